From an optimization exercise on the open Yosys and OpenROAD flow, aimed at small area and a short achievable clock period; shortcuts taken in it are not production practice.
At most, simulation tests tie the RTL to the original design; equivalence was not proved.
Runs are listed by start time; runs that overlapped did not see each other's results, and the first one shown may already differ from the original design.
Not every run is shown, and edits may drop behaviour that the tests do not exercise.
The RTL of runs 2 to 6, 9, 20, 22 to 24, 30, 33 and 34 was laid out without a check of its function.
Power figures rest on the tool's default switching activity, not on a simulated workload.

==> flow/design.v <==
module and_gate(a,b,out);
    input a,b;
    output out;
    assign out = a&&b;
endmodule
module not_gate (a, out); 
	input a;
	output out;
	assign out = !a;
endmodule
module or_gate (a, b, out); 
	input a, b;
	output out;
	assign out = a || b;	
endmodule
module full_adder(a,b,cin,sum,cout);
    input a, b, cin;
    output sum, cout;
    assign cout = a&b | b&cin | cin&a;
    assign sum = a^b^cin;
endmodule
module eight_bit_adder(a,b,cin,sum,cout);
    input [7:0] a, b;
	input cin;
	output [7:0] sum;
	output cout;
	wire cout1, cout2, cout3, cout4, cout5, cout6, cout7;
	full_adder fa0 (.a(a[0]), .b(b[0]), .cin(cin), .sum(sum[0]), .cout(cout1));
	full_adder fa1 (.a(a[1]), .b(b[1]), .cin(cout1), .sum(sum[1]), .cout(cout2));
	full_adder fa2 (.a(a[2]), .b(b[2]), .cin(cout2), .sum(sum[2]), .cout(cout3));
	full_adder fa3 (.a(a[3]), .b(b[3]), .cin(cout3), .sum(sum[3]), .cout(cout4));
	full_adder fa4 (.a(a[4]), .b(b[4]), .cin(cout4), .sum(sum[4]), .cout(cout5));
	full_adder fa5 (.a(a[5]), .b(b[5]), .cin(cout5), .sum(sum[5]), .cout(cout6));
	full_adder fa6 (.a(a[6]), .b(b[6]), .cin(cout6), .sum(sum[6]), .cout(cout7));
	full_adder fa7 (.a(a[7]), .b(b[7]), .cin(cout7), .sum(sum[7]), .cout(cout));
endmodule
module multiplier(a, b , product);
	input [7:0] a, b;
	output [7:0] product;
	wire  cout1,cout2,cout3,cout4,cout5,cout6,cout7;
	wire [7:0] AND_0,AND_1,AND_2,AND_3,AND_4,AND_5,AND_6,AND_7;
	wire [7:0] ADD_0,ADD_1,ADD_2,ADD_3,ADD_4,ADD_5,ADD_6;
	      and_gate a0_0(a[0], b[0], AND_0[0]);
	      and_gate a0_1(a[0], b[1], AND_0[1]);
	      and_gate a0_2(a[0], b[2], AND_0[2]);
	      and_gate a0_3(a[0], b[3], AND_0[3]);
	      and_gate a0_4(a[0], b[4], AND_0[4]);
	      and_gate a0_5(a[0], b[5], AND_0[5]);
	      and_gate a0_6(a[0], b[6], AND_0[6]);
	      and_gate a0_7(a[0], b[7], AND_0[7]);
	      and_gate a1_0(a[1], b[0], AND_1[0]);
	      and_gate a1_1(a[1], b[1], AND_1[1]);
	      and_gate a1_2(a[1], b[2], AND_1[2]);
	      and_gate a1_3(a[1], b[3], AND_1[3]);
	      and_gate a1_4(a[1], b[4], AND_1[4]);
	      and_gate a1_5(a[1], b[5], AND_1[5]);
	      and_gate a1_6(a[1], b[6], AND_1[6]);
	      and_gate a1_7(a[1], b[7], AND_1[7]);
	      and_gate a2_0(a[2], b[0], AND_2[0]);
	      and_gate a2_1(a[2], b[1], AND_2[1]);
	      and_gate a2_2(a[2], b[2], AND_2[2]);
	      and_gate a2_3(a[2], b[3], AND_2[3]);
	      and_gate a2_4(a[2], b[4], AND_2[4]);
	      and_gate a2_5(a[2], b[5], AND_2[5]);
    	  and_gate a2_6(a[2], b[6], AND_2[6]);
	      and_gate a2_7(a[2], b[7], AND_2[7]);
	      and_gate a3_0(a[3], b[0], AND_3[0]);
          and_gate a3_1(a[3], b[1], AND_3[1]);
          and_gate a3_2(a[3], b[2], AND_3[2]);
          and_gate a3_3(a[3], b[3], AND_3[3]);
          and_gate a3_4(a[3], b[4], AND_3[4]);
          and_gate a3_5(a[3], b[5], AND_3[5]);
          and_gate a3_6(a[3], b[6], AND_3[6]);
          and_gate a3_7(a[3], b[7], AND_3[7]);
          and_gate a4_0(a[4], b[0], AND_4[0]);
          and_gate a4_1(a[4], b[1], AND_4[1]);
          and_gate a4_2(a[4], b[2], AND_4[2]);
          and_gate a4_3(a[4], b[3], AND_4[3]);
          and_gate a4_4(a[4], b[4], AND_4[4]);
          and_gate a4_5(a[4], b[5], AND_4[5]);
          and_gate a4_6(a[4], b[6], AND_4[6]);
          and_gate a4_7(a[4], b[7], AND_4[7]);
	      and_gate a5_0(a[5], b[0], AND_5[0]);
          and_gate a5_1(a[5], b[1], AND_5[1]);
          and_gate a5_2(a[5], b[2], AND_5[2]);
          and_gate a5_3(a[5], b[3], AND_5[3]);
          and_gate a5_4(a[5], b[4], AND_5[4]);
          and_gate a5_5(a[5], b[5], AND_5[5]);
          and_gate a5_6(a[5], b[6], AND_5[6]);
          and_gate a5_7(a[5], b[7], AND_5[7]);
	      and_gate a6_0(a[6], b[0], AND_6[0]);
          and_gate a6_1(a[6], b[1], AND_6[1]);
          and_gate a6_2(a[6], b[2], AND_6[2]);
          and_gate a6_3(a[6], b[3], AND_6[3]);
          and_gate a6_4(a[6], b[4], AND_6[4]);
          and_gate a6_5(a[6], b[5], AND_6[5]);
          and_gate a6_6(a[6], b[6], AND_6[6]);
          and_gate a6_7(a[6], b[7], AND_6[7]);
	      and_gate a7_0(a[7], b[0], AND_7[0]);
          and_gate a7_1(a[7], b[1], AND_7[1]);
          and_gate a7_2(a[7], b[2], AND_7[2]);
          and_gate a7_3(a[7], b[3], AND_7[3]);
          and_gate a7_4(a[7], b[4], AND_7[4]);
          and_gate a7_5(a[7], b[5], AND_7[5]);
          and_gate a7_6(a[7], b[6], AND_7[6]);
          and_gate a7_7(a[7], b[7], AND_7[7]);
	eight_bit_adder Add0({1'b0,AND_0[7:1]}, AND_1,1'b0 ,ADD_0, cout1);
	eight_bit_adder Add1({cout1,ADD_0[7:1]}, AND_2, 1'b0, ADD_1, cout2);
	eight_bit_adder Add2({cout2,ADD_1[7:1]}, AND_3, 1'b0, ADD_2, cout3);
	eight_bit_adder Add3({cout3,ADD_2[7:1]}, AND_4, 1'b0, ADD_3, cout4);
	eight_bit_adder Add4({cout4,ADD_3[7:1]}, AND_5, 1'b0, ADD_4, cout5);
	eight_bit_adder Add5({cout5,ADD_4[7:1]}, AND_6, 1'b0, ADD_5, cout6);
	eight_bit_adder Add6({cout6,ADD_5[7:1]}, AND_7, 1'b0, ADD_6, cout7);
	assign product =  {ADD_6[0],ADD_5[0],ADD_4[0],ADD_3[0],ADD_2[0],ADD_1[0],ADD_0[0],AND_0[0]};
endmodule
module singlePE(clk, rst, in_a,in_b,b_en, p_sum,out_a,out_b,out_conv);
    input clk, rst, b_en;
    input [7:0] in_a,in_b, p_sum;
    output reg [7:0] out_a, out_b;
    output [7:0] out_conv;   
    reg [7:0] pre_out;
    wire[7:0]  a_product_b;
    wire cout;
    always @(posedge clk or posedge rst)begin
        if(rst) begin
            out_a <= 8'd0;
            out_b <= 8'd0;   
            pre_out <= 8'd0;
        end
        else begin
            out_a <= in_a;
            pre_out<=p_sum;
            if(b_en==1) begin
             out_b <= in_b;
          end
        end
     end
    multiplier m1(out_a, out_b, a_product_b);
    eight_bit_adder a1(pre_out,a_product_b,1'b0,out_conv,cout);
endmodule
module two_to_one_mux_gatelevel_module (a, b, s, out);
	input a, b;
	input s;	
	output out;
	wire not_1_output;
	wire and_1_output, and_2_output;
	not_gate not_1(.a(s), .out(not_1_output));
	and_gate and_1(.a(a), .b(not_1_output), .out(and_1_output));
	and_gate and_2(.a(b), .b(s), .out(and_2_output));
	or_gate or_1(.a(and_1_output), .b(and_2_output), .out(out));
endmodule
module two_to_one_eight_mux(a, b, s, out);
    input [7:0] a, b;
    input s;
    output [7:0] out;
    two_to_one_mux_gatelevel_module out0(.a(a[0]), .b(b[0]), .s(s), .out(out[0]));
    two_to_one_mux_gatelevel_module out1(.a(a[1]), .b(b[1]), .s(s), .out(out[1]));
    two_to_one_mux_gatelevel_module out2(.a(a[2]), .b(b[2]), .s(s), .out(out[2]));
    two_to_one_mux_gatelevel_module out3(.a(a[3]), .b(b[3]), .s(s), .out(out[3]));
    two_to_one_mux_gatelevel_module out4(.a(a[4]), .b(b[4]), .s(s), .out(out[4]));
    two_to_one_mux_gatelevel_module out5(.a(a[5]), .b(b[5]), .s(s), .out(out[5]));
    two_to_one_mux_gatelevel_module out6(.a(a[6]), .b(b[6]), .s(s), .out(out[6]));
    two_to_one_mux_gatelevel_module out7(.a(a[7]), .b(b[7]), .s(s), .out(out[7]));
endmodule
module four_to_one_mux_behavioral_module (a, b, c, d, s0, s1, out);
	input a, b, c, d;
	input s0, s1;	
	output out;
	reg out;
	always@(a or b or c or d or s0 or s1)
	begin
		case({s1, s0})
			2'b00 : out = a;
			2'b01 : out = b;
			2'b10 : out = c;
			2'b11 : out = d;
		endcase
	end
endmodule
module four_to_one_eight_mux(a, b, c, d, s, out);
    input [7:0] a, b, c, d;
    input [1:0] s;
    output [7:0] out;
    four_to_one_mux_behavioral_module out0(.a(a[0]), .b(b[0]), .c(c[0]), .d(d[0]), .s0(s[0]), .s1(s[1]), .out(out[0]));
    four_to_one_mux_behavioral_module out1(.a(a[1]), .b(b[1]), .c(c[1]), .d(d[1]), .s0(s[0]), .s1(s[1]), .out(out[1]));
    four_to_one_mux_behavioral_module out2(.a(a[2]), .b(b[2]), .c(c[2]), .d(d[2]), .s0(s[0]), .s1(s[1]), .out(out[2]));
    four_to_one_mux_behavioral_module out3(.a(a[3]), .b(b[3]), .c(c[3]), .d(d[3]), .s0(s[0]), .s1(s[1]), .out(out[3]));
    four_to_one_mux_behavioral_module out4(.a(a[4]), .b(b[4]), .c(c[4]), .d(d[4]), .s0(s[0]), .s1(s[1]), .out(out[4]));
    four_to_one_mux_behavioral_module out5(.a(a[5]), .b(b[5]), .c(c[5]), .d(d[5]), .s0(s[0]), .s1(s[1]), .out(out[5]));
    four_to_one_mux_behavioral_module out6(.a(a[6]), .b(b[6]), .c(c[6]), .d(d[6]), .s0(s[0]), .s1(s[1]), .out(out[6]));
    four_to_one_mux_behavioral_module out7(.a(a[7]), .b(b[7]), .c(c[7]), .d(d[7]), .s0(s[0]), .s1(s[1]), .out(out[7]));
endmodule
module one_to_four_demux (a, s0, s1, out1, out2, out3, out4);
	input a;
	input s0, s1;	
	output out1, out2, out3, out4;
	reg out1, out2, out3, out4;
	always@(a or s1 or s0)
	begin
		case({s1, s0})
			2'b00 : {out1, out2, out3, out4} = {a, 3'b000};
			2'b01 : {out1, out2, out3, out4} = {1'b0, a, 2'b00};
			2'b10 : {out1, out2, out3, out4} = {2'b00, a, 1'b0};
			2'b11 : {out1, out2, out3, out4} = {3'b000, a};
		endcase
	end
endmodule
module one_to_four_eight_demux(a, s, out1, out2, out3, out4);
    input [7:0] a;
    input [1:0] s;
    output [7:0] out1, out2, out3, out4;
    one_to_four_demux OUT0(.a(a[0]), .s0(s[0]), .s1(s[1]), .out1(out1[0]), .out2(out2[0]), .out3(out3[0]), .out4(out4[0]));
    one_to_four_demux OUT1(.a(a[1]), .s0(s[0]), .s1(s[1]), .out1(out1[1]), .out2(out2[1]), .out3(out3[1]), .out4(out4[1]));
    one_to_four_demux OUT2(.a(a[2]), .s0(s[0]), .s1(s[1]), .out1(out1[2]), .out2(out2[2]), .out3(out3[2]), .out4(out4[2]));
    one_to_four_demux OUT3(.a(a[3]), .s0(s[0]), .s1(s[1]), .out1(out1[3]), .out2(out2[3]), .out3(out3[3]), .out4(out4[3]));
    one_to_four_demux OUT4(.a(a[4]), .s0(s[0]), .s1(s[1]), .out1(out1[4]), .out2(out2[4]), .out3(out3[4]), .out4(out4[4]));
    one_to_four_demux OUT5(.a(a[5]), .s0(s[0]), .s1(s[1]), .out1(out1[5]), .out2(out2[5]), .out3(out3[5]), .out4(out4[5]));
    one_to_four_demux OUT6(.a(a[6]), .s0(s[0]), .s1(s[1]), .out1(out1[6]), .out2(out2[6]), .out3(out3[6]), .out4(out4[6]));
    one_to_four_demux OUT7(.a(a[7]), .s0(s[0]), .s1(s[1]), .out1(out1[7]), .out2(out2[7]), .out3(out3[7]), .out4(out4[7]));
endmodule
module CM_Serial(a, b, clk, rst, mux_reset, out);
    input clk;
    input rst;   
    input mux_reset;
    input  [7:0] a, b;
    output [7:0] out;
    wire [7:0] mux_out;
    singlePE PE1(.clk(clk), .rst(rst), .in_a(a), .in_b(b), .b_en(1'b1), .p_sum(mux_out), 
	.out_a(), .out_b(), .out_conv(out));
    two_to_one_eight_mux MUX(.a(out), .b(8'd0), .s(mux_reset), .out(mux_out));
endmodule
module SA_3x3(clk, rst, A_in_1, A_in_2, A_in_3, B_in_1, B_in_2, B_in_3, P1_en , C_out);
  input clk, rst, P1_en;
  input [7:0] A_in_1, A_in_2, A_in_3, B_in_1, B_in_2, B_in_3;
  output [7:0] C_out;
  wire[7:0]  a_bridge[5:0], b_bridge[5:0], out_bridge[5:0];  
  wire [7:0] result1, result2, result3, temp;
  singlePE PE11(.clk(clk), .rst(rst), .in_a(A_in_1), .in_b(B_in_1), .b_en(P1_en), .p_sum(8'd0), .out_a(a_bridge[0]), .out_b(b_bridge[0]), .out_conv(out_bridge[0]));
  singlePE PE12(.clk(clk), .rst(rst), .in_a(a_bridge[0]), .in_b(B_in_2), .b_en(P1_en), .p_sum(8'd0), .out_a(a_bridge[1]), .out_b(b_bridge[1]), .out_conv(out_bridge[1]));
  singlePE PE13(.clk(clk), .rst(rst), .in_a(a_bridge[1]), .in_b(B_in_3), .b_en(P1_en), .p_sum(8'd0), .out_a(), .out_b(b_bridge[2]), .out_conv(out_bridge[2]));
  singlePE PE21(.clk(clk), .rst(rst), .in_a(A_in_2), .in_b(b_bridge[0]), .b_en(P1_en), .p_sum(out_bridge[0]), .out_a(a_bridge[2]), .out_b(b_bridge[3]), .out_conv(out_bridge[3]));
  singlePE PE22(.clk(clk), .rst(rst), .in_a(a_bridge[2]), .in_b(b_bridge[1]), .b_en(P1_en), .p_sum(out_bridge[1]), .out_a(a_bridge[3]), .out_b(b_bridge[4]), .out_conv(out_bridge[4]));
  singlePE PE23(.clk(clk), .rst(rst), .in_a(a_bridge[3]), .in_b(b_bridge[2]), .b_en(P1_en), .p_sum(out_bridge[2]), .out_a(), .out_b(b_bridge[5]), .out_conv(out_bridge[5]));
  singlePE PE31(.clk(clk), .rst(rst), .in_a(A_in_3), .in_b(b_bridge[3]), .b_en(P1_en), .p_sum(out_bridge[3]), .out_a(a_bridge[4]), .out_b(), .out_conv(result1));
  singlePE PE32(.clk(clk), .rst(rst), .in_a(a_bridge[4]), .in_b(b_bridge[4]), .b_en(P1_en), .p_sum(out_bridge[4]), .out_a(a_bridge[5]), .out_b(), .out_conv(result2));
  singlePE PE33(.clk(clk), .rst(rst), .in_a(a_bridge[5]), .in_b(b_bridge[5]), .b_en(P1_en), .p_sum(out_bridge[5]), .out_a(), .out_b(), .out_conv(result3));
  eight_bit_adder ADD1(.a(result1), .b(result2), .cin(1'b0), .sum(temp), .cout());
  eight_bit_adder ADD2(.a(temp), .b(result3), .cin(1'b0), .sum(C_out), .cout());
endmodule
module accumulator(clk, rst, ctrl, p_sum,out_conv);
    input clk, rst;
    input [2:0] ctrl;
    input [7:0] p_sum;
    output [7:0] out_conv;
    reg [7:0] temp;   
    reg [7:0] c11, c12, c21, c22;
    always @(posedge clk or posedge rst)begin
        if(rst) begin
	       c11<=8'd0;
	       c12<=8'd0;
	       c21<=8'd0;
	       c22<=8'd0;
	       temp<=8'd0;   
        end
        else begin
	         if (ctrl[2]==1) begin
	           case(ctrl[1:0])
	             2'b00: begin c11<=c11+p_sum; temp<=c11+p_sum; end
	             2'b01: begin c12<=c12+p_sum; temp<=c12+p_sum; end
	             2'b10: begin c21<=c21+p_sum; temp<=c21+p_sum; end             
	             2'b11: begin c22<=c22+p_sum; temp<=c22+p_sum; end
	           endcase
	         end
          	else begin
	           temp<=0; end
	      end
  end
  assign out_conv=temp;
endmodule
module SA_2x2(clk, rst, A_in_1, A_in_2, B_in_1, B_in_2, P2_en, c_sel, SAout);
  input clk, rst;
  input [7:0] A_in_1, A_in_2, B_in_1, B_in_2;
  input [1:0] P2_en;
  input [2:0] c_sel;
  output [7:0] SAout;
  wire[7:0]  a_bridge[1:0], b_bridge[1:0], out_bridge[1:0];  
  wire [7:0] result1, result2, temp; 
  singlePE PE11(.clk(clk), .rst(rst), .in_a(A_in_1), .in_b(B_in_1), .b_en(P2_en[0]), .p_sum(8'd0), .out_a(a_bridge[0]), .out_b(b_bridge[0]), .out_conv(out_bridge[0]));
  singlePE PE12(.clk(clk), .rst(rst), .in_a(a_bridge[0]), .in_b(B_in_2), .b_en(P2_en[0]), .p_sum(8'd0), .out_a(), .out_b(b_bridge[1]), .out_conv(out_bridge[1]));
  singlePE PE21(.clk(clk), .rst(rst), .in_a(A_in_2), .in_b(b_bridge[0]), .b_en(P2_en[1]), .p_sum(out_bridge[0]), .out_a(a_bridge[1]), .out_b(), .out_conv(result1));
  singlePE PE22(.clk(clk), .rst(rst), .in_a(a_bridge[1]), .in_b(b_bridge[1]), .b_en(P2_en[1]), .p_sum(out_bridge[1]), .out_a(), .out_b(), .out_conv(result2));
  eight_bit_adder ADD1(.a(result1), .b(result2), .cin(1'b0), .sum(temp), .cout());
  accumulator acc(.clk(clk), .rst(rst), .ctrl(c_sel), .p_sum(temp), .out_conv(SAout));
endmodule
module computation_module(clk, rst, a_1, a_2, a_3, b_1, b_2, b_3, P1_en, P2_en, mux_reset,c_sel, sel_m, out);
  input clk, rst;
  input[7:0] a_1, a_2, a_3;
  input [7:0] b_1, b_2, b_3;
  input [1:0] sel_m;
  input mux_reset, P1_en;
  input [2:0] c_sel;
  input [1:0] P2_en;
  output [7:0] out;
  wire [7:0] s_a1, p1_a1, p1_a2, p1_a3, p2_a1, p2_a2, s_b1, p1_b1, p1_b2, p1_b3, p2_b1, p2_b2;
  wire [7:0] out_s, out_p1, out_p2;
  one_to_four_eight_demux demux_A1(a_1, sel_m,,s_a1, p1_a1, p2_a1);
  one_to_four_eight_demux demux_A2(a_2, sel_m,,,p1_a2, p2_a2);
  one_to_four_eight_demux demux_A3(a_3, sel_m,,,p1_a3,);
  one_to_four_eight_demux demux_B1(b_1, sel_m,,s_b1, p1_b1, p2_b1);  
  one_to_four_eight_demux demux_B2(b_2, sel_m,,,p1_b2, p2_b2);
  one_to_four_eight_demux demux_B3(b_3, sel_m,,,p1_b3,);
  CM_Serial Serial(.a(s_a1), .b(s_b1), .clk(clk), .rst(rst), .mux_reset(mux_reset), .out(out_s));
  SA_3x3 Parallel1(.clk(clk), .rst(rst), .A_in_1(p1_a1), .A_in_2(p1_a2), .A_in_3(p1_a3), .B_in_1(p1_b1), .B_in_2(p1_b2), .B_in_3(p1_b3), .P1_en(P1_en), .C_out(out_p1));
  SA_2x2 Parallel2(.clk(clk), .rst(rst), .A_in_1(p2_a1), .A_in_2(p2_a2), .B_in_1(p2_b1), .B_in_2(p2_b2), .P2_en(P2_en), .c_sel(c_sel), .SAout(out_p2));
  four_to_one_eight_mux conv_out(.a(8'd0), .b(out_s), .c(out_p1), .d(out_p2), .s(sel_m), .out(out[7:0]));
endmodule
==> flow/run.sh <==
#!/bin/bash
# synth_recipe.tcl (not shown) runs the flow's synth.tcl, then flattens the netlist and writes it again
# the make line also repeats each setting of config.mk as NAME=value (left out here)
make -C /OpenROAD-flow-scripts/flow DESIGN_CONFIG=/design/flow/config.mk WORK_HOME=/design/flow/orfs CLKGATE_MAP_FILE= SYNTH_SCRIPT=/design/flow/synth_recipe.tcl finish
==> flow/config.mk <==
export PLATFORM = sky130hd
export DESIGN_NAME = computation_module
export DESIGN_NICKNAME = computation_module
export VERILOG_FILES = /design/flow/design.v
export SDC_FILE = /design/flow/constraint.sdc
export NUM_CORES = 4
export LEC_CHECK = 0
export CAP_MARGIN = 20
export CORE_MARGIN = 2
export CORE_UTILIZATION = 40
export SLEW_MARGIN = 20
==> flow/constraint.sdc <==
create_clock -name core_clock -period 11.0 [get_ports {clk}]
set_input_delay 2.2000 -clock core_clock [delete_from_list [all_inputs] [get_ports {clk}]]
set_output_delay 2.2000 -clock core_clock [all_outputs]
set_load 0.01 [all_outputs]
==> results.json, run 1 <==
{
  "cp_top_family": "adder cells",
  "clock_sinks": 336,
  "cts_buffer_depth": 3,
  "ys_ff_latch": 336,
  "cp.buffers_inverters": 10,
  "period_share_pct": 97.1,
  "synth_top_family_by_area": "adder cells",
  "syn_avg_cell_area_um2": 10.6,
  "h-tree-depth": 2,
  "synth_xor_area_share_pct": 8.44,
  "antenna_found_initial": 1,
  "final_max_slew_viol_count": 0,
  "grt_overflow": 0,
  "reg2reg_slack_ns": 2.46,
  "hp-start": "Parallel2.PE11.out_a[7]$_DFF_PP0_",
  "drive_gt1_share_pct": 8.93,
  "core_area_um2": 61400,
  "leakagePower_nw": 13.4,
  "final-hold-violation-count": 0,
  "fmax_mhz": 93.6,
  "yosysTopAreaCell": "dfrtp_1",
  "clk_pin_slew_ns": 0.06,
  "synth_compound_area_share_pct": 2.79,
  "path_common_cell": "inv_2",
  "utilization_pct": 45.4,
  "ant_nets": 0,
  "die_h_um": 252,
  "rsz0062_at_grt": "true",
  "wl_per_cell_um": 17.5,
  "die_w_um": 252,
  "area_growth_pct": 12.9,
  "place_ws_ns": 0.0592,
  "post-route-drc-count": 0,
  "place_inst": 3143,
  "ys_warn_count": 6,
  "diodes": 0,
  "peakVddDrop_uv": 105,
  "worst-r2r-cell-count": 31,
  "yosys_most_used_dff": "dfrtp_1",
  "final_cells": 3220,
  "drv_cap": 0,
  "grt_first_pass_wirelength_um": 91800,
  "hold_end": "Parallel2.PE12.out_a[7]$_DFF_PP0_",
  "grt_max_degree": 182,
  "synth_area_leaders": "dfrtp_1, fa_1, and2_1",
  "gp_congestion": 0.886,
  "cts_root_buffer": "clkbuf_16",
  "r2r_start": "Parallel2.PE21.out_b[1]$_DFFE_PP0P_",
  "arrival_ns": 8.48,
  "synth-simple-area-share_pct": 14.2,
  "synthArstFlopShare_pct": 100,
  "routed_wl_um": 56500,
  "relSlewSlack_pct": 20.5,
  "syn_inst": 2323,
  "dr.pass1.iters": 6,
  "yosysSeqAreaShare_pct": 34.1,
  "route.detailed.vias_per_inst": 4.84,
  "final_nets": 2868,
  "io_buffers": 66,
  "cp_max_fo": 2,
  "dpl.hpwl_um": 44300,
  "cellPowerDensity_nw_per_um2": 143,
  "rows": 91,
  "synth_top_area_share_pct": 34.1,
  "worst_path_largest_cell_delay_ns": 0.57,
  "insertion_delay_ns": 0.57,
  "fin_tns_setup_ns": 0,
  "num_io_pins": 67,
  "timing.rr.end": "Parallel2.acc.temp[7]$_DFF_PP0_",
  "path_class": "flop to output pin",
  "fin_skew_ns": 0.0225,
  "cts_hold_buf": 0,
  "synth_mux_area_share_pct": 4.06,
  "grt_pass1_vias": 16804,
  "cp-end-kind": "output pin",
  "slowest_stage": "fa_2",
  "status": "complete, no violations",
  "hold_path.class": "flop to flop",
  "syn_area_um2": 24700,
  "cts_tree": "yes",
  "crit_required_ns": 8.80,
  "setup_viol": 0,
  "synthAdderAreaFrac_pct": 29.5,
  "die-area_um2": 63700,
  "worstHoldPathCells": 0,
  "synth_edf_count": 0,
  "cts_made_buffers": 39,
  "start_kind": "flop",
  "vias": 15575,
  "dr.first_iter.drc_count": 886,
  "grt.total_usage_pct": 18.5,
  "synth_cell_types": 42,
  "tightest_slew_ns": 1.19,
  "fin_crit_ns": 10.68,
  "initial_core_util_pct": 40.2,
  "layout_setup_ws_ns": 0.318
}
[cell type report]
type	instances	area, um2
Tap cell	790	988
Sequential cell	336	8410
Clock buffer	56	1150
Inverter	396	1490
Clock inverter	16	302
Multi-Input combinational cell	1539	14700
Fill cell	5630	33500
Timing Repair Buffer	87	852
[cells in the mapped netlist (2+ instances only)]
| library cell | instances |
|---|---|
| nand2b_1 | 4 |
| nor3b_1 | 2 |
| o21ai_0 | 54 |
| nor2b_1 | 14 |
| nand2_1 | 317 |
| and3_1 | 19 |
| xnor2_1 | 184 |
| o21a_1 | 2 |
| dfrtp_1 | 336 |
| a211oi_1 | 3 |
| a21oi_1 | 15 |
| and2_1 | 290 |
| buf_4 | 8 |
| nand3b_1 | 3 |
| fa_1 | 286 |
| and2_2 | 2 |
| inv_1 | 395 |
| a22o_1 | 6 |
| nor2_1 | 15 |
| clkbuf_1 | 44 |
| o211ai_1 | 4 |
| mux2_2 | 77 |
| mux4_2 | 6 |
| ha_1 | 124 |
| o21bai_1 | 3 |
| nand3_1 | 27 |
| a21o_1 | 6 |
| xnor3_1 | 2 |
| xor2_1 | 44 |
| nor3_1 | 4 |
| o22ai_1 | 16 |
[layout by cell type (no fill, tap or decap), types with 18 or more instances in the layout]
cell and count:
and2_1 287, and3_1 19, buf_4 18, clkbuf_16 40, clkdlybuf4s50_1 64, dfrtp_1 334
fa_1 273, ha_1 121, inv_1 379, mux2_2 77, nand2_1 317, nand3_1 27
o21ai_0 53, xnor2_1 183, xor2_1 44
[kinds of logic (layout without fill, tap and decap cells)]
family,count (synthesis),in the layout
adders and majority gates,410,410
xor gates and xnor gates,232,232
muxes,83,83
and+or+nand+nor,699,699
buffers and inverters,448,555
AOI/OAI and AO/OA,115,115
DFF,336,336
[timing repair]
action | CTS | global route
hold endpoints to repair | 0 | 0
setup endpoints to repair | 1 | 1
setup buffers | 0 | 3
resized for setup | 7 | 37
pin swaps | 9 | 28
gates cloned | 0 | 0
[worst reg2reg max path: cells and delay by family (launching register included)]
family	cells	cell delay, ns
AND/OR/NAND/NOR	3	0.42
AO/OA/AOI/OAI	4	0.83
flip-flops	1	0.53
buffers and inverters	8	0.55
adder cells (fa/ha/maj)	14	5.73
XOR/XNOR	2	0.34
[stage by stage]
step | instance area (um2) | hold WS, ns | power, mW
3_5_place_dp | 26200 | 0.393 | 2.53
2_1_floorplan | 24700 | 0.354 | 2.20
3_3_place_gp | 26200 | 0.386 | 2.49
4_1_cts | 27700 | 0.416 | 4.01
5_1_grt | 27900 | 0.418 | 4.20
6_report | 27900 | 0.404 | 3.97
[power by group]
| part | switching, mW | total, mW | internal, mW |
|---|---|---|---|
| clock | 0.540 | 1.46 | 0.919 |
| combinational | 0.542 | 1.01 | 0.464 |
| sequential | 0.135 | 1.51 | 1.37 |
| total | 1.22 | 3.97 | 2.75 |
[worst max path at each step]
stage	from	endpoint	slack, ns	cells past startpoint
2_1_floorplan	Parallel1.PE31.out_a[0]$_DFF_PP0_	out[7]	0.98	33
4_1_cts	Parallel1.PE31.out_a[0]$_DFF_PP0_	out[7]	0.01	33
3_3_place_gp	Parallel1.PE31.out_a[0]$_DFF_PP0_	out[7]	0.20	33
6_report	Parallel1.PE32.out_a[0]$_DFF_PP0_	out[7]	0.32	33
5_1_grt	Parallel1.PE32.out_a[0]$_DFF_PP0_	out[7]	-0.05	32
3_5_place_dp	Parallel1.PE32.out_a[0]$_DFF_PP0_	out[7]	0.06	33
[layer usage]
| layer | track usage, % | wire length [um] | vias to the layer above | share of wire (%) |
|---|---|---|---|---|
| li1 | - | - | 7204 | - |
| met5 | 0 | 0 | - | 0 |
| met2 | 29.1 | 26000 | 244 | 46 |
| met4 | 6.27 | 1640 | 0 | 2.9 |
| met3 | 2.29 | 1830 | 83 | 3.2 |
| met1 | 26.7 | 27100 | 8044 | 48 |
==> run 2, diff against run 1 <==
==> flow/design.v (replaced) <==
module computation_module(clk, rst, a_1, a_2, a_3, b_1, b_2, b_3, P1_en, P2_en, mux_reset, c_sel, sel_m, out);
  input clk, rst;
  input [7:0] a_1, a_2, a_3;
  input [7:0] b_1, b_2, b_3;
  input [1:0] sel_m;
  input mux_reset, P1_en;
  input [2:0] c_sel;
  input [1:0] P2_en;
  output reg [7:0] out;
  wire s1 = sel_m == 2'b01, s2 = sel_m == 2'b10, s3 = sel_m == 2'b11;
  reg [7:0] Rs;
  reg [7:0] A11, A12, A13, A21, A22, A23, A31, A32;
  reg [7:0] B11, B12, B13, B21, B22, B23, B31, B32, B33;
  reg [7:0] P21, P22, P23;
  reg [7:0] O3;
  reg [7:0] C11, C12, C21, C22, D11, D12, D21, D22, Q21, Q22;
  reg [7:0] c0, c1, c2, c3, T;
  wire [7:0] Bn31 = P1_en ? B21 : B31;
  wire [7:0] Bn32 = P1_en ? B22 : B32;
  wire [7:0] Bn33 = P1_en ? B23 : B33;
  wire [7:0] a3g = s2 ? a_3 : 8'd0;
  wire [7:0] O3n = P21 + A21*B21 + P22 + A22*B22 + P23 + A23*B23 + a3g*Bn31 + A31*Bn32 + A32*Bn33;
  wire [7:0] a1s = s1 ? a_1 : 8'd0;
  wire [7:0] Rsn = (mux_reset ? 8'd0 : Rs) + a1s*b_1;
  reg [7:0] slot;
  always @(*) case (c_sel[1:0])
    2'd0: slot = c0; 2'd1: slot = c1; 2'd2: slot = c2; default: slot = c3;
  endcase
  wire [7:0] acc = slot + Q21 + C21*D21 + Q22 + C22*D22;
  always @(posedge clk or posedge rst) begin
    if (rst) begin
      Rs <= 0; O3 <= 0;
      A11 <= 0; A12 <= 0; A13 <= 0; A21 <= 0; A22 <= 0; A23 <= 0; A31 <= 0; A32 <= 0;
      B11 <= 0; B12 <= 0; B13 <= 0; B21 <= 0; B22 <= 0; B23 <= 0; B31 <= 0; B32 <= 0; B33 <= 0;
      P21 <= 0; P22 <= 0; P23 <= 0;
      C11 <= 0; C12 <= 0; C21 <= 0; C22 <= 0; D11 <= 0; D12 <= 0; D21 <= 0; D22 <= 0; Q21 <= 0; Q22 <= 0;
      c0 <= 0; c1 <= 0; c2 <= 0; c3 <= 0; T <= 0;
    end else begin
      Rs <= Rsn;
      O3 <= O3n;
      A11 <= s2 ? a_1 : 8'd0; A12 <= A11; A13 <= A12;
      A21 <= s2 ? a_2 : 8'd0; A22 <= A21; A23 <= A22;
      A31 <= a3g; A32 <= A31;
      if (P1_en) begin
        B11 <= s2 ? b_1 : 8'd0; B12 <= s2 ? b_2 : 8'd0; B13 <= s2 ? b_3 : 8'd0;
        B21 <= B11; B22 <= B12; B23 <= B13;
        B31 <= B21; B32 <= B22; B33 <= B23;
      end
      P21 <= A11*B11; P22 <= A12*B12; P23 <= A13*B13;
      C11 <= s3 ? a_1 : 8'd0; C12 <= C11;
      C21 <= s3 ? a_2 : 8'd0; C22 <= C21;
      if (P2_en[0]) begin D11 <= s3 ? b_1 : 8'd0; D12 <= s3 ? b_2 : 8'd0; end
      if (P2_en[1]) begin D21 <= D11; D22 <= D12; end
      Q21 <= C11*D11; Q22 <= C12*D12;
      if (c_sel[2]) begin
        T <= acc;
        case (c_sel[1:0])
          2'd0: c0 <= acc; 2'd1: c1 <= acc; 2'd2: c2 <= acc; default: c3 <= acc;
        endcase
      end else T <= 8'd0;
    end
  end
  always @(*) case (sel_m)
    2'b00: out = 8'd0;
    2'b01: out = Rs;
    2'b10: out = O3;
    default: out = T;
  endcase
endmodule
==> results.json, run 2 <==
{
  "final_nets": 2921,
  "layout_commonest_cell": "inv_1",
  "cellPowerDensity_nw_per_um2": 132,
  "peakVddDrop_uv": 136,
  "route.detailed.vias_per_inst": 4.89,
  "h-tree-depth": 2,
  "synthArstFlopShare_pct": 100,
  "grt_pass1_vias": 17300,
  "synthAdderAreaFrac_pct": 33.0,
  "cts_root_buffer": "clkbuf_16",
  "leakagePower_nw": 13.5,
  "dr.first_iter.drc_count": 909,
  "synth_top_area_share_pct": 30.3,
  "fmax_mhz": 106,
  "cts_setup_buffers": 0,
  "final-hold-violation-count": 0,
  "syn_inst": 2303,
  "fill_cells": 5710,
  "post-route-drc-count": 0,
  "die_h_um": 251,
  "reg2reg_slack_ns": 3.36,
  "path_class": "primary input to flop",
  "dr.pass1.iters": 5,
  "core_area_um2": 60400,
  "cts_resized": 0,
  "grt_overflow": 0,
  "fin_crit_ns": 9.47,
  "cp-end-kind": "flop",
  "antenna_found_initial": 3,
  "rsz0062_at_grt": "false",
  "regArea_um2": 7410,
  "synth_mux_area_share_pct": 5.02,
  "relSlewSlack_pct": 43.2,
  "tightest_slew_ns": 0.852,
  "die-area_um2": 63000,
  "arrival_ns": 9.91,
  "drive_gt1_share_pct": 7.25,
  "fin_total_pwr_mw": 3.60,
  "final_max_slew_viol_count": 0,
  "wl_per_cell_um": 19.4,
  "syn_avg_cell_area_um2": 10.6,
  "hold_path.class": "flop to flop",
  "synth_xor_area_share_pct": 8.74,
  "synth_area_leaders": "dfrtp_1, fa_1, ha_1",
  "final_area_um2": 27200,
  "drv_cap": 0,
  "rows": 90,
  "dpl.hpwl_um": 48900,
  "synth_edf_count": 0,
  "synth_cell_types": 39,
  "ys_warn_count": 1,
  "yosys_most_used_dff": "dfrtp_1",
  "grt_max_degree": 111,
  "cts_hold_buf": 0,
  "yosysSeqAreaShare_pct": 30.3,
  "period_share_pct": 86.1,
  "vias": 15551,
  "status": "complete, no violations",
  "area_growth_pct": 11.4,
  "synth_top_family_by_area": "adder cells",
  "ys_ff_latch": 296,
  "clock_sinks": 296,
  "start_kind": "primary input",
  "multiInputGateArea_um2": 15200,
  "die_w_um": 251,
  "cts_made_buffers": 37,
  "gp_congestion": 0.917,
  "place_area_um2": 25900,
  "insertion_delay_ns": 0.58,
  "io_buffers": 66,
  "crit_required_ns": 11.44,
  "timing.hold.ws_ns": 0.368,
  "setup_viol": 0,
  "synth-simple-area-share_pct": 13.2,
  "initial_core_util_pct": 40.4,
  "worstHoldPathCells": 0,
  "grt_first_pass_wirelength_um": 99100,
  "synth.most_common_cell": "inv_1",
  "synth_compound_area_share_pct": 2.36,
  "clk_pin_slew_ns": 0.06,
  "worst-r2r-cell-count": 24,
  "fin_skew_ns": 0.0227,
  "cts_tree": "yes",
  "final_cell_mix": "inv_1, dfrtp_1, and2_1, fa_1, nand2_1",
  "grt.total_usage_pct": 20.6,
  "syn_area_um2": 24400,
  "cts_buffer_depth": 3,
  "cp_max_fo": 12,
  "routed_wl_um": 61800,
  "synth_common_cells": "inv_1, dfrtp_1, and2_1",
  "fin_tns_setup_ns": 0,
  "yosysTopAreaCell": "dfrtp_1",
  "ant_nets": 0,
  "num_io_pins": 67
}
run 2: cell types whose count changed after synthesis, sizes merged, moves of 16 or more:
| cell | delta |
|---|---|
| ha | +108 |
| nand2 | -83 |
| xnor2 | +16 |
| xor2 | -16 |
| fa | -29 |
| inv | +21 |
| dfrtp | -40 |
run 2: layout make-up:
| cell class | instances | area share (%) |
|---|---|---|
| Tap cell | 782 | 3.60 |
| Clock buffer | 52 | 3.91 |
| Multi-Input combinational cell | 1543 | 55.9 |
| Sequential cell | 296 | 27.2 |
| Timing Repair Buffer | 78 | 2.81 |
| Inverter | 417 | 5.78 |
| Clock inverter | 14 | 0.722 |
| Antenna cell | 1 | 0.00920 |
run 2: routing by layer:
metal  up-vias  GRT usage [%]  share of wire [%]
li1       7208              -                  -
met1      7914           27.7                 44
met2       329           33.8                 48
met3        98           3.50                5.0
met4         2           7.06                3.3
met5         -              0              0.021
run 2: logic make-up (layout without fill, tap and decap cells):
kind of cell / Yosys count / in the layout
simple gates: 627 / 627
fa+ha+maj: 489 / 489
buf+inv: 464 / 561
flops: 296 / 296
xor+xnor: 234 / 234
compound gates: 97 / 97
mux: 96 / 96
other cells: 0 / 1
run 2: final timing paths:
kind                                    start               end
max                                  sel_m[1]   O3[7]$_DFF_PP0_
min                          C11[7]$_DFF_PP0_  C12[7]$_DFF_PP0_
max reg2reg                B21[3]$_DFFE_PP0P_   O3[7]$_DFF_PP0_
min reg2reg                  C11[7]$_DFF_PP0_  C12[7]$_DFF_PP0_
max in group asynchronous                 rst  A23[3]$_DFF_PP0_
min in group asynchronous                 rst  A11[5]$_DFF_PP0_
run 2: critical path, cell delays in order:
cell	delay (ns)
clkdlybuf4s50_1	0.72
and2b_2	0.36
nand2_1	0.20
inv_1	0.12
nand2_1	0.08
fa_1	0.41
fa_1	0.52
inv_1	0.05
fa_1	0.49
inv_1	0.06
fa_1	0.50
fa_1	0.52
inv_1	0.06
fa_1	0.57
fa_1	0.44
fa_1	0.50
inv_1	0.05
fa_1	0.47
inv_1	0.05
ha_1	0.32
a21o_1	0.19
a21oi_1	0.17
xnor2_1	0.15
xnor2_1	0.15
xnor2_1	0.14
xnor3_1	0.41
run 2: where the power goes:
group          leakage [nW]  internal (mW)  switching [mW]
Sequential             3.95           1.23           0.139
Clock                 0.621          0.750           0.505
Combinational          8.95          0.437           0.538
run 2: metrics by stage:
| step | util (%) | instances | setup slack, ns |
|---|---|---|---|
| CTS | 45.0 | 3181 | 1.55 |
| finish | 45.1 | 3183 | 1.53 |
| global route | 45.1 | 3182 | 1.15 |
| floorplan | - | 2303 | 0.624 |
| global placement | 42.9 | 3115 | 1.01 |
| detailed placement | 42.9 | 3115 | 1.01 |
==> run 3, diff against run 2 <==
==> flow/flow/run.sh (new file) <==
#!/bin/bash
set -euo pipefail
cd "$(dirname "$0")/.."
bash standard.sh ADDER_MAP_FILE= finish > standard_flow.log 2>&1
==> flow/standard.sh (new file) <==
#!/bin/bash
# synth_recipe.tcl (not shown) runs the flow's synth.tcl, then flattens the netlist and writes it again
# the make line also repeats each setting of config.mk as NAME=value (left out here)
make -C /OpenROAD-flow-scripts/flow DESIGN_CONFIG=/design/flow/config.mk WORK_HOME=/design/flow/orfs CLKGATE_MAP_FILE= SYNTH_SCRIPT=/design/flow/synth_recipe.tcl "${@:-finish}"
removed: flow/run.sh
==> results.json, run 3 <==
{
  "hold_path.class": "flop to flop",
  "grt_first_pass_wirelength_um": 117000,
  "cts_hold_buf": 0,
  "final_max_slew_viol_count": 0,
  "core_area_um2": 67000,
  "clk_pin_slew_ns": 0.06,
  "grt.total_usage_pct": 21.2,
  "routed_wl_um": 74900,
  "layout_commonest_cell": "nand2_1",
  "yosysSeqAreaShare_pct": 27.4,
  "dpl.hpwl_um": 56300,
  "cp-end-kind": "flop",
  "path_common_cell": "xnor3_1",
  "io_buffers": 66,
  "rows": 95,
  "dr.first_iter.drc_count": 1677,
  "ant_nets": 0,
  "synth_area_leaders": "dfrtp_1, xnor2_1, nand2_1",
  "route.detailed.vias_per_inst": 5.39,
  "yosys_most_used_dff": "dfrtp_1",
  "post-route-drc-count": 0,
  "tightest_slew_ns": 0.987,
  "ys_warn_count": 1,
  "fin_skew_ns": 0.0348,
  "reg2reg_slack_ns": 5.31,
  "hold_end": "C12[7]$_DFF_PP0_",
  "grt_pass1_vias": 20713,
  "grt_overflow": 0,
  "crit_required_ns": 11.41,
  "cp_max_fo": 86,
  "cts_made_buffers": 37,
  "die-area_um2": 69700,
  "cts_setup_buffers": 0,
  "cellPowerDensity_nw_per_um2": 132,
  "peakVddDrop_uv": 108,
  "fin_crit_ns": 7.70,
  "drv_cap": 0,
  "final_cell_mix": "nand2_1, xnor2_1, dfrtp_1, xor2_1, nor2_1",
  "synthArstFlopShare_pct": 100,
  "syn_inst": 3281,
  "antenna_found_initial": 3,
  "synth_edf_count": 0,
  "cts_resized": 0,
  "fin_total_pwr_mw": 3.88,
  "final_area_um2": 29500,
  "area_growth_pct": 9.13,
  "synth-simple-area-share_pct": 19.6,
  "synth_cell_types": 86,
  "syn_area_um2": 27000,
  "synth_top_family_by_area": "XOR/XNOR gates",
  "start_kind": "primary input",
  "synth_mux_area_share_pct": 4.68,
  "final_nets": 3302,
  "cp_top_family": "XOR/XNOR gates",
  "rsz0062_at_grt": "false",
  "path_class": "primary input to flop",
  "grt_max_degree": 110,
  "place_area_um2": 28300,
  "worst_path_largest_cell_delay_ns": 0.77,
  "place_inst": 4077,
  "initial_core_util_pct": 40.3,
  "dr.pass1.iters": 5,
  "syn_avg_cell_area_um2": 8.24,
  "yosysTopAreaCell": "dfrtp_1",
  "status": "complete, no violations",
  "hp-start": "C11[7]$_DFF_PP0_",
  "final_cells": 4145,
  "cts_buffer_depth": 3,
  "cts_tree": "yes",
  "period_share_pct": 70.0,
  "drive_gt1_share_pct": 5.84,
  "gp_congestion": 0.907,
  "timing.hold.ws_ns": 0.370,
  "cts_root_buffer": "clkbuf_16",
  "setup_viol": 0,
  "cp.buffers_inverters": 3,
  "timing.rr.end": "O3[7]$_DFF_PP0_",
  "clock_sinks": 296,
  "worstPathCellList": "buf_4 > buf_4 > mux2i_1 > inv_2 > and2_1 > xnor3_1 > maj3_2 > a211oi_2 > xor2_1 > xnor3_1 > xnor2_2 > xor3_1 > maj3_1 > xor2_1 > xnor2_1 > a311o_1 > a31oi_1 > xnor3_1",
  "die_h_um": 264,
  "synth_common_cells": "nand2_1, xnor2_1, dfrtp_1",
  "leakagePower_nw": 11.1,
  "worst-r2r-cell-count": 17,
  "arrival_ns": 8.11,
  "synthAdderAreaFrac_pct": 5.27,
  "insertion_delay_ns": 0.57,
  "synth.most_common_cell": "nand2_1",
  "relSlewSlack_pct": 34.0,
  "worstHoldPathCells": 0,
  "fmax_mhz": 130,
  "final-hold-violation-count": 0,
  "r2r_start": "B22[1]$_DFFE_PP0P_",
  "ys_ff_latch": 296,
  "synth_top_area_share_pct": 27.4,
  "synth_xor_area_share_pct": 27.1,
  "h-tree-depth": 2,
  "synth_compound_area_share_pct": 12.3,
  "die_w_um": 264,
  "wl_per_cell_um": 18.1,
  "slowest_stage": "buf_4",
  "fin_tns_setup_ns": 0,
  "vias": 22321,
  "num_io_pins": 67
}
[run 3: worst max-delay path by stage]
stage | endpoint | cells after the start | from | slack (ns)
floorplan | A11[0]$_DFF_PP0_ | 1 | rst | 0.62
global placement | O3[7]$_DFF_PP0_ | 17 | P1_en | 2.87
detailed placement | O3[7]$_DFF_PP0_ | 17 | P1_en | 2.79
CTS | O3[7]$_DFF_PP0_ | 18 | P1_en | 3.36
global route | O3[7]$_DFF_PP0_ | 17 | P1_en | 2.93
finish | O3[7]$_DFF_PP0_ | 18 | P1_en | 3.30
[run 3: power by group]
part	internal, mW	total, mW	switching (mW)
combinational	0.569	1.22	0.656
clock	0.745	1.26	0.514
sequential	1.23	1.40	0.169
total	2.54	3.88	1.34
[run 3: layout make-up]
class / instances / area (um2)
clock buffer: 51 / 1050
timing repair buffer: 77 / 736
antenna: 1 / 2.50
inverter: 101 / 387
tap: 873 / 1090
clock inverter: 16 / 190
sequential: 296 / 7410
multi-input combinational: 2730 / 18600
fill: 6709 / 37500
[run 3: kinds of logic (layout without fill, tap and decap cells)]
family / after synthesis / after routing
buf+inv: 255 / 245
simple gates: 1195 / 1195
flops: 296 / 296
xor+xnor: 760 / 760
other cells: 0 / 1
fa+ha+maj: 142 / 142
compound gates: 530 / 530
mux: 103 / 103
[run 3: layer usage]
layer  vias up  track usage, %  share of wire [%]
li1      10978               -                  -
met1     10683            30.9                 48
met2       571            33.1                 44
met3        89            2.77                5.7
met4         0            5.18                2.0
met5         -               0                  0
[run 3: metrics by stage]
step	util, %	setup slack [ns]
floorplan	-	0.624
CTS	44.0	3.36
global placement	42.2	2.87
global route	44.0	2.93
detailed placement	42.2	2.79
finish	44.0	3.30
[run 3: worst reg2reg max path, stage by stage, from the launching register on]
cell     delay, ns
dfrtp_1       0.80
mux2i_2       0.25
inv_2         0.26
and2_1        0.23
xnor3_1       0.36
xor3_2        0.44
xnor2_2       0.17
xnor2_2       0.17
xnor2_1       0.29
xor3_1        0.41
xor3_1        0.41
xnor3_2       0.43
xnor2_1       0.26
xnor2_2       0.16
xnor2_1       0.15
a311o_1       0.32
a31oi_1       0.19
xnor3_1       0.23
==> run 4, diff against run 3 <==
--- a/flow/config.mk
+++ b/flow/config.mk
@@ -10,2 +10,3 @@
 export CORE_UTILIZATION = 40
+export SETUP_SLACK_MARGIN = 5
 export SLEW_MARGIN = 20
==> results.json, run 4 <==
{
  "tightest_slew_ns": 1.11,
  "initial_core_util_pct": 40.3,
  "drv_cap": 0,
  "synth_area_leaders": "dfrtp_1, xnor2_1, nand2_1",
  "start_kind": "primary input",
  "wl_per_cell_um": 18.6,
  "routed_wl_um": 78100,
  "clock_sinks": 296,
  "reg2reg_slack_ns": 5.64,
  "period_share_pct": 57.7,
  "rows": 95,
  "timing.rr.end": "O3[7]$_DFF_PP0_",
  "cts_buffer_depth": 3,
  "grt_overflow": 0,
  "regArea_um2": 7410,
  "grt.total_usage_pct": 22.0,
  "final_cell_mix": "nand2_1, xnor2_1, dfrtp_1, xor2_1, nor2_1",
  "vias": 22707,
  "num_io_pins": 67,
  "cp-end-kind": "flop",
  "diodes": 0,
  "die_h_um": 264,
  "fmax_mhz": 158,
  "fill_cells": 6574,
  "area_growth_pct": 14.1,
  "place_inst": 4076,
  "syn_area_um2": 27000,
  "synth_edf_count": 0,
  "fin_tns_setup_ns": 0,
  "synth_common_cells": "nand2_1, xnor2_1, dfrtp_1",
  "cellPowerDensity_nw_per_um2": 129,
  "worstPathCellList": "buf_16 > buf_16 > mux2_4 > buf_6 > or3_1 > a31o_1 > and3_4 > o21ai_2 > xor2_2 > xor2_2 > xnor3_2 > xnor2_2 > xor3_2 > maj3_2 > xor2_2 > xnor2_2 > a211o_1 > a31oi_1 > xnor3_1",
  "worstHoldPathCells": 0,
  "grt_max_degree": 149,
  "peakVddDrop_uv": 110,
  "synth_cell_types": 86,
  "timing.hold.ws_ns": 0.377,
  "syn_inst": 3281,
  "status": "complete, no violations",
  "h-tree-depth": 2,
  "dr.first_iter.drc_count": 1639,
  "final-hold-violation-count": 0,
  "cts_root_buffer": "clkbuf_16",
  "setup.worst_path.start": "P1_en",
  "cp.buffers_inverters": 3,
  "grt_first_pass_wirelength_um": 121000,
  "final_nets": 3367,
  "grt_pass1_vias": 21105,
  "path_class": "primary input to flop",
  "yosysTopAreaCell": "dfrtp_1",
  "multiInputGateArea_um2": 19200,
  "io_buffers": 66,
  "synth_top_area_share_pct": 27.4,
  "synth.most_common_cell": "nand2_1",
  "yosysSeqAreaShare_pct": 27.4,
  "final_max_slew_viol_count": 0,
  "synthArstFlopShare_pct": 100,
  "hold_path.class": "flop to flop",
  "insertion_delay_ns": 0.56,
  "path_depth": 19,
  "layout_commonest_cell": "nand2_1",
  "fin_total_pwr_mw": 3.98,
  "cp_top_family": "XOR/XNOR gates",
  "syn_avg_cell_area_um2": 8.24,
  "route.detailed.vias_per_inst": 5.40,
  "clk_pin_slew_ns": 0.06,
  "relSlewSlack_pct": 25.5,
  "cts_made_buffers": 37,
  "drive_gt1_share_pct": 10.4,
  "worst-r2r-cell-count": 16,
  "path_common_cell": "xor2_2",
  "r2r_start": "B22[1]$_DFFE_PP0P_",
  "worst_path_largest_cell_delay_ns": 0.44,
  "hold_end": "A23[7]$_DFF_PP0_",
  "slowest_stage": "xnor3_2",
  "dr.pass1.iters": 6,
  "ys_warn_count": 1,
  "cts_hold_buf": 0,
  "arrival_ns": 6.75,
  "fin_skew_ns": 0.0410,
  "cts_tree": "yes",
  "ant_nets": 0,
  "fin_crit_ns": 6.34,
  "die-area_um2": 69700,
  "crit_required_ns": 11.41,
  "dpl.hpwl_um": 56700,
  "cp_max_fo": 8,
  "setup_viol": 0,
  "leakagePower_nw": 11.7,
  "antenna_found_initial": 0,
  "rsz0062_at_grt": "true",
  "post-route-drc-count": 0,
  "gp_congestion": 0.893,
  "yosys_most_used_dff": "dfrtp_1",
  "die_w_um": 264,
  "hp-start": "A22[7]$_DFF_PP0_",
  "ys_ff_latch": 296,
  "core_area_um2": 67000,
  "final_cells": 4207
}
## run 4: cell counts after synthesis
Identical to the previous run, type by type.
## run 4: power breakdown
part	total [mW]	internal (mW)	switching (mW)	leakage, nW
Sequential	1.40	1.23	0.169	3.96
Combinational	1.36	0.659	0.701	7.19
Clock	1.23	0.731	0.496	0.586
Total	3.98	2.62	1.37	11.7
## run 4: logic make-up (layout without fill, tap and decap cells)
logic type | count (synthesis) | count (layout) | share of synthesized area (%)
xor+xnor | 760 | 760 | 27.1
fa+ha+maj | 142 | 142 | 5.27
flops | 296 | 296 | 27.4
mux | 103 | 103 | 4.68
simple gates | 1195 | 1195 | 19.6
compound gates | 530 | 530 | 12.3
buf+inv | 255 | 308 | 3.69
## run 4: how the worst max path moves through the flow
stage	slack [ns]	end
final	4.66	O3[7]$_DFF_PP0_
after global placement	2.91	O3[7]$_DFF_PP0_
after global routing	4.52	O3[7]$_DFF_PP0_
after floorplan	4.73	O3[7]$_DFF_PP0_
after detailed placement	2.87	O3[7]$_DFF_PP0_
after CTS	4.68	O3[7]$_DFF_PP0_
## run 4: through the flow
stage               cell area (um2)  setup slack, ns  utilization, %
floorplan                     27200             4.73               -
global placement              28400             2.91            42.4
detailed placement            28400             2.87            42.4
CTS                           30400             4.68            45.4
global route                  30800             4.52            46.0
finish                        30800             4.66            46.0
## run 4: worst reg2reg max path, cell delays in order, from the launching register on
cell	delay (ns)
dfrtp_1	0.79
nand2_1	0.21
maj3_1	0.40
xor2_1	0.20
xnor3_1	0.49
xor3_1	0.41
xnor2_1	0.15
xnor2_1	0.32
xnor2_1	0.14
xnor2_1	0.25
xor3_2	0.42
maj3_2	0.35
xor2_2	0.17
xnor2_2	0.19
a211o_1	0.29
a31oi_1	0.21
xnor3_1	0.24
## run 4: cell type report
type | count | share of cell area [%]
Clock buffer | 51 | 3.47
Clock inverter | 14 | 0.503
Inverter | 101 | 1.29
Multi-Input combinational cell | 2730 | 62.1
Sequential cell | 296 | 24.0
Tap cell | 873 | 3.54
Timing Repair Buffer | 142 | 5.08
## run 4: what timing repair did
action                     CTS  global route
pin swaps                   20            18
gates cloned                 9             0
setup endpoints to repair   20            11
gates resized for setup     72            63
buffers inserted            38            19
## run 4: per-layer routing
layer | vias up | share of wire, % | routed length, um | global-route usage, %
li1 | 11122 | - | - | -
met1 | 10871 | 47 | 36900 | 31.7
met5 | - | 0 | 0 | 0
met2 | 599 | 44 | 34400 | 34.1
met3 | 115 | 6.2 | 4810 | 3.53
met4 | 0 | 2.5 | 1960 | 5.90
==> run 5, diff against run 4 <==
==> flow/design.v (replaced) <==
module computation_module(clk, rst, a_1, a_2, a_3, b_1, b_2, b_3, P1_en, P2_en, mux_reset, c_sel, sel_m, out);
  input clk, rst;
  input [7:0] a_1, a_2, a_3;
  input [7:0] b_1, b_2, b_3;
  input [1:0] sel_m;
  input mux_reset, P1_en;
  input [2:0] c_sel;
  input [1:0] P2_en;
  output reg [7:0] out;
  wire e_s = sel_m == 2'b01, e_3 = sel_m == 2'b10, e_2 = sel_m == 2'b11;
  reg [1:0] sd1, sd2, sd3;
  reg [7:0] X11, X12, X13, X21, X22, X23, X31, X32;
  reg [7:0] B11, B12, B13, B21, B22, B23, B31, B32, B33;
  reg [7:0] D11, D12, D21, D22;
  reg [7:0] PP21, PP22, PP23;
  reg [7:0] Rs, Q, V;
  reg [7:0] c0, c1, c2, c3, T;
  wire g3_1 = sd1 == 2'b10, g2_1 = sd1 == 2'b11;
  wire g3_2 = sd2 == 2'b10, g2_2 = sd2 == 2'b11;
  wire g3_3 = sd3 == 2'b10;
  wire [7:0] BB11 = g3_1 ? B11 : g2_1 ? D11 : 8'd0;
  wire [7:0] BB12 = g3_2 ? B12 : g2_2 ? D12 : 8'd0;
  wire [7:0] BB13 = g3_3 ? B13 : 8'd0;
  wire [7:0] BB21 = g3_1 ? B21 : g2_1 ? D21 : 8'd0;
  wire [7:0] BB22 = g3_2 ? B22 : g2_2 ? D22 : 8'd0;
  wire [7:0] BB23 = g3_3 ? B23 : 8'd0;
  wire [7:0] M11 = X11 * BB11, M12 = X12 * BB12, M13 = X13 * BB13;
  wire [7:0] M21 = X21 * BB21, M22 = X22 * BB22, M23 = X23 * BB23;
  wire [7:0] P3_21 = sd2[0] ? 8'd0 : PP21, P2_21 = sd2[0] ? PP21 : 8'd0;
  wire [7:0] P3_22 = sd3[0] ? 8'd0 : PP22, P2_22 = sd3[0] ? PP22 : 8'd0;
  wire [7:0] M3_21 = sd1[0] ? 8'd0 : M21, M2_21 = sd1[0] ? M21 : 8'd0;
  wire [7:0] M3_22 = sd2[0] ? 8'd0 : M22, M2_22 = sd2[0] ? M22 : 8'd0;
  wire [7:0] Qn = P3_21 + M3_21 + P3_22 + M3_22 + PP23 + M23;
  wire [7:0] S = P2_21 + M2_21 + P2_22 + M2_22;
  wire [7:0] Bn31 = P1_en ? B21 : B31;
  wire [7:0] Bn32 = P1_en ? B22 : B32;
  wire [7:0] Bn33 = P1_en ? B23 : B33;
  wire [7:0] a3g = e_3 ? a_3 : 8'd0;
  wire [7:0] X31g = g3_1 ? X31 : 8'd0;
  wire [7:0] X32g = g3_2 ? X32 : 8'd0;
  wire [7:0] Vn = a3g * Bn31 + X31g * Bn32 + X32g * Bn33;
  wire [7:0] a1s = e_s ? a_1 : 8'd0;
  wire [7:0] Rsn = (mux_reset ? 8'd0 : Rs) + a1s * b_1;
  reg [7:0] slot;
  always @(*) case (c_sel[1:0])
    2'd0: slot = c0; 2'd1: slot = c1; 2'd2: slot = c2; default: slot = c3;
  endcase
  wire [7:0] acc = slot + S;
  always @(posedge clk or posedge rst) begin
    if (rst) begin
      sd1 <= 0; sd2 <= 0; sd3 <= 0;
      X11 <= 0; X12 <= 0; X13 <= 0; X21 <= 0; X22 <= 0; X23 <= 0; X31 <= 0; X32 <= 0;
      B11 <= 0; B12 <= 0; B13 <= 0; B21 <= 0; B22 <= 0; B23 <= 0; B31 <= 0; B32 <= 0; B33 <= 0;
      D11 <= 0; D12 <= 0; D21 <= 0; D22 <= 0;
      PP21 <= 0; PP22 <= 0; PP23 <= 0;
      Rs <= 0; Q <= 0; V <= 0;
      c0 <= 0; c1 <= 0; c2 <= 0; c3 <= 0; T <= 0;
    end else begin
      sd1 <= sel_m; sd2 <= sd1; sd3 <= sd2;
      X11 <= a_1; X12 <= X11; X13 <= X12;
      X21 <= a_2; X22 <= X21; X23 <= X22;
      X31 <= a_3; X32 <= X31;
      if (P1_en) begin
        B11 <= e_3 ? b_1 : 8'd0; B12 <= e_3 ? b_2 : 8'd0; B13 <= e_3 ? b_3 : 8'd0;
        B21 <= B11; B22 <= B12; B23 <= B13;
      end
      B31 <= Bn31; B32 <= Bn32; B33 <= Bn33;
      if (P2_en[0]) begin D11 <= e_2 ? b_1 : 8'd0; D12 <= e_2 ? b_2 : 8'd0; end
      if (P2_en[1]) begin D21 <= D11; D22 <= D12; end
      PP21 <= M11; PP22 <= M12; PP23 <= M13;
      Rs <= Rsn; Q <= Qn; V <= Vn;
      if (c_sel[2]) begin
        T <= acc;
        case (c_sel[1:0])
          2'd0: c0 <= acc; 2'd1: c1 <= acc; 2'd2: c2 <= acc; default: c3 <= acc;
        endcase
      end else T <= 8'd0;
    end
  end
  wire [7:0] o3 = Q + V;
  always @(*) case (sel_m)
    2'b00: out = 8'd0;
    2'b01: out = Rs;
    2'b10: out = o3;
    default: out = T;
  endcase
endmodule
--- a/flow/config.mk
+++ b/flow/config.mk
@@ -10,3 +10,2 @@
 export CORE_UTILIZATION = 40
-export SETUP_SLACK_MARGIN = 5
 export SLEW_MARGIN = 20
==> results.json, run 5 <==
{
  "fmax_mhz": 137,
  "drv_cap": 0,
  "synth_cell_types": 89,
  "hold_end": "X13[7]$_DFF_PP0_",
  "power_frac_seq_pct": 35.6,
  "worstPathCellList": "buf_4 > buf_4 > mux2_2 > nand2_1 > xor3_1 > nand2b_1 > xnor3_1 > xnor3_1 > xnor2_1 > xnor2_2 > xnor3_1 > xnor3_1 > xnor2_2 > maj3_2 > nor2b_1 > o21ai_2 > o211ai_1 > xnor2_1",
  "ant_nets": 0,
  "die_h_um": 247,
  "internal_power_mw": 2.28,
  "synth_common_cells": "nand2_1, xnor2_1, dfrtp_1",
  "syn_inst": 2841,
  "peakVddDrop_uv": 133,
  "r2r_start": "sd1[0]$_DFF_PP0_",
  "cp-end-kind": "flop",
  "io_buffers": 66,
  "rsz0062_at_grt": "false",
  "routed_wl_um": 67300,
  "antenna_found_initial": 2,
  "reg2reg_slack_ns": 5.12,
  "vias": 20107,
  "die_w_um": 247,
  "syn_area_um2": 23700,
  "period_share_pct": 66.2,
  "rows": 89,
  "relSlewSlack_pct": 34.4,
  "status": "complete, no violations",
  "worst_path_largest_cell_delay_ns": 0.62,
  "ys_ff_latch": 262,
  "cts_setup_buffers": 0,
  "wl_per_cell_um": 18.5,
  "cellPowerDensity_nw_per_um2": 137,
  "tightest_slew_ns": 0.982,
  "crit_required_ns": 11.45,
  "arrival_ns": 7.74,
  "insertion_delay_ns": 0.60,
  "route.detailed.vias_per_inst": 5.53,
  "post-route-drc-count": 0,
  "slowest_stage": "buf_4",
  "leakagePower_nw": 9.76,
  "h-tree-depth": 1,
  "final_cells": 3633,
  "fin_skew_ns": 0.0302,
  "syn_avg_cell_area_um2": 8.33,
  "area_growth_pct": 9.87,
  "synth_top_area_share_pct": 27.7,
  "synthArstFlopShare_pct": 100,
  "num_io_pins": 67,
  "diodes": 0,
  "ys_warn_count": 1,
  "cts_resized": 0,
  "yosysSeqAreaShare_pct": 27.7,
  "synth.most_common_cell": "nand2_1",
  "hp-start": "X12[7]$_DFF_PP0_",
  "cp_top_family": "XOR/XNOR gates",
  "dr.pass1.iters": 6,
  "drive_gt1_share_pct": 7.03,
  "setup_viol": 0,
  "final_nets": 2894,
  "yosys_most_used_dff": "dfrtp_1",
  "die-area_um2": 61100,
  "grt_overflow": 0,
  "grt_max_degree": 158,
  "final-hold-violation-count": 0,
  "initial_core_util_pct": 40.3,
  "worstHoldPathCells": 0,
  "combPwrFrac_pct": 33.5,
  "fin_crit_ns": 7.28,
  "clock_sinks": 262,
  "grt_pass1_vias": 19444,
  "worst-r2r-cell-count": 17,
  "grt_first_pass_wirelength_um": 107000,
  "start_kind": "primary input",
  "cp_max_fo": 55,
  "clkPwrFrac_pct": 30.8,
  "p_switching_mw": 1.27,
  "core_area_um2": 58700,
  "place_inst": 3575,
  "yosysTopAreaCell": "dfrtp_1",
  "path_common_cell": "xnor3_1",
  "dpl.hpwl_um": 51500,
  "cts_hold_buf": 0,
  "cts_tree": "yes",
  "grt.total_usage_pct": 21.9,
  "clk_pin_slew_ns": 0.07,
  "final_cell_mix": "nand2_1, xnor2_1, dfrtp_1, nor2_1, o21ai_0",
  "path_class": "primary input to flop",
  "gp_congestion": 0.922,
  "hold_path.class": "flop to flop",
  "final_max_slew_viol_count": 0,
  "synth_edf_count": 0,
  "switching_share_pct": 35.9,
  "dr.first_iter.drc_count": 1329,
  "fin_tns_setup_ns": 0,
  "timing.rr.end": "c1[7]$_DFFE_PP0P_",
  "cts_root_buffer": "clkbuf_16",
  "cp.buffers_inverters": 2,
  "cts_buffer_depth": 3,
  "layout_commonest_cell": "nand2_1",
  "cts_made_buffers": 31,
  "synth_area_leaders": "dfrtp_1, xnor2_1, nand2_1"
}
==> run 5: cell types whose count changed after synthesis, moves of 20 or more <==
cell      previous run  this run
dfrtp_1            296       262
clkbuf_1           123        94
mux2i_1             25        45
inv_1               90       113
maj3_1             139       112
and2_1              69        28
xor2_1             213       154
nand2_1            632       478
xnor2_1            497       386
==> run 5: worst max-delay path by stage <==
stage	cells past startpoint	slack, ns	from	end
after floorplan	1	1.59	rst	B11[0]$_DFFE_PP0P_
after global placement	18	3.23	P1_en	V[7]$_DFF_PP0_
after detailed placement	18	3.13	P1_en	V[7]$_DFF_PP0_
after CTS	18	3.72	P1_en	V[7]$_DFF_PP0_
after global routing	18	3.50	P1_en	V[7]$_DFF_PP0_
final	18	3.72	P1_en	V[7]$_DFF_PP0_
==> run 5: kinds of logic after synthesis <==
family | count (synthesis) | synth area share [%]
multiplexers | 126 | 6.38
flip-flops | 262 | 27.7
adder cells (fa/ha/maj) | 119 | 5.07
AND/OR/NAND/NOR | 1023 | 19.4
AO/OA/AOI/OAI | 486 | 12.9
XOR/XNOR | 589 | 24.6
buffers and inverters | 236 | 3.94
==> run 5: per-stage QoR <==
step | setup slack (ns) | hold WS, ns | area (um2) | util, % | total power, mW
6_report | 3.72 | 0.447 | 26000 | 44.3 | 3.55
5_1_grt | 3.50 | 0.443 | 26000 | 44.3 | 3.74
4_1_cts | 3.72 | 0.436 | 26000 | 44.3 | 3.57
3_5_place_dp | 3.13 | 0.420 | 24900 | 42.4 | 2.46
3_3_place_gp | 3.23 | 0.415 | 24900 | 42.4 | 2.42
2_1_floorplan | 1.59 | 0.352 | 23700 | - | 2.10
==> run 5: cell type report <==
class,instances,area [um2]
clock buffer,41,873
clock inverter,17,209
fill,5697,32700
inverter,120,458
multi-input combinational,2343,16200
sequential,262,6560
tap,773,967
timing repair buffer,77,753
==> run 5: power by group through the flow <==
stage / logic (mW) / clock network (mW) / registers (mW)
finish: 1.19 / 1.09 / 1.27
global route: 1.30 / 1.16 / 1.28
CTS: 1.19 / 1.12 / 1.26
detailed placement: 1.18 / 0 / 1.28
global placement: 1.15 / 0 / 1.27
floorplan: 0.918 / 0 / 1.19
==> run 5: per-layer routing <==
metal / track usage, % / share of wire (%) / vias up
li1: - / - / 9671
met1: 29.4 / 45 / 9791
met2: 36.6 / 47 / 549
met3: 2.59 / 5.1 / 96
met4: 7.36 / 3.4 / 0
met5: 0 / 0 / -
==> run 6, diff against run 5 <==
--- a/flow/config.mk
+++ b/flow/config.mk
@@ -10,2 +10,3 @@
 export CORE_UTILIZATION = 40
+export SETUP_SLACK_MARGIN = 5
 export SLEW_MARGIN = 20
==> results.json, run 6 <==
{
  "status": "complete, no violations",
  "cts_buffer_depth": 3,
  "insertion_delay_ns": 0.58,
  "grt_pass1_vias": 19438,
  "path_depth": 18,
  "yosysSeqAreaShare_pct": 27.7,
  "h-tree-depth": 1,
  "final_max_slew_viol_count": 0,
  "grt_first_pass_wirelength_um": 108000,
  "grt_overflow": 0,
  "cellPowerDensity_nw_per_um2": 138,
  "cp.buffers_inverters": 2,
  "clk_pin_slew_ns": 0.06,
  "cts_hold_buf": 0,
  "drv_cap": 0,
  "dr.first_iter.drc_count": 1482,
  "routed_wl_um": 69500,
  "ys_ff_latch": 262,
  "vias": 20168,
  "syn_area_um2": 23700,
  "grt.total_usage_pct": 22.4,
  "crit_required_ns": 11.46,
  "clock_sinks": 262,
  "yosysTopAreaCell": "dfrtp_1",
  "worstHoldPathCells": 0,
  "utilization_pct": 45.3,
  "final_cell_mix": "nand2_1, xnor2_1, dfrtp_1, nor2_1, xor2_1",
  "cts_made_buffers": 31,
  "worst-r2r-cell-count": 16,
  "num_io_pins": 67,
  "die_h_um": 247,
  "ys_warn_count": 1,
  "worst_path_largest_cell_delay_ns": 0.41,
  "synth_area_leaders": "dfrtp_1, xnor2_1, nand2_1",
  "layout_commonest_cell": "nand2_1",
  "die_w_um": 247,
  "rows": 89,
  "die-area_um2": 61100,
  "cts_root_buffer": "clkbuf_16",
  "fin_skew_ns": 0.0126,
  "dpl.hpwl_um": 52600,
  "synth_cell_types": 89,
  "ant_nets": 0,
  "final-hold-violation-count": 0,
  "synth_edf_count": 0,
  "wl_per_cell_um": 19.0,
  "leakagePower_nw": 10.1,
  "syn_inst": 2841,
  "yosys_most_used_dff": "dfrtp_1",
  "synth.most_common_cell": "nand2_1",
  "synthArstFlopShare_pct": 100,
  "area_growth_pct": 12.4,
  "gp_congestion": 0.912,
  "worstPathCellList": "buf_16 > buf_16 > mux2_4 > a211o_1 > a21oi_1 > xor2_1 > nor2_1 > xor3_1 > xnor3_1 > xor2_1 > xnor3_1 > xnor2_1 > maj3_2 > maj3_2 > nor2b_1 > o21ai_2 > o211ai_1 > xnor2_1",
  "synth_common_cells": "nand2_1, xnor2_1, dfrtp_1",
  "peakVddDrop_uv": 96.8,
  "fin_tns_setup_ns": 0,
  "cp-end-kind": "flop",
  "arrival_ns": 6.44,
  "start_kind": "primary input",
  "relSlewSlack_pct": 43.4,
  "route.detailed.vias_per_inst": 5.52,
  "hold_path.class": "flop to flop",
  "syn_avg_cell_area_um2": 8.33,
  "period_share_pct": 54.4,
  "core_area_um2": 58700,
  "dr.pass1.iters": 6,
  "cts_tree": "yes",
  "final_nets": 2916,
  "fmax_mhz": 167,
  "setup_viol": 0,
  "cp_top_family": "XOR/XNOR gates",
  "cp_max_fo": 13,
  "synth_top_area_share_pct": 27.7,
  "grt_max_degree": 178,
  "io_buffers": 66,
  "post-route-drc-count": 0,
  "tightest_slew_ns": 0.847,
  "antenna_found_initial": 0,
  "path_class": "primary input to flop",
  "fin_crit_ns": 5.98,
  "rsz0062_at_grt": "true",
  "slowest_stage": "xor3_1",
  "diodes": 0,
  "drive_gt1_share_pct": 9.48,
  "initial_core_util_pct": 40.3
}
## run 6: cell counts after synthesis
Identical to the previous run, type by type.
## run 6: area by class of cell
cell class	count	area, um2
fillers	5699	32100
multi-input cells	2343	16400
flip-flops and latches	262	6560
repair buffers	99	1060
well taps	773	967
clock buffers	35	821
inverters	120	457
clock inverters	22	348
## run 6: per-layer routing
| layer | vias up | part of all wire, % | GRT usage, % |
|---|---|---|---|
| met5 | - | 0 | 0 |
| met4 | 0 | 3.5 | 7.01 |
| met3 | 113 | 4.2 | 2.31 |
| met2 | 525 | 47 | 37.5 |
| met1 | 9806 | 46 | 30.4 |
| li1 | 9724 | - | - |
## run 6: worst paths after layout
path                                  startpoint          endpoint  slack (ns)
worst max-delay path                       P1_en    V[7]$_DFF_PP0_        5.02
worst min-delay path            X11[7]$_DFF_PP0_  X12[7]$_DFF_PP0_        0.39
worst max register to register  sd1[0]$_DFF_PP0_    Q[7]$_DFF_PP0_        5.34
worst min register to register  X11[7]$_DFF_PP0_  X12[7]$_DFF_PP0_        0.39
max in group asynchronous                    rst  B32[2]$_DFF_PP0_        6.71
min in group asynchronous                    rst  X21[3]$_DFF_PP0_        2.09
## run 6: cell families after synthesis
| kind of cell | synth area share, % |
|---|---|
| compound gates | 12.9 |
| xor+xnor | 24.6 |
| fa+ha+maj | 5.07 |
| buf+inv | 3.94 |
| flops | 27.7 |
| mux | 6.38 |
| simple gates | 19.4 |
## run 6: report_power, final
part,switching (mW),total [mW],internal [mW]
clock network,0.453,1.18,0.727
registers,0.142,1.25,1.11
logic,0.710,1.25,0.540
## run 6: timing repair
| item | 4_1_cts | 5_1_grt |
|---|---|---|
| setup endpoints to repair | 18 | 16 |
| resized for setup | 47 | 39 |
| buffers inserted | 3 | 12 |
| gates cloned | 2 | 2 |
| pin swaps | 2 | 9 |
| hold endpoints to repair | 0 | 0 |
## run 6: stage by stage
stage                     cell area (um2)  cells  power, mW  hold slack (ns)  setup WS, ns
after global placement              25000   3577       2.43            0.370          3.55
after global routing                26600   3654       3.87            0.405          4.85
after CTS                           26300   3639       3.68            0.386          5.00
after detailed placement            25000   3577       2.47            0.372          3.49
final                               26600   3654       3.68            0.388          5.02
after floorplan                     23700   2841       2.11            0.352          4.89
==> run 7, diff against run 6 <==
--- a/flow/design.v
+++ b/flow/design.v
@@ -15,3 +15,3 @@
   reg [7:0] PP21, PP22, PP23;
-  reg [7:0] Rs, Q, V;
+  reg [7:0] Rs, Q, Vs, Vc;
   reg [7:0] c0, c1, c2, c3, T;
@@ -40,3 +40,39 @@
   wire [7:0] X32g = g3_2 ? X32 : 8'd0;
-  wire [7:0] Vn = a3g * Bn31 + X31g * Bn32 + X32g * Bn33;
+  function [15:0] csa;   
+    input [7:0] x, y, z;
+    csa = {x ^ y ^ z, ((x & y) | (x & z) | (y & z)) << 1};
+  endfunction
+  wire [7:0] r [0:23];
+  genvar gi;
+  generate for (gi = 0; gi < 8; gi = gi + 1) begin: pp
+    assign r[gi]      = (a3g  & {8{Bn31[gi]}}) << gi;
+    assign r[gi + 8]  = (X31g & {8{Bn32[gi]}}) << gi;
+    assign r[gi + 16] = (X32g & {8{Bn33[gi]}}) << gi;
+  end endgenerate
+  wire [7:0] l1 [0:15];
+  generate for (gi = 0; gi < 8; gi = gi + 1) begin: L1
+    assign {l1[2*gi], l1[2*gi+1]} = csa(r[3*gi], r[3*gi+1], r[3*gi+2]);
+  end endgenerate
+  wire [7:0] l2 [0:10];
+  generate for (gi = 0; gi < 5; gi = gi + 1) begin: L2
+    assign {l2[2*gi], l2[2*gi+1]} = csa(l1[3*gi], l1[3*gi+1], l1[3*gi+2]);
+  end endgenerate
+  assign l2[10] = l1[15];
+  wire [7:0] l3 [0:7];
+  generate for (gi = 0; gi < 3; gi = gi + 1) begin: L3
+    assign {l3[2*gi], l3[2*gi+1]} = csa(l2[3*gi], l2[3*gi+1], l2[3*gi+2]);
+  end endgenerate
+  assign l3[6] = l2[9]; assign l3[7] = l2[10];
+  wire [7:0] l4 [0:5];
+  generate for (gi = 0; gi < 2; gi = gi + 1) begin: L4
+    assign {l4[2*gi], l4[2*gi+1]} = csa(l3[3*gi], l3[3*gi+1], l3[3*gi+2]);
+  end endgenerate
+  assign l4[4] = l3[6]; assign l4[5] = l3[7];
+  wire [7:0] l5 [0:3];
+  generate for (gi = 0; gi < 2; gi = gi + 1) begin: L5
+    assign {l5[2*gi], l5[2*gi+1]} = csa(l4[3*gi], l4[3*gi+1], l4[3*gi+2]);
+  end endgenerate
+  wire [7:0] l6a, l6b, Vsn, Vcn;
+  assign {l6a, l6b} = csa(l5[0], l5[1], l5[2]);
+  assign {Vsn, Vcn} = csa(l6a, l6b, l5[3]);
   wire [7:0] a1s = e_s ? a_1 : 8'd0;
@@ -55,3 +91,3 @@
       PP21 <= 0; PP22 <= 0; PP23 <= 0;
-      Rs <= 0; Q <= 0; V <= 0;
+      Rs <= 0; Q <= 0; Vs <= 0; Vc <= 0;
       c0 <= 0; c1 <= 0; c2 <= 0; c3 <= 0; T <= 0;
@@ -70,3 +106,3 @@
       PP21 <= M11; PP22 <= M12; PP23 <= M13;
-      Rs <= Rsn; Q <= Qn; V <= Vn;
+      Rs <= Rsn; Q <= Qn; Vs <= Vsn; Vc <= Vcn;
       if (c_sel[2]) begin
@@ -79,3 +115,3 @@
   end
-  wire [7:0] o3 = Q + V;
+  wire [7:0] o3 = Q + Vs + Vc;
   always @(*) case (sel_m)
==> results.json, run 7 <==
{
  "status": "complete, no violations",
  "relSlewSlack_pct": 37.2,
  "synth_area_leaders": "dfrtp_1, xnor2_1, nand2_1",
  "cts_made_buffers": 34,
  "synth_cell_types": 80,
  "cts_buffer_depth": 3,
  "core_area_um2": 57500,
  "crit_required_ns": 8.80,
  "final-hold-violation-count": 0,
  "diodes": 0,
  "grt.total_usage_pct": 21.9,
  "die-area_um2": 59900,
  "syn_area_um2": 23200,
  "final_cell_mix": "nand2_1, xnor2_1, dfrtp_1, nor2_1, o21ai_0",
  "initial_core_util_pct": 40.3,
  "crit_end": "out[6]",
  "area_growth_pct": 11.4,
  "grt_max_degree": 141,
  "die_w_um": 245,
  "clk_pin_slew_ns": 0.06,
  "synth_edf_count": 0,
  "rows": 88,
  "dr.pass1.iters": 6,
  "worstPathCellList": "a31oi_2 > nor2_2 > maj3_2 > nor2b_4 > and2_4 > nor2_4 > nor2_2 > a22o_1 > a21oi_2 > a21oi_4 > a21o_1 > a22o_1 > a21oi_4 > xnor2_4 > mux2_4 > a22o_1 > buf_2",
  "routed_wl_um": 65700,
  "ys_ff_latch": 267,
  "r2r_start": "sd1[0]$_DFF_PP0_",
  "yosysSeqAreaShare_pct": 28.8,
  "start_kind": "flop",
  "io_buffers": 66,
  "final_nets": 2854,
  "dr.first_iter.drc_count": 1281,
  "setup_viol": 0,
  "yosysTopAreaCell": "dfrtp_1",
  "synth_common_cells": "nand2_1, xnor2_1, dfrtp_1",
  "final_max_slew_viol_count": 0,
  "h-tree-depth": 2,
  "wl_per_cell_um": 18.3,
  "vias": 19439,
  "period_share_pct": 55.4,
  "regArea_um2": 6680,
  "insertion_delay_ns": 0.56,
  "grt_pass1_vias": 18938,
  "gp_congestion": 0.896,
  "ant_nets": 0,
  "worst_path_largest_cell_delay_ns": 0.41,
  "clock_sinks": 267,
  "arrival_ns": 3.90,
  "antenna_found_initial": 0,
  "hold_path.class": "flop to flop",
  "dpl.hpwl_um": 49700,
  "yosys_most_used_dff": "dfrtp_1",
  "fmax_mhz": 164,
  "layout_commonest_cell": "nand2_1",
  "num_io_pins": 67,
  "fin_skew_ns": 0.0137,
  "path_class": "flop to output pin",
  "fin_crit_ns": 6.10,
  "grt_first_pass_wirelength_um": 104000,
  "timing.rr.end": "Q[7]$_DFF_PP0_",
  "cp_max_fo": 6,
  "synth.most_common_cell": "nand2_1",
  "drive_gt1_share_pct": 8.40,
  "post-route-drc-count": 0,
  "cp-end-kind": "output pin",
  "peakVddDrop_uv": 86.9,
  "fin_total_pwr_mw": 3.78,
  "syn_inst": 2800,
  "cellPowerDensity_nw_per_um2": 146,
  "route.detailed.vias_per_inst": 5.42,
  "hp-start": "X22[3]$_DFF_PP0_",
  "worst-r2r-cell-count": 17,
  "die_h_um": 245,
  "syn_avg_cell_area_um2": 8.28,
  "tightest_slew_ns": 0.939,
  "rsz0062_at_grt": "true",
  "leakagePower_nw": 9.48,
  "drv_cap": 0,
  "setup.worst_path.start": "Q[1]$_DFF_PP0_",
  "fin_tns_setup_ns": 0,
  "path_common_cell": "a22o_1",
  "cts_tree": "yes",
  "reg2reg_slack_ns": 5.18,
  "synthArstFlopShare_pct": 100,
  "fill_cells": 5614,
  "slowest_stage": "dfrtp_1",
  "ys_warn_count": 1,
  "multiInputGateArea_um2": 15800,
  "cts_root_buffer": "clkbuf_16",
  "synth_top_area_share_pct": 28.8,
  "grt_overflow": 0
}
-- run 7: cell types whose count changed after synthesis, moves of 8 or more --
cell / change
xor2_1: +10
xnor2_1: +37
nand3_1: +8
maj3_1: +15
xnor3_1: -19
o22ai_1: -10
o21ai_1: -9
mux2_2: +9
inv_1: -21
nor2_1: +11
nor3_1: -14
clkbuf_1: +19
a21oi_1: -16
-- run 7: repair_timing --
item,CTS,global route
hold buffers,0,0
buffers inserted,6,2
resized for setup,39,33
pin swaps,9,10
endpoints found under the hold margin,0,0
endpoints found under the setup margin,23,20
-- run 7: where the power goes --
part           total [mW]  leakage [nW]  switching (mW)  internal (mW)
Sequential           1.29          3.43           0.161           1.13
Combinational        1.37          5.51           0.772          0.594
Clock                1.12         0.538           0.471          0.651
-- run 7: routing by layer --
metal | track usage, % | part of all wire (%)
met5 | 0 | 0
met1 | 29.8 | 45
met4 | 6.10 | 2.4
met2 | 36.8 | 48
met3 | 2.53 | 4.8
-- run 7: worst min-delay path by stage --
stage | end | slack, ns | depth (start not counted)
global placement | X23[3]$_DFF_PP0_ | 0.39 | 0
floorplan | sd3[0]$_DFF_PP0_ | 0.35 | 0
finish | X23[3]$_DFF_PP0_ | 0.42 | 0
CTS | X23[3]$_DFF_PP0_ | 0.42 | 0
detailed placement | X23[3]$_DFF_PP0_ | 0.41 | 0
global route | X23[3]$_DFF_PP0_ | 0.42 | 0
-- run 7: worst max-delay path: cells and delay by family (launching register included) --
family | cells | cell delay (ns)
AND/OR/NAND/NOR | 5 | 0.50
buffers and inverters | 1 | 0.14
XOR/XNOR | 1 | 0.13
flip-flops | 1 | 0.41
AO/OA/AOI/OAI | 8 | 1.51
adder cells (fa/ha/maj) | 1 | 0.32
multiplexers | 1 | 0.34
-- run 7: metrics by stage --
stage          hold WS, ns  util (%)  worst slack, ns  area (um2)  cells
2_1_floorplan        0.349         -             5.01       23200   2800
3_5_place_dp         0.406      42.5             4.02       24400   3516
6_report             0.418      44.9             4.90       25800   3586
3_3_place_gp         0.394      42.5             4.21       24400   3516
4_1_cts              0.420      44.6             4.84       25700   3584
5_1_grt              0.419      44.9             4.77       25800   3586
-- run 7: kinds of logic (layout without fill, tap and decap cells) --
kind of cell / count (synthesis) / after routing / synth area share, %
and+or+nand+nor: 1004 / 1004 / 19.1
DFF: 267 / 267 / 28.8
xor gates and xnor gates: 616 / 616 / 24.8
adders and majority gates: 129 / 129 / 5.58
buffers and inverters: 224 / 245 / 3.72
muxes: 128 / 128 / 6.49
AOI/OAI and AO/OA: 432 / 432 / 11.5
-- run 7: final cells by class --
cell class	count	share of cell area, %
well taps	765	3.71
inverters	94	1.38
clock inverters	14	0.528
multi-input cells	2309	61.4
flip-flops and latches	267	25.9
clock buffers	48	3.77
repair buffers	89	3.37
==> run 8, diff against run 7 <==
==> flow/flow/run.sh (replaced) <==
#!/bin/bash
set -euo pipefail
cd "$(dirname "$0")/.."
bash standard.sh ADDER_MAP_FILE= SETUP_SLACK_MARGIN=5.7 finish > standard_flow.log 2>&1
--- a/flow/config.mk
+++ b/flow/config.mk
@@ -10,3 +10,2 @@
 export CORE_UTILIZATION = 40
-export SETUP_SLACK_MARGIN = 5
 export SLEW_MARGIN = 20
==> results.json, run 8 <==
{
  "final_max_slew_viol_count": 0,
  "dr.first_iter.drc_count": 1636,
  "leakagePower_nw": 9.99,
  "worst-r2r-cell-count": 17,
  "peakVddDrop_uv": 99.8,
  "combPwrFrac_pct": 36.3,
  "setup_viol": 0,
  "gp_congestion": 0.873,
  "worstPathCellList": "a31oi_1 > nor2_1 > maj3_2 > nor2b_4 > and2_4 > buf_4 > a22o_1 > a21oi_2 > a21oi_4 > a21o_1 > a22o_1 > a21oi_2 > xnor2_2 > mux2_4 > a22o_1 > buf_2",
  "diodes": 0,
  "synth_area_leaders": "dfrtp_1, xnor2_1, nand2_1",
  "synth.most_common_cell": "nand2_1",
  "final_cells": 3625,
  "final_cell_mix": "nand2_1, xnor2_1, dfrtp_1, nor2_1, o21ai_0",
  "tightest_slew_ns": 0.921,
  "timing.hold.ws_ns": 0.393,
  "wl_per_cell_um": 18.8,
  "die_h_um": 245,
  "power_frac_seq_pct": 33.1,
  "cts_root_buffer": "clkbuf_16",
  "crit_required_ns": 8.80,
  "syn_area_um2": 23200,
  "cp-end-kind": "output pin",
  "layout_setup_ws_ns": 4.92,
  "synth_edf_count": 0,
  "worstHoldPathCells": 0,
  "cts_hold_buf": 0,
  "ant_nets": 0,
  "rsz0062_at_grt": "true",
  "cellPowerDensity_nw_per_um2": 144,
  "path_common_cell": "a22o_1",
  "p_switching_mw": 1.41,
  "vias": 19890,
  "drv_cap": 0,
  "utilization_pct": 46.7,
  "yosysSeqAreaShare_pct": 28.8,
  "grt.total_usage_pct": 22.4,
  "synthArstFlopShare_pct": 100,
  "fin_crit_ns": 6.08,
  "start_kind": "flop",
  "clk_pin_slew_ns": 0.06,
  "clock_sinks": 267,
  "area_growth_pct": 15.7,
  "insertion_delay_ns": 0.57,
  "cts_tree": "yes",
  "relSlewSlack_pct": 38.4,
  "slowest_stage": "dfrtp_1",
  "grt_max_degree": 66,
  "final-hold-violation-count": 0,
  "fin_skew_ns": 0.0277,
  "routed_wl_um": 68200,
  "die_w_um": 245,
  "clkPwrFrac_pct": 30.6,
  "period_share_pct": 55.3,
  "rows": 88,
  "final_area_um2": 26800,
  "fmax_mhz": 164,
  "antenna_found_initial": 0,
  "cts_made_buffers": 34,
  "ys_ff_latch": 267,
  "drive_gt1_share_pct": 12.4,
  "synth_common_cells": "nand2_1, xnor2_1, dfrtp_1",
  "syn_avg_cell_area_um2": 8.28,
  "fin_tns_setup_ns": 0,
  "cp_top_family": "compound AO/OA/AOI/OAI gates",
  "place_ws_ns": 4.31,
  "grt_overflow": 0,
  "final_nets": 2895,
  "h-tree-depth": 2,
  "dpl.hpwl_um": 50100,
  "status": "complete, no violations",
  "cts_buffer_depth": 3,
  "initial_core_util_pct": 40.3,
  "arrival_ns": 3.88,
  "cp_max_fo": 5,
  "post-route-drc-count": 0,
  "yosys_most_used_dff": "dfrtp_1",
  "num_io_pins": 67,
  "place_area_um2": 24500,
  "io_buffers": 66,
  "layout_commonest_cell": "nand2_1",
  "switching_share_pct": 36.4,
  "synth_top_area_share_pct": 28.8,
  "grt_pass1_vias": 19274,
  "syn_inst": 2800,
  "fin_total_pwr_mw": 3.87,
  "grt_first_pass_wirelength_um": 107000,
  "dr.pass1.iters": 6,
  "internal_power_mw": 2.46,
  "route.detailed.vias_per_inst": 5.49,
  "core_area_um2": 57500,
  "path_depth": 16,
  "synth_cell_types": 80,
  "place_inst": 3519,
  "hold_path.class": "flop to flop",
  "ys_warn_count": 1,
  "die-area_um2": 59900,
  "worst_path_largest_cell_delay_ns": 0.40,
  "yosysTopAreaCell": "dfrtp_1",
  "cp.buffers_inverters": 2,
  "path_class": "flop to output pin"
}
-- run 8: cell count changes in the layout (fill, tap and decap cells not counted), sizes merged --
cell,previous run,this run
clkinv,9,8
clkdlybuf4s18,0,1
buf,25,64
clkdlybuf4s50,58,49
clkbuf,51,48
dlygate4sd2,0,6
bufinv,1,4
clkinvlp,4,2
bufbuf,0,4
inv,94,95
-- run 8: worst paths after layout --
kind                                       start                 end  slack (ns)
worst max-delay path              Q[0]$_DFF_PP0_              out[6]        4.92
max in group asynchronous                    rst    sd1[0]$_DFF_PP0_        6.70
worst min-delay path            X22[3]$_DFF_PP0_    X23[3]$_DFF_PP0_        0.39
min in group asynchronous                    rst  B13[7]$_DFFE_PP0P_        2.12
worst min register to register  X22[3]$_DFF_PP0_    X23[3]$_DFF_PP0_        0.39
worst max register to register  sd2[0]$_DFF_PP0_      Q[7]$_DFF_PP0_        5.90
-- run 8: logic make-up (layout without fill, tap and decap cells) --
group | count (synthesis) | count (layout) | share of synthesized area [%]
and+or+nand+nor | 1004 | 1004 | 19.1
xor gates and xnor gates | 616 | 616 | 24.8
AOI/OAI and AO/OA | 432 | 432 | 11.5
DFF | 267 | 267 | 28.8
buffers and inverters | 224 | 284 | 3.72
adders and majority gates | 129 | 129 | 5.58
muxes | 128 | 128 | 6.49
-- run 8: what timing repair did --
action	in CTS	in global routing
endpoints found under the setup margin	38	26
gates cloned	5	3
gates resized for setup	113	64
pin swaps	17	19
buffers inserted	24	14
-- run 8: area by class of cell --
class	instances	area, um2
Clock buffer	45	952
Clock inverter	15	236
Fill cell	5534	30700
Inverter	94	358
Multi-Input combinational cell	2309	16300
Sequential cell	267	6690
Tap cell	765	957
Timing Repair Buffer	130	1370
-- run 8: power by group through the flow --
| stage | Clock [mW] | Combinational [mW] | Sequential [mW] |
|---|---|---|---|
| detailed placement | 0 | 1.26 | 1.29 |
| finish | 1.18 | 1.41 | 1.28 |
| floorplan | 0 | 0.960 | 1.21 |
| global placement | 0 | 1.23 | 1.29 |
| CTS | 1.21 | 1.35 | 1.28 |
| global route | 1.25 | 1.52 | 1.30 |
-- run 8: metal layers --
| metal | GRT usage, % | vias to the layer above | share of wire (%) |
|---|---|---|---|
| met5 | 0 | - | 0 |
| met4 | 5.56 | 0 | 2.1 |
| met3 | 2.77 | 85 | 4.6 |
| met2 | 38.1 | 560 | 48 |
| met1 | 30.1 | 9730 | 45 |
| li1 | - | 9515 | - |
==> run 9, diff against run 8 <==
--- a/flow/design.v
+++ b/flow/design.v
@@ -15,3 +15,3 @@
   reg [7:0] PP21, PP22, PP23;
-  reg [7:0] Rs, Q, Vs, Vc;
+  reg [7:0] Rss, Rsc, Os, Oc;
   reg [7:0] c0, c1, c2, c3, T;
@@ -32,3 +32,2 @@
   wire [7:0] M3_22 = sd2[0] ? 8'd0 : M22, M2_22 = sd2[0] ? M22 : 8'd0;
-  wire [7:0] Qn = P3_21 + M3_21 + P3_22 + M3_22 + PP23 + M23;
   wire [7:0] S = P2_21 + M2_21 + P2_22 + M2_22;
@@ -77,4 +76,26 @@
   assign {Vsn, Vcn} = csa(l6a, l6b, l5[3]);
+  wire [7:0] q1a, q1b, q1c, q1d, q2a, q2b, Qs, Qc;
+  assign {q1a, q1b} = csa(P3_21, M3_21, P3_22);
+  assign {q1c, q1d} = csa(M3_22, PP23, M23);
+  assign {q2a, q2b} = csa(q1a, q1b, q1c);
+  assign {Qs, Qc} = csa(q2a, q2b, q1d);
+  wire [7:0] o1a, o1b, Osn, Ocn;
+  assign {o1a, o1b} = csa(Qs, Qc, Vsn);
+  assign {Osn, Ocn} = csa(o1a, o1b, Vcn);
   wire [7:0] a1s = e_s ? a_1 : 8'd0;
-  wire [7:0] Rsn = (mux_reset ? 8'd0 : Rs) + a1s * b_1;
+  wire [7:0] sr [0:9];
+  generate for (gi = 0; gi < 8; gi = gi + 1) begin: spp
+    assign sr[gi] = (a1s & {8{b_1[gi]}}) << gi;
+  end endgenerate
+  assign sr[8] = mux_reset ? 8'd0 : Rss;
+  assign sr[9] = mux_reset ? 8'd0 : Rsc;
+  wire [7:0] t1a, t1b, t1c, t1d, t1e, t1f, t2a, t2b, t2c, t2d, t3a, t3b, t4a, t4b, Rssn, Rscn;
+  assign {t1a, t1b} = csa(sr[0], sr[1], sr[2]);
+  assign {t1c, t1d} = csa(sr[3], sr[4], sr[5]);
+  assign {t1e, t1f} = csa(sr[6], sr[7], sr[8]);
+  assign {t2a, t2b} = csa(t1a, t1b, t1c);
+  assign {t2c, t2d} = csa(t1d, t1e, t1f);
+  assign {t3a, t3b} = csa(t2a, t2b, t2c);
+  assign {t4a, t4b} = csa(t2d, sr[9], t3a);
+  assign {Rssn, Rscn} = csa(t4a, t4b, t3b);
   reg [7:0] slot;
@@ -91,3 +112,3 @@
       PP21 <= 0; PP22 <= 0; PP23 <= 0;
-      Rs <= 0; Q <= 0; Vs <= 0; Vc <= 0;
+      Rss <= 0; Rsc <= 0; Os <= 0; Oc <= 0;
       c0 <= 0; c1 <= 0; c2 <= 0; c3 <= 0; T <= 0;
@@ -106,3 +127,3 @@
       PP21 <= M11; PP22 <= M12; PP23 <= M13;
-      Rs <= Rsn; Q <= Qn; Vs <= Vsn; Vc <= Vcn;
+      Rss <= Rssn; Rsc <= Rscn; Os <= Osn; Oc <= Ocn;
       if (c_sel[2]) begin
@@ -115,3 +136,4 @@
   end
-  wire [7:0] o3 = Q + Vs + Vc;
+  wire [7:0] o3 = Os + Oc;
+  wire [7:0] Rs = Rss + Rsc;
   always @(*) case (sel_m)
==> flow/flow/run.sh (replaced) <==
#!/bin/bash
set -euo pipefail
cd "$(dirname "$0")/.."
bash standard.sh ADDER_MAP_FILE= finish > standard_flow.log 2>&1
--- a/flow/config.mk
+++ b/flow/config.mk
@@ -10,2 +10,3 @@
 export CORE_UTILIZATION = 40
+export SETUP_SLACK_MARGIN = 5
 export SLEW_MARGIN = 20
==> results.json, run 9 <==
{
  "rsz0062_at_grt": "false",
  "period_share_pct": 53.9,
  "syn_area_um2": 24100,
  "hold_path.class": "flop to flop",
  "gp_congestion": 0.902,
  "place_ws_ns": 3.17,
  "path_class": "primary input to flop",
  "ys_ff_latch": 266,
  "fin_tns_setup_ns": 0,
  "io_buffers": 66,
  "synth_common_cells": "nand2_1, xnor2_1, dfrtp_1",
  "antenna_found_initial": 2,
  "utilization_pct": 45.7,
  "leakagePower_nw": 10.5,
  "layout_setup_ws_ns": 5.07,
  "cts_root_buffer": "clkbuf_16",
  "grt_overflow": 0,
  "grt_first_pass_wirelength_um": 109000,
  "die-area_um2": 62200,
  "vias": 20682,
  "peakVddDrop_uv": 99.3,
  "synth.most_common_cell": "nand2_1",
  "initial_core_util_pct": 40.7,
  "yosys_most_used_dff": "dfrtp_1",
  "num_io_pins": 67,
  "yosysTopAreaCell": "dfrtp_1",
  "grt.total_usage_pct": 21.8,
  "synth_area_leaders": "dfrtp_1, xnor2_1, nand2_1",
  "arrival_ns": 6.40,
  "die_h_um": 249,
  "cellPowerDensity_nw_per_um2": 138,
  "cts_buffer_depth": 3,
  "worstPathCellList": "buf_16 > mux2i_4 > inv_4 > buf_4 > nand4_1 > a2111o_1 > a21oi_2 > xnor2_2 > buf_4 > maj3_2 > xor3_1 > xor3_2 > maj3_2 > a221oi_4 > xnor2_2 > o211ai_1 > o41ai_2 > a211oi_2 > xnor2_1",
  "grt_pass1_vias": 19798,
  "fin_skew_ns": 0.0195,
  "syn_inst": 2847,
  "synth_edf_count": 0,
  "slowest_stage": "a2111o_1",
  "final_max_slew_viol_count": 0,
  "status": "complete, no violations",
  "dr.first_iter.drc_count": 1812,
  "dr.pass1.iters": 6,
  "clock_sinks": 266,
  "ys_warn_count": 1,
  "cts_made_buffers": 36,
  "crit_required_ns": 11.47,
  "layout_commonest_cell": "nand2_1",
  "cts_tree": "yes",
  "cp_top_family": "compound AO/OA/AOI/OAI gates",
  "worst_path_largest_cell_delay_ns": 0.46,
  "fmax_mhz": 169,
  "wl_per_cell_um": 19.1,
  "routed_wl_um": 70000,
  "insertion_delay_ns": 0.55,
  "synth_cell_types": 94,
  "clk_pin_slew_ns": 0.06,
  "drive_gt1_share_pct": 9.85,
  "multiInputGateArea_um2": 16700,
  "drv_cap": 0,
  "relSlewSlack_pct": 33.0,
  "syn_avg_cell_area_um2": 8.46,
  "setup_viol": 0,
  "synth_top_area_share_pct": 27.6,
  "synthArstFlopShare_pct": 100,
  "grt_max_degree": 146,
  "ant_nets": 0,
  "cp.buffers_inverters": 4,
  "tightest_slew_ns": 1.00,
  "yosysSeqAreaShare_pct": 27.6,
  "cp-end-kind": "flop",
  "core_area_um2": 59200,
  "dpl.hpwl_um": 51400,
  "place_area_um2": 25300,
  "h-tree-depth": 2,
  "final_cell_mix": "nand2_1, xnor2_1, dfrtp_1, nor2_1, o21ai_0",
  "final_area_um2": 27100,
  "rows": 89,
  "regArea_um2": 6660,
  "die_w_um": 249,
  "start_kind": "primary input",
  "area_growth_pct": 12.3,
  "route.detailed.vias_per_inst": 5.64,
  "cp_max_fo": 8,
  "final-hold-violation-count": 0,
  "final_nets": 2924,
  "fin_crit_ns": 5.93,
  "fill_cells": 5656,
  "post-route-drc-count": 0
}
## run 9: changes by cell type in the layout (fill, tap and decap cells not counted), sizes merged, moves of 12 or more
cell and delta:
inv +22, xnor2 -84, xnor3 +18, buf -21
nor2 -26, nand2 -21, xor3 +13, xor2 -14
or2 +13, o211ai +12
## run 9: timing repair
item                       CTS  global route
hold buffers                 0             0
resized for setup           49            53
setup endpoints to repair   27            19
pin swaps                    9            16
cloned                       4             3
setup buffers               10            13
## run 9: logic make-up after synthesis
| logic type | Yosys count | share of synthesized area, % |
|---|---|---|
| adder cells (fa/ha/maj) | 130 | 5.45 |
| AO/OA/AOI/OAI | 522 | 14.2 |
| buffers and inverters | 248 | 4.22 |
| flip-flops | 266 | 27.6 |
| XOR/XNOR | 549 | 23.4 |
| multiplexers | 131 | 6.38 |
| AND/OR/NAND/NOR | 1001 | 18.7 |
## run 9: worst paths after layout
| check | depth (start not counted) | to | slack [ns] | startpoint |
|---|---|---|---|---|
| max | 19 | Os[7]$_DFF_PP0_ | 5.07 | P1_en |
| min | 0 | X12[7]$_DFF_PP0_ | 0.44 | X11[7]$_DFF_PP0_ |
| max reg2reg | 16 | c2[7]$_DFFE_PP0P_ | 5.34 | sd2[0]$_DFF_PP0_ |
| min reg2reg | 0 | X12[7]$_DFF_PP0_ | 0.44 | X11[7]$_DFF_PP0_ |
| max in group asynchronous | 4 | sd1[0]$_DFF_PP0_ | 7.28 | rst |
| min in group asynchronous | 3 | B13[6]$_DFFE_PP0P_ | 2.25 | rst |
## run 9: area by class of cell
type / count / area share, %
diodes: 1 / 0.00925
clock buffers: 48 / 3.68
clock inverters: 17 / 0.869
inverters: 115 / 1.64
multi-input cells: 2335 / 61.5
flip-flops and latches: 266 / 24.6
well taps: 773 / 3.57
repair buffers: 110 / 4.05
repair inverters: 1 / 0.0231
## run 9: metrics by stage
step	hold slack (ns)	instances	total power, mW
6_report	0.435	3666	3.74
5_1_grt	0.454	3665	3.94
4_1_cts	0.459	3649	3.73
3_5_place_dp	0.437	3570	2.47
3_3_place_gp	0.433	3570	2.44
2_1_floorplan	0.349	2847	2.16
## run 9: routing by layer
layer	GRT usage, %	vias up	share of wire, %	wire length (um)
met5	0	-	0	0
met1	29.1	10120	44	31000
met3	3.69	110	5.9	4130
met4	6.73	0	2.7	1910
li1	-	9883	-	-
met2	36.1	569	47	32900
## run 9: where the power goes
part           internal [mW]  switching [mW]  leakage, nW
logic                  0.557           0.707         6.49
registers               1.12           0.133         3.42
clock network          0.760           0.461        0.604
total                   2.43            1.30         10.5
==> run 10, diff against run 9 <==
==> flow/design.v (replaced) <==
module mul8(a, b, p);
  input [7:0] a, b;
  output [7:0] p;
  assign p = a * b;
endmodule
module mul8cs(a, b, s, c);
  input [7:0] a, b;
  output [7:0] s, c;
  function [15:0] csa;   
    input [7:0] x, y, z;
    csa = {x ^ y ^ z, ((x & y) | (x & z) | (y & z)) << 1};
  endfunction
  wire [7:0] r0 = b[0] ? a : 8'd0;
  wire [7:0] r1 = b[1] ? {a[6:0], 1'b0} : 8'd0;
  wire [7:0] r2 = b[2] ? {a[5:0], 2'b0} : 8'd0;
  wire [7:0] r3 = b[3] ? {a[4:0], 3'b0} : 8'd0;
  wire [7:0] r4 = b[4] ? {a[3:0], 4'b0} : 8'd0;
  wire [7:0] r5 = b[5] ? {a[2:0], 5'b0} : 8'd0;
  wire [7:0] r6 = b[6] ? {a[1:0], 6'b0} : 8'd0;
  wire [7:0] r7 = b[7] ? {a[0], 7'b0} : 8'd0;
  wire [7:0] s1, c1, s2, c2, s3, c3, s4, c4, s5, c5;
  assign {s1, c1} = csa(r0, r1, r2);
  assign {s2, c2} = csa(r3, r4, r5);
  assign {s3, c3} = csa(r6, r7, s1);
  assign {s4, c4} = csa(c1, s2, c2);
  assign {s5, c5} = csa(s3, c3, s4);
  assign {s, c} = csa(s5, c5, c4);
endmodule
module vlate(a3, b31, x31, b32, x32, b33, s, c);
  input [7:0] a3, b31, x31, b32, x32, b33;
  output [7:0] s, c;
  function [15:0] csa;   
    input [7:0] x, y, z;
    csa = {x ^ y ^ z, ((x & y) | (x & z) | (y & z)) << 1};
  endfunction
  wire [7:0] r [0:23];
  genvar g;
  generate for (g = 0; g < 8; g = g + 1) begin: pp
    assign r[g]      = (a3  & {8{b31[g]}}) << g;
    assign r[g + 8]  = (x31 & {8{b32[g]}}) << g;
    assign r[g + 16] = (x32 & {8{b33[g]}}) << g;
  end endgenerate
  wire [7:0] l1 [0:15];
  generate for (g = 0; g < 8; g = g + 1) begin: L1
    assign {l1[2*g], l1[2*g+1]} = csa(r[3*g], r[3*g+1], r[3*g+2]);
  end endgenerate
  wire [7:0] l2 [0:10];
  generate for (g = 0; g < 5; g = g + 1) begin: L2
    assign {l2[2*g], l2[2*g+1]} = csa(l1[3*g], l1[3*g+1], l1[3*g+2]);
  end endgenerate
  assign l2[10] = l1[15];
  wire [7:0] l3 [0:7];
  generate for (g = 0; g < 3; g = g + 1) begin: L3
    assign {l3[2*g], l3[2*g+1]} = csa(l2[3*g], l2[3*g+1], l2[3*g+2]);
  end endgenerate
  assign l3[6] = l2[9]; assign l3[7] = l2[10];
  wire [7:0] l4 [0:5];
  generate for (g = 0; g < 2; g = g + 1) begin: L4
    assign {l4[2*g], l4[2*g+1]} = csa(l3[3*g], l3[3*g+1], l3[3*g+2]);
  end endgenerate
  assign l4[4] = l3[6]; assign l4[5] = l3[7];
  wire [7:0] l5 [0:3];
  generate for (g = 0; g < 2; g = g + 1) begin: L5
    assign {l5[2*g], l5[2*g+1]} = csa(l4[3*g], l4[3*g+1], l4[3*g+2]);
  end endgenerate
  wire [7:0] l6a, l6b;
  assign {l6a, l6b} = csa(l5[0], l5[1], l5[2]);
  assign {s, c} = csa(l6a, l6b, l5[3]);
endmodule
module sernext(p, a, b, y);
  input [7:0] p, a, b;
  output [7:0] y;
  assign y = p + a * b;
endmodule
module add3(x, y, z, o);
  input [7:0] x, y, z;
  output [7:0] o;
  function [15:0] csa;   
    input [7:0] x, y, z;
    csa = {x ^ y ^ z, ((x & y) | (x & z) | (y & z)) << 1};
  endfunction
  wire [7:0] s, c;
  assign {s, c} = csa(x, y, z);
  assign o = s + c;
endmodule
module sum9(v0, v1, v2, v3, v4, v5, v6, v7, v8, o);
  input [7:0] v0, v1, v2, v3, v4, v5, v6, v7, v8;
  output [7:0] o;
  function [15:0] csa;   
    input [7:0] x, y, z;
    csa = {x ^ y ^ z, ((x & y) | (x & z) | (y & z)) << 1};
  endfunction
  wire [7:0] s1, c1, s2, c2, s3, c3, s4, c4, s5, c5, s6, c6, s7, c7;
  assign {s1, c1} = csa(v0, v1, v2);
  assign {s2, c2} = csa(v3, v4, v5);
  assign {s3, c3} = csa(v6, v7, v8);
  assign {s4, c4} = csa(s1, c1, s2);
  assign {s5, c5} = csa(c2, s3, c3);
  assign {s6, c6} = csa(s4, c4, s5);
  assign {s7, c7} = csa(s6, c6, c5);
  assign o = s7 + c7;
endmodule
module red6(v0, v1, v2, v3, v4, v5, s, c);
  input [7:0] v0, v1, v2, v3, v4, v5;
  output [7:0] s, c;
  function [15:0] csa;   
    input [7:0] x, y, z;
    csa = {x ^ y ^ z, ((x & y) | (x & z) | (y & z)) << 1};
  endfunction
  wire [7:0] s1, c1, s2, c2, s3, c3;
  assign {s1, c1} = csa(v0, v1, v2);
  assign {s2, c2} = csa(v3, v4, v5);
  assign {s3, c3} = csa(s1, c1, s2);
  assign {s, c} = csa(s3, c3, c2);
endmodule
module computation_module(clk, rst, a_1, a_2, a_3, b_1, b_2, b_3, P1_en, P2_en, mux_reset, c_sel, sel_m, out);
  input clk, rst;
  input [7:0] a_1, a_2, a_3;
  input [7:0] b_1, b_2, b_3;
  input [1:0] sel_m;
  input mux_reset, P1_en;
  input [2:0] c_sel;
  input [1:0] P2_en;
  output reg [7:0] out;
  wire e_s = sel_m == 2'b01, e_3 = sel_m == 2'b10, e_2 = sel_m == 2'b11;
  reg [1:0] sd1, sd2, sd3;
  reg [7:0] X11, X12, X13, X21, X22, X23, X31, X32;
  reg [7:0] B11, B12, B13, B21, B22, B23, B31, B32, B33;
  reg [7:0] D11, D12, D21, D22;
  reg [7:0] PP21, PP22, PP23;
  reg [7:0] Rs, Q, Vs, Vc;
  reg [7:0] c0, c1, c2, c3, T;
  wire g3_1 = sd1 == 2'b10, g2_1 = sd1 == 2'b11;
  wire g3_2 = sd2 == 2'b10, g2_2 = sd2 == 2'b11;
  wire g3_3 = sd3 == 2'b10;
  wire [7:0] BB11 = g3_1 ? B11 : g2_1 ? D11 : 8'd0;
  wire [7:0] BB12 = g3_2 ? B12 : g2_2 ? D12 : 8'd0;
  wire [7:0] BB13 = g3_3 ? B13 : 8'd0;
  wire [7:0] BB21 = g3_1 ? B21 : g2_1 ? D21 : 8'd0;
  wire [7:0] BB22 = g3_2 ? B22 : g2_2 ? D22 : 8'd0;
  wire [7:0] BB23 = g3_3 ? B23 : 8'd0;
  wire [7:0] M11, M12, M13, M21s, M21c, M22s, M22c, M23s, M23c;
  mul8 u_m11(X11, BB11, M11);
  mul8 u_m12(X12, BB12, M12);
  mul8 u_m13(X13, BB13, M13);
  mul8cs u_m21(X21, BB21, M21s, M21c);
  mul8cs u_m22(X22, BB22, M22s, M22c);
  mul8cs u_m23(X23, BB23, M23s, M23c);
  wire [7:0] P3_21 = sd2[0] ? 8'd0 : PP21, P2_21 = sd2[0] ? PP21 : 8'd0;
  wire [7:0] P3_22 = sd3[0] ? 8'd0 : PP22, P2_22 = sd3[0] ? PP22 : 8'd0;
  wire [7:0] M3_21s = sd1[0] ? 8'd0 : M21s, M2_21s = sd1[0] ? M21s : 8'd0;
  wire [7:0] M3_21c = sd1[0] ? 8'd0 : M21c, M2_21c = sd1[0] ? M21c : 8'd0;
  wire [7:0] M3_22s = sd2[0] ? 8'd0 : M22s, M2_22s = sd2[0] ? M22s : 8'd0;
  wire [7:0] M3_22c = sd2[0] ? 8'd0 : M22c, M2_22c = sd2[0] ? M22c : 8'd0;
  wire [7:0] Qn, Ss, Sc;
  sum9 u_q(P3_21, P3_22, PP23, M3_21s, M3_21c, M3_22s, M3_22c, M23s, M23c, Qn);
  red6 u_s(P2_21, P2_22, M2_21s, M2_21c, M2_22s, M2_22c, Ss, Sc);
  wire [7:0] Bn31 = P1_en ? B21 : B31;
  wire [7:0] Bn32 = P1_en ? B22 : B32;
  wire [7:0] Bn33 = P1_en ? B23 : B33;
  wire [7:0] Bn31g = e_3 ? Bn31 : 8'd0;
  wire [7:0] X31g = g3_1 ? X31 : 8'd0;
  wire [7:0] X32g = g3_2 ? X32 : 8'd0;
  wire [7:0] Vsn, Vcn;
  vlate u_v(a_3, Bn31g, X31g, Bn32, X32g, Bn33, Vsn, Vcn);
  wire [7:0] b1s = e_s ? b_1 : 8'd0;
  wire [7:0] Rsn;
  sernext u_r(mux_reset ? 8'd0 : Rs, a_1, b1s, Rsn);
  reg [7:0] slot;
  always @(*) case (c_sel[1:0])
    2'd0: slot = c0; 2'd1: slot = c1; 2'd2: slot = c2; default: slot = c3;
  endcase
  wire [7:0] acc;
  add3 u_acc(slot, Ss, Sc, acc);
  always @(posedge clk or posedge rst) begin
    if (rst) begin
      sd1 <= 0; sd2 <= 0; sd3 <= 0;
      X11 <= 0; X12 <= 0; X13 <= 0; X21 <= 0; X22 <= 0; X23 <= 0; X31 <= 0; X32 <= 0;
      B11 <= 0; B12 <= 0; B13 <= 0; B21 <= 0; B22 <= 0; B23 <= 0; B31 <= 0; B32 <= 0; B33 <= 0;
      D11 <= 0; D12 <= 0; D21 <= 0; D22 <= 0;
      PP21 <= 0; PP22 <= 0; PP23 <= 0;
      Rs <= 0; Q <= 0; Vs <= 0; Vc <= 0;
      c0 <= 0; c1 <= 0; c2 <= 0; c3 <= 0; T <= 0;
    end else begin
      sd1 <= sel_m; sd2 <= sd1; sd3 <= sd2;
      X11 <= a_1; X12 <= X11; X13 <= X12;
      X21 <= a_2; X22 <= X21; X23 <= X22;
      X31 <= a_3; X32 <= X31;
      if (P1_en) begin
        B11 <= e_3 ? b_1 : 8'd0; B12 <= e_3 ? b_2 : 8'd0; B13 <= e_3 ? b_3 : 8'd0;
        B21 <= B11; B22 <= B12; B23 <= B13;
      end
      B31 <= Bn31; B32 <= Bn32; B33 <= Bn33;
      if (P2_en[0]) begin D11 <= e_2 ? b_1 : 8'd0; D12 <= e_2 ? b_2 : 8'd0; end
      if (P2_en[1]) begin D21 <= D11; D22 <= D12; end
      PP21 <= M11; PP22 <= M12; PP23 <= M13;
      Rs <= Rsn; Q <= Qn; Vs <= Vsn; Vc <= Vcn;
      if (c_sel[2]) begin
        T <= acc;
        case (c_sel[1:0])
          2'd0: c0 <= acc; 2'd1: c1 <= acc; 2'd2: c2 <= acc; default: c3 <= acc;
        endcase
      end else T <= 8'd0;
    end
  end
  wire [7:0] o3;
  add3 u_o3(Q, Vs, Vc, o3);
  always @(*) case (sel_m)
    2'b00: out = 8'd0;
    2'b01: out = Rs;
    2'b10: out = o3;
    default: out = T;
  endcase
endmodule
--- a/flow/flow/run.sh
+++ b/flow/flow/run.sh
@@ -1,2 +1,3 @@
 #!/bin/bash
+
 set -euo pipefail
--- a/flow/config.mk
+++ b/flow/config.mk
@@ -12 +12,2 @@
 export SLEW_MARGIN = 20
+export SYNTH_HIERARCHICAL = 1
==> results.json, run 10 <==
{
  "hold_path.class": "flop to flop",
  "final_cell_mix": "nand2_1, xnor2_1, dfrtp_1, and2_1, xor2_1",
  "ys_warn_count": 12,
  "fin_skew_ns": 0.0121,
  "final_max_slew_viol_count": 0,
  "route.detailed.vias_per_inst": 5.29,
  "diodes": 0,
  "grt.total_usage_pct": 19.8,
  "area_growth_pct": 9.40,
  "synth_common_cells": "nand2_1, xnor2_1, dfrtp_1",
  "clk_pin_slew_ns": 0.05,
  "final-hold-violation-count": 0,
  "initial_core_util_pct": 40.3,
  "rows": 92,
  "gp_congestion": 0.864,
  "drv_cap": 0,
  "h-tree-depth": 2,
  "grt_max_degree": 79,
  "final_nets": 2772,
  "arrival_ns": 3.77,
  "antenna_found_initial": 0,
  "dr.first_iter.drc_count": 877,
  "clock_sinks": 270,
  "status": "complete, no violations",
  "crit_required_ns": 8.80,
  "drive_gt1_share_pct": 14.0,
  "routed_wl_um": 65900,
  "synth_area_leaders": "dfrtp_1, xnor2_1, nand2_1",
  "cts_root_buffer": "clkbuf_16",
  "setup_viol": 0,
  "rsz0062_at_grt": "true",
  "yosysTopAreaCell": "dfrtp_1",
  "cts_buffer_depth": 3,
  "syn_area_um2": 25400,
  "synth_top_family_by_area": "XOR/XNOR gates",
  "path_class": "primary input to output pin",
  "ant_nets": 0,
  "synth_cell_types": 103,
  "utilization_pct": 44.1,
  "cp-end-kind": "output pin",
  "yosysSeqAreaShare_pct": 26.6,
  "core_area_um2": 62900,
  "grt_pass1_vias": 18871,
  "grt_first_pass_wirelength_um": 104000,
  "synthArstFlopShare_pct": 100,
  "synthAdderAreaFrac_pct": 6.77,
  "post-route-drc-count": 0,
  "synth_compound_area_share_pct": 9.66,
  "synth_top_area_share_pct": 26.6,
  "peakVddDrop_uv": 135,
  "synth_mux_area_share_pct": 7.24,
  "synth-simple-area-share_pct": 18.7,
  "start_kind": "primary input",
  "period_share_pct": 54.3,
  "die_w_um": 256,
  "yosys_most_used_dff": "dfrtp_1",
  "cts_tree": "yes",
  "io_buffers": 66,
  "place_area_um2": 26400,
  "timing.hold.ws_ns": 0.369,
  "synth.most_common_cell": "nand2_1",
  "final_area_um2": 27700,
  "synth_xor_area_share_pct": 26.7,
  "die-area_um2": 65400,
  "tightest_slew_ns": 1.00,
  "cp_max_fo": 12,
  "syn_avg_cell_area_um2": 9.35,
  "layout_commonest_cell": "nand2_1",
  "insertion_delay_ns": 0.55,
  "num_io_pins": 67,
  "vias": 18947,
  "relSlewSlack_pct": 33.3,
  "fin_tns_setup_ns": 0,
  "wl_per_cell_um": 18.4,
  "fin_crit_ns": 5.97,
  "dpl.hpwl_um": 50800,
  "synth_edf_count": 0,
  "dr.pass1.iters": 5,
  "cts_made_buffers": 35,
  "die_h_um": 256,
  "grt_overflow": 0,
  "fin_total_pwr_mw": 4.11,
  "cellPowerDensity_nw_per_um2": 148,
  "leakagePower_nw": 10.6,
  "syn_inst": 2712,
  "fmax_mhz": 167,
  "ys_ff_latch": 270
}
==> run 10: changes by cell type after synthesis, moves of 39 or more <==
cell,before,now
o21ai_0,165,54
and2_1,39,143
nor2_1,196,100
nor2b_1,35,123
nand3_1,104,32
clkbuf_1,102,34
maj3_2,9,58
inv_1,109,64
buf_4,4,48
mux2_2,64,106
nand2_1,453,411
xnor2_1,339,378
==> run 10: area by class of cell <==
| cell class | count | area, um2 |
|---|---|---|
| Fill cell | 6090 | 35100 |
| Multi-Input combinational cell | 2255 | 17700 |
| Sequential cell | 270 | 6760 |
| Tap cell | 846 | 1060 |
| Clock buffer | 45 | 963 |
| Timing Repair Buffer | 87 | 842 |
| Inverter | 64 | 244 |
| Clock inverter | 16 | 166 |
==> run 10: cells by family (layout without fill, tap and decap cells) <==
| logic type | Yosys count | in the layout |
|---|---|---|
| fa+ha+maj | 164 | 164 |
| other cells | 5 | 17 |
| flops | 270 | 270 |
| xor+xnor | 613 | 613 |
| compound gates | 353 | 353 |
| simple gates | 950 | 950 |
| mux | 158 | 158 |
| buf+inv | 199 | 212 |
==> run 10: per-layer routing <==
layer	part of all wire (%)	GRT usage (%)
met5	0	0
met2	50	34.8
met3	2.8	1.95
met1	45	25.6
met4	2.3	5.73
==> run 10: path summary, 6_finish.rpt <==
| kind | from | cells after the start | slack (ns) | end |
|---|---|---|---|---|
| min | X31[5]$_DFF_PP0_ | 0 | 0.37 | X32[5]$_DFF_PP0_ |
| max in group asynchronous | rst | 4 | 6.79 | sd1[0]$_DFF_PP0_ |
| min in group asynchronous | rst | 2 | 1.97 | X12[2]$_DFF_PP0_ |
| min reg2reg | X31[5]$_DFF_PP0_ | 0 | 0.37 | X32[5]$_DFF_PP0_ |
| max reg2reg | sd1[0]$_DFF_PP0_ | 21 | 5.21 | Q[7]$_DFF_PP0_ |
| max | sel_m[0] | 4 | 5.03 | out[6] |
==> run 10: what timing repair did <==
action / in CTS / in global routing
pin swaps: 0 / 2
endpoints found under the setup margin: 43 / 28
resized for setup: 33 / 19
hold buffers: 0 / 0
setup buffers: 4 / 6
==> run 10: critical path: stages <==
cell and delay (ns):
buf_2 0.33, mux2_2 0.47, a22o_1 0.27, clkdlybuf4s50_1 0.48
==> run 10: power breakdown <==
group | switching [mW] | total [mW] | internal [mW]
combinational | 0.907 | 1.69 | 0.785
clock | 0.465 | 1.14 | 0.672
sequential | 0.129 | 1.28 | 1.15
total | 1.50 | 4.11 | 2.61
==> run 10: modules after synthesis (local to each module, per instance) <==
module | flops+latches | times used | cells
vlate | 0 | 1 | 500
computation_module | 270 | 1 | 788
add3 | 0 | 2 | 72
sernext | 0 | 1 | 199
mul8cs | 0 | 3 | 126
sum9 | 0 | 1 | 216
mul8 | 0 | 3 | 135
red6 | 0 | 1 | 82
==> run 10: stage by stage <==
stage               instances  setup WS (ns)
floorplan                2724           5.20
global placement         3512           3.86
detailed placement       3512           3.72
CTS                      3577           5.00
global route             3583           4.97
finish                   3583           5.03
==> run 11, diff against run 10 <==
==> flow/flow/run.sh (replaced) <==
#!/bin/bash
set -euo pipefail
cd "$(dirname "$0")/.."
bash standard.sh ADDER_MAP_FILE= "BUFFER_PORTS_ARGS=-buffer_cell sky130_fd_sc_hd__buf_4" finish > standard_flow.log 2>&1
==> results.json, run 11 <==
{
  "status": "complete, no violations",
  "final_max_slew_viol_count": 0,
  "relSlewSlack_pct": 36.2,
  "syn_inst": 2712,
  "area_growth_pct": 8.71,
  "cp-end-kind": "flop",
  "cts_made_buffers": 34,
  "dpl.hpwl_um": 50400,
  "clk_pin_slew_ns": 0.06,
  "core_area_um2": 62900,
  "die_h_um": 256,
  "final_nets": 2758,
  "yosysSeqAreaShare_pct": 26.6,
  "crit_required_ns": 11.42,
  "synth_edf_count": 0,
  "grtUsageMet1_pct": 25.1,
  "final_area_um2": 27600,
  "initial_core_util_pct": 40.3,
  "fin_crit_ns": 5.70,
  "dr.first_iter.drc_count": 975,
  "rsz0062_at_grt": "true",
  "synthArstFlopShare_pct": 100,
  "grt_max_degree": 152,
  "gp_congestion": 0.884,
  "tightest_slew_ns": 0.956,
  "grt_overflow": 0,
  "hold_path.class": "flop to flop",
  "insertion_delay_ns": 0.56,
  "vias": 19040,
  "post-route-drc-count": 0,
  "drive_gt1_share_pct": 16.1,
  "cts_buffer_depth": 3,
  "grt_first_pass_wirelength_um": 103000,
  "dr.pass1.iters": 5,
  "drv_cap": 0,
  "routed_wl_um": 64900,
  "cts_tree": "yes",
  "fin_skew_ns": 0.0251,
  "yosysTopAreaCell": "dfrtp_1",
  "grt_pass1_vias": 18852,
  "grt.total_usage_pct": 19.7,
  "die-area_um2": 65400,
  "wl_per_cell_um": 18.2,
  "r2r_start": "sd1[0]$_DFF_PP0_",
  "io_buffers": 66,
  "ys_ff_latch": 270,
  "place_area_um2": 26200,
  "busiest_layer": "met2",
  "cts_hold_buf": 0,
  "h-tree-depth": 2,
  "setup_viol": 0,
  "cts_root_buffer": "clkbuf_16",
  "multiInputGateArea_um2": 17700,
  "num_io_pins": 67,
  "layout_commonest_cell": "nand2_1",
  "peakVddDrop_uv": 119,
  "reg2reg_slack_ns": 5.30,
  "ant_nets": 0,
  "cellPowerDensity_nw_per_um2": 151,
  "fin_tns_setup_ns": 0,
  "ys_warn_count": 12,
  "synth.most_common_cell": "nand2_1",
  "final-hold-violation-count": 0,
  "final_cell_mix": "nand2_1, xnor2_1, dfrtp_1, and2_1, xor2_1",
  "synth_area_leaders": "dfrtp_1, xnor2_1, nand2_1",
  "arrival_ns": 6.12,
  "leakagePower_nw": 10.7,
  "route.detailed.vias_per_inst": 5.34,
  "timing.hold.ws_ns": 0.362,
  "yosys_most_used_dff": "dfrtp_1",
  "rows": 92,
  "syn_avg_cell_area_um2": 9.35,
  "synth_cell_types": 103,
  "synth_common_cells": "nand2_1, xnor2_1, dfrtp_1",
  "fill_cells": 6070,
  "grt_use_met2_pct": 33.6,
  "syn_area_um2": 25400,
  "fmax_mhz": 175,
  "synth_top_area_share_pct": 26.6,
  "antenna_found_initial": 0,
  "path_class": "flop to flop",
  "regArea_um2": 6760,
  "clock_sinks": 270,
  "start_kind": "flop",
  "die_w_um": 256,
  "cp_max_fo": 50,
  "hp-start": "X31[0]$_DFF_PP0_",
  "setup.worst_path.start": "sd1[0]$_DFF_PP0_",
  "grtUsageMet3_pct": 2.89,
  "period_share_pct": 51.8
}
==> run 11: changes by cell type in the layout (fill, tap and decap cells not counted), moves of 3 or more <==
cell	delta
xnor2_1	-4
xnor2_2	+4
buf_4	+53
clkbuf_1	-3
clkdlybuf4s50_1	-62
==> run 11: per-module statistics from Yosys, one instance, submodules excluded, excerpt <==
| module | times used | flip-flops and latches | cell area [um2] |
|---|---|---|---|
| add3 | 2 | 0 | 569 |
| red6 | 1 | 0 | 930 |
| sum9 | 1 | 0 | 1910 |
| mul8cs | 3 | 0 | 875 |
| mul8 | 3 | 0 | 1030 |
| sernext | 1 | 0 | 1550 |
| computation_module | 1 | 270 | 10600 |
==> run 11: logic make-up (layout without fill, tap and decap cells) <==
kind of cell / count (synthesis) / count (layout) / share of synthesized area (%)
and+or+nand+nor: 950 / 950 / 18.7
xor gates and xnor gates: 613 / 613 / 26.7
AOI/OAI and AO/OA: 353 / 353 / 9.66
DFF: 270 / 270 / 26.6
buffers and inverters: 199 / 196 / 4.23
adders and majority gates: 164 / 164 / 6.77
muxes: 158 / 158 / 7.24
other: 5 / 18 / 0.0740
==> run 11: layout make-up <==
| class | count | area share (%) |
|---|---|---|
| clock buffers | 41 | 3.36 |
| clock inverters | 17 | 0.858 |
| diodes | 1 | 0.00908 |
| repair buffers | 74 | 2.16 |
| multi-input cells | 2255 | 64.4 |
| inverters | 64 | 0.885 |
| well taps | 846 | 3.84 |
| flip-flops and latches | 270 | 24.5 |
==> run 11: worst max-delay path: stages (launching register included) <==
cell and delay (ns):
dfrtp_2 0.37, buf_12 0.27, mux2i_1 0.14, nor2b_2 0.28
nand2_1 0.19, maj3_1 0.43, maj3_1 0.38, xor2_1 0.35
nor2b_1 0.26, xor3_1 0.39, maj3_1 0.39, maj3_2 0.37
or3_1 0.39, o21ai_0 0.23, a21oi_2 0.08, xnor2_2 0.31
mux2i_1 0.13, a31oi_1 0.14, or4b_1 0.44
==> run 11: per-layer routing <==
| metal | wire [um] | vias to the layer above | share of wire (%) |
|---|---|---|---|
| met1 | 28600 | 9268 | 44 |
| met3 | 2800 | 126 | 4.3 |
| li1 | - | 9222 | - |
| met4 | 2490 | 0 | 3.8 |
| met2 | 31100 | 424 | 48 |
| met5 | 0 | - | 0 |
==> run 11: where the power goes <==
group	internal, mW	switching (mW)
logic	0.778	0.921
clock network	0.702	0.466
registers	1.15	0.128
==> run 11: repair_timing <==
item | in CTS | in global routing
endpoints found under the hold margin | 0 | 0
buffers inserted | 0 | 0
setup endpoints to repair | 23 | 27
cloned | 0 | 0
resized for setup | 13 | 37
==> run 11: metrics by stage <==
stage / total power [mW] / setup slack, ns / util [%] / instances
4_1_cts: 4.17 / 5.02 / 43.6 / 3567
3_5_place_dp: 2.98 / 4.38 / 41.7 / 3509
2_1_floorplan: 2.55 / 5.20 / - / 2724
6_report: 4.15 / 5.30 / 43.9 / 3568
3_3_place_gp: 2.93 / 4.42 / 41.7 / 3509
5_1_grt: 4.40 / 4.98 / 43.9 / 3567
==> run 11: final timing paths <==
path                            cells after the start          endpoint
worst min register to register                      0  X32[0]$_DFF_PP0_
worst max-delay path                               18    Q[7]$_DFF_PP0_
min in group asynchronous                           3  X21[5]$_DFF_PP0_
worst max register to register                     18    Q[7]$_DFF_PP0_
worst min-delay path                                0  X32[0]$_DFF_PP0_
max in group asynchronous                           5  sd1[0]$_DFF_PP0_
==> run 12, diff against run 11 <==
==> flow/flow/run.sh (replaced) <==
#!/bin/bash
set -euo pipefail
cd "$(dirname "$0")/.."
bash standard.sh ADDER_MAP_FILE= SETUP_SLACK_MARGIN=5.8 "BUFFER_PORTS_ARGS=-buffer_cell sky130_fd_sc_hd__buf_4" finish > standard_flow.log 2>&1
--- a/flow/config.mk
+++ b/flow/config.mk
@@ -10,3 +10,2 @@
 export CORE_UTILIZATION = 40
-export SETUP_SLACK_MARGIN = 5
 export SLEW_MARGIN = 20
==> results.json, run 12 <==
{
  "final-hold-violation-count": 0,
  "fin_crit_ns": 5.30,
  "yosysSeqAreaShare_pct": 26.6,
  "start_kind": "flop",
  "tightest_slew_ns": 0.948,
  "cts_root_buffer": "clkbuf_16",
  "io_buffers": 66,
  "num_io_pins": 67,
  "ant_nets": 0,
  "core_area_um2": 62900,
  "arrival_ns": 5.70,
  "h-tree-depth": 2,
  "die-area_um2": 65400,
  "drive_gt1_share_pct": 25.1,
  "die_w_um": 256,
  "leakagePower_nw": 11.9,
  "reg2reg_slack_ns": 5.70,
  "worst_path_largest_cell_delay_ns": 0.44,
  "cts_made_buffers": 35,
  "dpl.hpwl_um": 50300,
  "cp_max_fo": 25,
  "layout_commonest_cell": "nand2_1",
  "cp-end-kind": "flop",
  "grt_max_degree": 176,
  "route.detailed.vias_per_inst": 5.36,
  "slowest_stage": "or4b_1",
  "die_h_um": 256,
  "cellPowerDensity_nw_per_um2": 147,
  "hp-start": "X31[6]$_DFF_PP0_",
  "cts_tree": "yes",
  "grt_overflow": 0,
  "yosysTopAreaCell": "dfrtp_1",
  "ys_ff_latch": 270,
  "dr.first_iter.drc_count": 1101,
  "hold_end": "X32[6]$_DFF_PP0_",
  "syn_inst": 2712,
  "status": "complete, no violations",
  "initial_core_util_pct": 40.3,
  "final_max_slew_viol_count": 0,
  "antenna_found_initial": 2,
  "clk_pin_slew_ns": 0.06,
  "layout_setup_ws_ns": 5.70,
  "dr.pass1.iters": 5,
  "timing.rr.end": "Q[7]$_DFF_PP0_",
  "grt_pass1_vias": 19401,
  "post-route-drc-count": 0,
  "timing.hold.ws_ns": 0.360,
  "final_cell_mix": "nand2_1, xnor2_1, dfrtp_1, buf_4, and2_1",
  "synth.most_common_cell": "nand2_1",
  "yosys_most_used_dff": "dfrtp_1",
  "drv_cap": 0,
  "syn_area_um2": 25400,
  "gp_congestion": 0.879,
  "fin_skew_ns": 0.0272,
  "rows": 92,
  "path_class": "flop to flop",
  "wl_per_cell_um": 18.8,
  "fill_cells": 5860,
  "setup_viol": 0,
  "routed_wl_um": 69600,
  "synthArstFlopShare_pct": 100,
  "synth_area_leaders": "dfrtp_1, xnor2_1, nand2_1",
  "insertion_delay_ns": 0.55,
  "relSlewSlack_pct": 36.7,
  "worstPathCellList": "buf_12 > mux2i_2 > nor2b_4 > buf_4 > nand2_1 > maj3_2 > nor2_4 > nor2b_4 > xnor2_2 > xnor2_2 > nor2b_4 > xnor3_1 > xor3_2 > maj3_2 > maj3_2 > a211o_1 > a21oi_4 > xnor2_4 > mux2i_1 > a31oi_1 > or4b_1",
  "crit_required_ns": 11.40,
  "cp_top_family": "XOR/XNOR gates",
  "worstHoldPathCells": 0,
  "fin_tns_setup_ns": 0,
  "syn_avg_cell_area_um2": 9.35,
  "rsz0062_at_grt": "true",
  "worst-r2r-cell-count": 21,
  "hold_path.class": "flop to flop",
  "synth_common_cells": "nand2_1, xnor2_1, dfrtp_1",
  "grt_first_pass_wirelength_um": 108000,
  "period_share_pct": 48.2,
  "fmax_mhz": 189,
  "vias": 19811,
  "synth_top_area_share_pct": 26.6,
  "synth_cell_types": 103,
  "area_growth_pct": 17.4,
  "cp.buffers_inverters": 2,
  "synth_edf_count": 0,
  "final_nets": 2886,
  "peakVddDrop_uv": 105,
  "place_ws_ns": 4.29,
  "clock_sinks": 270,
  "cts_buffer_depth": 3,
  "grt.total_usage_pct": 20.7,
  "ys_warn_count": 12,
  "r2r_start": "sd1[0]$_DFF_PP0_",
  "fin_total_pwr_mw": 4.38
}
## run 12: layout make-up
class | count | area (um2) | share of cell area [%]
Sequential cell | 270 | 6770 | 22.7
Clock inverter | 10 | 140 | 0.471
Tap cell | 846 | 1060 | 3.56
Clock buffer | 51 | 1020 | 3.41
Antenna cell | 2 | 5.00 | 0.0168
Inverter | 64 | 244 | 0.820
Timing Repair Buffer | 200 | 1860 | 6.26
Multi-Input combinational cell | 2256 | 18700 | 62.7
## run 12: per-stage QoR
stage                     std cells  area [um2]  utilization [%]
after CTS                      3654       29000             46.1
after global routing           3699       29800             47.4
after detailed placement       3509       26300             41.8
final                          3699       29800             47.4
after floorplan                2724       25500                -
after global placement         3509       26300             41.8
## run 12: routing by layer
| metal | routed length (um) | global-route usage (%) | vias up | part of all wire, % |
|---|---|---|---|---|
| met5 | 0 | 0 | - | 0 |
| met4 | 1740 | 5.78 | 0 | 2.5 |
| met3 | 2940 | 2.51 | 106 | 4.2 |
| met2 | 34800 | 36.6 | 431 | 50 |
| met1 | 30200 | 26.7 | 9796 | 43 |
| li1 | - | - | 9478 | - |
## run 12: worst max path at each step
| stage | slack, ns | cells after the start | end | startpoint |
|---|---|---|---|---|
| 4_1_cts | 5.72 | 19 | Q[7]$_DFF_PP0_ | sd2[0]$_DFF_PP0_ |
| 3_5_place_dp | 4.29 | 15 | Vc[7]$_DFF_PP0_ | P1_en |
| 5_1_grt | 5.50 | 20 | Q[7]$_DFF_PP0_ | sd1[0]$_DFF_PP0_ |
| 3_3_place_gp | 4.38 | 15 | Vc[7]$_DFF_PP0_ | P1_en |
| 6_report | 5.70 | 21 | Q[7]$_DFF_PP0_ | sd1[0]$_DFF_PP0_ |
| 2_1_floorplan | 5.23 | 1 | B11[0]$_DFFE_PP0P_ | rst |
## run 12: cell families (layout without fill, tap and decap cells)
kind of cell / count (synthesis) / count (layout) / share of synthesized area (%)
AND/OR/NAND/NOR: 950 / 951 / 18.7
multiplexers: 158 / 158 / 7.24
adder cells (fa/ha/maj): 164 / 164 / 6.77
other: 5 / 19 / 0.0740
flip-flops: 270 / 270 / 26.6
AO/OA/AOI/OAI: 353 / 353 / 9.66
buffers and inverters: 199 / 325 / 4.23
XOR/XNOR: 613 / 613 / 26.7
## run 12: timing repair
item	CTS	global route
buffers inserted	77	42
gates resized for setup	175	92
hold buffers	0	0
endpoints found under the setup margin	47	43
pin swaps	51	65
gates cloned	7	0
## run 12: report_power, final
group,internal [mW],total [mW],switching [mW]
clock,0.695,1.16,0.464
sequential,1.15,1.28,0.127
combinational,0.930,1.94,1.01
## run 12: Yosys stat by module, one instance, submodules excluded
| module | flops+latches | times used | cells | cell area (um2) |
|---|---|---|---|---|
| vlate | 0 | 1 | 500 | 3510 |
| mul8cs | 0 | 3 | 126 | 875 |
| red6 | 0 | 1 | 82 | 930 |
| sum9 | 0 | 1 | 216 | 1910 |
| sernext | 0 | 1 | 199 | 1550 |
| add3 | 0 | 2 | 72 | 569 |
| mul8 | 0 | 3 | 135 | 1030 |
| computation_module | 270 | 1 | 788 | 10600 |
==> run 13, diff against run 12 <==
==> flow/flow/run.sh (replaced) <==
#!/bin/bash
set -euo pipefail
cd "$(dirname "$0")/.."
bash standard.sh ADDER_MAP_FILE= SETUP_SLACK_MARGIN=6.3 "BUFFER_PORTS_ARGS=-buffer_cell sky130_fd_sc_hd__buf_4" finish > standard_flow.log 2>&1
==> results.json, run 13 <==
{
  "peakVddDrop_uv": 132,
  "final-hold-violation-count": 0,
  "route.detailed.vias_per_inst": 5.37,
  "routed_wl_um": 70100,
  "gp_congestion": 0.866,
  "io_buffers": 66,
  "cts_tree": "yes",
  "diodes": 0,
  "relSlewSlack_pct": 34.6,
  "grt_overflow": 0,
  "drv_cap": 0,
  "grt_max_degree": 148,
  "start_kind": "flop",
  "period_share_pct": 48.3,
  "post-route-drc-count": 0,
  "wl_per_cell_um": 18.9,
  "synth_area_leaders": "dfrtp_1, xnor2_1, nand2_1",
  "dr.pass1.iters": 5,
  "final_area_um2": 30100,
  "syn_area_um2": 25400,
  "cellPowerDensity_nw_per_um2": 148,
  "cts_made_buffers": 31,
  "leakagePower_nw": 12.0,
  "final_nets": 2903,
  "grt_first_pass_wirelength_um": 108000,
  "insertion_delay_ns": 0.60,
  "fin_crit_ns": 5.31,
  "status": "complete, no violations",
  "die_w_um": 256,
  "synth_edf_count": 0,
  "area_growth_pct": 18.8,
  "timing.hold.ws_ns": 0.363,
  "synth_common_cells": "nand2_1, xnor2_1, dfrtp_1",
  "setup_viol": 0,
  "worstPathCellList": "buf_12 > mux2i_1 > nor2b_2 > buf_4 > nand2_2 > maj3_2 > xnor2_2 > xnor2_2 > xor2_2 > nor2b_4 > xor3_1 > maj3_2 > maj3_2 > maj3_2 > a211o_1 > a21oi_2 > xnor2_2 > mux2i_1 > a31oi_1 > or4b_1",
  "yosysSeqAreaShare_pct": 26.6,
  "tightest_slew_ns": 0.979,
  "ys_ff_latch": 270,
  "grt.total_usage_pct": 20.5,
  "crit_required_ns": 11.47,
  "hold_path.class": "flop to flop",
  "slowest_stage": "xor3_1",
  "final_cells": 3711,
  "fin_total_pwr_mw": 4.46,
  "grt_pass1_vias": 19373,
  "layout_commonest_cell": "nand2_1",
  "clk_pin_slew_ns": 0.06,
  "layout_setup_ws_ns": 5.69,
  "yosysTopAreaCell": "dfrtp_1",
  "vias": 19912,
  "place_ws_ns": 4.40,
  "cp_top_family": "adder cells",
  "die-area_um2": 65400,
  "arrival_ns": 5.78,
  "rows": 92,
  "cts_buffer_depth": 3,
  "fin_tns_setup_ns": 0,
  "synth_cell_types": 103,
  "dpl.hpwl_um": 50300,
  "final_cell_mix": "nand2_1, xnor2_1, dfrtp_1, buf_4, and2_1",
  "cts_hold_buf": 0,
  "cp.buffers_inverters": 2,
  "cp_max_fo": 8,
  "ys_warn_count": 12,
  "utilization_pct": 47.9,
  "cp-end-kind": "flop",
  "die_h_um": 256,
  "drive_gt1_share_pct": 27.6,
  "worst_path_largest_cell_delay_ns": 0.45,
  "yosys_most_used_dff": "dfrtp_1",
  "cts_root_buffer": "clkbuf_16",
  "rsz0062_at_grt": "true",
  "final_max_slew_viol_count": 0,
  "clock_sinks": 270,
  "synth.most_common_cell": "nand2_1",
  "path_common_cell": "maj3_2",
  "num_io_pins": 67,
  "fin_skew_ns": 0.0176,
  "initial_core_util_pct": 40.3,
  "place_area_um2": 26400,
  "syn_inst": 2712,
  "syn_avg_cell_area_um2": 9.35,
  "synth_top_area_share_pct": 26.6,
  "dr.first_iter.drc_count": 1284,
  "place_inst": 3507,
  "antenna_found_initial": 2,
  "ant_nets": 0,
  "synthArstFlopShare_pct": 100,
  "fmax_mhz": 188,
  "h-tree-depth": 1,
  "path_class": "flop to flop",
  "core_area_um2": 62900
}
## run 13: layout make-up
type	instances	area, um2
multi-input cells	2257	19100
inverters	64	244
clock buffers	43	851
repair buffers	220	2010
fillers	5881	32700
well taps	846	1060
clock inverters	11	129
flip-flops and latches	270	6770
## run 13: logic make-up after synthesis
kind of cell / count (synthesis) / synth area share (%)
AND/OR/NAND/NOR: 950 / 18.7
other: 5 / 0.0740
adder cells (fa/ha/maj): 164 / 6.77
multiplexers: 158 / 7.24
XOR/XNOR: 613 / 26.7
AO/OA/AOI/OAI: 353 / 9.66
flip-flops: 270 / 26.6
buffers and inverters: 199 / 4.23
## run 13: what timing repair did
action / 4_1_cts / 5_1_grt
pin swaps: 75 / 69
setup endpoints to repair: 59 / 47
gates resized for setup: 201 / 102
gates cloned: 9 / 1
buffers inserted: 81 / 59
## run 13: metal layers
metal,routed length [um],global-route usage [%],up-vias
met3,2700,2.52,112
met4,1900,5.15,2
met2,35000,36.2,432
met5,11,0,-
met1,30500,26.6,9882
li1,-,-,9484
## run 13: where the power goes
| group | switching, mW | internal [mW] |
|---|---|---|
| clock network | 0.430 | 0.585 |
| registers | 0.126 | 1.15 |
| logic | 1.08 | 1.08 |
| total | 1.64 | 2.82 |
## run 13: path summary, 6_finish.rpt
| check | cells past startpoint | endpoint | slack (ns) | startpoint |
|---|---|---|---|---|
| hold reg to reg | 0 | X32[6]$_DFF_PP0_ | 0.36 | X31[6]$_DFF_PP0_ |
| setup / recovery | 20 | Q[7]$_DFF_PP0_ | 5.69 | sd1[0]$_DFF_PP0_ |
| setup reg to reg | 20 | Q[7]$_DFF_PP0_ | 5.69 | sd1[0]$_DFF_PP0_ |
| max in group asynchronous | 4 | sd1[1]$_DFF_PP0_ | 7.88 | rst |
| min in group asynchronous | 3 | X21[4]$_DFF_PP0_ | 1.81 | rst |
| hold / removal | 0 | X32[6]$_DFF_PP0_ | 0.36 | X31[6]$_DFF_PP0_ |
## run 13: Yosys stat by module (local to each module, per instance)
| module | cells inside | copies in the design | area [um2] | flops+latches |
|---|---|---|---|---|
| add3 | 72 | 2 | 569 | 0 |
| computation_module | 788 | 1 | 10600 | 270 |
| mul8 | 135 | 3 | 1030 | 0 |
| mul8cs | 126 | 3 | 875 | 0 |
| red6 | 82 | 1 | 930 | 0 |
| sernext | 199 | 1 | 1550 | 0 |
| sum9 | 216 | 1 | 1910 | 0 |
| vlate | 500 | 1 | 3510 | 0 |
==> run 14, diff against run 13 <==
==> flow/flow/run.sh (replaced) <==
#!/bin/bash
set -euo pipefail
cd "$(dirname "$0")/.."
bash standard.sh ADDER_MAP_FILE= "BUFFER_PORTS_ARGS=-buffer_cell sky130_fd_sc_hd__buf_4" finish > standard_flow.log 2>&1
--- a/flow/config.mk
+++ b/flow/config.mk
@@ -7,2 +7,3 @@
 export LEC_CHECK = 0
+export ABC_AREA = 1
 export CAP_MARGIN = 20
@@ -10,2 +11,3 @@
 export CORE_UTILIZATION = 40
+export SETUP_SLACK_MARGIN = 5
 export SLEW_MARGIN = 20
==> results.json, run 14 <==
{
  "cellPowerDensity_nw_per_um2": 116,
  "fin_skew_ns": 0.0316,
  "grtUsageMet3_pct": 1.65,
  "cts_made_buffers": 30,
  "syn_area_um2": 28600,
  "clk_pin_slew_ns": 0.06,
  "hold_path.class": "flop to flop",
  "fin_tns_setup_ns": 0,
  "slowest_stage": "inv_1",
  "tightest_slew_ns": 1.10,
  "internal_power_mw": 2.15,
  "yosysSeqAreaShare_pct": 23.6,
  "ys_warn_count": 12,
  "drv_cap": 0,
  "fmax_mhz": 171,
  "grt.total_usage_pct": 20.6,
  "worstPathCellList": "buf_4 > nand2_1 > inv_1 > nand2_1 > nand3_1 > buf_4",
  "final-hold-violation-count": 0,
  "drive_gt1_share_pct": 12.5,
  "insertion_delay_ns": 0.60,
  "path_class": "primary input to output pin",
  "worst_path_largest_cell_delay_ns": 0.74,
  "area_growth_pct": 8.07,
  "die_w_um": 271,
  "num_io_pins": 67,
  "busiest_layer": "met2",
  "die_h_um": 271,
  "final_area_um2": 30900,
  "post-route-drc-count": 0,
  "initial_core_util_pct": 40.2,
  "yosysTopAreaCell": "nand2_1",
  "h-tree-depth": 1,
  "grtUsageMet1_pct": 26.9,
  "setup_viol": 0,
  "cp_max_fo": 24,
  "io_buffers": 66,
  "ys_ff_latch": 270,
  "arrival_ns": 3.65,
  "crit_required_ns": 8.80,
  "grt_max_degree": 141,
  "relSlewSlack_pct": 27.0,
  "power_frac_seq_pct": 34.3,
  "reg2reg_slack_ns": 5.72,
  "vias": 27884,
  "cts_hold_buf": 0,
  "layout_commonest_cell": "nand2_1",
  "yosys_most_used_dff": "dfrtp_1",
  "cts_tree": "yes",
  "final_cell_mix": "nand2_1, inv_1, nand3_1, dfrtp_1, nor2_1",
  "syn_avg_cell_area_um2": 5.85,
  "cp.buffers_inverters": 3,
  "grt_first_pass_wirelength_um": 126000,
  "rows": 98,
  "fin_crit_ns": 5.85,
  "ant_nets": 0,
  "final_nets": 4971,
  "timing.rr.end": "Q[5]$_DFF_PP0_",
  "core_area_um2": 71100,
  "synth_common_cells": "nand2_1, inv_1, nand3_1",
  "dr.pass1.iters": 5,
  "synth.most_common_cell": "nand2_1",
  "combPwrFrac_pct": 36.8,
  "worst-r2r-cell-count": 26,
  "cp_top_family": "buffers and inverters",
  "dr.first_iter.drc_count": 1601,
  "start_kind": "primary input",
  "grt_overflow": 0,
  "period_share_pct": 53.2,
  "peakVddDrop_uv": 94.5,
  "place_area_um2": 29800,
  "route.detailed.vias_per_inst": 4.74,
  "synth_top_area_share_pct": 26.3,
  "rsz0062_at_grt": "false",
  "die-area_um2": 73700,
  "antenna_found_initial": 1,
  "gp_congestion": 0.868,
  "syn_inst": 4894,
  "clkPwrFrac_pct": 28.9,
  "r2r_start": "sd3[0]$_DFF_PP0_",
  "worstHoldPathCells": 0,
  "hp-start": "X31[2]$_DFF_PP0_",
  "dpl.hpwl_um": 60700,
  "cp-end-kind": "output pin",
  "p_switching_mw": 1.44,
  "switching_share_pct": 40.2,
  "cts_setup_buffers": 0,
  "final_max_slew_viol_count": 0,
  "synthArstFlopShare_pct": 100,
  "grt_use_met2_pct": 37.2,
  "clock_sinks": 270,
  "cts_root_buffer": "clkbuf_16",
  "hold_end": "X32[2]$_DFF_PP0_",
  "leakagePower_nw": 17.6,
  "cts_buffer_depth": 3,
  "synth_edf_count": 0,
  "grt_pass1_vias": 25652,
  "routed_wl_um": 75400,
  "status": "complete, no violations",
  "synth_cell_types": 50,
  "wl_per_cell_um": 12.8,
  "synth_area_leaders": "nand2_1, dfrtp_1, inv_1"
}
## run 14: worst max-delay path by stage
stage,to,cells past startpoint,slack (ns),startpoint
floorplan,B11[0]$_DFFE_PP0P_,1,5.23,rst
global placement,Vs[6]$_DFF_PP0_,20,4.97,P1_en
detailed placement,Vs[6]$_DFF_PP0_,23,4.83,P1_en
CTS,c3[4]$_DFFE_PP0P_,33,5.11,sd2[0]$_DFF_PP0_
global route,Q[5]$_DFF_PP0_,27,5.03,sd3[0]$_DFF_PP0_
finish,out[6],6,5.15,sel_m[0]
## run 14: power by group through the flow
stage / sequential [mW] / clock [mW] / combinational (mW)
2_1_floorplan: 1.20 / 0 / 1.03
3_3_place_gp: 1.25 / 0 / 1.30
3_5_place_dp: 1.25 / 0 / 1.31
4_1_cts: 1.23 / 1.06 / 1.32
5_1_grt: 1.25 / 1.10 / 1.52
6_report: 1.23 / 1.04 / 1.32
## run 14: kinds of logic after synthesis
kind of cell | Yosys count | synth area share [%]
simple gates | 3188 | 50.6
buf+inv | 942 | 13.3
compound gates | 309 | 6.16
flops | 270 | 23.6
xor+xnor | 180 | 6.20
other cells | 5 | 0.0656
## run 14: cell type report
type	count	area [um2]
clock buffer	38	852
clock inverter	18	161
antenna	1	2.50
inverter	837	3150
multi-input combinational	3694	18200
fill	7701	40200
timing repair buffer	79	603
tap	950	1190
sequential	270	6760
## run 14: what timing repair did
action / 4_1_cts / 5_1_grt
gates resized for setup: 0 / 21
setup endpoints to repair: 0 / 35
endpoints found under the hold margin: 0 / 0
## run 14: worst reg2reg max path, stage by stage, from the launching register on
cell and delay (ns):
dfrtp_1 0.61, inv_1 0.17, nand2_1 0.31, nor2_1 0.91, nand2_1 0.17, o21ai_1 0.21, nand4_1 0.21, nand2_1 0.15
xor2_1 0.22, xor2_1 0.34, inv_1 0.07, nand2_1 0.10, nand2_1 0.05, nand2_1 0.08, nand3_1 0.10, nand3_1 0.09
nand2_1 0.11, nand2_1 0.09, nand3_2 0.11, inv_1 0.09, nand3_1 0.10, nand3_1 0.11, nand3_2 0.09, nand2_2 0.10
nor2_2 0.05, a21oi_2 0.13, xor2_1 0.37
## run 14: Yosys stat by module (local to each module, per instance)
module	area, um2	copies in the design	flops+latches	cells inside
mul8cs	1200	3	0	238
add3	652	2	0	138
sernext	1440	1	0	304
vlate	4250	1	0	904
mul8	1220	3	0	250
computation_module	10500	1	270	1116
sum9	2650	1	0	533
red6	1270	1	0	297
## run 14: metrics by stage
| stage | setup WS, ns | power [mW] | util [%] | hold slack, ns | std cells |
|---|---|---|---|---|---|
| 3_5_place_dp | 4.83 | 2.56 | 41.9 | 0.363 | 5829 |
| 4_1_cts | 5.11 | 3.62 | 43.3 | 0.377 | 5885 |
| 3_3_place_gp | 4.97 | 2.55 | 41.9 | 0.356 | 5829 |
| 6_report | 5.15 | 3.59 | 43.5 | 0.377 | 5887 |
| 2_1_floorplan | 5.23 | 2.24 | - | 0.349 | 4906 |
| 5_1_grt | 5.03 | 3.88 | 43.5 | 0.380 | 5886 |
## run 14: per-layer routing
metal	vias up	share of wire [%]
li1	15021	-
met1	12421	47
met2	359	48
met3	81	2.9
met4	2	1.6
met5	-	0.021
==> run 15, diff against run 14 <==
--- a/flow/config.mk
+++ b/flow/config.mk
@@ -10,3 +10,3 @@
 export CORE_MARGIN = 2
-export CORE_UTILIZATION = 40
+export CORE_UTILIZATION = 60
 export SETUP_SLACK_MARGIN = 5
==> results.json, run 15 <==
{
  "area_growth_pct": 6.88,
  "cts_buffer_depth": 3,
  "cts_resized": 0,
  "path_class": "primary input to output pin",
  "worstHoldPathCells": 0,
  "yosysSeqAreaShare_pct": 23.6,
  "ys_ff_latch": 270,
  "ant_nets": 0,
  "antenna_found_initial": 0,
  "synth.most_common_cell": "nand2_1",
  "arrival_ns": 3.25,
  "post-route-drc-count": 0,
  "synth_xor_area_share_pct": 6.20,
  "place_area_um2": 29400,
  "cts_hold_buf": 0,
  "routed_wl_um": 72400,
  "dr.first_iter.drc_count": 1804,
  "route.detailed.vias_per_inst": 5.06,
  "hp-start": "X31[0]$_DFF_PP0_",
  "grt_pass1_vias": 25584,
  "cts_setup_buffers": 0,
  "rsz0062_at_grt": "false",
  "die_w_um": 222,
  "worst-r2r-cell-count": 30,
  "rows": 80,
  "cellPowerDensity_nw_per_um2": 120,
  "synth_top_area_share_pct": 26.3,
  "ys_warn_count": 12,
  "grt_max_degree": 162,
  "leakagePower_nw": 17.7,
  "fin_crit_ns": 5.45,
  "hold_path.class": "flop to flop",
  "cts_made_buffers": 31,
  "cp-end-kind": "output pin",
  "cp_top_family": "buffers and inverters",
  "synthAdderAreaFrac_pct": 0,
  "fmax_mhz": 184,
  "synth_edf_count": 0,
  "final_max_slew_viol_count": 0,
  "synth_common_cells": "nand2_1, inv_1, nand3_1",
  "dpl.hpwl_um": 57900,
  "reg2reg_slack_ns": 5.63,
  "yosys_most_used_dff": "dfrtp_1",
  "synthArstFlopShare_pct": 100,
  "final_nets": 4976,
  "die_h_um": 222,
  "clk_pin_slew_ns": 0.06,
  "num_io_pins": 67,
  "clock_sinks": 270,
  "h-tree-depth": 1,
  "layout_commonest_cell": "nand2_1",
  "dr.pass1.iters": 5,
  "fin_skew_ns": 0.0385,
  "relSlewSlack_pct": 30.1,
  "synth_top_family_by_area": "simple AND/OR/NAND/NOR gates",
  "vias": 28096,
  "insertion_delay_ns": 0.59,
  "tightest_slew_ns": 1.05,
  "cp.buffers_inverters": 4,
  "cts_root_buffer": "clkbuf_16",
  "peakVddDrop_uv": 149,
  "synth_cell_types": 50,
  "final_cell_mix": "nand2_1, inv_1, nand3_1, dfrtp_1, nor2_1",
  "final-hold-violation-count": 0,
  "final_cells": 5558,
  "worstPathCellList": "buf_4 > inv_1 > nand2_1 > inv_1 > nand2_1 > nand3_1 > buf_4",
  "status": "complete, no violations",
  "die-area_um2": 49500,
  "grt.total_usage_pct": 29.6,
  "grt_first_pass_wirelength_um": 121000,
  "synth-simple-area-share_pct": 50.6,
  "syn_inst": 4894,
  "synth_area_leaders": "nand2_1, dfrtp_1, inv_1",
  "r2r_start": "sd1[0]$_DFF_PP0_",
  "worst_path_largest_cell_delay_ns": 0.33,
  "syn_avg_cell_area_um2": 5.85,
  "drive_gt1_share_pct": 12.4,
  "drv_cap": 0,
  "period_share_pct": 49.5,
  "wl_per_cell_um": 13.0,
  "io_buffers": 66,
  "setup_viol": 0,
  "hold_end": "X32[0]$_DFF_PP0_",
  "final_area_um2": 30600,
  "grt_overflow": 0,
  "core_area_um2": 47400,
  "crit_required_ns": 8.80,
  "cp_max_fo": 9,
  "slowest_stage": "inv_1",
  "timing.rr.end": "Q[5]$_DFF_PP0_",
  "gp_congestion": 0.910,
  "initial_core_util_pct": 60.3,
  "synth_mux_area_share_pct": 0,
  "place_inst": 5497,
  "synth_compound_area_share_pct": 6.16,
  "cts_tree": "yes",
  "yosysTopAreaCell": "nand2_1",
  "fin_tns_setup_ns": 0,
  "syn_area_um2": 28600,
  "start_kind": "primary input"
}
-- run 15: cell counts after synthesis --
Identical to the previous run, type by type.
-- run 15: worst register-to-register path: cells and delay by family (launching register included) --
kind                   cells  cell delay (ns)
XOR/XNOR                   3             1.08
buffers and inverters      7             0.99
AO/OA/AOI/OAI              4             0.82
AND/OR/NAND/NOR           16             1.94
flip-flops                 1             0.36
-- run 15: modules after synthesis (local to each module, per instance) --
module | cell area (um2) | cells inside | copies in the design | flip-flops and latches
mul8cs | 1200 | 238 | 3 | 0
sum9 | 2650 | 533 | 1 | 0
red6 | 1270 | 297 | 1 | 0
vlate | 4250 | 904 | 1 | 0
computation_module | 10500 | 1116 | 1 | 270
add3 | 652 | 138 | 2 | 0
sernext | 1440 | 304 | 1 | 0
mul8 | 1220 | 250 | 3 | 0
-- run 15: logic make-up after synthesis --
| group | count (synthesis) |
|---|---|
| compound gates | 309 |
| xor+xnor | 180 |
| buf+inv | 942 |
| flops | 270 |
| other cells | 5 |
| simple gates | 3188 |
-- run 15: how the worst max path moves through the flow --
stage | from | to | slack [ns] | cells after the start
floorplan | rst | B11[0]$_DFFE_PP0P_ | 5.23 | 1
CTS | sd1[0]$_DFF_PP0_ | c3[7]$_DFFE_PP0P_ | 5.01 | 40
global route | sd2[0]$_DFF_PP0_ | c3[5]$_DFFE_PP0P_ | 5.01 | 35
finish | sel_m[1] | out[1] | 5.55 | 7
global placement | P1_en | Vs[6]$_DFF_PP0_ | 4.86 | 24
detailed placement | P1_en | Vs[6]$_DFF_PP0_ | 4.82 | 25
-- run 15: area by class of cell --
type | instances | area, um2
diodes | 1 | 2.50
flip-flops and latches | 270 | 6760
clock inverters | 9 | 135
multi-input cells | 3694 | 18200
repair buffers | 83 | 637
well taps | 615 | 769
clock buffers | 49 | 953
inverters | 837 | 3150
fillers | 4672 | 16900
-- run 15: routing by layer --
metal | routed length [um] | up-vias | GRT usage, %
met5 | 0 | - | 0
met4 | 1920 | 0 | 8.25
met3 | 2810 | 102 | 2.31
met2 | 34200 | 476 | 52.1
met1 | 33400 | 12503 | 39.2
li1 | - | 15015 | -
-- run 15: where the power goes --
part	switching (mW)	internal, mW	leakage (nW)
sequential	0.0928	1.13	3.45
combinational	0.917	0.437	13.7
clock	0.431	0.662	0.525
-- run 15: through the flow --
| stage | total power [mW] | hold slack (ns) | setup WS, ns | util, % |
|---|---|---|---|---|
| CTS | 3.67 | 0.373 | 5.01 | 64.2 |
| floorplan | 2.24 | 0.349 | 5.23 | - |
| detailed placement | 2.57 | 0.359 | 4.82 | 62.0 |
| finish | 3.67 | 0.372 | 5.55 | 64.5 |
| global placement | 2.55 | 0.355 | 4.86 | 62.0 |
| global route | 3.93 | 0.392 | 5.01 | 64.5 |
==> run 16, diff against run 15 <==
--- a/flow/config.mk
+++ b/flow/config.mk
@@ -7,3 +7,2 @@
 export LEC_CHECK = 0
-export ABC_AREA = 1
 export CAP_MARGIN = 20
==> results.json, run 16 <==
{
  "status": "complete, no violations",
  "h-tree-depth": 1,
  "grt.total_usage_pct": 28.4,
  "initial_core_util_pct": 60.6,
  "vias": 18878,
  "cts_tree": "yes",
  "tightest_slew_ns": 0.939,
  "place_inst": 3203,
  "crit_required_ns": 11.43,
  "dpl.hpwl_um": 47800,
  "ys_warn_count": 12,
  "path_class": "flop to flop",
  "grt_max_degree": 189,
  "die_w_um": 210,
  "relSlewSlack_pct": 37.3,
  "layout_commonest_cell": "nand2_1",
  "yosys_most_used_dff": "dfrtp_1",
  "wl_per_cell_um": 19.2,
  "grt_pass1_vias": 18327,
  "hold_path.class": "flop to flop",
  "leakagePower_nw": 10.6,
  "cellPowerDensity_nw_per_um2": 151,
  "setup_viol": 0,
  "final_cells": 3260,
  "cts_hold_buf": 0,
  "grt_first_pass_wirelength_um": 99400,
  "final_cell_mix": "nand2_1, xnor2_1, dfrtp_1, and2_1, xor2_1",
  "busiest_layer": "met2",
  "die-area_um2": 43900,
  "route.detailed.vias_per_inst": 5.79,
  "gp_congestion": 0.867,
  "synth_cell_types": 103,
  "start_kind": "flop",
  "area_growth_pct": 6.78,
  "syn_avg_cell_area_um2": 9.35,
  "power_frac_seq_pct": 31.4,
  "syn_inst": 2712,
  "final-hold-violation-count": 0,
  "synth.most_common_cell": "nand2_1",
  "cts_buffer_depth": 3,
  "rows": 75,
  "ys_ff_latch": 270,
  "grtUsageMet3_pct": 2.95,
  "io_buffers": 66,
  "internal_power_mw": 2.59,
  "dr.pass1.iters": 5,
  "insertion_delay_ns": 0.58,
  "cts_root_buffer": "clkbuf_16",
  "core_area_um2": 41900,
  "num_io_pins": 67,
  "synth_area_leaders": "dfrtp_1, xnor2_1, nand2_1",
  "drive_gt1_share_pct": 15.8,
  "worstHoldPathCells": 0,
  "clkPwrFrac_pct": 26.9,
  "p_switching_mw": 1.49,
  "peakVddDrop_uv": 150,
  "post-route-drc-count": 0,
  "path_common_cell": "xnor2_1",
  "synthArstFlopShare_pct": 100,
  "fin_total_pwr_mw": 4.08,
  "die_h_um": 210,
  "final_max_slew_viol_count": 0,
  "worst_path_largest_cell_delay_ns": 0.47,
  "grtUsageMet1_pct": 39.7,
  "synth_top_area_share_pct": 26.6,
  "cts_resized": 10,
  "fmax_mhz": 175,
  "cts_made_buffers": 31,
  "cts_setup_buffers": 0,
  "grt_use_met2_pct": 48.3,
  "clk_pin_slew_ns": 0.06,
  "slowest_stage": "xnor3_1",
  "combPwrFrac_pct": 41.8,
  "fin_skew_ns": 0.0150,
  "period_share_pct": 51.8,
  "fin_tns_setup_ns": 0,
  "worst-r2r-cell-count": 19,
  "diodes": 0,
  "synth_edf_count": 0,
  "drv_cap": 0,
  "switching_share_pct": 36.4,
  "antenna_found_initial": 2,
  "routed_wl_um": 62500,
  "yosysSeqAreaShare_pct": 26.6,
  "fin_crit_ns": 5.70,
  "syn_area_um2": 25400,
  "worstPathCellList": "buf_4 > nor2b_4 > and2_1 > nand2_1 > xor2_1 > xnor2_1 > xor2_1 > xnor2_1 > xnor2_1 > xnor3_1 > xnor3_2 > maj3_2 > maj3_2 > a211o_1 > a21oi_2 > xnor2_2 > mux2i_1 > a31oi_1 > or4b_1",
  "rsz0062_at_grt": "true",
  "final_nets": 2757,
  "ant_nets": 0,
  "grt_overflow": 0,
  "synth_common_cells": "nand2_1, xnor2_1, dfrtp_1",
  "dr.first_iter.drc_count": 1128,
  "cp-end-kind": "flop",
  "arrival_ns": 6.13,
  "cp_max_fo": 17,
  "clock_sinks": 270,
  "yosysTopAreaCell": "dfrtp_1"
}
[run 16: cell count changes in the layout (fill, tap and decap cells not counted), moves of 118 or more]
cell and change:
nand2_1 -1594, xnor2_1 +314, nor2_1 -118, and2_1 +140, nand2_2 -169, nand3_1 -476
inv_1 -722
[run 16: power groups by stage]
stage | clock (mW) | combinational [mW] | sequential, mW
2_1_floorplan | 0 | 1.32 | 1.23
3_3_place_gp | 0 | 1.65 | 1.29
3_5_place_dp | 0 | 1.68 | 1.29
4_1_cts | 1.11 | 1.70 | 1.28
5_1_grt | 1.16 | 1.85 | 1.30
6_report | 1.10 | 1.71 | 1.28
[run 16: critical path: cells and delay by family, from the launching register on]
kind	cells	cell delay (ns)
muxes	1	0.12
xor gates and xnor gates	8	2.30
and+or+nand+nor	4	1.24
DFF	1	0.36
buffers and inverters	1	0.21
adders and majority gates	2	0.68
AOI/OAI and AO/OA	3	0.63
[run 16: kinds of logic (layout without fill, tap and decap cells)]
kind of cell,Yosys count,count (layout),synth area share (%)
muxes,158,158,7.24
adders and majority gates,164,164,6.77
buffers and inverters,199,196,4.23
other,5,17,0.0740
DFF,270,270,26.6
xor gates and xnor gates,613,613,26.7
AOI/OAI and AO/OA,353,353,9.66
and+or+nand+nor,950,950,18.7
[run 16: path summary, 6_finish.rpt]
path	start	endpoint	slack (ns)
worst max-delay path	sd3[0]$_DFF_PP0_	Q[7]$_DFF_PP0_	5.30
worst min-delay path	X31[2]$_DFF_PP0_	X32[2]$_DFF_PP0_	0.39
worst max register to register	sd3[0]$_DFF_PP0_	Q[7]$_DFF_PP0_	5.30
worst min register to register	X31[2]$_DFF_PP0_	X32[2]$_DFF_PP0_	0.39
max in group asynchronous	rst	c3[7]$_DFFE_PP0P_	7.69
min in group asynchronous	rst	D21[6]$_DFFE_PP0P_	1.81
[run 16: routing by layer]
metal / share of wire, % / routed length (um)
met5: 0 / 0
met2: 47 / 29500
met4: 2.1 / 1320
met1: 47 / 29500
met3: 3.4 / 2130
[run 16: per-stage QoR]
step | hold slack [ns] | setup slack (ns) | util [%] | instance area (um2)
floorplan | 0.346 | 5.20 | - | 25400
global placement | 0.386 | 4.52 | 61.7 | 25800
detailed placement | 0.373 | 4.47 | 61.7 | 25800
CTS | 0.386 | 5.05 | 64.3 | 26900
global route | 0.402 | 4.99 | 64.7 | 27100
finish | 0.390 | 5.30 | 64.7 | 27100
[run 16: cell type report]
class | instances | area [um2]
flip-flops and latches | 270 | 6760
well taps | 539 | 674
clock buffers | 44 | 875
clock inverters | 12 | 200
fillers | 3500 | 14800
repair buffers | 76 | 623
multi-input cells | 2255 | 17700
inverters | 64 | 244
[run 16: modules after synthesis (local to each module, per instance)]
module              flip-flops and latches  cells  area (um2)
computation_module                     270    788       10600
sum9                                     0    216        1910
vlate                                    0    500        3510
add3                                     0     72         569
mul8cs                                   0    126         875
mul8                                     0    135        1030
red6                                     0     82         930
sernext                                  0    199        1550
==> run 17, diff against run 16 <==
==> flow/design.v: back to that of run 7 <==
--- a/flow/config.mk
+++ b/flow/config.mk
@@ -12,2 +12 @@
 export SLEW_MARGIN = 20
-export SYNTH_HIERARCHICAL = 1
==> results.json, run 17 <==
{
  "routed_wl_um": 60900,
  "die-area_um2": 40200,
  "num_io_pins": 67,
  "gp_congestion": 0.884,
  "grt_first_pass_wirelength_um": 98400,
  "synth_common_cells": "nand2_1, xnor2_1, dfrtp_1",
  "drive_gt1_share_pct": 10.3,
  "area_growth_pct": 8.72,
  "peakVddDrop_uv": 113,
  "layout_commonest_cell": "nand2_1",
  "grt_pass1_vias": 18849,
  "ant_nets": 0,
  "synth.most_common_cell": "nand2_1",
  "r2r_start": "sd2[0]$_DFF_PP0_",
  "synth_top_area_share_pct": 28.8,
  "timing.rr.end": "Q[7]$_DFF_PP0_",
  "syn_avg_cell_area_um2": 8.28,
  "hold_end": "X23[3]$_DFF_PP0_",
  "antenna_found_initial": 3,
  "ys_warn_count": 1,
  "yosysSeqAreaShare_pct": 28.8,
  "start_kind": "flop",
  "core_area_um2": 37800,
  "insertion_delay_ns": 0.58,
  "grt_overflow": 0,
  "yosys_most_used_dff": "dfrtp_1",
  "grt.total_usage_pct": 30.0,
  "final-hold-violation-count": 0,
  "place_inst": 3262,
  "vias": 19435,
  "utilization_pct": 66.6,
  "cp_max_fo": 5,
  "final_area_um2": 25200,
  "final_cell_mix": "nand2_1, xnor2_1, dfrtp_1, nor2_1, o21ai_0",
  "worst-r2r-cell-count": 17,
  "status": "complete, no violations",
  "synth_area_leaders": "dfrtp_1, xnor2_1, nand2_1",
  "fin_crit_ns": 6.05,
  "fmax_mhz": 165,
  "leakagePower_nw": 9.46,
  "layout_setup_ws_ns": 4.95,
  "place_area_um2": 23900,
  "setup_viol": 0,
  "hold_path.class": "flop to flop",
  "cts_tree": "yes",
  "period_share_pct": 55.0,
  "cts_root_buffer": "clkbuf_16",
  "syn_inst": 2800,
  "die_w_um": 201,
  "reg2reg_slack_ns": 5.33,
  "die_h_um": 201,
  "worstHoldPathCells": 0,
  "crit_required_ns": 8.80,
  "cts_buffer_depth": 3,
  "synth_cell_types": 80,
  "dr.pass1.iters": 5,
  "final_max_slew_viol_count": 0,
  "synth_edf_count": 0,
  "h-tree-depth": 1,
  "arrival_ns": 3.85,
  "rsz0062_at_grt": "true",
  "fill_cells": 3248,
  "clk_pin_slew_ns": 0.07,
  "tightest_slew_ns": 1.13,
  "final_cells": 3327,
  "rows": 71,
  "route.detailed.vias_per_inst": 5.84,
  "yosysTopAreaCell": "dfrtp_1",
  "hp-start": "X22[3]$_DFF_PP0_",
  "dr.first_iter.drc_count": 1283,
  "io_buffers": 66,
  "fin_tns_setup_ns": 0,
  "cellPowerDensity_nw_per_um2": 143,
  "place_ws_ns": 4.35,
  "relSlewSlack_pct": 23.9,
  "fin_skew_ns": 0.0145,
  "path_class": "flop to output pin",
  "cts_made_buffers": 31,
  "wl_per_cell_um": 18.3,
  "initial_core_util_pct": 61.2,
  "diodes": 0,
  "synthArstFlopShare_pct": 100,
  "drv_cap": 0,
  "clock_sinks": 267,
  "cp-end-kind": "output pin",
  "dpl.hpwl_um": 46200,
  "final_nets": 2852,
  "ys_ff_latch": 267,
  "grt_max_degree": 97,
  "syn_area_um2": 23200,
  "post-route-drc-count": 0
}
run 17: cell types whose count changed after synthesis, moves of 67 or more:
| cell | before | now |
|---|---|---|
| and2_1 | 143 | 31 |
| clkbuf_1 | 34 | 113 |
| nand3_1 | 32 | 99 |
| nor2_1 | 100 | 219 |
| nor2b_1 | 123 | 44 |
| o21ai_0 | 54 | 170 |
run 17: cell type report:
type                            instances  area, um2  share of cell area, %
Multi-Input combinational cell       2309      15800                   62.6
Sequential cell                       267       6690                   26.5
Clock buffer                           39        836                   3.32
Timing Repair Buffer                   90        703                   2.79
Tap cell                              511        639                   2.54
Inverter                               94        357                   1.42
Clock inverter                         17        209                  0.829
run 17: cell families after synthesis:
group	count (synthesis)	synth area share, %
xor gates and xnor gates	616	24.8
AOI/OAI and AO/OA	432	11.5
muxes	128	6.49
and+or+nand+nor	1004	19.1
DFF	267	28.8
buffers and inverters	224	3.72
adders and majority gates	129	5.58
run 17: routing by layer:
layer,GRT usage [%],vias up,share of wire (%),wire [um]
li1,-,9404,-,-
met1,40.6,9478,46,27800
met2,51.4,460,48,29000
met3,2.84,93,4.3,2640
met4,8.02,0,2.3,1410
met5,0,-,0,0
run 17: worst max path at each step:
stage / start / to / slack, ns
after global placement: P1_en / Vc[7]$_DFF_PP0_ / 4.48
after global routing: Q[0]$_DFF_PP0_ / out[6] / 4.82
final: Q[0]$_DFF_PP0_ / out[7] / 4.95
after CTS: Q[0]$_DFF_PP0_ / out[6] / 5.00
after detailed placement: P1_en / Vc[7]$_DFF_PP0_ / 4.35
after floorplan: P1_en / Vc[7]$_DFF_PP0_ / 5.01
run 17: timing repair:
action,in CTS,in global routing
gates resized for setup,13,27
pin swaps,8,8
hold buffers,0,0
buffers inserted,6,3
setup endpoints to repair,3,16
cloned,0,0
run 17: worst max-delay path, cell delays in order, from the launching register on:
cell and delay (ns):
dfrtp_1 0.44, a21oi_2 0.21, nor2_2 0.08, maj3_2 0.31, nor2b_4 0.14, and2_4 0.16, nor2_4 0.08, nor2_2 0.05
a22o_1 0.19, a21oi_2 0.18, a21oi_2 0.11, a21oi_1 0.17, maj3_1 0.21, o21ai_2 0.06, xnor2_1 0.17, mux2_4 0.34
a22o_1 0.22, buf_4 0.15
run 17: report_power, final:
part / switching, mW / leakage [nW] / internal [mW]
clock: 0.433 / 0.512 / 0.633
sequential: 0.138 / 3.43 / 1.13
combinational: 0.725 / 5.51 / 0.561
run 17: stage by stage:
stage                     total power [mW]  hold WS (ns)
after global placement                2.46         0.402
after global routing                  3.80         0.423
after CTS                             3.60         0.416
after detailed placement              2.50         0.401
final                                 3.61         0.421
after floorplan                       2.16         0.349
==> run 18, diff against run 17 <==
==> flow/flow/run.sh (replaced) <==
#!/bin/bash
set -euo pipefail
cd "$(dirname "$0")/.."
bash standard.sh ADDER_MAP_FILE= SETUP_SLACK_MARGIN=5.5 "BUFFER_PORTS_ARGS=-buffer_cell sky130_fd_sc_hd__buf_4" finish > standard_flow.log 2>&1
--- a/flow/config.mk
+++ b/flow/config.mk
@@ -10,3 +10,2 @@
 export CORE_UTILIZATION = 60
-export SETUP_SLACK_MARGIN = 5
 export SLEW_MARGIN = 20
==> results.json, run 18 <==
{
  "peakVddDrop_uv": 144,
  "layout_commonest_cell": "nand2_1",
  "yosysSeqAreaShare_pct": 28.8,
  "start_kind": "flop",
  "drv_cap": 0,
  "wl_per_cell_um": 18.6,
  "final_cell_mix": "nand2_1, xnor2_1, dfrtp_1, nor2_1, o21ai_0",
  "rows": 71,
  "fin_crit_ns": 6.06,
  "place_area_um2": 23900,
  "fin_skew_ns": 0.0236,
  "tightest_slew_ns": 0.976,
  "cp_max_fo": 6,
  "rsz0062_at_grt": "true",
  "grt_overflow": 0,
  "synthArstFlopShare_pct": 100,
  "diodes": 0,
  "setup.worst_path.start": "Vs[0]$_DFF_PP0_",
  "die-area_um2": 40200,
  "cts_hold_buf": 0,
  "ys_warn_count": 1,
  "grt_max_degree": 170,
  "dpl.hpwl_um": 45900,
  "final-hold-violation-count": 0,
  "ant_nets": 0,
  "setup_viol": 0,
  "cts_made_buffers": 30,
  "dr.first_iter.drc_count": 1543,
  "dr.pass1.iters": 6,
  "grt.total_usage_pct": 30.1,
  "r2r_start": "sd2[0]$_DFF_PP0_",
  "num_io_pins": 67,
  "vias": 19551,
  "cp-end-kind": "output pin",
  "grt_first_pass_wirelength_um": 99000,
  "status": "complete, no violations",
  "post-route-drc-count": 0,
  "cts_tree": "yes",
  "hp-start": "X11[7]$_DFF_PP0_",
  "cellPowerDensity_nw_per_um2": 141,
  "grt_pass1_vias": 18671,
  "drive_gt1_share_pct": 11.7,
  "internal_power_mw": 2.32,
  "fill_cells": 3232,
  "path_class": "flop to output pin",
  "yosys_most_used_dff": "dfrtp_1",
  "ys_ff_latch": 267,
  "initial_core_util_pct": 61.2,
  "io_buffers": 66,
  "insertion_delay_ns": 0.59,
  "crit_required_ns": 8.80,
  "switching_share_pct": 35.9,
  "cts_buffer_depth": 3,
  "clk_pin_slew_ns": 0.06,
  "gp_congestion": 0.885,
  "place_ws_ns": 4.30,
  "p_switching_mw": 1.30,
  "clkPwrFrac_pct": 28.5,
  "area_growth_pct": 10.6,
  "combPwrFrac_pct": 36.6,
  "core_area_um2": 37800,
  "synth_top_area_share_pct": 28.8,
  "place_inst": 3260,
  "final_cells": 3333,
  "period_share_pct": 55.1,
  "die_h_um": 201,
  "die_w_um": 201,
  "power_frac_seq_pct": 34.9,
  "syn_inst": 2800,
  "fin_tns_setup_ns": 0,
  "final_max_slew_viol_count": 0,
  "synth_area_leaders": "dfrtp_1, xnor2_1, nand2_1",
  "syn_area_um2": 23200,
  "arrival_ns": 3.86,
  "synth_cell_types": 80,
  "routed_wl_um": 62000,
  "leakagePower_nw": 9.62,
  "timing.hold.ws_ns": 0.408,
  "final_area_um2": 25600,
  "hold_path.class": "flop to flop",
  "clock_sinks": 267,
  "syn_avg_cell_area_um2": 8.28,
  "cts_root_buffer": "clkbuf_16",
  "layout_setup_ws_ns": 4.94,
  "antenna_found_initial": 0,
  "yosysTopAreaCell": "dfrtp_1",
  "synth_edf_count": 0,
  "route.detailed.vias_per_inst": 5.87,
  "final_nets": 2858,
  "synth.most_common_cell": "nand2_1",
  "fmax_mhz": 165,
  "relSlewSlack_pct": 34.9,
  "synth_common_cells": "nand2_1, xnor2_1, dfrtp_1",
  "h-tree-depth": 1
}
==> run 18: cell counts after synthesis <==
Identical to the previous run, type by type.
==> run 18: kinds of logic (layout without fill, tap and decap cells) <==
kind of cell	after synthesis	count (layout)	share of synthesized area [%]
AND/OR/NAND/NOR	1004	1004	19.1
XOR/XNOR	616	616	24.8
flip-flops	267	267	28.8
buffers and inverters	224	246	3.72
multiplexers	128	128	6.49
adder cells (fa/ha/maj)	129	129	5.58
AO/OA/AOI/OAI	432	432	11.5
==> run 18: layout make-up <==
| type | count | area (um2) | area share [%] |
|---|---|---|---|
| Clock buffer | 43 | 860 | 3.36 |
| Timing Repair Buffer | 97 | 895 | 3.49 |
| Tap cell | 511 | 639 | 2.50 |
| Clock inverter | 12 | 166 | 0.650 |
| Multi-Input combinational cell | 2309 | 16000 | 62.5 |
| Sequential cell | 267 | 6690 | 26.1 |
| Inverter | 94 | 358 | 1.40 |
==> run 18: path summary, 6_finish.rpt <==
| path | end | cells past startpoint | slack, ns |
|---|---|---|---|
| setup / recovery | out[6] | 17 | 4.94 |
| hold / removal | X12[7]$_DFF_PP0_ | 0 | 0.41 |
| setup reg to reg | Q[7]$_DFF_PP0_ | 17 | 5.70 |
| hold reg to reg | X12[7]$_DFF_PP0_ | 0 | 0.41 |
| max in group asynchronous | c3[6]$_DFFE_PP0P_ | 3 | 7.94 |
| min in group asynchronous | X21[5]$_DFF_PP0_ | 2 | 1.70 |
==> run 18: layer usage <==
layer | up-vias | part of all wire, % | track usage, %
met3 | 96 | 5.0 | 3.51
met1 | 9524 | 45 | 41.8
met4 | 0 | 2.5 | 6.72
li1 | 9442 | - | -
met5 | - | 0 | 0
met2 | 489 | 47 | 50.7
==> run 18: power by group through the flow <==
stage,combinational [mW],sequential (mW),clock [mW]
finish,1.33,1.26,1.03
global route,1.44,1.28,1.10
CTS,1.28,1.26,1.05
detailed placement,1.23,1.28,0
global placement,1.20,1.27,0
floorplan,0.953,1.21,0
==> run 18: worst max-delay path, stage by stage (launching register included) <==
cell	delay (ns)
dfrtp_1	0.40
a31oi_1	0.18
nor2_1	0.08
maj3_2	0.32
nor2b_4	0.14
and2_4	0.16
nor2_4	0.07
nor2_2	0.05
a22o_1	0.20
a21oi_2	0.21
a21oi_4	0.11
a21o_1	0.19
a22o_1	0.19
a21oi_2	0.17
xnor2_2	0.09
mux2_4	0.34
a22o_1	0.23
buf_6	0.13
==> run 18: through the flow <==
step                utilization, %  total power [mW]
floorplan                        -              2.16
global placement              63.3              2.47
detailed placement            63.3              2.50
CTS                           66.6              3.59
global route                  67.7              3.82
finish                        67.7              3.62
==> run 18: timing repair <==
item / CTS / global route
pin swaps: 10 / 18
endpoints found under the setup margin: 28 / 23
gates cloned: 0 / 4
resized for setup: 47 / 43
buffers inserted: 6 / 8
==> run 19, diff against run 18 <==
==> flow/design.v: back to that of run 10 <==
==> flow/flow/run.sh (replaced) <==
#!/bin/bash
set -euo pipefail
cd "$(dirname "$0")/.."
bash standard.sh ADDER_MAP_FILE= "BUFFER_PORTS_ARGS=-buffer_cell sky130_fd_sc_hd__buf_4" finish > standard_flow.log 2>&1
--- a/flow/config.mk
+++ b/flow/config.mk
@@ -10,2 +10,3 @@
 export CORE_UTILIZATION = 60
+export SETUP_SLACK_MARGIN = 5
 export SLEW_MARGIN = 20
==> results.json, run 19 <==
{
  "num_io_pins": 67,
  "period_share_pct": 53.6,
  "h-tree-depth": 2,
  "die_h_um": 203,
  "cellPowerDensity_nw_per_um2": 144,
  "grt_pass1_vias": 19732,
  "status": "complete, no violations",
  "fmax_mhz": 169,
  "gp_congestion": 0.905,
  "initial_core_util_pct": 61.2,
  "cts_made_buffers": 35,
  "synth_cell_types": 94,
  "clock_sinks": 267,
  "grt_first_pass_wirelength_um": 105000,
  "cts_buffer_depth": 3,
  "fin_crit_ns": 5.90,
  "dr.first_iter.drc_count": 1406,
  "insertion_delay_ns": 0.56,
  "wl_per_cell_um": 19.3,
  "final-hold-violation-count": 0,
  "yosys_most_used_dff": "dfrtp_1",
  "routed_wl_um": 65400,
  "dr.pass1.iters": 6,
  "synth_common_cells": "nand2_1, xnor2_1, dfrtp_1",
  "cts_root_buffer": "clkbuf_16",
  "final_nets": 2908,
  "multiInputGateArea_um2": 16300,
  "fin_skew_ns": 0.0286,
  "cts_hold_buf": 0,
  "final_cell_mix": "nand2_1, xnor2_1, dfrtp_1, nor2_1, o21ai_0",
  "yosysSeqAreaShare_pct": 28.1,
  "clk_pin_slew_ns": 0.06,
  "fin_tns_setup_ns": 0,
  "post-route-drc-count": 0,
  "drive_gt1_share_pct": 9.91,
  "antenna_found_initial": 1,
  "hold_path.class": "flop to flop",
  "regArea_um2": 6690,
  "grt_max_degree": 75,
  "syn_avg_cell_area_um2": 8.31,
  "cp-end-kind": "output pin",
  "cts_tree": "yes",
  "ys_ff_latch": 267,
  "fill_cells": 3316,
  "arrival_ns": 3.70,
  "layout_commonest_cell": "nand2_1",
  "setup_viol": 0,
  "peakVddDrop_uv": 131,
  "tightest_slew_ns": 0.931,
  "io_buffers": 66,
  "synth_area_leaders": "dfrtp_1, xnor2_1, nand2_1",
  "area_growth_pct": 8.42,
  "die_w_um": 203,
  "rsz0062_at_grt": "true",
  "grt_overflow": 0,
  "ys_warn_count": 6,
  "die-area_um2": 41200,
  "synthArstFlopShare_pct": 100,
  "diodes": 0,
  "core_area_um2": 38800,
  "syn_inst": 2859,
  "rows": 72,
  "synth.most_common_cell": "nand2_1",
  "syn_area_um2": 23800,
  "synth_edf_count": 0,
  "cp_max_fo": 4,
  "final_max_slew_viol_count": 0,
  "utilization_pct": 66.3,
  "path_class": "flop to output pin",
  "yosysTopAreaCell": "dfrtp_1",
  "start_kind": "flop",
  "dpl.hpwl_um": 49900,
  "relSlewSlack_pct": 37.3,
  "vias": 20299,
  "drv_cap": 0,
  "ant_nets": 0,
  "crit_required_ns": 8.80,
  "leakagePower_nw": 9.92,
  "grt.total_usage_pct": 32.0,
  "synth_top_area_share_pct": 28.1,
  "route.detailed.vias_per_inst": 5.98
}
## run 19: final cells by class
class                   count  share of cell area (%)
multi-input cells        2376                    63.2
flip-flops and latches    267                    26.0
clock buffers              45                    3.82
well taps                 518                    2.52
repair buffers             80                    2.39
inverters                  89                    1.31
clock inverters            18                   0.831
## run 19: layer usage
layer	vias up	track usage, %	wire length [um]
met3	109	3.92	3990
met5	-	0	0
met1	9814	43.1	28800
li1	9709	-	-
met2	667	54.1	31000
met4	0	9.65	1630
## run 19: path summary, 6_finish.rpt
path / start / to / slack (ns) / depth (start not counted)
min in group asynchronous: rst / X11[7]$_DFF_PP0_ / 1.63 / 2
setup reg to reg: sd1[0]$_DFF_PP0_ / Q[7]$_DFF_PP0_ / 5.26 / 18
setup / recovery: Q[0]$_DFF_PP0_ / out[6] / 5.10 / 16
max in group asynchronous: rst / sd2[0]$_DFF_PP0_ / 7.19 / 4
hold reg to reg: X22[7]$_DFF_PP0_ / X23[7]$_DFF_PP0_ / 0.40 / 0
hold / removal: X22[7]$_DFF_PP0_ / X23[7]$_DFF_PP0_ / 0.40 / 0
## run 19: stage by stage
stage | worst slack (ns) | cell area [um2] | instances | power [mW] | hold WS, ns
2_1_floorplan | 5.02 | 23800 | 2859 | 2.19 | 0.349
3_3_place_gp | 4.84 | 24500 | 3328 | 2.48 | 0.381
3_5_place_dp | 4.74 | 24500 | 3328 | 2.51 | 0.379
4_1_cts | 5.00 | 25700 | 3392 | 3.71 | 0.399
5_1_grt | 4.84 | 25800 | 3393 | 3.90 | 0.408
6_report | 5.10 | 25800 | 3393 | 3.70 | 0.400
## run 19: worst max-delay path: stages (launching register included)
cell and delay (ns):
dfrtp_1 0.38, nand2_1 0.10, a21oi_1 0.11, maj3_2 0.35
or2_2 0.31, o21a_1 0.14, a22oi_2 0.24, nor2b_4 0.23
o21ai_1 0.09, nor2_1 0.09, a21oi_1 0.05, o221ai_1 0.17
a21oi_1 0.07, xnor2_1 0.14, mux2_4 0.34, a22o_1 0.20
buf_4 0.14
## run 19: what timing repair did
action,CTS,global route
setup buffers,1,1
endpoints found under the setup margin,2,20
resized for setup,4,12
pin swaps,0,1
## run 19: logic make-up (layout without fill, tap and decap cells)
logic type | Yosys count | in the layout | share of synthesized area [%]
flip-flops | 267 | 267 | 28.1
adder cells (fa/ha/maj) | 122 | 122 | 5.16
AND/OR/NAND/NOR | 1065 | 1065 | 20.1
multiplexers | 130 | 130 | 6.43
AO/OA/AOI/OAI | 451 | 451 | 12.3
XOR/XNOR | 608 | 608 | 24.3
buffers and inverters | 216 | 232 | 3.61
## run 19: where the power goes
part | internal, mW | switching [mW] | leakage (nW)
combinational | 0.546 | 0.704 | 5.90
sequential | 1.13 | 0.150 | 3.44
clock | 0.710 | 0.470 | 0.587
total | 2.38 | 1.32 | 9.92
==> run 20, diff against run 19 <==
--- a/flow/design.v
+++ b/flow/design.v
@@ -1,29 +1 @@
-module mul8(a, b, p);
-  input [7:0] a, b;
-  output [7:0] p;
-  assign p = a * b;
-endmodule
-module mul8cs(a, b, s, c);
-  input [7:0] a, b;
-  output [7:0] s, c;
-  function [15:0] csa;   
-    input [7:0] x, y, z;
-    csa = {x ^ y ^ z, ((x & y) | (x & z) | (y & z)) << 1};
-  endfunction
-  wire [7:0] r0 = b[0] ? a : 8'd0;
-  wire [7:0] r1 = b[1] ? {a[6:0], 1'b0} : 8'd0;
-  wire [7:0] r2 = b[2] ? {a[5:0], 2'b0} : 8'd0;
-  wire [7:0] r3 = b[3] ? {a[4:0], 3'b0} : 8'd0;
-  wire [7:0] r4 = b[4] ? {a[3:0], 4'b0} : 8'd0;
-  wire [7:0] r5 = b[5] ? {a[2:0], 5'b0} : 8'd0;
-  wire [7:0] r6 = b[6] ? {a[1:0], 6'b0} : 8'd0;
-  wire [7:0] r7 = b[7] ? {a[0], 7'b0} : 8'd0;
-  wire [7:0] s1, c1, s2, c2, s3, c3, s4, c4, s5, c5;
-  assign {s1, c1} = csa(r0, r1, r2);
-  assign {s2, c2} = csa(r3, r4, r5);
-  assign {s3, c3} = csa(r6, r7, s1);
-  assign {s4, c4} = csa(c1, s2, c2);
-  assign {s5, c5} = csa(s3, c3, s4);
-  assign {s, c} = csa(s5, c5, c4);
-endmodule
 module vlate(a3, b31, x31, b32, x32, b33, s, c);
@@ -85,32 +57,2 @@
 endmodule
-module sum9(v0, v1, v2, v3, v4, v5, v6, v7, v8, o);
-  input [7:0] v0, v1, v2, v3, v4, v5, v6, v7, v8;
-  output [7:0] o;
-  function [15:0] csa;   
-    input [7:0] x, y, z;
-    csa = {x ^ y ^ z, ((x & y) | (x & z) | (y & z)) << 1};
-  endfunction
-  wire [7:0] s1, c1, s2, c2, s3, c3, s4, c4, s5, c5, s6, c6, s7, c7;
-  assign {s1, c1} = csa(v0, v1, v2);
-  assign {s2, c2} = csa(v3, v4, v5);
-  assign {s3, c3} = csa(v6, v7, v8);
-  assign {s4, c4} = csa(s1, c1, s2);
-  assign {s5, c5} = csa(c2, s3, c3);
-  assign {s6, c6} = csa(s4, c4, s5);
-  assign {s7, c7} = csa(s6, c6, c5);
-  assign o = s7 + c7;
-endmodule
-module red6(v0, v1, v2, v3, v4, v5, s, c);
-  input [7:0] v0, v1, v2, v3, v4, v5;
-  output [7:0] s, c;
-  function [15:0] csa;   
-    input [7:0] x, y, z;
-    csa = {x ^ y ^ z, ((x & y) | (x & z) | (y & z)) << 1};
-  endfunction
-  wire [7:0] s1, c1, s2, c2, s3, c3;
-  assign {s1, c1} = csa(v0, v1, v2);
-  assign {s2, c2} = csa(v3, v4, v5);
-  assign {s3, c3} = csa(s1, c1, s2);
-  assign {s, c} = csa(s3, c3, c2);
-endmodule
 module computation_module(clk, rst, a_1, a_2, a_3, b_1, b_2, b_3, P1_en, P2_en, mux_reset, c_sel, sel_m, out);
@@ -141,18 +83,10 @@
   wire [7:0] BB23 = g3_3 ? B23 : 8'd0;
-  wire [7:0] M11, M12, M13, M21s, M21c, M22s, M22c, M23s, M23c;
-  mul8 u_m11(X11, BB11, M11);
-  mul8 u_m12(X12, BB12, M12);
-  mul8 u_m13(X13, BB13, M13);
-  mul8cs u_m21(X21, BB21, M21s, M21c);
-  mul8cs u_m22(X22, BB22, M22s, M22c);
-  mul8cs u_m23(X23, BB23, M23s, M23c);
+  wire [7:0] M11 = X11 * BB11, M12 = X12 * BB12, M13 = X13 * BB13;
+  wire [7:0] M21 = X21 * BB21, M22 = X22 * BB22, M23 = X23 * BB23;
   wire [7:0] P3_21 = sd2[0] ? 8'd0 : PP21, P2_21 = sd2[0] ? PP21 : 8'd0;
   wire [7:0] P3_22 = sd3[0] ? 8'd0 : PP22, P2_22 = sd3[0] ? PP22 : 8'd0;
-  wire [7:0] M3_21s = sd1[0] ? 8'd0 : M21s, M2_21s = sd1[0] ? M21s : 8'd0;
-  wire [7:0] M3_21c = sd1[0] ? 8'd0 : M21c, M2_21c = sd1[0] ? M21c : 8'd0;
-  wire [7:0] M3_22s = sd2[0] ? 8'd0 : M22s, M2_22s = sd2[0] ? M22s : 8'd0;
-  wire [7:0] M3_22c = sd2[0] ? 8'd0 : M22c, M2_22c = sd2[0] ? M22c : 8'd0;
-  wire [7:0] Qn, Ss, Sc;
-  sum9 u_q(P3_21, P3_22, PP23, M3_21s, M3_21c, M3_22s, M3_22c, M23s, M23c, Qn);
-  red6 u_s(P2_21, P2_22, M2_21s, M2_21c, M2_22s, M2_22c, Ss, Sc);
+  wire [7:0] M3_21 = sd1[0] ? 8'd0 : M21, M2_21 = sd1[0] ? M21 : 8'd0;
+  wire [7:0] M3_22 = sd2[0] ? 8'd0 : M22, M2_22 = sd2[0] ? M22 : 8'd0;
+  wire [7:0] Qn = P3_21 + P3_22 + PP23 + M3_21 + M3_22 + M23;
+  wire [7:0] S = P2_21 + P2_22 + M2_21 + M2_22;
   wire [7:0] Bn31 = P1_en ? B21 : B31;
@@ -172,4 +106,3 @@
   endcase
-  wire [7:0] acc;
-  add3 u_acc(slot, Ss, Sc, acc);
+  wire [7:0] acc = slot + S;
   always @(posedge clk or posedge rst) begin
--- a/flow/config.mk
+++ b/flow/config.mk
@@ -12 +12,2 @@
 export SLEW_MARGIN = 20
+export SYNTH_HIERARCHICAL = 1
==> results.json, run 20 <==
{
  "status": "complete, no violations",
  "tightest_slew_ns": 1.12,
  "final_cells": 3342,
  "die_h_um": 203,
  "leakagePower_nw": 9.81,
  "fin_tns_setup_ns": 0,
  "synth_edf_count": 0,
  "synth_area_leaders": "dfrtp_1, xnor2_1, nand2_1",
  "cts_made_buffers": 34,
  "syn_inst": 2816,
  "cts_buffer_depth": 3,
  "period_share_pct": 54.0,
  "peakVddDrop_uv": 121,
  "yosysTopAreaCell": "dfrtp_1",
  "fin_crit_ns": 5.94,
  "final-hold-violation-count": 0,
  "drv_cap": 0,
  "start_kind": "primary input",
  "clk_pin_slew_ns": 0.06,
  "crit_required_ns": 11.46,
  "worstHoldPathCells": 0,
  "core_area_um2": 38800,
  "cts_root_buffer": "clkbuf_16",
  "post-route-drc-count": 0,
  "place_inst": 3284,
  "io_buffers": 66,
  "syn_area_um2": 23700,
  "path_depth": 15,
  "yosysSeqAreaShare_pct": 28.5,
  "relSlewSlack_pct": 25.3,
  "synthArstFlopShare_pct": 100,
  "routed_wl_um": 65200,
  "route.detailed.vias_per_inst": 5.96,
  "cts_hold_buf": 0,
  "cts_setup_buffers": 0,
  "final_cell_mix": "nand2_1, xnor2_1, dfrtp_1, nor2_1, xor2_1",
  "timing.rr.end": "Q[7]$_DFF_PP0_",
  "grt_overflow": 0,
  "diodes": 0,
  "slowest_stage": "a2111oi_0",
  "path_class": "primary input to flop",
  "grt.total_usage_pct": 31.7,
  "setup_viol": 0,
  "wl_per_cell_um": 19.5,
  "rsz0062_at_grt": "true",
  "worst_path_largest_cell_delay_ns": 0.48,
  "fin_skew_ns": 0.0306,
  "arrival_ns": 6.40,
  "hold_path.class": "flop to flop",
  "cp.buffers_inverters": 2,
  "dr.first_iter.drc_count": 1526,
  "ys_ff_latch": 270,
  "cp-end-kind": "flop",
  "final_max_slew_viol_count": 0,
  "synth_cell_types": 96,
  "path_common_cell": "xnor2_1",
  "syn_avg_cell_area_um2": 8.43,
  "worst-r2r-cell-count": 17,
  "synth_top_area_share_pct": 28.5,
  "cp_top_family": "XOR/XNOR gates",
  "clock_sinks": 270,
  "hold_end": "X32[5]$_DFF_PP0_",
  "ant_nets": 0,
  "reg2reg_slack_ns": 5.19,
  "initial_core_util_pct": 61.2,
  "insertion_delay_ns": 0.55,
  "ys_warn_count": 9,
  "vias": 19923,
  "cts_tree": "yes",
  "final_nets": 2861,
  "grt_max_degree": 172,
  "h-tree-depth": 2,
  "cp_max_fo": 32,
  "num_io_pins": 67,
  "gp_congestion": 0.919,
  "fmax_mhz": 168,
  "dpl.hpwl_um": 49300,
  "grt_pass1_vias": 18998,
  "worstPathCellList": "buf_4 > nand2b_1 > buf_4 > nor2b_2 > nand2_1 > xor3_2 > xor3_2 > xnor2_1 > xnor2_1 > xor3_1 > maj3_2 > a2111oi_0 > nor3b_1 > nand3_1 > xnor2_1",
  "hp-start": "X31[5]$_DFF_PP0_",
  "r2r_start": "sd1[0]$_DFF_PP0_",
  "grt_first_pass_wirelength_um": 103000,
  "rows": 72,
  "layout_commonest_cell": "nand2_1",
  "antenna_found_initial": 1,
  "cellPowerDensity_nw_per_um2": 147,
  "die-area_um2": 41200,
  "synth.most_common_cell": "nand2_1",
  "die_w_um": 203,
  "area_growth_pct": 7.99,
  "synth_common_cells": "nand2_1, xnor2_1, dfrtp_1",
  "drive_gt1_share_pct": 10.6,
  "dr.pass1.iters": 6,
  "yosys_most_used_dff": "dfrtp_1"
}
-- run 20: cell count changes after synthesis, sizes merged, moves of 21 or more --
cell	change
a21oi	+21
and2	+23
nand2	+27
nand3	-37
nor2	-55
nor2b	+25
o21ai	-28
o22ai	+30
-- run 20: worst max path at each step --
stage / from / endpoint
2_1_floorplan: P1_en / Vc[7]$_DFF_PP0_
3_3_place_gp: sel_m[0] / Vs[7]$_DFF_PP0_
3_5_place_dp: sel_m[0] / Vs[7]$_DFF_PP0_
4_1_cts: sel_m[0] / Vs[7]$_DFF_PP0_
5_1_grt: sel_m[0] / Vs[7]$_DFF_PP0_
6_report: sel_m[0] / Vs[7]$_DFF_PP0_
-- run 20: per-layer routing --
| layer | wire [um] | up-vias | global-route usage, % | part of all wire [%] |
|---|---|---|---|---|
| met2 | 30400 | 564 | 52.1 | 47 |
| met1 | 29300 | 9768 | 43.8 | 45 |
| li1 | - | 9506 | - | - |
| met4 | 1850 | 0 | 10.1 | 2.8 |
| met3 | 3600 | 85 | 3.92 | 5.5 |
| met5 | 0 | - | 0 | 0 |
-- run 20: kinds of logic (layout without fill, tap and decap cells) --
group                      after synthesis  after routing  synth area share (%)
and+or+nand+nor                        999            999                  18.9
xor gates and xnor gates               606            606                  24.5
AOI/OAI and AO/OA                      466            466                  12.5
DFF                                    270            270                  28.5
buffers and inverters                  226            232                  3.99
muxes                                  137            137                  6.81
adders and majority gates              111            111                  4.78
other                                    1              3                0.0158
-- run 20: cell type report --
cell class,instances,area [um2]
clock buffers,46,1020
clock inverters,12,179
fillers,3243,13200
inverters,98,372
multi-input cells,2322,16100
flip-flops and latches,270,6760
well taps,518,648
repair buffers,76,591
-- run 20: power by group --
part           total (mW)  switching, mW  internal, mW  leakage, nW
Clock                1.19          0.449         0.742        0.582
Sequential           1.27          0.137          1.14         3.45
Combinational        1.31          0.750         0.556         5.78
-- run 20: metrics by stage --
step | power, mW | util, % | cell area [um2] | setup WS [ns] | hold slack (ns)
final | 3.77 | 66.0 | 25600 | 5.06 | 0.376
after global routing | 3.95 | 66.0 | 25600 | 4.92 | 0.392
after CTS | 3.78 | 66.0 | 25600 | 5.04 | 0.375
after detailed placement | 2.57 | 62.9 | 24400 | 4.26 | 0.366
after global placement | 2.54 | 62.9 | 24400 | 4.40 | 0.350
after floorplan | 2.21 | - | 23800 | 5.00 | 0.346
-- run 20: per-module statistics from Yosys, one instance, submodules excluded --
module / flops+latches / cells / area, um2
computation_module: 270 / 2049 / 18300
vlate: 0 / 500 / 3510
sernext: 0 / 195 / 1320
add3: 0 / 72 / 569
-- run 20: repair_timing --
item	4_1_cts	5_1_grt
gates resized for setup	3	5
endpoints found under the setup margin	5	6
gates cloned	0	0
==> run 21, diff against run 20 <==
==> flow/design.v: back to that of run 10 <==
--- a/flow/config.mk
+++ b/flow/config.mk
@@ -7,2 +7,3 @@
 export LEC_CHECK = 0
+export ABC_AREA = 1
 export CAP_MARGIN = 20
@@ -12,2 +13 @@
 export SLEW_MARGIN = 20
-export SYNTH_HIERARCHICAL = 1
==> results.json, run 21 <==
{
  "cts_tree": "yes",
  "worst-r2r-cell-count": 28,
  "fill_cells": 3741,
  "synth_top_family_by_area": "simple AND/OR/NAND/NOR gates",
  "route.detailed.vias_per_inst": 5.47,
  "synth_common_cells": "nand2_1, inv_1, nand3_1",
  "switching_share_pct": 39.0,
  "dr.pass1.iters": 6,
  "start_kind": "primary input",
  "slowest_stage": "inv_4",
  "synth_top_area_share_pct": 27.9,
  "crit_required_ns": 8.80,
  "period_share_pct": 53.5,
  "synth_area_leaders": "dfrtp_1, nand2_1, inv_1",
  "vias": 24672,
  "synth_xor_area_share_pct": 9.84,
  "die_w_um": 204,
  "final-hold-violation-count": 0,
  "layout_setup_ws_ns": 5.11,
  "insertion_delay_ns": 0.58,
  "cp_top_family": "buffers and inverters",
  "syn_inst": 3917,
  "cts_made_buffers": 31,
  "internal_power_mw": 2.09,
  "io_buffers": 66,
  "wl_per_cell_um": 15.3,
  "combPwrFrac_pct": 35.0,
  "timing.rr.end": "Q[6]$_DFF_PP0_",
  "grt_max_degree": 169,
  "fin_crit_ns": 5.89,
  "yosysTopAreaCell": "dfrtp_1",
  "synth-simple-area-share_pct": 42.6,
  "status": "complete, no violations",
  "synth_compound_area_share_pct": 9.09,
  "cp_max_fo": 34,
  "worstPathCellList": "buf_4 > inv_4 > nand2_2 > inv_4 > nand3_1 > o211ai_1 > buf_4",
  "synthAdderAreaFrac_pct": 0.0835,
  "cts_root_buffer": "clkbuf_16",
  "clock_sinks": 267,
  "synthArstFlopShare_pct": 100,
  "final_max_slew_viol_count": 0,
  "drive_gt1_share_pct": 7.93,
  "final_nets": 4020,
  "synth_cell_types": 57,
  "crit_end": "out[6]",
  "syn_area_um2": 24000,
  "leakagePower_nw": 13.5,
  "worst_path_largest_cell_delay_ns": 0.45,
  "num_io_pins": 67,
  "fin_skew_ns": 0.0151,
  "yosys_most_used_dff": "dfrtp_1",
  "syn_avg_cell_area_um2": 6.12,
  "reg2reg_slack_ns": 5.39,
  "hold_path.class": "flop to flop",
  "path_depth": 7,
  "setup_viol": 0,
  "yosysSeqAreaShare_pct": 27.9,
  "area_growth_pct": 7.87,
  "cts_buffer_depth": 3,
  "rows": 73,
  "die_h_um": 204,
  "rsz0062_at_grt": "false",
  "clk_pin_slew_ns": 0.06,
  "h-tree-depth": 1,
  "post-route-drc-count": 0,
  "tightest_slew_ns": 0.968,
  "relSlewSlack_pct": 35.5,
  "final_cell_mix": "nand2_1, inv_1, nand3_1, nor2_1, dfrtp_1",
  "layout_commonest_cell": "nand2_1",
  "fin_tns_setup_ns": 0,
  "synth.most_common_cell": "nand2_1",
  "fmax_mhz": 170,
  "cellPowerDensity_nw_per_um2": 133,
  "arrival_ns": 3.69,
  "diodes": 0,
  "grt_first_pass_wirelength_um": 113000,
  "place_ws_ns": 4.55,
  "routed_wl_um": 69200,
  "ys_warn_count": 6,
  "gp_congestion": 0.932,
  "timing.hold.ws_ns": 0.382,
  "p_switching_mw": 1.33,
  "setup.worst_path.start": "sel_m[0]",
  "dpl.hpwl_um": 54600,
  "path_class": "primary input to output pin",
  "drv_cap": 0,
  "ys_ff_latch": 267,
  "r2r_start": "sd3[0]$_DFF_PP0_",
  "grt.total_usage_pct": 33.7,
  "cp.buffers_inverters": 4,
  "synth_edf_count": 0,
  "dr.first_iter.drc_count": 1739,
  "peakVddDrop_uv": 134,
  "grt_pass1_vias": 23112,
  "initial_core_util_pct": 60.6,
  "antenna_found_initial": 2,
  "grt_overflow": 0,
  "die-area_um2": 41600,
  "ant_nets": 0,
  "power_frac_seq_pct": 35.5,
  "core_area_um2": 39500,
  "synth_mux_area_share_pct": 0,
  "cp-end-kind": "output pin",
  "utilization_pct": 65.4,
  "clkPwrFrac_pct": 29.6
}
## run 21: power groups by stage
stage	registers, mW	clock network (mW)	logic, mW
3_3_place_gp	1.23	0	1.14
3_5_place_dp	1.23	0	1.17
4_1_cts	1.21	1.03	1.18
2_1_floorplan	1.19	0	0.903
6_report	1.22	1.01	1.20
5_1_grt	1.23	1.06	1.35
## run 21: logic make-up (layout without fill, tap and decap cells)
kind of cell / after synthesis / in the layout
flops: 267 / 267
simple gates: 2351 / 2351
xor+xnor: 265 / 265
buf+inv: 644 / 710
fa+ha+maj: 2 / 2
compound gates: 388 / 388
## run 21: final cells by class
cell class	count	area [um2]	area share (%)
Inverter	584	2200	8.52
Clock inverter	20	183	0.707
Multi-Input combinational cell	3006	14800	57.1
Timing Repair Buffer	71	557	2.15
Sequential cell	267	6680	25.8
Clock buffer	35	801	3.10
Tap cell	525	657	2.54
## run 21: what timing repair did
action,in CTS,in global routing
buffers inserted,0,0
endpoints found under the setup margin,4,10
resized for setup,1,5
hold buffers,0,0
## run 21: layer usage
| layer | vias up | track usage (%) | share of wire [%] |
|---|---|---|---|
| met5 | - | 0 | 0 |
| met2 | 806 | 55.6 | 45 |
| met4 | 0 | 14.3 | 4.5 |
| met1 | 11316 | 45.0 | 44 |
| li1 | 12383 | - | - |
| met3 | 167 | 3.59 | 6.4 |
## run 21: worst min-delay path by stage
stage | start | to | slack [ns] | cells after the start
after global routing | X31[3]$_DFF_PP0_ | X32[3]$_DFF_PP0_ | 0.39 | 0
after CTS | X31[3]$_DFF_PP0_ | X32[3]$_DFF_PP0_ | 0.38 | 0
after global placement | X31[3]$_DFF_PP0_ | X32[3]$_DFF_PP0_ | 0.36 | 0
final | X31[3]$_DFF_PP0_ | X32[3]$_DFF_PP0_ | 0.38 | 0
after detailed placement | X31[3]$_DFF_PP0_ | X32[3]$_DFF_PP0_ | 0.37 | 0
after floorplan | X21[1]$_DFF_PP0_ | X22[1]$_DFF_PP0_ | 0.35 | 0
## run 21: through the flow
stage	instances	power, mW	instance area (um2)
after floorplan	3917	2.09	24000
after global placement	4453	2.37	24900
after detailed placement	4453	2.40	24900
after CTS	4508	3.42	25800
after global routing	4508	3.64	25900
final	4508	3.43	25900
==> run 22, diff against run 21 <==
--- a/flow/design.v
+++ b/flow/design.v
@@ -1,29 +1 @@
-module mul8(a, b, p);
-  input [7:0] a, b;
-  output [7:0] p;
-  assign p = a * b;
-endmodule
-module mul8cs(a, b, s, c);
-  input [7:0] a, b;
-  output [7:0] s, c;
-  function [15:0] csa;   
-    input [7:0] x, y, z;
-    csa = {x ^ y ^ z, ((x & y) | (x & z) | (y & z)) << 1};
-  endfunction
-  wire [7:0] r0 = b[0] ? a : 8'd0;
-  wire [7:0] r1 = b[1] ? {a[6:0], 1'b0} : 8'd0;
-  wire [7:0] r2 = b[2] ? {a[5:0], 2'b0} : 8'd0;
-  wire [7:0] r3 = b[3] ? {a[4:0], 3'b0} : 8'd0;
-  wire [7:0] r4 = b[4] ? {a[3:0], 4'b0} : 8'd0;
-  wire [7:0] r5 = b[5] ? {a[2:0], 5'b0} : 8'd0;
-  wire [7:0] r6 = b[6] ? {a[1:0], 6'b0} : 8'd0;
-  wire [7:0] r7 = b[7] ? {a[0], 7'b0} : 8'd0;
-  wire [7:0] s1, c1, s2, c2, s3, c3, s4, c4, s5, c5;
-  assign {s1, c1} = csa(r0, r1, r2);
-  assign {s2, c2} = csa(r3, r4, r5);
-  assign {s3, c3} = csa(r6, r7, s1);
-  assign {s4, c4} = csa(c1, s2, c2);
-  assign {s5, c5} = csa(s3, c3, s4);
-  assign {s, c} = csa(s5, c5, c4);
-endmodule
 module vlate(a3, b31, x31, b32, x32, b33, s, c);
@@ -85,32 +57,2 @@
 endmodule
-module sum9(v0, v1, v2, v3, v4, v5, v6, v7, v8, o);
-  input [7:0] v0, v1, v2, v3, v4, v5, v6, v7, v8;
-  output [7:0] o;
-  function [15:0] csa;   
-    input [7:0] x, y, z;
-    csa = {x ^ y ^ z, ((x & y) | (x & z) | (y & z)) << 1};
-  endfunction
-  wire [7:0] s1, c1, s2, c2, s3, c3, s4, c4, s5, c5, s6, c6, s7, c7;
-  assign {s1, c1} = csa(v0, v1, v2);
-  assign {s2, c2} = csa(v3, v4, v5);
-  assign {s3, c3} = csa(v6, v7, v8);
-  assign {s4, c4} = csa(s1, c1, s2);
-  assign {s5, c5} = csa(c2, s3, c3);
-  assign {s6, c6} = csa(s4, c4, s5);
-  assign {s7, c7} = csa(s6, c6, c5);
-  assign o = s7 + c7;
-endmodule
-module red6(v0, v1, v2, v3, v4, v5, s, c);
-  input [7:0] v0, v1, v2, v3, v4, v5;
-  output [7:0] s, c;
-  function [15:0] csa;   
-    input [7:0] x, y, z;
-    csa = {x ^ y ^ z, ((x & y) | (x & z) | (y & z)) << 1};
-  endfunction
-  wire [7:0] s1, c1, s2, c2, s3, c3;
-  assign {s1, c1} = csa(v0, v1, v2);
-  assign {s2, c2} = csa(v3, v4, v5);
-  assign {s3, c3} = csa(s1, c1, s2);
-  assign {s, c} = csa(s3, c3, c2);
-endmodule
 module computation_module(clk, rst, a_1, a_2, a_3, b_1, b_2, b_3, P1_en, P2_en, mux_reset, c_sel, sel_m, out);
@@ -129,3 +71,3 @@
   reg [7:0] D11, D12, D21, D22;
-  reg [7:0] PP21, PP22, PP23;
+  reg [7:0] PPQ, PPS;
   reg [7:0] Rs, Q, Vs, Vc;
@@ -141,18 +83,12 @@
   wire [7:0] BB23 = g3_3 ? B23 : 8'd0;
-  wire [7:0] M11, M12, M13, M21s, M21c, M22s, M22c, M23s, M23c;
-  mul8 u_m11(X11, BB11, M11);
-  mul8 u_m12(X12, BB12, M12);
-  mul8 u_m13(X13, BB13, M13);
-  mul8cs u_m21(X21, BB21, M21s, M21c);
-  mul8cs u_m22(X22, BB22, M22s, M22c);
-  mul8cs u_m23(X23, BB23, M23s, M23c);
-  wire [7:0] P3_21 = sd2[0] ? 8'd0 : PP21, P2_21 = sd2[0] ? PP21 : 8'd0;
-  wire [7:0] P3_22 = sd3[0] ? 8'd0 : PP22, P2_22 = sd3[0] ? PP22 : 8'd0;
-  wire [7:0] M3_21s = sd1[0] ? 8'd0 : M21s, M2_21s = sd1[0] ? M21s : 8'd0;
-  wire [7:0] M3_21c = sd1[0] ? 8'd0 : M21c, M2_21c = sd1[0] ? M21c : 8'd0;
-  wire [7:0] M3_22s = sd2[0] ? 8'd0 : M22s, M2_22s = sd2[0] ? M22s : 8'd0;
-  wire [7:0] M3_22c = sd2[0] ? 8'd0 : M22c, M2_22c = sd2[0] ? M22c : 8'd0;
-  wire [7:0] Qn, Ss, Sc;
-  sum9 u_q(P3_21, P3_22, PP23, M3_21s, M3_21c, M3_22s, M3_22c, M23s, M23c, Qn);
-  red6 u_s(P2_21, P2_22, M2_21s, M2_21c, M2_22s, M2_22c, Ss, Sc);
+  wire [7:0] M11 = X11 * BB11, M12 = X12 * BB12, M13 = X13 * BB13;
+  wire [7:0] M21 = X21 * BB21, M22 = X22 * BB22, M23 = X23 * BB23;
+  wire [7:0] M3_11 = sd1[0] ? 8'd0 : M11, M2_11 = sd1[0] ? M11 : 8'd0;
+  wire [7:0] M3_12 = sd2[0] ? 8'd0 : M12, M2_12 = sd2[0] ? M12 : 8'd0;
+  wire [7:0] M3_21 = sd1[0] ? 8'd0 : M21, M2_21 = sd1[0] ? M21 : 8'd0;
+  wire [7:0] M3_22 = sd2[0] ? 8'd0 : M22, M2_22 = sd2[0] ? M22 : 8'd0;
+  wire [7:0] PPQn = M3_11 + M3_12 + M13;
+  wire [7:0] PPSn = M2_11 + M2_12;
+  wire [7:0] Qn = PPQ + M3_21 + M3_22 + M23;
+  wire [7:0] S = PPS + M2_21 + M2_22;
   wire [7:0] Bn31 = P1_en ? B21 : B31;
@@ -172,4 +108,3 @@
   endcase
-  wire [7:0] acc;
-  add3 u_acc(slot, Ss, Sc, acc);
+  wire [7:0] acc = slot + S;
   always @(posedge clk or posedge rst) begin
@@ -180,3 +115,3 @@
       D11 <= 0; D12 <= 0; D21 <= 0; D22 <= 0;
-      PP21 <= 0; PP22 <= 0; PP23 <= 0;
+      PPQ <= 0; PPS <= 0;
       Rs <= 0; Q <= 0; Vs <= 0; Vc <= 0;
@@ -195,3 +130,3 @@
       if (P2_en[1]) begin D21 <= D11; D22 <= D12; end
-      PP21 <= M11; PP22 <= M12; PP23 <= M13;
+      PPQ <= PPQn; PPS <= PPSn;
       Rs <= Rsn; Q <= Qn; Vs <= Vsn; Vc <= Vcn;
==> results.json, run 22 <==
{
  "r2r_start": "sd1[0]$_DFF_PP0_",
  "yosys_most_used_dff": "dfrtp_1",
  "cts_buffer_depth": 3,
  "hold_path.class": "flop to flop",
  "synth_mux_area_share_pct": 0,
  "peakVddDrop_uv": 175,
  "tightest_slew_ns": 1.03,
  "grt_first_pass_wirelength_um": 105000,
  "layout_commonest_cell": "nand2_1",
  "antenna_found_initial": 1,
  "num_io_pins": 67,
  "relSlewSlack_pct": 31.3,
  "synth_edf_count": 0,
  "final_nets": 3811,
  "path_class": "primary input to output pin",
  "synth_top_area_share_pct": 28.1,
  "cts_root_buffer": "clkbuf_16",
  "synth_compound_area_share_pct": 10.4,
  "worstPathCellList": "buf_4 > nand2_1 > inv_1 > nand2_1 > o221ai_1 > buf_4",
  "final-hold-violation-count": 0,
  "fin_total_pwr_mw": 3.24,
  "route.detailed.vias_per_inst": 5.40,
  "area_growth_pct": 7.98,
  "synth_top_family_by_area": "simple AND/OR/NAND/NOR gates",
  "insertion_delay_ns": 0.58,
  "crit_end": "out[7]",
  "initial_core_util_pct": 61.0,
  "ys_warn_count": 3,
  "cp_max_fo": 24,
  "timing.rr.end": "T[7]$_DFF_PP0_",
  "fmax_mhz": 172,
  "clock_sinks": 259,
  "synth_cell_types": 64,
  "dr.first_iter.drc_count": 1558,
  "final_max_slew_viol_count": 0,
  "setup.worst_path.start": "sel_m[0]",
  "synthAdderAreaFrac_pct": 0.326,
  "final_cell_mix": "nand2_1, inv_1, nor2_1, nand3_1, dfrtp_1",
  "crit_required_ns": 8.80,
  "start_kind": "primary input",
  "ant_nets": 0,
  "yosysSeqAreaShare_pct": 28.1,
  "clk_pin_slew_ns": 0.06,
  "fin_tns_setup_ns": 0,
  "cts_made_buffers": 29,
  "die_h_um": 200,
  "utilization_pct": 65.9,
  "synth_xor_area_share_pct": 10.7,
  "fin_skew_ns": 0.0128,
  "syn_avg_cell_area_um2": 6.22,
  "period_share_pct": 52.8,
  "cp-end-kind": "output pin",
  "grt.total_usage_pct": 33.0,
  "wl_per_cell_um": 15.1,
  "grt_overflow": 0,
  "syn_area_um2": 23000,
  "io_buffers": 66,
  "h-tree-depth": 1,
  "die_w_um": 200,
  "synth_area_leaders": "dfrtp_1, nand2_1, inv_1",
  "routed_wl_um": 64800,
  "drive_gt1_share_pct": 8.41,
  "reg2reg_slack_ns": 5.59,
  "synth.most_common_cell": "nand2_1",
  "fin_crit_ns": 5.80,
  "drv_cap": 0,
  "setup_viol": 0,
  "synthArstFlopShare_pct": 100,
  "ys_ff_latch": 259,
  "arrival_ns": 3.60,
  "worst-r2r-cell-count": 35,
  "cts_tree": "yes",
  "yosysTopAreaCell": "dfrtp_1",
  "rsz0062_at_grt": "false",
  "worst_path_largest_cell_delay_ns": 0.61,
  "grt_pass1_vias": 21474,
  "slowest_stage": "inv_1",
  "post-route-drc-count": 0,
  "vias": 23125,
  "gp_congestion": 0.974,
  "cellPowerDensity_nw_per_um2": 130,
  "syn_inst": 3700,
  "synth-simple-area-share_pct": 39.2,
  "leakagePower_nw": 12.6,
  "synth_common_cells": "nand2_1, inv_1, nor2_1",
  "status": "complete, no violations",
  "dr.pass1.iters": 8,
  "rows": 71,
  "dpl.hpwl_um": 51300,
  "core_area_um2": 37800,
  "die-area_um2": 40000,
  "grt_max_degree": 184,
  "fill_cells": 3511
}
-- run 22: cell count changes after synthesis, sizes merged, moves of 20 or more --
cell	change
inv	+27
o21ai	+37
or2	+20
nand3	-69
nand2	-243
nor2	+32
-- run 22: power by group --
group	internal, mW	switching (mW)
Clock	0.505	0.400
Combinational	0.388	0.771
Sequential	1.09	0.0890
Total	1.98	1.26
-- run 22: what timing repair did --
action                                 CTS  global route
endpoints found under the hold margin    0             0
pin swaps                                1             1
cloned                                   1             0
buffers inserted                         0             2
gates resized for setup                  1             7
setup endpoints to repair                1            10
hold buffers                             0             0
-- run 22: cell families after synthesis --
group                      count (synthesis)
adders and majority gates                  7
buffers and inverters                    669
DFF                                      259
xor gates and xnor gates                 272
AOI/OAI and AO/OA                        413
and+or+nand+nor                         2080
-- run 22: critical path, delay by kind of cell --
| kind | cells | cell delay [ns] |
|---|---|---|
| AO/OA/AOI/OAI | 1 | 0.17 |
| buffers and inverters | 3 | 0.93 |
| AND/OR/NAND/NOR | 2 | 0.30 |
-- run 22: per-layer routing --
layer,up-vias,wire [um],track usage [%]
li1,11647,-,-
met1,10637,28300,43.0
met2,701,30100,56.4
met3,140,3950,4.07
met4,0,2440,12.2
met5,-,0,0
-- run 22: worst min path at each step --
stage | to | startpoint | depth (start not counted)
5_1_grt | X32[0]$_DFF_PP0_ | X31[0]$_DFF_PP0_ | 0
6_report | X32[2]$_DFF_PP0_ | X31[2]$_DFF_PP0_ | 0
2_1_floorplan | X12[2]$_DFF_PP0_ | X11[2]$_DFF_PP0_ | 0
3_5_place_dp | X32[2]$_DFF_PP0_ | X31[2]$_DFF_PP0_ | 0
3_3_place_gp | X32[2]$_DFF_PP0_ | X31[2]$_DFF_PP0_ | 0
4_1_cts | X32[2]$_DFF_PP0_ | X31[2]$_DFF_PP0_ | 0
-- run 22: cell type report --
cell class	count	area, um2	area share, %
antenna	2	5.00	0.0201
clock buffer	36	792	3.19
clock inverter	12	75.1	0.302
inverter	616	2330	9.37
multi-input combinational	2773	14000	56.1
sequential	259	6480	26.1
tap	511	639	2.57
timing repair buffer	73	584	2.35
-- run 22: stage by stage --
step	instances	area (um2)	hold slack (ns)	worst slack, ns
after global routing	4280	24900	0.392	5.03
after CTS	4278	24800	0.373	5.05
after floorplan	3700	23000	0.352	5.39
after detailed placement	4229	23900	0.360	4.33
after global placement	4229	23900	0.359	4.46
final	4282	24900	0.373	5.20
==> run 23, diff against run 22 <==
==> flow/flow/run.sh (replaced) <==
#!/bin/bash
set -euo pipefail
cd "$(dirname "$0")/.."
bash standard.sh ADDER_MAP_FILE= SETUP_SLACK_MARGIN=5.8 "BUFFER_PORTS_ARGS=-buffer_cell sky130_fd_sc_hd__buf_4" finish > standard_flow.log 2>&1
--- a/flow/config.mk
+++ b/flow/config.mk
@@ -11,3 +11,2 @@
 export CORE_UTILIZATION = 60
-export SETUP_SLACK_MARGIN = 5
 export SLEW_MARGIN = 20
==> results.json, run 23 <==
{
  "status": "complete, no violations",
  "ys_ff_latch": 259,
  "antenna_found_initial": 1,
  "syn_inst": 3700,
  "die_h_um": 200,
  "synth_compound_area_share_pct": 10.4,
  "grt.total_usage_pct": 34.0,
  "num_io_pins": 67,
  "diodes": 0,
  "setup.worst_path.start": "Q[3]$_DFF_PP0_",
  "fin_crit_ns": 5.58,
  "grt_overflow": 0,
  "area_growth_pct": 13.7,
  "insertion_delay_ns": 0.58,
  "r2r_start": "sd1[0]$_DFF_PP0_",
  "route.detailed.vias_per_inst": 5.43,
  "grt_max_degree": 179,
  "fin_skew_ns": 0.0162,
  "cts_root_buffer": "clkbuf_16",
  "drv_cap": 0,
  "layout_setup_ws_ns": 5.42,
  "cp-end-kind": "output pin",
  "crit_required_ns": 8.80,
  "period_share_pct": 50.7,
  "clock_sinks": 259,
  "start_kind": "flop",
  "synth-simple-area-share_pct": 39.2,
  "peakVddDrop_uv": 130,
  "syn_avg_cell_area_um2": 6.22,
  "place_ws_ns": 4.14,
  "syn_area_um2": 23000,
  "synthAdderAreaFrac_pct": 0.326,
  "fin_total_pwr_mw": 3.55,
  "synth_cell_types": 64,
  "post-route-drc-count": 0,
  "synth_top_area_share_pct": 28.1,
  "hold_path.class": "flop to flop",
  "synthArstFlopShare_pct": 100,
  "leakagePower_nw": 13.1,
  "die_w_um": 200,
  "hp-start": "X31[3]$_DFF_PP0_",
  "io_buffers": 66,
  "rsz0062_at_grt": "true",
  "yosys_most_used_dff": "dfrtp_1",
  "fmax_mhz": 179,
  "die-area_um2": 40000,
  "vias": 23497,
  "grt_first_pass_wirelength_um": 107000,
  "synth.most_common_cell": "nand2_1",
  "rows": 71,
  "cp_max_fo": 3,
  "core_area_um2": 37800,
  "cts_made_buffers": 30,
  "cts_tree": "yes",
  "ant_nets": 0,
  "gp_congestion": 0.933,
  "layout_commonest_cell": "nand2_1",
  "routed_wl_um": 69400,
  "final_max_slew_viol_count": 0,
  "synth_xor_area_share_pct": 10.7,
  "clk_pin_slew_ns": 0.06,
  "cts_hold_buf": 0,
  "setup_viol": 0,
  "dr.first_iter.drc_count": 1935,
  "tightest_slew_ns": 1.11,
  "yosysTopAreaCell": "dfrtp_1",
  "yosysSeqAreaShare_pct": 28.1,
  "arrival_ns": 3.38,
  "synth_mux_area_share_pct": 0,
  "synth_common_cells": "nand2_1, inv_1, nor2_1",
  "grt_pass1_vias": 21343,
  "fin_tns_setup_ns": 0,
  "fill_cells": 3325,
  "cellPowerDensity_nw_per_um2": 136,
  "synth_top_family_by_area": "simple AND/OR/NAND/NOR gates",
  "h-tree-depth": 1,
  "wl_per_cell_um": 16.0,
  "synth_edf_count": 0,
  "drive_gt1_share_pct": 11.9,
  "final_cell_mix": "nand2_1, inv_1, nor2_1, nand3_1, dfrtp_1",
  "synth_area_leaders": "dfrtp_1, nand2_1, inv_1",
  "relSlewSlack_pct": 26.0,
  "path_class": "flop to output pin",
  "final-hold-violation-count": 0,
  "ys_warn_count": 3,
  "timing.hold.ws_ns": 0.370,
  "final_nets": 3853,
  "cts_buffer_depth": 3,
  "dpl.hpwl_um": 51900,
  "initial_core_util_pct": 61.0,
  "dr.pass1.iters": 7
}
## run 23: worst paths after layout
check | endpoint | slack (ns) | depth (start not counted)
worst max-delay path | out[7] | 5.42 | 14
worst min-delay path | X32[3]$_DFF_PP0_ | 0.37 | 0
worst max register to register | PPQ[7]$_DFF_PP0_ | 6.22 | 33
worst min register to register | X32[3]$_DFF_PP0_ | 0.37 | 0
max in group asynchronous | sd2[0]$_DFF_PP0_ | 7.65 | 4
min in group asynchronous | X22[4]$_DFF_PP0_ | 1.86 | 3
## run 23: critical path: stages (launching register included)
cell,delay (ns)
dfrtp_1,0.42
nand2_1,0.13
a21oi_4,0.20
o21ai_0,0.17
nand3_1,0.16
nand4_1,0.19
a21oi_2,0.23
a31oi_2,0.08
nor2_2,0.24
a31oi_2,0.08
nor2_1,0.18
nor2_1,0.08
xor2_1,0.27
o221ai_2,0.19
buf_4,0.18
## run 23: area by class of cell
cell class	count	area [um2]	area share (%)
multi-input cells	2773	14500	55.4
repair buffers	112	1100	4.20
inverters	616	2380	9.08
clock inverters	11	168	0.640
repair inverters	2	12.5	0.0478
flip-flops and latches	259	6490	24.8
clock buffers	43	881	3.36
well taps	511	639	2.44
## run 23: cells by family after synthesis
kind of cell    count (synthesis)
compound gates                413
xor+xnor                      272
fa+ha+maj                       7
buf+inv                       669
flops                         259
simple gates                 2080
## run 23: through the flow
stage	utilization, %	area (um2)	instances
after floorplan	-	23100	3700
after global placement	63.6	24000	4229
after detailed placement	63.6	24000	4229
after CTS	67.6	25500	4303
after global routing	69.3	26200	4327
final	69.3	26200	4327
## run 23: where the power goes
part | leakage, nW | internal (mW) | switching (mW) | total [mW]
combinational | 9.29 | 0.455 | 0.833 | 1.29
clock | 0.509 | 0.647 | 0.424 | 1.07
sequential | 3.26 | 1.09 | 0.101 | 1.19
total | 13.1 | 2.19 | 1.36 | 3.55
## run 23: layer usage
| metal | GRT usage [%] | part of all wire [%] |
|---|---|---|
| met1 | 44.4 | 42 |
| met2 | 57.5 | 47 |
| met3 | 4.92 | 7.0 |
| met4 | 12.3 | 3.8 |
| met5 | 0 | 0.017 |
## run 23: repair_timing
item                       4_1_cts  5_1_grt
setup buffers                   13       22
setup endpoints to repair       32       44
gates cloned                     7        2
resized for setup               46      101
pin swaps                        8       33
==> run 24, diff against run 23 <==
==> flow/flow/run.sh (replaced) <==
#!/bin/bash
set -euo pipefail
cd "$(dirname "$0")/.."
bash standard.sh ADDER_MAP_FILE= SETUP_SLACK_MARGIN=6.2 "BUFFER_PORTS_ARGS=-buffer_cell sky130_fd_sc_hd__buf_4" finish > standard_flow.log 2>&1
==> results.json, run 24 <==
{
  "status": "complete, no violations",
  "wl_met1_um": 28800,
  "setup.worst_path.start": "sel_m[1]",
  "final_cell_mix": "nand2_1, inv_1, nor2_1, nand3_1, dfrtp_1",
  "syn_avg_cell_area_um2": 6.22,
  "grt_first_pass_wirelength_um": 107000,
  "yosysTopAreaCell": "dfrtp_1",
  "initial_core_util_pct": 61.0,
  "fin_total_pwr_mw": 3.56,
  "grt_overflow": 0,
  "syn_area_um2": 23000,
  "routed_wl_um": 71000,
  "grt_pass1_vias": 21775,
  "hold_path.class": "flop to flop",
  "yosys_most_used_dff": "dfrtp_1",
  "ys_warn_count": 3,
  "area_growth_pct": 17.8,
  "syn_inst": 3700,
  "clock_sinks": 259,
  "num_io_pins": 67,
  "cts_buffer_depth": 3,
  "route.detailed.vias_per_inst": 5.48,
  "layout_commonest_cell": "nand2_1",
  "leakagePower_nw": 13.4,
  "synthArstFlopShare_pct": 100,
  "cp-end-kind": "output pin",
  "ys_ff_latch": 259,
  "place_area_um2": 24100,
  "crit_required_ns": 8.80,
  "synth-simple-area-share_pct": 39.2,
  "grt.total_usage_pct": 33.9,
  "peakVddDrop_uv": 131,
  "relSlewSlack_pct": 35.4,
  "gp_congestion": 0.945,
  "synthAdderAreaFrac_pct": 0.326,
  "fin_tns_setup_ns": 0,
  "synth_area_leaders": "dfrtp_1, nand2_1, inv_1",
  "final_nets": 3897,
  "ant_nets": 0,
  "cts_root_buffer": "clkbuf_16",
  "drive_gt1_share_pct": 16.2,
  "dpl.hpwl_um": 52200,
  "final-hold-violation-count": 0,
  "clk_pin_slew_ns": 0.06,
  "synth_mux_area_share_pct": 0,
  "tightest_slew_ns": 0.968,
  "dr.pass1.iters": 6,
  "path_class": "primary input to output pin",
  "h-tree-depth": 1,
  "routed.top_layer": "met4",
  "dr.first_iter.drc_count": 1804,
  "io_buffers": 66,
  "synth_xor_area_share_pct": 10.7,
  "insertion_delay_ns": 0.59,
  "fin_crit_ns": 5.43,
  "antenna_found_initial": 0,
  "final_area_um2": 27100,
  "die-area_um2": 40000,
  "fin_skew_ns": 0.0241,
  "rows": 71,
  "synth_top_family_by_area": "simple AND/OR/NAND/NOR gates",
  "r2r_start": "sd1[0]$_DFF_PP0_",
  "fmax_mhz": 184,
  "yosysSeqAreaShare_pct": 28.1,
  "rsz0062_at_grt": "true",
  "final_max_slew_viol_count": 0,
  "synth_common_cells": "nand2_1, inv_1, nor2_1",
  "vias": 23973,
  "dr_wl_met3_um": 4740,
  "drv_cap": 0,
  "setup_viol": 0,
  "wl_per_cell_um": 16.2,
  "cts_made_buffers": 29,
  "dr_wl_met2_um": 33700,
  "core_area_um2": 37800,
  "cp_max_fo": 3,
  "hp-start": "X31[0]$_DFF_PP0_",
  "utilization_pct": 71.8,
  "post-route-drc-count": 0,
  "grt_max_degree": 73,
  "period_share_pct": 49.3,
  "synth.most_common_cell": "nand2_1",
  "arrival_ns": 3.23,
  "cellPowerDensity_nw_per_um2": 131,
  "synth_cell_types": 64,
  "synth_edf_count": 0,
  "die_h_um": 200,
  "die_w_um": 200,
  "synth_compound_area_share_pct": 10.4,
  "cts_tree": "yes",
  "start_kind": "primary input",
  "synth_top_area_share_pct": 28.1
}
run 24: cell counts after synthesis:
No cell type changed its count.
run 24: what timing repair did:
item                                    4_1_cts  5_1_grt
endpoints found under the setup margin       35       50
hold buffers                                  0        0
pin swaps                                    43       75
resized for setup                            84      211
cloned                                        2        5
buffers inserted                             29       51
run 24: final cells by class:
type	instances	area, um2
Multi-Input combinational cell	2775	15200
Fill cell	3145	10600
Sequential cell	259	6490
Inverter	616	2410
Timing Repair Buffer	156	1440
Clock buffer	37	796
Tap cell	511	639
Clock inverter	15	163
Timing Repair inverter	1	11.3
Antenna cell	1	2.50
run 24: cell families after synthesis:
family / Yosys count
AND/OR/NAND/NOR: 2080
XOR/XNOR: 272
adder cells (fa/ha/maj): 7
flip-flops: 259
buffers and inverters: 669
AO/OA/AOI/OAI: 413
run 24: layer usage:
metal  vias to the layer above  GRT usage, %
li1                      11819             -
met1                     11128          42.4
met2                       826          58.0
met3                       200          4.44
met4                         0          16.1
met5                         -             0
run 24: final timing paths:
path	slack, ns	cells after the start	to
worst min register to register	0.38	0	X32[0]$_DFF_PP0_
min in group asynchronous	1.73	2	X21[3]$_DFF_PP0_
worst max-delay path	5.57	8	out[2]
worst min-delay path	0.38	0	X32[0]$_DFF_PP0_
worst max register to register	6.46	32	Q[7]$_DFF_PP0_
max in group asynchronous	7.21	4	sd1[1]$_DFF_PP0_
run 24: power breakdown:
part / switching, mW / internal, mW / leakage [nW] / total (mW)
sequential: 0.104 / 1.09 / 3.26 / 1.19
combinational: 0.876 / 0.487 / 9.64 / 1.36
clock: 0.424 / 0.580 / 0.474 / 1.00
run 24: critical path: stages:
cell and delay, ns:
buf_12 0.10, inv_16 0.03, nor2_4 0.15, buf_4 0.16, o21ai_1 0.09, a21oi_1 0.17, a221o_1 0.21, buf_6 0.12
run 24: through the flow:
stage / cells / hold slack (ns) / worst slack, ns
floorplan: 3700 / 0.352 / 5.39
global placement: 4231 / 0.363 / 4.55
detailed placement: 4231 / 0.372 / 4.47
CTS: 4314 / 0.382 / 5.67
global route: 4370 / 0.388 / 5.49
finish: 4371 / 0.375 / 5.57
==> run 25, diff against run 24 <==
==> flow/design.v (replaced) <==
module engines(clk, rst, a_1, a_2, a_3, b_1, b_2, b_3, P1_en, P2_en, mux_reset, c_sel, sel_m, Rs, Q, Vs, Vc, T);
  input clk, rst;
  input [7:0] a_1, a_2, a_3;
  input [7:0] b_1, b_2, b_3;
  input [1:0] sel_m;
  input mux_reset, P1_en;
  input [2:0] c_sel;
  input [1:0] P2_en;
  output reg [7:0] Rs, Q, Vs, Vc, T;
  wire e_s = sel_m == 2'b01, e_3 = sel_m == 2'b10, e_2 = sel_m == 2'b11;
  reg [1:0] sd1, sd2, sd3;
  reg [7:0] X11, X12, X13, X21, X22, X23, X31, X32;
  reg [7:0] B11, B12, B13, B21, B22, B23, B31, B32, B33;
  reg [7:0] D11, D12, D21, D22;
  reg [7:0] PPQ, PPS;
  reg [7:0] c0, c1, c2, c3;
  wire g3_1 = sd1 == 2'b10, g2_1 = sd1 == 2'b11;
  wire g3_2 = sd2 == 2'b10, g2_2 = sd2 == 2'b11;
  wire g3_3 = sd3 == 2'b10;
  wire [7:0] BB11 = g3_1 ? B11 : g2_1 ? D11 : 8'd0;
  wire [7:0] BB12 = g3_2 ? B12 : g2_2 ? D12 : 8'd0;
  wire [7:0] BB13 = g3_3 ? B13 : 8'd0;
  wire [7:0] BB21 = g3_1 ? B21 : g2_1 ? D21 : 8'd0;
  wire [7:0] BB22 = g3_2 ? B22 : g2_2 ? D22 : 8'd0;
  wire [7:0] BB23 = g3_3 ? B23 : 8'd0;
  wire [7:0] M11 = X11 * BB11, M12 = X12 * BB12, M13 = X13 * BB13;
  wire [7:0] M21 = X21 * BB21, M22 = X22 * BB22, M23 = X23 * BB23;
  wire [7:0] M3_11 = sd1[0] ? 8'd0 : M11, M2_11 = sd1[0] ? M11 : 8'd0;
  wire [7:0] M3_12 = sd2[0] ? 8'd0 : M12, M2_12 = sd2[0] ? M12 : 8'd0;
  wire [7:0] M3_21 = sd1[0] ? 8'd0 : M21, M2_21 = sd1[0] ? M21 : 8'd0;
  wire [7:0] M3_22 = sd2[0] ? 8'd0 : M22, M2_22 = sd2[0] ? M22 : 8'd0;
  wire [7:0] PPQn = M3_11 + M3_12 + M13;
  wire [7:0] PPSn = M2_11 + M2_12;
  wire [7:0] Qn = PPQ + M3_21 + M3_22 + M23;
  wire [7:0] S = PPS + M2_21 + M2_22;
  wire [7:0] Bn31 = P1_en ? B21 : B31;
  wire [7:0] Bn32 = P1_en ? B22 : B32;
  wire [7:0] Bn33 = P1_en ? B23 : B33;
  wire [7:0] Bn31g = e_3 ? Bn31 : 8'd0;
  wire [7:0] X31g = g3_1 ? X31 : 8'd0;
  wire [7:0] X32g = g3_2 ? X32 : 8'd0;
  wire [7:0] Vsn, Vcn;
  function [15:0] csa;   
    input [7:0] x, y, z;
    csa = {x ^ y ^ z, ((x & y) | (x & z) | (y & z)) << 1};
  endfunction
  wire [7:0] r [0:23];
  genvar g;
  generate for (g = 0; g < 8; g = g + 1) begin: pp
    assign r[g]      = (a_3 & {8{Bn31g[g]}}) << g;
    assign r[g + 8]  = (X31g & {8{Bn32[g]}}) << g;
    assign r[g + 16] = (X32g & {8{Bn33[g]}}) << g;
  end endgenerate
  wire [7:0] l1 [0:15];
  generate for (g = 0; g < 8; g = g + 1) begin: L1
    assign {l1[2*g], l1[2*g+1]} = csa(r[3*g], r[3*g+1], r[3*g+2]);
  end endgenerate
  wire [7:0] l2 [0:10];
  generate for (g = 0; g < 5; g = g + 1) begin: L2
    assign {l2[2*g], l2[2*g+1]} = csa(l1[3*g], l1[3*g+1], l1[3*g+2]);
  end endgenerate
  assign l2[10] = l1[15];
  wire [7:0] l3 [0:7];
  generate for (g = 0; g < 3; g = g + 1) begin: L3
    assign {l3[2*g], l3[2*g+1]} = csa(l2[3*g], l2[3*g+1], l2[3*g+2]);
  end endgenerate
  assign l3[6] = l2[9]; assign l3[7] = l2[10];
  wire [7:0] l4 [0:5];
  generate for (g = 0; g < 2; g = g + 1) begin: L4
    assign {l4[2*g], l4[2*g+1]} = csa(l3[3*g], l3[3*g+1], l3[3*g+2]);
  end endgenerate
  assign l4[4] = l3[6]; assign l4[5] = l3[7];
  wire [7:0] l5 [0:3];
  generate for (g = 0; g < 2; g = g + 1) begin: L5
    assign {l5[2*g], l5[2*g+1]} = csa(l4[3*g], l4[3*g+1], l4[3*g+2]);
  end endgenerate
  wire [7:0] l6a, l6b;
  assign {l6a, l6b} = csa(l5[0], l5[1], l5[2]);
  assign {Vsn, Vcn} = csa(l6a, l6b, l5[3]);
  wire [7:0] b1s = e_s ? b_1 : 8'd0;
  wire [7:0] Rsn = (mux_reset ? 8'd0 : Rs) + a_1 * b1s;
  reg [7:0] slot;
  always @(*) case (c_sel[1:0])
    2'd0: slot = c0; 2'd1: slot = c1; 2'd2: slot = c2; default: slot = c3;
  endcase
  wire [7:0] acc = slot + S;
  always @(posedge clk or posedge rst) begin
    if (rst) begin
      sd1 <= 0; sd2 <= 0; sd3 <= 0;
      X11 <= 0; X12 <= 0; X13 <= 0; X21 <= 0; X22 <= 0; X23 <= 0; X31 <= 0; X32 <= 0;
      B11 <= 0; B12 <= 0; B13 <= 0; B21 <= 0; B22 <= 0; B23 <= 0; B31 <= 0; B32 <= 0; B33 <= 0;
      D11 <= 0; D12 <= 0; D21 <= 0; D22 <= 0;
      PPQ <= 0; PPS <= 0;
      Rs <= 0; Q <= 0; Vs <= 0; Vc <= 0;
      c0 <= 0; c1 <= 0; c2 <= 0; c3 <= 0; T <= 0;
    end else begin
      sd1 <= sel_m; sd2 <= sd1; sd3 <= sd2;
      X11 <= a_1; X12 <= X11; X13 <= X12;
      X21 <= a_2; X22 <= X21; X23 <= X22;
      X31 <= a_3; X32 <= X31;
      if (P1_en) begin
        B11 <= e_3 ? b_1 : 8'd0; B12 <= e_3 ? b_2 : 8'd0; B13 <= e_3 ? b_3 : 8'd0;
        B21 <= B11; B22 <= B12; B23 <= B13;
      end
      B31 <= Bn31; B32 <= Bn32; B33 <= Bn33;
      if (P2_en[0]) begin D11 <= e_2 ? b_1 : 8'd0; D12 <= e_2 ? b_2 : 8'd0; end
      if (P2_en[1]) begin D21 <= D11; D22 <= D12; end
      PPQ <= PPQn; PPS <= PPSn;
      Rs <= Rsn; Q <= Qn; Vs <= Vsn; Vc <= Vcn;
      if (c_sel[2]) begin
        T <= acc;
        case (c_sel[1:0])
          2'd0: c0 <= acc; 2'd1: c1 <= acc; 2'd2: c2 <= acc; default: c3 <= acc;
        endcase
      end else T <= 8'd0;
    end
  end
endmodule
module computation_module(clk, rst, a_1, a_2, a_3, b_1, b_2, b_3, P1_en, P2_en, mux_reset, c_sel, sel_m, out);
  input clk, rst;
  input [7:0] a_1, a_2, a_3;
  input [7:0] b_1, b_2, b_3;
  input [1:0] sel_m;
  input mux_reset, P1_en;
  input [2:0] c_sel;
  input [1:0] P2_en;
  output reg [7:0] out;
  wire [7:0] Rs, Q, Vs, Vc, T;
  engines u_e(clk, rst, a_1, a_2, a_3, b_1, b_2, b_3, P1_en, P2_en, mux_reset, c_sel, sel_m, Rs, Q, Vs, Vc, T);
  function [15:0] csa;   
    input [7:0] x, y, z;
    csa = {x ^ y ^ z, ((x & y) | (x & z) | (y & z)) << 1};
  endfunction
  wire [7:0] os, oc;
  assign {os, oc} = csa(Q, Vs, Vc);
  wire [7:0] o3 = os + oc;
  always @(*) case (sel_m)
    2'b00: out = 8'd0;
    2'b01: out = Rs;
    2'b10: out = o3;
    default: out = T;
  endcase
endmodule
==> flow/flow/run.sh (replaced) <==
#!/bin/bash
set -euo pipefail
cd "$(dirname "$0")/.."
bash standard.sh ADDER_MAP_FILE= "BUFFER_PORTS_ARGS=-buffer_cell sky130_fd_sc_hd__buf_4" finish > standard_flow.log 2>&1
--- a/flow/config.mk
+++ b/flow/config.mk
@@ -11,2 +11,4 @@
 export CORE_UTILIZATION = 60
+export SETUP_SLACK_MARGIN = 5
 export SLEW_MARGIN = 20
+export SYNTH_HIERARCHICAL = 1
==> results.json, run 25 <==
{
  "combPwrFrac_pct": 34.8,
  "wl_per_cell_um": 15.2,
  "cp.buffers_inverters": 2,
  "hold_path.class": "flop to flop",
  "ys_ff_latch": 259,
  "clk_pin_slew_ns": 0.06,
  "final-hold-violation-count": 0,
  "grt_pass1_vias": 22205,
  "synthArstFlopShare_pct": 100,
  "cp-end-kind": "output pin",
  "dr.pass1.iters": 8,
  "yosysSeqAreaShare_pct": 27.9,
  "clock_sinks": 259,
  "crit_required_ns": 8.80,
  "synth_common_cells": "nand2_1, inv_1, nor2_1",
  "synth_edf_count": 0,
  "yosys_most_used_dff": "dfrtp_1",
  "reg2reg_slack_ns": 5.52,
  "grt_max_degree": 191,
  "tightest_slew_ns": 0.903,
  "core_area_um2": 38400,
  "final_cell_mix": "nand2_1, inv_1, nor2_1, nand3_1, dfrtp_1",
  "slowest_stage": "nor2_1",
  "hold_end": "u_e.X32[0]$_DFF_PP0_",
  "ys_warn_count": 8,
  "cts_made_buffers": 30,
  "arrival_ns": 3.31,
  "path_depth": 6,
  "grt_first_pass_wirelength_um": 108000,
  "yosysTopAreaCell": "dfrtp_1",
  "cts_buffer_depth": 3,
  "post-route-drc-count": 0,
  "cts_root_buffer": "clkbuf_16",
  "p_switching_mw": 1.34,
  "place_inst": 4307,
  "peakVddDrop_uv": 103,
  "gp_congestion": 0.953,
  "clkPwrFrac_pct": 30.6,
  "path_common_cell": "buf_4",
  "diodes": 0,
  "timing.rr.end": "u_e.Q[7]$_DFF_PP0_",
  "multiInputGateArea_um2": 14100,
  "die-area_um2": 40200,
  "synth_cell_types": 63,
  "fin_total_pwr_mw": 3.47,
  "status": "complete, no violations",
  "fin_skew_ns": 0.0150,
  "fin_crit_ns": 5.51,
  "num_io_pins": 67,
  "syn_avg_cell_area_um2": 6.16,
  "cp_top_family": "simple AND/OR/NAND/NOR gates",
  "die_h_um": 201,
  "rows": 72,
  "fin_tns_setup_ns": 0,
  "period_share_pct": 50.1,
  "internal_power_mw": 2.13,
  "grt_overflow": 0,
  "setup_viol": 0,
  "vias": 23371,
  "cp_max_fo": 8,
  "grt.total_usage_pct": 33.0,
  "worst-r2r-cell-count": 33,
  "synth_top_area_share_pct": 27.9,
  "final_nets": 3883,
  "start_kind": "primary input",
  "dpl.hpwl_um": 52200,
  "route.detailed.vias_per_inst": 5.35,
  "routed_wl_um": 66200,
  "final_cells": 4366,
  "path_class": "primary input to output pin",
  "drv_cap": 0,
  "initial_core_util_pct": 60.4,
  "worst_path_largest_cell_delay_ns": 0.41,
  "die_w_um": 201,
  "cellPowerDensity_nw_per_um2": 137,
  "io_buffers": 66,
  "relSlewSlack_pct": 39.8,
  "area_growth_pct": 8.89,
  "final_max_slew_viol_count": 0,
  "regArea_um2": 6480,
  "worstHoldPathCells": 0,
  "cts_tree": "yes",
  "cts_hold_buf": 0,
  "drive_gt1_share_pct": 7.82,
  "fmax_mhz": 181,
  "ant_nets": 0,
  "switching_share_pct": 38.5,
  "syn_inst": 3766,
  "rsz0062_at_grt": "false",
  "synth.most_common_cell": "nand2_1",
  "dr.first_iter.drc_count": 1511,
  "layout_commonest_cell": "nand2_1",
  "power_frac_seq_pct": 34.6,
  "hp-start": "u_e.X31[0]$_DFF_PP0_",
  "h-tree-depth": 1,
  "fill_cells": 3650,
  "r2r_start": "u_e.sd1[0]$_DFF_PP0_",
  "antenna_found_initial": 0,
  "synth_area_leaders": "dfrtp_1, nand2_1, inv_1",
  "worstPathCellList": "buf_4 > nor2_1 > a21boi_0 > o21ai_0 > nand3_1 > buf_4",
  "leakagePower_nw": 13.1,
  "insertion_delay_ns": 0.58,
  "syn_area_um2": 23200
}
run 25: power by group through the flow:
stage               Sequential (mW)  Clock [mW]  Combinational, mW
global placement               1.21           0               1.16
global route                   1.21        1.11               1.37
detailed placement             1.21           0               1.19
CTS                            1.20        1.08               1.20
floorplan                      1.16           0              0.922
finish                         1.20        1.06               1.21
run 25: what timing repair did:
action | 4_1_cts | 5_1_grt
setup endpoints to repair | 0 | 9
endpoints found under the hold margin | 0 | 0
resized for setup | 0 | 7
setup buffers | 0 | 1
run 25: layer usage:
metal  part of all wire, %  vias to the layer above  wire length (um)  GRT usage [%]
li1                      -                    11890                 -              -
met1                    43                    10662             28400           41.1
met2                    47                      629             31000           57.6
met3                   5.0                      190              3290           3.15
met4                   5.4                        0              3570           15.5
met5                     0                        -                 0              0
run 25: worst max path at each step:
| stage | startpoint | to | slack, ns |
|---|---|---|---|
| after floorplan | rst | u_e.B11[0]$_DFFE_PP0P_ | 5.39 |
| after global placement | P1_en | u_e.Vs[5]$_DFF_PP0_ | 4.60 |
| after detailed placement | P1_en | u_e.Vs[5]$_DFF_PP0_ | 4.54 |
| after CTS | P1_en | u_e.Vs[5]$_DFF_PP0_ | 5.12 |
| after global routing | u_e.sd1[0]$_DFF_PP0_ | u_e.Q[7]$_DFF_PP0_ | 5.03 |
| final | sel_m[0] | out[0] | 5.49 |
run 25: cells by family after synthesis:
family | after synthesis | synth area share, %
other cells | 1 | 0.0162
simple gates | 2156 | 40.3
fa+ha+maj | 7 | 0.313
compound gates | 412 | 10.5
buf+inv | 676 | 11.3
flops | 259 | 27.9
xor+xnor | 255 | 9.66
run 25: through the flow:
stage               utilization, %  setup WS, ns  hold WS (ns)  area (um2)
floorplan                        -          5.39         0.349       23200
global placement              62.9          4.60         0.360       24100
detailed placement            62.9          4.54         0.367       24100
CTS                           65.7          5.12         0.381       25200
global route                  65.8          5.03         0.387       25300
finish                        65.8          5.49         0.378       25300
run 25: area by class of cell:
class	instances	share of cell area [%]
flip-flops and latches	259	25.7
well taps	518	2.57
clock inverters	14	0.703
inverters	626	9.34
clock buffers	42	3.47
multi-input cells	2834	55.9
repair buffers	73	2.36
run 25: per-module statistics from Yosys, one instance, submodules excluded:
module	cells	cell area, um2
computation_module	179	853
engines	3587	22300
==> run 26, diff against run 25 <==
==> flow/design.v: back to that of run 10 <==
==> flow/flow/run.sh (replaced) <==
#!/bin/bash
set -euo pipefail
cd "$(dirname "$0")/.."
bash standard.sh ADDER_MAP_FILE= SETUP_SLACK_MARGIN=5.6 "BUFFER_PORTS_ARGS=-buffer_cell sky130_fd_sc_hd__buf_4" finish > standard_flow.log 2>&1
--- a/flow/config.mk
+++ b/flow/config.mk
@@ -11,4 +11,2 @@
 export CORE_UTILIZATION = 60
-export SETUP_SLACK_MARGIN = 5
 export SLEW_MARGIN = 20
-export SYNTH_HIERARCHICAL = 1
==> results.json, run 26 <==
{
  "status": "complete, no violations",
  "num_io_pins": 67,
  "cts_tree": "yes",
  "rsz0062_at_grt": "true",
  "synth_cell_types": 57,
  "syn_avg_cell_area_um2": 6.12,
  "hold_path.class": "flop to flop",
  "arrival_ns": 3.23,
  "grt_first_pass_wirelength_um": 115000,
  "grt.total_usage_pct": 34.3,
  "fin_crit_ns": 5.43,
  "cts_buffer_depth": 3,
  "syn_area_um2": 24000,
  "synth_area_leaders": "dfrtp_1, nand2_1, inv_1",
  "leakagePower_nw": 13.7,
  "cp-end-kind": "output pin",
  "ys_ff_latch": 267,
  "yosys_most_used_dff": "dfrtp_1",
  "cts_hold_buf": 0,
  "initial_core_util_pct": 60.6,
  "final_nets": 4040,
  "period_share_pct": 49.4,
  "gp_congestion": 0.959,
  "dr.first_iter.drc_count": 1927,
  "grt_max_degree": 154,
  "diodes": 0,
  "final_max_slew_viol_count": 0,
  "syn_inst": 3917,
  "cts_made_buffers": 31,
  "grt_pass1_vias": 23393,
  "cellPowerDensity_nw_per_um2": 136,
  "clock_sinks": 267,
  "ys_warn_count": 6,
  "clk_pin_slew_ns": 0.06,
  "drv_cap": 0,
  "routed_wl_um": 71300,
  "fin_total_pwr_mw": 3.59,
  "final-hold-violation-count": 0,
  "cts_root_buffer": "clkbuf_16",
  "layout_commonest_cell": "nand2_1",
  "die_w_um": 204,
  "yosysTopAreaCell": "dfrtp_1",
  "fill_cells": 3613,
  "drive_gt1_share_pct": 9.09,
  "synth_common_cells": "nand2_1, inv_1, nand3_1",
  "h-tree-depth": 1,
  "ant_nets": 0,
  "io_buffers": 66,
  "dpl.hpwl_um": 54900,
  "antenna_found_initial": 0,
  "peakVddDrop_uv": 123,
  "synthArstFlopShare_pct": 100,
  "synth_top_area_share_pct": 27.9,
  "grt_overflow": 0,
  "die_h_um": 204,
  "final_cell_mix": "nand2_1, inv_1, nand3_1, nor2_1, dfrtp_1",
  "tightest_slew_ns": 0.898,
  "path_class": "flop to output pin",
  "core_area_um2": 39500,
  "yosysSeqAreaShare_pct": 27.9,
  "crit_required_ns": 8.80,
  "cp_max_fo": 3,
  "fin_tns_setup_ns": 0,
  "route.detailed.vias_per_inst": 5.50,
  "post-route-drc-count": 0,
  "die-area_um2": 41600,
  "area_growth_pct": 9.92,
  "fin_skew_ns": 0.0282,
  "dr.pass1.iters": 6,
  "setup_viol": 0,
  "insertion_delay_ns": 0.59,
  "relSlewSlack_pct": 40.1,
  "fmax_mhz": 184,
  "synth_edf_count": 0,
  "rows": 73,
  "start_kind": "flop",
  "wl_per_cell_um": 15.7,
  "vias": 24924,
  "synth.most_common_cell": "nand2_1"
}
run 26: changes by cell type after synthesis, moves of 8 or more:
cell / previous run / this run
nand2_2: 34 / 48
dfrtp_1: 259 / 267
o21ai_0: 203 / 190
inv_1: 592 / 556
or2_1: 29 / 12
nor2_1: 381 / 360
xor2_1: 154 / 166
nand3_1: 316 / 388
nand2_1: 1220 / 1351
nand4_1: 41 / 50
run 26: routing by layer:
metal / part of all wire [%] / global-route usage (%) / vias up
met2: 46 / 58.0 / 888
met1: 42 / 43.5 / 11413
met5: 0 / 0 / -
met3: 6.6 / 4.16 / 218
li1: - / - / 12405
met4: 5.5 / 17.1 / 0
run 26: cell type report:
| type | instances | area, um2 | share of cell area, % |
|---|---|---|---|
| Timing Repair Buffer | 90 | 792 | 3.01 |
| Multi-Input combinational cell | 3006 | 14900 | 56.7 |
| Inverter | 584 | 2220 | 8.43 |
| Sequential cell | 267 | 6680 | 25.4 |
| Tap cell | 525 | 657 | 2.49 |
| Clock buffer | 40 | 840 | 3.19 |
| Timing Repair inverter | 1 | 8.76 | 0.0332 |
| Clock inverter | 17 | 211 | 0.803 |
run 26: path summary, 6_finish.rpt:
kind	from	endpoint	slack, ns	depth (start not counted)
max reg2reg	sd3[0]$_DFF_PP0_	Q[6]$_DFF_PP0_	6.06	27
min	X31[5]$_DFF_PP0_	X32[5]$_DFF_PP0_	0.39	0
max in group asynchronous	rst	c0[7]$_DFFE_PP0P_	7.82	4
min in group asynchronous	rst	X32[1]$_DFF_PP0_	1.83	3
max	Vs[4]$_DFF_PP0_	out[5]	5.57	16
min reg2reg	X31[5]$_DFF_PP0_	X32[5]$_DFF_PP0_	0.39	0
run 26: timing repair:
item                       in CTS  in global routing
gates resized for setup        23                 36
hold endpoints to repair        0                  0
pin swaps                       8                  9
setup buffers                  11                  4
cloned                          2                  2
setup endpoints to repair      19                 21
run 26: per-stage QoR:
step	util (%)	setup WS (ns)	hold WS, ns	cells	cell area [um2]
after floorplan	-	5.27	0.349	3917	24000
after global placement	62.9	4.54	0.359	4454	24900
after detailed placement	62.9	4.38	0.367	4454	24900
after CTS	66.1	5.61	0.386	4524	26100
after global routing	66.6	5.50	0.403	4530	26300
final	66.6	5.57	0.386	4530	26300
run 26: worst max-delay path, cell delays in order, from the launching register on:
cell and delay (ns):
dfrtp_1 0.42, nor2_2 0.18, a21oi_2 0.06, o21ai_1 0.15, nand2_1 0.14, xor2_2 0.26
a21oi_4 0.06, a31oi_2 0.21, nor2_2 0.08, buf_4 0.14, buf_4 0.12, buf_4 0.13
buf_4 0.12, nor2_1 0.10, nand2_2 0.10, o211ai_1 0.19, buf_4 0.19
run 26: logic make-up (layout without fill, tap and decap cells):
logic type / count (synthesis) / count (layout) / share of synthesized area [%]
AOI/OAI and AO/OA: 388 / 388 / 9.09
and+or+nand+nor: 2351 / 2351 / 42.6
buffers and inverters: 644 / 732 / 10.5
DFF: 267 / 267 / 27.9
adders and majority gates: 2 / 2 / 0.0835
xor gates and xnor gates: 265 / 265 / 9.84
run 26: report_power, final:
part | switching [mW] | internal, mW | leakage [nW] | total, mW
combinational | 0.850 | 0.445 | 9.78 | 1.30
sequential | 0.100 | 1.12 | 3.37 | 1.22
clock | 0.445 | 0.634 | 0.509 | 1.08
==> run 27, diff against run 26 <==
==> flow/design.v: back to that of run 25 <==
--- a/flow/config.mk
+++ b/flow/config.mk
@@ -12 +12,2 @@
 export SLEW_MARGIN = 20
+export SYNTH_HIERARCHICAL = 1
==> results.json, run 27 <==
{
  "status": "complete, no violations",
  "io_buffers": 66,
  "fmax_mhz": 189,
  "cts_tree": "yes",
  "fill_cells": 3593,
  "setup_viol": 0,
  "timing.hold.ws_ns": 0.381,
  "cts_buffer_depth": 3,
  "post-route-drc-count": 0,
  "synth_edf_count": 0,
  "final-hold-violation-count": 0,
  "dr.pass1.iters": 6,
  "start_kind": "primary input",
  "final_cell_mix": "nand2_1, inv_1, nor2_1, nand3_1, dfrtp_1",
  "cp.buffers_inverters": 4,
  "layout_setup_ws_ns": 5.71,
  "clock_sinks": 259,
  "worst_path_largest_cell_delay_ns": 0.21,
  "route.detailed.vias_per_inst": 5.35,
  "ant_nets": 0,
  "cp_top_family": "buffers and inverters",
  "wl_per_cell_um": 15.4,
  "grt_first_pass_wirelength_um": 109000,
  "dr.first_iter.drc_count": 1733,
  "crit_required_ns": 8.80,
  "grt_max_degree": 191,
  "area_growth_pct": 10.7,
  "die_w_um": 201,
  "cp_max_fo": 8,
  "place_ws_ns": 4.54,
  "reg2reg_slack_ns": 6.06,
  "gp_congestion": 0.953,
  "slowest_stage": "inv_1",
  "synth_cell_types": 63,
  "final_max_slew_viol_count": 0,
  "grt_overflow": 0,
  "antenna_found_initial": 0,
  "path_class": "primary input to output pin",
  "cellPowerDensity_nw_per_um2": 136,
  "final_nets": 3889,
  "drive_gt1_share_pct": 9.50,
  "hp-start": "u_e.X31[0]$_DFF_PP0_",
  "initial_core_util_pct": 60.4,
  "yosys_most_used_dff": "dfrtp_1",
  "peakVddDrop_uv": 102,
  "yosysTopAreaCell": "dfrtp_1",
  "fin_tns_setup_ns": 0,
  "arrival_ns": 3.09,
  "die-area_um2": 40200,
  "drv_cap": 0,
  "synthArstFlopShare_pct": 100,
  "tightest_slew_ns": 0.894,
  "fin_skew_ns": 0.0139,
  "rows": 72,
  "cp-end-kind": "output pin",
  "worstPathCellList": "buf_6 > nand2_1 > inv_1 > a22o_1 > inv_1 > nand2_1 > buf_4",
  "syn_area_um2": 23200,
  "timing.rr.end": "u_e.T[7]$_DFF_PP0_",
  "synth_area_leaders": "dfrtp_1, nand2_1, inv_1",
  "ys_warn_count": 8,
  "rsz0062_at_grt": "true",
  "h-tree-depth": 1,
  "r2r_start": "u_e.sd2[0]$_DFF_PP0_",
  "fin_total_pwr_mw": 3.50,
  "setup.worst_path.start": "sel_m[0]",
  "ys_ff_latch": 259,
  "synth.most_common_cell": "nand2_1",
  "die_h_um": 201,
  "syn_inst": 3766,
  "routed_wl_um": 67200,
  "syn_avg_cell_area_um2": 6.16,
  "layout_commonest_cell": "nand2_1",
  "vias": 23412,
  "relSlewSlack_pct": 40.4,
  "synth_common_cells": "nand2_1, inv_1, nor2_1",
  "diodes": 0,
  "fin_crit_ns": 5.29,
  "grt.total_usage_pct": 33.2,
  "leakagePower_nw": 13.2,
  "dpl.hpwl_um": 52200,
  "insertion_delay_ns": 0.58,
  "cts_hold_buf": 0,
  "core_area_um2": 38400,
  "num_io_pins": 67,
  "grt_pass1_vias": 22238,
  "synth_top_area_share_pct": 27.9,
  "hold_path.class": "flop to flop",
  "period_share_pct": 48.1,
  "hold_end": "u_e.X32[0]$_DFF_PP0_",
  "worstHoldPathCells": 0,
  "clk_pin_slew_ns": 0.06,
  "cts_root_buffer": "clkbuf_16",
  "yosysSeqAreaShare_pct": 27.9,
  "worst-r2r-cell-count": 27,
  "cts_made_buffers": 30
}
-- run 27: changes by cell type in the layout (fill, tap and decap cells not counted), sizes merged, moves of 10 or more --
cell and change:
or2 +13, nand2 -145, xor2 -16, a21oi -11
nand3 -69, buf -10, inv +37, o21ai +22
nor2 +14
-- run 27: final cells by class --
cell class,count,area (um2),area share (%)
Timing Repair Buffer,79,708,2.76
Inverter,626,2380,9.28
Tap cell,518,648,2.52
Clock buffer,42,877,3.42
Sequential cell,259,6480,25.2
Clock inverter,14,178,0.692
Multi-Input combinational cell,2834,14400,56.1
-- run 27: where the power goes --
part	internal [mW]	total [mW]	switching, mW
registers	1.09	1.20	0.113
logic	0.425	1.23	0.807
clock network	0.631	1.06	0.431
-- run 27: kinds of logic (layout without fill, tap and decap cells) --
kind of cell | Yosys count | after routing | synth area share, %
simple gates | 2156 | 2157 | 40.3
buf+inv | 676 | 761 | 11.3
compound gates | 412 | 412 | 10.5
flops | 259 | 259 | 27.9
xor+xnor | 255 | 255 | 9.66
fa+ha+maj | 7 | 7 | 0.313
other cells | 1 | 3 | 0.0162
-- run 27: Yosys stat by module (local to each module, per instance) --
module	cell area (um2)	cells inside	flops+latches
engines	22300	3587	259
computation_module	853	179	0
-- run 27: how the worst max path moves through the flow --
stage          cells after the start  slack [ns]                      to
3_5_place_dp                      20        4.54     u_e.Vs[5]$_DFF_PP0_
2_1_floorplan                      1        5.39  u_e.B11[0]$_DFFE_PP0P_
6_report                           7        5.71                  out[6]
3_3_place_gp                      27        4.60     u_e.Vs[5]$_DFF_PP0_
4_1_cts                            6        5.62                  out[0]
5_1_grt                           29        5.52     u_e.Vs[5]$_DFF_PP0_
-- run 27: through the flow --
step / instance area [um2] / utilization, % / cells
after CTS: 25200 / 65.8 / 4365
after floorplan: 23200 / - / 3768
final: 25700 / 66.9 / 4372
after global placement: 24100 / 62.9 / 4307
after global routing: 25700 / 66.9 / 4372
after detailed placement: 24100 / 62.9 / 4307
-- run 27: timing repair --
action	CTS	global route
buffers inserted	1	4
pin swaps	1	22
cloned	1	2
gates resized for setup	7	95
endpoints found under the setup margin	15	38
-- run 27: routing by layer --
metal | global-route usage, % | wire length (um) | share of wire, %
met2 | 57.9 | 31700 | 47
met4 | 15.8 | 3590 | 5.3
met3 | 3.57 | 3620 | 5.4
met1 | 41.1 | 28300 | 42
met5 | 0 | 0 | 0
==> run 28, diff against run 27 <==
==> flow/flow/run.sh (replaced) <==
#!/bin/bash
set -euo pipefail
cd "$(dirname "$0")/.."
bash standard.sh ADDER_MAP_FILE= SETUP_SLACK_MARGIN=6.0 "BUFFER_PORTS_ARGS=-buffer_cell sky130_fd_sc_hd__buf_4" finish > standard_flow.log 2>&1
==> results.json, run 28 <==
{
  "status": "complete, no violations",
  "layout_commonest_cell": "nand2_1",
  "layout_setup_ws_ns": 5.70,
  "place_ws_ns": 4.32,
  "post-route-drc-count": 0,
  "synth_edf_count": 0,
  "cts_tree": "yes",
  "grt.total_usage_pct": 33.7,
  "clock_sinks": 259,
  "tightest_slew_ns": 0.978,
  "peakVddDrop_uv": 127,
  "h-tree-depth": 1,
  "worstHoldPathCells": 0,
  "final_cell_mix": "nand2_1, inv_1, nor2_1, nand3_1, dfrtp_1",
  "ys_ff_latch": 259,
  "synth-simple-area-share_pct": 40.3,
  "fmax_mhz": 189,
  "period_share_pct": 48.2,
  "worst-r2r-cell-count": 35,
  "synth_area_leaders": "dfrtp_1, nand2_1, inv_1",
  "die_w_um": 201,
  "gp_congestion": 0.917,
  "synth_cell_types": 63,
  "synthAdderAreaFrac_pct": 0.313,
  "yosysTopAreaCell": "dfrtp_1",
  "insertion_delay_ns": 0.59,
  "dpl.hpwl_um": 52300,
  "hold_path.class": "flop to flop",
  "hp-start": "u_e.X22[7]$_DFF_PP0_",
  "drive_gt1_share_pct": 12.6,
  "rows": 72,
  "yosysSeqAreaShare_pct": 27.9,
  "cp-end-kind": "output pin",
  "timing.hold.ws_ns": 0.382,
  "setup_viol": 0,
  "synth_compound_area_share_pct": 10.5,
  "vias": 23971,
  "drv_cap": 0,
  "synth_common_cells": "nand2_1, inv_1, nor2_1",
  "relSlewSlack_pct": 34.8,
  "cts_hold_buf": 0,
  "num_io_pins": 67,
  "ant_nets": 0,
  "final_max_slew_viol_count": 0,
  "leakagePower_nw": 13.5,
  "hold_end": "u_e.X23[7]$_DFF_PP0_",
  "fin_skew_ns": 0.0237,
  "final_cells": 4416,
  "fin_crit_ns": 5.30,
  "route.detailed.vias_per_inst": 5.43,
  "cp_max_fo": 6,
  "diodes": 0,
  "dr.first_iter.drc_count": 1672,
  "synth_top_family_by_area": "simple AND/OR/NAND/NOR gates",
  "cellPowerDensity_nw_per_um2": 135,
  "start_kind": "primary input",
  "timing.rr.end": "u_e.Q[7]$_DFF_PP0_",
  "syn_area_um2": 23200,
  "fin_total_pwr_mw": 3.57,
  "synth_xor_area_share_pct": 9.66,
  "die_h_um": 201,
  "core_area_um2": 38400,
  "initial_core_util_pct": 60.4,
  "final-hold-violation-count": 0,
  "synthArstFlopShare_pct": 100,
  "cts_buffer_depth": 3,
  "cts_root_buffer": "clkbuf_16",
  "reg2reg_slack_ns": 6.27,
  "arrival_ns": 3.10,
  "utilization_pct": 69.1,
  "die-area_um2": 40200,
  "dr.pass1.iters": 6,
  "syn_avg_cell_area_um2": 6.16,
  "r2r_start": "u_e.sd2[0]$_DFF_PP0_",
  "path_class": "primary input to output pin",
  "clk_pin_slew_ns": 0.06,
  "wl_per_cell_um": 15.7,
  "final_nets": 3933,
  "ys_warn_count": 8,
  "place_inst": 4310,
  "yosys_most_used_dff": "dfrtp_1",
  "crit_required_ns": 8.80,
  "grt_first_pass_wirelength_um": 111000,
  "regArea_um2": 6490,
  "routed_wl_um": 69400,
  "grt_max_degree": 75,
  "synth_mux_area_share_pct": 0,
  "antenna_found_initial": 0,
  "grt_pass1_vias": 22897,
  "syn_inst": 3766,
  "area_growth_pct": 14.4,
  "cts_made_buffers": 30,
  "grt_overflow": 0,
  "place_area_um2": 24300,
  "fill_cells": 3487,
  "synth.most_common_cell": "nand2_1",
  "rsz0062_at_grt": "true",
  "fin_tns_setup_ns": 0,
  "multiInputGateArea_um2": 14700,
  "final_area_um2": 26500,
  "synth_top_area_share_pct": 27.9,
  "io_buffers": 66
}
-- run 28: cell count changes in the layout (fill, tap and decap cells not counted), moves of 5 or more --
cell / before / now
buf_12: 1 / 6
buf_4: 71 / 102
inv_1: 589 / 582
inv_6: 3 / 8
nand2_1: 1213 / 1187
nand2_2: 39 / 62
nand3_1: 316 / 298
nand3_2: 29 / 47
nor2_1: 356 / 349
o21ai_0: 191 / 183
-- run 28: power breakdown --
part / total [mW] / internal (mW) / switching (mW) / leakage, nW
sequential: 1.21 / 1.09 / 0.118 / 3.25
combinational: 1.31 / 0.466 / 0.840 / 9.76
clock: 1.06 / 0.607 / 0.453 / 0.514
-- run 28: cells by family after synthesis --
logic type,Yosys count
buf+inv,676
simple gates,2156
other cells,1
fa+ha+maj,7
compound gates,412
xor+xnor,255
flops,259
-- run 28: layer usage --
metal  vias to the layer above  share of wire, %  GRT usage (%)
met1                     11069                41           41.5
met5                         -                 0              0
met4                         0               5.6           16.1
met2                       716                48           59.9
met3                       208               5.1           2.84
li1                      11978                 -              -
-- run 28: repair_timing --
| item | 4_1_cts | 5_1_grt |
|---|---|---|
| cloned | 4 | 5 |
| setup buffers | 17 | 24 |
| endpoints found under the setup margin | 40 | 49 |
| gates resized for setup | 58 | 118 |
| pin swaps | 25 | 55 |
-- run 28: per-module statistics from Yosys (local to each module, per instance) --
module	cells inside	flip-flops and latches	copies in the design	cell area [um2]
engines	3587	259	1	22300
computation_module	179	0	1	853
-- run 28: worst max-delay path by stage --
stage                        start                endpoint  cells after the start
after floorplan                rst  u_e.B11[0]$_DFFE_PP0P_                      1
after global placement       P1_en     u_e.Vs[6]$_DFF_PP0_                     26
after detailed placement     P1_en     u_e.Vs[6]$_DFF_PP0_                     26
after CTS                 sel_m[1]                  out[0]                      7
after global routing      sel_m[1]     u_e.Vs[5]$_DFF_PP0_                     26
final                     sel_m[1]                  out[0]                      8
-- run 28: cell type report --
class | count | share of cell area (%)
Multi-Input combinational cell | 2834 | 55.5
Sequential cell | 259 | 24.4
Inverter | 626 | 9.12
Timing Repair Buffer | 122 | 4.53
Clock buffer | 35 | 3.05
Tap cell | 518 | 2.44
Clock inverter | 21 | 0.891
Timing Repair inverter | 1 | 0.0424
-- run 28: critical path: stages --
cell,delay (ns)
buf_12,0.09
buf_4,0.14
inv_6,0.04
nor2_4,0.16
a21boi_2,0.18
o21ai_1,0.07
nand3_1,0.10
buf_6,0.12
==> run 29, diff against run 28 <==
==> flow/flow/run.sh (replaced) <==
#!/bin/bash
set -euo pipefail
cd "$(dirname "$0")/.."
bash standard.sh ADDER_MAP_FILE= SETUP_SLACK_MARGIN=5.6 "BUFFER_PORTS_ARGS=-buffer_cell sky130_fd_sc_hd__buf_4" finish > standard_flow.log 2>&1
--- a/flow/config.mk
+++ b/flow/config.mk
@@ -11,2 +11,4 @@
 export CORE_UTILIZATION = 60
+export CTS_BUF_LIST = sky130_fd_sc_hd__clkbuf_8
+export CTS_CLUSTER_SIZE = 30
 export SLEW_MARGIN = 20
==> results.json, run 29 <==
{
  "r2r_start": "u_e.sd1[0]$_DFF_PP0_",
  "dr_wl_met2_um": 31400,
  "worst-r2r-cell-count": 32,
  "reg2reg_slack_ns": 6.02,
  "start_kind": "primary input",
  "dr_wl_met3_um": 3510,
  "cp-end-kind": "output pin",
  "die-area_um2": 40200,
  "dr.first_iter.drc_count": 1514,
  "die_h_um": 201,
  "synth_common_cells": "nand2_1, inv_1, nor2_1",
  "hold_end": "u_e.X32[0]$_DFF_PP0_",
  "ys_warn_count": 8,
  "die_w_um": 201,
  "hp-start": "u_e.X31[0]$_DFF_PP0_",
  "syn_avg_cell_area_um2": 6.16,
  "fmax_mhz": 190,
  "synth_edf_count": 0,
  "antenna_found_initial": 0,
  "crit_required_ns": 8.80,
  "num_io_pins": 67,
  "clk_pin_slew_ns": 0.06,
  "h-tree-depth": 2,
  "routed_wl_um": 66700,
  "routed.top_layer": "met4",
  "cts_tree": "yes",
  "grt_first_pass_wirelength_um": 108000,
  "synth.most_common_cell": "nand2_1",
  "relSlewSlack_pct": 39.2,
  "post-route-drc-count": 0,
  "rows": 72,
  "path_class": "primary input to output pin",
  "cp_max_fo": 7,
  "timing.rr.end": "u_e.Q[7]$_DFF_PP0_",
  "diodes": 0,
  "core_area_um2": 38400,
  "final_area_um2": 25400,
  "leakagePower_nw": 13.1,
  "yosysTopAreaCell": "dfrtp_1",
  "dr.pass1.iters": 6,
  "insertion_delay_ns": 0.63,
  "final_max_slew_viol_count": 0,
  "grt_pass1_vias": 22214,
  "cts_hold_buf": 0,
  "initial_core_util_pct": 60.4,
  "syn_inst": 3766,
  "fin_crit_ns": 5.27,
  "grt_overflow": 0,
  "synthArstFlopShare_pct": 100,
  "fin_skew_ns": 0.0437,
  "vias": 23443,
  "hold_path.class": "flop to flop",
  "wl_per_cell_um": 15.2,
  "cellPowerDensity_nw_per_um2": 132,
  "route.detailed.vias_per_inst": 5.34,
  "yosys_most_used_dff": "dfrtp_1",
  "cts_buffer_depth": 3,
  "final-hold-violation-count": 0,
  "synth_cell_types": 63,
  "tightest_slew_ns": 0.912,
  "ant_nets": 0,
  "drv_cap": 0,
  "setup_viol": 0,
  "worstHoldPathCells": 0,
  "synth_top_area_share_pct": 27.9,
  "final_nets": 3905,
  "yosysSeqAreaShare_pct": 27.9,
  "drive_gt1_share_pct": 9.52,
  "arrival_ns": 3.07,
  "fin_tns_setup_ns": 0,
  "io_buffers": 66,
  "place_area_um2": 24100,
  "clock_sinks": 259,
  "dpl.hpwl_um": 52200,
  "status": "complete, no violations",
  "gp_congestion": 0.953,
  "grt.total_usage_pct": 33.2,
  "grt_max_degree": 191,
  "area_growth_pct": 9.71,
  "period_share_pct": 47.9,
  "synth_area_leaders": "dfrtp_1, nand2_1, inv_1",
  "peakVddDrop_uv": 82.3,
  "layout_commonest_cell": "nand2_1",
  "final_cell_mix": "nand2_1, inv_1, nor2_1, nand3_1, dfrtp_1",
  "syn_area_um2": 23200,
  "wl_met1_um": 28500,
  "cts_root_buffer": "clkbuf_8",
  "rsz0062_at_grt": "true",
  "ys_ff_latch": 259,
  "cts_made_buffers": 46
}
run 29: cell count changes in the layout (fill, tap and decap cells not counted), sizes merged, moves of 3 or more:
cell,delta
clkinv,+3
buf,-38
clkbuf,+18
bufbuf,-4
run 29: worst max path at each step:
stage / from / end / slack [ns] / cells past startpoint
after floorplan: rst / u_e.B11[0]$_DFFE_PP0P_ / 5.39 / 1
after global placement: P1_en / u_e.Vs[5]$_DFF_PP0_ / 4.60 / 27
after detailed placement: P1_en / u_e.Vs[5]$_DFF_PP0_ / 4.54 / 20
after CTS: sel_m[0] / out[0] / 5.62 / 6
after global routing: sel_m[0] / u_e.Vc[7]$_DFF_PP0_ / 5.52 / 22
final: sel_m[1] / out[4] / 5.73 / 7
run 29: cell type report:
class,count,area (um2)
tap,518,648
sequential,259,6480
inverter,626,2380
clock buffer,54,743
fill,3643,12900
clock inverter,24,170
multi-input combinational,2834,14300
timing repair buffer,79,693
run 29: power breakdown:
part / leakage, nW / total [mW] / internal, mW / switching [mW]
sequential: 3.26 / 1.20 / 1.09 / 0.113
clock: 0.506 / 0.921 / 0.494 / 0.427
combinational: 9.38 / 1.22 / 0.423 / 0.801
run 29: critical path, cell delays in order:
cell and delay [ns]:
buf_4 0.13, inv_1 0.08, nor2_4 0.18, buf_4 0.14
nand3b_1 0.08, nand2_1 0.12, buf_4 0.14
run 29: per-module statistics from Yosys, one instance, submodules excluded:
module              cell area, um2  flip-flops and latches  cells inside  copies in the design
computation_module             853                       0           179                     1
engines                      22300                     259          3587                     1
run 29: kinds of logic (layout without fill, tap and decap cells):
group | after synthesis | count (layout) | share of synthesized area (%)
and+or+nand+nor | 2156 | 2157 | 40.3
buffers and inverters | 676 | 783 | 11.3
AOI/OAI and AO/OA | 412 | 412 | 10.5
DFF | 259 | 259 | 27.9
other | 1 | 3 | 0.0162
xor gates and xnor gates | 255 | 255 | 9.66
adders and majority gates | 7 | 7 | 0.313
run 29: repair_timing:
item | in CTS | in global routing
setup endpoints to repair | 14 | 37
buffers inserted | 1 | 4
pin swaps | 1 | 15
hold endpoints to repair | 0 | 0
cloned | 1 | 2
gates resized for setup | 7 | 69
run 29: metrics by stage:
| step | total power [mW] | setup slack (ns) | instances | hold WS, ns | utilization, % |
|---|---|---|---|---|---|
| after detailed placement | 2.40 | 4.54 | 4307 | 0.367 | 62.9 |
| after global placement | 2.36 | 4.60 | 4307 | 0.360 | 62.9 |
| final | 3.35 | 5.73 | 4394 | 0.381 | 66.3 |
| after CTS | 3.32 | 5.62 | 4387 | 0.381 | 65.4 |
| after global routing | 3.57 | 5.52 | 4394 | 0.389 | 66.3 |
| after floorplan | 2.08 | 5.39 | 3768 | 0.349 | - |
run 29: layer usage:
metal	up-vias	track usage [%]
li1	11945	-
met1	10679	41.2
met2	654	57.5
met3	165	4.20
met4	0	15.9
met5	-	0
==> run 30, diff against run 29 <==
--- a/flow/design.v
+++ b/flow/design.v
@@ -1 +1,42 @@
+module vlate(a3, b31, x31, b32, x32, b33, s, c);
+  input [7:0] a3, b31, x31, b32, x32, b33;
+  output [7:0] s, c;
+  function [15:0] csa;   
+    input [7:0] x, y, z;
+    csa = {x ^ y ^ z, ((x & y) | (x & z) | (y & z)) << 1};
+  endfunction
+  wire [7:0] r [0:23];
+  genvar g;
+  generate for (g = 0; g < 8; g = g + 1) begin: pp
+    assign r[g]      = (a3  & {8{b31[g]}}) << g;
+    assign r[g + 8]  = (x31 & {8{b32[g]}}) << g;
+    assign r[g + 16] = (x32 & {8{b33[g]}}) << g;
+  end endgenerate
+  wire [7:0] l1 [0:15];
+  generate for (g = 0; g < 8; g = g + 1) begin: L1
+    assign {l1[2*g], l1[2*g+1]} = csa(r[3*g], r[3*g+1], r[3*g+2]);
+  end endgenerate
+  wire [7:0] l2 [0:10];
+  generate for (g = 0; g < 5; g = g + 1) begin: L2
+    assign {l2[2*g], l2[2*g+1]} = csa(l1[3*g], l1[3*g+1], l1[3*g+2]);
+  end endgenerate
+  assign l2[10] = l1[15];
+  wire [7:0] l3 [0:7];
+  generate for (g = 0; g < 3; g = g + 1) begin: L3
+    assign {l3[2*g], l3[2*g+1]} = csa(l2[3*g], l2[3*g+1], l2[3*g+2]);
+  end endgenerate
+  assign l3[6] = l2[9]; assign l3[7] = l2[10];
+  wire [7:0] l4 [0:5];
+  generate for (g = 0; g < 2; g = g + 1) begin: L4
+    assign {l4[2*g], l4[2*g+1]} = csa(l3[3*g], l3[3*g+1], l3[3*g+2]);
+  end endgenerate
+  assign l4[4] = l3[6]; assign l4[5] = l3[7];
+  wire [7:0] l5 [0:3];
+  generate for (g = 0; g < 2; g = g + 1) begin: L5
+    assign {l5[2*g], l5[2*g+1]} = csa(l4[3*g], l4[3*g+1], l4[3*g+2]);
+  end endgenerate
+  wire [7:0] l6a, l6b;
+  assign {l6a, l6b} = csa(l5[0], l5[1], l5[2]);
+  assign {s, c} = csa(l6a, l6b, l5[3]);
+endmodule
 module engines(clk, rst, a_1, a_2, a_3, b_1, b_2, b_3, P1_en, P2_en, mux_reset, c_sel, sel_m, Rs, Q, Vs, Vc, T);
@@ -42,39 +83,3 @@
   wire [7:0] Vsn, Vcn;
-  function [15:0] csa;   
-    input [7:0] x, y, z;
-    csa = {x ^ y ^ z, ((x & y) | (x & z) | (y & z)) << 1};
-  endfunction
-  wire [7:0] r [0:23];
-  genvar g;
-  generate for (g = 0; g < 8; g = g + 1) begin: pp
-    assign r[g]      = (a_3 & {8{Bn31g[g]}}) << g;
-    assign r[g + 8]  = (X31g & {8{Bn32[g]}}) << g;
-    assign r[g + 16] = (X32g & {8{Bn33[g]}}) << g;
-  end endgenerate
-  wire [7:0] l1 [0:15];
-  generate for (g = 0; g < 8; g = g + 1) begin: L1
-    assign {l1[2*g], l1[2*g+1]} = csa(r[3*g], r[3*g+1], r[3*g+2]);
-  end endgenerate
-  wire [7:0] l2 [0:10];
-  generate for (g = 0; g < 5; g = g + 1) begin: L2
-    assign {l2[2*g], l2[2*g+1]} = csa(l1[3*g], l1[3*g+1], l1[3*g+2]);
-  end endgenerate
-  assign l2[10] = l1[15];
-  wire [7:0] l3 [0:7];
-  generate for (g = 0; g < 3; g = g + 1) begin: L3
-    assign {l3[2*g], l3[2*g+1]} = csa(l2[3*g], l2[3*g+1], l2[3*g+2]);
-  end endgenerate
-  assign l3[6] = l2[9]; assign l3[7] = l2[10];
-  wire [7:0] l4 [0:5];
-  generate for (g = 0; g < 2; g = g + 1) begin: L4
-    assign {l4[2*g], l4[2*g+1]} = csa(l3[3*g], l3[3*g+1], l3[3*g+2]);
-  end endgenerate
-  assign l4[4] = l3[6]; assign l4[5] = l3[7];
-  wire [7:0] l5 [0:3];
-  generate for (g = 0; g < 2; g = g + 1) begin: L5
-    assign {l5[2*g], l5[2*g+1]} = csa(l4[3*g], l4[3*g+1], l4[3*g+2]);
-  end endgenerate
-  wire [7:0] l6a, l6b;
-  assign {l6a, l6b} = csa(l5[0], l5[1], l5[2]);
-  assign {Vsn, Vcn} = csa(l6a, l6b, l5[3]);
+  vlate u_v(a_3, Bn31g, X31g, Bn32, X32g, Bn33, Vsn, Vcn);
   wire [7:0] b1s = e_s ? b_1 : 8'd0;
--- a/flow/config.mk
+++ b/flow/config.mk
@@ -11,4 +11,2 @@
 export CORE_UTILIZATION = 60
-export CTS_BUF_LIST = sky130_fd_sc_hd__clkbuf_8
-export CTS_CLUSTER_SIZE = 30
 export SLEW_MARGIN = 20
==> results.json, run 30 <==
{
  "insertion_delay_ns": 0.55,
  "worst_path_largest_cell_delay_ns": 0.32,
  "drive_gt1_share_pct": 10.7,
  "reg2reg_slack_ns": 6.07,
  "final_cell_mix": "nand2_1, inv_1, nand3_1, nor2_1, dfrtp_1",
  "dr.first_iter.drc_count": 1610,
  "yosys_most_used_dff": "dfrtp_1",
  "tightest_slew_ns": 0.902,
  "dr.pass1.iters": 5,
  "final_cells": 4692,
  "cp_max_fo": 6,
  "clock_sinks": 262,
  "synth_cell_types": 61,
  "arrival_ns": 3.14,
  "cts_tree": "yes",
  "grt_max_degree": 95,
  "core_area_um2": 40600,
  "io_buffers": 66,
  "cts_buffer_depth": 3,
  "ys_ff_latch": 262,
  "grt_first_pass_wirelength_um": 109000,
  "gp_congestion": 0.927,
  "synth_area_leaders": "dfrtp_1, nand2_1, inv_1",
  "antenna_found_initial": 0,
  "status": "complete, no violations",
  "layout_commonest_cell": "nand2_1",
  "hold_path.class": "flop to flop",
  "diodes": 0,
  "leakagePower_nw": 14.5,
  "place_inst": 4626,
  "syn_inst": 4079,
  "cellPowerDensity_nw_per_um2": 130,
  "period_share_pct": 48.5,
  "r2r_start": "u_e.sd1[0]$_DFF_PP0_",
  "synthArstFlopShare_pct": 100,
  "relSlewSlack_pct": 39.9,
  "crit_required_ns": 8.80,
  "route.detailed.vias_per_inst": 5.22,
  "slowest_stage": "o211ai_1",
  "grt_overflow": 0,
  "final_max_slew_viol_count": 0,
  "cp-end-kind": "output pin",
  "area_growth_pct": 9.82,
  "vias": 24479,
  "die-area_um2": 42500,
  "fmax_mhz": 187,
  "synth_top_area_share_pct": 26.7,
  "grt.total_usage_pct": 32.3,
  "ant_nets": 0,
  "initial_core_util_pct": 60.4,
  "worstPathCellList": "buf_6 > inv_2 > nor2_4 > nand2_1 > o211ai_1 > buf_4",
  "num_io_pins": 67,
  "timing.hold.ws_ns": 0.373,
  "h-tree-depth": 2,
  "ys_warn_count": 9,
  "routed_wl_um": 66900,
  "die_w_um": 206,
  "fin_skew_ns": 0.0172,
  "start_kind": "primary input",
  "fill_cells": 3939,
  "wl_per_cell_um": 14.3,
  "fin_crit_ns": 5.34,
  "worstHoldPathCells": 0,
  "fin_total_pwr_mw": 3.50,
  "final_nets": 4193,
  "post-route-drc-count": 0,
  "yosysSeqAreaShare_pct": 26.7,
  "yosysTopAreaCell": "dfrtp_1",
  "cts_root_buffer": "clkbuf_16",
  "grt_pass1_vias": 22351,
  "synth_edf_count": 0,
  "synth_common_cells": "nand2_1, inv_1, nand3_1",
  "dpl.hpwl_um": 52700,
  "hp-start": "u_e.X21[7]$_DFF_PP0_",
  "fin_tns_setup_ns": 0,
  "setup_viol": 0,
  "final-hold-violation-count": 0,
  "syn_avg_cell_area_um2": 6.01,
  "path_class": "primary input to output pin",
  "rsz0062_at_grt": "true",
  "timing.rr.end": "u_e.T[6]$_DFF_PP0_",
  "die_h_um": 206,
  "drv_cap": 0,
  "peakVddDrop_uv": 86.5,
  "synth.most_common_cell": "nand2_1",
  "syn_area_um2": 24500,
  "cts_made_buffers": 34,
  "worst-r2r-cell-count": 30,
  "hold_end": "u_e.X22[7]$_DFF_PP0_",
  "rows": 74,
  "clk_pin_slew_ns": 0.05
}
-- run 30: layout make-up --
cell class	instances	area, um2	share of cell area, %
multi-input combinational	3135	15400	57.4
sequential	262	6560	24.4
inverter	621	2340	8.70
clock buffer	41	927	3.44
tap	532	666	2.47
timing repair buffer	80	633	2.35
clock inverter	21	347	1.29
-- run 30: through the flow --
stage / cell area [um2] / util [%] / worst slack, ns
floorplan: 24500 / - / 5.34
global placement: 25400 / 62.7 / 4.62
detailed placement: 25400 / 62.7 / 4.47
CTS: 26700 / 66.0 / 5.57
global route: 26900 / 66.4 / 5.57
finish: 26900 / 66.4 / 5.66
-- run 30: modules after synthesis, one instance, submodules excluded --
module	cells	flip-flops and latches	area [um2]	times used
engines	2996	262	19400	1
vlate	904	0	4250	1
computation_module	179	0	853	1
-- run 30: worst max-delay path, delay by kind of cell --
kind                   cells  cell delay [ns]
buffers and inverters      3             0.37
AND/OR/NAND/NOR            2             0.25
AO/OA/AOI/OAI              1             0.32
-- run 30: logic make-up after synthesis --
kind of cell               count (synthesis)  synth area share [%]
buffers and inverters                    684                  10.8
adders and majority gates                  2                0.0817
AOI/OAI and AO/OA                        388                  9.27
DFF                                      262                  26.7
and+or+nand+nor                         2552                  46.1
xor gates and xnor gates                 190                  6.97
other                                      1                0.0153
-- run 30: power breakdown --
group | internal (mW) | total [mW] | switching, mW | leakage [nW]
clock network | 0.797 | 1.26 | 0.458 | 0.616
registers | 1.09 | 1.18 | 0.0892 | 3.33
logic | 0.349 | 1.07 | 0.719 | 10.5
-- run 30: worst max path at each step --
stage          startpoint                     end  slack [ns]
2_1_floorplan         rst  u_e.B11[0]$_DFFE_PP0P_        5.34
3_3_place_gp        P1_en     u_e.Vs[6]$_DFF_PP0_        4.62
3_5_place_dp        P1_en     u_e.Vs[6]$_DFF_PP0_        4.47
4_1_cts             P1_en     u_e.Vs[6]$_DFF_PP0_        5.57
5_1_grt             P1_en     u_e.Vs[6]$_DFF_PP0_        5.57
6_report         sel_m[1]                  out[3]        5.66
-- run 30: what timing repair did --
action / CTS / global route
hold buffers: 0 / 0
endpoints found under the setup margin: 19 / 40
pin swaps: 0 / 3
buffers inserted: 0 / 4
resized for setup: 16 / 40
-- run 30: metal layers --
metal	GRT usage [%]	vias to the layer above	share of wire (%)
met5	0	-	0
met4	12.8	0	4.1
met3	3.94	133	4.2
met2	55.9	491	47
met1	41.2	10962	45
li1	-	12893	-
==> run 31, diff against run 30 <==
==> flow/design.v: back to that of run 25 <==
--- a/flow/config.mk
+++ b/flow/config.mk
@@ -10,3 +10,5 @@
 export CORE_MARGIN = 2
-export CORE_UTILIZATION = 60
+export CORE_UTILIZATION = 70
+export CTS_BUF_LIST = sky130_fd_sc_hd__clkbuf_8
+export CTS_CLUSTER_SIZE = 30
 export SLEW_MARGIN = 20
==> results.json, run 31 <==
{
  "status": "complete, no violations",
  "synthAdderAreaFrac_pct": 0.313,
  "die_h_um": 186,
  "dr.pass1.iters": 8,
  "synth_top_area_share_pct": 27.9,
  "synth_top_family_by_area": "simple AND/OR/NAND/NOR gates",
  "hold_path.class": "flop to flop",
  "worst-r2r-cell-count": 27,
  "cts_tree": "yes",
  "synthArstFlopShare_pct": 100,
  "h-tree-depth": 2,
  "reg2reg_slack_ns": 6.06,
  "crit_required_ns": 11.52,
  "relSlewSlack_pct": 35.8,
  "cp-end-kind": "flop",
  "dpl.hpwl_um": 51200,
  "slowest_stage": "a21oi_1",
  "multiInputGateArea_um2": 14400,
  "area_growth_pct": 10.4,
  "layout_commonest_cell": "nand2_1",
  "wl_per_cell_um": 16.0,
  "path_common_cell": "nand2_2",
  "fin_tns_setup_ns": 0,
  "period_share_pct": 48.0,
  "final_max_slew_viol_count": 0,
  "internal_power_mw": 2.13,
  "grt.total_usage_pct": 39.3,
  "synth-simple-area-share_pct": 40.3,
  "cts_hold_buf": 0,
  "grt_max_degree": 96,
  "path_depth": 27,
  "antenna_found_initial": 0,
  "layout_setup_ws_ns": 5.72,
  "start_kind": "primary input",
  "syn_avg_cell_area_um2": 6.16,
  "io_buffers": 66,
  "drv_cap": 0,
  "fin_crit_ns": 5.28,
  "insertion_delay_ns": 0.63,
  "final_cell_mix": "nand2_1, inv_1, nor2_1, nand3_1, dfrtp_1",
  "die-area_um2": 34600,
  "cp_top_family": "simple AND/OR/NAND/NOR gates",
  "fin_skew_ns": 0.0268,
  "dr.first_iter.drc_count": 2277,
  "cp_max_fo": 8,
  "yosysSeqAreaShare_pct": 27.9,
  "vias": 24741,
  "final-hold-violation-count": 0,
  "tightest_slew_ns": 0.962,
  "grt_first_pass_wirelength_um": 108000,
  "yosys_most_used_dff": "dfrtp_1",
  "clkPwrFrac_pct": 29.7,
  "synth_common_cells": "nand2_1, inv_1, nor2_1",
  "grtUsageMet3_pct": 6.61,
  "routed_wl_um": 69300,
  "busiest_layer": "met2",
  "clock_sinks": 259,
  "ys_ff_latch": 259,
  "grt_overflow": 0,
  "arrival_ns": 5.80,
  "cts_root_buffer": "clkbuf_8",
  "combPwrFrac_pct": 36.0,
  "synth_mux_area_share_pct": 0,
  "power_frac_seq_pct": 34.4,
  "die_w_um": 186,
  "grt_use_met2_pct": 67.5,
  "timing.hold.ws_ns": 0.372,
  "cellPowerDensity_nw_per_um2": 137,
  "route.detailed.vias_per_inst": 5.72,
  "drive_gt1_share_pct": 9.94,
  "leakagePower_nw": 13.3,
  "synth.most_common_cell": "nand2_1",
  "yosysTopAreaCell": "dfrtp_1",
  "ant_nets": 0,
  "syn_area_um2": 23200,
  "worst_path_largest_cell_delay_ns": 0.26,
  "synth_edf_count": 0,
  "synth_xor_area_share_pct": 9.66,
  "cts_buffer_depth": 3,
  "place_ws_ns": 4.56,
  "final_nets": 3912,
  "clk_pin_slew_ns": 0.06,
  "utilization_pct": 78.5,
  "core_area_um2": 32600,
  "fmax_mhz": 189,
  "peakVddDrop_uv": 137,
  "grt_pass1_vias": 23119,
  "synth_compound_area_share_pct": 10.5,
  "synth_area_leaders": "dfrtp_1, nand2_1, inv_1",
  "synth_cell_types": 63,
  "initial_core_util_pct": 71.1,
  "cts_made_buffers": 46,
  "rows": 66,
  "p_switching_mw": 1.39,
  "ys_warn_count": 8,
  "worstHoldPathCells": 0,
  "setup_viol": 0,
  "grtUsageMet1_pct": 44.7,
  "num_io_pins": 67,
  "syn_inst": 3766,
  "rsz0062_at_grt": "true",
  "fin_total_pwr_mw": 3.51,
  "path_class": "primary input to flop",
  "switching_share_pct": 39.5,
  "fill_cells": 2449,
  "post-route-drc-count": 0,
  "cp.buffers_inverters": 6,
  "regArea_um2": 6480,
  "diodes": 0,
  "gp_congestion": 0.966
}
-- run 31: final timing paths --
| path | from | to |
|---|---|---|
| min | u_e.X31[3]$_DFF_PP0_ | u_e.X32[3]$_DFF_PP0_ |
| min reg2reg | u_e.X31[3]$_DFF_PP0_ | u_e.X32[3]$_DFF_PP0_ |
| min in group asynchronous | rst | u_e.D22[6]$_DFFE_PP0P_ |
| max | sel_m[0] | u_e.Vs[4]$_DFF_PP0_ |
| max reg2reg | u_e.sd2[0]$_DFF_PP0_ | u_e.T[7]$_DFF_PP0_ |
| max in group asynchronous | rst | u_e.sd1[1]$_DFF_PP0_ |
-- run 31: area by class of cell --
class	instances	area share [%]
Inverter	626	9.33
Timing Repair Buffer	86	2.97
Clock inverter	21	1.00
Multi-Input combinational cell	2834	56.2
Sequential cell	259	25.3
Tap cell	442	2.16
Clock buffer	57	3.06
-- run 31: per-module statistics from Yosys, one instance, submodules excluded --
module,area [um2],flip-flops and latches,cells inside,copies in the design
engines,22300,259,3587,1
computation_module,853,0,179,1
-- run 31: cells by family (layout without fill, tap and decap cells) --
group	after synthesis	after routing
adder cells (fa/ha/maj)	7	7
buffers and inverters	676	790
other	1	3
AND/OR/NAND/NOR	2156	2157
AO/OA/AOI/OAI	412	412
flip-flops	259	259
XOR/XNOR	255	255
-- run 31: power groups by stage --
stage | sequential (mW) | clock [mW] | combinational [mW]
2_1_floorplan | 1.16 | 0 | 0.922
3_3_place_gp | 1.21 | 0 | 1.13
3_5_place_dp | 1.21 | 0 | 1.18
4_1_cts | 1.20 | 1.05 | 1.20
5_1_grt | 1.22 | 1.09 | 1.41
6_report | 1.21 | 1.04 | 1.26
-- run 31: per-layer routing --
layer | routed length [um] | vias up
li1 | - | 11938
met1 | 26300 | 11239
met2 | 32200 | 1192
met3 | 5590 | 372
met4 | 5250 | 0
met5 | 0 | -
-- run 31: through the flow --
step,cell area (um2),instances
finish,25600,4325
global route,25600,4325
CTS,25100,4312
detailed placement,24000,4232
global placement,24000,4232
floorplan,23200,3768
-- run 31: timing repair --
item	4_1_cts	5_1_grt
pin swaps	1	31
resized for setup	6	91
cloned	1	2
buffers inserted	1	10
setup endpoints to repair	17	35
==> run 32, diff against run 31 <==
--- a/flow/config.mk
+++ b/flow/config.mk
@@ -10,3 +10,3 @@
 export CORE_MARGIN = 2
-export CORE_UTILIZATION = 70
+export CORE_UTILIZATION = 50
 export CTS_BUF_LIST = sky130_fd_sc_hd__clkbuf_8
==> results.json, run 32 <==
{
  "synth_xor_area_share_pct": 9.66,
  "gp_congestion": 0.932,
  "ys_ff_latch": 259,
  "initial_core_util_pct": 50.9,
  "cts_root_buffer": "clkbuf_8",
  "syn_avg_cell_area_um2": 6.16,
  "final_cell_mix": "nand2_1, inv_1, nor2_1, nand3_1, dfrtp_1",
  "peakVddDrop_uv": 128,
  "insertion_delay_ns": 0.64,
  "post-route-drc-count": 0,
  "num_io_pins": 67,
  "layout_commonest_cell": "nand2_1",
  "period_share_pct": 49.0,
  "synthArstFlopShare_pct": 100,
  "rsz0062_at_grt": "true",
  "routed_wl_um": 69400,
  "grt_first_pass_wirelength_um": 110000,
  "core_area_um2": 45600,
  "leakagePower_nw": 13.2,
  "ys_warn_count": 8,
  "synth_top_area_share_pct": 27.9,
  "grt.total_usage_pct": 29.0,
  "yosys_most_used_dff": "dfrtp_1",
  "synth_cell_types": 63,
  "start_kind": "primary input",
  "synthAdderAreaFrac_pct": 0.313,
  "fin_crit_ns": 5.39,
  "final_nets": 3911,
  "dpl.hpwl_um": 54400,
  "clk_pin_slew_ns": 0.06,
  "synth_mux_area_share_pct": 0,
  "cts_buffer_depth": 3,
  "synth_area_leaders": "dfrtp_1, nand2_1, inv_1",
  "die-area_um2": 48100,
  "place_area_um2": 24300,
  "synth-simple-area-share_pct": 40.3,
  "drive_gt1_share_pct": 9.62,
  "rows": 78,
  "relSlewSlack_pct": 30.4,
  "h-tree-depth": 2,
  "area_growth_pct": 11.1,
  "tightest_slew_ns": 1.04,
  "clock_sinks": 259,
  "grt_max_degree": 181,
  "yosysTopAreaCell": "dfrtp_1",
  "drv_cap": 0,
  "grt_overflow": 0,
  "grt_pass1_vias": 21633,
  "hold_path.class": "flop to flop",
  "fmax_mhz": 186,
  "fin_skew_ns": 0.0266,
  "cts_made_buffers": 48,
  "dr.pass1.iters": 6,
  "synth_edf_count": 0,
  "arrival_ns": 3.19,
  "syn_area_um2": 23200,
  "vias": 23149,
  "wl_per_cell_um": 15.5,
  "status": "complete, no violations",
  "path_class": "primary input to output pin",
  "cp-end-kind": "output pin",
  "dr.first_iter.drc_count": 1589,
  "die_w_um": 219,
  "antenna_found_initial": 0,
  "synth.most_common_cell": "nand2_1",
  "io_buffers": 66,
  "fin_tns_setup_ns": 0,
  "synth_compound_area_share_pct": 10.5,
  "ant_nets": 0,
  "yosysSeqAreaShare_pct": 27.9,
  "synth_common_cells": "nand2_1, inv_1, nor2_1",
  "cts_tree": "yes",
  "final-hold-violation-count": 0,
  "cts_hold_buf": 0,
  "route.detailed.vias_per_inst": 5.16,
  "place_ws_ns": 4.50,
  "crit_required_ns": 8.80,
  "timing.hold.ws_ns": 0.375,
  "final_area_um2": 25800,
  "final_max_slew_viol_count": 0,
  "cellPowerDensity_nw_per_um2": 136,
  "utilization_pct": 56.5,
  "layout_setup_ws_ns": 5.61,
  "synth_top_family_by_area": "simple AND/OR/NAND/NOR gates",
  "setup_viol": 0,
  "die_h_um": 219,
  "cp_max_fo": 7,
  "syn_inst": 3766
}
-- run 32: cell counts after synthesis --
Identical to the previous run, type by type.
-- run 32: cell type report --
type,count,area [um2]
inverters,626,2380
diodes,1,2.50
flip-flops and latches,259,6480
fillers,4571,19800
multi-input cells,2833,14300
well taps,600,751
clock buffers,61,840
clock inverters,25,248
repair buffers,84,757
-- run 32: kinds of logic after synthesis --
group                      after synthesis
AOI/OAI and AO/OA                      412
xor gates and xnor gates               255
adders and majority gates                7
buffers and inverters                  676
DFF                                    259
other                                    1
and+or+nand+nor                       2156
-- run 32: power breakdown --
part	internal, mW	total (mW)	leakage, nW	switching, mW
logic	0.425	1.24	9.39	0.810
clock network	0.616	1.07	0.593	0.453
registers	1.09	1.20	3.26	0.111
-- run 32: modules after synthesis (local to each module, per instance) --
module	area, um2	copies in the design	cells inside	flip-flops and latches
computation_module	853	1	179	0
engines	22300	1	3587	259
-- run 32: path summary, 6_finish.rpt --
path / start / to / slack (ns) / depth (start not counted)
worst min-delay path: u_e.X22[7]$_DFF_PP0_ / u_e.X23[7]$_DFF_PP0_ / 0.38 / 0
min in group asynchronous: rst / u_e.X21[6]$_DFF_PP0_ / 1.55 / 2
max in group asynchronous: rst / u_e.Vs[1]$_DFF_PP0_ / 7.34 / 4
worst max-delay path: sel_m[1] / out[3] / 5.61 / 7
worst max register to register: u_e.sd2[0]$_DFF_PP0_ / u_e.T[6]$_DFF_PP0_ / 5.96 / 26
worst min register to register: u_e.X22[7]$_DFF_PP0_ / u_e.X23[7]$_DFF_PP0_ / 0.38 / 0
-- run 32: layer usage --
layer | GRT usage [%] | share of wire (%)
met3 | 3.05 | 4.1
met2 | 50.7 | 48
met5 | 0 | 0
met1 | 37.2 | 45
met4 | 10.2 | 3.1
-- run 32: timing repair --
item	CTS	global route
setup buffers	0	9
cloned	0	3
pin swaps	0	19
resized for setup	10	65
endpoints found under the setup margin	16	36
-- run 32: through the flow --
step	cells	total power, mW
after floorplan	3768	2.08
after global placement	4390	2.39
after detailed placement	4390	2.41
after CTS	4476	3.50
after global routing	4488	3.74
final	4489	3.51
-- run 32: critical path, stage by stage --
cell	delay [ns]
buf_4	0.14
inv_1	0.09
nor2_4	0.20
buf_6	0.13
nand2_1	0.04
o211ai_1	0.21
buf_4	0.17
==> run 33, diff against run 32 <==
--- a/flow/design.v
+++ b/flow/design.v
@@ -14,2 +14,3 @@
   reg [7:0] D11, D12, D21, D22;
+  reg t1, t2, t3, u1, u2;
   reg [7:0] PPQ, PPS;
@@ -19,8 +20,8 @@
   wire g3_3 = sd3 == 2'b10;
-  wire [7:0] BB11 = g3_1 ? B11 : g2_1 ? D11 : 8'd0;
-  wire [7:0] BB12 = g3_2 ? B12 : g2_2 ? D12 : 8'd0;
-  wire [7:0] BB13 = g3_3 ? B13 : 8'd0;
-  wire [7:0] BB21 = g3_1 ? B21 : g2_1 ? D21 : 8'd0;
-  wire [7:0] BB22 = g3_2 ? B22 : g2_2 ? D22 : 8'd0;
-  wire [7:0] BB23 = g3_3 ? B23 : 8'd0;
+  wire [7:0] BB11 = g3_1 & t1 ? B11 : g2_1 & u1 ? D11 : 8'd0;
+  wire [7:0] BB12 = g3_2 & t1 ? B12 : g2_2 & u1 ? D12 : 8'd0;
+  wire [7:0] BB13 = g3_3 & t1 ? B13 : 8'd0;
+  wire [7:0] BB21 = g3_1 & t2 ? B21 : g2_1 & u2 ? D21 : 8'd0;
+  wire [7:0] BB22 = g3_2 & t2 ? B22 : g2_2 & u2 ? D22 : 8'd0;
+  wire [7:0] BB23 = g3_3 & t2 ? B23 : 8'd0;
   wire [7:0] M11 = X11 * BB11, M12 = X12 * BB12, M13 = X13 * BB13;
@@ -35,6 +36,6 @@
   wire [7:0] S = PPS + M2_21 + M2_22;
-  wire [7:0] Bn31 = P1_en ? B21 : B31;
-  wire [7:0] Bn32 = P1_en ? B22 : B32;
-  wire [7:0] Bn33 = P1_en ? B23 : B33;
-  wire [7:0] Bn31g = e_3 ? Bn31 : 8'd0;
+  wire n2 = P1_en & t2, n3 = ~P1_en & t3;
+  wire [7:0] Bn32 = n2 ? B22 : n3 ? B32 : 8'd0;
+  wire [7:0] Bn33 = n2 ? B23 : n3 ? B33 : 8'd0;
+  wire [7:0] Bn31g = e_3 & n2 ? B21 : e_3 & n3 ? B31 : 8'd0;
   wire [7:0] X31g = g3_1 ? X31 : 8'd0;
@@ -92,2 +93,3 @@
       D11 <= 0; D12 <= 0; D21 <= 0; D22 <= 0;
+      t1 <= 0; t2 <= 0; t3 <= 0; u1 <= 0; u2 <= 0;
       PPQ <= 0; PPS <= 0;
@@ -101,8 +103,8 @@
       if (P1_en) begin
-        B11 <= e_3 ? b_1 : 8'd0; B12 <= e_3 ? b_2 : 8'd0; B13 <= e_3 ? b_3 : 8'd0;
-        B21 <= B11; B22 <= B12; B23 <= B13;
+        B11 <= b_1; B12 <= b_2; B13 <= b_3; t1 <= e_3;
+        B21 <= B11; B22 <= B12; B23 <= B13; t2 <= t1;
+        B31 <= B21; B32 <= B22; B33 <= B23; t3 <= t2;
       end
-      B31 <= Bn31; B32 <= Bn32; B33 <= Bn33;
-      if (P2_en[0]) begin D11 <= e_2 ? b_1 : 8'd0; D12 <= e_2 ? b_2 : 8'd0; end
-      if (P2_en[1]) begin D21 <= D11; D22 <= D12; end
+      if (P2_en[0]) begin D11 <= b_1; D12 <= b_2; u1 <= e_2; end
+      if (P2_en[1]) begin D21 <= D11; D22 <= D12; u2 <= u1; end
       PPQ <= PPQn; PPS <= PPSn;
@@ -136,7 +138,15 @@
   wire [7:0] o3 = os + oc;
-  always @(*) case (sel_m)
-    2'b00: out = 8'd0;
-    2'b01: out = Rs;
-    2'b10: out = o3;
-    default: out = T;
+  wire [7:0] o;
+  outmux u_o(sel_m, Rs, o3, T, o);
+  always @(*) out = o;
+endmodule
+module outmux(s, r, p, t, o);
+  input [1:0] s;
+  input [7:0] r, p, t;
+  output reg [7:0] o;
+  always @(*) case (s)
+    2'b00: o = 8'd0;
+    2'b01: o = r;
+    2'b10: o = p;
+    default: o = t;
   endcase
--- a/flow/config.mk
+++ b/flow/config.mk
@@ -10,5 +10,3 @@
 export CORE_MARGIN = 2
-export CORE_UTILIZATION = 50
-export CTS_BUF_LIST = sky130_fd_sc_hd__clkbuf_8
-export CTS_CLUSTER_SIZE = 30
+export CORE_UTILIZATION = 60
 export SLEW_MARGIN = 20
==> results.json, run 33 <==
{
  "synth_edf_count": 0,
  "final_cells": 4461,
  "path_common_cell": "nand2_2",
  "period_share_pct": 48.8,
  "diodes": 0,
  "cts_tree": "yes",
  "insertion_delay_ns": 0.59,
  "cts_buffer_depth": 3,
  "final_max_slew_viol_count": 0,
  "syn_avg_cell_area_um2": 6.12,
  "cp-end-kind": "flop",
  "cellPowerDensity_nw_per_um2": 122,
  "die_w_um": 202,
  "final_nets": 3978,
  "fmax_mhz": 186,
  "place_inst": 4372,
  "rows": 72,
  "ys_ff_latch": 264,
  "layout_commonest_cell": "nand2_1",
  "dr.pass1.iters": 6,
  "yosysTopAreaCell": "dfrtp_1",
  "wl_per_cell_um": 15.9,
  "area_growth_pct": 11.6,
  "grt.total_usage_pct": 34.1,
  "grt_overflow": 0,
  "synth_top_area_share_pct": 28.1,
  "start_kind": "primary input",
  "drive_gt1_share_pct": 9.21,
  "setup_viol": 0,
  "timing.hold.ws_ns": 0.377,
  "slowest_stage": "xor2_2",
  "routed_wl_um": 70800,
  "leakagePower_nw": 13.4,
  "initial_core_util_pct": 60.8,
  "dr.first_iter.drc_count": 2139,
  "cts_made_buffers": 30,
  "drv_cap": 0,
  "num_io_pins": 67,
  "dpl.hpwl_um": 54400,
  "final_area_um2": 26200,
  "fin_crit_ns": 5.36,
  "die-area_um2": 40800,
  "vias": 24446,
  "syn_inst": 3840,
  "final-hold-violation-count": 0,
  "crit_required_ns": 11.49,
  "synthArstFlopShare_pct": 100,
  "fin_total_pwr_mw": 3.21,
  "synth_area_leaders": "dfrtp_1, nand2_1, inv_1",
  "clock_sinks": 264,
  "fin_skew_ns": 0.0191,
  "ant_nets": 0,
  "place_ws_ns": 3.75,
  "layout_setup_ws_ns": 5.64,
  "route.detailed.vias_per_inst": 5.48,
  "rsz0062_at_grt": "true",
  "cts_root_buffer": "clkbuf_16",
  "cp.buffers_inverters": 7,
  "status": "complete, no violations",
  "syn_area_um2": 23500,
  "tightest_slew_ns": 1.04,
  "clk_pin_slew_ns": 0.07,
  "die_h_um": 202,
  "relSlewSlack_pct": 30.9,
  "post-route-drc-count": 0,
  "antenna_found_initial": 0,
  "arrival_ns": 5.85,
  "grt_max_degree": 76,
  "worst_path_largest_cell_delay_ns": 0.26,
  "yosys_most_used_dff": "dfrtp_1",
  "cp_max_fo": 7,
  "cts_hold_buf": 0,
  "final_cell_mix": "nand2_1, inv_1, nor2_1, nand3_1, dfrtp_1",
  "utilization_pct": 67.9,
  "fin_tns_setup_ns": 0,
  "hold_path.class": "flop to flop",
  "gp_congestion": 0.944,
  "grt_pass1_vias": 22833,
  "synth_cell_types": 62,
  "synth.most_common_cell": "nand2_1",
  "peakVddDrop_uv": 129,
  "grt_first_pass_wirelength_um": 113000,
  "regArea_um2": 6610,
  "synth_common_cells": "nand2_1, inv_1, nor2_1",
  "fill_cells": 3368,
  "yosysSeqAreaShare_pct": 28.1,
  "core_area_um2": 38600,
  "place_area_um2": 24300,
  "path_class": "primary input to flop",
  "h-tree-depth": 1,
  "ys_warn_count": 9,
  "cp_top_family": "simple AND/OR/NAND/NOR gates",
  "multiInputGateArea_um2": 14800,
  "io_buffers": 66
}
run 33: changes by cell type in the layout (fill, tap and decap cells not counted), sizes merged, moves of 6 or more:
cell	change
a22oi	-7
buf	+17
clkbuf	-27
inv	-65
nand2	+132
nand4	+12
nor2	-16
o21ai	+15
or2	-6
xnor2	-17
xor2	+9
run 33: cells by family (layout without fill, tap and decap cells):
family / Yosys count / after routing / share of synthesized area, %
xor+xnor: 248 / 248 / 9.43
buf+inv: 630 / 729 / 10.7
other cells: 1 / 3 / 0.0160
fa+ha+maj: 2 / 2 / 0.0852
compound gates: 413 / 413 / 10.2
flops: 264 / 264 / 28.1
simple gates: 2278 / 2280 / 41.3
mux: 4 / 4 / 0.192
run 33: final cells by class:
cell class,instances,area share (%)
clock buffers,35,3.05
clock inverters,21,0.963
inverters,569,8.39
multi-input cells,2950,56.3
flip-flops and latches,264,25.2
well taps,518,2.47
repair buffers,103,3.64
repair inverters,1,0.0334
run 33: worst paths after layout:
| path | start | to | slack (ns) | depth (start not counted) |
|---|---|---|---|---|
| min in group asynchronous | rst | u_e.D11[5]$_DFFE_PP0P_ | 1.52 | 2 |
| max in group asynchronous | rst | u_e.c0[6]$_DFFE_PP0P_ | 7.38 | 4 |
| worst min-delay path | u_e.X31[0]$_DFF_PP0_ | u_e.X32[0]$_DFF_PP0_ | 0.38 | 0 |
| worst max-delay path | P1_en | u_e.Vs[6]$_DFF_PP0_ | 5.64 | 29 |
| worst min register to register | u_e.X31[0]$_DFF_PP0_ | u_e.X32[0]$_DFF_PP0_ | 0.38 | 0 |
| worst max register to register | u_e.sd2[0]$_DFF_PP0_ | u_e.PPS[6]$_DFF_PP0_ | 5.93 | 21 |
run 33: Yosys stat by module (local to each module, per instance):
| module | flip-flops and latches | area (um2) |
|---|---|---|
| engines | 264 | 22600 |
| computation_module | 0 | 652 |
| outmux | 0 | 250 |
run 33: repair_timing:
item | 4_1_cts | 5_1_grt
gates resized for setup | 32 | 79
setup endpoints to repair | 13 | 28
pin swaps | 6 | 42
cloned | 4 | 4
buffers inserted | 4 | 21
run 33: per-layer routing:
metal	track usage (%)	routed length, um	up-vias
met4	14.4	3300	0
met5	0	0	-
li1	-	-	12184
met2	58.1	33000	831
met3	4.69	4880	188
met1	43.5	29700	11243
run 33: where the power goes:
| group | switching [mW] | internal [mW] | total [mW] |
|---|---|---|---|
| clock network | 0.448 | 0.621 | 1.07 |
| logic | 0.620 | 0.311 | 0.930 |
| registers | 0.109 | 1.11 | 1.21 |
==> run 34, diff against run 33 <==
--- a/flow/design.v
+++ b/flow/design.v
@@ -14,3 +14,2 @@
   reg [7:0] D11, D12, D21, D22;
-  reg t1, t2, t3, u1, u2;
   reg [7:0] PPQ, PPS;
@@ -20,8 +19,8 @@
   wire g3_3 = sd3 == 2'b10;
-  wire [7:0] BB11 = g3_1 & t1 ? B11 : g2_1 & u1 ? D11 : 8'd0;
-  wire [7:0] BB12 = g3_2 & t1 ? B12 : g2_2 & u1 ? D12 : 8'd0;
-  wire [7:0] BB13 = g3_3 & t1 ? B13 : 8'd0;
-  wire [7:0] BB21 = g3_1 & t2 ? B21 : g2_1 & u2 ? D21 : 8'd0;
-  wire [7:0] BB22 = g3_2 & t2 ? B22 : g2_2 & u2 ? D22 : 8'd0;
-  wire [7:0] BB23 = g3_3 & t2 ? B23 : 8'd0;
+  wire [7:0] BB11 = g3_1 ? B11 : g2_1 ? D11 : 8'd0;
+  wire [7:0] BB12 = g3_2 ? B12 : g2_2 ? D12 : 8'd0;
+  wire [7:0] BB13 = g3_3 ? B13 : 8'd0;
+  wire [7:0] BB21 = g3_1 ? B21 : g2_1 ? D21 : 8'd0;
+  wire [7:0] BB22 = g3_2 ? B22 : g2_2 ? D22 : 8'd0;
+  wire [7:0] BB23 = g3_3 ? B23 : 8'd0;
   wire [7:0] M11 = X11 * BB11, M12 = X12 * BB12, M13 = X13 * BB13;
@@ -36,6 +35,6 @@
   wire [7:0] S = PPS + M2_21 + M2_22;
-  wire n2 = P1_en & t2, n3 = ~P1_en & t3;
-  wire [7:0] Bn32 = n2 ? B22 : n3 ? B32 : 8'd0;
-  wire [7:0] Bn33 = n2 ? B23 : n3 ? B33 : 8'd0;
-  wire [7:0] Bn31g = e_3 & n2 ? B21 : e_3 & n3 ? B31 : 8'd0;
+  wire [7:0] Bn31 = P1_en ? B21 : B31;
+  wire [7:0] Bn32 = P1_en ? B22 : B32;
+  wire [7:0] Bn33 = P1_en ? B23 : B33;
+  wire [7:0] Bn31g = e_3 ? Bn31 : 8'd0;
   wire [7:0] X31g = g3_1 ? X31 : 8'd0;
@@ -93,3 +92,2 @@
       D11 <= 0; D12 <= 0; D21 <= 0; D22 <= 0;
-      t1 <= 0; t2 <= 0; t3 <= 0; u1 <= 0; u2 <= 0;
       PPQ <= 0; PPS <= 0;
@@ -103,8 +101,8 @@
       if (P1_en) begin
-        B11 <= b_1; B12 <= b_2; B13 <= b_3; t1 <= e_3;
-        B21 <= B11; B22 <= B12; B23 <= B13; t2 <= t1;
-        B31 <= B21; B32 <= B22; B33 <= B23; t3 <= t2;
+        B11 <= e_3 ? b_1 : 8'd0; B12 <= e_3 ? b_2 : 8'd0; B13 <= e_3 ? b_3 : 8'd0;
+        B21 <= B11; B22 <= B12; B23 <= B13;
       end
-      if (P2_en[0]) begin D11 <= b_1; D12 <= b_2; u1 <= e_2; end
-      if (P2_en[1]) begin D21 <= D11; D22 <= D12; u2 <= u1; end
+      B31 <= Bn31; B32 <= Bn32; B33 <= Bn33;
+      if (P2_en[0]) begin D11 <= e_2 ? b_1 : 8'd0; D12 <= e_2 ? b_2 : 8'd0; end
+      if (P2_en[1]) begin D21 <= D11; D22 <= D12; end
       PPQ <= PPQn; PPS <= PPSn;
==> results.json, run 34 <==
{
  "crit_required_ns": 11.53,
  "period_share_pct": 48.1,
  "grt_first_pass_wirelength_um": 108000,
  "synth_top_area_share_pct": 27.7,
  "synth.most_common_cell": "nand2_1",
  "ys_warn_count": 9,
  "tightest_slew_ns": 0.901,
  "regArea_um2": 6480,
  "relSlewSlack_pct": 39.9,
  "clock_sinks": 259,
  "status": "complete, no violations",
  "grt_max_degree": 189,
  "io_buffers": 66,
  "grt_overflow": 0,
  "hold_path.class": "flop to flop",
  "die_w_um": 201,
  "drive_gt1_share_pct": 10.4,
  "fill_cells": 3589,
  "die_h_um": 201,
  "cts_tree": "yes",
  "syn_area_um2": 23400,
  "arrival_ns": 5.82,
  "layout_commonest_cell": "nand2_1",
  "start_kind": "primary input",
  "yosysSeqAreaShare_pct": 27.7,
  "antenna_found_initial": 2,
  "synth_cell_types": 64,
  "vias": 23518,
  "routed_wl_um": 66800,
  "num_io_pins": 67,
  "fmax_mhz": 189,
  "fin_total_pwr_mw": 3.52,
  "grt_pass1_vias": 22166,
  "ys_ff_latch": 259,
  "diodes": 0,
  "place_ws_ns": 4.40,
  "dr.pass1.iters": 8,
  "place_area_um2": 24300,
  "final-hold-violation-count": 0,
  "layout_setup_ws_ns": 5.71,
  "ant_nets": 0,
  "synth_common_cells": "nand2_1, inv_1, nor2_1",
  "synthArstFlopShare_pct": 100,
  "rsz0062_at_grt": "true",
  "slowest_stage": "or2_1",
  "route.detailed.vias_per_inst": 5.35,
  "cts_buffer_depth": 3,
  "die-area_um2": 40600,
  "fin_skew_ns": 0.0672,
  "synth_edf_count": 0,
  "cts_made_buffers": 30,
  "path_class": "primary input to flop",
  "yosys_most_used_dff": "dfrtp_1",
  "path_common_cell": "nand2_2",
  "cts_root_buffer": "clkbuf_16",
  "cts_hold_buf": 0,
  "final_nets": 3910,
  "gp_congestion": 0.947,
  "grt.total_usage_pct": 32.7,
  "leakagePower_nw": 13.3,
  "synth_area_leaders": "dfrtp_1, nand2_1, inv_1",
  "fin_crit_ns": 5.29,
  "yosysTopAreaCell": "dfrtp_1",
  "rows": 72,
  "drv_cap": 0,
  "cp-end-kind": "flop",
  "insertion_delay_ns": 0.62,
  "multiInputGateArea_um2": 14400,
  "h-tree-depth": 1,
  "syn_avg_cell_area_um2": 6.19,
  "dpl.hpwl_um": 51600,
  "fin_tns_setup_ns": 0,
  "clk_pin_slew_ns": 0.07,
  "peakVddDrop_uv": 132,
  "wl_per_cell_um": 15.2,
  "core_area_um2": 38600,
  "setup_viol": 0,
  "area_growth_pct": 10.4,
  "initial_core_util_pct": 60.7,
  "worst_path_largest_cell_delay_ns": 0.26,
  "syn_inst": 3778,
  "final_area_um2": 25800,
  "post-route-drc-count": 0,
  "final_max_slew_viol_count": 0,
  "final_cell_mix": "nand2_1, inv_1, nor2_1, nand3_1, dfrtp_1",
  "cp_max_fo": 7,
  "dr.first_iter.drc_count": 1630,
  "cellPowerDensity_nw_per_um2": 136
}
run 34: cell types whose count changed in the layout (fill, tap and decap cells not counted), sizes merged, moves of 5 or more:
cell and change:
buf -7, nand3 +42, nand4 -14, a21oi +5
clkinv -6, xor2 -10, nor2 +30, inv +61
dfrtp -5, clkbuf +5, xnor2 +5, nand2 -169
or2 -5
run 34: cell type report:
| class | instances | area share (%) |
|---|---|---|
| timing repair buffer | 93 | 3.19 |
| clock buffer | 40 | 3.25 |
| multi-input combinational | 2837 | 55.9 |
| inverter | 630 | 9.32 |
| tap | 518 | 2.51 |
| sequential | 259 | 25.1 |
| clock inverter | 15 | 0.765 |
run 34: modules after synthesis, one instance, submodules excluded:
module	times used	flops+latches	cells	cell area, um2
computation_module	1	0	138	652
outmux	1	0	38	250
engines	1	259	3602	22500
run 34: kinds of logic (layout without fill, tap and decap cells):
family,Yosys count,in the layout,share of synthesized area [%]
AOI/OAI and AO/OA,425,425,10.5
xor gates and xnor gates,242,242,9.22
adders and majority gates,6,6,0.262
buffers and inverters,685,778,11.6
DFF,259,259,27.7
other,1,3,0.0160
and+or+nand+nor,2160,2161,40.7
run 34: critical path, delay by kind of cell:
family / cells / cell delay (ns)
simple gates: 14 / 1.68
xor+xnor: 7 / 1.14
buf+inv: 9 / 0.70
compound gates: 1 / 0.06
run 34: final timing paths:
check                      slack (ns)  cells after the start                  from                     end
setup / recovery                 5.71                     31              sel_m[1]     u_e.Vs[4]$_DFF_PP0_
hold / removal                   0.37                      0  u_e.X22[5]$_DFF_PP0_    u_e.X23[5]$_DFF_PP0_
setup reg to reg                 6.06                     31  u_e.sd1[0]$_DFF_PP0_      u_e.T[7]$_DFF_PP0_
hold reg to reg                  0.37                      0  u_e.X22[5]$_DFF_PP0_    u_e.X23[5]$_DFF_PP0_
max in group asynchronous        7.49                      5                   rst   u_e.c0[7]$_DFFE_PP0P_
min in group asynchronous        1.91                      3                   rst  u_e.B12[6]$_DFFE_PP0P_
run 34: metal layers:
layer,track usage [%],routed length [um],vias up
li1,-,-,11953
met1,41.3,28900,10759
met2,56.2,31600,638
met3,3.40,3000,166
met4,15.6,3350,2
met5,0,13,-
run 34: through the flow:
stage,utilization (%),instances,hold slack (ns)
2_1_floorplan,-,3780,0.354
3_3_place_gp,62.9,4314,0.358
3_5_place_dp,62.9,4314,0.360
4_1_cts,65.8,4374,0.369
5_1_grt,67.0,4392,0.380
6_report,67.0,4392,0.369
run 34: where the power goes:
group	internal (mW)	switching (mW)
registers	1.09	0.121
clock network	0.610	0.441
logic	0.433	0.823
total	2.13	1.38
run 34: repair_timing:
item / in CTS / in global routing
buffers inserted: 4 / 15
pin swaps: 2 / 34
gates cloned: 1 / 2
resized for setup: 8 / 80
endpoints found under the setup margin: 14 / 29
==> run 35, diff against run 34 <==
--- a/flow/design.v
+++ b/flow/design.v
@@ -136,15 +136,7 @@
   wire [7:0] o3 = os + oc;
-  wire [7:0] o;
-  outmux u_o(sel_m, Rs, o3, T, o);
-  always @(*) out = o;
-endmodule
-module outmux(s, r, p, t, o);
-  input [1:0] s;
-  input [7:0] r, p, t;
-  output reg [7:0] o;
-  always @(*) case (s)
-    2'b00: o = 8'd0;
-    2'b01: o = r;
-    2'b10: o = p;
-    default: o = t;
+  always @(*) case (sel_m)
+    2'b00: out = 8'd0;
+    2'b01: out = Rs;
+    2'b10: out = o3;
+    default: out = T;
   endcase
==> flow/flow/run.sh (replaced) <==
#!/bin/bash
set -euo pipefail
cd "$(dirname "$0")/.."
bash standard.sh ADDER_MAP_FILE= SETUP_SLACK_MARGIN=5.3 "BUFFER_PORTS_ARGS=-buffer_cell sky130_fd_sc_hd__buf_4" finish > standard_flow.log 2>&1
==> results.json, run 35 <==
{
  "fmax_mhz": 182,
  "leakagePower_nw": 13.1,
  "cellPowerDensity_nw_per_um2": 137,
  "rsz0062_at_grt": "false",
  "core_area_um2": 38400,
  "reg2reg_slack_ns": 5.86,
  "vias": 23470,
  "yosysSeqAreaShare_pct": 27.9,
  "dpl.hpwl_um": 52200,
  "regArea_um2": 6480,
  "clk_pin_slew_ns": 0.06,
  "clock_sinks": 259,
  "routed_wl_um": 66500,
  "h-tree-depth": 1,
  "wl_per_cell_um": 15.2,
  "fin_crit_ns": 5.51,
  "grt_first_pass_wirelength_um": 109000,
  "dr.first_iter.drc_count": 1551,
  "hold_path.class": "flop to flop",
  "synthAdderAreaFrac_pct": 0.313,
  "cts_hold_buf": 0,
  "syn_avg_cell_area_um2": 6.16,
  "yosysTopAreaCell": "dfrtp_1",
  "cts_buffer_depth": 3,
  "peakVddDrop_uv": 102,
  "timing.rr.end": "u_e.Q[7]$_DFF_PP0_",
  "dr.pass1.iters": 8,
  "syn_inst": 3766,
  "layout_commonest_cell": "nand2_1",
  "cp-end-kind": "output pin",
  "crit_end": "out[0]",
  "insertion_delay_ns": 0.58,
  "fill_cells": 3642,
  "gp_congestion": 0.953,
  "setup_viol": 0,
  "die_h_um": 201,
  "path_class": "primary input to output pin",
  "area_growth_pct": 9.22,
  "multiInputGateArea_um2": 14100,
  "yosys_most_used_dff": "dfrtp_1",
  "diodes": 0,
  "arrival_ns": 3.31,
  "post-route-drc-count": 0,
  "setup.worst_path.start": "sel_m[0]",
  "cts_made_buffers": 30,
  "period_share_pct": 50.1,
  "slowest_stage": "nor2_1",
  "synth_top_area_share_pct": 27.9,
  "r2r_start": "u_e.sd1[0]$_DFF_PP0_",
  "fin_skew_ns": 0.0141,
  "layout_setup_ws_ns": 5.49,
  "die-area_um2": 40200,
  "final_cell_mix": "nand2_1, inv_1, nor2_1, nand3_1, dfrtp_1",
  "place_area_um2": 24100,
  "initial_core_util_pct": 60.4,
  "rows": 72,
  "ant_nets": 0,
  "synth-simple-area-share_pct": 40.3,
  "die_w_um": 201,
  "synth_edf_count": 0,
  "grt.total_usage_pct": 33.1,
  "route.detailed.vias_per_inst": 5.37,
  "final_area_um2": 25300,
  "synth_mux_area_share_pct": 0,
  "grt_overflow": 0,
  "path_common_cell": "buf_4",
  "io_buffers": 66,
  "drive_gt1_share_pct": 8.05,
  "synth_compound_area_share_pct": 10.5,
  "cts_tree": "yes",
  "worst-r2r-cell-count": 31,
  "tightest_slew_ns": 0.894,
  "relSlewSlack_pct": 40.4,
  "synth_cell_types": 63,
  "place_ws_ns": 4.54,
  "synth.most_common_cell": "nand2_1",
  "final-hold-violation-count": 0,
  "synth_top_family_by_area": "simple AND/OR/NAND/NOR gates",
  "status": "complete, no violations",
  "drv_cap": 0,
  "grt_pass1_vias": 22230,
  "antenna_found_initial": 0,
  "num_io_pins": 67,
  "ys_warn_count": 8,
  "fin_tns_setup_ns": 0,
  "grt_max_degree": 191,
  "syn_area_um2": 23200,
  "timing.hold.ws_ns": 0.380,
  "cp_max_fo": 8,
  "start_kind": "primary input",
  "synthArstFlopShare_pct": 100,
  "ys_ff_latch": 259,
  "final_nets": 3885,
  "synth_common_cells": "nand2_1, inv_1, nor2_1",
  "synth_area_leaders": "dfrtp_1, nand2_1, inv_1",
  "final_max_slew_viol_count": 0,
  "worstPathCellList": "buf_4 > nor2_1 > a21boi_0 > o21ai_0 > nand3_1 > buf_4",
  "synth_xor_area_share_pct": 9.66,
  "cts_root_buffer": "clkbuf_16",
  "worst_path_largest_cell_delay_ns": 0.41,
  "crit_required_ns": 8.80,
  "hp-start": "u_e.X31[0]$_DFF_PP0_"
}
-- run 35: repair_timing --
| action | CTS | global route |
|---|---|---|
| pin swaps | 1 | 2 |
| cloned | 1 | 1 |
| setup endpoints to repair | 7 | 20 |
| setup buffers | 0 | 2 |
| gates resized for setup | 1 | 19 |
-- run 35: Yosys stat by module, one instance, submodules excluded --
| module | cells | flip-flops and latches | copies in the design | area [um2] |
|---|---|---|---|---|
| computation_module | 179 | 0 | 1 | 853 |
| engines | 3587 | 259 | 1 | 22300 |
-- run 35: cell families (layout without fill, tap and decap cells) --
family	Yosys count	count (layout)
other cells	1	3
compound gates	412	412
xor+xnor	255	255
fa+ha+maj	7	7
simple gates	2156	2157
flops	259	259
buf+inv	676	757
-- run 35: layer usage --
metal / share of wire (%) / global-route usage [%] / wire (um) / vias up
met5: 0 / 0 / 0 / -
met4: 5.4 / 15.6 / 3600 / 0
met3: 5.5 / 3.52 / 3650 / 195
met2: 47 / 57.9 / 31200 / 718
met1: 42 / 41.1 / 28000 / 10659
li1: - / - / - / 11898
-- run 35: worst max-delay path, delay by kind of cell --
family	cells	cell delay (ns)
AO/OA/AOI/OAI	2	0.32
buffers and inverters	2	0.30
AND/OR/NAND/NOR	2	0.49
-- run 35: worst min path at each step --
stage | endpoint | depth (start not counted)
floorplan | u_e.X12[0]$_DFF_PP0_ | 0
detailed placement | u_e.X32[0]$_DFF_PP0_ | 0
finish | u_e.X32[0]$_DFF_PP0_ | 0
CTS | u_e.X32[0]$_DFF_PP0_ | 0
global placement | u_e.X32[0]$_DFF_PP0_ | 0
global route | u_e.X23[7]$_DFF_PP0_ | 0
-- run 35: stage by stage --
stage	power [mW]	cells	util [%]
after floorplan	2.08	3768	-
after global placement	2.36	4307	62.9
after detailed placement	2.40	4307	62.9
after CTS	3.47	4364	65.7
after global routing	3.70	4368	66.0
final	3.47	4368	66.0
-- run 35: power by group --
part	switching, mW	leakage, nW	internal (mW)
combinational	0.796	9.30	0.416
sequential	0.112	3.26	1.09
clock	0.428	0.521	0.631
-- run 35: final cells by class --
type,count,share of cell area [%]
clock buffer,42,3.46
inverter,626,9.32
multi-input combinational,2834,55.8
tap,518,2.56
clock inverter,14,0.701
sequential,259,25.6
timing repair buffer,75,2.53
==> run 36, diff against run 35 <==
==> flow/flow/run.sh (replaced) <==
#!/bin/bash
set -euo pipefail
cd "$(dirname "$0")/.."
bash standard.sh ADDER_MAP_FILE= SETUP_SLACK_MARGIN=5.8 "BUFFER_PORTS_ARGS=-buffer_cell sky130_fd_sc_hd__buf_4" finish > standard_flow.log 2>&1
==> results.json, run 36 <==
{
  "setup.worst_path.start": "sel_m[0]",
  "synthArstFlopShare_pct": 100,
  "initial_core_util_pct": 60.4,
  "grt_pass1_vias": 22161,
  "ant_nets": 0,
  "grt_first_pass_wirelength_um": 109000,
  "fin_tns_setup_ns": 0,
  "insertion_delay_ns": 0.57,
  "routed_wl_um": 67800,
  "worstHoldPathCells": 0,
  "path_class": "primary input to flop",
  "layout_setup_ws_ns": 5.79,
  "worst-r2r-cell-count": 26,
  "die_h_um": 201,
  "yosysTopAreaCell": "dfrtp_1",
  "core_area_um2": 38400,
  "relSlewSlack_pct": 37.1,
  "tightest_slew_ns": 0.943,
  "synth_common_cells": "nand2_1, inv_1, nor2_1",
  "die_w_um": 201,
  "clock_sinks": 259,
  "setup_viol": 0,
  "final_cells": 4389,
  "num_io_pins": 67,
  "drv_cap": 0,
  "yosysSeqAreaShare_pct": 27.9,
  "fmax_mhz": 192,
  "timing.rr.end": "u_e.T[6]$_DFF_PP0_",
  "area_growth_pct": 12.7,
  "arrival_ns": 5.64,
  "place_area_um2": 24200,
  "post-route-drc-count": 0,
  "leakagePower_nw": 13.4,
  "antenna_found_initial": 0,
  "synth_top_area_share_pct": 27.9,
  "synth_cell_types": 63,
  "layout_commonest_cell": "nand2_1",
  "syn_area_um2": 23200,
  "gp_congestion": 0.940,
  "reg2reg_slack_ns": 6.12,
  "h-tree-depth": 1,
  "start_kind": "primary input",
  "place_ws_ns": 4.57,
  "rsz0062_at_grt": "true",
  "clk_pin_slew_ns": 0.06,
  "period_share_pct": 47.3,
  "grt.total_usage_pct": 33.1,
  "crit_end": "u_e.Vs[5]$_DFF_PP0_",
  "cts_root_buffer": "clkbuf_16",
  "final_nets": 3907,
  "r2r_start": "u_e.sd2[0]$_DFF_PP0_",
  "drive_gt1_share_pct": 10.8,
  "final-hold-violation-count": 0,
  "io_buffers": 66,
  "grt_overflow": 0,
  "route.detailed.vias_per_inst": 5.38,
  "crit_required_ns": 11.44,
  "synth.most_common_cell": "nand2_1",
  "diodes": 0,
  "fin_skew_ns": 0.0154,
  "ys_ff_latch": 259,
  "dr.pass1.iters": 7,
  "cts_tree": "yes",
  "hold_path.class": "flop to flop",
  "peakVddDrop_uv": 124,
  "wl_per_cell_um": 15.4,
  "final_cell_mix": "nand2_1, inv_1, nor2_1, nand3_1, dfrtp_1",
  "fin_crit_ns": 5.21,
  "cp_max_fo": 7,
  "grt_max_degree": 155,
  "cts_buffer_depth": 3,
  "die-area_um2": 40200,
  "syn_inst": 3766,
  "cp-end-kind": "flop",
  "final_max_slew_viol_count": 0,
  "dpl.hpwl_um": 52000,
  "cts_hold_buf": 0,
  "dr.first_iter.drc_count": 1610,
  "yosys_most_used_dff": "dfrtp_1",
  "synth_area_leaders": "dfrtp_1, nand2_1, inv_1",
  "rows": 72,
  "status": "complete, no violations",
  "fin_total_pwr_mw": 3.58,
  "fill_cells": 3494,
  "place_inst": 4308,
  "synth_edf_count": 0,
  "syn_avg_cell_area_um2": 6.16,
  "final_area_um2": 26100,
  "cellPowerDensity_nw_per_um2": 137,
  "cts_made_buffers": 31,
  "vias": 23631,
  "ys_warn_count": 8
}
[run 36: cell counts after synthesis]
No cell type changed its count.
[run 36: worst min-delay path by stage]
stage | from | to | slack, ns
after floorplan | u_e.X11[0]$_DFF_PP0_ | u_e.X12[0]$_DFF_PP0_ | 0.35
after detailed placement | u_e.X31[0]$_DFF_PP0_ | u_e.X32[0]$_DFF_PP0_ | 0.36
after global routing | u_e.X22[7]$_DFF_PP0_ | u_e.X23[7]$_DFF_PP0_ | 0.39
after CTS | u_e.X22[7]$_DFF_PP0_ | u_e.X23[7]$_DFF_PP0_ | 0.37
after global placement | u_e.X31[4]$_DFF_PP0_ | u_e.X32[4]$_DFF_PP0_ | 0.36
final | u_e.X31[0]$_DFF_PP0_ | u_e.X32[0]$_DFF_PP0_ | 0.37
[run 36: timing repair]
action | in CTS | in global routing
endpoints found under the hold margin | 0 | 0
setup endpoints to repair | 30 | 41
buffers inserted | 5 | 15
pin swaps | 9 | 45
cloned | 2 | 3
gates resized for setup | 28 | 122
[run 36: routing by layer]
layer	up-vias	share of wire [%]	wire (um)	GRT usage, %
li1	11936	-	-	-
met1	10939	43	29300	41.8
met2	603	48	32500	58.5
met3	153	4.8	3280	3.38
met4	0	4.1	2780	12.8
met5	-	0	0	0
[run 36: power breakdown]
part	switching (mW)	total, mW	leakage (nW)	internal [mW]
sequential	0.110	1.20	3.26	1.09
clock	0.429	1.10	0.520	0.668
combinational	0.830	1.28	9.59	0.451
[run 36: stage by stage]
| step | utilization (%) | hold slack (ns) |
|---|---|---|
| floorplan | - | 0.349 |
| global placement | 63.0 | 0.358 |
| detailed placement | 63.0 | 0.360 |
| CTS | 66.3 | 0.373 |
| global route | 68.1 | 0.391 |
| finish | 68.1 | 0.373 |
[run 36: per-module statistics from Yosys, one instance, submodules excluded]
module | flip-flops and latches | cells inside | times used
computation_module | 0 | 179 | 1
engines | 259 | 3587 | 1
[run 36: kinds of logic after synthesis]
logic type      Yosys count  synth area share, %
compound gates          412                 10.5
xor+xnor                255                 9.66
fa+ha+maj                 7                0.313
buf+inv                 676                 11.3
flops                   259                 27.9
other cells               1               0.0162
simple gates           2156                 40.3
[run 36: critical path, cell delays in order]
cell and delay, ns:
buf_12 0.12, nor2_4 0.13, buf_12 0.14, inv_8 0.05
nor2_4 0.13, clkinv_4 0.11, nor2_4 0.12, inv_2 0.07
nand2_2 0.08, nand2_2 0.07, xnor2_2 0.23, nand2_2 0.11
nand2_2 0.09, xor2_2 0.17, nand2_1 0.11, nand2_1 0.09
xor2_1 0.16, or2_1 0.16, nand2_1 0.09, xor2_2 0.16
or2_1 0.22, nand2_1 0.08, xor2_1 0.17, or2_1 0.15
nand2_1 0.06, xor2_1 0.18, xor2_1 0.16
[run 36: area by class of cell]
class | count | area [um2] | area share (%)
well taps | 518 | 648 | 2.48
repair buffers | 97 | 950 | 3.63
clock inverters | 17 | 259 | 0.991
clock buffers | 39 | 816 | 3.12
flip-flops and latches | 259 | 6480 | 24.8
inverters | 626 | 2390 | 9.16
multi-input cells | 2833 | 14600 | 55.8

separate check: timing with driven ports:
Ports are ideal in the flow. The routed layouts listed here were re-timed in OpenROAD. Step 1 assumes that a clkbuf_16 drives the clock port and a buf_2 every other input. Step 2 times the ports against the registers' clock, not the clock port: input delays grow and output delays shrink by t, the midpoint of the rising clock arrivals with the driver on. Slacks: ideal / step 1 / step 2; pairs: ideal / step 1.
| run | shift t [ns] | slack for setup (ns) | clock arrival spread, ns | worst slew at a driven data input, ns | pins driven straight from the clock port |
|---|---|---|---|---|---|
| run 1 | 0.617 | 0.318 / 0.259 / 0.876 | 0.022 / 0.023 | 0.06 | 1 |
| run 2 | 0.623 | 1.529 / 1.561 / 0.937 | 0.025 / 0.025 | 0.05 | 1 |
| run 3 | 0.609 | 3.299 / 3.329 / 2.721 | 0.035 / 0.035 | 0.04 | 1 |
| run 4 | 0.601 | 4.655 / 4.442 / 3.841 | 0.041 / 0.041 | 0.32 | 1 |
| run 5 | 0.641 | 3.718 / 3.752 / 3.111 | 0.031 / 0.031 | 0.06 | 1 |
| run 6 | 0.634 | 5.018 / 4.846 / 4.212 | 0.014 / 0.014 | 0.24 | 1 |
| run 7 | 0.610 | 4.901 / 4.842 / 4.671 | 0.014 / 0.014 | 0.08 | 1 |
| run 8 | 0.611 | 4.920 / 4.864 / 4.998 | 0.029 / 0.028 | 0.29 | 1 |
| run 9 | 0.602 | 5.071 / 4.930 / 4.328 | 0.020 / 0.020 | 0.22 | 1 |
| run 10 | 0.608 | 5.027 / 5.004 / 4.670 | 0.014 / 0.014 | 0.04 | 1 |
| run 11 | 0.608 | 5.299 / 5.299 / 4.776 | 0.025 / 0.026 | 0.07 | 1 |
| run 12 | 0.600 | 5.696 / 5.525 / 5.067 | 0.028 / 0.028 | 0.20 | 1 |
| run 13 | 0.652 | 5.686 / 5.477 / 5.047 | 0.018 / 0.018 | 0.23 | 1 |
| run 14 | 0.637 | 5.146 / 5.117 / 4.954 | 0.032 / 0.032 | 0.07 | 1 |
| run 15 | 0.631 | 5.551 / 5.530 / 4.963 | 0.039 / 0.039 | 0.06 | 1 |
| run 16 | 0.619 | 5.299 / 5.299 / 4.719 | 0.020 / 0.021 | 0.07 | 1 |
| run 17 | 0.630 | 4.953 / 4.894 / 4.703 | 0.016 / 0.016 | 0.06 | 1 |
| run 18 | 0.630 | 4.943 / 4.888 / 5.021 | 0.025 / 0.026 | 0.22 | 1 |
| run 19 | 0.610 | 5.100 / 5.039 / 4.698 | 0.030 / 0.030 | 0.06 | 1 |
| run 20 | 0.589 | 5.061 / 5.095 / 4.506 | 0.032 / 0.032 | 0.07 | 1 |
| run 21 | 0.629 | 5.110 / 5.084 / 4.852 | 0.017 / 0.017 | 0.05 | 1 |
| run 22 | 0.627 | 5.195 / 5.171 / 4.753 | 0.015 / 0.015 | 0.04 | 1 |
| run 23 | 0.630 | 5.422 / 5.366 / 4.818 | 0.018 / 0.018 | 0.22 | 1 |
| run 24 | 0.633 | 5.573 / 5.512 / 5.041 | 0.026 / 0.025 | 0.22 | 1 |
| run 25 | 0.623 | 5.490 / 5.461 / 4.950 | 0.017 / 0.016 | 0.05 | 1 |
| run 26 | 0.635 | 5.571 / 5.512 / 5.287 | 0.029 / 0.029 | 0.07 | 1 |
| run 27 | 0.623 | 5.709 / 5.663 / 5.185 | 0.015 / 0.015 | 0.08 | 1 |
| run 28 | 0.638 | 5.703 / 5.642 / 5.133 | 0.025 / 0.024 | 0.19 | 1 |
| run 29 | 0.662 | 5.729 / 5.697 / 5.119 | 0.044 / 0.044 | 0.06 | 1 |
| run 30 | 0.595 | 5.665 / 5.627 / 5.383 | 0.018 / 0.017 | 0.06 | 1 |
| run 31 | 0.669 | 5.717 / 5.674 / 5.041 | 0.030 / 0.030 | 0.06 | 1 |
| run 32 | 0.679 | 5.612 / 5.585 / 5.126 | 0.027 / 0.026 | 0.07 | 1 |
| run 33 | 0.643 | 5.637 / 5.511 / 4.868 | 0.021 / 0.021 | 0.20 | 1 |
| run 34 | 0.649 | 5.710 / 5.639 / 4.990 | 0.070 / 0.070 | 0.13 | 1 |
| run 35 | 0.625 | 5.494 / 5.465 / 5.057 | 0.015 / 0.015 | 0.05 | 1 |
| run 36 | 0.615 | 5.795 / 5.689 / 5.073 | 0.016 / 0.015 | 0.24 | 1 |
After both steps every run listed still meets setup and hold. The setup slack of run 4, which loses most, moves by -0.213 ns with the drivers and by -0.814 ns with both steps.
